What follows belongs to an exercise in optimizing a design on an open flow for small area and a short achievable clock period; a production flow would make more cautious choices. At most, simulation tests tie the RTL to the original design; equivalence was not proved. The runs stand in the order in which they began. Some may have run side by side, so a run need not build on the results above it, and the first need not be the original design. Not every run is shown, and edits may drop behaviour that the tests do not exercise. For runs 15, 16, 19, 20, 22, 23 and 30, only the layout was checked, not whether the RTL still works. Power figures rest on the tool's default switching activity, not on a simulated workload.

===== run.sh =====
#!/bin/bash
# synth_recipe.tcl (not shown) runs the flow's synth.tcl, then flattens the netlist and writes it again
# the make line also repeats each setting of config.mk as NAME=value (left out here)
make -C /OpenROAD-flow-scripts/flow DESIGN_CONFIG=/design/flow/config.mk WORK_HOME=/design/flow/orfs CLKGATE_MAP_FILE= SYNTH_SCRIPT=/design/flow/synth_recipe.tcl finish

===== config.mk =====
export PLATFORM = sky130hd
export DESIGN_NAME = float_add
export DESIGN_NICKNAME = float_add
export VERILOG_FILES = /design/flow/design.v
export SDC_FILE = /design/flow/constraint.sdc
export NUM_CORES = 4
export LEC_CHECK = 0
export ABC_CLOCK_PERIOD_IN_PS = 2000
export CAP_MARGIN = 20
export CORE_MARGIN = 2
export CORE_UTILIZATION = 40
export SLEW_MARGIN = 20

===== constraint.sdc =====
create_clock -name core_clock -period 6.0 [get_ports {clk}]
set_input_delay 1.2000 -clock core_clock [delete_from_list [all_inputs] [get_ports {clk}]]
set_output_delay 1.2000 -clock core_clock [all_outputs]
set_load 0.01 [all_outputs]

===== design.v =====
module lz_sub(i_data, z_bar, o_zeros);
    input wire [7:0] i_data;
    output wire z_bar;
    output reg [2:0] o_zeros;
    assign z_bar =|i_data[7:0];
    always@*
        begin
            casex(i_data)
                8'b1xxxxxxx:o_zeros[2:0]=3'b000;
                8'b01xxxxxx:o_zeros[2:0]=3'b001;
                8'b001xxxxx:o_zeros[2:0]=3'b010;
                8'b0001xxxx:o_zeros[2:0]=3'b011;
                8'b00001xxx:o_zeros[2:0]=3'b100;     
                8'b000001xx:o_zeros[2:0]=3'b101;
                8'b0000001x:o_zeros[2:0]=3'b110;
                8'b00000001:o_zeros[2:0]=3'b111;
                8'b00000000:o_zeros[2:0]=3'b000;
            endcase
        end
endmodule
module float_add_lz(sj, lz_final_result);
    input wire [47:0] sj;
    output wire [5:0] lz_final_result;	 
    wire [23:0] lz_result;
    wire zb0, zb1, zb2, zb3, zb4, zb5, zb6, zbl;                    
    wire [2:0] zs0, zs1, zs2, zs3, zs4, zs5,   lz_hi_results;              
    wire lz_msb_result;
    reg [2:0] lz_low_results;
    lz_sub lz_sub0(.i_data(sj[7:0]),  .z_bar(zb0), .o_zeros(zs0));
    lz_sub lz_sub1(.i_data(sj[15:8]), .z_bar(zb1), .o_zeros(zs1));
    lz_sub lz_sub2(.i_data(sj[23:16]),.z_bar(zb2), .o_zeros(zs2));
    lz_sub lz_sub3(.i_data(sj[31:24]),.z_bar(zb3), .o_zeros(zs3));
    lz_sub lz_sub4(.i_data(sj[39:32]),.z_bar(zb4), .o_zeros(zs4));
    lz_sub lz_sub5(.i_data(sj[47:40]),.z_bar(zb5), .o_zeros(zs5));
    lz_sub lz_sub_lower(.i_data({zb5,zb4,zb3,zb2,zb1,zb0,2'b00}),.z_bar(zbl), .o_zeros(lz_hi_results));  
    assign lz_msb_result = ~|{zb0, zb1, zb2, zb3, zb4, zb5};
    assign lz_final_result = (sj == 0) ? 6'b0 :   + {lz_msb_result, lz_hi_results[2:0], lz_low_results[2:0]};  
    always@*
    begin
        case(lz_hi_results[2:0])
            3'b000:lz_low_results[2:0]=zs5;
            3'b001:lz_low_results[2:0]=zs4;
            3'b010:lz_low_results[2:0]=zs3;
            3'b011:lz_low_results[2:0]=zs2;
            3'b100:lz_low_results[2:0]=zs1;
            3'b101:lz_low_results[2:0]=zs0;
            default: lz_low_results = 3'b0;
        endcase
    end
endmodule
module float_add(clk, rst, i_cip, i_vstart,i_vector_length, i_sj, i_sk,i_v0,i_v1,i_v2,i_v3,i_v4,i_v5,i_v6,i_v7, o_busy, o_result, err);
    input wire        clk;
	 input wire        rst;
	 input wire [15:0] i_cip;
	 input wire        i_vstart;
	 input wire [6:0]  i_vector_length;
    input wire [63:0] i_sj;
    input wire [63:0] i_sk;
	 input wire [63:0] i_v0;
	 input wire [63:0] i_v1;
	 input wire [63:0] i_v2;
	 input wire [63:0] i_v3;
	 input wire [63:0] i_v4;
	 input wire [63:0] i_v5;
	 input wire [63:0] i_v6;
	 input wire [63:0] i_v7;
    output reg [63:0] o_result;
	 output wire       o_busy;
    output wire err;
    wire [6:0] instr;
	 wire [2:0] cip_j,cip_k;
	 reg [2:0]  cur_j, cur_k;    
	 reg [6:0]  reservation_time;
	 reg  [63:0] v_k_src;
	 reg  [63:0] v_j_src;
	 wire [63:0] selected_j_src;
	 wire [63:0] selected_k_src;
    reg sj_sign0, sk_sign0;
    reg sj_sign1, sk_sign1;
    reg sj_sign2, sk_sign2;
    reg result_sign3, result_sign4;
    reg [14:0] sj_exp0, sk_exp0;
    reg [14:0] sj_exp1, sk_exp1;
    reg [14:0] result_exp2, result_exp3, result_exp4;
    reg [47:0] sj_coef0, sk_coef0;
    reg [47:0] sj_coef1, sk_coef1;
    reg [47:0] sj_coef2, sk_coef2;
    reg [48:0] pre_norm_result3;
    reg [48:0] pre_norm_result4;
    wire jgtk0, jeqk0;
    reg  c_jgtk2;                   
    reg  c_jeqk2;                   
    reg [14:0] exp_sj_minus_sk0;
    reg [14:0] exp_sk_minus_sj0;
    reg [6:0] instr0, instr1, instr2;
    wire [5:0] lz_result;
    reg [5:0] lz_result4;
    wire shift_j1;
    wire shift_k1;
    wire exp_diff_too_big;       
    wire [47:0] pre_norm_result_carry;
    wire [48:0] norm_coef;
    wire [14:0] norm_exp;
    reg add2;                    
assign err = exp_diff_too_big;
assign instr = i_cip[15:9];
assign cip_j = i_cip[5:3];
assign cip_k = i_cip[2:0];
always@(posedge clk)
   if(i_vstart)
	   begin
		   cur_j <= cip_j;
			cur_k <= cip_k;
		end
always@*
   begin
	   case(cur_j)
		   3'o0:v_j_src = i_v0;
			3'o1:v_j_src = i_v1;
			3'o2:v_j_src = i_v2;
			3'o3:v_j_src = i_v3;
			3'o4:v_j_src = i_v4;
			3'o5:v_j_src = i_v5;
			3'o6:v_j_src = i_v6;
			3'o7:v_j_src = i_v7;
		endcase
	end
always@*
   begin
	   case(cur_k)
		   3'o0:v_k_src = i_v0;
			3'o1:v_k_src = i_v1;
			3'o2:v_k_src = i_v2;
			3'o3:v_k_src = i_v3;
			3'o4:v_k_src = i_v4;
			3'o5:v_k_src = i_v5;
			3'o6:v_k_src = i_v6;
			3'o7:v_k_src = i_v7;
		endcase
	end
assign selected_j_src = (reservation_time==7'b1111111) ? i_sj : v_j_src;
assign selected_k_src = (reservation_time==7'b1111111) ? i_sk : v_k_src;
always@(posedge clk)
   if(rst)
	    reservation_time <= 7'b1111111;
	else if(i_vstart)
	    reservation_time <= i_vector_length;  
	else if(reservation_time!=7'b1111111)	 
	    reservation_time <= reservation_time - 7'b1;
assign o_busy = ~reservation_time [6] | (reservation_time[5:0] == 6'b0);	 
always@(posedge clk)
   o_result <= {result_sign4, (result_exp4[14:0] + ~{8'b0,lz_result4[5:0]} + 15'b1), (pre_norm_result4[47:0] << lz_result4[5:0])};
float_add_lz lz(.sj(pre_norm_result_carry[47:0]), .lz_final_result(lz_result[5:0]));
    assign shift_j1 = (~jgtk0 & ~jeqk0);                 
    assign shift_k1 = jgtk0;                             
    assign exp_diff_too_big = (shift_j1 & (exp_sk_minus_sj0 > 15'b110000)) | (shift_k1 & (exp_sj_minus_sk0 > 15'b110000));       
    assign pre_norm_result_carry[47:0] = pre_norm_result3[48] ? pre_norm_result3[48:1] : pre_norm_result3[47:0];
assign jgtk0 = (sj_exp0 > sk_exp0);               
assign jeqk0 = (sj_exp0 == sk_exp0);              
always@(posedge clk)
   begin
      sj_sign0 <= selected_j_src[63];
      sk_sign0 <= selected_k_src[63];
      sj_exp0[14:0]  <= selected_j_src[62:48];
      sk_exp0[14:0]  <= selected_k_src[62:48];
      sj_coef0[47:0] <= selected_j_src[47:0];
      sk_coef0[47:0] <= selected_k_src[47:0];
      exp_sj_minus_sk0 <= (selected_j_src[62:48] + ~selected_k_src[62:48] + 15'b1);      
      exp_sk_minus_sj0 <= (selected_k_src[62:48] + ~selected_j_src[62:48] + 15'b1);      
      instr0[6:0] <= instr[6:0];
      sj_exp1[14:0] <= shift_j1 ? (sj_exp0[14:0] + exp_sk_minus_sj0[14:0]) : sj_exp0[14:0];      
      sj_coef1[47:0] <= shift_j1 ? (sj_coef0[47:0] >> exp_sk_minus_sj0[5:0]) : sj_coef0[47:0];   
      sk_coef1[47:0] <= shift_k1 ? (sk_coef0[47:0] >> exp_sj_minus_sk0[5:0]) : sk_coef0[47:0];   
      sj_sign1 <= sj_sign0;      
      sk_sign1 <= sk_sign0;
      instr1[6:0] <= instr0[6:0];
      result_exp2 <= sj_exp1[14:0];              
      c_jgtk2 <= (sj_coef1[47:0] > sk_coef1[47:0]);              
      c_jeqk2 <= (sj_coef1[47:0] == sk_coef1[47:0]);
      instr2[6:0] <= instr1[6:0];
      sj_coef2[47:0] <= sj_coef1[47:0];
      sk_coef2[47:0] <= sk_coef1[47:0];
      sj_sign2 <= sj_sign1;     
      sk_sign2 <= sk_sign1;
	  add2 <= (instr1[6:0]==7'b0110010);	 
      result_exp3 <= result_exp2;
      case({add2,(c_jgtk2  ),sj_sign2, sk_sign2})             
         4'b0000: begin	 
                    pre_norm_result3[48:0] <= sk_coef2[47:0] + ~sj_coef2[47:0] + 48'b1;              
                    result_sign3 <= 1'b1;         
                  end
         4'b0001: begin	 
                    pre_norm_result3[48:0] <= sj_coef2[47:0] + sk_coef2[47:0];         
                    result_sign3 <= 1'b0;         
                  end
         4'b0010: begin	 
                    pre_norm_result3[48:0] <= sj_coef2[47:0] + sk_coef2[47:0];       
                    result_sign3 <= 1'b1;
                  end
         4'b0011: begin	 
                    pre_norm_result3[48:0] <= sk_coef2[47:0] + ~sj_coef2[47:0] + 48'b1;       
                    result_sign3 <= 1'b0;
                  end
         4'b0100: begin	 
                    pre_norm_result3[48:0] <= sj_coef2[47:0] + ~sk_coef2[47:0] + 48'b1;     
                    result_sign3 <= 1'b0;
                  end
         4'b0101: begin	 
                    pre_norm_result3[48:0] <= sj_coef2[47:0] + sk_coef2[47:0];
                    result_sign3 <= 1'b0;
                  end
         4'b0110: begin	 
                    pre_norm_result3[48:0] <= sj_coef2[47:0] + sk_coef2[47:0];        
                    result_sign3 <= 1'b1;
                  end
         4'b0111: begin	 
                    pre_norm_result3[48:0] <= sj_coef2[47:0] + ~sk_coef2[47:0] + 48'b1;        
                    result_sign3 <= 1'b1;
                  end
         4'b1000: begin	 
                    pre_norm_result3[48:0] <= sj_coef2[47:0] + sk_coef2[47:0];
                    result_sign3 <= 1'b0;
                  end
         4'b1001: begin	 
                    pre_norm_result3[48:0] <= sk_coef2[47:0] + ~sj_coef2[47:0] + 48'b1;
                    result_sign3 <= 1'b1;
                  end
         4'b1010: begin	 
                    pre_norm_result3[48:0] <= sk_coef2[47:0] + ~sj_coef2[47:0] + 48'b1;
                    result_sign3 <= 1'b0;
                  end
         4'b1011: begin	 
                    pre_norm_result3[48:0] <= sj_coef2[47:0] + sk_coef2[47:0];
                    result_sign3 <= 1'b1;
                  end
         4'b1100: begin	 
                    pre_norm_result3[48:0] <= sj_coef2[47:0] + sk_coef2[47:0];
                    result_sign3 <= 1'b0;
                  end
         4'b1101: begin	 
                    pre_norm_result3[48:0] <= sj_coef2[47:0] + ~sk_coef2[47:0] + 48'b1;
                    result_sign3 <= 1'b0;
                  end
         4'b1110: begin	 
                    pre_norm_result3[48:0] <= sj_coef2[47:0] + ~sk_coef2[47:0] + 48'b1;
                    result_sign3 <= 1'b1;
                  end
         4'b1111: begin	 
                    pre_norm_result3[48:0] <= sj_coef2[47:0] + sk_coef2[47:0];
                    result_sign3 <= 1'b1;
                  end
      endcase      
        pre_norm_result4[47:0] <= pre_norm_result_carry[47:0];
        lz_result4[5:0] <= lz_result;
        result_sign4 <= result_sign3;
        result_exp4[14:0] <= (|pre_norm_result_carry) ? (pre_norm_result3[48] ? (result_exp3[14:0] + 15'b1) : result_exp3[14:0]) : 15'b0;
   end    
endmodule

==> impl_results.md, run 1 <==
- Congestion Overflow GR: 0
- Multi-input logic area: 29400 um2
- Number of buffers added on ports: 728
- Synthesized area: 44400 um2
- Die ar.: 114000 um2
- Skew-Pair Late Insertion Delay: 670 ps
- R2R Path Start: cur_k[0]
- P_int: 16.3 mW
- P_leak: 22.8 nW
- Total area of sequential cells: 12300 um2
- CTS clk-pin slew, worst paths: 60 ps
- Clock sink total: 611
- Worst setup SP type: register
- Post-synth EDFFs: 6
- Crit end category: output port
- Layout cells sized above 1: 8.16%
- Starting Density: 40.2%
- Initial antenna violation count: 84
- Setup TNS Final: 0 ps
- DP Wirelength: 187000 um
- Final instance area: 55400 um2
- Routed len/inst: 29.8 um
- Rows: 122
- WP data required: 4800 ps
- Placeable Area: 110000 um2
- CTS tree: done
- DR iter-0 viols: 5881
- Root buffer cell: clkbuf_16
- Max Slew Vio Count: 0
- Switching pwr: 17.0 mW
- Flop2flop setup slack: 1360 ps
- Post-Syn Instances: 5563
- Post-Syn Area per Cell: 7.98 um2
- CP Cell Sequence: ha_1 > a21o_1 > a21o_1 > a21oi_1 > nor2_1 > a211oi_1 > o21ai_1 > a211oi_1 > buf_4 > clkdlybuf4s50_1
- Final ANT Viol Nets: 0
- Tightest Pin Transition: 1300 ps
- Worst Reg-to-Reg Cells: 16
- Synth Warn #: 3
- Sequential power share: 22.5%
- Top_reg_cell synth: dfxtp_1
- Hold Violations, Final: 0
- CP max stage cell: clkdlybuf4s50_1
- Sw frac: 51.0%
- Final Cycle Share: 81.9%
- Power per cell area: 601 nW/um2
- Post-layout util: 50.2%
- Maximum fanout along the worst path: 5
- Total number of vias: 46928
- Top flop regs: o_result: 64 flops, pre_norm_result3: 49 flops
- H-Tree Level Count: 3
- Crit path largest cell delay: 560 ps
- Largest Register: o_result
- Tot GR Track Use: 38.9%
- Vias per cell: 6.11
- I/O Pins: 732
- Vias in the first global route: 44590
- FILL cells: 10929
- Cell area after placement: 52800 um2
- P&R area growth vs syn: 24.9%
- Post-CTS Hold Fix Bufs: 0
- First-pass GRT wire length: 320000 um
- Max reg flops: 64
- Data arrival, critical path: 3710 ps
- Max Clk Rate: 0.204 GHz
- #FFs+latches synth: 611
- Post-Route WL: 229000 um
- Critical path type: register to output port
- Critical path launch point: sj_exp0[8]
- Yosys cell types: 88
- Hold Path Cell Cnt: 0
- Pin count of the biggest net entering global routing: 95
- Synth async-reset ratio: 0%
- Sequential area share after synthesis: 27.7%
- Final #Nets: 7013
- Clock Power Share: 13.5%
- Unrepaired setup endpoints after global routing: no
- Origin of the worst min-delay path: sj_exp1[7]
- # resized after CTS: 0
- Outcome: timing/DRC/antenna clean
- Peak VDD IR: 300 uV
- CTS buffer count: 70
- Die X: 337 um
- Max-cap violations: 0
- Final Setup Violations: 0
- Die Y-Extent: 337 um
- Worst min-delay path class: register to register
- DRC viols: 0
- Clock Skews: 38.6 ps
- Gate power share: 64.0%
- 1st-pass router iterations: 8
- Final min period: 4910 ps
- Slew HR: 12.6%
- Post-CTS Setup Bufs: 0
- Max Root-Sink Buffers: 3
- GPL Wtd Cong: 1.06
-- synthesized netlist by cell type (all sizes together) (32+ instances only) --
library cell	number	share of area (%)
nor2b	50	0.70
ha	259	7.3
mux2	64	1.6
xnor2	82	1.6
nor2	528	4.5
mux4	177	9.0
a22o	39	0.77
nand4	43	0.61
o21a	34	0.57
a22oi	39	0.66
a31oi	48	0.68
o211ai	42	0.71
buf	127	1.3
nand3	62	0.70
mux2i	243	5.5
o22ai	62	0.87
a21oi	539	6.1
xor2	37	0.73
nand2b	49	0.69
nor4	32	0.49
o31ai	65	1.1
clkbuf	244	2.1
a21o	63	1.1
nor3	75	0.88
inv	336	2.8
nand2	705	6.0
dfxtp	605	27
o21bai	52	0.88
a221oi	34	0.67
a211oi	82	1.4
o21ai	468	5.3
-- logic make-up after synthesis --
family / share of synthesized area, %
AOI/OAI and AO/OA: 24.1
xor gates and xnor gates: 2.35
adders and majority gates: 7.62
buffers and inverters: 6.26
DFF: 27.7
muxes: 16.1
and+or+nand+nor: 15.9
-- stage by stage --
stage / worst slack [ps] / std cells / power (mW) / hold WS, ps
after global placement: 1040 / 7496 / 28.1 / 310
after detailed placement: 993 / 7496 / 28.2 / 312
after global routing: 903 / 7669 / 35.2 / 328
after CTS: 962 / 7617 / 32.8 / 303
after floorplan: 1960 / 5563 / 20.7 / 310
final: 1090 / 7684 / 33.3 / 319
-- worst max-delay path, delay by kind of cell, from the launching register on --
family	cells	cell delay, ps
AO/OA/AOI/OAI	6	1530
adder cells (fa/ha/maj)	1	310
buffers and inverters	2	810
flip-flops	1	340
AND/OR/NAND/NOR	1	60
-- final cells by class --
class | instances | share of cell area [%]
Sequential cell | 611 | 22.2
Multi-Input combinational cell | 4238 | 53.0
Clock inverter | 32 | 0.916
Antenna cell | 66 | 0.298
Clock buffer | 89 | 3.51
Timing Repair Buffer | 817 | 14.4
Tap cell | 1488 | 3.36
Inverter | 343 | 2.32
-- metal layers --
| metal | part of all wire [%] | wire, um | track usage [%] |
|---|---|---|---|
| met5 | 0.18 | 407 | 0 |
| met4 | 8.0 | 18300 | 28.1 |
| met3 | 9.1 | 20900 | 8.22 |
| met2 | 44 | 100000 | 59.6 |
| met1 | 39 | 88800 | 48.5 |
-- power by group through the flow --
stage	Combinational, mW	Sequential [mW]	Clock, mW
floorplan	13.8	6.91	0
global placement	20.6	7.51	0
detailed placement	20.6	7.55	0
CTS	20.7	7.47	4.57
global route	22.8	7.68	4.73
finish	21.4	7.50	4.49
-- placed cells by master, fill, tap and decap left out, drive strengths merged, types with 22 or more instances in the layout --
cell type and n:
nor2 528, a31oi 48, o21ai 468, o22a 30, clkbuf 89, nor3 75
a21oi 539, clkdlybuf4s50 728, nor4 32, nand3 62, o31ai 65, mux2i 243
ha 259, a22oi 39, mux4 177, xor2 37, diode 66, o21a 34
a221oi 34, xnor2 82, clkinv 22, inv 343, buf 89, o22ai 62
o21bai 52, a22o 39, nor2b 50, o211ai 42, dfxtp 605, nand2b 49
nand4 43, nand2 705, a21o 63, mux2 64, a211oi 82
-- worst paths after layout --
kind                          endpoint
setup reg to reg  exp_sj_minus_sk0[13]
hold reg to reg         result_exp2[7]
hold / removal          result_exp2[7]
setup / recovery                   err
==> run 2: changes to the inputs <==
==> design.v (replaced) <==
module float_add_lz(d, z, v);
    input  wire [63:0] d;
    output wire [5:0]  z;
    output wire        v;
    wire [31:0] v1;  wire [31:0]  z1;
    wire [15:0] v2;  wire [31:0]  z2;
    wire [7:0]  v3;  wire [23:0]  z3;
    wire [3:0]  v4;  wire [15:0]  z4;
    wire [1:0]  v5;  wire [9:0]   z5;
    genvar i;
    generate
        for (i = 0; i < 32; i = i + 1) begin : l1
            assign v1[i] = d[2*i+1] | d[2*i];
            assign z1[i] = ~d[2*i+1];
        end
        for (i = 0; i < 16; i = i + 1) begin : l2
            assign v2[i] = v1[2*i+1] | v1[2*i];
            assign z2[2*i+1:2*i] = v1[2*i+1] ? {1'b0, z1[2*i+1]} : {1'b1, z1[2*i]};
        end
        for (i = 0; i < 8; i = i + 1) begin : l3
            assign v3[i] = v2[2*i+1] | v2[2*i];
            assign z3[3*i+2:3*i] = v2[2*i+1] ? {1'b0, z2[4*i+3:4*i+2]} : {1'b1, z2[4*i+1:4*i]};
        end
        for (i = 0; i < 4; i = i + 1) begin : l4
            assign v4[i] = v3[2*i+1] | v3[2*i];
            assign z4[4*i+3:4*i] = v3[2*i+1] ? {1'b0, z3[6*i+5:6*i+3]} : {1'b1, z3[6*i+2:6*i]};
        end
        for (i = 0; i < 2; i = i + 1) begin : l5
            assign v5[i] = v4[2*i+1] | v4[2*i];
            assign z5[5*i+4:5*i] = v4[2*i+1] ? {1'b0, z4[8*i+7:8*i+4]} : {1'b1, z4[8*i+3:8*i]};
        end
    endgenerate
    assign v = v5[1] | v5[0];
    assign z = v5[1] ? {1'b0, z5[9:5]} : {1'b1, z5[4:0]};
endmodule
module float_add(clk, rst, i_cip, i_vstart, i_vector_length, i_sj, i_sk,
                 i_v0, i_v1, i_v2, i_v3, i_v4, i_v5, i_v6, i_v7,
                 o_busy, o_result, err);
    input  wire        clk;
    input  wire        rst;
    input  wire [15:0] i_cip;
    input  wire        i_vstart;
    input  wire [6:0]  i_vector_length;
    input  wire [63:0] i_sj;
    input  wire [63:0] i_sk;
    input  wire [63:0] i_v0;
    input  wire [63:0] i_v1;
    input  wire [63:0] i_v2;
    input  wire [63:0] i_v3;
    input  wire [63:0] i_v4;
    input  wire [63:0] i_v5;
    input  wire [63:0] i_v6;
    input  wire [63:0] i_v7;
    output reg  [63:0] o_result;
    output wire        o_busy;
    output wire        err;
    reg [6:0] reservation_time;
    reg [2:0] cur_j, cur_k;
    reg       busy_q;
    wire [6:0] rt_next = rst ? 7'h7f :
                         i_vstart ? i_vector_length :
                         (reservation_time != 7'h7f) ? reservation_time - 7'd1 :
                         reservation_time;
    always @(posedge clk) begin
        reservation_time <= rt_next;
        busy_q <= ~rt_next[6] | (rt_next[5:0] == 6'd0);
        if (i_vstart) begin
            cur_j <= i_cip[5:3];
            cur_k <= i_cip[2:0];
        end
    end
    assign o_busy = busy_q;
    wire scalar = &reservation_time;
    reg [63:0] vj, vk;
    always @* begin
        case (cur_j)
            3'd0: vj = i_v0;  3'd1: vj = i_v1;  3'd2: vj = i_v2;  3'd3: vj = i_v3;
            3'd4: vj = i_v4;  3'd5: vj = i_v5;  3'd6: vj = i_v6;  default: vj = i_v7;
        endcase
        case (cur_k)
            3'd0: vk = i_v0;  3'd1: vk = i_v1;  3'd2: vk = i_v2;  3'd3: vk = i_v3;
            3'd4: vk = i_v4;  3'd5: vk = i_v5;  3'd6: vk = i_v6;  default: vk = i_v7;
        endcase
    end
    wire [63:0] a = scalar ? i_sj : vj;
    wire [63:0] b = scalar ? i_sk : vk;
    wire [14:0] ea = a[62:48];
    wire [14:0] eb = b[62:48];
    wire        jgt = ea > eb;
    wire [5:0]  d_ab = ea[5:0] - eb[5:0];
    wire [5:0]  d_ba = eb[5:0] - ea[5:0];
    wire        big_diff = ({1'b0, ea} > {1'b0, eb} + 16'd48) |
                           ({1'b0, eb} > {1'b0, ea} + 16'd48);
    wire        is_add = (i_cip[15:9] == 7'b0110010);
    reg [47:0] ca1, cb1;
    reg [14:0] e1;
    reg [5:0]  sh1;
    reg        jgt1, sa1, sub1, err_q;
    always @(posedge clk) begin
        ca1   <= a[47:0];
        cb1   <= b[47:0];
        e1    <= jgt ? ea : eb;
        sh1   <= jgt ? d_ab : d_ba;
        jgt1  <= jgt;
        sa1   <= a[63];
        sub1  <= a[63] ^ b[63] ^ ~is_add;
        err_q <= big_diff;
    end
    assign err = err_q;
    wire [47:0] x1 = jgt1 ? ca1 : cb1;
    wire [47:0] y1 = jgt1 ? cb1 : ca1;
    reg [47:0] x2, y2;
    reg [14:0] e2;
    reg        jgt2, sa2, sub2;
    always @(posedge clk) begin
        x2   <= x1;
        y2   <= y1 >> sh1;
        e2   <= e1 + 15'd1;
        jgt2 <= jgt1;
        sa2  <= sa1;
        sub2 <= sub1;
    end
    wire [47:0] s0, s1;
    wire        c0, c1;
    fadd_cadd48 u_add(.x(x2), .y(y2 ^ {48{sub2}}), .s0(s0), .s1(s1), .c0(c0), .c1(c1));
    wire [48:0] s2 = sub2 ? (c0 ? {1'b0, s1} : {1'b0, ~s0}) : {c0, s0};
    wire        a_gt_b = jgt2 ? c0 : ~c1;
    reg [48:0] s3;
    reg [14:0] e3;
    reg        sg3;
    always @(posedge clk) begin
        s3  <= s2;
        e3  <= e2;
        sg3 <= sa2 ^ (sub2 & ~a_gt_b);
    end
    wire [5:0] lz;
    wire       nz;
    float_add_lz u_lz(.d({s3, 15'h7fff}), .z(lz), .v(nz));
    wire       zero3 = ~|s3;
    reg [48:0] t4;
    reg [3:0]  lz4;
    reg [14:0] e4;
    reg        sg4;
    always @(posedge clk) begin
        t4  <= s3 << {lz[5:4], 4'b0};
        lz4 <= lz[3:0];
        e4  <= zero3 ? 15'd0 : e3 - {9'd0, lz};
        sg4 <= sg3;
    end
    wire [48:0] t5 = t4 << lz4;
    reg  [63:0] r5;
    always @(posedge clk) begin
        r5       <= {sg4, e4, t5[48:1]};
        o_result <= r5;
    end
endmodule
module fadd_cadd48(x, y, s0, s1, c0, c1);
    input  wire [47:0] x, y;
    output wire [47:0] s0, s1;
    output wire        c0, c1;
    wire [47:0] g [0:6];
    wire [47:0] p [0:6];
    assign g[0] = x & y;
    assign p[0] = x ^ y;
    genvar l, i;
    generate
        for (l = 0; l < 6; l = l + 1) begin : lev
            for (i = 0; i < 48; i = i + 1) begin : bt
                if ((i >> l) & 1) begin : comb
                    localparam integer J = ((i >> l) << l) - 1;
                    assign g[l+1][i] = g[l][i] | (p[l][i] & g[l][J]);
                    assign p[l+1][i] = p[l][i] & p[l][J];
                end else begin : pass
                    assign g[l+1][i] = g[l][i];
                    assign p[l+1][i] = p[l][i];
                end
            end
        end
    endgenerate
    wire [48:0] cg = {g[6], 1'b0};
    wire [48:0] cp = {p[6], 1'b1};
    assign s0 = p[0] ^ cg[47:0];
    assign s1 = p[0] ^ (cg[47:0] | cp[47:0]);
    assign c0 = cg[48];
    assign c1 = cg[48] | cp[48];
endmodule
==> run 2 against run 1 <==
Against the previous run: still clean; utilization up 2.7 points; clock skew increased by 55 ps; sequential power is 17% lower; sequential cell count shrank 100; design area shrank 22%; global-route usage decreased by 0.75 points; via count down 29%; wire length is 27% lower; synthesized cell count is 34% lower; power decreased by 30%; critical path type is now register to register; critical endpoint is now e1[4]; largest cell class unchanged.
==> impl_results.md, run 2 <==
- Max Slew Vio Count: 0 (unchanged)
- Synth top area cells: dfxtp_1 31%, mux4_2 11%, mux2i_1 6.6%, mux2_2 4.7%, nand2_1 4.7%
- Top_reg_cell synth: dfxtp_1
- Congestion Overflow GR: 0 (unchanged)
- Data arrival, critical path: 5510 ps (+1800 ps)
- Root buffer cell: clkbuf_16
- Power per cell area: 541 nW/um2 (-10%)
- # resized after CTS: 0 (unchanged)
- DR iter-0 viols: 4325 (-26%)
- Final #Nets: 5032 (-28%)
- Total area of sequential cells: 10300 um2 (-16%)
- Post-Syn Area per Cell: 8.96 um2 (+12%)
- Clock sink total: 511 (-16%)
- Die ar.: 84300 um2 (-26%)
- CTS clk-pin slew, worst paths: 70 ps (about the same)
- Finished Layout Cells: 5438 (-29%)
- Post-synth EDFFs: 6 (unchanged)
- FILL cells: 7683 (-30%)
- H-Tree Level Count: 2 (-1)
- Setup ws final: 1060 ps (-29.8 ps)
- Critical path type: register to register
- Setup TNS Final: 0 ps (unchanged)
- Commonest cells after routing, fill and taps aside: 728 x clkdlybuf4s50_1, 496 x dfxtp_1, 408 x nand2_1
- Initial antenna violation count: 124 (+48%)
- CTS tree: done
- Die Y-Extent: 290 um (-14%)
- 1st-pass router iterations: 6 (-2)
- Max Clk Rate: 0.202 GHz (-0.60%)
- Post-Route WL: 167000 um (-27%)
- Starting Density: 40.2% (about the same)
- CTS buffer count: 55 (-21%)
- Placeable Area: 81600 um2 (-26%)
- Slew HR: 28.4% (+16 points)
- Synth async-reset ratio: 0% (unchanged)
- Tot GR Track Use: 38.2% (-0.75 points)
- Yosys cell types: 86 (-2.3%)
- Multi-input logic area: 21000 um2 (-28%)
- Final Total Pwr: 23.3 mW (-30%)
- Synth Warn #: 2 (-1)
- Global Route met1 Usage: 52.3% (+3.8 points)
- Unrepaired setup endpoints after global routing: no
- Worst setup SP type: register
- I/O Pins: 732 (unchanged)
- Sequential area share after synthesis: 31.4% (+3.7 points)
- Tightest Pin Transition: 1060 ps (-236 ps)
- Final min period: 4940 ps (+29.9 ps)
- Maximum fanout along the worst path: 18 (+13)
- DRC viols: 0 (unchanged)
- GRT Max-Usage Layer: met2
- Vias per cell: 6.09 (-0.24%)
- Placed instance count: 5268 (-30%)
- Commonest non-fill, non-tap cell in the layout: clkdlybuf4s50_1
- Die X: 290 um (-14%)
- Layout cells sized above 1: 12.3% (+4.2 points)
- Routing usage on met3: 13.4% (+5.2 points)
- Vias in the first global route: 30839 (-31%)
- P&R area growth vs syn: 31.6%
- Max-cap violations: 0 (unchanged)
- Worst min-delay path class: register to register
- Synthesized area: 32800 um2 (-26%)
- Peak VDD IR: 342 uV (+14%)
- P_leak: 16.8 nW (-26%)
- Total number of vias: 33133 (-29%)
- Post-Syn Instances: 3659 (-34%)
- Post-synth top area share: 30.8% (+3.5 points)
- Cell with the most instances after synthesis: dfxtp_1
- DP Worst Slack: 570 ps (-423 ps)
- Final Setup Violations: 0 (unchanged)
- Hold Violations, Final: 0 (unchanged)
- Post-CTS Setup Bufs: 0 (unchanged)
- Top cells by count, synth: 505 x dfxtp_1, 408 x nand2_1, 316 x nor2_1, 294 x o21ai_0, 217 x mux2i_1
- Outcome: timing/DRC/antenna clean
- Rows: 105 (-14%)
- Skew-Pair Late Insertion Delay: 670 ps (about the same)
- Top flop regs: o_result: 64 flops, r5: 64 flops
- Final ANT Viol Nets: 0 (unchanged)
- Synth area leader: dfxtp_1
- Number of buffers added on ports: 728 (unchanged)
- Final Cycle Share: 82.4% (+0.50 points)
- Post-CTS Hold Fix Bufs: 0 (unchanged)
- Met2 Use GR: 55.0% (-4.7 points)
- WP data required: 6570 ps (+1770 ps)
- DP Wirelength: 138000 um (-26%)
- First-pass GRT wire length: 231000 um (-28%)
- GPL Wtd Cong: 1.07 (+0.90%)
- Clock Skews: 93.9 ps (+55.3 ps)
- Pin count of the biggest net entering global routing: 111 (+17%)
- Max Root-Sink Buffers: 3 (unchanged)
- Crit end category: register
- Routed len/inst: 30.7 um (+3.0%)
- #FFs+latches synth: 511 (-16%)
-- run 2: final cells by class --
type,instances,area share [%]
clock buffers,72,3.59
well taps,1070,3.10
multi-input cells,2783,48.8
flip-flops and latches,511,23.9
repair buffers,817,18.5
clock inverters,28,0.951
inverters,88,0.765
diodes,69,0.400
-- run 2: logic make-up (layout without fill, tap and decap cells) --
family                   Yosys count  count (layout)  synth area share (%)
AND/OR/NAND/NOR                 1037            1037                  14.1
adder cells (fa/ha/maj)          110             110                  4.40
multiplexers                     521             521                  22.8
XOR/XNOR                         148             148                  3.95
other                              0              69                     0
AO/OA/AOI/OAI                    967             967                  18.9
flip-flops                       511             511                  31.4
buffers and inverters            365            1005                  4.55
-- run 2: path summary, 6_finish.rpt --
check | cells after the start | slack, ps | start | to
setup / recovery | 20 | 1060 | cur_k[1] | e1[4]
hold / removal | 0 | 320 | r5[54] | o_result[54]
setup reg to reg | 20 | 1060 | cur_k[1] | e1[4]
hold reg to reg | 0 | 320 | r5[54] | o_result[54]
-- run 2: layer usage --
metal  up-vias  share of wire [%]
met2      2085                 42
met4        52                3.6
met3       305                 13
met5         -               0.19
li1      14751                  -
met1     15940                 41
-- run 2: critical path, stage by stage, from the launching register on --
cell	delay [ps]
edfxtp_1	700
buf_4	240
buf_4	240
mux2i_1	230
nor2_1	60
a21oi_1	150
o221ai_1	120
o21ai_0	90
nor2_1	60
a21oi_1	440
inv_1	160
ha_1	350
nor2b_1	120
o21ai_0	120
a21boi_0	190
o21ai_0	120
a21boi_0	210
o21ai_0	120
a21oi_2	520
buf_4	350
mux2i_1	240
-- run 2: power by group --
| group | switching, mW | internal [mW] | leakage [nW] |
|---|---|---|---|
| logic | 7.62 | 5.81 | 11.5 |
| clock network | 1.51 | 2.14 | 0.959 |
| registers | 1.22 | 5.04 | 4.31 |
| total | 10.4 | 13.0 | 16.8 |
-- run 2: per-stage QoR --
step	cell area, um2	hold WS, ps	util (%)
after floorplan	32800	310	-
after detailed placement	41000	312	50.3
after CTS	43000	322	52.7
final	43200	321	52.9
after global routing	43100	327	52.8
after global placement	41000	310	50.3
==> run 3: changes to the inputs <==
==> flow/run.sh (new file) <==
#!/bin/bash
set -euo pipefail
export BUFFER_PORTS_ARGS="-buffer_cell sky130_fd_sc_hd__buf_1"
bash standard.sh > standard.log 2>&1
==> standard.sh (new file) <==
#!/bin/bash
# synth_recipe.tcl (not shown) runs the flow's synth.tcl, then flattens the netlist and writes it again
# the make line also repeats each setting of config.mk as NAME=value (left out here)
make -C /OpenROAD-flow-scripts/flow DESIGN_CONFIG=/design/flow/config.mk WORK_HOME=/design/flow/orfs CLKGATE_MAP_FILE= SYNTH_SCRIPT=/design/flow/synth_recipe.tcl "${@:-finish}"
--- a/config.mk
+++ b/config.mk
@@ -7,6 +7,6 @@
 export LEC_CHECK = 0
-export ABC_CLOCK_PERIOD_IN_PS = 2000
 export CAP_MARGIN = 20
 export CORE_MARGIN = 2
-export CORE_UTILIZATION = 40
+export CORE_UTILIZATION = 60
+export SETUP_SLACK_MARGIN = 3.6
 export SLEW_MARGIN = 20
removed: run.sh
==> run 3 against run 2 <==
Against the previous run: the run now fails in global routing (5_1_grt); area after synthesis unchanged; synthesized cell count is the same.
==> impl_results.md, run 3 <==
- Worst_ep kind: sequential cell input
- Outcome: did not finish
- Tot GR Track Use: 88.7%
- #FFs+latches synth: 511 (unchanged)
- I/O Pins: 732 (unchanged)
- Clock sink total: 511 (unchanged)
- Post-Syn Instances: 3659 (unchanged)
- Sequential area share after synthesis: 31.4% (unchanged)
- Rows: 85 (-19%)
- H-Tree Level Count: 2 (unchanged)
- Root buffer cell: clkbuf_16
- Max Root-Sink Buffers: 3 (unchanged)
- DP Wirelength: 132000 um (-4.1%)
- Post-synth top area share: 30.8% (unchanged)
- CTS buffer count: 50 (-9.1%)
- Cell with the most instances after synthesis: dfxtp_1
- Synth area leader: dfxtp_1
- Congestion Overflow GR: 486
- Synth async-reset ratio: 0% (unchanged)
- Synthesized area: 32800 um2 (unchanged)
- Log Error: [ERROR GRT-0232] Routing congestion too high. Check the congestion heatmap in the GUI.
- Post-synth EDFFs: 6 (unchanged)
- Die X: 238 um (-18%)
- Exit stage: global routing (5_1_grt)
- Die Y-Extent: 238 um (-18%)
- Number of buffers added on ports: 728 (unchanged)
- Synth Warn #: 2 (unchanged)
- Synth top area cells: dfxtp_1 31%, mux4_2 11%, mux2i_1 6.6%, mux2_2 4.7%, nand2_1 4.7%
- Pin count of the biggest net entering global routing: 83
- Post-Syn Area per Cell: 8.96 um2 (unchanged)
- Top_reg_cell synth: dfxtp_1
- GPL Wtd Cong: 1.24 (+15%)
- Grt repair worst endpoint: err_q$_DFF_P_/D
- Starting Density: 60.8% (+21 points)
- Top cells by count, synth: 505 x dfxtp_1, 408 x nand2_1, 316 x nor2_1, 294 x o21ai_0, 217 x mux2i_1
- Yosys cell types: 86 (unchanged)
- Post-CTS Hold Fix Bufs: 0 (unchanged)
-- run 3: worst max-delay path by stage --
stage / from / to / slack (ps)
2_1_floorplan: i_v6[53] / err_q / 2160
3_3_place_gp: i_v5[55] / err_q / 1350
3_5_place_dp: i_v5[55] / err_q / 1260
4_1_cts: reservation_time[0] / err_q / 2200
-- run 3: power by group through the flow --
| stage | combinational [mW] | clock (mW) | sequential, mW |
|---|---|---|---|
| global placement | 12.2 | 0 | 6.20 |
| floorplan | 9.54 | 0 | 5.76 |
| CTS | 16.2 | 3.40 | 6.19 |
| detailed placement | 12.5 | 0 | 6.27 |
-- run 3: through the flow --
stage / utilization [%] / std cells / cell area [um2] / setup slack (ps)
after CTS: 79.2 / 5211 / 42700 / 2200
after global placement: 67.2 / 4883 / 36200 / 1350
after detailed placement: 67.2 / 4883 / 36200 / 1260
after floorplan: - / 3659 / 33300 / 2160
-- run 3: cells by family after synthesis --
family                     count (synthesis)  share of synthesized area (%)
and+or+nand+nor                         1037                           14.1
AOI/OAI and AO/OA                        967                           18.9
muxes                                    521                           22.8
DFF                                      511                           31.4
buffers and inverters                    365                           4.55
xor gates and xnor gates                 148                           3.95
adders and majority gates                110                           4.40
-- run 3: timing repair --
action / in CTS
setup buffers: 194
gates cloned: 41
pin swaps: 129
gates resized for setup: 506
endpoints found under the setup margin: 276
-- run 3: layer usage --
metal  GRT overflow  global-route usage [%]
met5              8                    65.4
met4            164                    86.8
met3             61                    79.9
met2            200                    98.5
met1             53                    88.9
==> run 4: changes to the inputs <==
==> run.sh (new file) <==
#!/bin/bash
# synth_recipe.tcl (not shown) runs the flow's synth.tcl, then flattens the netlist and writes it again
# the make line also repeats each setting of config.mk as NAME=value (left out here)
make -C /OpenROAD-flow-scripts/flow DESIGN_CONFIG=/design/flow/config.mk WORK_HOME=/design/flow/orfs CLKGATE_MAP_FILE= SYNTH_SCRIPT=/design/flow/synth_recipe.tcl finish
removed: flow/run.sh
removed: standard.sh
==> run 4 against run 3 <==
Against the previous run: the run again fails in global routing (5_1_grt); area after synthesis unchanged; synthesized cell count unchanged.
==> impl_results.md, run 4 <==
- Largest family of logic cells by synthesized area: multiplexers
- Synth Warn #: 2 (unchanged)
- Post-synth top area share: 30.8% (unchanged)
- Tot GR Track Use: 91.8%
- DP Worst Slack: 968 ps (-296 ps)
- XOR/XNOR Fraction of Synth Area: 3.95% (unchanged)
- Synth Area in Compound Gates: 18.9% (unchanged)
- Post-synth EDFFs: 6 (unchanged)
- Synth area leader: dfxtp_1
- Post-synthesis mux area share: 22.8% (unchanged)
- Yosys cell types: 86 (unchanged)
- Outcome: did not finish
- Synth top area cells: dfxtp_1 31%, mux4_2 11%, mux2i_1 6.6%, mux2_2 4.7%, nand2_1 4.7%
- Grt repair worst endpoint: e4[14]$_SDFF_PN0_/D
- Simple-gate share of the synthesized area: 14.1% (unchanged)
- DP Wirelength: 132000 um (-0.11%)
- Congestion Overflow GR: 921
- Clock sink total: 511 (unchanged)
- Cell with the most instances after synthesis: dfxtp_1
- Top cells by count, synth: 505 x dfxtp_1, 408 x nand2_1, 316 x nor2_1, 294 x o21ai_0, 217 x mux2i_1
- Post-CTS Hold Fix Bufs: 0 (unchanged)
- Synthesized area: 32800 um2 (unchanged)
- Synth async-reset ratio: 0% (unchanged)
- Max Root-Sink Buffers: 3 (unchanged)
- Sequential area share after synthesis: 31.4% (unchanged)
- Number of buffers added on ports: 728 (unchanged)
- Pin count of the biggest net entering global routing: 65
- GPL Wtd Cong: 1.24 (+0.53%)
- Rows: 85 (unchanged)
- Root buffer cell: clkbuf_16
- Starting Density: 60.8% (unchanged)
- Die X: 238 um (unchanged)
- Worst_ep kind: sequential cell input
- Post-Syn Area per Cell: 8.96 um2 (unchanged)
- H-Tree Level Count: 2 (unchanged)
- Exit stage: global routing (5_1_grt)
- Top_reg_cell synth: dfxtp_1
- CTS buffer count: 50 (unchanged)
- #FFs+latches synth: 511 (unchanged)
- Synth Area in Adders: 4.40% (unchanged)
- I/O Pins: 732 (unchanged)
- Die Y-Extent: 238 um (unchanged)
- Post-Syn Instances: 3659 (unchanged)
- Log Error: [ERROR GRT-0232] Routing congestion too high. Check the congestion heatmap in the GUI.
-- run 4: cell counts after synthesis --
No cell type changed its count.
-- run 4: worst min-delay path by stage --
stage                       from      endpoint  depth (start not counted)
after detailed placement   e2[3]         e3[3]                          0
after global placement    r5[38]  o_result[38]                          0
after floorplan            e2[0]         e3[0]                          0
after CTS                  e2[4]         e3[4]                          0
-- run 4: through the flow --
step	cell area, um2	instances
floorplan	33300	3659
global placement	40800	4886
detailed placement	40800	4886
CTS	46800	5218
-- run 4: power by group through the flow --
stage                     registers (mW)  logic, mW  clock network (mW)
after floorplan                     5.76       9.54                   0
after global placement              6.22       12.8                   0
after detailed placement            6.33       13.1                   0
after CTS                           6.26       16.7                3.25
-- run 4: layer usage --
layer | overflow | GRT usage [%]
met4 | 311 | 96.8
met2 | 393 | 101
met3 | 99 | 83.0
met1 | 112 | 89.4
met5 | 6 | 66.7
-- run 4: logic make-up after synthesis --
kind of cell / Yosys count
buffers and inverters: 365
muxes: 521
adders and majority gates: 110
and+or+nand+nor: 1037
DFF: 511
xor gates and xnor gates: 148
AOI/OAI and AO/OA: 967
-- run 4: what timing repair did --
action | 4_1_cts
gates cloned | 27
pin swaps | 137
gates resized for setup | 809
buffers inserted | 214
setup endpoints to repair | 362
==> run 5: changes to the inputs <==
==> design.v (replaced) <==
module float_add_lz(d, z, v);
    input  wire [63:0] d;
    output wire [5:0]  z;
    output wire        v;
    wire [31:0] v1;  wire [31:0]  z1;
    wire [15:0] v2;  wire [31:0]  z2;
    wire [7:0]  v3;  wire [23:0]  z3;
    wire [3:0]  v4;  wire [15:0]  z4;
    wire [1:0]  v5;  wire [9:0]   z5;
    genvar i;
    generate
        for (i = 0; i < 32; i = i + 1) begin : l1
            assign v1[i] = d[2*i+1] | d[2*i];
            assign z1[i] = ~d[2*i+1];
        end
        for (i = 0; i < 16; i = i + 1) begin : l2
            assign v2[i] = v1[2*i+1] | v1[2*i];
            assign z2[2*i+1:2*i] = v1[2*i+1] ? {1'b0, z1[2*i+1]} : {1'b1, z1[2*i]};
        end
        for (i = 0; i < 8; i = i + 1) begin : l3
            assign v3[i] = v2[2*i+1] | v2[2*i];
            assign z3[3*i+2:3*i] = v2[2*i+1] ? {1'b0, z2[4*i+3:4*i+2]} : {1'b1, z2[4*i+1:4*i]};
        end
        for (i = 0; i < 4; i = i + 1) begin : l4
            assign v4[i] = v3[2*i+1] | v3[2*i];
            assign z4[4*i+3:4*i] = v3[2*i+1] ? {1'b0, z3[6*i+5:6*i+3]} : {1'b1, z3[6*i+2:6*i]};
        end
        for (i = 0; i < 2; i = i + 1) begin : l5
            assign v5[i] = v4[2*i+1] | v4[2*i];
            assign z5[5*i+4:5*i] = v4[2*i+1] ? {1'b0, z4[8*i+7:8*i+4]} : {1'b1, z4[8*i+3:8*i]};
        end
    endgenerate
    assign v = v5[1] | v5[0];
    assign z = v5[1] ? {1'b0, z5[9:5]} : {1'b1, z5[4:0]};
endmodule
module float_add(clk, rst, i_cip, i_vstart, i_vector_length, i_sj, i_sk,
                 i_v0, i_v1, i_v2, i_v3, i_v4, i_v5, i_v6, i_v7,
                 o_busy, o_result, err);
    input  wire        clk;
    input  wire        rst;
    input  wire [15:0] i_cip;
    input  wire        i_vstart;
    input  wire [6:0]  i_vector_length;
    input  wire [63:0] i_sj;
    input  wire [63:0] i_sk;
    input  wire [63:0] i_v0;
    input  wire [63:0] i_v1;
    input  wire [63:0] i_v2;
    input  wire [63:0] i_v3;
    input  wire [63:0] i_v4;
    input  wire [63:0] i_v5;
    input  wire [63:0] i_v6;
    input  wire [63:0] i_v7;
    output reg  [63:0] o_result;
    output wire        o_busy;
    output wire        err;
    reg [6:0] reservation_time;
    reg       busy_q;
    reg       sel_s;
    reg [7:0] sel_j, sel_k;
    wire [6:0] rt_next = rst ? 7'h7f :
                         i_vstart ? i_vector_length :
                         (reservation_time != 7'h7f) ? reservation_time - 7'd1 :
                         reservation_time;
    wire       scalar_next = &rt_next;
    wire [7:0] j_dec = 8'd1 << i_cip[5:3];
    wire [7:0] k_dec = 8'd1 << i_cip[2:0];
    always @(posedge clk) begin
        reservation_time <= rt_next;
        busy_q <= ~rt_next[6] | (rt_next[5:0] == 6'd0);
        sel_s  <= scalar_next;
        sel_j  <= scalar_next ? 8'd0 : i_vstart ? j_dec : sel_j;
        sel_k  <= scalar_next ? 8'd0 : i_vstart ? k_dec : sel_k;
    end
    assign o_busy = busy_q;
    wire [63:0] a, b;
    fadd_sel u_sel_a(.s(sel_s), .v(sel_j), .xs(i_sj), .x0(i_v0), .x1(i_v1), .x2(i_v2),
                     .x3(i_v3), .x4(i_v4), .x5(i_v5), .x6(i_v6), .x7(i_v7), .y(a));
    fadd_sel u_sel_b(.s(sel_s), .v(sel_k), .xs(i_sk), .x0(i_v0), .x1(i_v1), .x2(i_v2),
                     .x3(i_v3), .x4(i_v4), .x5(i_v5), .x6(i_v6), .x7(i_v7), .y(b));
    wire [14:0] ea = a[62:48];
    wire [14:0] eb = b[62:48];
    wire        jgt, big;
    wire [5:0]  dab, dba;
    fadd_exp u_exp(.ea(ea), .eb(eb), .jgt(jgt), .big(big), .dab(dab), .dba(dba));
    wire        is_add = (i_cip[15:9] == 7'b0110010);
    wire        sub = a[63] ^ b[63] ^ ~is_add;
    reg [47:0] ca1, cb1;
    reg [14:0] ea1, eb1;
    reg [5:0]  dab1, dba1;
    reg        jgt1, sa1, sub1, err_q;
    always @(posedge clk) begin
        ca1   <= a[47:0];
        cb1   <= b[47:0] ^ {48{sub}};
        ea1   <= ea;
        eb1   <= eb;
        dab1  <= dab;
        dba1  <= dba;
        jgt1  <= jgt;
        sa1   <= a[63];
        sub1  <= sub;
        err_q <= big;
    end
    assign err = err_q;
    wire [47:0] xa  = jgt1 ? ca1 : cb1;
    wire [47:0] y1  = jgt1 ? cb1 : ca1;
    wire [5:0]  sh1 = jgt1 ? dab1 : dba1;
    wire        fill1 = sub1 & jgt1;
    wire [47:0] t5 = sh1[5] ? {{32{fill1}}, y1[47:32]}  : y1;
    wire [47:0] t4 = sh1[4] ? {{16{fill1}}, t5[47:16]} : t5;
    wire [47:0] t3 = sh1[3] ? {{8{fill1}},  t4[47:8]}  : t4;
    wire [47:0] t2 = sh1[2] ? {{4{fill1}},  t3[47:4]}  : t3;
    wire [47:0] t1 = sh1[1] ? {{2{fill1}},  t2[47:2]}  : t2;
    wire [47:0] yb = sh1[0] ? {fill1,       t1[47:1]}  : t1;
    reg [47:0] x2, y2;
    reg [14:0] e2;
    reg        sa2, sub2;
    always @(posedge clk) begin
        x2   <= xa;
        y2   <= yb;
        e2   <= (jgt1 ? ea1 : eb1) + 15'd1;
        sa2  <= sa1;
        sub2 <= sub1;
    end
    wire [47:0] s2;
    wire        c2;
    fadd_add48 u_add(.x(x2), .y(y2), .s(s2), .co(c2));
    reg [47:0] s3;
    reg        c3, sub3, sa3;
    reg [14:0] e3;
    always @(posedge clk) begin
        s3   <= s2;
        c3   <= c2;
        sub3 <= sub2;
        sa3  <= sa2;
        e3   <= e2;
    end
    wire [47:0] ones;       
    fadd_ones48 u_ones(.d(s3), .o(ones));
    wire [48:0] m3 = {~sub3 & c3, s3 ^ ({48{sub3}} & (ones | {48{~c3}}))};
    reg [48:0] m4;
    reg        sg4;
    reg [14:0] e4;
    always @(posedge clk) begin
        m4  <= m3;
        sg4 <= sa3 ^ (sub3 & ~c3);
        e4  <= e3;
    end
    wire [5:0] lz;
    wire       nz;
    float_add_lz u_lz(.d({m4, 15'h7fff}), .z(lz), .v(nz));
    reg [48:0] m5;
    reg [5:0]  lz5;
    reg        zero5, sg5;
    reg [14:0] e5;
    always @(posedge clk) begin
        m5    <= m4;
        lz5   <= lz;
        zero5 <= ~|m4;
        sg5   <= sg4;
        e5    <= e4;
    end
    wire [48:0] n5 = m5 << lz5;
    always @(posedge clk)
        o_result <= {sg5, zero5 ? 15'd0 : e5 - {9'd0, lz5}, n5[48:1]};
endmodule
module fadd_sel(s, v, xs, x0, x1, x2, x3, x4, x5, x6, x7, y);
    input  wire        s;
    input  wire [7:0]  v;
    input  wire [63:0] xs, x0, x1, x2, x3, x4, x5, x6, x7;
    output wire [63:0] y;
    assign y = ({64{s}}    & xs) |
               ({64{v[0]}} & x0) | ({64{v[1]}} & x1) | ({64{v[2]}} & x2) |
               ({64{v[3]}} & x3) | ({64{v[4]}} & x4) | ({64{v[5]}} & x5) |
               ({64{v[6]}} & x6) | ({64{v[7]}} & x7);
endmodule
module fadd_exp(ea, eb, jgt, big, dab, dba);
    input  wire [14:0] ea, eb;
    output wire        jgt, big;
    output wire [5:0]  dab, dba;
    function carry16;
        input [15:0] x, y;
        reg   [15:0] g, p;
        reg   [7:0]  g1, p1;
        reg   [3:0]  g2, p2;
        reg   [1:0]  g3, p3;
        integer i;
        begin
            g = x & y;
            p = x | y;
            for (i = 0; i < 8; i = i + 1) begin
                g1[i] = g[2*i+1] | (p[2*i+1] & g[2*i]);
                p1[i] = p[2*i+1] & p[2*i];
            end
            for (i = 0; i < 4; i = i + 1) begin
                g2[i] = g1[2*i+1] | (p1[2*i+1] & g1[2*i]);
                p2[i] = p1[2*i+1] & p1[2*i];
            end
            for (i = 0; i < 2; i = i + 1) begin
                g3[i] = g2[2*i+1] | (p2[2*i+1] & g2[2*i]);
                p3[i] = p2[2*i+1] & p2[2*i];
            end
            carry16 = g3[1] | (p3[1] & g3[0]);
        end
    endfunction
    function far_above;
        input [14:0] x, y;
        reg   [15:0] u, v, k, s, c;
        begin
            u = {1'b0, x};
            v = {1'b0, ~y};
            k = 16'd32720;
            s = u ^ v ^ k;
            c = (u & v) | (u & k) | (v & k);
            far_above = carry16(s, {c[14:0], 1'b0});
        end
    endfunction
    assign jgt = carry16({ea, 1'b0}, {~eb, 1'b0});
    assign big = far_above(ea, eb) | far_above(eb, ea);
    assign dab = ea[5:0] - eb[5:0];
    assign dba = eb[5:0] - ea[5:0];
endmodule
module fadd_add48(x, y, s, co);
    input  wire [47:0] x, y;
    output wire [47:0] s;
    output wire        co;
    wire [47:0] g [0:6];
    wire [47:0] p [0:6];
    assign g[0] = x & y;
    assign p[0] = x ^ y;
    genvar l, i;
    generate
        for (l = 0; l < 6; l = l + 1) begin : lev
            for (i = 0; i < 48; i = i + 1) begin : bt
                if ((i >> l) & 1) begin : comb
                    localparam integer J = ((i >> l) << l) - 1;
                    assign g[l+1][i] = g[l][i] | (p[l][i] & g[l][J]);
                    assign p[l+1][i] = p[l][i] & p[l][J];
                end else begin : pass
                    assign g[l+1][i] = g[l][i];
                    assign p[l+1][i] = p[l][i];
                end
            end
        end
    endgenerate
    assign s  = p[0] ^ {g[6][46:0], 1'b0};
    assign co = g[6][47];
endmodule
module fadd_ones48(d, o);
    input  wire [47:0] d;
    output wire [47:0] o;
    wire [47:0] t [0:6];
    assign t[0] = d;
    genvar l, i;
    generate
        for (l = 0; l < 6; l = l + 1) begin : lev
            for (i = 0; i < 48; i = i + 1) begin : bt
                if ((i >> l) & 1) begin : comb
                    localparam integer J = ((i >> l) << l) - 1;
                    assign t[l+1][i] = t[l][i] & t[l][J];
                end else begin : pass
                    assign t[l+1][i] = t[l][i];
                end
            end
        end
    endgenerate
    assign o = {t[6][46:0], 1'b1};
endmodule
==> flow/run.sh (new file) <==
#!/bin/bash
# The standard layout (standard.sh: ORFS synthesis to final), with one
# change: the port buffers that ORFS inserts at placement are the smallest
# buffer cell (buf_1) rather than the tool's default choice. Every input
# and output port still gets its own buffer. ORFS keeps each step's log in
# orfs/logs; make's own output goes to standard.log here.
set -euo pipefail
export BUFFER_PORTS_ARGS="-buffer_cell sky130_fd_sc_hd__buf_1"
bash standard.sh > standard.log 2>&1
==> standard.sh (new file) <==
#!/bin/bash
# synth_recipe.tcl (not shown) runs the flow's synth.tcl, then flattens the netlist and writes it again
# the make line also repeats each setting of config.mk as NAME=value (left out here)
make -C /OpenROAD-flow-scripts/flow DESIGN_CONFIG=/design/flow/config.mk WORK_HOME=/design/flow/orfs CLKGATE_MAP_FILE= SYNTH_SCRIPT=/design/flow/synth_recipe.tcl "${@:-finish}"
--- a/config.mk
+++ b/config.mk
@@ -9,4 +9,5 @@
 export CORE_MARGIN = 2
-export CORE_UTILIZATION = 60
-export SETUP_SLACK_MARGIN = 3.6
+export CORE_UTILIZATION = 40
+export SETUP_SLACK_MARGIN = 3.4
 export SLEW_MARGIN = 20
+export SYNTH_HIERARCHICAL = 1
removed: run.sh
==> run 5 against run 4 <==
Against the previous run: area after synthesis grew 0.50%; synthesized cell count shrank 6.1%; the run now finishes clean.
==> impl_results.md, run 5 <==
- Cell area after placement: 36100 um2 (-12%)
- Initial antenna violation count: 86
- Post-Syn Area per Cell: 9.59 um2 (+7.0%)
- Final min period: 2840 ps
- Crit end category: register
- Origin of the worst min-delay path: e3[12]
- R2R Path Start: x2[1]
- Synthesized area: 33000 um2 (+0.50%)
- Post-Syn Instances: 3436 (-6.1%)
- CTS buffer count: 59 (+18%)
- P_leak: 15.6 nW
- Clock Power Share: 14.0%
- Top flop regs: o_result: 64 flops, m4: 49 flops, m5: 49 flops
- Switching pwr: 11.9 mW
- Data arrival, critical path: 3400 ps
- Final instance area: 41000 um2
- Outcome: timing/DRC/antenna clean
- R2r endpoint: s3[45]
- WP data required: 6550 ps
- Final ANT Viol Nets: 0
- Tightest Pin Transition: 800 ps
- H-Tree Level Count: 2 (unchanged)
- Total number of vias: 33817
- Clock Skews: 33.3 ps
- Max-cap violations: 0
- I/O Pins: 732 (unchanged)
- Flop2flop setup slack: 3190 ps
- Routed len/inst: 31.8 um
- Maximum fanout along the worst path: 5
- Vias per cell: 6.35
- Hold Path Cell Cnt: 0
- 1st-pass router iterations: 12
- Die Y-Extent: 291 um (+22%)
- Power per cell area: 638 nW/um2
- DR iter-0 viols: 4877
- CTS tree: done
- First-pass GRT wire length: 233000 um
- CTS clk-pin slew, worst paths: 60 ps
- Die ar.: 84700 um2
- DP Wirelength: 129000 um (-1.9%)
- Hold Violations, Final: 0
- Gate power share: 58.7%
- Max reg flops: 64
- Final Setup Violations: 0
- GPL Wtd Cong: 1.01 (-19%)
- Worst min-delay path class: register to register
- Synth Warn #: 10 (+8)
- Commonest cells after routing, fill and taps aside: 718 x buf_1, 517 x dfxtp_1, 202 x nand2_1
- Rows: 105 (+24%)
- Placeable Area: 81800 um2
- Hold path endpoint: e4[12]
- Post-CTS Hold Fix Bufs: 0 (unchanged)
- Commonest non-fill, non-tap cell in the layout: buf_1
- Layout cells sized above 1: 22.3%
- DRC viols: 0
- Largest Register: o_result
- Slew HR: 46.6%
- Skew-Pair Late Insertion Delay: 660 ps
- P_int: 14.3 mW
- Peak VDD IR: 417 uV
- Die X: 291 um (+22%)
- Clock sink total: 547 (+7.0%)
- P&R area growth vs syn: 24.5%
- Final Cycle Share: 47.4%
- Starting Density: 40.3% (-21 points)
- Post-Route WL: 169000 um
- Unrepaired setup endpoints after global routing: yes
- Max Root-Sink Buffers: 3 (unchanged)
- Sequential power share: 27.3%
- Max Clk Rate: 0.352 GHz
- Critical path type: primary input to register
- Congestion Overflow GR: 0
- Root buffer cell: clkbuf_16
- Worst setup SP type: primary input
- Sw frac: 45.6%
- Final #Nets: 4931
- Vias in the first global route: 31537
- Setup TNS Final: 0 ps
- Pin count of the biggest net entering global routing: 86
- Number of buffers added on ports: 728 (unchanged)
- Hold Slack: 298 ps
- Max Slew Vio Count: 0
- Critical path launch point: i_v6[59]
- Tot GR Track Use: 37.8%
- Worst Reg-to-Reg Cells: 11
## run 5: critical path: stages
cell	delay [ps]
buf_1	150
a22o_1	220
a221oi_2	230
nand3_2	160
inv_2	120
ha_4	220
a222oi_1	410
o31ai_1	160
a221oi_1	310
o21ai_1	120
o211ai_2	80
## run 5: area by class of cell
cell class	instances	area (um2)
fillers	7848	40800
multi-input cells	2563	21600
flip-flops and latches	547	11100
repair buffers	883	4530
clock buffers	81	1680
well taps	1070	1340
inverters	101	413
clock inverters	27	315
diodes	54	135
## run 5: timing repair
action / 4_1_cts / 5_1_grt
resized for setup: 212 / 148
endpoints found under the hold margin: 0 / 0
pin swaps: 63 / 70
setup endpoints to repair: 161 / 135
setup buffers: 56 / 50
gates cloned: 11 / 5
## run 5: layer usage
metal | track usage, % | vias up | routed length (um)
met5 | 0 | - | 284
met4 | 14.2 | 44 | 7450
met3 | 15.0 | 418 | 22800
met2 | 55.3 | 2114 | 70200
met1 | 49.8 | 16455 | 68600
li1 | - | 14786 | -
## run 5: metrics by stage
stage | utilization, % | cells | power, mW | setup WS (ps)
final | 50.1 | 5326 | 26.2 | 3160
after global routing | 50.1 | 5306 | 27.6 | 3100
after CTS | 48.6 | 5217 | 24.8 | 3260
after detailed placement | 44.1 | 5042 | 20.0 | 2220
after global placement | 44.1 | 5042 | 20.0 | 2200
after floorplan | - | 3472 | 16.1 | 2820
## run 5: worst max path at each step
| stage | endpoint | slack (ps) | cells past startpoint |
|---|---|---|---|
| 6_report | err_q | 3160 | 11 |
| 5_1_grt | err_q | 3100 | 9 |
| 4_1_cts | err_q | 3260 | 9 |
| 3_5_place_dp | err_q | 2220 | 10 |
| 3_3_place_gp | err_q | 2200 | 10 |
| 2_1_floorplan | err_q | 2820 | 11 |
## run 5: power groups by stage
stage	Sequential (mW)	Combinational, mW	Clock (mW)
3_5_place_dp	7.16	12.9	0
5_1_grt	7.28	16.4	3.90
4_1_cts	7.08	14.0	3.75
3_3_place_gp	7.13	12.9	0
2_1_floorplan	6.43	9.68	0
6_report	7.14	15.4	3.67
==> run 6: changes to the inputs <==
==> run.sh (new file) <==
#!/bin/bash
# synth_recipe.tcl (not shown) runs the flow's synth.tcl, then flattens the netlist and writes it again
# the make line also repeats each setting of config.mk as NAME=value (left out here)
make -C /OpenROAD-flow-scripts/flow DESIGN_CONFIG=/design/flow/config.mk WORK_HOME=/design/flow/orfs CLKGATE_MAP_FILE= SYNTH_SCRIPT=/design/flow/synth_recipe.tcl finish
removed: flow/run.sh
removed: standard.sh
==> run 6 against run 5 <==
Against the previous run: power up 3.1%; highest routed layer unchanged; synthesized cell count is the same; clock power decreased by 2%; critical path depth down 1; largest cell class unchanged; design area rose by 12%; still clean on timing, DRC and antenna; global-route usage increased by 0.31 points; critical endpoint unchanged; register-to-register slack improved by 50 ps; non-clock buffer count up 44.
==> impl_results.md, run 6 <==
- Top flop regs: o_result: 64 flops, m4: 49 flops, m5: 49 flops
- Total number of vias: 33941 (+0.37%)
- Unrepaired setup endpoints after global routing: yes
- DR iter-0 viols: 5044 (+3.4%)
- Max reg flops: 64 (unchanged)
- Gate power share: 59.8% (+1.1 points)
- Critical path type: primary input to register
- DP Wirelength: 130000 um (+0.26%)
- Peak VDD IR: 316 uV (-24%)
- Power per cell area: 586 nW/um2 (-8.1%)
- Post-Route WL: 172000 um (+1.5%)
- Synthesized area: 33000 um2 (unchanged)
- Clock Power Share: 13.3% (-0.7 points)
- Max Root-Sink Buffers: 3 (unchanged)
- Layout cells sized above 1: 24.4% (+2.1 points)
- Final ANT Viol Nets: 0 (unchanged)
- Post-layout util: 56.2% (+6.1 points)
- Maximum fanout along the worst path: 5 (unchanged)
- Final #Nets: 4974 (+0.87%)
- Tightest Pin Transition: 890 ps (+89.7 ps)
- Commonest cells after routing, fill and taps aside: 573 x clkdlybuf4s50_1, 510 x dfxtp_1, 203 x nand2_1
- Number of buffers added on ports: 728 (unchanged)
- CP Cell Sequence: clkdlybuf4s50_1 > a222oi_1 > nand3_2 > inv_1 > ha_2 > a31oi_1 > o31ai_2 > a221oi_2 > o21ai_2 > o211ai_2
- Setup ws final: 3090 ps (-68.1 ps)
- Post-CTS Hold Fix Bufs: 0 (unchanged)
- Crit path largest cell delay: 420 ps (about the same)
- GPL Wtd Cong: 1.02 (+1.3%)
- Max-cap violations: 0 (unchanged)
- First-pass GRT wire length: 235000 um (+1.1%)
- Sw frac: 44.9% (-0.67 points)
- Outcome: timing/DRC/antenna clean
- Max Clk Rate: 0.344 GHz (-2.3%)
- 1st-pass router iterations: 8 (-4)
- Post-Syn Instances: 3436 (unchanged)
- DP Worst Slack: 1930 ps (-295 ps)
- P_leak: 18.2 nW (+16%)
- DRC viols: 0 (unchanged)
- Finished Layout Cells: 5378 (+0.98%)
- Placed instance count: 5045 (+0.060%)
- Final Cycle Share: 48.5% (+1.1 points)
- Data arrival, critical path: 3470 ps (+70 ps)
- Commonest non-fill, non-tap cell in the layout: clkdlybuf4s50_1
- Setup TNS Final: 0 ps (unchanged)
- Die Y-Extent: 291 um (unchanged)
- CP max stage cell: clkdlybuf4s50_1
- Switching pwr: 12.1 mW (+1.5%)
- Placeable Area: 81800 um2 (unchanged)
- Multi-input logic area: 21800 um2 (+1.1%)
- Hold Violations, Final: 0 (unchanged)
- CTS tree: done
- Starting Density: 40.3% (unchanged)
- Max Slew Vio Count: 0 (unchanged)
- Congestion Overflow GR: 0 (unchanged)
- Vias in the first global route: 31710 (+0.55%)
- Vias per cell: 6.31 (-0.60%)
- Initial antenna violation count: 96 (+12%)
- Sequential power share: 26.9% (-0.4 points)
- Final Total Pwr: 27.0 mW (+3.1%)
- Die X: 291 um (unchanged)
- Pin count of the biggest net entering global routing: 87 (+1.2%)
- Total area of sequential cells: 11100 um2 (about the same)
- FILL cells: 7376 (-6.0%)
- WP data required: 6560 ps (about the same)
- Worst min-delay path class: register to register
- P&R area growth vs syn: 39.7%
- Cell area after placement: 40600 um2 (+13%)
- Clock Skews: 35.6 ps (+2.30 ps)
- Clock sink total: 547 (unchanged)
- Root buffer cell: clkbuf_16
- Final instance area: 46000 um2 (+12%)
- Die ar.: 84700 um2 (unchanged)
- Rows: 105 (unchanged)
- Final Setup Violations: 0 (unchanged)
- H-Tree Level Count: 2 (unchanged)
- Tot GR Track Use: 38.2% (+0.31 points)
- Synth Warn #: 10 (unchanged)
- Routed len/inst: 32.0 um (+0.57%)
- Final min period: 2910 ps (+68.1 ps)
- Skew-Pair Late Insertion Delay: 650 ps (about the same)
- CTS buffer count: 58 (-1.7%)
- Crit end category: register
- P_int: 14.9 mW (+4.3%)
- CTS clk-pin slew, worst paths: 60 ps (about the same)
- I/O Pins: 732 (unchanged)
- Worst setup SP type: primary input
- Post-Syn Area per Cell: 9.59 um2 (unchanged)
- Slew HR: 40.7% (-6.0 points)
- Hold Slack: 302 ps (+4.23 ps)
- Largest Register: o_result
## run 6: power by group through the flow
stage / Sequential (mW) / Clock, mW / Combinational, mW
finish: 7.26 / 3.59 / 16.1
detailed placement: 7.26 / 0 / 13.3
global placement: 7.23 / 0 / 13.3
floorplan: 6.43 / 0 / 9.68
CTS: 7.18 / 3.65 / 14.4
global route: 7.40 / 3.80 / 17.2
## run 6: cell type report
class,instances,area share (%)
Clock inverter,31,0.810
Multi-Input combinational cell,2562,47.4
Sequential cell,547,24.0
Timing Repair Buffer,927,20.2
Clock buffer,73,3.38
Inverter,101,0.924
Tap cell,1070,2.91
Antenna cell,66,0.359
Timing Repair inverter,1,0.0109
## run 6: critical path, delay by kind of cell
family	cells	cell delay, ps
simple gates	1	230
fa+ha+maj	1	330
compound gates	6	1130
buf+inv	2	580
## run 6: path summary, 6_finish.rpt
check,slack [ps],start,depth (start not counted),endpoint
worst max register to register,3240,sel_j[2],10,err_q
worst min-delay path,300,e3[6],0,e4[6]
worst max-delay path,3090,i_v0[56],10,err_q
worst min register to register,300,e3[6],0,e4[6]
## run 6: timing repair
action                     4_1_cts  5_1_grt
resized for setup              426      183
buffers inserted                79       58
pin swaps                      127      104
setup endpoints to repair      257      140
cloned                          10       16
## run 6: layer usage
layer	share of wire [%]	GRT usage, %	up-vias
met3	13	14.5	367
met2	42	56.6	2128
li1	-	-	14878
met5	0.14	0	-
met1	40	50.7	16530
met4	3.7	12.5	38
==> run 7: changes to the inputs <==
==> flow/run.sh (new file) <==
#!/bin/bash
# The standard layout (standard.sh: ORFS synthesis to final), with one
# change: the port buffers that ORFS inserts at placement are the smallest
# buffer cell (buf_1) rather than the tool's default choice. Every input
# and output port still gets its own buffer. ORFS keeps each step's log in
# orfs/logs; make's own output goes to standard.log here.
set -euo pipefail
export BUFFER_PORTS_ARGS="-buffer_cell sky130_fd_sc_hd__buf_1"
bash standard.sh > standard.log 2>&1
==> standard.sh (new file) <==
#!/bin/bash
# synth_recipe.tcl (not shown) runs the flow's synth.tcl, then flattens the netlist and writes it again
# the make line also repeats each setting of config.mk as NAME=value (left out here)
make -C /OpenROAD-flow-scripts/flow DESIGN_CONFIG=/design/flow/config.mk WORK_HOME=/design/flow/orfs CLKGATE_MAP_FILE= SYNTH_SCRIPT=/design/flow/synth_recipe.tcl "${@:-finish}"
--- a/config.mk
+++ b/config.mk
@@ -7,2 +7,3 @@
 export LEC_CHECK = 0
+export ABC_AREA = 1
 export CAP_MARGIN = 20
@@ -10,2 +11,5 @@
 export CORE_UTILIZATION = 40
+export CTS_CLUSTER_DIAMETER = 80
+export CTS_CLUSTER_SIZE = 30
+export PLACE_DENSITY = 0.75
 export SETUP_SLACK_MARGIN = 3.4
removed: run.sh
==> run 7 against run 6 <==
Against the previous run: combinational power decreased by 18%; worst hold slack improved by 33 ps; critical path type is now register to register; largest power group unchanged; worst setup slack better by 310 ps; clock skew is 1.1 ps lower; clock power shrank 35%; largest cell class unchanged; area after synthesis is 9.9% higher; global-route usage shrank 7.7 points; synthesized cell count is 71% higher; die area rose by 9.8%; wire length fell by 14%; via count grew 17%; critical endpoint unchanged; sequential cell count unchanged.
==> impl_results.md, run 7 <==
- Outcome: timing/DRC/antenna clean
- Commonest cells after routing, fill and taps aside: 2736 x nand2_1, 728 x buf_1, 681 x nand3_1
- Top flop regs: o_result: 64 flops, m4: 49 flops, m5: 49 flops
- DRC viols: 0 (unchanged)
- P&R area growth vs syn: 10.5%
- Largest delay share family, worst path: simple AND/OR/NAND/NOR gates
- Peak VDD IR: 255 uV (-19%)
- Max-cap violations: 0 (unchanged)
- Max Root-Sink Buffers: 3 (unchanged)
- Hold Violations, Final: 0 (unchanged)
- Post-Syn Instances: 5884 (+71%)
- DP Wirelength: 119000 um (-8.4%)
- Pin count of the biggest net entering global routing: 97 (+11%)
- Worst min-delay path class: register to register
- Maximum fanout along the worst path: 24 (+19)
- Cell area after placement: 38500 um2 (-5.1%)
- Final instance area: 40100 um2 (-13%)
- Max reg flops: 64 (unchanged)
- CP max stage cell: dfxtp_2
- Routed len/inst: 19.4 um (-39%)
- Final min period: 2600 ps (-308 ps)
- Post-Syn Area per Cell: 6.16 um2 (-36%)
- Final Setup Violations: 0 (unchanged)
- GPL Wtd Cong: 1.05 (+2.8%)
- CP dominant cell by count: nand2_1
- CTS buffer count: 28 (-52%)
- Crit end category: register
- Placeable Area: 89900 um2 (+9.8%)
- Synth Warn #: 10 (unchanged)
- Critical path type: register to register
- Final #Nets: 7196 (+45%)
- Final Cycle Share: 43.4% (-5.1 points)
- Initial antenna violation count: 73 (-24%)
- Total number of vias: 39592 (+17%)
- Clock Skews: 34.5 ps (-1.14 ps)
- DR iter-0 viols: 4454 (-12%)
- Final ANT Viol Nets: 0 (unchanged)
- CP Cell Sequence: nand2_1 > nand3_1 > nor2_1 > nand2_1 > inv_1 > ha_1 > or2_0 > nand3_1 > nor2_1 > nand2_1 > nand2_1 > nand2_1 > nand3_1
- First-pass GRT wire length: 216000 um (-8.1%)
- Worst setup SP type: register
- Die ar.: 93000 um2 (+9.8%)
- Root buffer cell: clkbuf_16
- Setup ws final: 3400 ps (+308 ps)
- Number of buffers added on ports: 728 (unchanged)
- Starting Density: 40.3% (+0.044 points)
- Worst Path Buf+Inv: 1 (-1)
- I/O Pins: 732 (unchanged)
- Congestion Overflow GR: 0 (unchanged)
- WP data required: 6520 ps (-40 ps)
- CTS tree: done
- Layout cells sized above 1: 4.72% (-20 points)
- Die X: 305 um (+4.8%)
- P_leak: 20.0 nW (+10%)
- 1st-pass router iterations: 7 (-1)
- Slew HR: 41.4% (+0.69 points)
- Clock sink total: 547 (unchanged)
- CTS clk-pin slew, worst paths: 110 ps (+50 ps)
- Die Y-Extent: 305 um (+4.8%)
- Tot GR Track Use: 30.5% (-7.7 points)
- Rows: 110 (+4.8%)
- Max Clk Rate: 0.384 GHz (+12%)
- H-Tree Level Count: 1 (-1)
- Largest Register: o_result
- DP Worst Slack: 2600 ps (+668 ps)
- Data arrival, critical path: 3120 ps (-350 ps)
- Skew-Pair Late Insertion Delay: 650 ps (about the same)
- Tightest Pin Transition: 871 ps (-19.5 ps)
- Max Slew Vio Count: 0 (unchanged)
- Vias in the first global route: 35409 (+12%)
- FILL cells: 9588 (+30%)
- Commonest non-fill, non-tap cell in the layout: nand2_1
- Vias per cell: 5.16 (-18%)
- Power per cell area: 551 nW/um2 (-5.9%)
- Post-Route WL: 149000 um (-14%)
- Crit path largest cell delay: 800 ps (+380 ps)
- Unrepaired setup endpoints after global routing: yes
- Synthesized area: 36200 um2 (+9.9%)
- Setup TNS Final: 0 ps (unchanged)
[run 7: where the power goes]
| part | internal [mW] | total (mW) | switching, mW | leakage, nW |
|---|---|---|---|---|
| clock | 0.982 | 2.35 | 1.37 | 0.489 |
| combinational | 4.36 | 13.2 | 8.81 | 14.9 |
| sequential | 5.46 | 6.57 | 1.11 | 4.61 |
| total | 10.8 | 22.1 | 11.3 | 20.0 |
[run 7: cell type report]
cell class | count | area, um2 | share of cell area (%)
clock inverter | 16 | 282 | 0.703
timing repair inverter | 1 | 7.51 | 0.0187
timing repair buffer | 777 | 3290 | 8.21
multi-input combinational | 4740 | 21900 | 54.6
clock buffer | 30 | 739 | 1.85
antenna | 56 | 140 | 0.350
tap | 1176 | 1470 | 3.67
sequential | 547 | 11000 | 27.5
inverter | 325 | 1250 | 3.11
[run 7: repair_timing]
item	CTS	global route
hold buffers	0	0
pin swaps	0	1
setup buffers	7	4
endpoints found under the hold margin	0	0
endpoints found under the setup margin	122	130
resized for setup	35	31
gates cloned	1	0
[run 7: final timing paths]
kind / from / to / slack (ps) / cells after the start
worst min-delay path: e4[12] / e5[12] / 340 / 0
worst min register to register: e4[12] / e5[12] / 340 / 0
worst max-delay path: sel_j[1] / err_q / 3400 / 13
worst max register to register: sel_j[1] / err_q / 3400 / 13
[run 7: per-stage QoR]
step | std cells | total power [mW] | hold slack, ps | utilization [%]
floorplan | 5904 | 15.9 | 310 | -
global placement | 7554 | 19.1 | 311 | 42.9
detailed placement | 7554 | 19.3 | 312 | 42.9
CTS | 7608 | 21.8 | 334 | 44.2
global route | 7646 | 24.1 | 340 | 44.5
finish | 7668 | 22.1 | 335 | 44.6
[run 7: routing by layer]
layer	part of all wire, %	track usage, %	vias to the layer above
met5	0.10	0	-
met4	4.4	12.7	22
met3	11	7.95	346
met2	43	46.7	1902
met1	42	40.5	17815
li1	-	-	19507
==> run 8: changes to the inputs <==
--- a/config.mk
+++ b/config.mk
@@ -11,5 +11,2 @@
 export CORE_UTILIZATION = 40
-export CTS_CLUSTER_DIAMETER = 80
-export CTS_CLUSTER_SIZE = 30
-export PLACE_DENSITY = 0.75
 export SETUP_SLACK_MARGIN = 3.4
==> run 8 against run 7 <==
Against the previous run: still clean; utilization rose by 1.5 points; first-iteration DRC count down 13%; critical path depth is 2 lower; sequential share of layout area fell by 0.94 points; critical endpoint is now y2[8].
==> impl_results.md, run 8 <==
- Outcome: timing/DRC/antenna clean
- Max Clk Rate: 0.392 GHz (+1.9%)
- Clock Skews: 28.0 ps (-6.46 ps)
- Initial antenna violation count: 84 (+15%)
- Worst setup SP type: register
- I/O Pins: 732 (unchanged)
- H-Tree Level Count: 2 (+1)
- Root buffer cell: clkbuf_16
- DP Wirelength: 125000 um (+4.9%)
- Placed instance count: 7565 (+0.15%)
- Hold Slack: 323 ps (-11.9 ps)
- Skew-Pair Late Insertion Delay: 640 ps (about the same)
- P&R area growth vs syn: 14.3%
- Max Slew Vio Count: 0 (unchanged)
- Max Root-Sink Buffers: 3 (unchanged)
- Hold Path Cell Cnt: 0 (unchanged)
- Largest Register: o_result
- DRC viols: 0 (unchanged)
- 1st-pass router iterations: 6 (-1)
- Post-Syn Instances: 5884 (unchanged)
- Final instance area: 41400 um2 (+3.4%)
- Number of buffers added on ports: 728 (unchanged)
- Cell area after placement: 38600 um2 (+0.23%)
- Synthesized area: 36200 um2 (unchanged)
- Post-layout util: 46.1% (+1.5 points)
- Die X: 305 um (unchanged)
- Final #Nets: 7247 (+0.71%)
- Congestion Overflow GR: 0 (unchanged)
- Max-cap violations: 0 (unchanged)
- Data arrival, critical path: 3060 ps (-60 ps)
- First-pass GRT wire length: 224000 um (+3.3%)
- CTS tree: done
- CTS clk-pin slew, worst paths: 60 ps (-50 ps)
- Final Setup Violations: 0 (unchanged)
- Routed len/inst: 20.1 um (+4.0%)
- WP data required: 6510 ps (about the same)
- Final ANT Viol Nets: 0 (unchanged)
- Vias per cell: 5.10 (-1.3%)
- Peak VDD IR: 310 uV (+22%)
- Post-CTS Hold Fix Bufs: 0 (unchanged)
- Clock sink total: 547 (unchanged)
- CTS buffer count: 59 (+110%)
- Die Y-Extent: 305 um (unchanged)
- Die ar.: 93000 um2 (unchanged)
- Commonest cells after routing, fill and taps aside: 2736 x nand2_1, 728 x buf_1, 681 x nand3_1
- Flop2flop setup slack: 3450 ps (+50 ps)
- Origin of the worst min-delay path: e2[2]
- Setup TNS Final: 0 ps (unchanged)
- Synth Warn #: 10 (unchanged)
- Unrepaired setup endpoints after global routing: yes
- Slew HR: 33.9% (-7.5 points)
- Finished Layout Cells: 7755 (+1.1%)
- GPL Wtd Cong: 0.994 (-5.6%)
- Worst Reg-to-Reg Cells: 11 (-2)
- FILL cells: 9655 (+0.70%)
- Worst min-delay path class: register to register
- Pin count of the biggest net entering global routing: 87 (-10%)
- Maximum fanout along the worst path: 48 (+100%)
- Final Cycle Share: 42.5% (-0.82 points)
- Power per cell area: 578 nW/um2 (+4.9%)
- Commonest non-fill, non-tap cell in the layout: nand2_1
- Starting Density: 40.3% (unchanged)
- Post-Route WL: 156000 um (+5.2%)
- Rows: 110 (unchanged)
- Critical path type: register to register
- Tightest Pin Transition: 981 ps (+111 ps)
- Tot GR Track Use: 32.0% (+1.5 points)
- R2r endpoint: y2[8]
- Placeable Area: 89900 um2 (unchanged)
- Vias in the first global route: 35468 (+0.17%)
- Crit end category: register
- Top flop regs: o_result: 64 flops, m4: 49 flops, m5: 49 flops
- DR iter-0 viols: 3875 (-13%)
- P_leak: 20.7 nW (+3.5%)
- R2R Path Start: jgt1
- Total number of vias: 39527 (-0.16%)
- Max reg flops: 64 (unchanged)
- Post-Syn Area per Cell: 6.16 um2 (unchanged)
- Layout cells sized above 1: 5.92% (+1.2 points)
- Hold Violations, Final: 0 (unchanged)
- Hold path endpoint: e3[2]
- Final min period: 2550 ps (-49.0 ps)
-- run 8: worst max path at each step --
stage	from	end	slack, ps	cells past startpoint
2_1_floorplan	i_v0[48]	dab1[4]	3420	11
3_3_place_gp	i_vstart	sel_k[1]	2450	7
3_5_place_dp	i_vstart	sel_j[3]	2440	7
4_1_cts	jgt1	y2[46]	3400	11
5_1_grt	jgt1	y2[8]	3360	11
6_report	jgt1	y2[8]	3450	11
-- run 8: stage by stage --
step / power (mW) / setup slack (ps)
3_5_place_dp: 19.5 / 2440
3_3_place_gp: 19.4 / 2450
5_1_grt: 26.0 / 3360
6_report: 24.0 / 3450
4_1_cts: 23.7 / 3400
2_1_floorplan: 15.9 / 3420
-- run 8: power by group --
group          total (mW)  internal (mW)  switching [mW]
sequential           6.58           5.48            1.10
combinational        13.4           4.45            8.97
clock                3.97           2.42            1.55
total                24.0           12.3            11.6
-- run 8: area by class of cell --
cell class / instances / area, um2 / area share, %
Antenna cell: 60 / 150 / 0.362
Clock inverter: 30 / 467 / 1.13
Timing Repair Buffer: 797 / 3480 / 8.40
Sequential cell: 547 / 11000 / 26.5
Tap cell: 1176 / 1470 / 3.55
Inverter: 325 / 1270 / 3.07
Multi-Input combinational cell: 4740 / 21900 / 52.8
Timing Repair inverter: 1 / 7.51 / 0.0181
Clock buffer: 79 / 1690 / 4.08
-- run 8: repair_timing --
action	in CTS	in global routing
gates resized for setup	32	39
hold endpoints to repair	0	0
pin swaps	0	0
setup buffers	9	9
gates cloned	1	2
setup endpoints to repair	133	113
-- run 8: layer usage --
layer,GRT usage [%],vias up,routed length (um)
li1,-,19637,-
met1,42.1,17790,64300
met2,49.1,1757,66500
met3,8.48,311,17100
met4,14.1,32,7870
met5,0,-,410
-- run 8: critical path: stages (launching register included) --
cell,delay (ps)
dfxtp_4,410
clkbuf_4,220
buf_4,160
o21ai_4,300
buf_6,390
nand3_1,220
nand3_1,140
nand3_1,120
nand3_1,110
nand2_1,130
nand2_1,90
nand2_1,90
==> run 9: changes to the inputs <==
==> flow/run.sh (replaced) <==
#!/bin/bash
# The standard layout (standard.sh: ORFS from synthesis to the final
# layout) with two changes:
#  - synthesis is the standard flow's own script (synth_recipe.tcl) except that Yosys's
#    abc pass runs flow/abc_map.script, a delay-targeted mapping
#    (dch + map -D 1200) in place of ORFS's default ABC script. Registers
#    are not touched by abc, so they are the standard synthesis's.
#  - the port buffers that ORFS inserts at placement are buf_1 cells.
#    Every input and output port still gets its own buffer.
# ORFS keeps each step's log in orfs/logs; make's output goes to
# standard.log here.
set -euo pipefail
here=$PWD
export BUFFER_PORTS_ARGS="-buffer_cell sky130_fd_sc_hd__buf_1"
export FLOW_ABC_SCRIPT=$here/flow/abc_map.script
cat flow/abc_proc.tcl synth_recipe.tcl > flow_synth.tcl
sed "s#SYNTH_SCRIPT=[^ ]*#SYNTH_SCRIPT=$here/flow_synth.tcl#" standard.sh > flow_standard.sh
grep -q "SYNTH_SCRIPT=$here/flow_synth.tcl" flow_standard.sh
bash flow_standard.sh > standard.log 2>&1
==> flow/abc_map.script (new file) <==
strash
dch -f
map -D 1200
topo
stime -c
buffer -c
upsize -c -D 1200
dnsize -c -D 1200
==> flow/abc_proc.tcl (new file) <==
# abc as the standard flow's synthesis calls it, but with the ABC script named by
# FLOW_ABC_SCRIPT (which carries its own delay target, so no -D)
proc abc {args} {
  set i [lsearch -exact $args -script]
  if {$i >= 0} { set args [lreplace $args $i [expr {$i + 1}]] }
  set j [lsearch -exact $args -D]
  if {$j >= 0} { set args [lreplace $args $j [expr {$j + 1}]] }
  yosys abc -script $::env(FLOW_ABC_SCRIPT) {*}$args
}
--- a/config.mk
+++ b/config.mk
@@ -7,3 +7,2 @@
 export LEC_CHECK = 0
-export ABC_AREA = 1
 export CAP_MARGIN = 20
==> run 9 against run 8 <==
Against the previous run: still clean on timing, DRC and antenna; power increased by 0.48%; worst setup slack lost 100 ps; clock power decreased by 5.3%; global-route usage is 6.5 points higher; largest cell class unchanged; highest routed layer unchanged.
==> impl_results.md, run 9 <==
- Top flop regs: o_result: 64 flops, m4: 49 flops, m5: 49 flops
- Die X: 283 um (-7.3%)
- Skew-Pair Late Insertion Delay: 650 ps (about the same)
- P_leak: 16.2 nW (-22%)
- 1st-pass router iterations: 8 (+2)
- Post-Route WL: 163000 um (+4.3%)
- Peak VDD IR: 346 uV (+12%)
- Placeable Area: 77200 um2 (-14%)
- R2R Path Start: sel_k[2]
- CTS buffer count: 58 (-1.7%)
- Max reg flops: 64 (unchanged)
- Die Y-Extent: 283 um (-7.3%)
- DR iter-0 viols: 4684 (+21%)
- R2r endpoint: cb1[17]
- I/O Pins: 732 (unchanged)
- DRC viols: 0 (unchanged)
- Vias in the first global route: 31796 (-10%)
- Final Setup Violations: 0 (unchanged)
- Synthesized area: 31100 um2 (-14%)
- Pin count of the biggest net entering global routing: 65 (-25%)
- Post-Syn Instances: 4165 (-29%)
- Tightest Pin Transition: 970 ps (-11.6 ps)
- Max Root-Sink Buffers: 3 (unchanged)
- Crit path largest cell delay: 380 ps (-30 ps)
- Hold Violations, Final: 0 (unchanged)
- Commonest cells after routing, fill and taps aside: 970 x nand2_1, 721 x buf_1, 524 x dfxtp_1
- FILL cells: 7834 (-19%)
- Commonest non-fill, non-tap cell in the layout: nand2_1
- Routed len/inst: 27.1 um (+35%)
- CTS tree: done
- Unrepaired setup endpoints after global routing: yes
- Final Cycle Share: 44.3% (+1.7 points)
- Post-layout util: 50.3% (+4.2 points)
- WP data required: 6570 ps (+60 ps)
- Data arrival, critical path: 3230 ps (+170 ps)
- Largest Register: o_result
- Tot GR Track Use: 38.5% (+6.5 points)
- Clock sink total: 547 (unchanged)
- GPL Wtd Cong: 1.07 (+7.6%)
- CP Cell Sequence: buf_1 > a22oi_1 > nand2_1 > a221oi_1 > nand3_2 > ha_1 > nor4_2 > o211ai_1 > o211ai_1
- Maximum fanout along the worst path: 4 (-92%)
- Synth Warn #: 10 (unchanged)
- Worst min-delay path class: register to register
- Power per cell area: 620 nW/um2 (+7.2%)
- Origin of the worst min-delay path: e2[8]
- Setup TNS Final: 0 ps (unchanged)
- Critical path type: primary input to register
- Hold Path Cell Cnt: 0 (unchanged)
- Crit end category: register
- Root buffer cell: clkbuf_16
- Post-Syn Area per Cell: 7.47 um2 (+21%)
- Vias per cell: 5.90 (+16%)
- Outcome: timing/DRC/antenna clean
- Number of buffers added on ports: 728 (unchanged)
- Rows: 102 (-7.3%)
- Setup ws final: 3340 ps (-103 ps)
- CTS clk-pin slew, worst paths: 60 ps (about the same)
- Flop2flop setup slack: 3340 ps (-100 ps)
- H-Tree Level Count: 2 (unchanged)
- Congestion Overflow GR: 0 (unchanged)
- Initial antenna violation count: 106 (+26%)
- CP dominant cell by count: o211ai_1
- Final min period: 2660 ps (+103 ps)
- Clock Skews: 43.1 ps (+15.0 ps)
- Hold path endpoint: e3[8]
- Worst Reg-to-Reg Cells: 6 (-5)
- Worst setup SP type: primary input
- Slew HR: 35.2% (+1.3 points)
- Max-cap violations: 0 (unchanged)
- P&R area growth vs syn: 24.9%
- First-pass GRT wire length: 222000 um (-0.84%)
- Max Clk Rate: 0.377 GHz (-3.9%)
- Starting Density: 40.3% (about the same)
- Total number of vias: 35436 (-10%)
- Die ar.: 80000 um2 (-14%)
- Final #Nets: 5612 (-23%)
- DP Wirelength: 124000 um (-0.56%)
- Layout cells sized above 1: 10.1% (+4.2 points)
- Final ANT Viol Nets: 0 (unchanged)
- DP Worst Slack: 2250 ps (-190 ps)
- Max Slew Vio Count: 0 (unchanged)
- CP max stage cell: nor4_2
==> run 9: worst max-delay path by stage <==
stage,end,slack (ps),cells past startpoint,startpoint
2_1_floorplan,dab1[4],3140,11,i_v3[48]
3_3_place_gp,y2[31],2300,12,jgt1
3_5_place_dp,y2[31],2250,12,jgt1
4_1_cts,y2[4],3390,13,jgt1
5_1_grt,err_q,3290,12,i_v2[51]
6_report,jgt1,3340,9,i_v6[60]
==> run 9: routing by layer <==
metal,wire [um],GRT usage (%),up-vias
li1,-,-,16123
met1,63700,50.4,16500
met2,65900,53.6,2297
met3,23300,15.2,484
met4,9870,20.9,32
met5,196,1.34,-
==> run 9: what timing repair did <==
item / in CTS / in global routing
gates resized for setup: 110 / 183
hold buffers: 0 / 0
buffers inserted: 35 / 36
setup endpoints to repair: 152 / 122
gates cloned: 7 / 17
pin swaps: 19 / 49
==> run 9: area by class of cell <==
| type | count | area, um2 | area share [%] |
|---|---|---|---|
| clock buffers | 73 | 1600 | 4.11 |
| inverters | 250 | 1000 | 2.59 |
| diodes | 83 | 208 | 0.535 |
| repair buffers | 849 | 4210 | 10.8 |
| clock inverters | 35 | 452 | 1.16 |
| well taps | 1040 | 1300 | 3.35 |
| repair inverters | 4 | 35.0 | 0.0902 |
| multi-input cells | 3126 | 19000 | 49.0 |
| flip-flops and latches | 547 | 11000 | 28.4 |
==> run 9: critical path, delay by kind of cell <==
| kind | cells | cell delay (ps) |
|---|---|---|
| compound gates | 4 | 830 |
| fa+ha+maj | 1 | 270 |
| buf+inv | 1 | 220 |
| simple gates | 3 | 700 |
==> run 9: power by group <==
| part | internal, mW | switching (mW) |
|---|---|---|
| sequential | 5.48 | 1.15 |
| clock | 2.18 | 1.59 |
| combinational | 5.01 | 8.69 |
==> run 9: through the flow <==
step                instance area (um2)  power [mW]  cells  hold slack [ps]
floorplan                         31400        14.9   4192              310
global placement                  34400        18.2   5721              311
detailed placement                34400        18.2   5721              312
CTS                               37400        22.7   5871              301
global route                      38700        25.8   5970              312
finish                            38800        24.1   6007              317
==> run 10: changes to the inputs <==
--- a/flow/run.sh
+++ b/flow/run.sh
@@ -15,2 +15,3 @@
 export FLOW_ABC_SCRIPT=$here/flow/abc_map.script
+export FLOW_ABC_FAST_SCRIPT=$here/flow/abc_fast.script
 cat flow/abc_proc.tcl synth_recipe.tcl > flow_synth.tcl
==> flow/abc_fast.script (new file) <==
strash
dch -f
map -D 900
topo
stime -c
buffer -c
upsize -c -D 900
dnsize -c -D 900
==> flow/abc_proc.tcl (replaced) <==
# abc as the standard flow's synthesis calls it, but with ABC scripts of our own (each
# carries its own delay target, so no -D): the input-stage modules
# (operand select, exponent compare) with flow/abc_fast.script, then the
# rest with flow/abc_map.script.
proc abc {args} {
  set i [lsearch -exact $args -script]
  if {$i >= 0} { set args [lreplace $args $i [expr {$i + 1}]] }
  set j [lsearch -exact $args -D]
  if {$j >= 0} { set args [lreplace $args $j [expr {$j + 1}]] }
  yosys abc -script $::env(FLOW_ABC_FAST_SCRIPT) {*}$args fadd_sel fadd_exp
  yosys abc -script $::env(FLOW_ABC_SCRIPT) {*}$args
}
==> run 10 against run 9 <==
Against the previous run: clock power fell by 1%; die area rose by 0.23%; sequential cell count did not move; power fell by 0.40%; maximum frequency fell by 2.3%; worst setup slack got worse by 63 ps; critical path type unchanged; non-clock buffer count fell by 6; global-route usage rose by 0.62 points; synthesized cell count barely moved; first-iteration DRC count fell by 3.2%; sequential power rose by 0.6%.
==> impl_results.md, run 10 <==
- Outcome: timing/DRC/antenna clean
- Slew HR: 32.2% (-3.0 points)
- 1st-pass router iterations: 6 (-2)
- Vias per cell: 5.89 (-0.11%)
- CTS clk-pin slew, worst paths: 60 ps (about the same)
- Rows: 102 (unchanged)
- Worst min-delay path class: register to register
- P_leak: 16.3 nW (+0.24%)
- DR iter-0 viols: 4533 (-3.2%)
- Post-layout util: 50.7% (+0.37 points)
- Max-cap violations: 0 (unchanged)
- Synth Warn #: 10 (unchanged)
- Maximum fanout along the worst path: 7 (+3)
- Pin count of the biggest net entering global routing: 79 (+22%)
- Final Setup Violations: 0 (unchanged)
- Commonest cells after routing, fill and taps aside: 964 x nand2_1, 710 x buf_1, 525 x dfxtp_1
- Final Cycle Share: 45.3% (+1.1 points)
- Final instance area: 39200 um2 (+0.90%)
- Layout cells sized above 1: 11.3% (+1.3 points)
- Placeable Area: 77300 um2 (+0.17%)
- Data arrival, critical path: 3200 ps (-30 ps)
- Largest Register: o_result
- Skew-Pair Late Insertion Delay: 630 ps (-20 ps)
- DP Wirelength: 130000 um (+4.5%)
- Crit end category: register
- Gate power share: 56.7% (-0.2 points)
- Hold Slack: 320 ps (+3.30 ps)
- Vias in the first global route: 32113 (+1.0%)
- Root buffer cell: clkbuf_16
- Congestion Overflow GR: 0 (unchanged)
- Peak VDD IR: 367 uV (+6.0%)
- Max Root-Sink Buffers: 3 (unchanged)
- FILL cells: 7811 (-0.29%)
- Commonest non-fill, non-tap cell in the layout: nand2_1
- Synthesized area: 31200 um2 (+0.24%)
- P&R area growth vs syn: 25.7%
- DRC viols: 0 (unchanged)
- Switching pwr: 11.4 mW (about the same)
- First-pass GRT wire length: 229000 um (+3.2%)
- Hold Violations, Final: 0 (unchanged)
- Number of buffers added on ports: 728 (unchanged)
- Clock Skews: 26.0 ps (-17.0 ps)
- Die X: 283 um (+0.12%)
- Total area of sequential cells: 11000 um2 (-0.12%)
- Max reg flops: 64 (unchanged)
- Multi-input logic area: 19600 um2 (+3.2%)
- Post-Syn Instances: 4163 (-0.048%)
- Final ANT Viol Nets: 0 (unchanged)
- Post-Route WL: 166000 um (+2.1%)
- GPL Wtd Cong: 1.10 (+3.0%)
- Unrepaired setup endpoints after global routing: yes
- Tot GR Track Use: 39.1% (+0.62 points)
- Clock sink total: 547 (unchanged)
- Die ar.: 80200 um2 (+0.23%)
- H-Tree Level Count: 2 (unchanged)
- Routed len/inst: 27.8 um (+2.6%)
- Max Clk Rate: 0.368 GHz (-2.3%)
- I/O Pins: 732 (unchanged)
- Tightest Pin Transition: 1020 ps (+46.7 ps)
- Worst setup SP type: primary input
- Sw frac: 47.6% (+0.20 points)
- Cell area after placement: 34500 um2 (+0.16%)
- Power per cell area: 612 nW/um2 (-1.3%)
- Post-CTS Hold Fix Bufs: 0 (unchanged)
- Starting Density: 40.3% (about the same)
- Final #Nets: 5598 (-0.25%)
- Critical path type: primary input to register
- WP data required: 6480 ps (-90 ps)
- P_int: 12.6 mW (-0.77%)
- Initial antenna violation count: 110 (+3.8%)
- Die Y-Extent: 283 um (+0.12%)
- Top flop regs: o_result: 64 flops, m4: 49 flops, m5: 49 flops
- Post-Syn Area per Cell: 7.49 um2 (+0.29%)
- Total number of vias: 35203 (-0.66%)
- Clock Power Share: 15.5% (about the same)
- Max Slew Vio Count: 0 (unchanged)
- CTS tree: done
- Sequential power share: 27.8% (+0.3 points)
- CTS buffer count: 56 (-3.4%)
- Setup TNS Final: 0 ps (unchanged)
- Final min period: 2720 ps (+63.3 ps)
- Final Total Pwr: 24.0 mW (-0.40%)
-- run 10: cell count changes in the layout (fill, tap and decap cells not counted), moves of 10 or more --
cell,before,now
a221oi_4,0,19
nand3_1,202,188
diode_2,83,70
a221oi_2,27,15
o21ai_1,120,108
buf_1,721,710
buf_6,5,16
ha_1,89,79
o21ai_2,23,33
-- run 10: power by group through the flow --
stage	Combinational, mW	Clock, mW	Sequential, mW
3_5_place_dp	11.7	0	6.70
3_3_place_gp	11.7	0	6.69
2_1_floorplan	8.61	0	6.27
6_report	13.6	3.72	6.66
4_1_cts	12.6	3.78	6.61
5_1_grt	14.9	3.93	6.82
-- run 10: path summary, 6_finish.rpt --
| path | from | to | slack (ps) | depth (start not counted) |
|---|---|---|---|---|
| setup / recovery | i_v6[50] | err_q | 3280 | 12 |
| hold / removal | e4[5] | e5[5] | 320 | 0 |
| setup reg to reg | sel_j[6] | jgt1 | 3340 | 12 |
| hold reg to reg | e4[5] | e5[5] | 320 | 0 |
-- run 10: timing repair --
action,CTS,global route
setup buffers,46,18
setup endpoints to repair,177,115
gates resized for setup,187,216
pin swaps,43,93
cloned,6,9
-- run 10: cell type report --
| cell class | count | area share, % |
|---|---|---|
| repair buffers | 843 | 10.4 |
| multi-input cells | 3123 | 50.1 |
| diodes | 70 | 0.447 |
| clock buffers | 74 | 4.16 |
| inverters | 249 | 2.55 |
| flip-flops and latches | 547 | 28.1 |
| repair inverters | 2 | 0.0319 |
| well taps | 1040 | 3.32 |
| clock inverters | 26 | 0.945 |
-- run 10: routing by layer --
metal	up-vias	track usage (%)	share of wire (%)
met5	-	0	0.16
met4	46	17.7	4.8
met3	404	15.3	13
met2	2176	55.7	41
met1	16528	51.7	41
li1	16049	-	-
-- run 10: worst max-delay path, stage by stage --
cell,delay (ps)
clkbuf_2,120
a22oi_2,150
nand2_1,80
a221oi_2,270
nand3_2,230
ha_4,330
o211ai_1,240
nand3_1,130
nand3_1,110
nand3_2,80
nand4_1,130
o2111ai_2,120
-- run 10: through the flow --
step | cells | setup WS, ps
global placement | 5725 | 2180
CTS | 5877 | 3350
detailed placement | 5725 | 2190
finish | 5974 | 3280
global route | 5947 | 3240
floorplan | 4190 | 3140
==> run 11: changes to the inputs <==
--- a/flow/run.sh
+++ b/flow/run.sh
@@ -15,3 +15,2 @@
 export FLOW_ABC_SCRIPT=$here/flow/abc_map.script
-export FLOW_ABC_FAST_SCRIPT=$here/flow/abc_fast.script
 cat flow/abc_proc.tcl synth_recipe.tcl > flow_synth.tcl
==> flow/abc_proc.tcl (replaced) <==
# abc as the standard flow's synthesis calls it, but with the ABC script named by
# FLOW_ABC_SCRIPT (which carries its own delay target, so no -D)
proc abc {args} {
  set i [lsearch -exact $args -script]
  if {$i >= 0} { set args [lreplace $args $i [expr {$i + 1}]] }
  set j [lsearch -exact $args -D]
  if {$j >= 0} { set args [lreplace $args $j [expr {$j + 1}]] }
  yosys abc -script $::env(FLOW_ABC_SCRIPT) {*}$args
}
--- a/config.mk
+++ b/config.mk
@@ -10,3 +10,3 @@
 export CORE_UTILIZATION = 40
-export SETUP_SLACK_MARGIN = 3.4
+export SETUP_SLACK_MARGIN = 3.6
 export SLEW_MARGIN = 20
removed: flow/abc_fast.script
==> run 11 against run 10 <==
Against the previous run: register-to-register slack better by 110 ps; first-iteration DRC count grew 0.49%; largest cell class unchanged; critical endpoint is now jgt1; sequential power about the same; global-route usage rose by 0.45 points; still clean on timing, DRC and antenna; worst setup slack improved by 130 ps; critical path type unchanged; wire length grew 0.84%; worst hold slack worse by 9.7 ps; highest routed layer unchanged.
==> impl_results.md, run 11 <==
- Number of buffers added on ports: 728 (unchanged)
- DRT met1 WL: 68500 um (+1.2%)
- Skew-Pair Late Insertion Delay: 650 ps (+20 ps)
- Final Cycle Share: 43.2% (-2.1 points)
- Layout cells sized above 1: 16.4% (+5.1 points)
- Post-CTS Hold Fix Bufs: 0 (unchanged)
- Worst min-delay path class: register to register
- Slew HR: 36.4% (+4.1 points)
- I/O Pins: 732 (unchanged)
- Root buffer cell: clkbuf_16
- Rows: 102 (unchanged)
- Highest metal used: met5
- Outcome: timing/DRC/antenna clean
- Max-cap violations: 0 (unchanged)
- Congestion Overflow GR: 0 (unchanged)
- H-Tree Level Count: 2 (unchanged)
- Largest Register: o_result
- CTS buffer count: 56 (unchanged)
- Hold Slack: 311 ps (-9.65 ps)
- Routed len/inst: 27.6 um (-0.81%)
- Critical path type: primary input to register
- Final #Nets: 5690 (+1.6%)
- Final min period: 2590 ps (-126 ps)
- Clock Skews: 31.9 ps (+5.92 ps)
- CTS clk-pin slew, worst paths: 60 ps (about the same)
- Crit end category: register
- Die X: 283 um (-0.12%)
- Die Y-Extent: 283 um (-0.12%)
- Tot GR Track Use: 39.6% (+0.45 points)
- Commonest cells after routing, fill and taps aside: 945 x nand2_1, 702 x buf_1, 520 x dfxtp_1
- Max Root-Sink Buffers: 3 (unchanged)
- Tightest Pin Transition: 952 ps (-64.2 ps)
- Starting Density: 40.3% (about the same)
- WP data required: 6540 ps (+60 ps)
- Post-Syn Instances: 4165 (+0.048%)
- Data arrival, critical path: 3140 ps (-60 ps)
- Max Slew Vio Count: 0 (unchanged)
- GPL Wtd Cong: 1.04 (-5.6%)
- Final Total Pwr: 26.3 mW (+9.8%)
- Final Setup Violations: 0 (unchanged)
- Post-Route WL: 168000 um (+0.84%)
- Initial antenna violation count: 92 (-16%)
- Placeable Area: 77200 um2 (-0.16%)
- Vias per cell: 5.95 (+0.95%)
- Power per cell area: 639 nW/um2 (+4.4%)
- Synth Warn #: 10 (unchanged)
- First-pass GRT wire length: 228000 um (-0.35%)
- Setup TNS Final: 0 ps (unchanged)
- CTS tree: done
- Pin count of the biggest net entering global routing: 69 (-13%)
- Synthesized area: 31100 um2 (-0.24%)
- Die ar.: 80000 um2 (-0.23%)
- Worst setup SP type: primary input
- DR iter-0 viols: 4555 (+0.49%)
- DP Worst Slack: 2310 ps (+119 ps)
- Setup ws final: 3410 ps (+126 ps)
- Hold Violations, Final: 0 (unchanged)
- Commonest non-fill, non-tap cell in the layout: nand2_1
- P_leak: 17.1 nW (+5.0%)
- Final ANT Viol Nets: 0 (unchanged)
- FILL cells: 7630 (-2.3%)
- Total number of vias: 36125 (+2.6%)
- Top flop regs: o_result: 64 flops, m4: 49 flops, m5: 49 flops
- Unrepaired setup endpoints after global routing: yes
- Post-Syn Area per Cell: 7.47 um2 (-0.28%)
- DRC viols: 0 (unchanged)
- 1st-pass router iterations: 8 (+2)
- Peak VDD IR: 367 uV (-0.12%)
- Maximum fanout along the worst path: 4 (-3)
- Vias in the first global route: 32324 (+0.66%)
- Max reg flops: 64 (unchanged)
- Routed met3 length: 21100 um (-5.2%)
- Clock sink total: 547 (unchanged)
- Met2 WL: 67900 um (-0.49%)
- P&R area growth vs syn: 32.4%
- Max Clk Rate: 0.386 GHz (+4.9%)
- DP Wirelength: 126000 um (-2.8%)
-- run 11: power breakdown --
| part | leakage (nW) | internal (mW) | switching [mW] | total (mW) |
|---|---|---|---|---|
| clock | 0.991 | 2.25 | 1.54 | 3.79 |
| combinational | 11.5 | 6.19 | 9.71 | 15.9 |
| sequential | 4.61 | 5.48 | 1.16 | 6.64 |
| total | 17.1 | 13.9 | 12.4 | 26.3 |
-- run 11: area by class of cell --
class	count	area, um2	share of cell area, %
clock buffer	73	1570	3.80
antenna	74	185	0.450
clock inverter	30	470	1.14
timing repair buffer	928	5220	12.7
inverter	250	1050	2.54
tap	1040	1300	3.16
multi-input combinational	3126	20300	49.4
timing repair inverter	5	41.3	0.100
sequential	547	11000	26.8
-- run 11: worst max-delay path: stages --
cell and delay [ps]:
buf_8 110, a22oi_2 140, nand2_1 90, a221oi_2 280, nand3_2 260, ha_4 240, nor2_4 70, nand2_2 60
a2111oi_4 360, o211ai_1 170, o211ai_1 150
-- run 11: worst paths after layout --
path              startpoint  endpoint  slack [ps]  cells after the start
setup / recovery    i_v6[49]      jgt1        3410                     11
hold / removal        e4[10]    e5[10]         310                      0
setup reg to reg    sel_k[2]      jgt1        3450                     10
hold reg to reg       e4[10]    e5[10]         310                      0
-- run 11: through the flow --
step                      instances  instance area, um2  utilization, %
after global routing           6042               41100            53.3
after floorplan                4192               31400               -
final                          6073               41200            53.4
after detailed placement       5721               34500            44.6
after CTS                      5913               38700            50.1
after global placement         5721               34500            44.6
-- run 11: routing by layer --
metal / global-route usage, % / up-vias
met5: 3.48 / -
met4: 21.1 / 36
met3: 14.9 / 489
met2: 54.8 / 2267
met1: 52.5 / 17063
li1: - / 16270
-- run 11: repair_timing --
| action | 4_1_cts | 5_1_grt |
|---|---|---|
| pin swaps | 76 | 167 |
| hold endpoints to repair | 0 | 0 |
| gates cloned | 18 | 19 |
| endpoints found under the setup margin | 206 | 186 |
| buffers inserted | 71 | 67 |
| resized for setup | 291 | 403 |
==> run 12: changes to the inputs <==
--- a/config.mk
+++ b/config.mk
@@ -10,3 +10,6 @@
 export CORE_UTILIZATION = 40
-export SETUP_SLACK_MARGIN = 3.6
+export CTS_CLUSTER_DIAMETER = 80
+export CTS_CLUSTER_SIZE = 30
+export PLACE_DENSITY = 0.75
+export SETUP_SLACK_MARGIN = 3.4
 export SLEW_MARGIN = 20
==> run 12 against run 11 <==
Against the previous run: design area is 8.7% lower; maximum frequency is 8.3% lower; worst hold slack better by 23 ps; power is 16% lower; sequential power hardly changed; clock skew is 8.4 ps lower; utilization is 4.6 points lower; worst setup slack worse by 240 ps; area after synthesis stayed put; sequential share of layout area is 2.5 points higher; synthesized cell count stayed put; cell count is 2.7% lower.
==> impl_results.md, run 12 <==
- Max Slew Vio Count: 0 (unchanged)
- Post-CTS Hold Fix Bufs: 0 (unchanged)
- Origin of the worst min-delay path: sub2
- Skew-Pair Late Insertion Delay: 640 ps (about the same)
- DR iter-0 viols: 5294 (+16%)
- Congestion Overflow GR: 0 (unchanged)
- Final Total Pwr: 22.0 mW (-16%)
- Largest Register: o_result
- WP data required: 6530 ps (about the same)
- CTS tree: done
- Peak VDD IR: 381 uV (+3.7%)
- Die ar.: 80000 um2 (unchanged)
- Worst min-delay path class: register to register
- Max Root-Sink Buffers: 3 (unchanged)
- DP Wirelength: 120000 um (-4.4%)
- Vias in the first global route: 31250 (-3.3%)
- GPL Wtd Cong: 1.07 (+3.0%)
- Synth Warn #: 10 (unchanged)
- Multi-input logic area: 19100 um2 (-6.0%)
- Number of buffers added on ports: 728 (unchanged)
- Critical path type: primary input to register
- Rows: 102 (unchanged)
- Tightest Pin Transition: 996 ps (+43.7 ps)
- Starting Density: 40.3% (unchanged)
- Max-cap violations: 0 (unchanged)
- Max Clk Rate: 0.354 GHz (-8.3%)
- CP max stage cell: a221oi_2
- Final instance area: 37600 um2 (-8.7%)
- Clock sink total: 547 (unchanged)
- Post-Route WL: 156000 um (-6.9%)
- Total area of sequential cells: 11000 um2 (-0.15%)
- Hold Slack: 334 ps (+22.8 ps)
- CTS clk-pin slew, worst paths: 100 ps (+40 ps)
- P_leak: 15.6 nW (-8.8%)
- Unrepaired setup endpoints after global routing: yes
- Clock Skews: 23.5 ps (-8.39 ps)
- R2R Path Start: sel_k[3]
- Initial antenna violation count: 124 (+35%)
- DRC viols: 0 (unchanged)
- Hold Violations, Final: 0 (unchanged)
- Die X: 283 um (unchanged)
- Outcome: timing/DRC/antenna clean
- Commonest cells after routing, fill and taps aside: 969 x nand2_1, 714 x buf_1, 523 x dfxtp_1
- Total number of vias: 35310 (-2.3%)
- Critical path launch point: i_v6[58]
- Tot GR Track Use: 36.7% (-2.8 points)
- Final min period: 2830 ps (+235 ps)
- Layout cells sized above 1: 7.92% (-8.5 points)
- 1st-pass router iterations: 7 (-1)
- CTS buffer count: 28 (-50%)
- Power per cell area: 584 nW/um2 (-8.5%)
- Cell area after placement: 34400 um2 (-0.13%)
- Commonest non-fill, non-tap cell in the layout: nand2_1
- Placeable Area: 77200 um2 (unchanged)
- First-pass GRT wire length: 213000 um (-6.5%)
- Final #Nets: 5547 (-2.5%)
- CP Cell Sequence: buf_1 > a22oi_1 > nand2_1 > a221oi_2 > nand3_2 > inv_1 > ha_1 > inv_1 > o21ai_0 > o21ai_0 > a32oi_1 > nand4_1
- Setup TNS Final: 0 ps (unchanged)
- Vias per cell: 5.98 (+0.51%)
- Routed len/inst: 26.4 um (-4.3%)
- Crit end category: register
- Final Setup Violations: 0 (unchanged)
- Final Cycle Share: 47.1% (+3.9 points)
- Maximum fanout along the worst path: 4 (unchanged)
- Top flop regs: o_result: 64 flops, m4: 49 flops, m5: 49 flops
- I/O Pins: 732 (unchanged)
- H-Tree Level Count: 1 (-1)
- Synthesized area: 31100 um2 (unchanged)
- P&R area growth vs syn: 20.9%
- Slew HR: 33.4% (-2.9 points)
- Post-Syn Area per Cell: 7.47 um2 (unchanged)
- Final ANT Viol Nets: 0 (unchanged)
- Die Y-Extent: 283 um (unchanged)
- FILL cells: 7679 (+0.64%)
- Worst setup SP type: primary input
- Post-Syn Instances: 4165 (unchanged)
- Max reg flops: 64 (unchanged)
- Root buffer cell: clkbuf_16
- Crit path largest cell delay: 390 ps (+30 ps)
- Data arrival, critical path: 3350 ps (+210 ps)
- Pin count of the biggest net entering global routing: 81 (+17%)
## run 12: per-stage QoR
stage / std cells / utilization [%] / setup slack, ps
floorplan: 4192 / - / 3140
global route: 5874 / 48.6 / 3050
detailed placement: 5718 / 44.6 / 2150
finish: 5906 / 48.7 / 3170
global placement: 5718 / 44.6 / 2190
CTS: 5799 / 47.2 / 3330
## run 12: area by class of cell
cell class                 count  share of cell area, %
antenna                       79                  0.525
clock buffer                  30                   1.91
clock inverter                16                  0.735
inverter                     250                   2.71
multi-input combinational   3126                   50.8
sequential                   547                   29.3
tap                         1040                   3.46
timing repair buffer         816                   10.6
timing repair inverter         2                 0.0432
## run 12: worst max-delay path, delay by kind of cell
| kind | cells | cell delay, ps |
|---|---|---|
| buf+inv | 3 | 370 |
| simple gates | 3 | 400 |
| compound gates | 5 | 1130 |
| fa+ha+maj | 1 | 270 |
## run 12: layer usage
layer | up-vias | GRT usage (%) | routed length (um)
met1 | 16173 | 45.8 | 58400
met5 | - | 0.611 | 457
met3 | 608 | 16.3 | 23300
li1 | 15911 | - | -
met2 | 2556 | 51.6 | 62500
met4 | 62 | 22.4 | 11500
## run 12: worst paths after layout
check | end | slack [ps] | cells past startpoint
max | err_q | 3170 | 12
min | sub3 | 330 | 0
max reg2reg | err_q | 3310 | 11
min reg2reg | sub3 | 330 | 0
## run 12: timing repair
action	in CTS	in global routing
gates resized for setup	128	172
buffers inserted	27	18
pin swaps	22	43
gates cloned	8	10
endpoints found under the setup margin	159	132
hold endpoints to repair	0	0
## run 12: power breakdown
group          internal [mW]  total (mW)  switching (mW)
clock network          0.952        2.30            1.34
logic                   4.74        13.1            8.34
registers               5.46        6.62            1.16
total                   11.2        22.0            10.8
==> run 13: changes to the inputs <==
--- a/config.mk
+++ b/config.mk
@@ -10,6 +10,3 @@
 export CORE_UTILIZATION = 40
-export CTS_CLUSTER_DIAMETER = 80
-export CTS_CLUSTER_SIZE = 30
-export PLACE_DENSITY = 0.75
-export SETUP_SLACK_MARGIN = 3.4
+export SETUP_SLACK_MARGIN = 3.2
 export SLEW_MARGIN = 20
==> run 13 against run 12 <==
Against the previous run: still clean on timing, DRC and antenna; sequential cell count unchanged; worst setup slack better by 47 ps; wire length up 1.3%; critical path type unchanged.
==> impl_results.md, run 13 <==
- Top flop regs: o_result: 64 flops, m4: 49 flops, m5: 49 flops
- Crit path largest cell delay: 370 ps (-20 ps)
- P_leak: 15.7 nW (+0.88%)
- DP Worst Slack: 2240 ps (+88.0 ps)
- CTS tree: done
- Sw frac: 47.1% (-2.1 points)
- Max Root-Sink Buffers: 3 (unchanged)
- Tot GR Track Use: 38.0% (+1.2 points)
- Setup TNS Final: 0 ps (unchanged)
- Unrepaired setup endpoints after global routing: yes
- Starting Density: 40.3% (unchanged)
- Slew HR: 35.4% (+1.9 points)
- Final ANT Viol Nets: 0 (unchanged)
- CP Cell Sequence: buf_1 > a22oi_1 > nand2_1 > a221oi_2 > nand3_2 > ha_1 > inv_1 > nor2_1 > nor3_1 > a21oi_1 > nand2_1 > a21oi_1 > nand4_1
- Flop2flop setup slack: 3240 ps (-70 ps)
- Vias in the first global route: 31276 (+0.083%)
- Initial antenna violation count: 90 (-27%)
- Congestion Overflow GR: 0 (unchanged)
- FILL cells: 7950 (+3.5%)
- Total number of vias: 34388 (-2.6%)
- GPL Wtd Cong: 1.03 (-4.0%)
- Tightest Pin Transition: 966 ps (-30.2 ps)
- Max-cap violations: 0 (unchanged)
- Commonest non-fill, non-tap cell in the layout: nand2_1
- Worst min-delay path class: register to register
- Final instance area: 37400 um2 (-0.52%)
- Final #Nets: 5559 (+0.22%)
- Max Clk Rate: 0.360 GHz (+1.7%)
- Multi-input logic area: 18500 um2 (-3.1%)
- DR iter-0 viols: 3882 (-27%)
- Die Y-Extent: 283 um (unchanged)
- Post-Route WL: 158000 um (+1.3%)
- Total area of sequential cells: 11000 um2 (-0.25%)
- CTS buffer count: 56 (+100%)
- 1st-pass router iterations: 7 (unchanged)
- CTS clk-pin slew, worst paths: 60 ps (-40 ps)
- Clock Power Share: 16.2% (+5.8 points)
- Clock Skews: 15.3 ps (-8.22 ps)
- Outcome: timing/DRC/antenna clean
- Layout cells sized above 1: 6.59% (-1.3 points)
- Post-Syn Area per Cell: 7.47 um2 (unchanged)
- Sequential power share: 29.0% (-1.1 points)
- P&R area growth vs syn: 20.3%
- Hold Violations, Final: 0 (unchanged)
- Synthesized area: 31100 um2 (unchanged)
- P_int: 12.0 mW (+7.8%)
- CP max stage cell: ha_1
- Switching pwr: 10.7 mW (-0.98%)
- Critical path type: primary input to register
- Worst setup SP type: primary input
- Final min period: 2780 ps (-46.9 ps)
- Gate power share: 54.8% (-4.7 points)
- DRC viols: 0 (unchanged)
- Die ar.: 80000 um2 (unchanged)
- Placeable Area: 77200 um2 (unchanged)
- Routed len/inst: 26.7 um (+1.1%)
- Peak VDD IR: 275 uV (-28%)
- Largest Register: o_result
- Number of buffers added on ports: 728 (unchanged)
- Clock sink total: 547 (unchanged)
- Synth Warn #: 10 (unchanged)
- Skew-Pair Late Insertion Delay: 630 ps (about the same)
- Largest delay share family, worst path: compound AO/OA/AOI/OAI gates
- Power per cell area: 608 nW/um2 (+4.0%)
- Final Setup Violations: 0 (unchanged)
- Commonest cells after routing, fill and taps aside: 972 x nand2_1, 724 x buf_1, 527 x dfxtp_1
- Max Slew Vio Count: 0 (unchanged)
- Pin count of the biggest net entering global routing: 73 (-9.9%)
- Data arrival, critical path: 3280 ps (-70 ps)
- Vias per cell: 5.81 (-2.9%)
- Setup ws final: 3220 ps (+46.9 ps)
- Rows: 102 (unchanged)
- Die X: 283 um (unchanged)
- Max reg flops: 64 (unchanged)
- Post-layout util: 48.5% (-0.25 points)
- Cell area after placement: 34400 um2 (about the same)
- WP data required: 6500 ps (-30 ps)
- H-Tree Level Count: 2 (+1)
- Worst Path Buf+Inv: 2 (-1)
- Root buffer cell: clkbuf_16
- Crit end category: register
- I/O Pins: 732 (unchanged)
- Maximum fanout along the worst path: 4 (unchanged)
- First-pass GRT wire length: 219000 um (+2.7%)
- Final Cycle Share: 46.4% (-0.78 points)
- DP Wirelength: 127000 um (+5.1%)
- Post-Syn Instances: 4165 (unchanged)
- Final Total Pwr: 22.8 mW (+3.5%)
run 13: per-layer routing:
| metal | part of all wire [%] | vias to the layer above | GRT usage, % | routed length, um |
|---|---|---|---|---|
| met5 | 0.39 | - | 3.11 | 618 |
| met4 | 5.0 | 60 | 18.4 | 7870 |
| met3 | 14 | 405 | 15.8 | 21500 |
| met2 | 41 | 1939 | 53.4 | 64100 |
| met1 | 41 | 16039 | 49.5 | 64100 |
| li1 | - | 15945 | - | - |
run 13: stage by stage:
step	cells	hold WS, ps
floorplan	4192	310
CTS	5838	307
finish	5921	323
global route	5900	320
global placement	5727	310
detailed placement	5727	312
run 13: path summary, 6_finish.rpt:
check,depth (start not counted),start,end
setup / recovery,13,i_v6[59],err_q
hold / removal,0,e2[7],e3[7]
setup reg to reg,14,sel_j[4],err_q
hold reg to reg,0,e2[7],e3[7]
run 13: final cells by class:
type	count	area share [%]
antenna	57	0.381
inverter	250	2.65
sequential	547	29.4
clock inverter	26	1.12
timing repair buffer	803	9.38
timing repair inverter	1	0.0134
multi-input combinational	3124	49.5
tap	1040	3.48
clock buffer	73	4.13
run 13: power groups by stage:
stage                     combinational, mW  clock [mW]  sequential, mW
after detailed placement               11.6           0            6.69
final                                  12.5        3.68            6.60
after floorplan                        8.57           0            6.27
after CTS                              11.9        3.74            6.59
after global routing                   13.9        3.89            6.78
after global placement                 11.5           0            6.67
run 13: repair_timing:
action,CTS,global route
setup buffers,8,24
hold buffers,0,0
gates resized for setup,43,70
setup endpoints to repair,126,148
gates cloned,4,2
pin swaps,3,15
==> run 14: changes to the inputs <==
--- a/flow/run.sh
+++ b/flow/run.sh
@@ -4,5 +4,6 @@
 #  - synthesis is the standard flow's own script (synth_recipe.tcl) except that Yosys's
-#    abc pass runs flow/abc_map.script, a delay-targeted mapping
-#    (dch + map -D 1200) in place of ORFS's default ABC script. Registers
-#    are not touched by abc, so they are the standard synthesis's.
+#    abc pass runs delay-targeted ABC scripts from flow/ (see
+#    flow/abc_proc.tcl) in place of ORFS's default ABC script. abc maps
+#    only combinational logic, so the registers are the standard
+#    synthesis's.
 #  - the port buffers that ORFS inserts at placement are buf_1 cells.
@@ -14,3 +15,3 @@
 export BUFFER_PORTS_ARGS="-buffer_cell sky130_fd_sc_hd__buf_1"
-export FLOW_ABC_SCRIPT=$here/flow/abc_map.script
+export FLOW_ABC_DIR=$here/flow
 cat flow/abc_proc.tcl synth_recipe.tcl > flow_synth.tcl
==> flow/abc_d1200.script (new file) <==
strash
dch -f
map -D 1200
topo
stime -c
buffer -c
upsize -c -D 1200
dnsize -c -D 1200
==> flow/abc_d400.script (new file) <==
strash
dch -f
map -D 400
topo
stime -c
buffer -c
upsize -c -D 400
dnsize -c -D 400
==> flow/abc_d700.script (new file) <==
strash
dch -f
map -D 700
topo
stime -c
buffer -c
upsize -c -D 700
dnsize -c -D 700
==> flow/abc_proc.tcl (replaced) <==
# abc as the standard flow's synthesis calls it, but with ABC scripts of our own, each
# a delay-targeted mapping (dch + map -D) carrying its own target, so no
# -D: the operand select with 400 ps, the exponent compare with 700 ps,
# then everything else with 1200 ps. abc maps only the combinational
# logic; the registers are left as the standard flow's synthesis made them.
proc abc {args} {
  set i [lsearch -exact $args -script]
  if {$i >= 0} { set args [lreplace $args $i [expr {$i + 1}]] }
  set j [lsearch -exact $args -D]
  if {$j >= 0} { set args [lreplace $args $j [expr {$j + 1}]] }
  set d $::env(FLOW_ABC_DIR)
  yosys abc -script $d/abc_d400.script {*}$args fadd_sel
  yosys abc -script $d/abc_d700.script {*}$args fadd_exp
  yosys abc -script $d/abc_d1200.script {*}$args
}
--- a/config.mk
+++ b/config.mk
@@ -10,3 +10,3 @@
 export CORE_UTILIZATION = 40
-export SETUP_SLACK_MARGIN = 3.2
+export SETUP_SLACK_MARGIN = 3.4
 export SLEW_MARGIN = 20
removed: flow/abc_map.script
==> run 14 against run 13 <==
Against the previous run: sequential cell count unchanged; combinational power rose by 8%; power up 5.2%; via count is 1.1% lower; sequential share of layout area is 0.63 points lower; clock skew grew 33 ps; largest cell class unchanged.
==> impl_results.md, run 14 <==
- Rows: 102 (unchanged)
- Data arrival, critical path: 3270 ps (about the same)
- Top flop regs: o_result: 64 flops, m4: 49 flops, m5: 49 flops
- Commonest cells after routing, fill and taps aside: 726 x buf_1, 722 x nand2_1, 525 x dfxtp_1
- CP max stage cell: a221oi_2
- Final min period: 2700 ps (-77.7 ps)
- Vias per cell: 5.82 (+0.18%)
- Pin count of the biggest net entering global routing: 98 (+34%)
- FILL cells: 7884 (-0.83%)
- Vias in the first global route: 30943 (-1.1%)
- Commonest non-fill, non-tap cell in the layout: buf_1
- P&R area growth vs syn: 22.4%
- Post-Route WL: 153000 um (-3.5%)
- Max Slew Vio Count: 0 (unchanged)
- Die X: 284 um (+0.34%)
- Routed len/inst: 26.1 um (-2.3%)
- Slew HR: 36.2% (+0.79 points)
- Hold Violations, Final: 0 (unchanged)
- 1st-pass router iterations: 9 (+2)
- Layout cells sized above 1: 9.21% (+2.6 points)
- Finished Layout Cells: 5848 (-1.2%)
- I/O Pins: 732 (unchanged)
- Total number of vias: 34026 (-1.1%)
- Worst min-delay path class: register to register
- Placed instance count: 5592 (-2.4%)
- Largest delay share family, worst path: compound AO/OA/AOI/OAI gates
- Final ANT Viol Nets: 0 (unchanged)
- GPL Wtd Cong: 1.03 (about the same)
- Unrepaired setup endpoints after global routing: yes
- P_leak: 15.4 nW (-1.9%)
- Number of buffers added on ports: 728 (unchanged)
- Maximum fanout along the worst path: 4 (unchanged)
- H-Tree Level Count: 2 (unchanged)
- Post-Syn Area per Cell: 7.76 um2 (+3.9%)
- Worst setup SP type: primary input
- Max Root-Sink Buffers: 3 (unchanged)
- Clock Skews: 48.0 ps (+32.7 ps)
- Max Clk Rate: 0.370 GHz (+2.9%)
- Placeable Area: 77500 um2 (+0.33%)
- Congestion Overflow GR: 0 (unchanged)
- Synth Warn #: 10 (unchanged)
- DR iter-0 viols: 4057 (+4.5%)
- Worst Path Buf+Inv: 2 (unchanged)
- CTS buffer count: 59 (+5.4%)
- Final Cycle Share: 45.1% (-1.3 points)
- Setup TNS Final: 0 ps (unchanged)
- WP data required: 6570 ps (+70 ps)
- Skew-Pair Late Insertion Delay: 650 ps (+20 ps)
- Largest Register: o_result
- Outcome: timing/DRC/antenna clean
- First-pass GRT wire length: 212000 um (-3.3%)
- Max-cap violations: 0 (unchanged)
- CP Cell Sequence: buf_1 > a22o_1 > a21oi_4 > nand4_1 > inv_1 > ha_4 > a21oi_1 > nand3_2 > a221oi_2 > a311oi_2 > nand3_2
- CP dominant cell by count: nand3_2
- Tightest Pin Transition: 955 ps (-10.5 ps)
- Final Setup Violations: 0 (unchanged)
- Crit end category: register
- Synthesized area: 31300 um2 (+0.68%)
- CTS clk-pin slew, worst paths: 60 ps (about the same)
- Critical path type: primary input to register
- Starting Density: 40.4% (+0.14 points)
- Post-Syn Instances: 4037 (-3.1%)
- Root buffer cell: clkbuf_16
- Initial antenna violation count: 91 (+1.1%)
- Clock sink total: 547 (unchanged)
- Die Y-Extent: 284 um (+0.34%)
- DRC viols: 0 (unchanged)
- Die ar.: 80600 um2 (+0.67%)
- Final #Nets: 5472 (-1.6%)
- Crit path largest cell delay: 270 ps (-100 ps)
- Tot GR Track Use: 35.6% (-2.4 points)
- CTS tree: done
- DP Wirelength: 120000 um (-5.2%)
- Max reg flops: 64 (unchanged)
- Power per cell area: 624 nW/um2 (+2.7%)
- Peak VDD IR: 361 uV (+31%)
==> run 14: cell count changes in the layout (fill, tap and decap cells not counted), moves of 18 or more <==
cell | before | now
a22o_1 | 0 | 128
o21ai_0 | 276 | 238
o21ai_2 | 1 | 20
nand2_1 | 972 | 722
a21oi_1 | 124 | 214
a21oi_2 | 4 | 32
a221oi_1 | 110 | 0
nand4_1 | 22 | 151
buf_4 | 57 | 75
nand3_1 | 211 | 92
==> run 14: area by class of cell <==
type	instances	area (um2)	area share, %
clock inverter	28	383	0.999
timing repair buffer	840	4030	10.5
inverter	245	982	2.56
sequential	547	11000	28.7
tap	1040	1300	3.39
clock buffer	81	1700	4.43
antenna	64	160	0.418
multi-input combinational	3001	18800	48.9
timing repair inverter	2	10.0	0.0261
==> run 14: metal layers <==
| metal | wire [um] | global-route usage [%] |
|---|---|---|
| met2 | 65400 | 53.5 |
| met4 | 6890 | 14.9 |
| met3 | 17700 | 9.61 |
| met1 | 62600 | 47.8 |
| met5 | 76 | 0 |
==> run 14: power breakdown <==
part / switching, mW / total [mW] / internal [mW]
clock network: 1.55 / 3.80 / 2.25
logic: 8.66 / 13.5 / 4.84
registers: 1.16 / 6.64 / 5.47
==> run 14: timing repair <==
| item | 4_1_cts | 5_1_grt |
|---|---|---|
| setup endpoints to repair | 178 | 163 |
| pin swaps | 21 | 46 |
| hold buffers | 0 | 0 |
| resized for setup | 127 | 158 |
| buffers inserted | 30 | 38 |
| cloned | 7 | 8 |
==> run 14: path summary, 6_finish.rpt <==
| check | slack (ps) | start | cells after the start | endpoint |
|---|---|---|---|---|
| setup / recovery | 3300 | i_sj[62] | 11 | err_q |
| hold / removal | 320 | e3[7] | 0 | e4[7] |
| hold reg to reg | 320 | e3[7] | 0 | e4[7] |
| setup reg to reg | 3400 | sel_j[6] | 10 | jgt1 |
==> run 14: metrics by stage <==
stage	hold WS (ps)	power [mW]	worst slack (ps)	util [%]	area, um2
floorplan	310	14.9	3220	-	31500
global placement	311	18.3	2290	44.1	34200
detailed placement	312	18.4	2280	44.1	34200
CTS	321	22.9	3370	48.0	37200
global route	321	25.6	3290	49.4	38300
finish	318	23.9	3300	49.5	38300
==> run 15: changes to the inputs <==
--- a/design.v
+++ b/design.v
@@ -75,14 +75,25 @@
     assign o_busy = busy_q;
-    wire [63:0] a, b;
-    fadd_sel u_sel_a(.s(sel_s), .v(sel_j), .xs(i_sj), .x0(i_v0), .x1(i_v1), .x2(i_v2),
-                     .x3(i_v3), .x4(i_v4), .x5(i_v5), .x6(i_v6), .x7(i_v7), .y(a));
-    fadd_sel u_sel_b(.s(sel_s), .v(sel_k), .xs(i_sk), .x0(i_v0), .x1(i_v1), .x2(i_v2),
-                     .x3(i_v3), .x4(i_v4), .x5(i_v5), .x6(i_v6), .x7(i_v7), .y(b));
-    wire [14:0] ea = a[62:48];
-    wire [14:0] eb = b[62:48];
+    wire [48:0] a, b;
+    fadd_sel u_sel_a(.s(sel_s), .v(sel_j),
+                     .xs({i_sj[63], i_sj[47:0]}), .x0({i_v0[63], i_v0[47:0]}),
+                     .x1({i_v1[63], i_v1[47:0]}), .x2({i_v2[63], i_v2[47:0]}),
+                     .x3({i_v3[63], i_v3[47:0]}), .x4({i_v4[63], i_v4[47:0]}),
+                     .x5({i_v5[63], i_v5[47:0]}), .x6({i_v6[63], i_v6[47:0]}),
+                     .x7({i_v7[63], i_v7[47:0]}), .y(a));
+    fadd_sel u_sel_b(.s(sel_s), .v(sel_k),
+                     .xs({i_sk[63], i_sk[47:0]}), .x0({i_v0[63], i_v0[47:0]}),
+                     .x1({i_v1[63], i_v1[47:0]}), .x2({i_v2[63], i_v2[47:0]}),
+                     .x3({i_v3[63], i_v3[47:0]}), .x4({i_v4[63], i_v4[47:0]}),
+                     .x5({i_v5[63], i_v5[47:0]}), .x6({i_v6[63], i_v6[47:0]}),
+                     .x7({i_v7[63], i_v7[47:0]}), .y(b));
+    wire [14:0] ea, eb;
     wire        jgt, big;
     wire [5:0]  dab, dba;
-    fadd_exp u_exp(.ea(ea), .eb(eb), .jgt(jgt), .big(big), .dab(dab), .dba(dba));
+    fadd_exp u_exp(.s(sel_s), .vj(sel_j), .vk(sel_k),
+                   .xj(i_sj[62:48]), .xk(i_sk[62:48]),
+                   .x0(i_v0[62:48]), .x1(i_v1[62:48]), .x2(i_v2[62:48]), .x3(i_v3[62:48]),
+                   .x4(i_v4[62:48]), .x5(i_v5[62:48]), .x6(i_v6[62:48]), .x7(i_v7[62:48]),
+                   .ea(ea), .eb(eb), .jgt(jgt), .big(big), .dab(dab), .dba(dba));
     wire        is_add = (i_cip[15:9] == 7'b0110010);
-    wire        sub = a[63] ^ b[63] ^ ~is_add;
+    wire        sub = a[48] ^ b[48] ^ ~is_add;
     reg [47:0] ca1, cb1;
@@ -99,3 +110,3 @@
         jgt1  <= jgt;
-        sa1   <= a[63];
+        sa1   <= a[48];
         sub1  <= sub;
@@ -169,13 +180,25 @@
     input  wire [7:0]  v;
-    input  wire [63:0] xs, x0, x1, x2, x3, x4, x5, x6, x7;
-    output wire [63:0] y;
-    assign y = ({64{s}}    & xs) |
-               ({64{v[0]}} & x0) | ({64{v[1]}} & x1) | ({64{v[2]}} & x2) |
-               ({64{v[3]}} & x3) | ({64{v[4]}} & x4) | ({64{v[5]}} & x5) |
-               ({64{v[6]}} & x6) | ({64{v[7]}} & x7);
-endmodule
-module fadd_exp(ea, eb, jgt, big, dab, dba);
-    input  wire [14:0] ea, eb;
+    input  wire [48:0] xs, x0, x1, x2, x3, x4, x5, x6, x7;
+    output wire [48:0] y;
+    assign y = ({49{s}}    & xs) |
+               ({49{v[0]}} & x0) | ({49{v[1]}} & x1) | ({49{v[2]}} & x2) |
+               ({49{v[3]}} & x3) | ({49{v[4]}} & x4) | ({49{v[5]}} & x5) |
+               ({49{v[6]}} & x6) | ({49{v[7]}} & x7);
+endmodule
+module fadd_exp(s, vj, vk, xj, xk, x0, x1, x2, x3, x4, x5, x6, x7,
+                ea, eb, jgt, big, dab, dba);
+    input  wire        s;
+    input  wire [7:0]  vj, vk;
+    input  wire [14:0] xj, xk, x0, x1, x2, x3, x4, x5, x6, x7;
+    output wire [14:0] ea, eb;
     output wire        jgt, big;
     output wire [5:0]  dab, dba;
+    assign ea = ({15{s}}     & xj) |
+                ({15{vj[0]}} & x0) | ({15{vj[1]}} & x1) | ({15{vj[2]}} & x2) |
+                ({15{vj[3]}} & x3) | ({15{vj[4]}} & x4) | ({15{vj[5]}} & x5) |
+                ({15{vj[6]}} & x6) | ({15{vj[7]}} & x7);
+    assign eb = ({15{s}}     & xk) |
+                ({15{vk[0]}} & x0) | ({15{vk[1]}} & x1) | ({15{vk[2]}} & x2) |
+                ({15{vk[3]}} & x3) | ({15{vk[4]}} & x4) | ({15{vk[5]}} & x5) |
+                ({15{vk[6]}} & x6) | ({15{vk[7]}} & x7);
     function carry16;
==> flow/abc_d500.script (new file) <==
strash
dch -f
map -D 500
topo
stime -c
buffer -c
upsize -c -D 500
dnsize -c -D 500
--- a/flow/abc_proc.tcl
+++ b/flow/abc_proc.tcl
@@ -2,3 +2,3 @@
 # a delay-targeted mapping (dch + map -D) carrying its own target, so no
-# -D: the operand select with 400 ps, the exponent compare with 700 ps,
+# -D: the operand select with 400 ps, the exponent select and compare with 500 ps,
 # then everything else with 1200 ps. abc maps only the combinational
@@ -12,3 +12,3 @@
   yosys abc -script $d/abc_d400.script {*}$args fadd_sel
-  yosys abc -script $d/abc_d700.script {*}$args fadd_exp
+  yosys abc -script $d/abc_d500.script {*}$args fadd_exp
   yosys abc -script $d/abc_d1200.script {*}$args
removed: flow/abc_d700.script
==> run 15 against run 14 <==
Against the previous run: worst hold slack lost 0.91 ps; sequential cell count did not move; clock-buffer cell count decreased by 4; first-iteration DRC count down 4.1%; clock power rose by 4%; worst setup slack got worse by 43 ps; area after synthesis grew 0.34%; maximum frequency down 1.6%; sequential power hardly changed; clock skew down 17 ps; critical path type unchanged; critical endpoint unchanged; highest routed layer unchanged.
==> impl_results.md, run 15 <==
- Crit end category: register
- Worst Reg-to-Reg Cells: 12 (+2)
- Peak VDD IR: 308 uV (-15%)
- P_leak: 16.3 nW (+5.5%)
- Congestion Overflow GR: 0 (unchanged)
- Setup ws final: 3250 ps (-43.0 ps)
- Routed len/inst: 25.3 um (-3.2%)
- I/O Pins: 732 (unchanged)
- Final min period: 2750 ps (+43.0 ps)
- Commonest cells after routing, fill and taps aside: 791 x nand2_1, 715 x buf_1, 525 x dfxtp_1
- WP data required: 6540 ps (-30 ps)
- CTS buffer count: 59 (unchanged)
- Clock Skews: 31.0 ps (-17.0 ps)
- Die X: 284 um (+0.17%)
- Vias in the first global route: 31977 (+3.3%)
- Slew HR: 36.6% (+0.45 points)
- Maximum fanout along the worst path: 3 (-1)
- Max reg flops: 64 (unchanged)
- Max-cap violations: 0 (unchanged)
- Post-Syn Area per Cell: 7.59 um2 (-2.2%)
- Synth Warn #: 10 (unchanged)
- Post-CTS Hold Fix Bufs: 0 (unchanged)
- Placed instance count: 5724 (+2.4%)
- Flop2flop setup slack: 3280 ps (-120 ps)
- Commonest non-fill, non-tap cell in the layout: nand2_1
- Post-Syn Instances: 4143 (+2.6%)
- Rows: 102 (unchanged)
- Final ANT Viol Nets: 0 (unchanged)
- Vias per cell: 5.77 (-0.80%)
- CTS clk-pin slew, worst paths: 60 ps (about the same)
- Total number of vias: 34589 (+1.7%)
- Clock sink total: 547 (unchanged)
- Final instance area: 39500 um2 (+3.0%)
- Skew-Pair Late Insertion Delay: 640 ps (about the same)
- Tightest Pin Transition: 949 ps (-6.79 ps)
- Top flop regs: o_result: 64 flops, m4: 49 flops, m5: 49 flops
- Setup TNS Final: 0 ps (unchanged)
- Die Y-Extent: 284 um (+0.17%)
- DP Wirelength: 117000 um (-2.2%)
- Final Setup Violations: 0 (unchanged)
- Synthesized area: 31400 um2 (+0.34%)
- Tot GR Track Use: 35.3% (-0.30 points)
- DR iter-0 viols: 3890 (-4.1%)
- Outcome: timing/DRC/antenna clean
- Max Clk Rate: 0.364 GHz (-1.6%)
- R2r endpoint: err_q
- Final #Nets: 5616 (+2.6%)
- Hold Violations, Final: 0 (unchanged)
- DP Worst Slack: 2200 ps (-76.4 ps)
- Final Cycle Share: 45.8% (+0.72 points)
- Max Slew Vio Count: 0 (unchanged)
- Pin count of the biggest net entering global routing: 61 (-38%)
- Die ar.: 80800 um2 (+0.33%)
- First-pass GRT wire length: 212000 um (about the same)
- Unrepaired setup endpoints after global routing: yes
- Crit path to: err_q
- Initial antenna violation count: 85 (-6.6%)
- Post-Route WL: 152000 um (-0.76%)
- Largest Register: o_result
- Number of buffers added on ports: 728 (unchanged)
- 1st-pass router iterations: 9 (unchanged)
- Root buffer cell: clkbuf_16
- Power per cell area: 603 nW/um2 (-3.4%)
- Critical path type: primary input to register
- Layout cells sized above 1: 11.2% (+2.0 points)
- Starting Density: 40.5% (+0.069 points)
- P&R area growth vs syn: 25.6%
- Max Root-Sink Buffers: 3 (unchanged)
- Cell area after placement: 34800 um2 (+1.9%)
- DRC viols: 0 (unchanged)
- Data arrival, critical path: 3290 ps (+20 ps)
- Finished Layout Cells: 5993 (+2.5%)
- GPL Wtd Cong: 1.00 (-2.2%)
- H-Tree Level Count: 2 (unchanged)
- Critical path launch point: i_v6[61]
- R2R Path Start: sel_s
- Worst setup SP type: primary input
- Placeable Area: 77600 um2 (+0.16%)
- CTS tree: done
- Worst min-delay path class: register to register
-- run 15: cell count changes in the layout (fill, tap and decap cells not counted), sizes merged, moves of 23 or more --
| cell | previous run | this run |
|---|---|---|
| nand4 | 153 | 128 |
| a21oi | 255 | 221 |
| inv | 242 | 294 |
| nor4 | 32 | 57 |
| o21ai | 391 | 414 |
| a22oi | 403 | 366 |
| nand2 | 727 | 811 |
-- run 15: area by class of cell --
type / count / area, um2
Sequential cell: 547 / 11000
Fill cell: 7826 / 38100
Clock inverter: 33 / 493
Timing Repair Buffer: 864 / 4340
Timing Repair inverter: 5 / 27.5
Antenna cell: 59 / 148
Multi-Input combinational cell: 3068 / 19300
Clock buffer: 77 / 1690
Inverter: 300 / 1210
Tap cell: 1040 / 1300
-- run 15: critical path, cell delays in order --
cell      delay, ps
buf_1           150
a22oi_1         280
o221ai_1        250
nor4_4          340
inv_1           150
ha_1            250
a21oi_1         200
nand3_1         170
o221ai_2        300
-- run 15: per-layer routing --
metal / routed length, um / GRT usage, %
met3: 18600 / 11.6
met1: 61400 / 46.0
met4: 7880 / 16.0
met5: 218 / 0
met2: 63500 / 52.7
-- run 15: stage by stage --
stage          utilization, %  power, mW  hold slack [ps]
2_1_floorplan               -       14.9              310
3_3_place_gp             44.9       18.4              310
3_5_place_dp             44.9       18.4              312
4_1_cts                  48.8       22.9              322
5_1_grt                  50.8       25.6              328
6_report                 50.9       23.8              317
-- run 15: how the worst min path moves through the flow --
stage / endpoint / depth (start not counted) / start
finish: e3[5] / 0 / e2[5]
global route: e3[5] / 0 / e2[5]
CTS: e3[5] / 0 / e2[5]
detailed placement: e4[0] / 0 / e3[0]
global placement: sub3 / 0 / sub2
floorplan: e3[0] / 0 / e2[0]
-- run 15: what timing repair did --
| action | 4_1_cts | 5_1_grt |
|---|---|---|
| setup endpoints to repair | 184 | 162 |
| cloned | 6 | 8 |
| resized for setup | 112 | 240 |
| buffers inserted | 37 | 49 |
| pin swaps | 12 | 86 |
-- run 15: power by group --
group	total (mW)	internal (mW)	switching [mW]	leakage, nW
clock network	3.96	2.39	1.57	1.06
registers	6.66	5.47	1.19	4.61
logic	13.2	4.79	8.41	10.6
==> run 16: changes to the inputs <==
--- a/flow/run.sh
+++ b/flow/run.sh
@@ -16,2 +16,3 @@
 export FLOW_ABC_DIR=$here/flow
+export ADDER_MAP_FILE=
 cat flow/abc_proc.tcl synth_recipe.tcl > flow_synth.tcl
==> run 16 against run 15 <==
Against the previous run: still clean on timing, DRC and antenna; design area down 2.5%; worst hold slack better by 2.0 ps; register-to-register slack better by 140 ps; utilization down 2.9 points; sequential share of layout area up 0.64 points; critical endpoint unchanged; largest power group unchanged; highest routed layer unchanged.
==> impl_results.md, run 16 <==
- Outcome: timing/DRC/antenna clean
- Global Route met1 Usage: 42.7% (-3.3 points)
- Routed len/inst: 24.0 um (-4.9%)
- Die X: 288 um (+1.5%)
- Worst min-delay path class: register to register
- Final ANT Viol Nets: 0 (unchanged)
- Synthesized area: 32400 um2 (+3.0%)
- Max Clk Rate: 0.388 GHz (+6.6%)
- Peak VDD IR: 316 uV (+2.4%)
- P_int: 12.0 mW (-4.8%)
- Setup TNS Final: 0 ps (unchanged)
- DRC viols: 0 (unchanged)
- Slew HR: 37.5% (+0.86 points)
- Final Cycle Share: 42.9% (-2.8 points)
- Gate power share: 55.9% (+0.5 points)
- Clock sink total: 547 (unchanged)
- Power per cell area: 603 nW/um2 (about the same)
- Layout cells sized above 1: 8.03% (-3.1 points)
- H-Tree Level Count: 2 (unchanged)
- Total number of vias: 36146 (+4.5%)
- Final min period: 2580 ps (-170 ps)
- FILL cells: 8287 (+5.9%)
- Root buffer cell: clkbuf_16
- Clock Skews: 31.5 ps (+0.501 ps)
- Data arrival, critical path: 3050 ps (-240 ps)
- 1st-pass router iterations: 7 (-2)
- Largest Register: o_result
- Max Slew Vio Count: 0 (unchanged)
- Top flop regs: o_result: 64 flops, m4: 49 flops, m5: 49 flops
- Critical path type: register to register
- Sw frac: 48.2% (+1.2 points)
- GRT Max-Usage Layer: met2
- Final Setup Violations: 0 (unchanged)
- Hold Violations, Final: 0 (unchanged)
- Rows: 104 (+2.0%)
- DR iter-0 viols: 3885 (-0.13%)
- Finished Layout Cells: 6274 (+4.7%)
- CTS tree: done
- Clock Power Share: 15.8% (-0.8 points)
- P&R area growth vs syn: 19.0%
- Max Root-Sink Buffers: 3 (unchanged)
- Max-cap violations: 0 (unchanged)
- Number of buffers added on ports: 728 (unchanged)
- Vias per cell: 5.76 (-0.18%)
- Worst setup SP type: register
- CTS clk-pin slew, worst paths: 70 ps (about the same)
- Congestion Overflow GR: 0 (unchanged)
- Skew-Pair Late Insertion Delay: 640 ps (about the same)
- Tightest Pin Transition: 937 ps (-11.7 ps)
- Starting Density: 40.3% (-0.19 points)
- Synth Warn #: 10 (unchanged)
- Placed instance count: 6059 (+5.9%)
- Tot GR Track Use: 34.3% (-0.93 points)
- GPL Wtd Cong: 1.01 (+0.20%)
- CP Cell Sequence: buf_6 > nand2_1 > nand2_1 > nor3_2 > o31ai_2 > nand4_1 > o2111ai_1 > nor2_1 > o21ai_1 > nand4_1
- Sequential power share: 28.3% (+0.3 points)
- Post-Route WL: 151000 um (-0.41%)
- DP Wirelength: 117000 um (-0.31%)
- Max reg flops: 64 (unchanged)
- Commonest cells after routing, fill and taps aside: 1071 x nand2_1, 727 x buf_1, 528 x dfxtp_1
- Crit path largest cell delay: 710 ps (+370 ps)
- Die ar.: 83200 um2 (+2.9%)
- Pin count of the biggest net entering global routing: 69 (+13%)
- Routing usage on met3: 11.5% (-0.14 points)
- Initial antenna violation count: 88 (+3.5%)
- Met2 Use GR: 51.4% (-1.3 points)
- P_leak: 15.4 nW (-5.3%)
- CP max stage cell: dfxtp_2
- Post-Syn Instances: 4479 (+8.1%)
- First-pass GRT wire length: 211000 um (-0.26%)
- Crit end category: register
- Unrepaired setup endpoints after global routing: yes
- Placeable Area: 80300 um2 (+3.5%)
- Post-Syn Area per Cell: 7.23 um2 (-4.7%)
- Switching pwr: 11.2 mW (+0.13%)
- WP data required: 6480 ps (-60 ps)
- Final #Nets: 5776 (+2.8%)
- Die Y-Extent: 288 um (+1.5%)
- CTS buffer count: 58 (-1.7%)
- Vias in the first global route: 32204 (+0.71%)
- I/O Pins: 732 (unchanged)
- Commonest non-fill, non-tap cell in the layout: nand2_1
- Maximum fanout along the worst path: 50 (+47)
- Post-CTS Hold Fix Bufs: 0 (unchanged)
==> run 16: what timing repair did <==
item | CTS | global route
resized for setup | 57 | 108
buffers inserted | 13 | 25
setup endpoints to repair | 163 | 109
pin swaps | 4 | 9
gates cloned | 5 | 8
==> run 16: per-layer routing <==
| metal | up-vias | share of wire, % |
|---|---|---|
| met5 | - | 0.23 |
| met4 | 42 | 6.3 |
| met3 | 459 | 11 |
| met2 | 1928 | 43 |
| met1 | 16685 | 39 |
| li1 | 17032 | - |
==> run 16: through the flow <==
stage | setup WS (ps) | cell area, um2 | utilization, % | total power [mW] | hold WS (ps)
finish | 3420 | 38500 | 48.0 | 23.2 | 319
global route | 3340 | 38500 | 47.9 | 24.9 | 328
CTS | 3380 | 37700 | 47.0 | 22.4 | 322
detailed placement | 2190 | 35400 | 44.1 | 18.4 | 312
global placement | 2260 | 35400 | 44.1 | 18.3 | 312
floorplan | 3410 | 32500 | - | 15.0 | 310
==> run 16: worst paths after layout <==
path | slack (ps) | endpoint | from | depth (start not counted)
min reg2reg | 320 | e5[5] | e4[5] | 0
max reg2reg | 3420 | err_q | sel_k[2] | 10
min | 320 | e5[5] | e4[5] | 0
max | 3420 | err_q | sel_k[2] | 10
==> run 16: power groups by stage <==
stage / clock network, mW / registers (mW) / logic (mW)
2_1_floorplan: 0 / 6.29 / 8.68
3_3_place_gp: 0 / 6.65 / 11.6
3_5_place_dp: 0 / 6.67 / 11.7
4_1_cts: 3.73 / 6.57 / 12.1
5_1_grt: 3.87 / 6.74 / 14.3
6_report: 3.67 / 6.57 / 13.0
==> run 16: area by class of cell <==
cell class                      instances  area (um2)  share of cell area (%)
Multi-Input combinational cell       3459       19500                    50.7
Sequential cell                       547       11000                    28.6
Timing Repair Buffer                  806        3610                    9.38
Clock buffer                           80        1650                    4.30
Tap cell                             1060        1330                    3.44
Inverter                              234         935                    2.43
Clock inverter                         23         293                   0.760
Antenna cell                           61         153                   0.396
Timing Repair inverter                  4        27.5                  0.0715
==> run 16: worst max-delay path: cells and delay by family, from the launching register on <==
family	cells	cell delay, ps
compound gates	3	450
buf+inv	1	510
simple gates	6	700
flops	1	710
==> run 17: changes to the inputs <==
--- a/design.v
+++ b/design.v
@@ -89,3 +89,3 @@
     wire [14:0] ea, eb;
-    wire        jgt, big;
+    wire        jgt, far_ab, far_ba;
     wire [5:0]  dab, dba;
@@ -95,3 +95,4 @@
                    .x4(i_v4[62:48]), .x5(i_v5[62:48]), .x6(i_v6[62:48]), .x7(i_v7[62:48]),
-                   .ea(ea), .eb(eb), .jgt(jgt), .big(big), .dab(dab), .dba(dba));
+                   .ea(ea), .eb(eb), .jgt(jgt), .far_ab(far_ab), .far_ba(far_ba),
+                   .dab(dab), .dba(dba));
     wire        is_add = (i_cip[15:9] == 7'b0110010);
@@ -101,3 +102,3 @@
     reg [5:0]  dab1, dba1;
-    reg        jgt1, sa1, sub1, err_q;
+    reg        jgt1, sa1, sub1, far_ab1, far_ba1;
     always @(posedge clk) begin
@@ -112,5 +113,6 @@
         sub1  <= sub;
-        err_q <= big;
-    end
-    assign err = err_q;
+        far_ab1 <= far_ab;
+        far_ba1 <= far_ba;
+    end
+    assign err = far_ab1 | far_ba1;
     wire [47:0] xa  = jgt1 ? ca1 : cb1;
@@ -188,3 +190,3 @@
 module fadd_exp(s, vj, vk, xj, xk, x0, x1, x2, x3, x4, x5, x6, x7,
-                ea, eb, jgt, big, dab, dba);
+                ea, eb, jgt, far_ab, far_ba, dab, dba);
     input  wire        s;
@@ -193,3 +195,3 @@
     output wire [14:0] ea, eb;
-    output wire        jgt, big;
+    output wire        jgt, far_ab, far_ba;
     output wire [5:0]  dab, dba;
@@ -241,3 +243,4 @@
     assign jgt = carry16({ea, 1'b0}, {~eb, 1'b0});
-    assign big = far_above(ea, eb) | far_above(eb, ea);
+    assign far_ab = far_above(ea, eb);
+    assign far_ba = far_above(eb, ea);
     assign dab = ea[5:0] - eb[5:0];
==> run 17 against run 16 <==
Against the previous run: synthesized cell count grew 0.13%; register-to-register slack hardly changed; power shrank 0.21%; largest cell class unchanged; sequential share of layout area about the same; critical endpoint is now y2[14]; wire length is 3.7% higher; via count decreased by 0.14%; worst setup slack improved by 5.4 ps; critical path depth unchanged; highest routed layer unchanged; critical path type unchanged.
==> impl_results.md, run 17 <==
- Die Y-Extent: 289 um (+0.32%)
- Routed len/inst: 24.9 um (+3.6%)
- Maximum fanout along the worst path: 11 (-78%)
- Rows: 104 (unchanged)
- Commonest non-fill, non-tap cell in the layout: nand2_1
- FILL cells: 8394 (+1.3%)
- Pin count of the biggest net entering global routing: 97 (+41%)
- Final instance area: 38600 um2 (+0.31%)
- Worst Path Buf+Inv: 0 (-1)
- CP Cell Sequence: nor2_4 > o21bai_4 > a21oi_1 > o21ai_1 > o21ai_0 > nand2_1 > o21ai_1 > nand2_1 > o21ai_0 > mux2i_1
- H-Tree Level Count: 2 (unchanged)
- Critical path type: register to register
- DP Wirelength: 121000 um (+3.4%)
- Max reg flops: 64 (unchanged)
- Clock Skews: 41.7 ps (+10.2 ps)
- Root buffer cell: clkbuf_16
- Post-Syn Area per Cell: 7.26 um2 (+0.51%)
- Hold Slack: 318 ps (-0.993 ps)
- Crit end category: register
- Vias in the first global route: 32789 (+1.8%)
- Outcome: timing/DRC/antenna clean
- Tot GR Track Use: 35.7% (+1.3 points)
- Post-Route WL: 156000 um (+3.7%)
- Clock sink total: 548 (+0.18%)
- Worst min-delay path class: register to register
- 1st-pass router iterations: 6 (-1)
- CP max stage cell: dfxtp_4
- Crit path largest cell delay: 470 ps (-240 ps)
- DRC viols: 0 (unchanged)
- First-pass GRT wire length: 219000 um (+3.6%)
- Top flop regs: o_result: 64 flops, m4: 49 flops, m5: 49 flops
- Cell area after placement: 35600 um2 (+0.53%)
- Max Slew Vio Count: 0 (unchanged)
- Largest Register: o_result
- Max Clk Rate: 0.389 GHz (+0.21%)
- DR iter-0 viols: 3840 (-1.2%)
- Congestion Overflow GR: 0 (unchanged)
- Max-cap violations: 0 (unchanged)
- Tightest Pin Transition: 954 ps (+17.0 ps)
- Placeable Area: 80500 um2 (+0.32%)
- Final #Nets: 5770 (-0.10%)
- Post-layout util: 47.9% (about the same)
- Max Root-Sink Buffers: 3 (unchanged)
- Synthesized area: 32600 um2 (+0.65%)
- Final min period: 2570 ps (-5.44 ps)
- Synth Warn #: 10 (unchanged)
- Setup TNS Final: 0 ps (unchanged)
- Final ANT Viol Nets: 0 (unchanged)
- Finished Layout Cells: 6280 (+0.096%)
- Final Cycle Share: 42.8% (-0.091 points)
- CTS tree: done
- Worst setup SP type: register
- Number of buffers added on ports: 728 (unchanged)
- Unrepaired setup endpoints after global routing: yes
- Hold Violations, Final: 0 (unchanged)
- Vias per cell: 5.75 (-0.23%)
- Data arrival, critical path: 3060 ps (about the same)
- Commonest cells after routing, fill and taps aside: 1079 x nand2_1, 724 x buf_1, 529 x dfxtp_1
- Post-Syn Instances: 4485 (+0.13%)
- Initial antenna violation count: 88 (unchanged)
- Slew HR: 36.3% (-1.1 points)
- Peak VDD IR: 308 uV (-2.5%)
- Starting Density: 40.4% (+0.13 points)
- Die ar.: 83700 um2 (+0.64%)
- P_leak: 15.6 nW (+1.2%)
- Placed instance count: 6062 (+0.050%)
- Largest delay share family, worst path: compound AO/OA/AOI/OAI gates
- P&R area growth vs syn: 18.6%
- Die X: 289 um (+0.32%)
- I/O Pins: 732 (unchanged)
- Total number of vias: 36096 (-0.14%)
- CTS clk-pin slew, worst paths: 70 ps (about the same)
- Layout cells sized above 1: 8.19% (+0.16 points)
- Final Setup Violations: 0 (unchanged)
- CTS buffer count: 59 (+1.7%)
- WP data required: 6490 ps (about the same)
- GPL Wtd Cong: 1.01 (about the same)
- Power per cell area: 600 nW/um2 (-0.52%)
- Skew-Pair Late Insertion Delay: 650 ps (about the same)
==> run 17: final cells by class <==
cell class / count / area [um2] / area share [%]
clock buffer: 80 / 1660 / 4.29
sequential: 548 / 11000 / 28.5
tap: 1060 / 1330 / 3.43
timing repair buffer: 799 / 3590 / 9.31
inverter: 230 / 921 / 2.38
antenna: 67 / 168 / 0.434
timing repair inverter: 3 / 15.0 / 0.0389
clock inverter: 30 / 342 / 0.885
multi-input combinational: 3463 / 19600 / 50.7
==> run 17: layer usage <==
| metal | track usage (%) | routed length (um) |
|---|---|---|
| met2 | 52.4 | 65800 |
| met4 | 23.2 | 11600 |
| met3 | 10.1 | 17300 |
| met5 | 1.76 | 333 |
| met1 | 45.4 | 61500 |
==> run 17: through the flow <==
| stage | setup WS (ps) | power (mW) |
|---|---|---|
| 4_1_cts | 3400 | 22.6 |
| 5_1_grt | 3350 | 24.9 |
| 6_report | 3430 | 23.2 |
| 3_5_place_dp | 2120 | 18.4 |
| 3_3_place_gp | 2180 | 18.3 |
| 2_1_floorplan | 3410 | 14.9 |
==> run 17: repair_timing <==
item                                   4_1_cts  5_1_grt
resized for setup                           60       61
hold buffers                                 0        0
endpoints found under the hold margin        0        0
setup endpoints to repair                  145      107
buffers inserted                             7       22
pin swaps                                    3        7
gates cloned                                 7        5
==> run 17: worst paths after layout <==
check	depth (start not counted)	slack, ps	from	end
worst max-delay path	10	3430	jgt1	y2[14]
worst max register to register	10	3430	jgt1	y2[14]
worst min register to register	0	320	e4[3]	e5[3]
worst min-delay path	0	320	e4[3]	e5[3]
==> run 17: power breakdown <==
group	internal (mW)	switching [mW]
Sequential	5.47	1.14
Combinational	4.38	8.49
Clock	2.13	1.58
Total	12.0	11.2
==> run 18: changes to the inputs <==
--- a/config.mk
+++ b/config.mk
@@ -10,2 +10,4 @@
 export CORE_UTILIZATION = 40
+export CTS_CLUSTER_DIAMETER = 80
+export CTS_CLUSTER_SIZE = 30
 export SETUP_SLACK_MARGIN = 3.4
==> run 18 against run 17 <==
Against the previous run: still clean; cell count down 0.84%; clock skew decreased by 4.1 ps; die area is the same; power fell by 5.0%; sequential power barely moved; wire length down 1.1%; critical path depth down 8; critical endpoint is now err.
==> impl_results.md, run 18 <==
- Outcome: timing/DRC/antenna clean
- Initial antenna violation count: 91 (+3.4%)
- CP Depth: 2 (-8)
- Setup TNS Final: 0 ps (unchanged)
- Sw frac: 50.4% (+2.1 points)
- DR iter-0 viols: 4035 (+5.1%)
- R2r endpoint: far_ab1
- Clock Skews: 37.5 ps (-4.13 ps)
- Worst Reg-to-Reg Cells: 9 (-1)
- 1st-pass router iterations: 6 (unchanged)
- Commonest non-fill, non-tap cell in the layout: nand2_1
- Clock Power Share: 11.7% (-4.3 points)
- Max Root-Sink Buffers: 3 (unchanged)
- Final ANT Viol Nets: 0 (unchanged)
- Post-Route WL: 155000 um (-1.1%)
- Starting Density: 40.4% (unchanged)
- Max-cap violations: 0 (unchanged)
- Routed len/inst: 24.9 um (-0.22%)
- DP Wirelength: 121000 um (unchanged)
- Die Y-Extent: 289 um (unchanged)
- Hold Path Cell Cnt: 0 (unchanged)
- Critical path type: register to output port
- Gate power share: 58.5% (+3.0 points)
- CTS tree: done
- Largest Register: o_result
- Top flop regs: o_result: 64 flops, m4: 49 flops, m5: 49 flops
- P_leak: 15.2 nW (-2.8%)
- Post-Syn Area per Cell: 7.26 um2 (unchanged)
- Tot GR Track Use: 35.4% (-0.26 points)
- Sequential power share: 29.9% (+1.4 points)
- Placed instance count: 6062 (unchanged)
- Crit end category: output port
- Synth Warn #: 10 (unchanged)
- Post-Syn Instances: 4485 (unchanged)
- P&R area growth vs syn: 15.9%
- Max Clk Rate: 0.387 GHz (-0.40%)
- Finished Layout Cells: 6227 (-0.84%)
- Final Setup Violations: 0 (unchanged)
- Tightest Pin Transition: 956 ps (+2.46 ps)
- Vias in the first global route: 32531 (-0.79%)
- Flop2flop setup slack: 3470 ps (+40 ps)
- Peak VDD IR: 314 uV (+1.8%)
- Final Total Pwr: 22.0 mW (-5.0%)
- GPL Wtd Cong: 1.01 (unchanged)
- FILL cells: 8494 (+1.2%)
- Skew-Pair Late Insertion Delay: 670 ps (+20 ps)
- Final Cycle Share: 43.0% (+0.17 points)
- Pin count of the biggest net entering global routing: 97 (unchanged)
- Die X: 289 um (unchanged)
- Max Slew Vio Count: 0 (unchanged)
- WP data required: 4800 ps (-1690 ps)
- Hold path endpoint: sg5
- Clock sink total: 548 (unchanged)
- CTS buffer count: 31 (-47%)
- Congestion Overflow GR: 0 (unchanged)
- Rows: 104 (unchanged)
- Data arrival, critical path: 1380 ps (-1680 ps)
- Max reg flops: 64 (unchanged)
- Origin of the worst min-delay path: sg4
- I/O Pins: 732 (unchanged)
- P_int: 10.9 mW (-8.8%)
- Hold Violations, Final: 0 (unchanged)
- Die ar.: 83700 um2 (unchanged)
- Worst min-delay path class: register to register
- Layout cells sized above 1: 7.40% (-0.79 points)
- CTS clk-pin slew, worst paths: 100 ps (+30 ps)
- Final #Nets: 5741 (-0.50%)
- Largest delay share family, worst path: flip-flops
- Unrepaired setup endpoints after global routing: yes
- Commonest cells after routing, fill and taps aside: 1079 x nand2_1, 724 x buf_1, 529 x dfxtp_1
- Placeable Area: 80500 um2 (unchanged)
- Worst setup SP type: register
- CP Cell Sequence: or2_4 > buf_6
- CP max stage cell: dfxtp_1
- Synthesized area: 32600 um2 (unchanged)
- Hold Slack: 328 ps (+9.51 ps)
- Number of buffers added on ports: 728 (unchanged)
- DRC viols: 0 (unchanged)
- Slew HR: 36.2% (-0.16 points)
- H-Tree Level Count: 1 (-1)
- R2R Path Start: sel_s
- Total number of vias: 35791 (-0.84%)
- Crit path largest cell delay: 320 ps (-150 ps)
- Power per cell area: 583 nW/um2 (-2.9%)
- First-pass GRT wire length: 218000 um (-0.50%)
- Vias per cell: 5.75 (about the same)
- Switching pwr: 11.1 mW (-0.91%)
- Post-CTS Hold Fix Bufs: 0 (unchanged)
- Final min period: 2580 ps (+10.4 ps)
- Maximum fanout along the worst path: 1 (-10)
- Worst Path Buf+Inv: 1 (+1)
- Root buffer cell: clkbuf_16
-- run 18: power by group through the flow --
stage | logic [mW] | registers, mW | clock network (mW)
after CTS | 12.3 | 6.56 | 2.62
after global routing | 14.2 | 6.76 | 2.74
after detailed placement | 11.8 | 6.63 | 0
after floorplan | 8.64 | 6.30 | 0
after global placement | 11.7 | 6.61 | 0
final | 12.9 | 6.58 | 2.57
-- run 18: how the worst max path moves through the flow --
stage / from / to
6_report: far_ab1 / err
5_1_grt: jgt1 / y2[19]
4_1_cts: jgt1 / y2[37]
3_5_place_dp: i_cip[9] / cb1[11]
3_3_place_gp: i_cip[9] / cb1[38]
2_1_floorplan: i_sj[63] / cb1[28]
-- run 18: timing repair --
| action | 4_1_cts | 5_1_grt |
|---|---|---|
| cloned | 9 | 3 |
| setup endpoints to repair | 150 | 126 |
| endpoints found under the hold margin | 0 | 0 |
| gates resized for setup | 61 | 73 |
| setup buffers | 10 | 18 |
| pin swaps | 6 | 7 |
-- run 18: final cells by class --
type                       count  area, um2  share of cell area [%]
sequential                   548      11000                    29.1
inverter                     230        921                    2.44
timing repair inverter         3       15.0                  0.0398
timing repair buffer         797       3540                    9.38
multi-input combinational   3464      19600                    52.0
clock buffer                  33        793                    2.10
tap                         1060       1330                    3.51
clock inverter                21        358                   0.947
antenna                       71        178                   0.470
-- run 18: metrics by stage --
stage | setup slack, ps | instance area (um2) | util, %
6_report | 3420 | 37800 | 46.9
5_1_grt | 3390 | 37700 | 46.8
4_1_cts | 3410 | 37200 | 46.2
3_5_place_dp | 2120 | 35600 | 44.2
3_3_place_gp | 2180 | 35600 | 44.2
2_1_floorplan | 3410 | 32700 | -
-- run 18: per-layer routing --
layer,track usage [%],routed length (um),vias to the layer above
met3,9.65,16800,427
met1,45.2,60800,16437
met5,1.53,207,-
li1,-,-,16989
met4,22.5,11400,24
met2,52.5,65500,1914
==> run 19: changes to the inputs <==
--- a/design.v
+++ b/design.v
@@ -117,12 +117,5 @@
     assign err = far_ab1 | far_ba1;
-    wire [47:0] xa  = jgt1 ? ca1 : cb1;
-    wire [47:0] y1  = jgt1 ? cb1 : ca1;
-    wire [5:0]  sh1 = jgt1 ? dab1 : dba1;
-    wire        fill1 = sub1 & jgt1;
-    wire [47:0] t5 = sh1[5] ? {{32{fill1}}, y1[47:32]}  : y1;
-    wire [47:0] t4 = sh1[4] ? {{16{fill1}}, t5[47:16]} : t5;
-    wire [47:0] t3 = sh1[3] ? {{8{fill1}},  t4[47:8]}  : t4;
-    wire [47:0] t2 = sh1[2] ? {{4{fill1}},  t3[47:4]}  : t3;
-    wire [47:0] t1 = sh1[1] ? {{2{fill1}},  t2[47:2]}  : t2;
-    wire [47:0] yb = sh1[0] ? {fill1,       t1[47:1]}  : t1;
+    wire [47:0] xa, yb;
+    fadd_align u_align(.jgt(jgt1), .sub(sub1), .ca(ca1), .cb(cb1), .dab(dab1), .dba(dba1),
+                       .x(xa), .y(yb));
     reg [47:0] x2, y2;
@@ -178,2 +171,18 @@
         o_result <= {sg5, zero5 ? 15'd0 : e5 - {9'd0, lz5}, n5[48:1]};
+endmodule
+module fadd_align(jgt, sub, ca, cb, dab, dba, x, y);
+    input  wire        jgt, sub;
+    input  wire [47:0] ca, cb;
+    input  wire [5:0]  dab, dba;
+    output wire [47:0] x, y;
+    assign x = jgt ? ca : cb;
+    wire [47:0] y1  = jgt ? cb : ca;
+    wire [5:0]  sh  = jgt ? dab : dba;
+    wire        fill = sub & jgt;
+    wire [47:0] t5 = sh[5] ? {{32{fill}}, y1[47:32]} : y1;
+    wire [47:0] t4 = sh[4] ? {{16{fill}}, t5[47:16]} : t5;
+    wire [47:0] t3 = sh[3] ? {{8{fill}},  t4[47:8]}  : t4;
+    wire [47:0] t2 = sh[2] ? {{4{fill}},  t3[47:4]}  : t3;
+    wire [47:0] t1 = sh[1] ? {{2{fill}},  t2[47:2]}  : t2;
+    assign y       = sh[0] ? {fill,       t1[47:1]}  : t1;
 endmodule
==> flow/abc_d800.script (new file) <==
strash
dch -f
map -D 800
topo
stime -c
buffer -c
upsize -c -D 800
dnsize -c -D 800
--- a/flow/abc_proc.tcl
+++ b/flow/abc_proc.tcl
@@ -2,4 +2,5 @@
 # a delay-targeted mapping (dch + map -D) carrying its own target, so no
-# -D: the operand select with 400 ps, the exponent select and compare with 500 ps,
-# then everything else with 1200 ps. abc maps only the combinational
+# -D: the operand select with 400 ps, the exponent select and compare with
+# 500 ps, the swap and align shift with 800 ps, then everything else with
+# 1200 ps. abc maps only the combinational
 # logic; the registers are left as the standard flow's synthesis made them.
@@ -13,2 +14,3 @@
   yosys abc -script $d/abc_d500.script {*}$args fadd_exp
+  yosys abc -script $d/abc_d800.script {*}$args fadd_align
   yosys abc -script $d/abc_d1200.script {*}$args
--- a/config.mk
+++ b/config.mk
@@ -10,4 +10,2 @@
 export CORE_UTILIZATION = 40
-export CTS_CLUSTER_DIAMETER = 80
-export CTS_CLUSTER_SIZE = 30
 export SETUP_SLACK_MARGIN = 3.4
==> run 19 against run 18 <==
Against the previous run: still clean; die area is 2.2% higher; via count is 2.5% higher; wire length is 0.85% higher; clock-buffer cell count is 39 higher.
==> impl_results.md, run 19 <==
- Final min period: 2640 ps (+60.1 ps)
- 1st-pass router iterations: 8 (+2)
- P_leak: 15.8 nW (+4.3%)
- Cell area after placement: 36200 um2 (+1.7%)
- Layout cells sized above 1: 7.83% (+0.43 points)
- DRC viols: 0 (unchanged)
- Skew-Pair Late Insertion Delay: 660 ps (about the same)
- Max Clk Rate: 0.379 GHz (-2.3%)
- CTS tree: done
- Die Y-Extent: 293 um (+1.1%)
- WP data required: 6490 ps (+1690 ps)
- Vias in the first global route: 33132 (+1.8%)
- Unrepaired setup endpoints after global routing: yes
- Routed len/inst: 24.6 um (-1.0%)
- Worst setup SP type: register
- Hold Violations, Final: 0 (unchanged)
- Max-cap violations: 0 (unchanged)
- Total number of vias: 36690 (+2.5%)
- Top flop regs: o_result: 64 flops, m4: 49 flops, m5: 49 flops
- R2R Path Start: sel_k[5]
- I/O Pins: 732 (unchanged)
- Commonest cells after routing, fill and taps aside: 1087 x nand2_1, 726 x buf_1, 528 x dfxtp_1
- Placeable Area: 82200 um2 (+2.1%)
- CTS clk-pin slew, worst paths: 70 ps (-30 ps)
- Peak VDD IR: 326 uV (+4.0%)
- Max Slew Vio Count: 0 (unchanged)
- Pin count of the biggest net entering global routing: 97 (unchanged)
- Outcome: timing/DRC/antenna clean
- First-pass GRT wire length: 219000 um (+0.71%)
- Final instance area: 39000 um2 (+3.1%)
- Synth Warn #: 10 (unchanged)
- Origin of the worst min-delay path: sg5
- H-Tree Level Count: 2 (+1)
- Max Root-Sink Buffers: 3 (unchanged)
- Final #Nets: 5831 (+1.6%)
- Rows: 105 (+0.96%)
- Largest Register: o_result
- Critical path launch point: sel_k[5]
- Max reg flops: 64 (unchanged)
- Synthesized area: 33300 um2 (+2.3%)
- Tightest Pin Transition: 930 ps (-26.3 ps)
- GPL Wtd Cong: 1.05 (+4.3%)
- Commonest non-fill, non-tap cell in the layout: nand2_1
- P&R area growth vs syn: 16.9%
- Vias per cell: 5.78 (+0.61%)
- DR iter-0 viols: 4130 (+2.4%)
- Initial antenna violation count: 86 (-5.5%)
- Die X: 293 um (+1.1%)
- Critical path type: register to register
- Die ar.: 85600 um2 (+2.2%)
- Final Cycle Share: 44.0% (+1.0 points)
- Crit end category: register
- Maximum fanout along the worst path: 46 (+45)
- Worst min-delay path class: register to register
- Post-Syn Instances: 4581 (+2.1%)
- Starting Density: 40.5% (+0.066 points)
- Congestion Overflow GR: 0 (unchanged)
- Data arrival, critical path: 3130 ps (+1750 ps)
- Post-Route WL: 156000 um (+0.85%)
- Power per cell area: 605 nW/um2 (+3.8%)
- CTS buffer count: 59 (+90%)
- Tot GR Track Use: 34.5% (-0.89 points)
- DP Wirelength: 122000 um (+0.88%)
- Slew HR: 38.0% (+1.8 points)
- Number of buffers added on ports: 728 (unchanged)
- Root buffer cell: clkbuf_16
- Post-Syn Area per Cell: 7.27 um2 (+0.13%)
- Final Setup Violations: 0 (unchanged)
- Clock Skews: 46.7 ps (+9.20 ps)
- Clock sink total: 548 (unchanged)
- Final ANT Viol Nets: 0 (unchanged)
- Setup TNS Final: 0 ps (unchanged)
[run 19: changes by cell type in the layout (fill, tap and decap cells not counted), sizes merged, moves of 27 or more]
cell	delta
xnor2	+46
clkbuf	+41
nand3	+224
xor2	-48
o21ai	-158
o211ai	+27
[run 19: cell type report]
class | count | area, um2
Antenna cell | 62 | 155
Timing Repair inverter | 1 | 5.00
Clock inverter | 37 | 495
Timing Repair Buffer | 780 | 3360
Tap cell | 1070 | 1340
Multi-Input combinational cell | 3544 | 20100
Clock buffer | 72 | 1610
Inverter | 231 | 891
Sequential cell | 548 | 11000
Fill cell | 8574 | 43300
[run 19: what timing repair did]
action                                 CTS  global route
gates resized for setup                 33            46
gates cloned                             1             3
pin swaps                                2             2
setup endpoints to repair              134           103
hold buffers                             0             0
endpoints found under the hold margin    0             0
setup buffers                            7             5
[run 19: worst max-delay path, stage by stage (launching register included)]
cell and delay (ps):
dfxtp_2 900, buf_4 690, a22oi_1 490, nand4_1 270
xnor2_1 90
[run 19: stage by stage]
stage	setup WS, ps	utilization (%)	instances	hold slack, ps	power [mW]
after floorplan	3410	-	4608	310	15.7
after global placement	2550	44.0	6158	310	19.0
after detailed placement	2520	44.0	6158	312	19.1
after CTS	3400	46.8	6275	316	23.2
after global routing	3360	47.3	6331	325	25.3
final	3360	47.4	6345	316	23.6
[run 19: worst paths after layout]
path                       end  slack (ps)  cells past startpoint
setup / recovery       cb1[27]        3360                      4
hold / removal    o_result[63]         320                      0
setup reg to reg       cb1[27]        3360                      4
hold reg to reg   o_result[63]         320                      0
[run 19: routing by layer]
| metal | GRT usage, % | share of wire, % |
|---|---|---|
| met2 | 50.7 | 42 |
| met1 | 43.9 | 40 |
| met5 | 0 | 0.13 |
| met3 | 9.99 | 11 |
| met4 | 22.8 | 7.2 |
[run 19: power breakdown]
part | total, mW | leakage, nW | switching, mW | internal, mW
registers | 6.60 | 4.62 | 1.14 | 5.46
logic | 13.1 | 10.2 | 8.69 | 4.40
clock network | 3.88 | 1.03 | 1.57 | 2.30
==> run 20: changes to the inputs <==
--- a/config.mk
+++ b/config.mk
@@ -10,2 +10,4 @@
 export CORE_UTILIZATION = 40
+export CTS_CLUSTER_DIAMETER = 70
+export CTS_CLUSTER_SIZE = 25
 export SETUP_SLACK_MARGIN = 3.4
==> run 20 against run 19 <==
Against the previous run: first-iteration DRC count increased by 1.9%; critical endpoint is now cb1[29]; register-to-register slack got worse by 30 ps; global-route usage decreased by 0.18 points; largest cell class unchanged; critical path depth unchanged; cell count decreased by 0.72%; utilization decreased by 0.91 points; via count decreased by 0.56%; sequential cell count unchanged; area after synthesis unchanged; maximum frequency decreased by 1.1%.
==> impl_results.md, run 20 <==
- Outcome: timing/DRC/antenna clean
- Sequential power share: 29.2% (+1.2 points)
- Max-cap violations: 0 (unchanged)
- Placeable Area: 82200 um2 (unchanged)
- P_int: 11.2 mW (-7.7%)
- Die ar.: 85600 um2 (unchanged)
- Post-layout util: 46.5% (-0.91 points)
- Synth Warn #: 10 (unchanged)
- Vias in the first global route: 32770 (-1.1%)
- Crit end category: register
- Final min period: 2670 ps (+28.8 ps)
- Final Total Pwr: 22.6 mW (-4.3%)
- P&R area growth vs syn: 14.7%
- Number of buffers added on ports: 728 (unchanged)
- Post-Route WL: 155000 um (-0.69%)
- Initial antenna violation count: 86 (unchanged)
- CP Cell Sequence: buf_4 > a22oi_1 > nand4_1 > xnor2_1
- H-Tree Level Count: 2 (unchanged)
- Largest delay share family, worst path: flip-flops
- R2r endpoint: cb1[29]
- Clock sink total: 548 (unchanged)
- Hold Slack: 319 ps (+3.31 ps)
- 1st-pass router iterations: 6 (-2)
- Final Cycle Share: 44.5% (+0.48 points)
- Crit path to: cb1[29]
- Congestion Overflow GR: 0 (unchanged)
- Met2 WL: 65000 um (-0.24%)
- Setup TNS Final: 0 ps (unchanged)
- Critical path launch point: sel_k[4]
- Maximum fanout along the worst path: 46 (unchanged)
- Unrepaired setup endpoints after global routing: yes
- Post-Syn Instances: 4581 (unchanged)
- Critical path type: register to register
- Data arrival, critical path: 3130 ps (about the same)
- DR iter-0 viols: 4210 (+1.9%)
- Crit path largest cell delay: 920 ps (+20 ps)
- CTS tree: done
- Peak VDD IR: 335 uV (+2.8%)
- Synthesized area: 33300 um2 (unchanged)
- Post-CTS Hold Fix Bufs: 0 (unchanged)
- Final #Nets: 5812 (-0.33%)
- Skew-Pair Late Insertion Delay: 600 ps (-60 ps)
- Worst setup SP type: register
- GPL Wtd Cong: 1.05 (unchanged)
- Max Root-Sink Buffers: 3 (unchanged)
- DRC viols: 0 (unchanged)
- Sw frac: 50.2% (+1.8 points)
- Highest metal used: met5
- DP Wirelength: 122000 um (unchanged)
- WP data required: 6460 ps (-30 ps)
- Final ANT Viol Nets: 0 (unchanged)
- Die X: 293 um (unchanged)
- Flop2flop setup slack: 3330 ps (-30 ps)
- CP Depth: 4 (unchanged)
- R2R Path Start: sel_k[4]
- Switching pwr: 11.3 mW (-0.64%)
- Clock Power Share: 12.6% (-3.9 points)
- CTS clk-pin slew, worst paths: 90 ps (+20 ps)
- P_leak: 15.5 nW (-2.3%)
- Max Slew Vio Count: 0 (unchanged)
- Commonest non-fill, non-tap cell in the layout: nand2_1
- Slew HR: 36.6% (-1.4 points)
- Largest Register: o_result
- Gate power share: 58.2% (+2.6 points)
- Tot GR Track Use: 34.3% (-0.18 points)
- Routed len/inst: 24.6 um (about the same)
- Max Clk Rate: 0.375 GHz (-1.1%)
- CTS buffer count: 39 (-34%)
- Worst Path Buf+Inv: 1 (unchanged)
- Tightest Pin Transition: 951 ps (+21.0 ps)
- Worst Reg-to-Reg Cells: 4 (unchanged)
- Die Y-Extent: 293 um (unchanged)
- Pin count of the biggest net entering global routing: 97 (unchanged)
- Layout cells sized above 1: 7.19% (-0.63 points)
- Commonest cells after routing, fill and taps aside: 1087 x nand2_1, 726 x buf_1, 529 x dfxtp_1
- I/O Pins: 732 (unchanged)
- CP max stage cell: dfxtp_2
- Vias per cell: 5.79 (+0.17%)
- Routed met3 length: 16600 um (-3.8%)
- Power per cell area: 591 nW/um2 (-2.4%)
- Top flop regs: o_result: 64 flops, m4: 49 flops, m5: 49 flops
- Worst min-delay path class: register to register
- Final Setup Violations: 0 (unchanged)
- Hold Violations, Final: 0 (unchanged)
- DRT met1 WL: 62200 um (about the same)
- Total number of vias: 36486 (-0.56%)
- Rows: 105 (unchanged)
- Post-Syn Area per Cell: 7.27 um2 (unchanged)
- Root buffer cell: clkbuf_16
- Max reg flops: 64 (unchanged)
- Clock Skews: 23.8 ps (-22.9 ps)
- First-pass GRT wire length: 218000 um (-0.56%)
- Starting Density: 40.5% (unchanged)
## run 20: power by group through the flow
stage | Clock, mW | Combinational [mW] | Sequential [mW]
3_5_place_dp | 0 | 12.4 | 6.68
2_1_floorplan | 0 | 9.41 | 6.31
6_report | 2.84 | 13.1 | 6.59
4_1_cts | 2.89 | 12.7 | 6.56
3_3_place_gp | 0 | 12.3 | 6.65
5_1_grt | 3.02 | 14.5 | 6.78
## run 20: layout make-up
| cell class | count | area, um2 |
|---|---|---|
| Fill cell | 8652 | 44000 |
| Multi-Input combinational cell | 3544 | 20100 |
| Sequential cell | 548 | 11000 |
| Timing Repair Buffer | 781 | 3380 |
| Tap cell | 1070 | 1340 |
| Clock buffer | 40 | 980 |
| Inverter | 231 | 893 |
| Clock inverter | 27 | 350 |
| Antenna cell | 57 | 143 |
| Timing Repair inverter | 1 | 5.00 |
## run 20: metrics by stage
step	setup slack, ps	instances	cell area, um2
floorplan	3410	4608	33400
CTS	3410	6234	37800
global route	3380	6290	38200
detailed placement	2520	6158	36200
finish	3330	6299	38200
global placement	2550	6158	36200
## run 20: per-layer routing
metal	vias to the layer above	global-route usage, %
met5	-	0
met4	48	22.4
met3	459	10.7
met2	1937	50.4
met1	16698	43.3
li1	17344	-
## run 20: worst min path at each step
stage	cells past startpoint	slack, ps	to	start
after detailed placement	0	310	e3[12]	e2[12]
after global routing	0	320	e5[11]	e4[11]
final	0	320	e5[12]	e4[12]
after floorplan	0	310	e3[0]	e2[0]
after global placement	0	310	sub3	sub2
after CTS	0	320	e5[12]	e4[12]
## run 20: what timing repair did
item / CTS / global route
hold endpoints to repair: 0 / 0
pin swaps: 3 / 2
resized for setup: 37 / 45
setup endpoints to repair: 135 / 123
cloned: 1 / 3
setup buffers: 8 / 5
==> run 21: changes to the inputs <==
--- a/design.v
+++ b/design.v
@@ -117,5 +117,12 @@
     assign err = far_ab1 | far_ba1;
-    wire [47:0] xa, yb;
-    fadd_align u_align(.jgt(jgt1), .sub(sub1), .ca(ca1), .cb(cb1), .dab(dab1), .dba(dba1),
-                       .x(xa), .y(yb));
+    wire [47:0] xa  = jgt1 ? ca1 : cb1;
+    wire [47:0] y1  = jgt1 ? cb1 : ca1;
+    wire [5:0]  sh1 = jgt1 ? dab1 : dba1;
+    wire        fill1 = sub1 & jgt1;
+    wire [47:0] t5 = sh1[5] ? {{32{fill1}}, y1[47:32]}  : y1;
+    wire [47:0] t4 = sh1[4] ? {{16{fill1}}, t5[47:16]} : t5;
+    wire [47:0] t3 = sh1[3] ? {{8{fill1}},  t4[47:8]}  : t4;
+    wire [47:0] t2 = sh1[2] ? {{4{fill1}},  t3[47:4]}  : t3;
+    wire [47:0] t1 = sh1[1] ? {{2{fill1}},  t2[47:2]}  : t2;
+    wire [47:0] yb = sh1[0] ? {fill1,       t1[47:1]}  : t1;
     reg [47:0] x2, y2;
@@ -171,18 +178,2 @@
         o_result <= {sg5, zero5 ? 15'd0 : e5 - {9'd0, lz5}, n5[48:1]};
-endmodule
-module fadd_align(jgt, sub, ca, cb, dab, dba, x, y);
-    input  wire        jgt, sub;
-    input  wire [47:0] ca, cb;
-    input  wire [5:0]  dab, dba;
-    output wire [47:0] x, y;
-    assign x = jgt ? ca : cb;
-    wire [47:0] y1  = jgt ? cb : ca;
-    wire [5:0]  sh  = jgt ? dab : dba;
-    wire        fill = sub & jgt;
-    wire [47:0] t5 = sh[5] ? {{32{fill}}, y1[47:32]} : y1;
-    wire [47:0] t4 = sh[4] ? {{16{fill}}, t5[47:16]} : t5;
-    wire [47:0] t3 = sh[3] ? {{8{fill}},  t4[47:8]}  : t4;
-    wire [47:0] t2 = sh[2] ? {{4{fill}},  t3[47:4]}  : t3;
-    wire [47:0] t1 = sh[1] ? {{2{fill}},  t2[47:2]}  : t2;
-    assign y       = sh[0] ? {fill,       t1[47:1]}  : t1;
 endmodule
--- a/flow/run.sh
+++ b/flow/run.sh
@@ -5,5 +5,6 @@
 #    abc pass runs delay-targeted ABC scripts from flow/ (see
-#    flow/abc_proc.tcl) in place of ORFS's default ABC script. abc maps
-#    only combinational logic, so the registers are the standard
-#    synthesis's.
+#    flow/abc_proc.tcl) in place of ORFS's default ABC script, and that
+#    ADDER_MAP_FILE is empty, so ORFS does not extract full and half
+#    adder cells before abc and abc maps all the logic itself. Neither
+#    touches the registers, so they are the standard synthesis's.
 #  - the port buffers that ORFS inserts at placement are buf_1 cells.
--- a/flow/abc_proc.tcl
+++ b/flow/abc_proc.tcl
@@ -2,5 +2,4 @@
 # a delay-targeted mapping (dch + map -D) carrying its own target, so no
-# -D: the operand select with 400 ps, the exponent select and compare with
-# 500 ps, the swap and align shift with 800 ps, then everything else with
-# 1200 ps. abc maps only the combinational
+# -D: the operand select with 400 ps, the exponent select and compare with 500 ps,
+# then everything else with 1200 ps. abc maps only the combinational
 # logic; the registers are left as the standard flow's synthesis made them.
@@ -14,3 +13,2 @@
   yosys abc -script $d/abc_d500.script {*}$args fadd_exp
-  yosys abc -script $d/abc_d800.script {*}$args fadd_align
   yosys abc -script $d/abc_d1200.script {*}$args
--- a/config.mk
+++ b/config.mk
@@ -10,4 +10,2 @@
 export CORE_UTILIZATION = 40
-export CTS_CLUSTER_DIAMETER = 70
-export CTS_CLUSTER_SIZE = 25
 export SETUP_SLACK_MARGIN = 3.4
removed: flow/abc_d800.script
==> run 21 against run 20 <==
Against the previous run: worst setup slack better by 99 ps; design area up 1.1%; sequential power hardly changed; clock-buffer cell count rose by 40; largest power group unchanged.
==> impl_results.md, run 21 <==
- Sequential power share: 28.5% (-0.7 points)
- Final ANT Viol Nets: 0 (unchanged)
- Commonest cells after routing, fill and taps aside: 1079 x nand2_1, 724 x buf_1, 529 x dfxtp_1
- Worst setup SP type: register
- Clock sink total: 548 (unchanged)
- Synthesized area: 32600 um2 (-2.2%)
- Clock Skews: 41.7 ps (+17.8 ps)
- Routed len/inst: 24.9 um (+1.2%)
- Pin count of the biggest net entering global routing: 97 (unchanged)
- CTS tree: done
- Total number of vias: 36096 (-1.1%)
- Highest metal used: met5
- Data arrival, critical path: 3060 ps (-70 ps)
- Clock Power Share: 16.0% (+3.4 points)
- GPL Wtd Cong: 1.01 (-4.1%)
- Post-Route WL: 156000 um (+0.92%)
- Met2 WL: 65800 um (+1.2%)
- Final Total Pwr: 23.2 mW (+2.8%)
- CTS clk-pin slew, worst paths: 70 ps (-20 ps)
- Die ar.: 83700 um2 (-2.2%)
- H-Tree Level Count: 2 (unchanged)
- Synth Warn #: 10 (unchanged)
- 1st-pass router iterations: 6 (unchanged)
- Maximum fanout along the worst path: 11 (-76%)
- Cell area after placement: 35600 um2 (-1.7%)
- Final min period: 2570 ps (-99.3 ps)
- I/O Pins: 732 (unchanged)
- Commonest non-fill, non-tap cell in the layout: nand2_1
- Peak VDD IR: 308 uV (-8.1%)
- Power per cell area: 600 nW/um2 (+1.7%)
- DP Wirelength: 121000 um (-0.87%)
- Post-Syn Instances: 4485 (-2.1%)
- Critical path type: register to register
- Gate power share: 55.5% (-2.7 points)
- First-pass GRT wire length: 219000 um (+0.35%)
- Max Root-Sink Buffers: 3 (unchanged)
- Final #Nets: 5770 (-0.72%)
- Routed met3 length: 17300 um (+4.5%)
- Outcome: timing/DRC/antenna clean
- Tightest Pin Transition: 954 ps (+2.83 ps)
- Starting Density: 40.4% (-0.066 points)
- Vias in the first global route: 32789 (+0.058%)
- Largest delay share family, worst path: compound AO/OA/AOI/OAI gates
- Largest Register: o_result
- Unrepaired setup endpoints after global routing: yes
- DRT met1 WL: 61500 um (-1.1%)
- P&R area growth vs syn: 18.6%
- Skew-Pair Late Insertion Delay: 650 ps (+50 ps)
- Max reg flops: 64 (unchanged)
- Post-layout util: 47.9% (+1.5 points)
- Final Cycle Share: 42.8% (-1.7 points)
- Crit path largest cell delay: 470 ps (-450 ps)
- Number of buffers added on ports: 728 (unchanged)
- Initial antenna violation count: 88 (+2.3%)
- Switching pwr: 11.2 mW (-1.1%)
- Tot GR Track Use: 35.7% (+1.3 points)
- P_leak: 15.6 nW (+0.88%)
- FILL cells: 8394 (-3.0%)
- CTS buffer count: 59 (+51%)
- Sw frac: 48.4% (-1.9 points)
- Final instance area: 38600 um2 (+1.1%)
- Worst min-delay path class: register to register
- Max Clk Rate: 0.389 GHz (+3.9%)
- P_int: 12.0 mW (+6.7%)
- CP Cell Sequence: nor2_4 > o21bai_4 > a21oi_1 > o21ai_1 > o21ai_0 > nand2_1 > o21ai_1 > nand2_1 > o21ai_0 > mux2i_1
- Die X: 289 um (-1.1%)
- Post-Syn Area per Cell: 7.26 um2 (-0.13%)
- DRC viols: 0 (unchanged)
- Root buffer cell: clkbuf_16
- Setup TNS Final: 0 ps (unchanged)
- Worst Path Buf+Inv: 0 (-1)
- Hold Violations, Final: 0 (unchanged)
- DR iter-0 viols: 3840 (-8.8%)
- WP data required: 6490 ps (+30 ps)
- CP max stage cell: dfxtp_4
- Post-CTS Hold Fix Bufs: 0 (unchanged)
- Die Y-Extent: 289 um (-1.1%)
- Final Setup Violations: 0 (unchanged)
- Congestion Overflow GR: 0 (unchanged)
- Layout cells sized above 1: 8.19% (+1.0 points)
- Top flop regs: o_result: 64 flops, m4: 49 flops, m5: 49 flops
- Crit end category: register
- Rows: 104 (-0.95%)
- Vias per cell: 5.75 (-0.77%)
- Max Slew Vio Count: 0 (unchanged)
- Slew HR: 36.3% (-0.26 points)
- Placeable Area: 80500 um2 (-2.1%)
- Max-cap violations: 0 (unchanged)
==> run 21: timing repair <==
action,CTS,global route
gates resized for setup,60,61
setup endpoints to repair,145,107
buffers inserted,7,22
pin swaps,3,7
gates cloned,7,5
==> run 21: final timing paths <==
path / slack (ps) / from / cells past startpoint / to
hold reg to reg: 320 / e4[3] / 0 / e5[3]
setup / recovery: 3430 / jgt1 / 10 / y2[14]
hold / removal: 320 / e4[3] / 0 / e5[3]
setup reg to reg: 3430 / jgt1 / 10 / y2[14]
==> run 21: power groups by stage <==
stage          sequential [mW]  clock, mW  combinational, mW
6_report                  6.61       3.70               12.9
5_1_grt                   6.79       3.92               14.1
4_1_cts                   6.58       3.76               12.2
3_5_place_dp              6.63          0               11.8
3_3_place_gp              6.61          0               11.7
2_1_floorplan             6.30          0               8.64
==> run 21: stage by stage <==
stage                     cells  hold slack, ps  setup slack, ps
after detailed placement   6062             312             2120
after global routing       6265             323             3350
after CTS                  6186             320             3400
after floorplan            4512             310             3410
after global placement     6062             311             2180
final                      6280             318             3430
==> run 21: area by class of cell <==
type / count / area (um2) / area share (%)
inverters: 230 / 921 / 2.38
multi-input cells: 3463 / 19600 / 50.7
clock inverters: 30 / 342 / 0.885
clock buffers: 80 / 1660 / 4.29
repair buffers: 799 / 3590 / 9.31
repair inverters: 3 / 15.0 / 0.0389
well taps: 1060 / 1330 / 3.43
flip-flops and latches: 548 / 11000 / 28.5
diodes: 67 / 168 / 0.434
==> run 21: metal layers <==
layer	GRT usage, %	vias up
met3	10.1	439
met5	1.76	-
met1	45.4	16654
met4	23.2	28
met2	52.4	1900
li1	-	17075
==> run 22: changes to the inputs <==
--- a/design.v
+++ b/design.v
@@ -60,2 +60,4 @@
     reg [7:0] sel_j, sel_k;
+    reg       nsel_s;
+    reg [7:0] nsel_j, nsel_k;
     wire [6:0] rt_next = rst ? 7'h7f :
@@ -73,2 +75,5 @@
         sel_k  <= scalar_next ? 8'd0 : i_vstart ? k_dec : sel_k;
+        nsel_s <= ~scalar_next;
+        nsel_j <= scalar_next ? 8'hff : i_vstart ? ~j_dec : nsel_j;
+        nsel_k <= scalar_next ? 8'hff : i_vstart ? ~k_dec : nsel_k;
     end
@@ -91,3 +96,3 @@
     wire [5:0]  dab, dba;
-    fadd_exp u_exp(.s(sel_s), .vj(sel_j), .vk(sel_k),
+    fadd_exp u_exp(.ns(nsel_s), .nvj(nsel_j), .nvk(nsel_k),
                    .xj(i_sj[62:48]), .xk(i_sk[62:48]),
@@ -189,7 +194,10 @@
 endmodule
-module fadd_exp(s, vj, vk, xj, xk, x0, x1, x2, x3, x4, x5, x6, x7,
+module fadd_exp(ns, nvj, nvk, xj, xk, x0, x1, x2, x3, x4, x5, x6, x7,
                 ea, eb, jgt, far_ab, far_ba, dab, dba);
-    input  wire        s;
-    input  wire [7:0]  vj, vk;
+    input  wire        ns;
+    input  wire [7:0]  nvj, nvk;
     input  wire [14:0] xj, xk, x0, x1, x2, x3, x4, x5, x6, x7;
+    wire        s  = ~ns;
+    wire [7:0]  vj = ~nvj;
+    wire [7:0]  vk = ~nvk;
     output wire [14:0] ea, eb;
==> run 22 against run 21 <==
Against the previous run: still clean; clock power increased by 5%; synthesized cell count up 2.2%; design area rose by 3.4%; sequential power decreased by 2%; sequential cell count up 17; clock-buffer cell count is 5 lower; non-clock buffer count increased by 21; area after synthesis rose by 2.0%; worst hold slack gained 4.4 ps; largest power group unchanged.
==> impl_results.md, run 22 <==
- Outcome: timing/DRC/antenna clean
- Total area of sequential cells: 11400 um2 (+3.2%)
- Max Root-Sink Buffers: 3 (unchanged)
- Power per cell area: 553 nW/um2 (-7.8%)
- Worst min-delay path class: register to register
- GPL Wtd Cong: 1.07 (+6.6%)
- H-Tree Level Count: 2 (unchanged)
- Data arrival, critical path: 3120 ps (+60 ps)
- Rows: 105 (+0.96%)
- Worst setup SP type: register
- DRT met1 WL: 66000 um (+7.3%)
- Die X: 292 um (+0.99%)
- 1st-pass router iterations: 8 (+2)
- Die ar.: 85400 um2 (+2.0%)
- Largest Register: o_result
- Routed len/inst: 26.3 um (+5.4%)
- DRC viols: 0 (unchanged)
- Unrepaired setup endpoints after global routing: yes
- Die Y-Extent: 292 um (+0.99%)
- Final Cycle Share: 43.3% (+0.44 points)
- Crit end category: register
- Placeable Area: 82100 um2 (+1.9%)
- WP data required: 6520 ps (+30 ps)
- CTS tree: done
- Skew-Pair Late Insertion Delay: 640 ps (about the same)
- Synthesized area: 33200 um2 (+2.0%)
- Layout cells sized above 1: 8.90% (+0.71 points)
- Pin count of the biggest net entering global routing: 65 (-33%)
- CTS buffer count: 61 (+3.4%)
- Maximum fanout along the worst path: 18 (+7)
- Max-cap violations: 0 (unchanged)
- Tot GR Track Use: 37.2% (+1.6 points)
- Max reg flops: 64 (unchanged)
- P&R area growth vs syn: 20.2%
- Top flop regs: o_result: 64 flops, m4: 49 flops, m5: 49 flops
- Total number of vias: 37965 (+5.2%)
- Vias in the first global route: 34112 (+4.0%)
- P_leak: 16.4 nW (+5.2%)
- Peak VDD IR: 294 uV (-4.6%)
- DP Wirelength: 131000 um (+7.9%)
- Setup TNS Final: 0 ps (unchanged)
- Vias per cell: 5.92 (+3.0%)
- Routed met3 length: 19300 um (+12%)
- Multi-input logic area: 20000 um2 (+1.9%)
- Slew HR: 36.1% (-0.22 points)
- Final ANT Viol Nets: 0 (unchanged)
- Highest metal used: met5
- Final #Nets: 5895 (+2.2%)
- Congestion Overflow GR: 0 (unchanged)
- Clock Skews: 19.4 ps (-22.3 ps)
- FILL cells: 8479 (+1.0%)
- Root buffer cell: clkbuf_16
- Commonest non-fill, non-tap cell in the layout: nand2_1
- Tightest Pin Transition: 934 ps (-19.8 ps)
- First-pass GRT wire length: 233000 um (+6.7%)
- Critical path type: register to register
- I/O Pins: 732 (unchanged)
- Hold Violations, Final: 0 (unchanged)
- Final Setup Violations: 0 (unchanged)
- Hold Slack: 323 ps (+4.42 ps)
- Max Slew Vio Count: 0 (unchanged)
- Final min period: 2600 ps (+26.2 ps)
- Synth Warn #: 10 (unchanged)
- Commonest cells after routing, fill and taps aside: 1018 x nand2_1, 727 x buf_1, 535 x dfxtp_1
- Post-Route WL: 169000 um (+7.7%)
- Post-Syn Area per Cell: 7.25 um2 (-0.21%)
- DR iter-0 viols: 4463 (+16%)
- Starting Density: 40.5% (about the same)
- Number of buffers added on ports: 728 (unchanged)
- Clock sink total: 565 (+3.1%)
- Post-Syn Instances: 4585 (+2.2%)
- CTS clk-pin slew, worst paths: 60 ps (about the same)
- Met2 WL: 70400 um (+7.0%)
- Max Clk Rate: 0.385 GHz (-1.0%)
- Initial antenna violation count: 88 (unchanged)
==> run 22: layer usage <==
metal | global-route usage (%) | vias up
li1 | - | 17570
met1 | 47.0 | 17635
met2 | 55.1 | 2202
met3 | 11.5 | 528
met4 | 23.3 | 30
met5 | 0.397 | -
==> run 22: stage by stage <==
stage          utilization [%]  instance area [um2]  worst slack [ps]  total power, mW  std cells
4_1_cts                   47.4                38900              3330             21.4       6302
3_3_place_gp              44.2                36300              1810             17.1       6169
3_5_place_dp              44.2                36300              1740             17.2       6169
6_report                  48.6                39900              3400             22.1       6414
2_1_floorplan                -                33300              3410             13.9       4612
5_1_grt                   48.6                39900              3380             23.5       6393
==> run 22: repair_timing <==
action	in CTS	in global routing
pin swaps	5	20
gates resized for setup	77	124
setup endpoints to repair	156	119
setup buffers	13	36
hold buffers	0	0
cloned	7	11
==> run 22: path summary, 6_finish.rpt <==
path                  start  endpoint  slack (ps)  cells after the start
setup / recovery  nsel_k[3]   far_ab1        3400                     10
hold / removal        e4[6]     e5[6]         320                      0
setup reg to reg  nsel_k[3]   far_ab1        3400                     10
hold reg to reg       e4[6]     e5[6]         320                      0
==> run 22: cell type report <==
class | count | area share, %
Antenna cell | 65 | 0.407
Clock buffer | 75 | 4.24
Clock inverter | 38 | 1.10
Inverter | 278 | 2.83
Multi-Input combinational cell | 3500 | 50.0
Sequential cell | 565 | 28.4
Tap cell | 1070 | 3.35
Timing Repair Buffer | 820 | 9.58
Timing Repair inverter | 3 | 0.0658
==> run 22: worst max-delay path, stage by stage, from the launching register on <==
cell	delay (ps)
dfxtp_1	550
inv_2	330
nand2_1	180
o221a_2	190
nand4_1	330
nand2_1	280
nand2_1	100
a31oi_1	200
nand2_1	90
a21oi_1	140
nand2_1	80
==> run 22: power breakdown <==
group | internal (mW) | leakage [nW] | switching (mW)
Combinational | 3.95 | 10.6 | 7.75
Clock | 2.28 | 1.03 | 1.61
Sequential | 5.45 | 4.75 | 1.06
Total | 11.7 | 16.4 | 10.4
==> run 23: changes to the inputs <==
--- a/config.mk
+++ b/config.mk
@@ -10,2 +10,4 @@
 export CORE_UTILIZATION = 40
+export CTS_CLUSTER_DIAMETER = 80
+export CTS_CLUSTER_SIZE = 30
 export SETUP_SLACK_MARGIN = 3.4
==> run 23 against run 22 <==
Against the previous run: worst setup slack improved by 2.6 ps; via count decreased by 0.40%; power decreased by 5.9%; worst hold slack improved by 9.4 ps; utilization decreased by 1.1 points; cell count decreased by 0.81%; global-route usage decreased by 0.23 points; wire length decreased by 0.34%; design area decreased by 2.3%; clock power decreased by 31%; critical endpoint unchanged; largest power group unchanged.
==> impl_results.md, run 23 <==
- Total number of vias: 37815 (-0.40%)
- Slew HR: 34.0% (-2.1 points)
- Setup ws final: 3410 ps (+2.63 ps)
- Post-Route WL: 168000 um (-0.34%)
- Placeable Area: 82100 um2 (unchanged)
- Crit end category: register
- Final ANT Viol Nets: 0 (unchanged)
- H-Tree Level Count: 2 (unchanged)
- I/O Pins: 732 (unchanged)
- Pin count of the biggest net entering global routing: 65 (unchanged)
- Post-layout util: 47.5% (-1.1 points)
- GPL Wtd Cong: 1.07 (unchanged)
- P_leak: 16.0 nW (-2.7%)
- Final instance area: 39000 um2 (-2.3%)
- Peak VDD IR: 236 uV (-20%)
- Unrepaired setup endpoints after global routing: yes
- Commonest cells after routing, fill and taps aside: 1017 x nand2_1, 727 x buf_1, 535 x dfxtp_1
- Cell area after placement: 36300 um2 (unchanged)
- CTS tree: done
- Commonest non-fill, non-tap cell in the layout: nand2_1
- Layout cells sized above 1: 7.88% (-1.0 points)
- Final #Nets: 5872 (-0.39%)
- Final Cycle Share: 43.2% (-0.044 points)
- Rows: 105 (unchanged)
- Worst min-delay path class: register to register
- Max Root-Sink Buffers: 3 (unchanged)
- Die ar.: 85400 um2 (unchanged)
- Max Slew Vio Count: 0 (unchanged)
- Congestion Overflow GR: 0 (unchanged)
- Post-Syn Area per Cell: 7.25 um2 (unchanged)
- Starting Density: 40.5% (unchanged)
- Final Setup Violations: 0 (unchanged)
- Final min period: 2590 ps (-2.63 ps)
- CTS clk-pin slew, worst paths: 100 ps (+40 ps)
- First-pass GRT wire length: 232000 um (-0.69%)
- Worst setup SP type: register
- 1st-pass router iterations: 6 (-2)
- WP data required: 6480 ps (-40 ps)
- Maximum fanout along the worst path: 18 (unchanged)
- Critical path type: register to register
- Post-Syn Instances: 4585 (unchanged)
- DP Worst Slack: 1740 ps (unchanged)
- Max reg flops: 64 (unchanged)
- Vias in the first global route: 33794 (-0.93%)
- Root buffer cell: clkbuf_16
- Vias per cell: 5.94 (+0.42%)
- Largest Register: o_result
- Max Clk Rate: 0.385 GHz (+0.10%)
- P&R area growth vs syn: 17.3%
- Hold Violations, Final: 0 (unchanged)
- Outcome: timing/DRC/antenna clean
- Setup TNS Final: 0 ps (unchanged)
- Tightest Pin Transition: 965 ps (+31.1 ps)
- Max-cap violations: 0 (unchanged)
- Tot GR Track Use: 37.0% (-0.23 points)
- Synth Warn #: 10 (unchanged)
- DP Wirelength: 131000 um (unchanged)
- Routed len/inst: 26.4 um (+0.48%)
- Die X: 292 um (unchanged)
- Die Y-Extent: 292 um (unchanged)
- Synthesized area: 33200 um2 (unchanged)
- Data arrival, critical path: 3080 ps (-40 ps)
- Clock Skews: 39.6 ps (+20.3 ps)
- CTS buffer count: 34 (-44%)
- DR iter-0 viols: 4576 (+2.5%)
- DRC viols: 0 (unchanged)
- Number of buffers added on ports: 728 (unchanged)
- Initial antenna violation count: 85 (-3.4%)
- Skew-Pair Late Insertion Delay: 610 ps (-30 ps)
- Clock sink total: 565 (unchanged)
- Top flop regs: o_result: 64 flops, m4: 49 flops, m5: 49 flops
- Power per cell area: 533 nW/um2 (-3.7%)
run 23: cell types whose count changed in the layout (fill, tap and decap cells not counted), sizes merged:
cell / delta
bufinv: -6
buf: +6
diode: -3
clkinvlp: -5
inv: +9
clkinv: -11
clkbuf: -42
run 23: timing repair:
item | in CTS | in global routing
setup endpoints to repair | 156 | 155
gates resized for setup | 67 | 106
hold buffers | 0 | 0
setup buffers | 14 | 41
cloned | 7 | 9
pin swaps | 5 | 12
run 23: through the flow:
| stage | std cells | hold WS (ps) | power, mW |
|---|---|---|---|
| 6_report | 6362 | 332 | 20.8 |
| 5_1_grt | 6341 | 340 | 22.2 |
| 3_5_place_dp | 6169 | 312 | 17.2 |
| 3_3_place_gp | 6169 | 311 | 17.1 |
| 4_1_cts | 6250 | 336 | 20.1 |
| 2_1_floorplan | 4612 | 310 | 13.9 |
run 23: critical path, cell delays in order, from the launching register on:
cell     delay, ps
dfxtp_1        570
inv_2          310
nand2_1        180
o221a_2        190
nand4_1        310
nand2_1        280
nand2_1        100
a31oi_1        200
nand2_1         90
a21oi_1        150
nand2_1         80
run 23: path summary, 6_finish.rpt:
check | slack (ps) | cells after the start | startpoint | end
worst max register to register | 3410 | 10 | nsel_k[3] | far_ab1
worst min-delay path | 330 | 0 | e4[1] | e5[1]
worst max-delay path | 3410 | 10 | nsel_k[3] | far_ab1
worst min register to register | 330 | 0 | e4[1] | e5[1]
run 23: final cells by class:
| cell class | instances | area, um2 |
|---|---|---|
| Inverter | 278 | 1120 |
| Clock inverter | 25 | 334 |
| Clock buffer | 35 | 876 |
| Tap cell | 1070 | 1340 |
| Timing Repair inverter | 3 | 26.3 |
| Multi-Input combinational cell | 3500 | 19900 |
| Timing Repair Buffer | 824 | 3870 |
| Antenna cell | 62 | 155 |
| Fill cell | 8597 | 43100 |
| Sequential cell | 565 | 11400 |
run 23: metal layers:
metal | part of all wire (%) | global-route usage (%)
met3 | 11 | 11.2
met1 | 40 | 47.1
met2 | 42 | 54.6
met4 | 7.2 | 23.2
met5 | 0.13 | 0
run 23: report_power, final:
group	leakage, nW	switching [mW]	internal (mW)	total, mW
clock	0.583	1.50	1.18	2.68
sequential	4.75	1.06	5.43	6.49
combinational	10.6	7.69	3.92	11.6
==> run 24: changes to the inputs <==
--- a/design.v
+++ b/design.v
@@ -60,4 +60,2 @@
     reg [7:0] sel_j, sel_k;
-    reg       nsel_s;
-    reg [7:0] nsel_j, nsel_k;
     wire [6:0] rt_next = rst ? 7'h7f :
@@ -75,5 +73,2 @@
         sel_k  <= scalar_next ? 8'd0 : i_vstart ? k_dec : sel_k;
-        nsel_s <= ~scalar_next;
-        nsel_j <= scalar_next ? 8'hff : i_vstart ? ~j_dec : nsel_j;
-        nsel_k <= scalar_next ? 8'hff : i_vstart ? ~k_dec : nsel_k;
     end
@@ -96,3 +91,3 @@
     wire [5:0]  dab, dba;
-    fadd_exp u_exp(.ns(nsel_s), .nvj(nsel_j), .nvk(nsel_k),
+    fadd_exp u_exp(.s(sel_s), .vj(sel_j), .vk(sel_k),
                    .xj(i_sj[62:48]), .xk(i_sk[62:48]),
@@ -194,10 +189,7 @@
 endmodule
-module fadd_exp(ns, nvj, nvk, xj, xk, x0, x1, x2, x3, x4, x5, x6, x7,
+module fadd_exp(s, vj, vk, xj, xk, x0, x1, x2, x3, x4, x5, x6, x7,
                 ea, eb, jgt, far_ab, far_ba, dab, dba);
-    input  wire        ns;
-    input  wire [7:0]  nvj, nvk;
+    input  wire        s;
+    input  wire [7:0]  vj, vk;
     input  wire [14:0] xj, xk, x0, x1, x2, x3, x4, x5, x6, x7;
-    wire        s  = ~ns;
-    wire [7:0]  vj = ~nvj;
-    wire [7:0]  vk = ~nvk;
     output wire [14:0] ea, eb;
--- a/config.mk
+++ b/config.mk
@@ -10,4 +10,4 @@
 export CORE_UTILIZATION = 40
-export CTS_CLUSTER_DIAMETER = 80
-export CTS_CLUSTER_SIZE = 30
+export CTS_CLUSTER_DIAMETER = 70
+export CTS_CLUSTER_SIZE = 25
 export SETUP_SLACK_MARGIN = 3.4
==> run 24 against run 23 <==
Against the previous run: still clean; worst setup slack improved by 25 ps; die area decreased by 1.9%; critical path depth increased by 1; sequential share of layout area decreased by 0.31 points; critical endpoint is now y2[22].
==> impl_results.md, run 24 <==
- Critical path type: register to register
- I/O Pins: 732 (unchanged)
- Clock Skews: 30.9 ps (-8.77 ps)
- CTS buffer count: 41 (+21%)
- Routed len/inst: 24.9 um (-5.6%)
- Hold Violations, Final: 0 (unchanged)
- Worst Path Buf+Inv: 2 (+1)
- Outcome: timing/DRC/antenna clean
- Final min period: 2570 ps (-24.8 ps)
- Data arrival, critical path: 3090 ps (about the same)
- Rows: 104 (-0.95%)
- WP data required: 6520 ps (+40 ps)
- Post-Route WL: 156000 um (-7.4%)
- Final Cycle Share: 42.8% (-0.41 points)
- GPL Wtd Cong: 1.01 (-6.2%)
- Vias per cell: 5.74 (-3.5%)
- DRC viols: 0 (unchanged)
- Finished Layout Cells: 6241 (-1.9%)
- Commonest cells after routing, fill and taps aside: 1079 x nand2_1, 724 x buf_1, 529 x dfxtp_1
- Initial antenna violation count: 91 (+7.1%)
- Total area of sequential cells: 11000 um2 (-3.1%)
- Skew-Pair Late Insertion Delay: 610 ps (about the same)
- Tightest Pin Transition: 969 ps (+3.62 ps)
- Max Root-Sink Buffers: 3 (unchanged)
- Power per cell area: 592 nW/um2 (+11%)
- 1st-pass router iterations: 6 (unchanged)
- Commonest non-fill, non-tap cell in the layout: nand2_1
- Clock sink total: 548 (-3.0%)
- Setup TNS Final: 0 ps (unchanged)
- Final Setup Violations: 0 (unchanged)
- Unrepaired setup endpoints after global routing: yes
- Worst setup SP type: register
- Number of buffers added on ports: 728 (unchanged)
- CP Cell Sequence: buf_4 > nand2_4 > nor2_8 > buf_4 > nor2_1 > o21ai_1 > mux2i_1 > o21ai_1 > or2_2 > o21ai_0 > o21ai_1
- Cell area after placement: 35600 um2 (-2.0%)
- CTS clk-pin slew, worst paths: 90 ps (about the same)
- Synth Warn #: 10 (unchanged)
- Die ar.: 83700 um2 (-1.9%)
- Final ANT Viol Nets: 0 (unchanged)
- Pin count of the biggest net entering global routing: 97 (+49%)
- CP max stage cell: dfxtp_4
- Max reg flops: 64 (unchanged)
- Crit end category: register
- Peak VDD IR: 285 uV (+21%)
- First-pass GRT wire length: 218000 um (-5.8%)
- DP Wirelength: 121000 um (-7.3%)
- P_leak: 15.4 nW (-3.8%)
- Vias in the first global route: 32588 (-3.6%)
- Post-layout util: 47.4% (-0.077 points)
- Multi-input logic area: 19700 um2 (-1.1%)
- Hold Slack: 325 ps (-7.31 ps)
- Final #Nets: 5750 (-2.1%)
- Top flop regs: o_result: 64 flops, m4: 49 flops, m5: 49 flops
- Final Total Pwr: 22.6 mW (+8.9%)
- FILL cells: 8435 (-1.9%)
- Placed instance count: 6062 (-1.7%)
- Max Slew Vio Count: 0 (unchanged)
- Starting Density: 40.4% (about the same)
- Largest delay share family, worst path: compound AO/OA/AOI/OAI gates
- Worst min-delay path class: register to register
- Maximum fanout along the worst path: 12 (-6)
- Final instance area: 38200 um2 (-2.1%)
- Root buffer cell: clkbuf_16
- H-Tree Level Count: 2 (unchanged)
- CTS tree: done
- Crit path largest cell delay: 480 ps (-90 ps)
- Setup ws final: 3430 ps (+24.8 ps)
- Synthesized area: 32600 um2 (-2.0%)
- CP dominant cell by count: o21ai_1
- Largest Register: o_result
- Die Y-Extent: 289 um (-0.98%)
- Die X: 289 um (-0.98%)
- Post-Syn Instances: 4485 (-2.2%)
- P&R area growth vs syn: 17.2% (about the same)
- Tot GR Track Use: 35.6% (-1.4 points)
- Congestion Overflow GR: 0 (unchanged)
- Max-cap violations: 0 (unchanged)
- Placeable Area: 80500 um2 (-1.9%)
- Layout cells sized above 1: 8.05% (+0.18 points)
- DP Worst Slack: 2120 ps (+379 ps)
- Slew HR: 35.3% (+1.4 points)
- Post-Syn Area per Cell: 7.26 um2 (+0.21%)
- DR iter-0 viols: 3792 (-17%)
- Max Clk Rate: 0.389 GHz (+0.96%)
- Total number of vias: 35795 (-5.3%)
-- run 24: layout make-up --
cell class              count  area share [%]
clock inverters            29            1.08
repair inverters            3          0.0393
flip-flops and latches    548            28.8
well taps                1060            3.47
multi-input cells        3464            51.6
inverters                 230            2.42
repair buffers            796            9.30
clock buffers              45            2.86
diodes                     66           0.432
-- run 24: metal layers --
layer | vias to the layer above | part of all wire (%) | track usage, %
li1 | 17001 | - | -
met1 | 16487 | 40 | 45.4
met2 | 1827 | 42 | 52.2
met3 | 454 | 11 | 9.81
met4 | 26 | 7.6 | 23.7
met5 | - | 0.22 | 1.53
-- run 24: timing repair --
action	CTS	global route
endpoints found under the setup margin	159	129
resized for setup	66	90
hold buffers	0	0
gates cloned	10	3
buffers inserted	7	19
pin swaps	5	6
-- run 24: path summary, 6_finish.rpt --
kind,cells after the start,to,start,slack [ps]
worst max-delay path,11,y2[22],jgt1,3430
worst min register to register,0,e5[11],e4[11],320
worst max register to register,11,y2[22],jgt1,3430
worst min-delay path,0,e5[11],e4[11],320
-- run 24: power by group --
group	total (mW)	leakage [nW]	switching (mW)	internal, mW
logic	13.0	10.0	8.55	4.42
registers	6.59	4.62	1.13	5.46
clock network	3.07	0.727	1.59	1.49
total	22.6	15.4	11.3	11.4
==> run 25: changes to the inputs <==
--- a/config.mk
+++ b/config.mk
@@ -10,5 +10,5 @@
 export CORE_UTILIZATION = 40
-export CTS_CLUSTER_DIAMETER = 70
-export CTS_CLUSTER_SIZE = 25
-export SETUP_SLACK_MARGIN = 3.4
+export CTS_CLUSTER_DIAMETER = 80
+export CTS_CLUSTER_SIZE = 30
+export SETUP_SLACK_MARGIN = 3.6
 export SLEW_MARGIN = 20
==> run 25 against run 24 <==
Against the previous run: still clean; clock-buffer cell count down 13; first-iteration DRC count up 4.3%; worst setup slack better by 45 ps; sequential cell count unchanged; die area unchanged; global-route usage down 1.1 points; clock power down 17%; wire length down 0.90%; critical path depth down 9; clock skew down 3.1 ps; maximum frequency up 1.8%; sequential power about the same; highest routed layer unchanged.
==> impl_results.md, run 25 <==
- Final min period: 2520 ps (-44.9 ps)
- Placed instance count: 6060 (-0.033%)
- Max Root-Sink Buffers: 3 (unchanged)
- Pin count of the biggest net entering global routing: 75 (-23%)
- CTS buffer count: 31 (-24%)
- Hold Violations, Final: 0 (unchanged)
- First-pass GRT wire length: 214000 um (-2.2%)
- WP data required: 4800 ps (-1720 ps)
- Worst Path Buf+Inv: 1 (-1)
- CP max stage cell: dfxtp_1
- Final Setup Violations: 0 (unchanged)
- Switching pwr: 11.6 mW (+3.3%)
- Post-Syn Area per Cell: 7.26 um2 (unchanged)
- CP Depth: 2 (-9)
- Worst Reg-to-Reg Cells: 13 (+2)
- Skew-Pair Late Insertion Delay: 650 ps (+40 ps)
- DP Wirelength: 119000 um (-1.5%)
- Top flop regs: o_result: 64 flops, m4: 49 flops, m5: 49 flops
- Initial antenna violation count: 72 (-21%)
- CTS tree: done
- Max Slew Vio Count: 0 (unchanged)
- Post-Route WL: 154000 um (-0.90%)
- Worst setup SP type: register
- Die X: 289 um (unchanged)
- Congestion Overflow GR: 0 (unchanged)
- CP Cell Sequence: or2_4 > buf_6
- Synth Warn #: 10 (unchanged)
- Placeable Area: 80500 um2 (unchanged)
- Commonest non-fill, non-tap cell in the layout: nand2_1
- Tot GR Track Use: 34.5% (-1.1 points)
- Total number of vias: 36146 (+0.98%)
- Number of buffers added on ports: 728 (unchanged)
- Tightest Pin Transition: 985 ps (+16.6 ps)
- Critical path type: register to output port
- Maximum fanout along the worst path: 1 (-11)
- Starting Density: 40.4% (unchanged)
- Final Cycle Share: 42.1% (-0.75 points)
- I/O Pins: 732 (unchanged)
- Sw frac: 49.8% (about the same)
- Max reg flops: 64 (unchanged)
- DRC viols: 0 (unchanged)
- P_int: 11.7 mW (+3.3%)
- Die ar.: 83700 um2 (unchanged)
- Rows: 104 (unchanged)
- Hold Path Cell Cnt: 0 (unchanged)
- H-Tree Level Count: 1 (-1)
- Largest Register: o_result
- Peak VDD IR: 375 uV (+31%)
- P_leak: 15.8 nW (+2.6%)
- Layout cells sized above 1: 11.1% (+3.0 points)
- CTS clk-pin slew, worst paths: 100 ps (about the same)
- Routed len/inst: 24.6 um (-1.2%)
- DR iter-0 viols: 3956 (+4.3%)
- Die Y-Extent: 289 um (unchanged)
- Multi-input logic area: 20300 um2 (+2.9%)
- FILL cells: 8344 (-1.1%)
- Data arrival, critical path: 1320 ps (-1770 ps)
- Vias in the first global route: 32340 (-0.76%)
- Vias per cell: 5.77 (+0.63%)
- Root buffer cell: clkbuf_16
- 1st-pass router iterations: 7 (+1)
- Unrepaired setup endpoints after global routing: yes
- Slew HR: 34.3% (-1.0 points)
- P&R area growth vs syn: 20.7%
- Commonest cells after routing, fill and taps aside: 1071 x nand2_1, 711 x buf_1, 528 x dfxtp_1
- Setup TNS Final: 0 ps (unchanged)
- Power per cell area: 595 nW/um2 (+0.38%)
- Final ANT Viol Nets: 0 (unchanged)
- Crit path largest cell delay: 310 ps (-170 ps)
- Sequential power share: 28.2% (-0.9 points)
- GPL Wtd Cong: 1.01 (about the same)
- Finished Layout Cells: 6263 (+0.35%)
- Max Clk Rate: 0.396 GHz (+1.8%)
- Synthesized area: 32600 um2 (unchanged)
- Outcome: timing/DRC/antenna clean
- Clock sink total: 548 (unchanged)
- Clock Power Share: 10.9% (-2.7 points)
- Largest delay share family, worst path: flip-flops
- Clock Skews: 27.8 ps (-3.10 ps)
- Crit end category: output port
- Post-Syn Instances: 4485 (unchanged)
- Worst min-delay path class: register to register
- Max-cap violations: 0 (unchanged)
- Post-CTS Hold Fix Bufs: 0 (unchanged)
- Final #Nets: 5797 (+0.82%)
- Gate power share: 61.0% (+3.7 points)
- Total area of sequential cells: 11000 um2 (+0.28%)
-- run 25: path summary, 6_finish.rpt --
check                             start     end  slack, ps
worst min-delay path             e2[11]  e3[11]        320
worst max-delay path            far_ab1     err       3480
worst max register to register     jgt1   y2[6]       3600
worst min register to register   e2[11]  e3[11]        320
-- run 25: power by group through the flow --
stage / registers (mW) / clock network, mW / logic (mW)
2_1_floorplan: 6.30 / 0 / 8.65
3_3_place_gp: 6.61 / 0 / 11.6
3_5_place_dp: 6.63 / 0 / 11.7
4_1_cts: 6.55 / 2.59 / 12.7
5_1_grt: 6.76 / 2.72 / 15.6
6_report: 6.58 / 2.54 / 14.3
-- run 25: cell type report --
class                   count  area share, %
clock inverters            24          0.910
inverters                 230           2.35
well taps                1060           3.37
repair buffers            854           11.4
flip-flops and latches    548           28.1
repair inverters            4         0.0668
multi-input cells        3462           51.6
clock buffers              32           1.98
diodes                     49          0.312
-- run 25: metrics by stage --
step | instance area (um2) | util (%) | power (mW) | hold slack (ps) | setup WS [ps]
after floorplan | 32700 | - | 14.9 | 310 | 3420
after global placement | 35600 | 44.2 | 18.3 | 311 | 2370
after detailed placement | 35600 | 44.2 | 18.3 | 312 | 2360
after CTS | 37800 | 47.0 | 21.9 | 325 | 3450
after global routing | 39300 | 48.8 | 25.1 | 332 | 3430
final | 39300 | 48.8 | 23.4 | 323 | 3480
-- run 25: layer usage --
| metal | wire length (um) | track usage, % |
|---|---|---|
| met2 | 65800 | 51.8 |
| met1 | 60800 | 44.0 |
| met4 | 10800 | 21.0 |
| met5 | 187 | 0 |
| met3 | 16600 | 9.40 |
-- run 25: repair_timing --
action                     CTS  global route
setup buffers               36            41
hold endpoints to repair     0             0
setup endpoints to repair  207           167
gates cloned                10            11
pin swaps                   16            40
gates resized for setup    183           227
==> run 26: changes to the inputs <==
--- a/config.mk
+++ b/config.mk
@@ -10,5 +10,5 @@
 export CORE_UTILIZATION = 40
-export CTS_CLUSTER_DIAMETER = 80
-export CTS_CLUSTER_SIZE = 30
-export SETUP_SLACK_MARGIN = 3.6
+export CTS_CLUSTER_DIAMETER = 70
+export CTS_CLUSTER_SIZE = 25
+export SETUP_SLACK_MARGIN = 3.5
 export SLEW_MARGIN = 20
==> run 26 against run 25 <==
Against the previous run: still clean; utilization shrank 0.90 points; register-to-register slack got worse by 110 ps; cell count is 0.21% higher; wire length is 0.69% lower; critical path type is now register to register; critical endpoint is now y2[33].
==> impl_results.md, run 26 <==
- Die X: 289 um (unchanged)
- Tot GR Track Use: 34.7% (+0.25 points)
- P_leak: 15.5 nW (-1.6%)
- Die Y-Extent: 289 um (unchanged)
- Max Clk Rate: 0.399 GHz (+0.74%)
- Max reg flops: 64 (unchanged)
- CTS buffer count: 40 (+29%)
- Final Total Pwr: 22.8 mW (-2.5%)
- Routed len/inst: 24.4 um (-0.89%)
- Vias per cell: 5.77 (about the same)
- Switching pwr: 11.3 mW (-3.2%)
- Pin count of the biggest net entering global routing: 102 (+36%)
- Maximum fanout along the worst path: 15 (+14)
- Data arrival, critical path: 2960 ps (+1640 ps)
- Peak VDD IR: 271 uV (-28%)
- Initial antenna violation count: 98 (+36%)
- Skew-Pair Late Insertion Delay: 610 ps (-40 ps)
- Total number of vias: 36186 (+0.11%)
- Final ANT Viol Nets: 0 (unchanged)
- Hold Violations, Final: 0 (unchanged)
- Post-CTS Hold Fix Bufs: 0 (unchanged)
- Post-Route WL: 153000 um (-0.69%)
- Final instance area: 38600 um2 (-1.8%)
- Post-Syn Area per Cell: 7.26 um2 (unchanged)
- Clock sink total: 548 (unchanged)
- Die ar.: 83700 um2 (unchanged)
- Post-layout util: 47.9% (-0.90 points)
- Outcome: timing/DRC/antenna clean
- Sequential power share: 29.0% (+0.8 points)
- R2r endpoint: y2[33]
- Synth Warn #: 10 (unchanged)
- Worst Reg-to-Reg Cells: 14 (+1)
- WP data required: 6450 ps (+1650 ps)
- Cell area after placement: 35600 um2 (about the same)
- GPL Wtd Cong: 1.02 (+0.90%)
- DP Wirelength: 120000 um (+0.87%)
- Largest Register: o_result
- Max Slew Vio Count: 0 (unchanged)
- Layout cells sized above 1: 8.82% (-2.2 points)
- Crit path to: y2[33]
- First-pass GRT wire length: 214000 um (+0.16%)
- Congestion Overflow GR: 0 (unchanged)
- Starting Density: 40.4% (unchanged)
- Clock Power Share: 13.0% (+2.1 points)
- H-Tree Level Count: 2 (+1)
- Vias in the first global route: 32176 (-0.51%)
- Number of buffers added on ports: 728 (unchanged)
- I/O Pins: 732 (unchanged)
- DRC viols: 0 (unchanged)
- CTS clk-pin slew, worst paths: 90 ps (about the same)
- CTS tree: done
- Setup TNS Final: 0 ps (unchanged)
- Worst min-delay path class: register to register
- Rows: 104 (unchanged)
- Commonest cells after routing, fill and taps aside: 1079 x nand2_1, 726 x buf_1, 527 x dfxtp_1
- Final min period: 2510 ps (-18.6 ps)
- Clock Skews: 36.6 ps (+8.88 ps)
- Flop2flop setup slack: 3490 ps (-110 ps)
- P&R area growth vs syn: 18.4%
- Gate power share: 58.0% (-3.0 points)
- Root buffer cell: clkbuf_16
- Max-cap violations: 0 (unchanged)
- Max Root-Sink Buffers: 3 (unchanged)
- Placeable Area: 80500 um2 (unchanged)
- Final Setup Violations: 0 (unchanged)
- Slew HR: 35.2% (+0.91 points)
- R2R Path Start: jgt1
- Commonest non-fill, non-tap cell in the layout: nand2_1
- Synthesized area: 32600 um2 (unchanged)
- DR iter-0 viols: 4168 (+5.4%)
- Final #Nets: 5776 (-0.36%)
- Top flop regs: o_result: 64 flops, m4: 49 flops, m5: 49 flops
- Worst setup SP type: register
- GRT Max-Usage Layer: met2
- Tightest Pin Transition: 947 ps (-38.2 ps)
- Routing usage on met3: 10.3% (+0.89 points)
- Final Cycle Share: 41.8% (-0.31 points)
- Met2 Use GR: 51.0% (-0.76 points)
- Post-Syn Instances: 4485 (unchanged)
- Critical path launch point: jgt1
- Global Route met1 Usage: 43.9% (-0.11 points)
- Power per cell area: 591 nW/um2 (-0.64%)
- P_int: 11.5 mW (-1.8%)
- 1st-pass router iterations: 8 (+1)
- Unrepaired setup endpoints after global routing: yes
- Sw frac: 49.4% (-0.36 points)
- Critical path type: register to register
- Crit end category: register
==> run 26: how the worst min path moves through the flow <==
stage | startpoint | end | slack, ps | depth (start not counted)
4_1_cts | e4[13] | e5[13] | 320 | 0
2_1_floorplan | e2[0] | e3[0] | 310 | 0
3_5_place_dp | e2[9] | e3[9] | 310 | 0
3_3_place_gp | sub2 | sub3 | 310 | 0
5_1_grt | e3[11] | e4[11] | 330 | 0
6_report | e4[13] | e5[13] | 320 | 0
==> run 26: worst max-delay path, cell delays in order, from the launching register on <==
cell and delay, ps:
dfxtp_4 420, buf_4 170, buf_16 170, nand2_8 100
nor2_8 50, inv_4 160, o21ai_0 190, a21oi_2 290
nand2_1 80, nand2_1 90, nor2_1 40, a31oi_1 240
nand2_1 110, o21ai_0 130, o21ai_0 130
==> run 26: layout make-up <==
cell class,count,area [um2]
Timing Repair Buffer,828,3930
Clock buffer,41,1030
Multi-Input combinational cell,3461,19800
Fill cell,8432,42000
Sequential cell,548,11000
Inverter,230,912
Timing Repair inverter,1,5.00
Antenna cell,81,203
Tap cell,1060,1330
Clock inverter,26,394
==> run 26: timing repair <==
item,in CTS,in global routing
endpoints found under the setup margin,186,158
gates resized for setup,90,123
gates cloned,8,2
pin swaps,9,8
endpoints found under the hold margin,0,0
buffers inserted,20,32
==> run 26: per-layer routing <==
metal	part of all wire, %	vias to the layer above
li1	-	17081
met1	39	16680
met2	43	1960
met3	11	437
met4	7.1	28
met5	0.18	-
==> run 26: through the flow <==
stage	instances	setup slack [ps]	hold slack, ps
floorplan	4512	3420	310
global placement	6065	2360	312
detailed placement	6066	2340	312
CTS	6161	3430	323
global route	6251	3400	326
finish	6276	3490	320
==> run 26: power groups by stage <==
| stage | registers (mW) | clock network, mW | logic, mW |
|---|---|---|---|
| 2_1_floorplan | 6.30 | 0 | 8.64 |
| 4_1_cts | 6.59 | 3.00 | 12.4 |
| 5_1_grt | 6.79 | 3.16 | 14.5 |
| 6_report | 6.61 | 2.96 | 13.2 |
| 3_5_place_dp | 6.66 | 0 | 11.8 |
| 3_3_place_gp | 6.64 | 0 | 11.7 |
==> run 27: changes to the inputs <==
--- a/config.mk
+++ b/config.mk
@@ -10,4 +10,4 @@
 export CORE_UTILIZATION = 40
-export CTS_CLUSTER_DIAMETER = 70
-export CTS_CLUSTER_SIZE = 25
+export CTS_CLUSTER_DIAMETER = 80
+export CTS_CLUSTER_SIZE = 30
 export SETUP_SLACK_MARGIN = 3.5
==> run 27 against run 26 <==
Against the previous run: still clean on timing, DRC and antenna; global-route usage is 0.078 points lower; area after synthesis unchanged; clock power is 8.8% lower; die area did not move; first-iteration DRC count rose by 3.2%; maximum frequency rose by 0.93%; largest power group unchanged.
==> impl_results.md, run 27 <==
- CTS clk-pin slew, worst paths: 100 ps (about the same)
- Post-Route WL: 153000 um (-0.14%)
- H-Tree Level Count: 2 (unchanged)
- Final Setup Violations: 0 (unchanged)
- P_leak: 15.4 nW (-0.93%)
- 1st-pass router iterations: 8 (unchanged)
- Unrepaired setup endpoints after global routing: yes
- Outcome: timing/DRC/antenna clean
- First-pass GRT wire length: 213000 um (-0.28%)
- Synthesized area: 32600 um2 (unchanged)
- Post-Syn Area per Cell: 7.26 um2 (unchanged)
- Peak VDD IR: 298 uV (+10%)
- Layout cells sized above 1: 8.56% (-0.26 points)
- Rows: 104 (unchanged)
- Number of buffers added on ports: 728 (unchanged)
- Starting Density: 40.4% (unchanged)
- Routed len/inst: 24.5 um (+0.31%)
- Flop2flop setup slack: 3520 ps (+20 ps)
- R2r endpoint: cb1[31]
- DRC viols: 0 (unchanged)
- Hold path endpoint: e5[10]
- Pin count of the biggest net entering global routing: 102 (unchanged)
- CTS buffer count: 34 (-15%)
- Clock sink total: 548 (unchanged)
- Max-cap violations: 0 (unchanged)
- Post-Syn Instances: 4485 (unchanged)
- Die ar.: 83700 um2 (unchanged)
- Max Clk Rate: 0.403 GHz (+0.93%)
- Worst min-delay path class: register to register
- Power per cell area: 586 nW/um2 (-0.75%)
- Max Slew Vio Count: 0 (unchanged)
- Tightest Pin Transition: 933 ps (-14.4 ps)
- Largest Register: o_result
- Max Root-Sink Buffers: 3 (unchanged)
- Data arrival, critical path: 2980 ps (+20 ps)
- CP Cell Sequence: buf_1 > nor4_1 > nor3b_1 > xnor2_2 > buf_6 > xor2_1
- Crit path largest cell delay: 630 ps (+210 ps)
- R2R Path Start: sel_k[5]
- Total number of vias: 36068 (-0.33%)
- Synth Warn #: 10 (unchanged)
- Final Cycle Share: 41.4% (-0.38 points)
- Worst Reg-to-Reg Cells: 7 (-7)
- Origin of the worst min-delay path: e4[10]
- Maximum fanout along the worst path: 30 (+15)
- Vias per cell: 5.77 (+0.12%)
- Commonest non-fill, non-tap cell in the layout: nand2_1
- Final #Nets: 5761 (-0.26%)
- Max reg flops: 64 (unchanged)
- Worst setup SP type: primary input
- Congestion Overflow GR: 0 (unchanged)
- WP data required: 6490 ps (+40 ps)
- Root buffer cell: clkbuf_16
- Hold Violations, Final: 0 (unchanged)
- Tot GR Track Use: 34.7% (-0.078 points)
- Hold Path Cell Cnt: 0 (unchanged)
- GPL Wtd Cong: 1.02 (unchanged)
- I/O Pins: 732 (unchanged)
- CP max stage cell: nor3b_1
- Setup TNS Final: 0 ps (unchanged)
- Largest delay share family, worst path: simple AND/OR/NAND/NOR gates
- Post-CTS Hold Fix Bufs: 0 (unchanged)
- Vias in the first global route: 32075 (-0.31%)
- Final ANT Viol Nets: 0 (unchanged)
- P&R area growth vs syn: 17.6%
- DP Wirelength: 120000 um (unchanged)
- Placeable Area: 80500 um2 (unchanged)
- Slew HR: 36.2% (+0.98 points)
- DR iter-0 viols: 4303 (+3.2%)
- Crit end category: register
- Top flop regs: o_result: 64 flops, m4: 49 flops, m5: 49 flops
- Initial antenna violation count: 92 (-6.1%)
- Die X: 289 um (unchanged)
- Post-layout util: 47.5% (-0.36 points)
- Worst Path Buf+Inv: 2 (-1)
- Die Y-Extent: 289 um (unchanged)
- Skew-Pair Late Insertion Delay: 600 ps (about the same)
- Clock Skews: 44.4 ps (+7.80 ps)
- CTS tree: done
- Commonest cells after routing, fill and taps aside: 1079 x nand2_1, 726 x buf_1, 527 x dfxtp_1
- Critical path type: primary input to register
- Final min period: 2480 ps (-23.0 ps)
[run 27: per-layer routing]
metal	GRT usage, %	vias to the layer above	routed length [um]
met5	0.511	-	193
met1	44.8	16738	60800
met4	22.0	24	10400
li1	-	17019	-
met2	51.4	1887	65400
met3	8.81	400	16000
[run 27: power by group]
part	switching, mW	internal, mW	total [mW]
Combinational	8.60	4.54	13.1
Clock	1.47	1.23	2.70
Sequential	1.15	5.46	6.60
[run 27: how the worst max path moves through the flow]
stage	startpoint	endpoint	cells after the start
after detailed placement	i_vstart	sel_j[5]	8
after global routing	lz5[3]	o_result[62]	12
after global placement	i_vstart	sel_k[6]	8
after floorplan	i_sj[63]	cb1[28]	8
after CTS	jgt1	y2[11]	10
final	i_cip[9]	cb1[31]	6
[run 27: metrics by stage]
stage | instances | total power [mW] | cell area [um2] | hold WS [ps] | worst slack (ps)
finish | 6248 | 22.5 | 38300 | 331 | 3520
global route | 6226 | 24.1 | 38200 | 341 | 3440
detailed placement | 6066 | 18.4 | 35600 | 312 | 2340
global placement | 6065 | 18.3 | 35600 | 312 | 2360
CTS | 6150 | 21.7 | 37500 | 336 | 3460
floorplan | 4512 | 14.9 | 32700 | 310 | 3420
[run 27: final cells by class]
type,count,area (um2)
Antenna cell,72,180
Timing Repair inverter,1,5.00
Multi-Input combinational cell,3461,19800
Fill cell,8415,42300
Tap cell,1060,1330
Timing Repair Buffer,819,3820
Inverter,230,910
Sequential cell,548,11000
Clock inverter,20,374
Clock buffer,37,883
[run 27: timing repair]
action                     CTS  global route
setup endpoints to repair  186           162
gates cloned                 7             3
gates resized for setup     83           129
setup buffers               20            23
pin swaps                   10            12
==> run 28: changes to the inputs <==
--- a/config.mk
+++ b/config.mk
@@ -9,3 +9,3 @@
 export CORE_MARGIN = 2
-export CORE_UTILIZATION = 40
+export CORE_UTILIZATION = 50
 export CTS_CLUSTER_DIAMETER = 80
==> run 28 against run 27 <==
Against the previous run: clock skew shrank 2.3 ps; maximum frequency shrank 6.1%; worst hold slack lost 8.8 ps; utilization grew 13 points; first-iteration DRC count grew 26%; critical endpoint is now y2[7]; synthesized cell count is the same; sequential cell count is the same; clock-buffer cell count shrank 6; combinational power grew 11%; sequential power grew 0.9%.
==> impl_results.md, run 28 <==
- Final min period: 2640 ps (+160 ps)
- CTS tree: done
- Finished Layout Cells: 6108 (-2.2%)
- Max Root-Sink Buffers: 3 (unchanged)
- Commonest non-fill, non-tap cell in the layout: nand2_1
- Placeable Area: 64500 um2 (-20%)
- GPL Wtd Cong: 1.10 (+7.9%)
- Post-layout util: 60.2% (+13 points)
- Total number of vias: 37973 (+5.3%)
- Top flop regs: o_result: 64 flops, m4: 49 flops, m5: 49 flops
- 1st-pass router iterations: 9 (+1)
- Setup TNS Final: 0 ps (unchanged)
- Post-Route WL: 165000 um (+7.9%)
- Data arrival, critical path: 3210 ps (+230 ps)
- CTS clk-pin slew, worst paths: 100 ps (about the same)
- Max Clk Rate: 0.378 GHz (-6.1%)
- Power per cell area: 611 nW/um2 (+4.2%)
- Final Cycle Share: 44.1% (+2.7 points)
- Largest Register: o_result
- Die Y-Extent: 259 um (-10%)
- Synth Warn #: 10 (unchanged)
- H-Tree Level Count: 1 (-1)
- Unrepaired setup endpoints after global routing: yes
- Worst setup SP type: register
- Max reg flops: 64 (unchanged)
- R2R Path Start: jgt1
- Vias per cell: 6.22 (+7.7%)
- Max-cap violations: 0 (unchanged)
- P&R area growth vs syn: 19.2%
- Root buffer cell: clkbuf_16
- Clock sink total: 548 (unchanged)
- Placed instance count: 5867 (-3.3%)
- Routed len/inst: 27.0 um (+10%)
- Outcome: timing/DRC/antenna clean
- CTS buffer count: 31 (-8.8%)
- Max Slew Vio Count: 0 (unchanged)
- Layout cells sized above 1: 10.2% (+1.6 points)
- Critical path launch point: jgt1
- Critical path type: register to register
- Die ar.: 67200 um2 (-20%)
- DP Worst Slack: 2220 ps (-118 ps)
- Rows: 93 (-11%)
- DRC viols: 0 (unchanged)
- Clock Skews: 42.2 ps (-2.26 ps)
- Peak VDD IR: 305 uV (+2.2%)
- Congestion Overflow GR: 0 (unchanged)
- Post-Syn Instances: 4485 (unchanged)
- Pin count of the biggest net entering global routing: 68 (-33%)
- P_leak: 15.7 nW (+2.3%)
- Slew HR: 43.0% (+6.8 points)
- WP data required: 6570 ps (+80 ps)
- Setup ws final: 3360 ps (-160 ps)
- Tot GR Track Use: 45.7% (+11 points)
- Maximum fanout along the worst path: 8 (-73%)
- Die X: 259 um (-10%)
- DR iter-0 viols: 5424 (+26%)
- Skew-Pair Late Insertion Delay: 660 ps (+60 ps)
- Vias in the first global route: 32169 (+0.29%)
- I/O Pins: 732 (unchanged)
- Final ANT Viol Nets: 0 (unchanged)
- Origin of the worst min-delay path: e3[6]
- Post-Syn Area per Cell: 7.26 um2 (unchanged)
- Crit end category: register
- Initial antenna violation count: 112 (+22%)
- Worst min-delay path class: register to register
- Hold Violations, Final: 0 (unchanged)
- Synthesized area: 32600 um2 (unchanged)
- Number of buffers added on ports: 728 (unchanged)
- First-pass GRT wire length: 223000 um (+4.6%)
- Final Setup Violations: 0 (unchanged)
- Commonest cells after routing, fill and taps aside: 1073 x nand2_1, 725 x buf_1, 526 x dfxtp_1
- DP Wirelength: 126000 um (+4.7%)
- Starting Density: 50.5% (+10 points)
- Final #Nets: 5819 (+1.0%)
- Tightest Pin Transition: 855 ps (-77.7 ps)
-- run 28: metal layers --
metal | up-vias | GRT usage (%) | share of wire [%]
met2 | 2661 | 64.9 | 40
met5 | - | 2.42 | 0.23
li1 | 17184 | - | -
met1 | 17463 | 56.4 | 37
met4 | 50 | 25.9 | 7.0
met3 | 615 | 21.5 | 16
-- run 28: final cells by class --
class                      count  area (um2)
clock inverter                21         300
multi-input combinational   3463       19900
tap                          855        1070
fill                        6237       25600
inverter                     230         928
timing repair buffer         874        4540
antenna                       81         203
clock buffer                  31         776
sequential                   548       11000
timing repair inverter         5        31.3
-- run 28: report_power, final --
group | internal (mW) | total, mW | leakage [nW] | switching [mW]
sequential | 5.46 | 6.66 | 4.62 | 1.20
combinational | 5.09 | 14.6 | 10.6 | 9.49
clock | 1.04 | 2.47 | 0.510 | 1.43
total | 11.6 | 23.7 | 15.7 | 12.1
-- run 28: through the flow --
stage               area (um2)  power [mW]  hold WS, ps
detailed placement       35400        18.6          312
global route             38800        25.0          320
global placement         35400        18.4          310
floorplan                32700        14.9          310
CTS                      37300        21.8          320
finish                   38800        23.7          323
-- run 28: path summary, 6_finish.rpt --
| kind | end | slack (ps) | cells after the start |
|---|---|---|---|
| hold / removal | e4[6] | 320 | 0 |
| setup reg to reg | y2[7] | 3360 | 12 |
| setup / recovery | y2[7] | 3360 | 12 |
| hold reg to reg | e4[6] | 320 | 0 |
-- run 28: repair_timing --
action | in CTS | in global routing
hold endpoints to repair | 0 | 0
hold buffers | 0 | 0
resized for setup | 94 | 211
pin swaps | 10 | 37
cloned | 11 | 13
endpoints found under the setup margin | 201 | 148
setup buffers | 32 | 52
-- run 28: worst max-delay path: stages (launching register included) --
cell and delay, ps:
dfxtp_4 550, clkinv_8 140, buf_16 180, o21bai_4 270
clkbuf_16 240, o211ai_1 150, o21ai_1 110, o21ai_1 120
mux2i_2 230, o21ai_1 130, mux2i_1 250, nand2_1 80
o21ai_1 90
==> run 29: changes to the inputs <==
--- a/config.mk
+++ b/config.mk
@@ -9,5 +9,6 @@
 export CORE_MARGIN = 2
-export CORE_UTILIZATION = 50
+export CORE_UTILIZATION = 40
 export CTS_CLUSTER_DIAMETER = 80
 export CTS_CLUSTER_SIZE = 30
+export PLACE_DENSITY = 0.7
 export SETUP_SLACK_MARGIN = 3.5
==> run 29 against run 28 <==
Against the previous run: still clean; sequential cell count did not move; area after synthesis did not move; non-clock buffer count fell by 32; register-to-register slack improved by 90 ps; utilization fell by 12 points; clock-buffer cell count rose by 2; sequential share of layout area barely moved; cell count rose by 2.9%; critical path depth fell by 10; first-iteration DRC count fell by 23%; combinational power fell by 4%; largest power group unchanged.
==> impl_results.md, run 29 <==
- Outcome: timing/DRC/antenna clean
- Largest Register: o_result
- Tot GR Track Use: 34.9% (-11 points)
- Die X: 289 um (+12%)
- Crit end category: output port
- Final Setup Violations: 0 (unchanged)
- Post-CTS Hold Fix Bufs: 0 (unchanged)
- Post-layout util: 48.2% (-12 points)
- Total area of sequential cells: 11000 um2 (about the same)
- Setup TNS Final: 0 ps (unchanged)
- Number of buffers added on ports: 728 (unchanged)
- Max-cap violations: 0 (unchanged)
- CTS buffer count: 31 (unchanged)
- Worst Reg-to-Reg Cells: 9 (-3)
- Final min period: 2550 ps (-93.0 ps)
- Synthesized area: 32600 um2 (unchanged)
- Origin of the worst min-delay path: e2[11]
- Worst Path Buf+Inv: 1 (-2)
- I/O Pins: 732 (unchanged)
- CTS clk-pin slew, worst paths: 100 ps (about the same)
- Vias per cell: 5.88 (-5.4%)
- Congestion Overflow GR: 0 (unchanged)
- Max Root-Sink Buffers: 3 (unchanged)
- Layout cells sized above 1: 9.53% (-0.66 points)
- H-Tree Level Count: 1 (unchanged)
- Power per cell area: 596 nW/um2 (-2.3%)
- Hold Violations, Final: 0 (unchanged)
- CTS tree: done
- Vias in the first global route: 32643 (+1.5%)
- DR iter-0 viols: 4150 (-23%)
- Initial antenna violation count: 99 (-12%)
- Pin count of the biggest net entering global routing: 75 (+10%)
- P_leak: 15.6 nW (-0.80%)
- Clock sink total: 548 (unchanged)
- Synth Warn #: 10 (unchanged)
- FILL cells: 8139 (+30%)
- Die Y-Extent: 289 um (+12%)
- Unrepaired setup endpoints after global routing: yes
- Multi-input logic area: 20000 um2 (+0.11%)
- CP Cell Sequence: or2_4 > buf_6
- Commonest non-fill, non-tap cell in the layout: nand2_1
- Max Clk Rate: 0.392 GHz (+3.6%)
- Post-Route WL: 156000 um (-5.4%)
- Final Cycle Share: 42.5% (-1.5 points)
- Die ar.: 83700 um2 (+25%)
- Worst min-delay path class: register to register
- Routed len/inst: 24.8 um (-8.1%)
- Data arrival, critical path: 1350 ps (-1860 ps)
- Peak VDD IR: 392 uV (+29%)
- Flop2flop setup slack: 3450 ps (+90 ps)
- Critical path type: register to output port
- Post-Syn Area per Cell: 7.26 um2 (unchanged)
- R2r endpoint: far_ba1
- P&R area growth vs syn: 19.3% (about the same)
- Total number of vias: 36974 (-2.6%)
- Starting Density: 40.4% (-10 points)
- Largest delay share family, worst path: flip-flops
- Root buffer cell: clkbuf_16
- Commonest cells after routing, fill and taps aside: 1078 x nand2_1, 726 x buf_1, 529 x dfxtp_1
- Tightest Pin Transition: 896 ps (+40.3 ps)
- Hold Path Cell Cnt: 0 (unchanged)
- R2R Path Start: sel_k[0]
- Slew HR: 40.2% (-2.8 points)
- First-pass GRT wire length: 214000 um (-3.9%)
- WP data required: 4800 ps (-1770 ps)
- Top flop regs: o_result: 64 flops, m4: 49 flops, m5: 49 flops
- Hold path endpoint: e3[11]
- Clock Skews: 44.7 ps (+2.52 ps)
- Skew-Pair Late Insertion Delay: 660 ps (about the same)
- DRC viols: 0 (unchanged)
- 1st-pass router iterations: 10 (+1)
- Max Slew Vio Count: 0 (unchanged)
- Final #Nets: 5785 (-0.58%)
- Post-Syn Instances: 4485 (unchanged)
- Placeable Area: 80500 um2 (+25%)
- Crit path largest cell delay: 310 ps (-240 ps)
- Rows: 104 (+12%)
- Final ANT Viol Nets: 0 (unchanged)
- Max reg flops: 64 (unchanged)
- Maximum fanout along the worst path: 1 (-7)
- Worst setup SP type: register
- GPL Wtd Cong: 1.03 (-6.0%)
- CP max stage cell: dfxtp_1
- DP Wirelength: 119000 um (-5.5%)
-- run 29: layout make-up --
| cell class | instances | share of cell area [%] |
|---|---|---|
| timing repair inverter | 3 | 0.0548 |
| clock inverter | 23 | 0.989 |
| clock buffer | 33 | 2.07 |
| antenna | 83 | 0.535 |
| sequential | 548 | 28.4 |
| tap | 1060 | 3.41 |
| timing repair buffer | 842 | 10.7 |
| inverter | 230 | 2.44 |
| multi-input combinational | 3463 | 51.4 |
-- run 29: worst max-delay path by stage --
stage                    end  slack (ps)      from  cells past startpoint
detailed placement  sel_j[5]        2280  i_vstart                      8
global placement    sel_k[4]        2340  i_vstart                      8
finish                   err        3450   far_ba1                      2
CTS                    y2[9]        3420      jgt1                     12
global route          y2[36]        3390      jgt1                     18
floorplan            cb1[28]        3420  i_sj[63]                      8
-- run 29: stage by stage --
stage               instances  area (um2)  hold WS, ps  setup slack (ps)  power [mW]
finish                   6285       38800          324              3450        23.2
global route             6257       38800          327              3390        24.8
CTS                      6145       37400          324              3420        21.4
detailed placement       6061       35600          312              2280        18.2
global placement         6061       35600          310              2340        18.1
floorplan                4512       32700          310              3420        14.9
-- run 29: worst register-to-register path: stages, from the launching register on --
cell and delay [ps]:
dfxtp_2 890, nand2_1 140, nand4_1 230, nor2_1 60
nand2_1 140, nand2_2 120, a32oi_1 420, nand4_1 220
o211a_1 200, nand2_1 70
-- run 29: power breakdown --
group          internal, mW  switching (mW)  leakage [nW]
registers              5.45            1.11          4.62
clock network          1.16            1.42         0.573
logic                  5.04            8.99          10.4
total                  11.7            11.5          15.6
-- run 29: what timing repair did --
action                     in CTS  in global routing
gates resized for setup        91                202
pin swaps                       5                 32
cloned                          6                 15
setup endpoints to repair     178                160
buffers inserted               22                 42
hold endpoints to repair        0                  0
-- run 29: routing by layer --
| metal | up-vias | track usage [%] | share of wire, % |
|---|---|---|---|
| li1 | 17108 | - | - |
| met1 | 17050 | 44.0 | 38 |
| met2 | 2287 | 51.3 | 42 |
| met3 | 499 | 10.4 | 12 |
| met4 | 30 | 23.1 | 7.6 |
| met5 | - | 0.455 | 0.17 |
==> run 30: changes to the inputs <==
--- a/design.v
+++ b/design.v
@@ -105,3 +105,3 @@
         ca1   <= a[47:0];
-        cb1   <= b[47:0] ^ {48{sub}};
+        cb1   <= b[47:0];
         ea1   <= ea;
@@ -117,4 +117,5 @@
     assign err = far_ab1 | far_ba1;
-    wire [47:0] xa  = jgt1 ? ca1 : cb1;
-    wire [47:0] y1  = jgt1 ? cb1 : ca1;
+    wire [47:0] cbx = cb1 ^ {48{sub1}};
+    wire [47:0] xa  = jgt1 ? ca1 : cbx;
+    wire [47:0] y1  = jgt1 ? cbx : ca1;
     wire [5:0]  sh1 = jgt1 ? dab1 : dba1;
--- a/config.mk
+++ b/config.mk
@@ -12,3 +12,2 @@
 export CTS_CLUSTER_SIZE = 30
-export PLACE_DENSITY = 0.7
 export SETUP_SLACK_MARGIN = 3.5
==> run 30 against run 29 <==
Against the previous run: critical endpoint unchanged; critical path depth stayed put; still clean on timing, DRC and antenna; critical path type unchanged; cell count is 0.67% lower; clock power increased by 8.1%; worst hold slack barely moved; synthesized cell count is 0.60% lower; largest power group unchanged; clock-buffer cell count increased by 5; via count down 0.59%.
==> impl_results.md, run 30 <==
- Layout cells sized above 1: 8.75% (-0.78 points)
- Setup TNS Final: 0 ps (unchanged)
- Sequential power share: 28.2% (about the same)
- Post-Syn Area per Cell: 7.34 um2 (+1.0%)
- Post-Syn Instances: 4458 (-0.60%)
- H-Tree Level Count: 2 (+1)
- Max reg flops: 64 (unchanged)
- CTS clk-pin slew, worst paths: 100 ps (about the same)
- Commonest cells after routing, fill and taps aside: 1022 x nand2_1, 726 x buf_1, 527 x dfxtp_1
- Worst Reg-to-Reg Cells: 11 (+2)
- Post-Route WL: 165000 um (+5.5%)
- GPL Wtd Cong: 1.04 (+0.73%)
- Total number of vias: 36757 (-0.59%)
- Placeable Area: 80800 um2 (+0.32%)
- WP data required: 4800 ps (about the same)
- Worst setup SP type: register
- Skew-Pair Late Insertion Delay: 610 ps (-50 ps)
- I/O Pins: 732 (unchanged)
- Switching pwr: 11.7 mW (+1.2%)
- Final Setup Violations: 0 (unchanged)
- Crit end category: output port
- Synthesized area: 32700 um2 (+0.43%)
- Worst min-delay path class: register to register
- DR iter-0 viols: 4608 (+11%)
- Critical path type: register to output port
- CTS tree: done
- Final min period: 2510 ps (-37.7 ps)
- Clock sink total: 548 (unchanged)
- Largest Register: o_result
- Hold Path Cell Cnt: 0 (unchanged)
- P_int: 11.4 mW (-2.6%)
- P&R area growth vs syn: 17.4%
- Number of buffers added on ports: 728 (unchanged)
- Origin of the worst min-delay path: e3[12]
- Data arrival, critical path: 1310 ps (-40 ps)
- Final #Nets: 5740 (-0.78%)
- R2r endpoint: dab1[5]
- Top flop regs: o_result: 64 flops, m4: 49 flops, m5: 49 flops
- Die Y-Extent: 290 um (+0.21%)
- Congestion Overflow GR: 0 (unchanged)
- Vias in the first global route: 32894 (+0.77%)
- 1st-pass router iterations: 9 (-1)
- Hold Violations, Final: 0 (unchanged)
- Initial antenna violation count: 115 (+16%)
- Clock Power Share: 12.1% (+1.0 points)
- Peak VDD IR: 299 uV (-24%)
- First-pass GRT wire length: 226000 um (+5.5%)
- Max Clk Rate: 0.398 GHz (+1.5%)
- Slew HR: 30.4% (-9.8 points)
- Max-cap violations: 0 (unchanged)
- Unrepaired setup endpoints after global routing: yes
- Final Cycle Share: 41.9% (-0.63 points)
- DP Wirelength: 129000 um (+8.6%)
- Hold path endpoint: e4[12]
- DRC viols: 0 (unchanged)
- Root buffer cell: clkbuf_16
- Rows: 104 (unchanged)
- Die X: 290 um (+0.21%)
- Tot GR Track Use: 36.6% (+1.8 points)
- Tightest Pin Transition: 1010 ps (+119 ps)
- Routed len/inst: 26.4 um (+6.2%)
- Hold Slack: 324 ps (+0.0910 ps)
- Max Slew Vio Count: 0 (unchanged)
- Maximum fanout along the worst path: 1 (unchanged)
- CTS buffer count: 35 (+13%)
- Pin count of the biggest net entering global routing: 90 (+20%)
- R2R Path Start: sel_k[6]
- Post-CTS Hold Fix Bufs: 0 (unchanged)
- Flop2flop setup slack: 3520 ps (+70 ps)
- Starting Density: 40.5% (+0.042 points)
- Commonest non-fill, non-tap cell in the layout: nand2_1
- CP Cell Sequence: or2_4 > buf_6
- Vias per cell: 5.89 (about the same)
- Gate power share: 59.7% (-0.9 points)
- Outcome: timing/DRC/antenna clean
- Critical path launch point: far_ba1
- Clock Skews: 50.1 ps (+5.38 ps)
- CP max stage cell: dfxtp_1
- P_leak: 15.3 nW (-2.2%)
- Final ANT Viol Nets: 0 (unchanged)
- Synth Warn #: 10 (unchanged)
- Post-layout util: 47.5% (-0.70 points)
- Crit path largest cell delay: 310 ps (about the same)
- Sw frac: 50.7% (+0.96 points)
- Max Root-Sink Buffers: 3 (unchanged)
- Die ar.: 84100 um2 (+0.42%)
- Power per cell area: 599 nW/um2 (+0.46%)
==> run 30: cell types whose count changed in the layout (fill, tap and decap cells not counted), sizes merged, moves of 7 or more <==
cell,change
a21oi,+7
mux2i,-14
buf,-18
o221ai,+8
xor2,-24
nand2,-52
inv,-21
o211ai,+22
nand3,+104
o21ai,-79
a31oi,+8
xnor2,+24
or2,-9
==> run 30: worst max-delay path: cells and delay by family, from the launching register on <==
family                 cells  cell delay (ps)
and+or+nand+nor            1              280
buffers and inverters      1              140
DFF                        1              310
==> run 30: area by class of cell <==
class,count,area (um2)
antenna,83,208
multi-input combinational,3459,19800
timing repair buffer,822,3860
fill,8450,42400
timing repair inverter,3,36.3
clock inverter,25,358
tap,1060,1330
inverter,205,831
sequential,548,11000
clock buffer,38,940
==> run 30: per-layer routing <==
metal	wire, um	track usage (%)	vias up
li1	-	-	17093
met1	66100	47.7	17187
met2	70500	54.6	2061
met3	17800	9.37	396
met4	10100	21.5	20
met5	118	0	-
==> run 30: worst max path at each step <==
stage / endpoint / slack, ps / cells past startpoint
final: err / 3490 / 2
after global routing: far_ab1 / 3410 / 9
after CTS: err / 3480 / 2
after detailed placement: sel_k[3] / 2190 / 8
after global placement: sel_j[1] / 2220 / 8
after floorplan: sel_j[6] / 3530 / 9
==> run 30: stage by stage <==
stage / setup slack [ps] / std cells / cell area, um2 / total power, mW
after global routing: 3410 / 6218 / 38400 / 24.6
after CTS: 3480 / 6122 / 37400 / 22.0
after global placement: 2220 / 6031 / 35600 / 18.7
after floorplan: 3530 / 4485 / 32800 / 15.2
final: 3490 / 6243 / 38400 / 23.0
after detailed placement: 2190 / 6032 / 35600 / 18.7
==> run 30: timing repair <==
item / in CTS / in global routing
resized for setup: 83 / 98
pin swaps: 8 / 10
hold endpoints to repair: 0 / 0
gates cloned: 6 / 9
endpoints found under the setup margin: 145 / 97
setup buffers: 21 / 29
==> run 30: power groups by stage <==
stage / registers (mW) / clock network [mW] / logic (mW)
2_1_floorplan: 6.17 / 0 / 9.06
3_3_place_gp: 6.52 / 0 / 12.2
3_5_place_dp: 6.53 / 0 / 12.2
4_1_cts: 6.47 / 2.84 / 12.7
5_1_grt: 6.63 / 2.97 / 15.0
6_report: 6.48 / 2.79 / 13.7
==> run 31: changes to the inputs <==
--- a/design.v
+++ b/design.v
@@ -105,3 +105,3 @@
         ca1   <= a[47:0];
-        cb1   <= b[47:0];
+        cb1   <= b[47:0] ^ {48{sub}};
         ea1   <= ea;
@@ -117,5 +117,4 @@
     assign err = far_ab1 | far_ba1;
-    wire [47:0] cbx = cb1 ^ {48{sub1}};
-    wire [47:0] xa  = jgt1 ? ca1 : cbx;
-    wire [47:0] y1  = jgt1 ? cbx : ca1;
+    wire [47:0] xa  = jgt1 ? ca1 : cb1;
+    wire [47:0] y1  = jgt1 ? cb1 : ca1;
     wire [5:0]  sh1 = jgt1 ? dab1 : dba1;
==> flow/abc_d800.script (new file) <==
strash
dch -f
map -D 800
topo
stime -c
buffer -c
upsize -c -D 800
dnsize -c -D 800
--- a/flow/abc_proc.tcl
+++ b/flow/abc_proc.tcl
@@ -12,3 +12,3 @@
   yosys abc -script $d/abc_d400.script {*}$args fadd_sel
-  yosys abc -script $d/abc_d500.script {*}$args fadd_exp
+  yosys abc -script $d/abc_d800.script {*}$args fadd_exp
   yosys abc -script $d/abc_d1200.script {*}$args
==> run 31 against run 30 <==
Against the previous run: clock-buffer cell count is 1 lower; sequential power rose by 2%; first-iteration DRC count fell by 6.6%; utilization hardly changed; clock power fell by 3%; area after synthesis down 0.42%; maximum frequency rose by 1.2%; die area down 0.42%; design area is 0.32% lower.
==> impl_results.md, run 31 <==
- Tot GR Track Use: 34.7% (-2.0 points)
- Post-Syn Area per Cell: 7.26 um2 (-1.0%)
- Post-Syn Instances: 4485 (+0.61%)
- DRC viols: 0 (unchanged)
- Die X: 289 um (-0.21%)
- Post-Route WL: 153000 um (-7.2%)
- Die ar.: 83700 um2 (-0.42%)
- Slew HR: 36.2% (+5.8 points)
- Critical path type: primary input to register
- FILL cells: 8415 (-0.41%)
- Unrepaired setup endpoints after global routing: yes
- Max reg flops: 64 (unchanged)
- Setup TNS Final: 0 ps (unchanged)
- Total number of vias: 36068 (-1.9%)
- H-Tree Level Count: 2 (unchanged)
- CTS buffer count: 34 (-2.9%)
- Crit end category: register
- Vias in the first global route: 32075 (-2.5%)
- Max Slew Vio Count: 0 (unchanged)
- Hold Path Cell Cnt: 0 (unchanged)
- CTS clk-pin slew, worst paths: 100 ps (about the same)
- Final Setup Violations: 0 (unchanged)
- I/O Pins: 732 (unchanged)
- First-pass GRT wire length: 213000 um (-5.7%)
- Sw frac: 50.0% (-0.68 points)
- Max-cap violations: 0 (unchanged)
- P&R area growth vs syn: 17.6%
- Outcome: timing/DRC/antenna clean
- Hold Slack: 331 ps (+7.86 ps)
- Routed len/inst: 24.5 um (-7.2%)
- Starting Density: 40.4% (-0.042 points)
- Initial antenna violation count: 92 (-20%)
- Final min period: 2480 ps (-29.3 ps)
- 1st-pass router iterations: 8 (-1)
- Synthesized area: 32600 um2 (-0.42%)
- Max Clk Rate: 0.403 GHz (+1.2%)
- Number of buffers added on ports: 728 (unchanged)
- Tightest Pin Transition: 933 ps (-81.7 ps)
- Data arrival, critical path: 2980 ps (+1670 ps)
- Commonest cells after routing, fill and taps aside: 1079 x nand2_1, 726 x buf_1, 527 x dfxtp_1
- Skew-Pair Late Insertion Delay: 600 ps (about the same)
- DR iter-0 viols: 4303 (-6.6%)
- Synth Warn #: 10 (unchanged)
- Final Cycle Share: 41.4% (-0.49 points)
- Maximum fanout along the worst path: 30 (+29)
- P_leak: 15.4 nW (+0.77%)
- DP Wirelength: 120000 um (-6.9%)
- WP data required: 6490 ps (+1690 ps)
- GPL Wtd Cong: 1.02 (-2.0%)
- Top flop regs: o_result: 64 flops, m4: 49 flops, m5: 49 flops
- P_int: 11.2 mW (-1.1%)
- Final #Nets: 5761 (+0.37%)
- Sequential power share: 29.4% (+1.2 points)
- Power per cell area: 586 nW/um2 (-2.1%)
- Final ANT Viol Nets: 0 (unchanged)
- Die Y-Extent: 289 um (-0.21%)
- Clock Power Share: 12.0% (about the same)
- Peak VDD IR: 298 uV (-0.35%)
- Congestion Overflow GR: 0 (unchanged)
- Clock sink total: 548 (unchanged)
- Max Root-Sink Buffers: 3 (unchanged)
- Worst setup SP type: primary input
- Rows: 104 (unchanged)
- Root buffer cell: clkbuf_16
- Commonest non-fill, non-tap cell in the layout: nand2_1
- Switching pwr: 11.2 mW (-3.8%)
- Layout cells sized above 1: 8.56% (-0.18 points)
- Largest Register: o_result
- Placeable Area: 80500 um2 (-0.32%)
- Vias per cell: 5.77 (-2.0%)
- Worst Reg-to-Reg Cells: 7 (-4)
- Gate power share: 58.6% (-1.1 points)
- Hold Violations, Final: 0 (unchanged)
- Worst min-delay path class: register to register
- Pin count of the biggest net entering global routing: 102 (+13%)
- CTS tree: done
- Clock Skews: 44.4 ps (-5.64 ps)
==> run 31: cell count changes in the layout (fill, tap and decap cells not counted), sizes merged, moves of 11 or more <==
cell	change
diode	-11
inv	+18
mux2i	+14
nand2	+52
nand3	-104
o211ai	-22
o21ai	+79
xnor2	-24
xor2	+24
==> run 31: path summary, 6_finish.rpt <==
check                start      end  slack [ps]
setup / recovery  i_cip[9]  cb1[31]        3520
hold / removal      e4[10]   e5[10]         330
setup reg to reg  sel_k[5]  cb1[31]        3520
hold reg to reg     e4[10]   e5[10]         330
==> run 31: routing by layer <==
metal	GRT usage [%]	routed length (um)	up-vias
li1	-	-	17019
met1	44.8	60800	16738
met2	51.4	65400	1887
met3	8.81	16000	400
met4	22.0	10400	24
met5	0.511	193	-
==> run 31: area by class of cell <==
type	count	area, um2	area share (%)
inverters	230	910	2.38
flip-flops and latches	548	11000	28.8
diodes	72	180	0.471
multi-input cells	3461	19800	51.6
clock buffers	37	883	2.31
clock inverters	20	374	0.977
repair inverters	1	5.00	0.0131
repair buffers	819	3820	9.99
well taps	1060	1330	3.46
==> run 31: critical path, stage by stage <==
cell and delay (ps):
buf_1 70, nor4_1 250, nor3b_1 630, xnor2_2 200, buf_6 360, xor2_1 230
==> run 31: what timing repair did <==
item                                    CTS  global route
endpoints found under the hold margin     0             0
setup buffers                            20            23
pin swaps                                10            12
gates resized for setup                  83           129
endpoints found under the setup margin  186           162
gates cloned                              7             3
hold buffers                              0             0
==> run 31: per-stage QoR <==
| stage | instances | utilization [%] | power (mW) | cell area [um2] | setup WS (ps) |
|---|---|---|---|---|---|
| after floorplan | 4512 | - | 14.9 | 32700 | 3420 |
| after global placement | 6065 | 44.2 | 18.3 | 35600 | 2360 |
| after detailed placement | 6066 | 44.2 | 18.4 | 35600 | 2340 |
| after CTS | 6150 | 46.5 | 21.7 | 37500 | 3460 |
| after global routing | 6226 | 47.5 | 24.1 | 38200 | 3440 |
| final | 6248 | 47.5 | 22.5 | 38300 | 3520 |
==> run 31: power by group through the flow <==
stage | registers [mW] | clock network, mW | logic, mW
final | 6.60 | 2.70 | 13.1
after global routing | 6.78 | 2.89 | 14.4
after CTS | 6.58 | 2.76 | 12.3
after detailed placement | 6.66 | 0 | 11.8
after global placement | 6.64 | 0 | 11.7
after floorplan | 6.30 | 0 | 8.64
==> run 32: changes to the inputs <==
==> flow/abc_d1100.script (new file) <==
strash
dch -f
map -D 1100
topo
stime -c
buffer -c
upsize -c -D 1100
dnsize -c -D 1100
--- a/flow/abc_proc.tcl
+++ b/flow/abc_proc.tcl
@@ -12,3 +12,3 @@
   yosys abc -script $d/abc_d400.script {*}$args fadd_sel
-  yosys abc -script $d/abc_d800.script {*}$args fadd_exp
+  yosys abc -script $d/abc_d1100.script {*}$args fadd_exp
   yosys abc -script $d/abc_d1200.script {*}$args
removed: flow/abc_d800.script
==> run 32 against run 31 <==
Against the previous run: wire length is 0.50% lower; worst hold slack worse by 9.5 ps; still clean on timing, DRC and antenna; power is 0.84% lower; sequential cell count stayed put; clock power is 14% lower; sequential share of layout area is 0.22 points higher; largest power group unchanged.
==> impl_results.md, run 32 <==
- CTS clk-pin slew, worst paths: 110 ps (about the same)
- Worst setup SP type: register
- Cell area after placement: 34800 um2 (-2.2%)
- Initial antenna violation count: 78 (-15%)
- H-Tree Level Count: 1 (-1)
- Routed len/inst: 24.8 um (+1.2%)
- Finished Layout Cells: 6140 (-1.7%)
- Synth Warn #: 10 (unchanged)
- Outcome: timing/DRC/antenna clean
- Die Y-Extent: 285 um (-1.6%)
- Final instance area: 38000 um2 (-0.70%)
- Post-CTS Hold Fix Bufs: 0 (unchanged)
- I/O Pins: 732 (unchanged)
- Post-Syn Area per Cell: 7.23 um2 (-0.45%)
- DP Worst Slack: 2200 ps (-135 ps)
- CTS buffer count: 28 (-18%)
- Hold Violations, Final: 0 (unchanged)
- Clock sink total: 548 (unchanged)
- First-pass GRT wire length: 211000 um (-1.1%)
- Worst min-delay path class: register to register
- Setup TNS Final: 0 ps (unchanged)
- Commonest non-fill, non-tap cell in the layout: nand2_1
- Congestion Overflow GR: 0 (unchanged)
- Layout cells sized above 1: 8.73% (+0.17 points)
- Peak VDD IR: 379 uV (+27%)
- Vias per cell: 5.77 (about the same)
- P&R area growth vs syn: 20.7%
- DP Wirelength: 116000 um (-3.3%)
- Setup ws final: 3490 ps (-28.6 ps)
- WP data required: 4800 ps (-1690 ps)
- 1st-pass router iterations: 7 (-1)
- Post-Syn Instances: 4359 (-2.8%)
- Final Cycle Share: 41.9% (+0.48 points)
- Data arrival, critical path: 1310 ps (-1670 ps)
- Placeable Area: 77700 um2 (-3.5%)
- FILL cells: 8040 (-4.5%)
- Number of buffers added on ports: 728 (unchanged)
- Synthesized area: 31500 um2 (-3.2%)
- Die X: 285 um (-1.6%)
- Clock Skews: 37.8 ps (-6.60 ps)
- Maximum fanout along the worst path: 1 (-97%)
- Max Root-Sink Buffers: 3 (unchanged)
- Skew-Pair Late Insertion Delay: 640 ps (+40 ps)
- Vias in the first global route: 31726 (-1.1%)
- Rows: 102 (-1.9%)
- Die ar.: 81000 um2 (-3.2%)
- Post-Route WL: 152000 um (-0.50%)
- Tightest Pin Transition: 808 ps (-125 ps)
- Final #Nets: 5695 (-1.1%)
- Slew HR: 45.6% (+9.4 points)
- Starting Density: 40.5% (+0.11 points)
- Max Clk Rate: 0.398 GHz (-1.1%)
- Worst Reg-to-Reg Cells: 11 (+4)
- Hold Path Cell Cnt: 0 (unchanged)
- Max Slew Vio Count: 0 (unchanged)
- Crit end category: output port
- Max-cap violations: 0 (unchanged)
- Origin of the worst min-delay path: e3[4]
- Final ANT Viol Nets: 0 (unchanged)
- Post-layout util: 48.9% (+1.4 points)
- DR iter-0 viols: 4077 (-5.3%)
- P_leak: 15.3 nW (-0.46%)
- Hold Slack: 322 ps (-9.48 ps)
- Hold path endpoint: e4[4]
- R2R Path Start: sel_k[4]
- GPL Wtd Cong: 0.998 (-1.7%)
- Unrepaired setup endpoints after global routing: yes
- Root buffer cell: clkbuf_16
- Largest Register: o_result
- Placed instance count: 5947 (-2.0%)
- Tot GR Track Use: 34.8% (+0.13 points)
- Final Setup Violations: 0 (unchanged)
- Critical path type: register to output port
- R2r endpoint: far_ab1
- Final Total Pwr: 22.3 mW (-0.84%)
- Top flop regs: o_result: 64 flops, m4: 49 flops, m5: 49 flops
- Flop2flop setup slack: 3520 ps (about the same)
- DRC viols: 0 (unchanged)
- Commonest cells after routing, fill and taps aside: 951 x nand2_1, 726 x buf_1, 527 x dfxtp_1
- Final min period: 2510 ps (+28.6 ps)
- Total number of vias: 35426 (-1.8%)
- CTS tree: done
- Power per cell area: 586 nW/um2 (-0.14%)
- Pin count of the biggest net entering global routing: 65 (-36%)
- Max reg flops: 64 (unchanged)
[run 32: layer usage]
| metal | vias up | track usage, % | part of all wire (%) |
|---|---|---|---|
| met5 | - | 0 | 0.097 |
| met4 | 24 | 16.0 | 5.4 |
| met3 | 338 | 6.93 | 9.2 |
| met2 | 1822 | 53.7 | 44 |
| met1 | 16566 | 46.6 | 41 |
| li1 | 16676 | - | - |
[run 32: area by class of cell]
class	count	area, um2	share of cell area (%)
tap	1040	1300	3.42
timing repair buffer	871	4610	12.1
multi-input combinational	3312	18900	49.7
sequential	548	11000	29.0
clock inverter	18	284	0.747
clock buffer	32	716	1.88
antenna	51	128	0.336
timing repair inverter	3	17.5	0.0461
inverter	265	1060	2.78
[run 32: repair_timing]
action | in CTS | in global routing
buffers inserted | 27 | 45
cloned | 6 | 14
setup endpoints to repair | 161 | 145
gates resized for setup | 97 | 190
pin swaps | 8 | 29
[run 32: how the worst max path moves through the flow]
stage | startpoint | to | slack (ps)
after global routing | lz5[1] | o_result[62] | 3440
after CTS | far_ab1 | err | 3470
after detailed placement | i_vstart | sel_j[2] | 2200
after global placement | i_vstart | sel_j[2] | 2300
final | far_ba1 | err | 3490
after floorplan | i_sj[63] | cb1[28] | 3420
[run 32: worst max-delay path, cell delays in order, from the launching register on]
cell	delay, ps
dfxtp_1	310
or2_4	270
buf_6	130
[run 32: power by group]
part	switching, mW	internal, mW	leakage (nW)	total (mW)
logic	8.65	4.72	10.2	13.4
registers	1.11	5.46	4.62	6.56
clock network	1.34	0.986	0.475	2.33
total	11.1	11.2	15.3	22.3
==> run 33: changes to the inputs <==
--- a/flow/abc_proc.tcl
+++ b/flow/abc_proc.tcl
@@ -12,3 +12,3 @@
   yosys abc -script $d/abc_d400.script {*}$args fadd_sel
-  yosys abc -script $d/abc_d1100.script {*}$args fadd_exp
+  yosys abc -script $d/abc_d500.script {*}$args fadd_exp
   yosys abc -script $d/abc_d1200.script {*}$args
--- a/config.mk
+++ b/config.mk
@@ -15 +15,2 @@
 export SYNTH_HIERARCHICAL = 1
+export TNS_END_PERCENT = 30
removed: flow/abc_d1100.script
==> run 33 against run 32 <==
Against the previous run: clock skew rose by 0.67 ps; largest cell class unchanged; area after synthesis rose by 3.4%; synthesized cell count rose by 2.9%; via count rose by 1.5%; sequential share of layout area rose by 0.26 points; register-to-register slack got worse by 60 ps; clock-buffer cell count did not move; critical path depth did not move; maximum frequency fell by 1.9%; critical endpoint unchanged; non-clock buffer count fell by 66.
==> impl_results.md, run 33 <==
- Crit path largest cell delay: 310 ps (about the same)
- CTS buffer count: 30 (+7.1%)
- Placeable Area: 80500 um2 (+3.6%)
- Power per cell area: 578 nW/um2 (-1.3%)
- Outcome: timing/DRC/antenna clean
- Flop2flop setup slack: 3460 ps (-60 ps)
- Setup TNS Final: 0 ps (unchanged)
- Layout cells sized above 1: 7.36% (-1.4 points)
- Tightest Pin Transition: 1160 ps (+355 ps)
- CTS clk-pin slew, worst paths: 110 ps (about the same)
- Largest delay share family, worst path: flip-flops
- Clock Skews: 38.5 ps (+0.672 ps)
- Placed instance count: 6070 (+2.1%)
- Commonest cells after routing, fill and taps aside: 1079 x nand2_1, 726 x buf_1, 528 x dfxtp_1
- Total area of sequential cells: 11000 um2 (+0.10%)
- Top flop regs: o_result: 64 flops, m4: 49 flops, m5: 49 flops
- Max reg flops: 64 (unchanged)
- DR iter-0 viols: 3704 (-9.1%)
- Post-Syn Instances: 4485 (+2.9%)
- Die Y-Extent: 289 um (+1.6%)
- Peak VDD IR: 333 uV (-12%)
- Data arrival, critical path: 1360 ps (+50 ps)
- Post-CTS Hold Fix Bufs: 0 (unchanged)
- 1st-pass router iterations: 7 (unchanged)
- Worst Reg-to-Reg Cells: 12 (+1)
- GPL Wtd Cong: 1.02 (+2.1%)
- Multi-input logic area: 19500 um2 (+3.5%)
- Post-Syn Area per Cell: 7.26 um2 (+0.46%)
- Synthesized area: 32600 um2 (+3.4%)
- Max-cap violations: 0 (unchanged)
- Vias per cell: 5.78 (+0.25%)
- DP Wirelength: 122000 um (+5.0%)
- Synth Warn #: 10 (unchanged)
- Critical path type: register to output port
- Total number of vias: 35965 (+1.5%)
- CP Cell Sequence: or2_4 > buf_4
- WP data required: 4800 ps (about the same)
- First-pass GRT wire length: 216000 um (+2.1%)
- Max Root-Sink Buffers: 3 (unchanged)
- Clock sink total: 548 (unchanged)
- Die ar.: 83700 um2 (+3.3%)
- FILL cells: 8422 (+4.8%)
- Starting Density: 40.4% (-0.11 points)
- Final ANT Viol Nets: 0 (unchanged)
- Max Clk Rate: 0.390 GHz (-1.9%)
- DRC viols: 0 (unchanged)
- Worst Path Buf+Inv: 1 (unchanged)
- Final Total Pwr: 21.8 mW (-2.1%)
- CTS tree: done
- Initial antenna violation count: 79 (+1.3%)
- Largest Register: o_result
- Number of buffers added on ports: 728 (unchanged)
- Final Cycle Share: 42.7% (+0.83 points)
- Commonest non-fill, non-tap cell in the layout: nand2_1
- Worst setup SP type: register
- Tot GR Track Use: 35.1% (+0.28 points)
- CP Depth: 2 (unchanged)
- CP max stage cell: dfxtp_1
- Hold Path Cell Cnt: 0 (unchanged)
- Vias in the first global route: 32189 (+1.5%)
- Final min period: 2560 ps (+49.8 ps)
- Rows: 104 (+2.0%)
- H-Tree Level Count: 1 (unchanged)
- Maximum fanout along the worst path: 1 (unchanged)
- Skew-Pair Late Insertion Delay: 650 ps (about the same)
- Pin count of the biggest net entering global routing: 67 (+3.1%)
- P_leak: 15.2 nW (-0.95%)
- Worst min-delay path class: register to register
- P&R area growth vs syn: 15.8%
- Crit end category: output port
- I/O Pins: 732 (unchanged)
- Die X: 289 um (+1.6%)
- Final Setup Violations: 0 (unchanged)
- Slew HR: 20.5% (-25 points)
- Congestion Overflow GR: 0 (unchanged)
- Max Slew Vio Count: 0 (unchanged)
- Unrepaired setup endpoints after global routing: yes
- Routed len/inst: 24.9 um (+0.38%)
- Hold Violations, Final: 0 (unchanged)
- Finished Layout Cells: 6218 (+1.3%)
- Root buffer cell: clkbuf_16
- Post-Route WL: 155000 um (+1.7%)
- Final #Nets: 5742 (+0.83%)
-- run 33: where the power goes --
group          switching [mW]  internal (mW)
registers                1.11           5.45
clock network            1.42           1.02
logic                    8.49           4.30
-- run 33: final cells by class --
cell class / instances / area share, %
clock buffer: 32 / 2.01
tap: 1060 / 3.52
antenna: 62 / 0.411
inverter: 230 / 2.37
clock inverter: 20 / 0.869
timing repair buffer: 805 / 9.72
sequential: 548 / 29.2
multi-input combinational: 3459 / 51.8
timing repair inverter: 2 / 0.0332
-- run 33: timing repair --
action	4_1_cts	5_1_grt
endpoints found under the setup margin	167	160
pin swaps	3	1
gates resized for setup	60	70
gates cloned	4	2
buffers inserted	18	10
-- run 33: worst paths after layout --
kind / startpoint / end
setup / recovery: far_ba1 / err
hold / removal: e4[9] / e5[9]
hold reg to reg: e4[9] / e5[9]
setup reg to reg: jgt1 / y2[24]
-- run 33: metrics by stage --
stage                     worst slack, ps  util [%]  hold WS [ps]  instance area, um2
after floorplan                      3420         -           310               32700
after global placement               2330      44.3           310               35600
after detailed placement             2290      44.3           312               35600
after CTS                            3390      46.1           329               37200
after global routing                 3330      46.8           335               37700
final                                3440      46.8           326               37700
-- run 33: routing by layer --
| metal | up-vias | part of all wire [%] | global-route usage [%] |
|---|---|---|---|
| li1 | 16960 | - | - |
| met1 | 16605 | 40 | 45.5 |
| met2 | 1939 | 42 | 51.3 |
| met3 | 437 | 11 | 8.91 |
| met4 | 24 | 7.4 | 22.9 |
| met5 | - | 0.17 | 1.02 |
==> run 34: changes to the inputs <==
==> flow/abc_d1100.script (new file) <==
strash
dch -f
map -D 1100
topo
stime -c
buffer -c
upsize -c -D 1100
dnsize -c -D 1100
--- a/flow/abc_proc.tcl
+++ b/flow/abc_proc.tcl
@@ -12,3 +12,3 @@
   yosys abc -script $d/abc_d400.script {*}$args fadd_sel
-  yosys abc -script $d/abc_d500.script {*}$args fadd_exp
+  yosys abc -script $d/abc_d1100.script {*}$args fadd_exp
   yosys abc -script $d/abc_d1200.script {*}$args
--- a/config.mk
+++ b/config.mk
@@ -15,2 +15,2 @@
 export SYNTH_HIERARCHICAL = 1
-export TNS_END_PERCENT = 30
+export TNS_END_PERCENT = 60
==> run 34 against run 33 <==
Against the previous run: register-to-register slack about the same; wire length fell by 2.7%; critical path depth did not move; area after synthesis decreased by 3.2%; sequential share of layout area hardly changed; clock-buffer cell count shrank 2; largest cell class unchanged.
==> impl_results.md, run 34 <==
- Outcome: timing/DRC/antenna clean
- Peak VDD IR: 299 uV (-10%)
- Layout cells sized above 1: 8.24% (+0.89 points)
- Commonest cells after routing, fill and taps aside: 957 x nand2_1, 726 x buf_1, 528 x dfxtp_1
- Post-Syn Instances: 4359 (-2.8%)
- Max reg flops: 64 (unchanged)
- Die ar.: 81000 um2 (-3.2%)
- Clock Skews: 36.0 ps (-2.47 ps)
- CTS clk-pin slew, worst paths: 110 ps (about the same)
- Final Setup Violations: 0 (unchanged)
- Crit end category: output port
- Hold Violations, Final: 0 (unchanged)
- Final Cycle Share: 42.3% (-0.36 points)
- First-pass GRT wire length: 212000 um (-1.4%)
- Clock Power Share: 11.2% (about the same)
- Worst min-delay path class: register to register
- Die X: 285 um (-1.6%)
- Sw frac: 49.8% (-0.76 points)
- Tot GR Track Use: 35.1% (+0.046 points)
- Final Total Pwr: 22.2 mW (+1.9%)
- I/O Pins: 732 (unchanged)
- Crit path to: err
- Final ANT Viol Nets: 0 (unchanged)
- Max-cap violations: 0 (unchanged)
- Vias per cell: 5.73 (-0.92%)
- DR iter-0 viols: 3814 (+3.0%)
- Critical path type: register to output port
- Sequential power share: 29.6% (-0.5 points)
- Synth Warn #: 10 (unchanged)
- Largest Register: o_result
- Post-Syn Area per Cell: 7.23 um2 (-0.45%)
- DRC viols: 0 (unchanged)
- Final #Nets: 5668 (-1.3%)
- Hold Slack: 323 ps (-3.23 ps)
- Critical path launch point: far_ba1
- WP data required: 4800 ps (about the same)
- Commonest non-fill, non-tap cell in the layout: nand2_1
- Root buffer cell: clkbuf_16
- Rows: 102 (-1.9%)
- FILL cells: 8080 (-4.1%)
- Setup ws final: 3460 ps (+21.7 ps)
- Top flop regs: o_result: 64 flops, m4: 49 flops, m5: 49 flops
- 1st-pass router iterations: 7 (unchanged)
- Initial antenna violation count: 78 (-1.3%)
- Flop2flop setup slack: 3470 ps (about the same)
- Vias in the first global route: 31990 (-0.62%)
- Setup TNS Final: 0 ps (unchanged)
- Max Clk Rate: 0.394 GHz (+0.85%)
- DP Worst Slack: 2210 ps (-79.7 ps)
- H-Tree Level Count: 1 (unchanged)
- P_leak: 15.2 nW (about the same)
- Gate power share: 59.2% (+0.5 points)
- Final min period: 2540 ps (-21.7 ps)
- Max Root-Sink Buffers: 3 (unchanged)
- DP Wirelength: 118000 um (-3.3%)
- CTS buffer count: 30 (unchanged)
- Switching pwr: 11.1 mW (+0.36%)
- Placeable Area: 77700 um2 (-3.5%)
- Unrepaired setup endpoints after global routing: yes
- Routed len/inst: 24.6 um (-0.96%)
- CTS tree: done
- Pin count of the biggest net entering global routing: 60 (-10%)
- R2r endpoint: cb1[15]
- Clock sink total: 548 (unchanged)
- Skew-Pair Late Insertion Delay: 640 ps (about the same)
- Power per cell area: 590 nW/um2 (+2.2%)
- Number of buffers added on ports: 728 (unchanged)
- Total number of vias: 35010 (-2.7%)
- Slew HR: 40.7% (+20 points)
- Tightest Pin Transition: 889 ps (-274 ps)
- Die Y-Extent: 285 um (-1.6%)
- Worst Reg-to-Reg Cells: 8 (-4)
- R2R Path Start: sel_s
- Congestion Overflow GR: 0 (unchanged)
- Max Slew Vio Count: 0 (unchanged)
- Worst setup SP type: register
- Synthesized area: 31500 um2 (-3.2%)
- Starting Density: 40.5% (+0.11 points)
- Data arrival, critical path: 1340 ps (-20 ps)
- P_int: 11.1 mW (+3.5%)
- Post-Route WL: 150000 um (-2.7%)
- P&R area growth vs syn: 19.4%
- Maximum fanout along the worst path: 1 (unchanged)
- GPL Wtd Cong: 1.00 (-1.7%)
run 34: metrics by stage:
| step | cell area (um2) | util [%] | cells |
|---|---|---|---|
| global placement | 34800 | 44.8 | 5945 |
| CTS | 36700 | 47.2 | 6026 |
| global route | 37600 | 48.3 | 6091 |
| detailed placement | 34800 | 44.8 | 5946 |
| finish | 37600 | 48.4 | 6109 |
| floorplan | 31600 | - | 4386 |
run 34: how the worst min path moves through the flow:
stage	cells after the start	end	from	slack, ps
2_1_floorplan	0	e3[0]	e2[0]	310
3_3_place_gp	0	e4[10]	e3[10]	310
3_5_place_dp	0	e3[14]	e2[14]	310
4_1_cts	0	e3[11]	e2[11]	320
5_1_grt	0	e3[11]	e2[11]	330
6_report	0	e3[11]	e2[11]	320
run 34: power groups by stage:
stage	clock [mW]	combinational, mW	sequential, mW
5_1_grt	2.67	14.5	6.75
3_5_place_dp	0	11.7	6.62
2_1_floorplan	0	8.52	6.30
3_3_place_gp	0	11.6	6.60
4_1_cts	2.53	12.3	6.54
6_report	2.48	13.1	6.58
run 34: cell type report:
class | instances | area, um2 | share of cell area [%]
multi-input cells | 3311 | 18900 | 50.1
flip-flops and latches | 548 | 11000 | 29.3
repair buffers | 843 | 4150 | 11.0
well taps | 1040 | 1300 | 3.46
inverters | 265 | 1050 | 2.79
clock buffers | 30 | 751 | 2.00
clock inverters | 22 | 367 | 0.974
diodes | 47 | 118 | 0.313
repair inverters | 3 | 21.3 | 0.0565
run 34: timing repair:
item                                    4_1_cts  5_1_grt
cloned                                        7        6
pin swaps                                     6       18
buffers inserted                             21       30
endpoints found under the setup margin      166      120
hold buffers                                  0        0
gates resized for setup                     112      169
run 34: routing by layer:
layer	global-route usage (%)	up-vias	share of wire [%]
met2	54.0	1766	43
met5	0	-	0.14
li1	-	16598	-
met3	9.34	339	10
met4	15.8	32	5.0
met1	45.9	16275	41
run 34: critical path, stage by stage (launching register included):
cell and delay [ps]:
dfxtp_1 310, or2_4 280, buf_6 130
==> run 35: changes to the inputs <==
--- a/config.mk
+++ b/config.mk
@@ -12,5 +12,4 @@
 export CTS_CLUSTER_SIZE = 30
-export SETUP_SLACK_MARGIN = 3.5
+export SETUP_SLACK_MARGIN = 3.6
 export SLEW_MARGIN = 20
 export SYNTH_HIERARCHICAL = 1
-export TNS_END_PERCENT = 60
==> run 35 against run 34 <==
Against the previous run: still clean; power rose by 5.9%; cell count rose by 0.54%; worst setup slack improved by 1.1 ps; first-iteration DRC count up 7.6%; non-clock buffer count increased by 35; combinational power up 11%; die area did not move; clock skew down 13 ps; register-to-register slack better by 60 ps; synthesized cell count stayed put; sequential power about the same; critical path type unchanged; largest power group unchanged.
==> impl_results.md, run 35 <==
- Vias per cell: 5.76 (+0.58%)
- Gate power share: 61.9% (+2.7 points)
- Crit path largest cell delay: 310 ps (about the same)
- Critical path launch point: far_ba1
- Outcome: timing/DRC/antenna clean
- Hold Slack: 325 ps (+2.77 ps)
- P_int: 11.9 mW (+6.5%)
- Commonest cells after routing, fill and taps aside: 943 x nand2_1, 718 x buf_1, 517 x dfxtp_1
- Skew-Pair Late Insertion Delay: 640 ps (about the same)
- CP max stage cell: dfxtp_1
- Sequential power share: 27.9% (-1.7 points)
- Setup ws final: 3460 ps (+1.06 ps)
- 1st-pass router iterations: 6 (-1)
- Initial antenna violation count: 74 (-5.1%)
- Post-Syn Instances: 4359 (unchanged)
- Hold Violations, Final: 0 (unchanged)
- Critical path type: register to output port
- Tightest Pin Transition: 938 ps (+48.4 ps)
- GPL Wtd Cong: 0.988 (-1.4%)
- Final Cycle Share: 42.3% (about the same)
- Die Y-Extent: 285 um (unchanged)
- Final ANT Viol Nets: 0 (unchanged)
- Power per cell area: 607 nW/um2 (+2.9%)
- CTS clk-pin slew, worst paths: 110 ps (about the same)
- Total number of vias: 35404 (+1.1%)
- CTS buffer count: 28 (-6.7%)
- Sw frac: 49.5% (-0.31 points)
- Synth Warn #: 10 (unchanged)
- CTS tree: done
- Post-Route WL: 151000 um (+0.46%)
- I/O Pins: 732 (unchanged)
- Final Setup Violations: 0 (unchanged)
- DP Wirelength: 118000 um (-0.28%)
- Worst Path Buf+Inv: 1 (unchanged)
- Hold Path Cell Cnt: 0 (unchanged)
- Worst setup SP type: register
- Tot GR Track Use: 35.1% (about the same)
- DP Worst Slack: 2130 ps (-74.5 ps)
- P_leak: 15.5 nW (+2.3%)
- Routed len/inst: 24.6 um (about the same)
- Unrepaired setup endpoints after global routing: yes
- Max Root-Sink Buffers: 3 (unchanged)
- Top flop regs: o_result: 64 flops, m4: 49 flops, m5: 49 flops
- Flop2flop setup slack: 3530 ps (+60 ps)
- Setup TNS Final: 0 ps (unchanged)
- Slew HR: 36.8% (-3.8 points)
- WP data required: 4800 ps (about the same)
- CP Cell Sequence: or2_4 > buf_6
- Pin count of the biggest net entering global routing: 60 (unchanged)
- Data arrival, critical path: 1340 ps (about the same)
- Post-Syn Area per Cell: 7.23 um2 (unchanged)
- Switching pwr: 11.6 mW (+5.2%)
- Die ar.: 81000 um2 (unchanged)
- Hold path endpoint: e5[3]
- First-pass GRT wire length: 213000 um (+0.25%)
- R2R Path Start: x2[18]
- Max reg flops: 64 (unchanged)
- Synthesized area: 31500 um2 (unchanged)
- Origin of the worst min-delay path: e4[3]
- Root buffer cell: clkbuf_16
- Clock sink total: 548 (unchanged)
- Worst Reg-to-Reg Cells: 12 (+4)
- Max Clk Rate: 0.394 GHz (about the same)
- Placed instance count: 5945 (-0.017%)
- Final min period: 2540 ps (-1.06 ps)
- Final Total Pwr: 23.5 mW (+5.9%)
- Largest delay share family, worst path: flip-flops
- Finished Layout Cells: 6142 (+0.54%)
- Starting Density: 40.5% (unchanged)
- Die X: 285 um (unchanged)
- Maximum fanout along the worst path: 1 (unchanged)
- Commonest non-fill, non-tap cell in the layout: nand2_1
- R2r endpoint: c3
- Worst min-delay path class: register to register
- P&R area growth vs syn: 22.8%
- DR iter-0 viols: 4105 (+7.6%)
- Final #Nets: 5701 (+0.58%)
- H-Tree Level Count: 1 (unchanged)
- Number of buffers added on ports: 728 (unchanged)
- Crit end category: output port
- Largest Register: o_result
- Max Slew Vio Count: 0 (unchanged)
- Layout cells sized above 1: 11.3% (+3.1 points)
- Placeable Area: 77700 um2 (unchanged)
- Rows: 102 (unchanged)
- Congestion Overflow GR: 0 (unchanged)
- Max-cap violations: 0 (unchanged)
- DRC viols: 0 (unchanged)
- Vias in the first global route: 32071 (+0.25%)
- Peak VDD IR: 338 uV (+13%)
- Clock Power Share: 10.2% (-1.0 points)
- Clock Skews: 23.3 ps (-12.7 ps)
run 35: how the worst max path moves through the flow:
stage | cells past startpoint | endpoint | slack (ps)
global route | 2 | err | 3430
detailed placement | 8 | sel_j[1] | 2130
finish | 2 | err | 3460
global placement | 8 | sel_k[3] | 2250
CTS | 2 | err | 3430
floorplan | 8 | cb1[28] | 3420
run 35: power by group through the flow:
stage                     combinational [mW]  sequential [mW]  clock, mW
after floorplan                         8.54             6.30          0
after global placement                  11.6             6.63          0
after detailed placement                11.7             6.65          0
after CTS                               12.9             6.53       2.45
after global routing                    15.9             6.74       2.59
final                                   14.5             6.56       2.40
run 35: area by class of cell:
type	count	area, um2
Antenna cell	52	130
Clock buffer	29	714
Clock inverter	16	323
Fill cell	8054	39000
Inverter	265	1100
Multi-Input combinational cell	3312	19500
Sequential cell	548	11000
Tap cell	1040	1300
Timing Repair Buffer	878	4610
Timing Repair inverter	2	10.0
run 35: per-layer routing:
metal	wire length [um]	track usage [%]	vias to the layer above
li1	-	-	16662
met1	62400	48.0	16507
met2	66200	53.7	1889
met3	15700	7.09	326
met4	6650	14.8	20
met5	109	0	-
run 35: timing repair:
item / in CTS / in global routing
endpoints found under the setup margin: 197 / 155
pin swaps: 19 / 62
hold buffers: 0 / 0
gates cloned: 10 / 7
buffers inserted: 39 / 44
gates resized for setup: 180 / 309
run 35: stage by stage:
stage | instance area, um2 | utilization (%)
CTS | 37100 | 47.7
finish | 38700 | 49.8
global placement | 34900 | 44.9
floorplan | 31700 | -
detailed placement | 34900 | 44.9
global route | 38700 | 49.7
==> run 36: changes to the inputs <==
--- a/flow/abc_proc.tcl
+++ b/flow/abc_proc.tcl
@@ -2,4 +2,4 @@
 # a delay-targeted mapping (dch + map -D) carrying its own target, so no
-# -D: the operand select with 400 ps, the exponent select and compare with 500 ps,
-# then everything else with 1200 ps. abc maps only the combinational
+# -D: the operand select with 400 ps, the exponent select and compare with
+# 1100 ps, then everything else with 1200 ps. abc maps only the combinational
 # logic; the registers are left as the standard flow's synthesis made them.
--- a/config.mk
+++ b/config.mk
@@ -12,3 +12,3 @@
 export CTS_CLUSTER_SIZE = 30
-export SETUP_SLACK_MARGIN = 3.6
+export SETUP_SLACK_MARGIN = 3.5
 export SLEW_MARGIN = 20
removed: flow/abc_d500.script
==> run 36 against run 35 <==
Against the previous run: combinational power down 8%; utilization down 0.88 points; power down 5.3%; sequential share of layout area up 0.49 points; synthesized cell count unchanged; critical path depth unchanged; die area unchanged; maximum frequency up 1.1%; area after synthesis unchanged; register-to-register slack about the same; global-route usage down 0.35 points; worst hold slack worse by 3.4 ps.
==> impl_results.md, run 36 <==
- Switching pwr: 11.1 mW (-4.6%)
- Commonest cells after routing, fill and taps aside: 951 x nand2_1, 726 x buf_1, 527 x dfxtp_1
- CTS tree: done
- Initial antenna violation count: 78 (+5.4%)
- Crit path largest cell delay: 310 ps (about the same)
- Routed met3 length: 14100 um (-11%)
- Hold Path Cell Cnt: 0 (unchanged)
- Clock Power Share: 10.5% (+0.3 points)
- Max-cap violations: 0 (unchanged)
- CTS clk-pin slew, worst paths: 110 ps (about the same)
- Highest metal used: met5
- Placed instance count: 5947 (+0.034%)
- Post-CTS Hold Fix Bufs: 0 (unchanged)
- Total number of vias: 35426 (+0.062%)
- Critical path type: register to output port
- Max Root-Sink Buffers: 3 (unchanged)
- CP max stage cell: dfxtp_1
- Top flop regs: o_result: 64 flops, m4: 49 flops, m5: 49 flops
- I/O Pins: 732 (unchanged)
- Slew HR: 45.6% (+8.8 points)
- H-Tree Level Count: 1 (unchanged)
- CP Cell Sequence: or2_4 > buf_6
- Crit end category: output port
- Max reg flops: 64 (unchanged)
- R2r endpoint: far_ab1
- DRT met1 WL: 62800 um (+0.57%)
- Hold path endpoint: e4[4]
- Number of buffers added on ports: 728 (unchanged)
- Final instance area: 38000 um2 (-1.8%)
- Outcome: timing/DRC/antenna clean
- Finished Layout Cells: 6140 (-0.033%)
- Power per cell area: 586 nW/um2 (-3.6%)
- Hold Violations, Final: 0 (unchanged)
- Maximum fanout along the worst path: 1 (unchanged)
- Final min period: 2510 ps (-27.0 ps)
- Worst Reg-to-Reg Cells: 11 (-1)
- Worst setup SP type: register
- Sequential power share: 29.5% (+1.6 points)
- Cell area after placement: 34800 um2 (about the same)
- Origin of the worst min-delay path: e3[4]
- Congestion Overflow GR: 0 (unchanged)
- Post-Syn Instances: 4359 (unchanged)
- Final #Nets: 5695 (-0.11%)
- Root buffer cell: clkbuf_16
- CTS buffer count: 28 (unchanged)
- Final Setup Violations: 0 (unchanged)
- Tot GR Track Use: 34.8% (-0.35 points)
- Post-Route WL: 152000 um (+0.64%)
- Clock sink total: 548 (unchanged)
- DR iter-0 viols: 4077 (-0.68%)
- WP data required: 4800 ps (about the same)
- First-pass GRT wire length: 211000 um (-0.90%)
- GPL Wtd Cong: 0.998 (+0.98%)
- Peak VDD IR: 379 uV (+12%)
- Final Total Pwr: 22.3 mW (-5.3%)
- Vias in the first global route: 31726 (-1.1%)
- Skew-Pair Late Insertion Delay: 640 ps (about the same)
- Commonest non-fill, non-tap cell in the layout: nand2_1
- Setup TNS Final: 0 ps (unchanged)
- Final ANT Viol Nets: 0 (unchanged)
- Flop2flop setup slack: 3520 ps (about the same)
- P_leak: 15.3 nW (-1.4%)
- Die X: 285 um (unchanged)
- P&R area growth vs syn: 20.7%
- Clock Skews: 37.8 ps (+14.5 ps)
- P_int: 11.2 mW (-6.0%)
- Post-Syn Area per Cell: 7.23 um2 (unchanged)
- Gate power share: 60.1% (-1.8 points)
- Post-layout util: 48.9% (-0.88 points)
- Final Cycle Share: 41.9% (-0.45 points)
- Unrepaired setup endpoints after global routing: yes
- Worst min-delay path class: register to register
- DRC viols: 0 (unchanged)
- 1st-pass router iterations: 7 (+1)
- DP Wirelength: 116000 um (-1.3%)
- Pin count of the biggest net entering global routing: 65 (+8.3%)
- Routed len/inst: 24.8 um (+0.67%)
- Data arrival, critical path: 1310 ps (-30 ps)
- Largest Register: o_result
- Vias per cell: 5.77 (about the same)
- Layout cells sized above 1: 8.73% (-2.6 points)
- Sw frac: 49.8% (+0.35 points)
- Starting Density: 40.5% (unchanged)
- Rows: 102 (unchanged)
- Tightest Pin Transition: 808 ps (-130 ps)
- Synthesized area: 31500 um2 (unchanged)
- Die Y-Extent: 285 um (unchanged)
- Placeable Area: 77700 um2 (unchanged)
- Max Slew Vio Count: 0 (unchanged)
- Max Clk Rate: 0.398 GHz (+1.1%)
- R2R Path Start: sel_k[4]
- Synth Warn #: 10 (unchanged)
- Met2 WL: 66900 um (+0.99%)
- Die ar.: 81000 um2 (unchanged)
## run 36: critical path: cells and delay by family (launching register included)
family | cells | cell delay, ps
flip-flops | 1 | 310
AND/OR/NAND/NOR | 1 | 270
buffers and inverters | 1 | 130
## run 36: worst max-delay path by stage
stage	startpoint	to	slack, ps	cells after the start
2_1_floorplan	i_sj[63]	cb1[28]	3420	8
3_3_place_gp	i_vstart	sel_j[2]	2300	8
3_5_place_dp	i_vstart	sel_j[2]	2200	8
4_1_cts	far_ab1	err	3470	2
5_1_grt	lz5[1]	o_result[62]	3440	14
6_report	far_ba1	err	3490	2
## run 36: power groups by stage
stage / Clock [mW] / Combinational, mW / Sequential (mW)
3_5_place_dp: 0 / 11.7 / 6.65
4_1_cts: 2.38 / 12.3 / 6.54
5_1_grt: 2.51 / 14.7 / 6.74
6_report: 2.33 / 13.4 / 6.56
2_1_floorplan: 0 / 8.53 / 6.30
3_3_place_gp: 0 / 11.6 / 6.63
## run 36: timing repair
item | 4_1_cts | 5_1_grt
pin swaps | 8 | 29
gates resized for setup | 97 | 190
setup buffers | 27 | 45
endpoints found under the setup margin | 161 | 145
cloned | 6 | 14
## run 36: layout make-up
class / count / area, um2
Multi-Input combinational cell: 3312 / 18900
Clock inverter: 18 / 284
Sequential cell: 548 / 11000
Timing Repair inverter: 3 / 17.5
Fill cell: 8040 / 39700
Clock buffer: 32 / 716
Inverter: 265 / 1060
Timing Repair Buffer: 871 / 4610
Tap cell: 1040 / 1300
Antenna cell: 51 / 128
## run 36: per-stage QoR
stage / hold WS, ps / setup slack, ps
floorplan: 310 / 3420
global placement: 310 / 2300
detailed placement: 312 / 2200
CTS: 323 / 3470
global route: 322 / 3440
finish: 322 / 3490
## run 36: per-layer routing
layer / GRT usage (%) / vias up
li1: - / 16676
met2: 53.7 / 1822
met4: 16.0 / 24
met5: 0 / -
met1: 46.6 / 16566
met3: 6.93 / 338
==> run 37: changes to the inputs <==
==> flow/abc_d1500.script (new file) <==
strash
dch -f
map -D 1500
topo
stime -c
buffer -c
upsize -c -D 1500
dnsize -c -D 1500
--- a/flow/abc_proc.tcl
+++ b/flow/abc_proc.tcl
@@ -13,2 +13,3 @@
   yosys abc -script $d/abc_d1100.script {*}$args fadd_exp
+  yosys abc -script $d/abc_d1500.script {*}$args fadd_add48 fadd_ones48 float_add_lz
   yosys abc -script $d/abc_d1200.script {*}$args
==> run 37 against run 36 <==
Against the previous run: register-to-register slack better by 30 ps; clock power hardly changed; clock skew is 11 ps lower; critical path depth stayed put; worst setup slack hardly changed; utilization is 0.61 points lower; sequential power hardly changed; area after synthesis is 1.8% lower; maximum frequency hardly changed.
==> impl_results.md, run 37 <==
- Gate power share: 59.4% (-0.7 points)
- Data arrival, critical path: 1310 ps (about the same)
- H-Tree Level Count: 1 (unchanged)
- GPL Wtd Cong: 0.999 (+0.10%)
- Post-Route WL: 145000 um (-4.5%)
- Commonest cells after routing, fill and taps aside: 905 x nand2_1, 726 x buf_1, 528 x dfxtp_1
- Sequential power share: 29.9% (+0.4 points)
- Placeable Area: 77100 um2 (-0.82%)
- Slew HR: 40.6% (-5.0 points)
- Number of buffers added on ports: 728 (unchanged)
- Clock Skews: 26.9 ps (-11.0 ps)
- Power per cell area: 589 nW/um2 (+0.57%)
- Worst setup SP type: register
- Largest delay share family, worst path: flip-flops
- Worst Path Buf+Inv: 1 (unchanged)
- Rows: 102 (unchanged)
- Routed len/inst: 24.1 um (-2.8%)
- P&R area growth vs syn: 20.3%
- Congestion Overflow GR: 0 (unchanged)
- Starting Density: 40.2% (-0.40 points)
- Sw frac: 49.1% (-0.75 points)
- Final Setup Violations: 0 (unchanged)
- Routing usage on met3: 9.76% (+2.8 points)
- Crit end category: output port
- Synthesized area: 31000 um2 (-1.8%)
- P_int: 11.2 mW (about the same)
- DP Wirelength: 114000 um (-1.9%)
- Tot GR Track Use: 34.2% (-0.56 points)
- FILL cells: 8003 (-0.46%)
- First-pass GRT wire length: 202000 um (-4.4%)
- DR iter-0 viols: 3699 (-9.3%)
- Final #Nets: 5575 (-2.1%)
- Largest Register: o_result
- Clock Power Share: 10.8% (+0.3 points)
- Post-Syn Instances: 4265 (-2.2%)
- Max Slew Vio Count: 0 (unchanged)
- Vias in the first global route: 30595 (-3.6%)
- CP Cell Sequence: or2_4 > buf_6
- GRT Max-Usage Layer: met2
- DRC viols: 0 (unchanged)
- Global Route met1 Usage: 43.6% (-3.0 points)
- CTS buffer count: 29 (+3.6%)
- Top flop regs: o_result: 64 flops, m4: 49 flops, m5: 49 flops
- Hold Violations, Final: 0 (unchanged)
- Final instance area: 37200 um2 (-2.1%)
- Crit path largest cell delay: 300 ps (about the same)
- Critical path type: register to output port
- CP max stage cell: dfxtp_1
- WP data required: 4800 ps (about the same)
- Unrepaired setup endpoints after global routing: yes
- Worst min-delay path class: register to register
- Die Y-Extent: 282 um (-0.89%)
- Max reg flops: 64 (unchanged)
- Synth Warn #: 10 (unchanged)
- Total number of vias: 34307 (-3.2%)
- Vias per cell: 5.69 (-1.4%)
- Commonest non-fill, non-tap cell in the layout: nand2_1
- Max Clk Rate: 0.398 GHz (about the same)
- P_leak: 14.9 nW (-2.4%)
- Maximum fanout along the worst path: 1 (unchanged)
- I/O Pins: 732 (unchanged)
- Pin count of the biggest net entering global routing: 60 (-7.7%)
- CTS tree: done
- Met2 Use GR: 52.3% (-1.4 points)
- Max-cap violations: 0 (unchanged)
- Setup TNS Final: 0 ps (unchanged)
- Final min period: 2510 ps (-0.0900 ps)
- Outcome: timing/DRC/antenna clean
- Final Cycle Share: 41.9% (about the same)
- Die ar.: 79600 um2 (-1.8%)
- CTS clk-pin slew, worst paths: 110 ps (about the same)
- Die X: 282 um (-0.89%)
- Max Root-Sink Buffers: 3 (unchanged)
- Initial antenna violation count: 88 (+13%)
- Final ANT Viol Nets: 0 (unchanged)
- Clock sink total: 548 (unchanged)
- Tightest Pin Transition: 890 ps (+82.8 ps)
- Switching pwr: 10.8 mW (-3.0%)
- Cell area after placement: 34300 um2 (-1.6%)
- Peak VDD IR: 349 uV (-7.9%)
- Root buffer cell: clkbuf_16
- 1st-pass router iterations: 9 (+2)
- Skew-Pair Late Insertion Delay: 630 ps (about the same)
- Layout cells sized above 1: 7.91% (-0.82 points)
- Post-Syn Area per Cell: 7.26 um2 (+0.37%)
## run 37: path summary, 6_finish.rpt
kind	cells after the start	start	slack (ps)	endpoint
setup / recovery	2	far_ab1	3490	err
hold / removal	0	e4[0]	320	e5[0]
setup reg to reg	13	jgt1	3550	y2[22]
hold reg to reg	0	e4[0]	320	e5[0]
## run 37: area by class of cell
| class | instances | area (um2) | share of cell area [%] |
|---|---|---|---|
| Clock inverter | 20 | 270 | 0.726 |
| Timing Repair inverter | 1 | 5.00 | 0.0134 |
| Inverter | 246 | 975 | 2.62 |
| Sequential cell | 548 | 11000 | 29.6 |
| Tap cell | 1040 | 1300 | 3.49 |
| Clock buffer | 31 | 743 | 2.00 |
| Multi-Input combinational cell | 3242 | 18500 | 49.7 |
| Timing Repair Buffer | 841 | 4260 | 11.4 |
| Antenna cell | 61 | 153 | 0.410 |
## run 37: power groups by stage
stage          Clock, mW  Sequential, mW  Combinational (mW)
2_1_floorplan          0            6.30                8.31
3_3_place_gp           0            6.63                11.3
3_5_place_dp           0            6.64                11.4
4_1_cts             2.42            6.55                11.9
5_1_grt             2.55            6.73                14.4
6_report            2.36            6.55                13.0
## run 37: what timing repair did
action | in CTS | in global routing
setup endpoints to repair | 176 | 147
hold buffers | 0 | 0
pin swaps | 5 | 21
resized for setup | 119 | 188
cloned | 5 | 7
buffers inserted | 19 | 35
## run 37: metrics by stage
stage / util (%) / power, mW / hold WS, ps / std cells / setup WS, ps
3_5_place_dp: 44.5 / 18.0 / 312 / 5852 / 2220
3_3_place_gp: 44.4 / 17.9 / 311 / 5851 / 2290
4_1_cts: 46.7 / 20.9 / 324 / 5927 / 3460
6_report: 48.3 / 21.9 / 323 / 6030 / 3490
5_1_grt: 48.2 / 23.7 / 322 / 6011 / 3360
2_1_floorplan: - / 14.6 / 310 / 4292 / 3420
## run 37: per-layer routing
metal | part of all wire [%] | up-vias | routed length, um
met5 | 0.13 | - | 195
met3 | 10 | 374 | 15200
met1 | 40 | 15881 | 57900
li1 | - | 16265 | -
met4 | 6.2 | 28 | 9020
met2 | 43 | 1759 | 62900
## run 37: worst reg2reg max path, stage by stage (launching register included)
cell and delay, ps:
dfxtp_4 380, buf_12 130, buf_4 140, nor2_4 50, o21bai_4 220, buf_12 150, clkbuf_16 160, a21oi_1 220
o21ai_2 110, mux2i_2 200, o21ai_2 100, or2_1 240, o211ai_1 100, o21ai_1 120
==> run 38: changes to the inputs <==
--- a/flow/abc_proc.tcl
+++ b/flow/abc_proc.tcl
@@ -3,4 +3,6 @@
 # -D: the operand select with 400 ps, the exponent select and compare with
-# 1100 ps, then everything else with 1200 ps. abc maps only the combinational
-# logic; the registers are left as the standard flow's synthesis made them.
+# 1100 ps, the adder, the |A - B| increment and the leading-zero count with
+# 1500 ps, then everything else with 1200 ps. abc maps only the
+# combinational logic; the registers are left as the standard flow's synthesis made
+# them.
 proc abc {args} {
==> run 38 against run 37 <==
Against the previous run: still clean on timing, DRC and antenna; maximum frequency stayed put; non-clock buffer count stayed put; via count stayed put; die area stayed put; register-to-register slack hardly changed; sequential cell count stayed put; design area stayed put; clock skew stayed put; critical path depth stayed put; clock power hardly changed; power stayed put; global-route usage stayed put; critical path type unchanged; largest cell class unchanged.
==> impl_results.md, run 38 <==
- Synth Warn #: 10 (unchanged)
- Die Y-Extent: 282 um (unchanged)
- DP Wirelength: 114000 um (unchanged)
- Max Root-Sink Buffers: 3 (unchanged)
- Vias per cell: 5.69 (unchanged)
- Final instance area: 37200 um2 (unchanged)
- Post-Syn Instances: 4265 (unchanged)
- Critical path type: register to output port
- R2r endpoint: y2[22]
- P&R area growth vs syn: 20.3% (unchanged)
- Commonest cells after routing, fill and taps aside: 905 x nand2_1, 726 x buf_1, 528 x dfxtp_1
- GPL Wtd Cong: 0.999 (unchanged)
- Total number of vias: 34307 (unchanged)
- WP data required: 4800 ps (about the same)
- Critical path launch point: far_ab1
- Final #Nets: 5575 (unchanged)
- Max Clk Rate: 0.398 GHz (unchanged)
- Slew HR: 40.6% (unchanged)
- DR iter-0 viols: 3699 (unchanged)
- Top flop regs: o_result: 64 flops, m4: 49 flops, m5: 49 flops
- Hold Violations, Final: 0 (unchanged)
- Commonest non-fill, non-tap cell in the layout: nand2_1
- Largest Register: o_result
- Post-Syn Area per Cell: 7.26 um2 (unchanged)
- Number of buffers added on ports: 728 (unchanged)
- P_leak: 14.9 nW (unchanged)
- Hold Slack: 323 ps (unchanged)
- Final Cycle Share: 41.9% (unchanged)
- Initial antenna violation count: 88 (unchanged)
- Rows: 102 (unchanged)
- I/O Pins: 732 (unchanged)
- Flop2flop setup slack: 3550 ps (about the same)
- Power per cell area: 589 nW/um2 (unchanged)
- Max reg flops: 64 (unchanged)
- R2R Path Start: jgt1
- Max Slew Vio Count: 0 (unchanged)
- Max-cap violations: 0 (unchanged)
- Die X: 282 um (unchanged)
- Final Setup Violations: 0 (unchanged)
- Skew-Pair Late Insertion Delay: 630 ps (about the same)
- Post-CTS Hold Fix Bufs: 0 (unchanged)
- Layout cells sized above 1: 7.91% (unchanged)
- Tot GR Track Use: 34.2% (unchanged)
- Routed len/inst: 24.1 um (unchanged)
- Placeable Area: 77100 um2 (unchanged)
- Setup TNS Final: 0 ps (unchanged)
- CTS buffer count: 29 (unchanged)
- Vias in the first global route: 30595 (unchanged)
- Peak VDD IR: 349 uV (unchanged)
- H-Tree Level Count: 1 (unchanged)
- DRC viols: 0 (unchanged)
- Post-Route WL: 145000 um (unchanged)
- Cell area after placement: 34300 um2 (unchanged)
- Final ANT Viol Nets: 0 (unchanged)
- Crit end category: output port
- Crit path to: err
- Maximum fanout along the worst path: 1 (unchanged)
- First-pass GRT wire length: 202000 um (unchanged)
- Root buffer cell: clkbuf_16
- Clock Skews: 26.9 ps (unchanged)
- Pin count of the biggest net entering global routing: 60 (unchanged)
- 1st-pass router iterations: 9 (unchanged)
- Worst setup SP type: register
- CTS tree: done
- Starting Density: 40.2% (unchanged)
- Tightest Pin Transition: 890 ps (unchanged)
- Final min period: 2510 ps (unchanged)
- Data arrival, critical path: 1310 ps (about the same)
- Worst min-delay path class: register to register
- Outcome: timing/DRC/antenna clean
- Synthesized area: 31000 um2 (unchanged)
- CTS clk-pin slew, worst paths: 110 ps (about the same)
- Congestion Overflow GR: 0 (unchanged)
- Unrepaired setup endpoints after global routing: yes
- Worst Reg-to-Reg Cells: 13 (unchanged)
- Clock sink total: 548 (unchanged)
- Die ar.: 79600 um2 (unchanged)
## run 38: stage by stage
stage | power, mW | util (%) | std cells | worst slack (ps)
3_3_place_gp | 17.9 | 44.4 | 5851 | 2290
3_5_place_dp | 18.0 | 44.5 | 5852 | 2220
2_1_floorplan | 14.6 | - | 4292 | 3420
5_1_grt | 23.7 | 48.2 | 6011 | 3360
6_report | 21.9 | 48.3 | 6030 | 3490
4_1_cts | 20.9 | 46.7 | 5927 | 3460
## run 38: critical path, stage by stage (launching register included)
cell and delay, ps:
dfxtp_1 300, or2_4 270, buf_6 130
## run 38: cell type report
cell class,count,area [um2]
clock inverters,20,270
inverters,246,975
well taps,1040,1300
repair inverters,1,5.00
repair buffers,841,4260
clock buffers,31,743
flip-flops and latches,548,11000
diodes,61,153
multi-input cells,3242,18500
fillers,8003,39800
## run 38: routing by layer
metal	GRT usage, %	wire length, um
met5	2.50	195
met4	17.7	9020
met3	9.76	15200
met2	52.3	62900
met1	43.6	57900
## run 38: worst min-delay path by stage
| stage | startpoint | to | slack [ps] | cells past startpoint |
|---|---|---|---|---|
| floorplan | e2[0] | e3[0] | 310 | 0 |
| global route | e3[11] | e4[11] | 320 | 0 |
| global placement | sa2 | sa3 | 310 | 0 |
| detailed placement | e2[10] | e3[10] | 310 | 0 |
| finish | e4[0] | e5[0] | 320 | 0 |
| CTS | e3[11] | e4[11] | 320 | 0 |
## run 38: timing repair
action | 4_1_cts | 5_1_grt
gates cloned | 5 | 7
resized for setup | 119 | 188
pin swaps | 5 | 21
setup endpoints to repair | 176 | 147
setup buffers | 19 | 35
## run 38: power breakdown
part	switching [mW]	internal [mW]
logic	8.31	4.71
registers	1.08	5.46
clock network	1.37	0.994
total	10.8	11.2
==> run 39: changes to the inputs <==
==> flow/abc_d1800.script (new file) <==
strash
dch -f
map -D 1800
topo
stime -c
buffer -c
upsize -c -D 1800
dnsize -c -D 1800
--- a/flow/abc_proc.tcl
+++ b/flow/abc_proc.tcl
@@ -15,3 +15,3 @@
   yosys abc -script $d/abc_d1100.script {*}$args fadd_exp
-  yosys abc -script $d/abc_d1500.script {*}$args fadd_add48 fadd_ones48 float_add_lz
+  yosys abc -script $d/abc_d1800.script {*}$args fadd_add48 fadd_ones48 float_add_lz
   yosys abc -script $d/abc_d1200.script {*}$args
==> run 39 against run 38 <==
Against the previous run: design area grew 0.60%; maximum frequency shrank 2.0%; non-clock buffer count grew 1; synthesized cell count grew 0.42%; clock power is essentially flat; die area grew 0.32%; sequential cell count is the same; cell count grew 0.12%; sequential power is essentially flat; first-iteration DRC count shrank 0.65%; area after synthesis grew 0.32%; global-route usage grew 0.91 points; largest cell class unchanged.
==> impl_results.md, run 39 <==
- Outcome: timing/DRC/antenna clean
- Hold Violations, Final: 0 (unchanged)
- Setup TNS Final: 0 ps (unchanged)
- Max Slew Vio Count: 0 (unchanged)
- Max reg flops: 64 (unchanged)
- Commonest cells after routing, fill and taps aside: 889 x nand2_1, 726 x buf_1, 521 x dfxtp_1
- Post-Syn Instances: 4283 (+0.42%)
- Worst Reg-to-Reg Cells: 7 (-6)
- Congestion Overflow GR: 0 (unchanged)
- DP Wirelength: 114000 um (+0.10%)
- Root buffer cell: clkbuf_16
- Final Setup Violations: 0 (unchanged)
- 1st-pass router iterations: 7 (-2)
- P&R area growth vs syn: 20.7%
- Clock Power Share: 10.7% (about the same)
- Die ar.: 79900 um2 (+0.32%)
- DRC viols: 0 (unchanged)
- Number of buffers added on ports: 728 (unchanged)
- Vias in the first global route: 30965 (+1.2%)
- Final Cycle Share: 42.7% (+0.86 points)
- Synth Warn #: 10 (unchanged)
- Layout cells sized above 1: 8.69% (+0.78 points)
- DR iter-0 viols: 3675 (-0.65%)
- Final Total Pwr: 22.3 mW (+1.7%)
- P_int: 11.3 mW (+1.4%)
- Peak VDD IR: 318 uV (-9.1%)
- Placed instance count: 5867 (+0.26%)
- Finished Layout Cells: 6037 (+0.12%)
- Maximum fanout along the worst path: 43 (+42)
- I/O Pins: 732 (unchanged)
- CTS clk-pin slew, worst paths: 110 ps (about the same)
- Tightest Pin Transition: 879 ps (-11.8 ps)
- Unrepaired setup endpoints after global routing: yes
- Final ANT Viol Nets: 0 (unchanged)
- Top flop regs: o_result: 64 flops, m4: 49 flops, m5: 49 flops
- Max Clk Rate: 0.390 GHz (-2.0%)
- Pin count of the biggest net entering global routing: 60 (unchanged)
- Die Y-Extent: 283 um (+0.16%)
- Sw frac: 49.3% (+0.16 points)
- Crit end category: register
- Critical path type: register to register
- Hold path endpoint: e4[5]
- Commonest non-fill, non-tap cell in the layout: nand2_1
- P_leak: 15.0 nW (+0.33%)
- Synthesized area: 31100 um2 (+0.32%)
- Starting Density: 40.2% (+0.063 points)
- CTS tree: done
- First-pass GRT wire length: 206000 um (+2.3%)
- H-Tree Level Count: 1 (unchanged)
- WP data required: 6560 ps (+1760 ps)
- GPL Wtd Cong: 0.990 (-0.93%)
- Max-cap violations: 0 (unchanged)
- Switching pwr: 11.0 mW (+2.0%)
- Initial antenna violation count: 85 (-3.4%)
- Power per cell area: 595 nW/um2 (+1.1%)
- Placeable Area: 77200 um2 (+0.17%)
- Rows: 102 (unchanged)
- Vias per cell: 5.71 (+0.36%)
- CTS buffer count: 28 (-3.4%)
- Gate power share: 59.9% (+0.5 points)
- Largest Register: o_result
- Sequential power share: 29.4% (-0.5 points)
- Data arrival, critical path: 3130 ps (+1820 ps)
- Total number of vias: 34471 (+0.48%)
- Worst min-delay path class: register to register
- Post-Syn Area per Cell: 7.25 um2 (about the same)
- Origin of the worst min-delay path: e3[5]
- Slew HR: 41.4% (+0.85 points)
- Clock Skews: 31.6 ps (+4.70 ps)
- Worst setup SP type: register
- Post-Route WL: 148000 um (+2.2%)
- Max Root-Sink Buffers: 3 (unchanged)
- Skew-Pair Late Insertion Delay: 640 ps (about the same)
- Die X: 283 um (+0.16%)
- Final #Nets: 5594 (+0.34%)
- Routed len/inst: 24.6 um (+2.1%)
- R2r endpoint: cb1[28]
- Hold Path Cell Cnt: 0 (unchanged)
- Flop2flop setup slack: 3440 ps (-110 ps)
- Post-CTS Hold Fix Bufs: 0 (unchanged)
- Tot GR Track Use: 35.1% (+0.91 points)
- Clock sink total: 548 (unchanged)
- Final min period: 2560 ps (+51.5 ps)
- R2R Path Start: sel_s
==> run 39: repair_timing <==
item | CTS | global route
endpoints found under the setup margin | 184 | 115
pin swaps | 9 | 25
gates cloned | 7 | 9
endpoints found under the hold margin | 0 | 0
resized for setup | 101 | 238
setup buffers | 38 | 17
==> run 39: how the worst max path moves through the flow <==
stage,endpoint,startpoint,slack (ps),cells after the start
detailed placement,sel_k[2],i_vstart,2150,8
floorplan,cb1[28],i_sj[63],3420,8
finish,cb1[28],sel_s,3440,7
global placement,sel_k[1],i_vstart,2210,8
CTS,y2[23],jgt1,3450,14
global route,far_ba1,sel_k[7],3420,11
==> run 39: metal layers <==
| layer | routed length [um] | GRT usage [%] | vias to the layer above |
|---|---|---|---|
| li1 | - | - | 16312 |
| met1 | 60100 | 45.5 | 15939 |
| met2 | 64100 | 53.3 | 1777 |
| met3 | 15600 | 9.75 | 401 |
| met4 | 8440 | 18.0 | 42 |
| met5 | 252 | 0 | - |
==> run 39: worst max-delay path, stage by stage (launching register included) <==
cell,delay (ps)
dfxtp_4,490
buf_4,310
buf_4,340
buf_4,590
a22o_1,250
a21oi_1,70
nand4_1,210
xor2_1,150
==> run 39: metrics by stage <==
step / setup slack [ps] / hold slack, ps / cell area [um2] / util, %
2_1_floorplan: 3420 / 310 / 31200 / -
6_report: 3440 / 329 / 37500 / 48.5
4_1_cts: 3450 / 331 / 36300 / 47.0
5_1_grt: 3420 / 332 / 37400 / 48.5
3_5_place_dp: 2150 / 312 / 34300 / 44.5
3_3_place_gp: 2210 / 311 / 34300 / 44.5
==> run 39: final cells by class <==
class,count,area (um2)
Clock inverter,19,312
Sequential cell,548,11000
Clock buffer,30,718
Inverter,260,1040
Tap cell,1040,1300
Timing Repair Buffer,842,4250
Antenna cell,50,125
Fill cell,8031,39700
Multi-Input combinational cell,3246,18700
Timing Repair inverter,2,10.0
==> run 39: power groups by stage <==
stage               Combinational [mW]  Clock [mW]  Sequential (mW)
floorplan                         8.37           0             6.28
global placement                  11.3           0             6.64
detailed placement                11.4           0             6.66
CTS                               12.3        2.44             6.51
global route                      14.7        2.56             6.75
finish                            13.3        2.39             6.56
==> run 40: changes to the inputs <==
==> flow/abc_d1300.script (new file) <==
strash
dch -f
map -D 1300
topo
stime -c
buffer -c
upsize -c -D 1300
dnsize -c -D 1300
--- a/flow/abc_proc.tcl
+++ b/flow/abc_proc.tcl
@@ -15,4 +15,4 @@
   yosys abc -script $d/abc_d1100.script {*}$args fadd_exp
-  yosys abc -script $d/abc_d1800.script {*}$args fadd_add48 fadd_ones48 float_add_lz
-  yosys abc -script $d/abc_d1200.script {*}$args
+  yosys abc -script $d/abc_d1500.script {*}$args fadd_add48 fadd_ones48 float_add_lz
+  yosys abc -script $d/abc_d1300.script {*}$args
 }
removed: flow/abc_d1800.script
==> run 40 against run 39 <==
Against the previous run: clock-buffer cell count grew 1; power increased by 0.95%; via count increased by 1.2%; first-iteration DRC count increased by 5.8%; register-to-register slack improved by 80 ps.
==> impl_results.md, run 40 <==
- Tightest Pin Transition: 1030 ps (+147 ps)
- Post-Route WL: 157000 um (+5.6%)
- Final Cycle Share: 42.5% (-0.22 points)
- Final Setup Violations: 0 (unchanged)
- Die Y-Extent: 282 um (-0.18%)
- Placed instance count: 5838 (-0.49%)
- Congestion Overflow GR: 0 (unchanged)
- Crit end category: output port
- Clock sink total: 548 (unchanged)
- Power per cell area: 603 nW/um2 (+1.3%)
- Commonest cells after routing, fill and taps aside: 927 x nand2_1, 726 x buf_1, 527 x dfxtp_1
- Hold path endpoint: e3[13]
- FILL cells: 8029 (-0.025%)
- Worst setup SP type: register
- Rows: 101 (-0.98%)
- Hold Path Cell Cnt: 0 (unchanged)
- Layout cells sized above 1: 8.19% (-0.51 points)
- Max-cap violations: 0 (unchanged)
- Largest Register: o_result
- Number of buffers added on ports: 728 (unchanged)
- WP data required: 4800 ps (-1760 ps)
- Worst Reg-to-Reg Cells: 12 (+5)
- H-Tree Level Count: 1 (unchanged)
- Max reg flops: 64 (unchanged)
- Pin count of the biggest net entering global routing: 69 (+15%)
- GPL Wtd Cong: 1.02 (+2.6%)
- Commonest non-fill, non-tap cell in the layout: nand2_1
- Final min period: 2550 ps (-13.4 ps)
- Outcome: timing/DRC/antenna clean
- P_leak: 15.1 nW (+0.61%)
- Post-Syn Instances: 4273 (-0.23%)
- Worst min-delay path class: register to register
- I/O Pins: 732 (unchanged)
- 1st-pass router iterations: 6 (-1)
- CTS buffer count: 30 (+7.1%)
- Post-CTS Hold Fix Bufs: 0 (unchanged)
- Starting Density: 40.6% (+0.39 points)
- Total area of sequential cells: 11000 um2 (+0.11%)
- DP Wirelength: 122000 um (+6.3%)
- Root buffer cell: clkbuf_16
- Initial antenna violation count: 95 (+12%)
- Finished Layout Cells: 6052 (+0.25%)
- Slew HR: 31.6% (-9.9 points)
- Multi-input logic area: 18500 um2 (-0.86%)
- Vias in the first global route: 31015 (+0.16%)
- Tot GR Track Use: 37.1% (+1.9 points)
- Max Root-Sink Buffers: 3 (unchanged)
- Critical path type: register to output port
- Peak VDD IR: 377 uV (+19%)
- Routed len/inst: 25.9 um (+5.3%)
- R2r endpoint: y2[2]
- CTS clk-pin slew, worst paths: 110 ps (about the same)
- Setup TNS Final: 0 ps (unchanged)
- R2R Path Start: jgt1
- Data arrival, critical path: 1350 ps (-1780 ps)
- CTS tree: done
- DR iter-0 viols: 3888 (+5.8%)
- Final ANT Viol Nets: 0 (unchanged)
- Placeable Area: 76200 um2 (-1.3%)
- Synth Warn #: 10 (unchanged)
- Skew-Pair Late Insertion Delay: 660 ps (+20 ps)
- Max Clk Rate: 0.392 GHz (+0.53%)
- Final #Nets: 5592 (-0.036%)
- Clock Skews: 21.5 ps (-10.1 ps)
- Maximum fanout along the worst path: 1 (-98%)
- Die X: 282 um (-0.18%)
- DRC viols: 0 (unchanged)
- Synthesized area: 30900 um2 (-0.36%)
- Vias per cell: 5.76 (+0.92%)
- Origin of the worst min-delay path: e2[13]
- Flop2flop setup slack: 3520 ps (+80 ps)
- P&R area growth vs syn: 20.7% (about the same)
- Die ar.: 79600 um2 (-0.36%)
- Top flop regs: o_result: 64 flops, m4: 49 flops, m5: 49 flops
- Hold Violations, Final: 0 (unchanged)
- Unrepaired setup endpoints after global routing: yes
- Post-Syn Area per Cell: 7.24 um2 (-0.13%)
- Total number of vias: 34874 (+1.2%)
- First-pass GRT wire length: 214000 um (+3.4%)
- Max Slew Vio Count: 0 (unchanged)
## run 40: layout make-up
cell class	instances	area share, %
multi-input cells	3245	49.6
clock inverters	22	0.941
flip-flops and latches	548	29.5
well taps	1030	3.45
inverters	255	2.84
clock buffers	31	2.02
repair inverters	4	0.0804
repair buffers	842	11.0
diodes	75	0.502
## run 40: timing repair
item / CTS / global route
gates cloned: 11 / 7
gates resized for setup: 110 / 224
buffers inserted: 32 / 36
setup endpoints to repair: 180 / 144
pin swaps: 10 / 27
## run 40: how the worst max path moves through the flow
stage,start,endpoint,slack [ps],cells past startpoint
CTS,far_ab1,err,3440,2
global route,jgt1,y2[5],3420,14
detailed placement,i_vstart,sel_k[0],2300,7
finish,far_ab1,err,3450,2
global placement,i_vstart,sel_k[7],2320,7
floorplan,i_sj[63],cb1[28],3430,8
## run 40: stage by stage
| stage | utilization (%) | power (mW) | hold slack (ps) | worst slack (ps) | instance area (um2) |
|---|---|---|---|---|---|
| after CTS | 47.3 | 21.2 | 334 | 3440 | 36100 |
| after global routing | 49.0 | 24.1 | 337 | 3420 | 37300 |
| after global placement | 44.8 | 18.0 | 311 | 2320 | 34200 |
| after detailed placement | 44.8 | 18.0 | 312 | 2300 | 34200 |
| final | 49.0 | 22.5 | 331 | 3450 | 37400 |
| after floorplan | - | 14.5 | 310 | 3430 | 31100 |
## run 40: worst max-delay path: stages, from the launching register on
cell and delay, ps:
dfxtp_2 340, or2_4 240, buf_6 130
## run 40: where the power goes
part,switching [mW],internal [mW],total (mW)
sequential,1.10,5.46,6.56
combinational,8.73,4.73,13.5
clock,1.46,1.03,2.50
total,11.3,11.2,22.5
## run 40: metal layers
metal  GRT usage (%)  routed length, um  vias to the layer above  share of wire (%)
met5               0                315                        -               0.20
met4            22.2              10400                       37                6.7
met3            10.9              17400                      423                 11
met2            53.9              66000                     1803                 42
met1            48.3              62500                    16285                 40
li1                -                  -                    16326                  -
==> run 41: changes to the inputs <==
--- a/flow/abc_proc.tcl
+++ b/flow/abc_proc.tcl
@@ -16,3 +16,3 @@
   yosys abc -script $d/abc_d1500.script {*}$args fadd_add48 fadd_ones48 float_add_lz
-  yosys abc -script $d/abc_d1300.script {*}$args
+  yosys abc -script $d/abc_d1200.script {*}$args
 }
--- a/config.mk
+++ b/config.mk
@@ -15 +15,2 @@
 export SYNTH_HIERARCHICAL = 1
+export TNS_END_PERCENT = 60
removed: flow/abc_d1300.script
==> run 41 against run 40 <==
Against the previous run: still clean on timing, DRC and antenna; worst setup slack improved by 28 ps; utilization fell by 1.3 points; die area barely moved; clock power fell by 4%; combinational power fell by 7%; via count fell by 2.5%; sequential cell count did not move; wire length fell by 8.9%; sequential power barely moved; worst hold slack improved by 2.5 ps; non-clock buffer count fell by 14; design area fell by 1.5%; critical endpoint unchanged; highest routed layer unchanged.
==> impl_results.md, run 41 <==
- Clock Power Share: 11.1% (about the same)
- Clock Skews: 46.5 ps (+25.0 ps)
- CP max stage cell: dfxtp_1
- WP data required: 4800 ps (about the same)
- Max Clk Rate: 0.397 GHz (+1.1%)
- R2R Path Start: sel_j[2]
- Post-Route WL: 143000 um (-8.9%)
- First-pass GRT wire length: 200000 um (-6.2%)
- Final ANT Viol Nets: 0 (unchanged)
- Placeable Area: 77100 um2 (+1.2%)
- Global Route met1 Usage: 43.2% (-5.1 points)
- Switching pwr: 10.6 mW (-6.4%)
- Crit end category: output port
- Final Total Pwr: 21.5 mW (-4.3%)
- Critical path type: register to output port
- I/O Pins: 732 (unchanged)
- Routing usage on met3: 9.74% (-1.1 points)
- Worst setup SP type: register
- Largest delay share family, worst path: flip-flops
- Final Cycle Share: 42.0% (-0.46 points)
- P&R area growth vs syn: 18.8%
- Root buffer cell: clkbuf_16
- Max-cap violations: 0 (unchanged)
- Met2 Use GR: 51.7% (-2.2 points)
- Outcome: timing/DRC/antenna clean
- Total number of vias: 34001 (-2.5%)
- Layout cells sized above 1: 7.05% (-1.1 points)
- Vias in the first global route: 30725 (-0.94%)
- Data arrival, critical path: 1320 ps (-30 ps)
- Unrepaired setup endpoints after global routing: yes
- Hold Path Cell Cnt: 0 (unchanged)
- DR iter-0 viols: 3486 (-10%)
- DRC viols: 0 (unchanged)
- Sequential power share: 30.4% (+1.3 points)
- Final Setup Violations: 0 (unchanged)
- FILL cells: 8175 (+1.8%)
- Max Root-Sink Buffers: 3 (unchanged)
- P_int: 11.0 mW (-2.2%)
- Final #Nets: 5561 (-0.55%)
- DP Wirelength: 113000 um (-7.4%)
- Worst min-delay path class: register to register
- Max Slew Vio Count: 0 (unchanged)
- Max reg flops: 64 (unchanged)
- Die X: 282 um (about the same)
- Setup TNS Final: 0 ps (unchanged)
- Peak VDD IR: 312 uV (-17%)
- Synthesized area: 31000 um2 (about the same)
- GPL Wtd Cong: 1.02 (+0.13%)
- CTS clk-pin slew, worst paths: 100 ps (about the same)
- Pin count of the biggest net entering global routing: 68 (-1.4%)
- Slew HR: 47.3% (+16 points)
- GRT Max-Usage Layer: met2
- Final min period: 2520 ps (-27.7 ps)
- Hold path endpoint: e3[11]
- Clock sink total: 548 (unchanged)
- Worst Path Buf+Inv: 1 (unchanged)
- Origin of the worst min-delay path: e2[11]
- Finished Layout Cells: 6006 (-0.76%)
- Placed instance count: 5851 (+0.22%)
- Vias per cell: 5.66 (-1.8%)
- Die ar.: 79600 um2 (about the same)
- Post-Syn Area per Cell: 7.26 um2 (+0.23%)
- Post-layout util: 47.7% (-1.3 points)
- Initial antenna violation count: 85 (-11%)
- Skew-Pair Late Insertion Delay: 640 ps (-20 ps)
- Crit path largest cell delay: 310 ps (-30 ps)
- CTS buffer count: 28 (-6.7%)
- CP Cell Sequence: or2_4 > buf_6
- Power per cell area: 586 nW/um2 (-2.8%)
- Worst Reg-to-Reg Cells: 10 (-2)
- Flop2flop setup slack: 3500 ps (-20 ps)
- Commonest cells after routing, fill and taps aside: 908 x nand2_1, 726 x buf_1, 527 x dfxtp_1
- Tightest Pin Transition: 788 ps (-237 ps)
- Rows: 102 (+0.99%)
- Top flop regs: o_result: 64 flops, m4: 49 flops, m5: 49 flops
- CTS tree: done
- Sw frac: 49.1% (-1.1 points)
- Synth Warn #: 10 (unchanged)
- P_leak: 14.8 nW (-2.2%)
- Gate power share: 58.5% (-1.3 points)
- 1st-pass router iterations: 9 (+3)
- Post-CTS Hold Fix Bufs: 0 (unchanged)
- Congestion Overflow GR: 0 (unchanged)
- R2r endpoint: far_ba1
- Starting Density: 40.2% (-0.45 points)
- Commonest non-fill, non-tap cell in the layout: nand2_1
- Tot GR Track Use: 34.0% (-3.0 points)
- Largest Register: o_result
- Number of buffers added on ports: 728 (unchanged)
- Maximum fanout along the worst path: 1 (unchanged)
- Hold Violations, Final: 0 (unchanged)
- Post-Syn Instances: 4265 (-0.19%)
- H-Tree Level Count: 1 (unchanged)
- Routed len/inst: 23.8 um (-8.2%)
- Die Y-Extent: 282 um (about the same)
run 41: routing by layer:
layer / vias to the layer above / wire length (um)
li1: 16233 / -
met1: 15650 / 57700
met2: 1688 / 61500
met3: 394 / 14500
met4: 36 / 8880
met5: - / 276
run 41: worst max-delay path by stage:
stage,from,to,slack [ps],depth (start not counted)
floorplan,i_sj[63],cb1[28],3420,8
global placement,i_vstart,sel_j[0],2360,8
detailed placement,i_vstart,sel_j[0],2290,8
CTS,lz5[3],o_result[62],3350,13
global route,jgt1,y2[40],3430,9
finish,far_ab1,err,3480,2
run 41: layout make-up:
type | count | area [um2] | area share [%]
multi-input combinational | 3241 | 18400 | 49.9
sequential | 548 | 11000 | 30.0
timing repair buffer | 828 | 3930 | 10.7
tap | 1040 | 1300 | 3.54
inverter | 246 | 977 | 2.66
clock buffer | 31 | 743 | 2.02
clock inverter | 15 | 292 | 0.793
antenna | 55 | 138 | 0.374
timing repair inverter | 2 | 10.0 | 0.0272
run 41: power by group through the flow:
stage	clock network, mW	logic, mW	registers (mW)
6_report	2.39	12.6	6.56
5_1_grt	2.58	14.0	6.75
4_1_cts	2.44	11.8	6.55
3_5_place_dp	0	11.3	6.66
3_3_place_gp	0	11.3	6.63
2_1_floorplan	0	8.30	6.30
run 41: stage by stage:
| step | hold slack [ps] | setup slack, ps | cell area (um2) |
|---|---|---|---|
| final | 333 | 3480 | 36800 |
| after detailed placement | 312 | 2290 | 34300 |
| after CTS | 332 | 3350 | 35900 |
| after global routing | 341 | 3430 | 36700 |
| after global placement | 311 | 2360 | 34300 |
| after floorplan | 310 | 3420 | 31100 |
run 41: repair_timing:
item	CTS	global route
gates cloned	5	5
pin swaps	6	10
setup buffers	23	21
resized for setup	81	160
setup endpoints to repair	184	179

static timing again, ports no longer ideal:
The results above use ideal ports. As a check the final layouts listed here were re-extracted and re-timed, cells and wires unchanged. Step 1 (the two cells are an assumption about what drives the block):
set clk [get_ports {clk}]
set_driving_cell -lib_cell sky130_fd_sc_hd__clkbuf_16 $clk
set_driving_cell -lib_cell sky130_fd_sc_hd__buf_2 [delete_from_list [all_inputs] $clk]
Step 2 also shifts input and output timing later by t, the mid clock arrival at the registers, as if the neighbouring blocks saw the same clock. a / b / c = ideal ports / drivers / drivers and shift; a / b = the first two.
| run | t, ns | setup slack, ns | worst register clock-pin slew, ns |
|---|---|---|---|
| run 1 | 0.737 | 1.088 / 0.997 / 0.892 | 0.08 / 0.08 |
| run 2 | 0.680 | 1.058 / 1.058 / 0.527 | 0.07 / 0.07 |
| run 5 | 0.718 | 3.158 / 3.184 / 2.466 | 0.07 / 0.07 |
| run 6 | 0.711 | 3.090 / 3.113 / 2.402 | 0.07 / 0.07 |
| run 7 | 0.703 | 3.398 / 3.398 / 2.824 | 0.11 / 0.11 |
| run 8 | 0.702 | 3.447 / 3.447 / 2.809 | 0.07 / 0.07 |
| run 9 | 0.711 | 3.344 / 3.344 / 2.683 | 0.07 / 0.07 |
| run 10 | 0.692 | 3.281 / 3.311 / 2.619 | 0.07 / 0.07 |
| run 11 | 0.714 | 3.407 / 3.431 / 2.717 | 0.07 / 0.07 |
| run 12 | 0.704 | 3.172 / 3.210 / 2.506 | 0.11 / 0.11 |
| run 13 | 0.699 | 3.219 / 3.245 / 2.559 | 0.07 / 0.07 |
| run 14 | 0.692 | 3.297 / 3.339 / 2.647 | 0.07 / 0.07 |
| run 15 | 0.708 | 3.254 / 3.228 / 2.520 | 0.06 / 0.06 |
| run 16 | 0.702 | 3.424 / 3.424 / 2.788 | 0.07 / 0.07 |
| run 17 | 0.708 | 3.429 / 3.364 / 2.819 | 0.07 / 0.07 |
| run 18 | 0.729 | 3.419 / 3.342 / 2.775 | 0.12 / 0.12 |
| run 19 | 0.686 | 3.359 / 3.359 / 2.827 | 0.07 / 0.07 |
| run 20 | 0.634 | 3.330 / 3.330 / 2.814 | 0.09 / 0.09 |
| run 21 | 0.708 | 3.429 / 3.364 / 2.819 | 0.07 / 0.07 |
| run 22 | 0.710 | 3.403 / 3.402 / 2.793 | 0.07 / 0.07 |
| run 23 | 0.661 | 3.406 / 3.351 / 2.853 | 0.11 / 0.11 |
| run 24 | 0.671 | 3.430 / 3.398 / 2.823 | 0.09 / 0.09 |
| run 25 | 0.711 | 3.475 / 3.398 / 2.892 | 0.11 / 0.11 |
| run 26 | 0.665 | 3.494 / 3.433 / 2.943 | 0.10 / 0.10 |
| run 27 | 0.653 | 3.517 / 3.470 / 2.914 | 0.11 / 0.11 |
| run 28 | 0.709 | 3.357 / 3.357 / 2.865 | 0.11 / 0.11 |
| run 29 | 0.711 | 3.450 / 3.374 / 2.740 | 0.11 / 0.11 |
| run 30 | 0.657 | 3.488 / 3.411 / 2.846 | 0.11 / 0.11 |
| run 31 | 0.653 | 3.517 / 3.470 / 2.914 | 0.11 / 0.11 |
| run 32 | 0.698 | 3.488 / 3.409 / 2.877 | 0.11 / 0.11 |
| run 33 | 0.706 | 3.439 / 3.362 / 2.871 | 0.12 / 0.12 |
| run 34 | 0.702 | 3.460 / 3.380 / 2.848 | 0.11 / 0.11 |
| run 35 | 0.704 | 3.461 / 3.387 / 2.875 | 0.11 / 0.11 |
| run 36 | 0.698 | 3.488 / 3.409 / 2.877 | 0.11 / 0.11 |
| run 37 | 0.689 | 3.488 / 3.414 / 2.809 | 0.11 / 0.11 |
| run 38 | 0.689 | 3.488 / 3.414 / 2.809 | 0.11 / 0.11 |
| run 39 | 0.702 | 3.437 / 3.420 / 2.755 | 0.11 / 0.11 |
| run 40 | 0.718 | 3.450 / 3.376 / 2.791 | 0.11 / 0.11 |
| run 41 | 0.695 | 3.478 / 3.401 / 2.906 | 0.12 / 0.12 |
After both steps setup and hold are still met in every run listed. For run 15, which loses most, drivers alone change the setup slack by -0.026 ns; drivers and shift together by -0.734 ns.
